What follows belongs to an exercise in optimizing a design on an open flow for small area; a production flow would make more cautious choices. The RTL was checked by simulation tests, not by an equivalence proof against the original design. The runs stand in the order in which they began. Some may have run side by side, so a run need not build on the results above it, and the first need not be the original design. Some runs may be left out. An edit can pass the tests and still lose a function that they never use. Power figures rest on the tool's default switching activity, not on a simulated workload.

`flow/config.mk`:
```
export PLATFORM = sky130hd
export DESIGN_NAME = top
export DESIGN_NICKNAME = top
export VERILOG_FILES = /design/flow/design.v
export SDC_FILE = /design/flow/constraint.sdc
export NUM_CORES = 4
export LEC_CHECK = 0
export CAP_MARGIN = 20
export CORE_MARGIN = 2
export CORE_UTILIZATION = 40
export SLEW_MARGIN = 20
```
`flow/constraint.sdc`:
```
create_clock -name core_clock -period 10.0 [get_ports {clock_12MHz}]
set_input_delay 2.0000 -clock core_clock [delete_from_list [all_inputs] [get_ports {clock_12MHz}]]
set_output_delay 2.0000 -clock core_clock [all_outputs]
set_load 0.01 [all_outputs]
```
`flow/design.v`:
```
`timescale 1ns / 1ps
module bin2seg(
	input [3:0] bin_data,
	output wire [7:0] seg_data
);
assign seg_data = (bin_data==0)?8'b00000011:
						(bin_data==1)?8'b10011111:
						(bin_data==2)?8'b00100101:
						(bin_data==3)?8'b00001101:
						(bin_data==4)?8'b10011001:
						(bin_data==5)?8'b01001001:
						(bin_data==6)?8'b01000001:
						(bin_data==7)?8'b00011011:
						(bin_data==8)?8'b00000001:
						8'b00001001;
endmodule
`timescale 1ns / 1ps
module led_ctrl(
	input RESET,
	input CLK,
	input Mode_Switch,
	input [8:0] KEY,
	output [7:0] LED,
	input		[3:0]	LEFT_KEY
);
reg status_led;
reg [24:0] cnt;
reg [7:0] regLED;
reg [7:0] regLED2;
reg LEFT_K0;
reg LEFT_K1;
reg LEFT_K2;
reg LEFT_K3;
reg Rec_on;
reg [26:0] Rec_cnt;
reg		[26:0] Rec_wait;
reg		Rec_start;
always @ (posedge CLK or posedge RESET)
begin
	if(RESET)
		cnt <= 25'd0;
	else if(cnt<25'd11999)
		cnt <= cnt + 25'd1;
	else
	cnt <= 25'd0;
end
always @ (posedge CLK or posedge RESET)
begin
	if(RESET)
		status_led <= 0;
	else if(cnt==25'd11999)
		status_led <= ~(status_led);
end
always @ (posedge CLK or posedge RESET)
begin
	if(RESET)
	begin
		regLED <= 8'b11111111;
		regLED2 <= 8'b11111111;
		LEFT_K0 <= 0;
		LEFT_K1 <= 0;
		LEFT_K2 <= 0;
		LEFT_K3 <= 0;
		Rec_on <=0;
		Rec_cnt <=27'd0;
		Rec_wait <= 27'd0;
		Rec_start <=0;
	end
	else
	begin
		if(LEFT_KEY[0]==1) begin
			LEFT_K0<=1;
			LEFT_K1<=0;
			LEFT_K2<=0;
			LEFT_K3<=0;
			Rec_on<= 0;
			Rec_start <=0; end
		else if(LEFT_KEY[1]==1) begin
			LEFT_K0<=0;
			LEFT_K1<=1;
			LEFT_K2<=0;
			LEFT_K3<=0;
			Rec_on<= 0;
			Rec_start <=0; end	
		else if(LEFT_KEY[2]==1) begin
			LEFT_K0<=0;
			LEFT_K1<=0;
			LEFT_K2<=1;
			LEFT_K3<=0;end	
		else if(LEFT_KEY[3]==1) begin
			LEFT_K0<=0;
			LEFT_K1<=0;
			LEFT_K2<=0;
			LEFT_K3<=1;
			Rec_on<= 0;
			Rec_start <=0; end	
		if(LEFT_K0==1) begin
				regLED 	<= 8'b11101110; 
				regLED2 	<= 8'b11101110; end
		else if(LEFT_K1==1) begin
				regLED 	<= 8'b11011101;
				regLED2	<= 8'b11011101;end	
		else if(LEFT_K2==1) 
		begin
				if(LEFT_KEY[2]==1)
				begin
					if(Rec_on ==0)
					begin
							if(Rec_cnt >27'd71999)
							begin
									Rec_on <=1;
									Rec_cnt<= 27'd0;
							end
							else	begin	Rec_cnt<= Rec_cnt+ 27'd1;	end
					end
				Rec_wait <=27'd0;	
				end
				else begin Rec_cnt<= 27'd0; end
				if((Rec_on==1) && (LEFT_KEY[2]==0))
				begin 
					if(Rec_wait>27'd71999)
					begin
							Rec_start <=1;
							Rec_wait <=27'd0;
					end
					else begin Rec_wait <= Rec_wait + 27'd1; end
					if(Rec_start==1)
					begin
						if(status_led==1)begin
							regLED<=8'b10111011;
							regLED2<=8'b10111011; end
						else begin
							regLED<=8'b11111111;
							regLED2<=8'b11111111; end
					end
				end
				else
				begin
					regLED<=8'b10111011;	
					regLED2<=8'b10111011;
				end
		end
		else if(LEFT_K3==1) 
				begin
					regLED<=8'b01110111;
					if(status_led==1)begin
						regLED2<=8'b01110111; end
					else begin
						regLED2<=8'b11111111; end
				end
		else begin
				regLED 	<= 8'b11111111;
				regLED	<= 8'b11111111;end	
	end
end
assign LED = (!Mode_Switch) ? regLED : regLED2;       
endmodule
`timescale 1ns / 1ps
module segment(
	input					CLK,
	input					RESET,
	input		[8:0]		KEY,
	input					Mode_Switch,
	output	reg	[3:0]		FND_COM,
	output	reg	[7:0]		FND_DATA
);
reg	[31:0]	cnt_time0;
reg				sec;
reg	[15:0]	cnt64k;
reg	[1:0]		cnt4;
reg	[15:0]	regseg;
wire	[7:0]		seg0;
wire	[7:0]		seg1;
wire	[7:0]		seg2;
wire	[7:0]		seg3;
reg [3:0] off_cnt;
reg [3:0] on_cnt;
reg [24:0] cnt1;
reg [1:0] cnt1_bit;
always @ (posedge CLK or posedge RESET)
begin
	if(RESET)
		cnt1 <= 25'd0;
	else if(cnt1<25'd11999)                          
		cnt1 <= cnt1 + 25'd1;
	else
	cnt1 <= 25'd0;
end
always @ (posedge CLK or posedge RESET)
begin
	if(RESET)
		cnt1_bit <= 0;
	else if(cnt1==25'd11999)
	begin
			if(cnt1_bit == 2'd3)
				cnt1_bit <= 2'd0;
			else
				cnt1_bit<= cnt1_bit + 1'd1;
	end
end
always @ (posedge RESET or posedge CLK)
begin
	if(RESET)
		cnt_time0 <= 32'd0;
	else
		if (cnt_time0 < 32'd23999)	
			cnt_time0 <= cnt_time0 + 32'd1;
		else
			cnt_time0 <= 32'd0;
end
always @ (posedge RESET or posedge CLK)
begin
	if (RESET)
		sec <= 16'd0;
	else
		if (cnt_time0 == 32'd23999)
			sec <= 1'b1;
		else
			sec <= 1'b0;
end
always @ (posedge RESET or posedge CLK)
begin
	if (RESET)
		cnt64k <= 16'd0;
	else
		begin
			if (cnt64k < 16'hffff)
				cnt64k <= cnt64k + 16'd1;
			else
				cnt64k <= 16'd0;
		end
end
always @ (posedge RESET or posedge CLK)
begin
	if (RESET)
		cnt4 <= 2'b00;
	else
		begin
			if (cnt64k == 16'hffff)
				begin
					if (cnt4 < 2'b11)
						cnt4 <= cnt4 + 2'b01;
					else
						cnt4 <= 2'b00;
				end
		end
end
always @ (posedge RESET or posedge CLK)
begin
	if(RESET)
	begin
		regseg <= 16'd0;
		off_cnt <= 4'd0;
		on_cnt <= 4'd0;
	end
	else 
	begin
		if(sec)
			if(regseg == 16'h9999)
				regseg <= 16'h0000;
			else if (regseg[11:0] == 12'h999)
				regseg <= {regseg[15:12] + 4'd1, 12'h000};
			else if (regseg[7:0] == 8'h99)
				regseg[11:0] <= {regseg[11:8] + 4'd1, 8'h00};
			else if (regseg[3:0] == 4'h9)
				regseg[7:0] <= {regseg[7:4] + 4'd1, 4'h0};
			else
				regseg[3:0] <= regseg[3:0] + 4'd1;
	end
end
always @ (cnt4)
begin
	case (cnt4)
		2'b00		:	FND_COM	<=	4'b1000;
		2'b01		:	FND_COM	<=	4'b0100;
		2'b10		:	FND_COM	<=	4'b0010;
		default	:	FND_COM	<=	4'b0001;
	endcase
end
bin2seg u0 (.bin_data(regseg[15:12]), .seg_data(seg0));
bin2seg u1 (.bin_data(regseg[11:8]), .seg_data(seg1));
bin2seg u2 (.bin_data(regseg[7:4]), .seg_data(seg2));
bin2seg u3 (.bin_data(regseg[3:0]), .seg_data(seg3));
always @*
begin
	FND_DATA	<=	8'b11110011;
	if(cnt1_bit ==2'd0)
	begin
		case (FND_COM)
			4'b1000	:	FND_DATA	<=	8'b11101110; 
			4'b0100	:	FND_DATA	<=	8'b11110011; 
			4'b0010	:	FND_DATA	<=	8'b11110011;  
			default	:	FND_DATA	<=	8'b11110011; 
		endcase
	end
	if(cnt1_bit ==2'd1)
	begin
		case (FND_COM)
			4'b1000	:	FND_DATA	<=	8'b11110011; 
			4'b0100	:	FND_DATA	<=	8'b11101110; 
			4'b0010	:	FND_DATA	<=	8'b11110011;  
			default	:	FND_DATA	<=	8'b11110011; 
		endcase
	end
	if(cnt1_bit ==2'd2)
	begin
		case (FND_COM)
			4'b1000	:	FND_DATA	<=	8'b11110011; 
			4'b0100	:	FND_DATA	<=	8'b11110011; 
			4'b0010	:	FND_DATA	<=	8'b11101110;  
			default	:	FND_DATA	<=	8'b11110011; 
		endcase
	end
	if(cnt1_bit ==2'd3)
	begin
		case (FND_COM)
			4'b1000	:	FND_DATA	<=	8'b11110011; 
			4'b0100	:	FND_DATA	<=	8'b11110011; 
			4'b0010	:	FND_DATA	<=	8'b11110011;  
			default	:	FND_DATA	<=	8'b11101110; 
		endcase
	end
end 
endmodule
`timescale 1ns / 1ps
module dot(
	input RESET,
	input CLK,
	output [9:0] DOT_COL,
	output [13:0] DOT_RAW,
	input[8:0] KEY,
	input Mode_Switch,
	input		[3:0]	LEFT_KEY
);
reg [12:0]	cnt;
reg [7:0]	COL_counter;
reg [24:0] 	DOT_Data_counter;
reg [9:0]	dot_COL_reg;
reg [6:0]	dot_raw_reg;
reg [24:0]  Dot_raw_counter;
reg [7:0]   Dot_raw0;
reg [10:0]  Dot_COL0;
reg [7:0]   Dot_raw1;
reg [10:0]  Dot_COL1;
reg [7:0]   Dot_raw2;
reg [10:0]  Dot_COL2;
reg [7:0]   Dot_raw3;
reg [10:0]  Dot_COL3;
reg [7:0]   Dot_raw4; reg[7:0] Dot_raw4_1; reg[7:0] Dot_raw4_2; reg[7:0] Dot_raw4_3; reg[7:0] Dot_raw4_4;
reg [10:0]  Dot_COL4;
reg [7:0]   Dot_raw5;
reg [10:0]  Dot_COL5;
reg [7:0]   Dot_raw6;
reg [10:0]  Dot_COL6;
reg [7:0]   Dot_raw7;
reg [10:0]  Dot_COL7;
reg [7:0]   Dot_raw8;
reg [10:0]  Dot_COL8;
reg n0;	reg n1;	reg n2;	reg n3;	reg n4;	reg n5;	reg n6;	reg n7;	reg n8;
reg c0;	reg c1;	reg c2;	reg c3;	reg c4;	reg c5;	reg c6;	reg c7;	reg c8;
reg [4:0] n4_b;
reg SW[8:0];
reg LEFT_K0;
reg LEFT_K1;
reg LEFT_K2;
reg LEFT_K3;
reg [25:0] cnt_K1;
reg [24:0] cnt_K3;
reg cnt_K3_on;
reg Rec_on;
reg [26:0] Rec_cnt;
reg		[26:0] Rec_wait;
reg [2:0] Rec_start_sec;
always @ (posedge RESET or posedge CLK)
begin
	if (RESET)
		begin
			cnt <= 13'd0;
		end
	else
		begin
			if (cnt < 13'd5)
				cnt <= cnt + 13'd1;
			else
				cnt <= 13'd0;
		end
end
always @ (posedge RESET or posedge CLK)
begin
	if (RESET)
		COL_counter <=8'd0;
	else
		if (cnt > 13'd4)
			if(COL_counter > 8'd89)
				COL_counter <=8'd0;
			else
				COL_counter <= COL_counter + 1'b1;
end
always @ (posedge RESET or posedge CLK)
begin
	if(RESET)
		DOT_Data_counter <=25'd0;
	else
		if(DOT_Data_counter < 25'd23999)
			DOT_Data_counter <= DOT_Data_counter + 25'd1;
		else
			DOT_Data_counter <= 25'd0;
end
always @ (posedge RESET or posedge CLK)
begin
	if(RESET)
		Dot_raw_counter <=25'd0;
	else
		if(Dot_raw_counter < 25'd4799)
			Dot_raw_counter <= Dot_raw_counter + 25'd1;
		else
			Dot_raw_counter <= 25'd0;
end
always @ (posedge RESET or posedge CLK)
begin
	if(RESET)
	begin
		Dot_raw0<=8'b0;	Dot_raw1<=8'b0;		Dot_raw2<=8'b0;		Dot_raw3<=8'b0;		Dot_raw4<=8'b0;	Dot_raw4_1<=8'b0; Dot_raw4_2<=8'b0; Dot_raw4_3<=8'b0; Dot_raw4_4<=8'b0;
		Dot_raw5<=8'b0;	Dot_raw6<=8'b0;		Dot_raw7<=8'b0;		Dot_raw8<=8'b0;	
		Dot_COL0<=11'b0;	Dot_COL1<=11'b0;		Dot_COL2<=11'b0;		Dot_COL3<=11'b0;		Dot_COL4<=11'b0;
		Dot_COL5<=11'b0;	Dot_COL6<=11'b0;		Dot_COL7<=11'b0;		Dot_COL8<=11'b0;
		n0<=0;	n1<=0;	n2<=0;	n3<=0;	n4<=0;	n5<=0;	n6<=0;	n7<=0;	n8<=0;	
		c0<=0;	c1<=0;	c2<=0;	c3<=0;	c4<=0;	c5<=0;	c6<=0;	c7<=0;	c8<=0;
		n4_b<=5'd0;
		LEFT_K0 <= 0;
		LEFT_K1 <= 0;
		LEFT_K2 <= 0;
		LEFT_K3 <= 0;
		cnt_K3 <=25'd0;
		cnt_K3_on <=0;
		cnt_K1 <=26'd0;
		SW[0]<=0; SW[1]<=0; SW[2]<=0; SW[3]<=0; SW[4]<=0; SW[5]<=0; SW[6]<=0; SW[7]<=0; SW[8]<=0;
		Rec_on <=0;
		Rec_cnt <=27'd0;
		Rec_wait <= 27'd0;
		Rec_start_sec <=3'd0;
	end
	else begin
		if(LEFT_KEY[0]==1) begin
				LEFT_K0<=1;
				LEFT_K1<=0;
				LEFT_K2<=0;
				LEFT_K3<=0;
				Rec_on<= 0;
				Rec_start_sec <=3'd0;				
				end
			else if(LEFT_KEY[1]==1) begin
				LEFT_K0<=0;
				LEFT_K1<=1;
				LEFT_K2<=0;
				LEFT_K3<=0;
				Rec_on<= 0;
				Rec_start_sec <=3'd0;
				end	
			else if(LEFT_KEY[2]==1) begin
				LEFT_K0<=0;
				LEFT_K1<=0;
				LEFT_K2<=1;
				LEFT_K3<=0;
				SW[8]<=0;
				end	
			else if(LEFT_KEY[3]==1) begin
				LEFT_K0<=0;
				LEFT_K1<=0;
				LEFT_K2<=0;
				LEFT_K3<=1;
				Rec_on<= 0;
				Rec_start_sec <=3'd0;
				end
		if(LEFT_K0==1) 
		begin
			if(KEY[0] == 1)
			begin
				Dot_raw0<=8'b0;
				Dot_COL0<=11'b0;
				n0<=1;
				c0<=1;
				SW[0]<=1;
			end
			if(KEY[1] == 1)
			begin
				Dot_raw1<=8'b0;
				Dot_COL1<=11'b0;
				n1<=1;
				c1<=1;
				SW[1]<=1; 		
			end
			if(KEY[2] == 1)
			begin
				Dot_raw2<=8'b0;
				Dot_COL2<=11'b0;
				n2<=1;
				c2<=1;
				SW[2]<=1; 
			end
			if(KEY[3] == 1)
			begin
				Dot_raw3<=8'b0;
				Dot_COL3<=11'b0;
				n3<=1;
				c3<=1;
				SW[3]<=1; 
			end
			if(KEY[4] == 1)
			begin
				Dot_raw4<=8'b0;
				Dot_raw4_1 <=8'b0;
				Dot_raw4_2 <=8'b0;
				Dot_raw4_3 <=8'b0;
				Dot_raw4_4 <=8'b0;
				Dot_COL4<=11'b0;
				n4_b<= 5'd0;
				n4<=1;
				c4<=1;
				SW[4]<=1; 
			end
			if(KEY[5] == 1)
			begin
				Dot_raw5<=8'b0;
				Dot_COL5<=11'b0;
				n5<=1;
				c5<=1;
				SW[5]<=1; 
			end		
			if(KEY[6] == 1)
			begin
				Dot_raw6<=8'b0;
				Dot_COL6<=11'b0;
				n6<=1;
				c6<=1;
				SW[6]<=1; 
			end	
			if(KEY[7] == 1)
			begin
				Dot_raw7<=8'b0;
				Dot_COL7<=11'b0;
				n7<=1;
				c7<=1;
				SW[7]<=1; 		
			end
			if(KEY[8] == 1)
			begin
				Dot_raw8<=8'b0;
				Dot_COL8<=11'b0;
				n8<=1;
				c8<=1;
				SW[8]<=1; 
			end		
			if(Dot_raw_counter == 25'd4799)
			begin
				if(n0==1)
				begin
					if(Dot_raw0 == 8'b00000000)
						Dot_raw0 <= 8'b10000000;
					else 
						Dot_raw0 <= (Dot_raw0>>1);
					if(Dot_raw0 == 8'b00000001)
						n0<=0;                         
				end
				if(c0==1)
				begin
					if(Dot_COL0 == 11'b00000000000)
						Dot_COL0 <= 11'b00000000001;
					else
						Dot_COL0 <= (Dot_COL0<<1);
					if(Dot_COL0 == 11'b10000000000)
						c0<=0;
				end
				if(n1==1)
				begin
					if(Dot_raw1 == 8'b00000000)
						Dot_raw1 <= 8'b11111111;
					else
						Dot_raw1 <= 8'b11111111;
				end
				if(c1==1)
				begin
					if(Dot_COL1 == 11'b00000000000)
						Dot_COL1 <= 11'b00000000001;
					else
						Dot_COL1 <= (Dot_COL1<<1)+1'b1;
					if(Dot_COL1 == 11'b11111111111)begin
						c1<=0;
						Dot_COL1 <= 11'b00000000000;
						end
				end
				if(n2==1)
				begin
					if(Dot_raw2 == 8'b00000000)
						Dot_raw2 <= 8'b00000001;
					else 
						Dot_raw2 <= (Dot_raw2<<1);
					if(Dot_raw2 == 8'b10000000)
						n2<=0;                         
				end
				if(c2==1)
				begin
					if(Dot_COL2 == 11'b00000000000)
						Dot_COL2 <= 11'b00000000001;
					else
						Dot_COL2 <= (Dot_COL2<<1);
					if(Dot_COL2 == 11'b10000000000)
						c2<=0;
				end		
				if(n3==1)
				begin
					if(Dot_raw3 == 8'b00000000)
						Dot_raw3 <= 8'b10000000;
					else
						Dot_raw3 <= (Dot_raw3>>1);
					if(Dot_raw3 == 8'b00000001)
						n3<=0;
				end
				if(c3==1)
				begin
					if(Dot_COL3 == 11'b00000000000)
						Dot_COL3 <= 11'b11111111111;
					else
						Dot_COL3 <= 11'b11111111111;
				end
				if(n4==1)
				begin
					if (n4_b > 5'd0  &&	n4_b<5'd31)
					begin
							Dot_raw4 <=~(Dot_raw4); 
							Dot_raw4_1 <=~(Dot_raw4_1);
							Dot_raw4_2 <=~(Dot_raw4_2);
							Dot_raw4_3 <=~(Dot_raw4_3);
							Dot_raw4_4 <=~(Dot_raw4_4);
							n4_b <= n4_b + 5'd1;
					end
					else if(n4_b==5'd31)
					begin
							n4_b <=5'd0;
							n4<=0;
					end
					else if(Dot_raw4 == 8'b00000000)
							Dot_raw4 <= 8'b00001000;
					else if(Dot_raw4 == 8'b00001000)
					begin
							Dot_raw4 <= 8'b00011100;
							Dot_raw4_1 <=8'b00011100;
					end
					else if(Dot_raw4 == 8'b00011100)
					begin
							Dot_raw4 <= 8'b00111110;
							Dot_raw4_1 <=8'b00111110;	
							Dot_raw4_2 <=8'b00111110;					
					end
					else if(Dot_raw4 == 8'b00111110)
					begin
							Dot_raw4 <= 8'b01111111;
							Dot_raw4_1 <=8'b01111111;	
							Dot_raw4_2 <=8'b01111111;	
							Dot_raw4_3 <=8'b01111111;						
					end
					else if(Dot_raw4 == 8'b01111111)
					begin
							Dot_raw4 <= 8'b11111111;
							Dot_raw4_1 <=8'b11111111;	
							Dot_raw4_2 <=8'b11111111;	
							Dot_raw4_3 <=8'b11111111;
							Dot_raw4_4 <=8'b01111111;						
					end
					else if(Dot_raw4 ==8'b11111111)
					begin
							Dot_raw4 <=8'b00000000; 
							Dot_raw4_1 <=8'b00000000;
							Dot_raw4_2 <=8'b00000000;
							Dot_raw4_3 <=8'b00000000;
							Dot_raw4_4 <=8'b00000000;		
							n4_b <= n4_b + 5'd1;
					end				
				end
				if(n5==1)
				begin
					if(Dot_raw5 == 8'b00000000)
						Dot_raw5 <= 8'b00000001;
					else
						Dot_raw5 <= (Dot_raw5<<1);
					if(Dot_raw5 == 8'b10000000)
						n5<=0;
				end
				if(c5==1)
				begin
					if(Dot_COL5 == 11'b00000000000)
						Dot_COL5 <= 11'b11111111111;
					else
						Dot_COL5 <= 11'b11111111111;
				end
				if(n6==1)
				begin
					if(Dot_raw6 == 8'b00000000)
						Dot_raw6 <= 8'b10000000;
					else
						Dot_raw6 <= (Dot_raw6>>1);
					if(Dot_raw6 == 8'b00000001)
						n6<=0;
				end
				if(c6==1)
				begin
					if(Dot_COL6 == 11'b00000000000)
						Dot_COL6 <= 11'b10000000000;
					else
						Dot_COL6 <= (Dot_COL6>>1);
					if(Dot_COL6 == 11'b00000000001)	
						c6<=0;
				end
				if(n7==1)
				begin
					if(Dot_raw7 == 8'b00000000)
						Dot_raw7 <= 8'b11111111;
					else
						Dot_raw7 <= 8'b11111111;
				end
				if(c7==1)
				begin
					if(Dot_COL7 == 11'b00000000000)
						Dot_COL7 <= 11'b10000000000;
					else
						Dot_COL7 <= (Dot_COL7>>1)+11'b10000000000;
					if(Dot_COL7 == 11'b11111111111)
					begin
						c7<=0;
						Dot_COL7 <= 11'b00000000000;
					end
				end
				if(n8==1)
				begin
					if(Dot_raw8 == 8'b00000000)
						Dot_raw8 <= 8'b00000001;
					else
						Dot_raw8 <= (Dot_raw8<<1);
					if(Dot_raw8 == 8'b10000000)
						n8<=0;
				end
				if(c8==1)
				begin
					if(Dot_COL8 == 11'b00000000000)
						Dot_COL8 <= 11'b10000000000;
					else
						Dot_COL8 <= (Dot_COL8>>1);
					if(Dot_COL8 == 11'b00000000001)	
						c8<=0;
				end			
			end
		end 
		else if(LEFT_K1==1)
		begin
			if(KEY[0] == 1)	begin SW[0]<= 1; SW[1]<= 0; SW[2]<= 0; SW[3]<= 0; SW[4]<= 0; SW[5]<= 0; SW[6]<= 0; SW[7]<= 0; SW[8]<= 0; cnt_K1<= 26'd0; end
			if(KEY[1] == 1)	begin SW[0]<= 0; SW[1]<= 1; SW[2]<= 0; SW[3]<= 0; SW[4]<= 0; SW[5]<= 0; SW[6]<= 0; SW[7]<= 0; SW[8]<= 0; cnt_K1<= 26'd0; end
			if(KEY[2] == 1)	begin SW[0]<= 0; SW[1]<= 0; SW[2]<= 1; SW[3]<= 0; SW[4]<= 0; SW[5]<= 0; SW[6]<= 0; SW[7]<= 0; SW[8]<= 0; cnt_K1<= 26'd0; end
			if(KEY[3] == 1)	begin SW[0]<= 0; SW[1]<= 0; SW[2]<= 0; SW[3]<= 1; SW[4]<= 0; SW[5]<= 0; SW[6]<= 0; SW[7]<= 0; SW[8]<= 0; cnt_K1<= 26'd0; end
			if(KEY[4] == 1)	begin SW[0]<= 0; SW[1]<= 0; SW[2]<= 0; SW[3]<= 0; SW[4]<= 1; SW[5]<= 0; SW[6]<= 0; SW[7]<= 0; SW[8]<= 0; cnt_K1<= 26'd0; end
			if(KEY[5] == 1)	begin SW[0]<= 0; SW[1]<= 0; SW[2]<= 0; SW[3]<= 0; SW[4]<= 0; SW[5]<= 1; SW[6]<= 0; SW[7]<= 0; SW[8]<= 0; cnt_K1<= 26'd0; end
			if(KEY[6] == 1)	begin SW[0]<= 0; SW[1]<= 0; SW[2]<= 0; SW[3]<= 0; SW[4]<= 0; SW[5]<= 0; SW[6]<= 1; SW[7]<= 0; SW[8]<= 0; cnt_K1<= 26'd0; end
			if(KEY[7] == 1)	begin SW[0]<= 0; SW[1]<= 0; SW[2]<= 0; SW[3]<= 0; SW[4]<= 0; SW[5]<= 0; SW[6]<= 0; SW[7]<= 1; SW[8]<= 0; cnt_K1<= 26'd0; end
			if(KEY[8] == 1)	begin SW[0]<= 0; SW[1]<= 0; SW[2]<= 0; SW[3]<= 0; SW[4]<= 0; SW[5]<= 0; SW[6]<= 0; SW[7]<= 0; SW[8]<= 1; cnt_K1<= 26'd0; end
			if(SW[0]==1)
			begin
				if(cnt_K1 > 26'd35999)	begin	cnt_K1<= 26'd0;	SW[0]<=0;	end
				else	begin	cnt_K1 <=cnt_K1 + 26'd1;	SW[0]<=1;	end
			end
			else if(SW[1]==1)
			begin
				if(cnt_K1 > 26'd17999)	begin	cnt_K1<= 26'd0;	SW[1]<=0;	end
				else	begin	cnt_K1 <=cnt_K1 + 26'd1;	SW[1]<=1;	end
			end
			else if(SW[2]==1)
			begin
				if(cnt_K1 > 26'd35999)	begin	cnt_K1<= 26'd0;	SW[2]<=0;	end
				else	begin	cnt_K1 <=cnt_K1 + 26'd1;	SW[2]<=1;	end
			end
			else if(SW[3]==1)
			begin
				if(cnt_K1 > 26'd17999)	begin	cnt_K1<= 26'd0;	SW[3]<=0;	end
				else	begin	cnt_K1 <=cnt_K1 + 26'd1;	SW[3]<=1;	end
			end
			else if(SW[4]==1)
			begin
				if(cnt_K1 > 26'd17999)	begin	cnt_K1<= 26'd0;	SW[4]<=0;	end
				else	begin	cnt_K1 <=cnt_K1 + 26'd1;	SW[4]<=1;	end
			end
			else if(SW[5]==1)
			begin
				if(cnt_K1 > 26'd35999)	begin	cnt_K1<= 26'd0;	SW[5]<=0;	end
				else	begin	cnt_K1 <=cnt_K1 + 26'd1;	SW[5]<=1;	end
			end
			else if(SW[6]==1)
			begin
				if(cnt_K1 > 26'd35999)	begin	cnt_K1<= 26'd0;	SW[6]<=0;	end
				else	begin	cnt_K1 <=cnt_K1 + 26'd1;	SW[6]<=1;	end
			end
			else if(SW[7]==1)
			begin
				if(cnt_K1 > 26'd17999)	begin	cnt_K1<= 26'd0;	SW[7]<=0;	end
				else	begin	cnt_K1 <=cnt_K1 + 26'd1;	SW[7]<=1;	end
			end
			else if(SW[8]==1)
			begin
				if(cnt_K1 > 26'd35999)	begin	cnt_K1<= 26'd0;	SW[8]<=0;	end
				else	begin	cnt_K1 <=cnt_K1 + 26'd1;	SW[8]<=1;	end
			end
		end 
					else if(LEFT_K2==1)
					begin
								if(LEFT_KEY[2]==1)
								begin
									if(Rec_on ==0)
									begin
												if(Rec_cnt >27'd71999)
												begin
														Rec_on <=1;
														Rec_start_sec <= 3'd1;
														Rec_cnt<= 27'd0;
												end
												else	begin	Rec_cnt<= Rec_cnt+ 27'd1;	end
									end
									Rec_wait <=27'd0;	
								end
					else begin Rec_cnt<= 27'd0; end
					if((Rec_on==1) && (LEFT_KEY[2]==0))
					begin 
						if(Rec_start_sec <3'd4)
						begin
							if(Rec_wait>27'd23999)
							begin
									Rec_start_sec <= Rec_start_sec + 3'd1;
									Rec_wait <=27'd0;
							end
							else begin Rec_wait <= Rec_wait + 27'd1; end
						end
					end
					if( Rec_start_sec == 3'd4)
					begin
						if(KEY[8])
							SW[8]<=1;
					end
		end 
		else if((LEFT_K3==1) && (Mode_Switch))
		begin
			if(KEY[0] == 1)	begin SW[0]<= 1; SW[1]<= 0; SW[2]<= 0; SW[3]<= 0; SW[4]<= 0; SW[5]<= 0; SW[6]<= 0; SW[7]<= 0; SW[8]<= 0; end
			if(KEY[1] == 1)	begin SW[0]<= 0; SW[1]<= 1; SW[2]<= 0; SW[3]<= 0; SW[4]<= 0; SW[5]<= 0; SW[6]<= 0; SW[7]<= 0; SW[8]<= 0; end
			if(KEY[2] == 1)	begin SW[0]<= 0; SW[1]<= 0; SW[2]<= 1; SW[3]<= 0; SW[4]<= 0; SW[5]<= 0; SW[6]<= 0; SW[7]<= 0; SW[8]<= 0; end
			if(KEY[3] == 1)	begin SW[0]<= 0; SW[1]<= 0; SW[2]<= 0; SW[3]<= 1; SW[4]<= 0; SW[5]<= 0; SW[6]<= 0; SW[7]<= 0; SW[8]<= 0; end
			if(KEY[4] == 1)	begin SW[0]<= 0; SW[1]<= 0; SW[2]<= 0; SW[3]<= 0; SW[4]<= 1; SW[5]<= 0; SW[6]<= 0; SW[7]<= 0; SW[8]<= 0; end
			if(KEY[5] == 1)	begin SW[0]<= 0; SW[1]<= 0; SW[2]<= 0; SW[3]<= 0; SW[4]<= 0; SW[5]<= 1; SW[6]<= 0; SW[7]<= 0; SW[8]<= 0; end
			if(KEY[6] == 1)	begin SW[0]<= 0; SW[1]<= 0; SW[2]<= 0; SW[3]<= 0; SW[4]<= 0; SW[5]<= 0; SW[6]<= 1; SW[7]<= 0; SW[8]<= 0; end
			if(KEY[7] == 1)	begin SW[0]<= 0; SW[1]<= 0; SW[2]<= 0; SW[3]<= 0; SW[4]<= 0; SW[5]<= 0; SW[6]<= 0; SW[7]<= 1; SW[8]<= 0; end
			if(KEY[8] == 1)	begin SW[0]<= 0; SW[1]<= 0; SW[2]<= 0; SW[3]<= 0; SW[4]<= 0; SW[5]<= 0; SW[6]<= 0; SW[7]<= 0; SW[8]<= 1; end
			if(KEY[0]==1 || KEY[1]==1 || KEY[2]==1 || KEY[3]==1 || KEY[4]==1 || KEY[5]==1 || KEY[6]==1 || KEY[7]==1 || KEY[8]==1)
			begin
				cnt_K3_on <=1;
				cnt_K3 <=25'd0;
			end
			if(cnt_K3_on ==1)
			begin
				if(cnt_K3 > 25'd47999)
				begin
					cnt_K3 <= 25'd0;
					cnt_K3_on <=0;
				end
				else
				begin
					cnt_K3 <= cnt_K3+25'd1;
					cnt_K3_on <=1;	
				end
			end	
		end 
	end
end
always @ (posedge CLK or posedge RESET)
begin
	if(RESET)
	begin
		dot_COL_reg<=10'b0000000000;
		dot_raw_reg<=7'b0000000;
	end
	else
	begin
		if(LEFT_K0==1) 
		begin
			if(SW[0] == 1)
			begin
					case(COL_counter)
						8'd0	: begin dot_COL_reg <= 10'b0000000001; dot_raw_reg <= ~{Dot_raw0[7:1]}; end
						8'd1	: begin dot_COL_reg <= Dot_COL0[9:0]; dot_raw_reg <= ~{7'b1000000}; end
						8'd2	: begin dot_COL_reg <= 10'b0000000000; dot_raw_reg <= ~{7'b0000000}; end
						8'd3	: begin dot_COL_reg <= 10'b0000000000; dot_raw_reg <= ~{7'b0000000}; end
						8'd4	: begin dot_COL_reg <= 10'b0000000000; dot_raw_reg <= ~{7'b0000000}; end
						8'd5	: begin dot_COL_reg <= 10'b0000000000; dot_raw_reg <= ~{7'b0000000}; end
						8'd6	: begin dot_COL_reg <= 10'b0000000000; dot_raw_reg <= ~{7'b0000000}; end
						8'd7	: begin dot_COL_reg <= 10'b0000000000; dot_raw_reg <= ~{7'b0000000}; end
						8'd8	: begin dot_COL_reg <= 10'b0000000000; dot_raw_reg <= ~{7'b0000000}; end
						8'd9	: begin dot_COL_reg <= 10'b0000000000; dot_raw_reg <= ~{7'b0000000}; end
					endcase
			end
			if(SW[1] == 1)
			begin
					case(COL_counter)
						8'd10	: begin dot_COL_reg <= Dot_COL1[9:0]; dot_raw_reg <= ~{7'b1111111}; end
						8'd11	: begin dot_COL_reg <= Dot_COL1[9:0]; dot_raw_reg <= ~{7'b1111111}; end
						8'd12	: begin dot_COL_reg <= Dot_COL1[9:0]; dot_raw_reg <= ~{7'b1111111}; end
						8'd13	: begin dot_COL_reg <= Dot_COL1[9:0]; dot_raw_reg <= ~{7'b1111111}; end
						8'd14	: begin dot_COL_reg <= Dot_COL1[9:0]; dot_raw_reg <= ~{7'b1111111}; end
						8'd15	: begin dot_COL_reg <= Dot_COL1[9:0]; dot_raw_reg <= ~{7'b1111111}; end
						8'd16	: begin dot_COL_reg <= Dot_COL1[9:0]; dot_raw_reg <= ~{7'b1111111}; end
						8'd17	: begin dot_COL_reg <= Dot_COL1[9:0]; dot_raw_reg <= ~{7'b1111111}; end
						8'd18	: begin dot_COL_reg <= Dot_COL1[9:0]; dot_raw_reg <= ~{7'b1111111}; end
						8'd19	: begin dot_COL_reg <= Dot_COL1[9:0]; dot_raw_reg <= ~{7'b1111111}; end
					endcase
			end
			if(SW[2] == 1)
			begin
					case(COL_counter)
						8'd20	: begin dot_COL_reg <= 10'b0000000001; dot_raw_reg <= ~{Dot_raw2[6:0]}; end
						8'd21	: begin dot_COL_reg <= 10'b0000000001; dot_raw_reg <= ~{Dot_raw2[6:0]}; end
						8'd22	: begin dot_COL_reg <= 10'b0000000001; dot_raw_reg <= ~{Dot_raw2[6:0]}; end
						8'd23	: begin dot_COL_reg <= 10'b0000000001; dot_raw_reg <= ~{Dot_raw2[6:0]}; end
						8'd24	: begin dot_COL_reg <= 10'b0000000000; dot_raw_reg <= ~{7'b0000000}; end
						8'd25	: begin dot_COL_reg <= 10'b0000000000; dot_raw_reg <= ~{7'b0000000}; end
						8'd26	: begin dot_COL_reg <= Dot_COL2[9:0]; dot_raw_reg <= ~{7'b0000001}; end
						8'd27	: begin dot_COL_reg <= Dot_COL2[9:0]; dot_raw_reg <= ~{7'b0000001}; end
						8'd28	: begin dot_COL_reg <= Dot_COL2[9:0]; dot_raw_reg <= ~{7'b0000001}; end
						8'd29	: begin dot_COL_reg <= Dot_COL2[9:0]; dot_raw_reg <= ~{7'b0000001}; end
					endcase
			end
			if(SW[3] == 1)
			begin
					case(COL_counter)
						8'd30	: begin dot_COL_reg <= 10'b1111111111; dot_raw_reg <= ~{Dot_raw3[7:1]}; end
						8'd31	: begin dot_COL_reg <= 10'b1111111111; dot_raw_reg <= ~{Dot_raw3[7:1]}; end
						8'd32	: begin dot_COL_reg <= 10'b1111111111; dot_raw_reg <= ~{Dot_raw3[7:1]}; end
						8'd33	: begin dot_COL_reg <= 10'b1111111111; dot_raw_reg <= ~{Dot_raw3[7:1]}; end
						8'd34	: begin dot_COL_reg <= 10'b1111111111; dot_raw_reg <= ~{Dot_raw3[7:1]}; end
						8'd35	: begin dot_COL_reg <= 10'b1111111111; dot_raw_reg <= ~{Dot_raw3[7:1]}; end
						8'd36	: begin dot_COL_reg <= 10'b1111111111; dot_raw_reg <= ~{Dot_raw3[7:1]}; end
						8'd37	: begin dot_COL_reg <= 10'b1111111111; dot_raw_reg <= ~{Dot_raw3[7:1]}; end
						8'd38	: begin dot_COL_reg <= 10'b1111111111; dot_raw_reg <= ~{Dot_raw3[7:1]}; end
						8'd39	: begin dot_COL_reg <= 10'b1111111111; dot_raw_reg <= ~{Dot_raw3[7:1]}; end
					endcase
			end
			if(SW[4] == 1)
			begin
					case(COL_counter)
						8'd40	: begin dot_COL_reg <= 10'b1111111111; dot_raw_reg <= ~{Dot_raw4_4[6:0]}; end
						8'd41	: begin dot_COL_reg <= 10'b0111111110; dot_raw_reg <= ~{Dot_raw4_3[6:0]}; end
						8'd42	: begin dot_COL_reg <= 10'b0011111100; dot_raw_reg <= ~{Dot_raw4_2[6:0]}; end
						8'd43	: begin dot_COL_reg <= 10'b0001111000; dot_raw_reg <= ~{Dot_raw4_1[6:0]}; end
						8'd44	: begin dot_COL_reg <= 10'b0000110000; dot_raw_reg <= ~{Dot_raw4[6:0]}; end
						8'd45	: begin dot_COL_reg <= 10'b0000110000; dot_raw_reg <= ~{Dot_raw4[6:0]}; end
						8'd46	: begin dot_COL_reg <= 10'b0001111000; dot_raw_reg <= ~{Dot_raw4_1[6:0]}; end
						8'd47	: begin dot_COL_reg <= 10'b0011111100; dot_raw_reg <= ~{Dot_raw4_2[6:0]}; end
						8'd48	: begin dot_COL_reg <= 10'b0111111110; dot_raw_reg <= ~{Dot_raw4_3[6:0]}; end
						8'd49	: begin dot_COL_reg <= 10'b1111111111; dot_raw_reg <= ~{Dot_raw4_4[6:0]}; end
					endcase
			end
			if(SW[5] == 1)
			begin
					case(COL_counter)
						8'd50	: begin dot_COL_reg <= 10'b1111111111; dot_raw_reg <= ~{Dot_raw5[6:0]}; end
						8'd51	: begin dot_COL_reg <= 10'b1111111111; dot_raw_reg <= ~{Dot_raw5[6:0]}; end
						8'd52	: begin dot_COL_reg <= 10'b1111111111; dot_raw_reg <= ~{Dot_raw5[6:0]}; end
						8'd53	: begin dot_COL_reg <= 10'b1111111111; dot_raw_reg <= ~{Dot_raw5[6:0]}; end
						8'd54	: begin dot_COL_reg <= 10'b1111111111; dot_raw_reg <= ~{Dot_raw5[6:0]}; end
						8'd55	: begin dot_COL_reg <= 10'b1111111111; dot_raw_reg <= ~{Dot_raw5[6:0]}; end
						8'd56	: begin dot_COL_reg <= 10'b1111111111; dot_raw_reg <= ~{Dot_raw5[6:0]}; end
						8'd57	: begin dot_COL_reg <= 10'b1111111111; dot_raw_reg <= ~{Dot_raw5[6:0]}; end
						8'd58	: begin dot_COL_reg <= 10'b1111111111; dot_raw_reg <= ~{Dot_raw5[6:0]}; end
						8'd59	: begin dot_COL_reg <= 10'b1111111111; dot_raw_reg <= ~{Dot_raw5[6:0]}; end
					endcase
			end
			if(SW[6] == 1)
			begin
					case(COL_counter)
						8'd60	: begin dot_COL_reg <= 10'b1000000000; dot_raw_reg <= ~{Dot_raw6[7:1]}; end
						8'd61	: begin dot_COL_reg <= 10'b1000000000; dot_raw_reg <= ~{Dot_raw6[7:1]}; end
						8'd62	: begin dot_COL_reg <= 10'b1000000000; dot_raw_reg <= ~{Dot_raw6[7:1]}; end
						8'd63	: begin dot_COL_reg <= 10'b1000000000; dot_raw_reg <= ~{Dot_raw6[7:1]}; end
						8'd64	: begin dot_COL_reg <= 10'b0000000000; dot_raw_reg <= ~{7'b0000000}; end
						8'd65	: begin dot_COL_reg <= 10'b0000000000; dot_raw_reg <= ~{7'b0000000}; end
						8'd66	: begin dot_COL_reg <= Dot_COL6[10:1]; dot_raw_reg <= ~{7'b1000000}; end
						8'd67	: begin dot_COL_reg <= Dot_COL6[10:1]; dot_raw_reg <= ~{7'b1000000}; end
						8'd68	: begin dot_COL_reg <= Dot_COL6[10:1]; dot_raw_reg <= ~{7'b1000000}; end
						8'd69	: begin dot_COL_reg <= Dot_COL6[10:1]; dot_raw_reg <= ~{7'b1000000}; end
					endcase
			end
			if(SW[7] == 1)
			begin
					case(COL_counter)
						8'd70	: begin dot_COL_reg <= Dot_COL7[10:1]; dot_raw_reg <= ~{7'b1111111}; end
						8'd71	: begin dot_COL_reg <= Dot_COL7[10:1]; dot_raw_reg <= ~{7'b1111111}; end
						8'd72	: begin dot_COL_reg <= Dot_COL7[10:1]; dot_raw_reg <= ~{7'b1111111}; end
						8'd73	: begin dot_COL_reg <= Dot_COL7[10:1]; dot_raw_reg <= ~{7'b1111111}; end
						8'd74	: begin dot_COL_reg <= Dot_COL7[10:1]; dot_raw_reg <= ~{7'b1111111}; end
						8'd75	: begin dot_COL_reg <= Dot_COL7[10:1]; dot_raw_reg <= ~{7'b1111111}; end
						8'd76	: begin dot_COL_reg <= Dot_COL7[10:1]; dot_raw_reg <= ~{7'b1111111}; end
						8'd77	: begin dot_COL_reg <= Dot_COL7[10:1]; dot_raw_reg <= ~{7'b1111111}; end
						8'd78	: begin dot_COL_reg <= Dot_COL7[10:1]; dot_raw_reg <= ~{7'b1111111}; end
						8'd79	: begin dot_COL_reg <= Dot_COL7[10:1]; dot_raw_reg <= ~{7'b1111111}; end
					endcase
			end		
			if(SW[8] == 1)
			begin
					case(COL_counter)
						8'd80	: begin dot_COL_reg <= 10'b1000000000; dot_raw_reg <= ~{Dot_raw8[6:0]}; end
						8'd81	: begin dot_COL_reg <= 10'b1000000000; dot_raw_reg <= ~{Dot_raw8[6:0]}; end
						8'd82	: begin dot_COL_reg <= 10'b1000000000; dot_raw_reg <= ~{Dot_raw8[6:0]}; end
						8'd83	: begin dot_COL_reg <= 10'b1000000000; dot_raw_reg <= ~{Dot_raw8[6:0]}; end
						8'd84	: begin dot_COL_reg <= 10'b0000000000; dot_raw_reg <= ~{7'b0000000}; end
						8'd85	: begin dot_COL_reg <= 10'b0000000000; dot_raw_reg <= ~{7'b0000000}; end
						8'd86	: begin dot_COL_reg <= Dot_COL8[10:1]; dot_raw_reg <= ~{7'b0000001}; end
						8'd87	: begin dot_COL_reg <= Dot_COL8[10:1]; dot_raw_reg <= ~{7'b0000001}; end
						8'd88	: begin dot_COL_reg <= Dot_COL8[10:1]; dot_raw_reg <= ~{7'b0000001}; end
						8'd89	: begin dot_COL_reg <= Dot_COL8[10:1]; dot_raw_reg <= ~{7'b0000001}; end
					endcase
			end
			else
			begin
				case(COL_counter%10)
						8'd0	: begin dot_COL_reg <= 10'b0000000000; dot_raw_reg <= ~{7'b0000000}; end
						8'd1	: begin dot_COL_reg <= 10'b0000000000; dot_raw_reg <= ~{7'b0000000}; end
						8'd2	: begin dot_COL_reg <= 10'b0000000000; dot_raw_reg <= ~{7'b0000000}; end
						8'd3	: begin dot_COL_reg <= 10'b0000000000; dot_raw_reg <= ~{7'b0000000}; end
						8'd4	: begin dot_COL_reg <= 10'b0000000000; dot_raw_reg <= ~{7'b0000000}; end
						8'd5	: begin dot_COL_reg <= 10'b0000000000; dot_raw_reg <= ~{7'b0000000}; end
						8'd6	: begin dot_COL_reg <= 10'b0000000000; dot_raw_reg <= ~{7'b0000000}; end
						8'd7	: begin dot_COL_reg <= 10'b0000000000; dot_raw_reg <= ~{7'b0000000}; end
						8'd8	: begin dot_COL_reg <= 10'b0000000000; dot_raw_reg <= ~{7'b0000000}; end
						8'd9	: begin dot_COL_reg <= 10'b0000000000; dot_raw_reg <= ~{7'b0000000}; end
				endcase
			end
		end 
		else if(LEFT_K1==1)
		begin
			if(SW[0] == 1)
			begin
					case(COL_counter%10)
						8'd0	: begin dot_COL_reg <= 10'b0000000000; dot_raw_reg <= ~{7'b0000000}; end
						8'd1	: begin dot_COL_reg <= 10'b0000000000; dot_raw_reg <= ~{7'b0000000}; end
						8'd2	: begin dot_COL_reg <= 10'b1111111111; dot_raw_reg <= ~{7'b1110111}; end
						8'd3	: begin dot_COL_reg <= 10'b1111111111; dot_raw_reg <= ~{7'b1110111}; end
						8'd4	: begin dot_COL_reg <= 10'b1111111111; dot_raw_reg <= ~{7'b1110111}; end
						8'd5	: begin dot_COL_reg <= 10'b1111111111; dot_raw_reg <= ~{7'b1110111}; end
						8'd6	: begin dot_COL_reg <= 10'b1111111111; dot_raw_reg <= ~{7'b1110111}; end
						8'd7	: begin dot_COL_reg <= 10'b1111111111; dot_raw_reg <= ~{7'b1110111}; end
						8'd8	: begin dot_COL_reg <= 10'b0000000000; dot_raw_reg <= ~{7'b0000000}; end
						8'd9	: begin dot_COL_reg <= 10'b0000000000; dot_raw_reg <= ~{7'b0000000}; end
					endcase
			end
			else if(SW[1] == 1)
			begin
					case(COL_counter%10 +10 )
						8'd10	: begin dot_COL_reg <= 10'b0000000000; dot_raw_reg <= ~{7'b0000000}; end
						8'd11	: begin dot_COL_reg <= 10'b0000000000; dot_raw_reg <= ~{7'b0000000}; end
						8'd12	: begin dot_COL_reg <= 10'b1111111111; dot_raw_reg <= ~{7'b1110111}; end
						8'd13	: begin dot_COL_reg <= 10'b1111111111; dot_raw_reg <= ~{7'b1110111}; end
						8'd14	: begin dot_COL_reg <= 10'b1111111111; dot_raw_reg <= ~{7'b1110111}; end
						8'd15	: begin dot_COL_reg <= 10'b0000000111; dot_raw_reg <= ~{7'b0001000}; end
						8'd16	: begin dot_COL_reg <= 10'b0000000111; dot_raw_reg <= ~{7'b0001000}; end
						8'd17	: begin dot_COL_reg <= 10'b0000000111; dot_raw_reg <= ~{7'b0001000}; end
						8'd18	: begin dot_COL_reg <= 10'b0000000000; dot_raw_reg <= ~{7'b0000000}; end
						8'd19	: begin dot_COL_reg <= 10'b0000000000; dot_raw_reg <= ~{7'b0000000}; end
					endcase
			end
			else if(SW[2] == 1)
			begin
					case(COL_counter%10 + 20)
						8'd20	: begin dot_COL_reg <= 10'b0000000000; dot_raw_reg <= ~{7'b0000000}; end
						8'd21	: begin dot_COL_reg <= 10'b0000000000; dot_raw_reg <= ~{7'b0000000}; end
						8'd22	: begin dot_COL_reg <= 10'b1111111000; dot_raw_reg <= ~{7'b1110111}; end
						8'd23	: begin dot_COL_reg <= 10'b1111111000; dot_raw_reg <= ~{7'b1110111}; end
						8'd24	: begin dot_COL_reg <= 10'b1111111000; dot_raw_reg <= ~{7'b1110111}; end
						8'd25	: begin dot_COL_reg <= 10'b0000000111; dot_raw_reg <= ~{7'b0000111}; end
						8'd26	: begin dot_COL_reg <= 10'b0000000111; dot_raw_reg <= ~{7'b0000111}; end
						8'd27	: begin dot_COL_reg <= 10'b0000000111; dot_raw_reg <= ~{7'b0000111}; end
						8'd28	: begin dot_COL_reg <= 10'b0000000000; dot_raw_reg <= ~{7'b0000000}; end
						8'd29	: begin dot_COL_reg <= 10'b0000000000; dot_raw_reg <= ~{7'b0000000}; end
					endcase
			end
			else if(SW[3] == 1)
			begin
					case(COL_counter%10 + 30)
						8'd30	: begin dot_COL_reg <= 10'b0000000000; dot_raw_reg <= ~{7'b0000000}; end
						8'd31	: begin dot_COL_reg <= 10'b0000000000; dot_raw_reg <= ~{7'b0000000}; end
						8'd32	: begin dot_COL_reg <= 10'b1111111000; dot_raw_reg <= ~{7'b1110111}; end
						8'd33	: begin dot_COL_reg <= 10'b1111111000; dot_raw_reg <= ~{7'b1110111}; end
						8'd34	: begin dot_COL_reg <= 10'b1111111000; dot_raw_reg <= ~{7'b1110111}; end
						8'd35	: begin dot_COL_reg <= 10'b1111111000; dot_raw_reg <= ~{7'b1110111}; end
						8'd36	: begin dot_COL_reg <= 10'b1111111000; dot_raw_reg <= ~{7'b1110111}; end
						8'd37	: begin dot_COL_reg <= 10'b1111111000; dot_raw_reg <= ~{7'b1110111}; end
						8'd38	: begin dot_COL_reg <= 10'b0000000000; dot_raw_reg <= ~{7'b0000000}; end
						8'd39	: begin dot_COL_reg <= 10'b0000000000; dot_raw_reg <= ~{7'b0000000}; end
					endcase
			end
			else if(SW[4] == 1)
			begin
					case(COL_counter%10 +40)
						8'd40	: begin dot_COL_reg <= 10'b0000000000; dot_raw_reg <= ~{7'b0000000}; end
						8'd41	: begin dot_COL_reg <= 10'b0000000000; dot_raw_reg <= ~{7'b0000000}; end
						8'd42	: begin dot_COL_reg <= 10'b1111111111; dot_raw_reg <= ~{7'b1110111}; end
						8'd43	: begin dot_COL_reg <= 10'b1111111111; dot_raw_reg <= ~{7'b1110111}; end
						8'd44	: begin dot_COL_reg <= 10'b1111111111; dot_raw_reg <= ~{7'b1110111}; end
						8'd45	: begin dot_COL_reg <= 10'b0001111111; dot_raw_reg <= ~{7'b0001000}; end
						8'd46	: begin dot_COL_reg <= 10'b0001111111; dot_raw_reg <= ~{7'b0001000}; end
						8'd47	: begin dot_COL_reg <= 10'b0001111111; dot_raw_reg <= ~{7'b0001000}; end
						8'd48	: begin dot_COL_reg <= 10'b0000000000; dot_raw_reg <= ~{7'b0000000}; end
						8'd49	: begin dot_COL_reg <= 10'b0000000000; dot_raw_reg <= ~{7'b0000000}; end
					endcase
			end
			else if(SW[5] == 1)
			begin
					case(COL_counter%10 + 50)
						8'd50	: begin dot_COL_reg <= 10'b0000000000; dot_raw_reg <= ~{7'b0000000}; end
						8'd51	: begin dot_COL_reg <= 10'b0000000000; dot_raw_reg <= ~{7'b0000000}; end
						8'd52	: begin dot_COL_reg <= 10'b1110000000; dot_raw_reg <= ~{7'b1110111}; end
						8'd53	: begin dot_COL_reg <= 10'b1110000000; dot_raw_reg <= ~{7'b1110111}; end
						8'd54	: begin dot_COL_reg <= 10'b1110000000; dot_raw_reg <= ~{7'b1110111}; end
						8'd55	: begin dot_COL_reg <= 10'b0001111000; dot_raw_reg <= ~{7'b0000111}; end
						8'd56	: begin dot_COL_reg <= 10'b0001111000; dot_raw_reg <= ~{7'b0000111}; end
						8'd57	: begin dot_COL_reg <= 10'b0001111000; dot_raw_reg <= ~{7'b0000111}; end
						8'd58	: begin dot_COL_reg <= 10'b0000000000; dot_raw_reg <= ~{7'b0000000}; end
						8'd59	: begin dot_COL_reg <= 10'b0000000000; dot_raw_reg <= ~{7'b0000000}; end
					endcase
			end
			else if(SW[6] == 1)
			begin
					case(COL_counter%10 + 60)
						8'd60	: begin dot_COL_reg <= 10'b0000000000; dot_raw_reg <= ~{7'b0000000}; end
						8'd61	: begin dot_COL_reg <= 10'b0000000000; dot_raw_reg <= ~{7'b0000000}; end
						8'd62	: begin dot_COL_reg <= 10'b1110000000; dot_raw_reg <= ~{7'b1110111}; end
						8'd63	: begin dot_COL_reg <= 10'b1110000000; dot_raw_reg <= ~{7'b1110111}; end
						8'd64	: begin dot_COL_reg <= 10'b1110000000; dot_raw_reg <= ~{7'b1110111}; end
						8'd65	: begin dot_COL_reg <= 10'b1110000000; dot_raw_reg <= ~{7'b1110111}; end
						8'd66	: begin dot_COL_reg <= 10'b1110000000; dot_raw_reg <= ~{7'b1110111}; end
						8'd67	: begin dot_COL_reg <= 10'b1110000000; dot_raw_reg <= ~{7'b1110111}; end
						8'd68	: begin dot_COL_reg <= 10'b0000000000; dot_raw_reg <= ~{7'b0000000}; end
						8'd69	: begin dot_COL_reg <= 10'b0000000000; dot_raw_reg <= ~{7'b0000000}; end
					endcase
			end
			else if(SW[7] == 1)
			begin
					case(COL_counter%10 + 70)
						8'd70	: begin dot_COL_reg <= 10'b0000000000; dot_raw_reg <= ~{7'b0000000}; end
						8'd71	: begin dot_COL_reg <= 10'b0000000000; dot_raw_reg <= ~{7'b0000000}; end
						8'd72	: begin dot_COL_reg <= 10'b1111111111; dot_raw_reg <= ~{7'b1111111}; end
						8'd73	: begin dot_COL_reg <= 10'b1111111111; dot_raw_reg <= ~{7'b1111111}; end
						8'd74	: begin dot_COL_reg <= 10'b1111111111; dot_raw_reg <= ~{7'b1111111}; end
						8'd75	: begin dot_COL_reg <= 10'b1111111111; dot_raw_reg <= ~{7'b1111111}; end
						8'd76	: begin dot_COL_reg <= 10'b1111111111; dot_raw_reg <= ~{7'b1111111}; end
						8'd77	: begin dot_COL_reg <= 10'b1111111111; dot_raw_reg <= ~{7'b1111111}; end
						8'd78	: begin dot_COL_reg <= 10'b0000000000; dot_raw_reg <= ~{7'b0000000}; end
						8'd79	: begin dot_COL_reg <= 10'b0000000000; dot_raw_reg <= ~{7'b0000000}; end
					endcase
			end		
			else if(SW[8] == 1)
			begin
					case(COL_counter%10 + 80)
						8'd80	: begin dot_COL_reg <= 10'b0000000000; dot_raw_reg <= ~{7'b0000000}; end
						8'd81	: begin dot_COL_reg <= 10'b0000000000; dot_raw_reg <= ~{7'b0000000}; end
						8'd82	: begin dot_COL_reg <= 10'b1110000000; dot_raw_reg <= ~{7'b0000111}; end
						8'd83	: begin dot_COL_reg <= 10'b1110000000; dot_raw_reg <= ~{7'b0000111}; end
						8'd84	: begin dot_COL_reg <= 10'b1110000000; dot_raw_reg <= ~{7'b0000111}; end
						8'd85	: begin dot_COL_reg <= 10'b1110000000; dot_raw_reg <= ~{7'b0000111}; end
						8'd86	: begin dot_COL_reg <= 10'b1110000000; dot_raw_reg <= ~{7'b0000111}; end
						8'd87	: begin dot_COL_reg <= 10'b1110000000; dot_raw_reg <= ~{7'b0000111}; end
						8'd88	: begin dot_COL_reg <= 10'b0000000000; dot_raw_reg <= ~{7'b0000000}; end
						8'd89	: begin dot_COL_reg <= 10'b0000000000; dot_raw_reg <= ~{7'b0000000}; end
					endcase
			end
			else
			begin
				case(COL_counter%10)
						8'd0	: begin dot_COL_reg <= 10'b0000000000; dot_raw_reg <= ~{7'b0000000}; end
						8'd1	: begin dot_COL_reg <= 10'b0000000000; dot_raw_reg <= ~{7'b0000000}; end
						8'd2	: begin dot_COL_reg <= 10'b0000000000; dot_raw_reg <= ~{7'b0000000}; end
						8'd3	: begin dot_COL_reg <= 10'b0000000000; dot_raw_reg <= ~{7'b0000000}; end
						8'd4	: begin dot_COL_reg <= 10'b0000000000; dot_raw_reg <= ~{7'b0000000}; end
						8'd5	: begin dot_COL_reg <= 10'b0000000000; dot_raw_reg <= ~{7'b0000000}; end
						8'd6	: begin dot_COL_reg <= 10'b0000000000; dot_raw_reg <= ~{7'b0000000}; end
						8'd7	: begin dot_COL_reg <= 10'b0000000000; dot_raw_reg <= ~{7'b0000000}; end
						8'd8	: begin dot_COL_reg <= 10'b0000000000; dot_raw_reg <= ~{7'b0000000}; end
						8'd9	: begin dot_COL_reg <= 10'b0000000000; dot_raw_reg <= ~{7'b0000000}; end
				endcase
			end
		end 
		else if(LEFT_K2==1)
		begin			
				if(Rec_start_sec==3'd1)
				begin
					case(COL_counter%10)
					4'd0	: begin dot_COL_reg <= 10'b0000000001; dot_raw_reg <= ~{7'b1111111}; end
					4'd1	: begin dot_COL_reg <= 10'b0000000010; dot_raw_reg <= ~{7'b1111111}; end
					4'd2	: begin dot_COL_reg <= 10'b0000000100; dot_raw_reg <= ~{7'b0000011}; end
					4'd3	: begin dot_COL_reg <= 10'b0000001000; dot_raw_reg <= ~{7'b0000011}; end
					4'd4	: begin dot_COL_reg <= 10'b0000010000; dot_raw_reg <= ~{7'b1111111}; end
					4'd5	: begin dot_COL_reg <= 10'b0000100000; dot_raw_reg <= ~{7'b1111111}; end
					4'd6	: begin dot_COL_reg <= 10'b0001000000; dot_raw_reg <= ~{7'b0000011}; end
					4'd7	: begin dot_COL_reg <= 10'b0010000000; dot_raw_reg <= ~{7'b0000011}; end
					4'd8	: begin dot_COL_reg <= 10'b0100000000; dot_raw_reg <= ~{7'b1111111}; end
					4'd9	: begin dot_COL_reg <= 10'b1000000000; dot_raw_reg <= ~{7'b1111111}; end
					endcase
				end
				else if(Rec_start_sec==3'd2)
				begin
					case(COL_counter%10)
					4'd0	: begin dot_COL_reg <= 10'b0000000001; dot_raw_reg <= ~{7'b1111111}; end
					4'd1	: begin dot_COL_reg <= 10'b0000000010; dot_raw_reg <= ~{7'b1111111}; end
					4'd2	: begin dot_COL_reg <= 10'b0000000100; dot_raw_reg <= ~{7'b0000011}; end
					4'd3	: begin dot_COL_reg <= 10'b0000001000; dot_raw_reg <= ~{7'b0000011}; end
					4'd4	: begin dot_COL_reg <= 10'b0000010000; dot_raw_reg <= ~{7'b1111111}; end
					4'd5	: begin dot_COL_reg <= 10'b0000100000; dot_raw_reg <= ~{7'b1111111}; end
					4'd6	: begin dot_COL_reg <= 10'b0001000000; dot_raw_reg <= ~{7'b1100000}; end
					4'd7	: begin dot_COL_reg <= 10'b0010000000; dot_raw_reg <= ~{7'b1100000}; end
					4'd8	: begin dot_COL_reg <= 10'b0100000000; dot_raw_reg <= ~{7'b1111111}; end
					4'd9	: begin dot_COL_reg <= 10'b1000000000; dot_raw_reg <= ~{7'b1111111}; end
					endcase
				end
				else if(Rec_start_sec==3'd3)
				begin
					case(COL_counter%10)
					4'd0	: begin dot_COL_reg <= 10'b0000000001; dot_raw_reg <= ~{7'b0001100}; end
					4'd1	: begin dot_COL_reg <= 10'b0000000010; dot_raw_reg <= ~{7'b0011100}; end
					4'd2	: begin dot_COL_reg <= 10'b0000000100; dot_raw_reg <= ~{7'b0011100}; end
					4'd3	: begin dot_COL_reg <= 10'b0000001000; dot_raw_reg <= ~{7'b0001100}; end
					4'd4	: begin dot_COL_reg <= 10'b0000010000; dot_raw_reg <= ~{7'b0001100}; end
					4'd5	: begin dot_COL_reg <= 10'b0000100000; dot_raw_reg <= ~{7'b0001100}; end
					4'd6	: begin dot_COL_reg <= 10'b0001000000; dot_raw_reg <= ~{7'b0001100}; end
					4'd7	: begin dot_COL_reg <= 10'b0010000000; dot_raw_reg <= ~{7'b0001100}; end
					4'd8	: begin dot_COL_reg <= 10'b0100000000; dot_raw_reg <= ~{7'b0001100}; end
					4'd9	: begin dot_COL_reg <= 10'b1000000000; dot_raw_reg <= ~{7'b0011110}; end
					endcase
				end
				else if(Rec_start_sec==3'd4)
				begin
					if(SW[8]==0)
					begin
							case(COL_counter%10)
							4'd0	: begin dot_COL_reg <= 10'b0000000001; dot_raw_reg <= ~{7'b1111110}; end
							4'd1	: begin dot_COL_reg <= 10'b0000000010; dot_raw_reg <= ~{7'b1111111}; end
							4'd2	: begin dot_COL_reg <= 10'b0000000100; dot_raw_reg <= ~{7'b1100011}; end
							4'd3	: begin dot_COL_reg <= 10'b0000001000; dot_raw_reg <= ~{7'b1100110}; end
							4'd4	: begin dot_COL_reg <= 10'b0000010000; dot_raw_reg <= ~{7'b1101100}; end
							4'd5	: begin dot_COL_reg <= 10'b0000100000; dot_raw_reg <= ~{7'b1111000}; end
							4'd6	: begin dot_COL_reg <= 10'b0001000000; dot_raw_reg <= ~{7'b1110000}; end
							4'd7	: begin dot_COL_reg <= 10'b0010000000; dot_raw_reg <= ~{7'b1101100}; end
							4'd8	: begin dot_COL_reg <= 10'b0100000000; dot_raw_reg <= ~{7'b1100110}; end
							4'd9	: begin dot_COL_reg <= 10'b1000000000; dot_raw_reg <= ~{7'b1100011}; end
							endcase
					end
					else
					begin
							case(COL_counter%10)
							4'd0	: begin dot_COL_reg <= 10'b0000000001; dot_raw_reg <= ~{7'b1111110}; end
							4'd1	: begin dot_COL_reg <= 10'b0000000010; dot_raw_reg <= ~{7'b1111111}; end
							4'd2	: begin dot_COL_reg <= 10'b0000000100; dot_raw_reg <= ~{7'b1100011}; end
							4'd3	: begin dot_COL_reg <= 10'b0000001000; dot_raw_reg <= ~{7'b1100011}; end
							4'd4	: begin dot_COL_reg <= 10'b0000010000; dot_raw_reg <= ~{7'b1111110}; end
							4'd5	: begin dot_COL_reg <= 10'b0000100000; dot_raw_reg <= ~{7'b1111100}; end
							4'd6	: begin dot_COL_reg <= 10'b0001000000; dot_raw_reg <= ~{7'b1100000}; end
							4'd7	: begin dot_COL_reg <= 10'b0010000000; dot_raw_reg <= ~{7'b1100000}; end
							4'd8	: begin dot_COL_reg <= 10'b0100000000; dot_raw_reg <= ~{7'b1100000}; end
							4'd9	: begin dot_COL_reg <= 10'b1000000000; dot_raw_reg <= ~{7'b1100000}; end
							endcase
					end
				end
				else
				begin
						case(COL_counter%10)
							8'd0	: begin dot_COL_reg <= 10'b0000000000; dot_raw_reg <= ~{7'b0000000}; end             
							8'd1	: begin dot_COL_reg <= 10'b0000000000; dot_raw_reg <= ~{7'b0000000}; end
							8'd2	: begin dot_COL_reg <= 10'b0000000000; dot_raw_reg <= ~{7'b0000000}; end
							8'd3	: begin dot_COL_reg <= 10'b0000000000; dot_raw_reg <= ~{7'b0000000}; end
							8'd4	: begin dot_COL_reg <= 10'b0000000000; dot_raw_reg <= ~{7'b0000000}; end
							8'd5	: begin dot_COL_reg <= 10'b0000000000; dot_raw_reg <= ~{7'b0000000}; end
							8'd6	: begin dot_COL_reg <= 10'b0000000000; dot_raw_reg <= ~{7'b0000000}; end
							8'd7	: begin dot_COL_reg <= 10'b0000000000; dot_raw_reg <= ~{7'b0000000}; end
							8'd8	: begin dot_COL_reg <= 10'b0000000000; dot_raw_reg <= ~{7'b0000000}; end
							8'd9	: begin dot_COL_reg <= 10'b0000000000; dot_raw_reg <= ~{7'b0000000}; end
						endcase
				end
		end 
		else if(LEFT_K3==1)
		begin	
			if( (!(Mode_Switch)&&(KEY[0] == 1))		||		((Mode_Switch)&&(SW[0]==1)&&(cnt_K3_on)))
			begin
					case(COL_counter%10)
						8'd0	: begin dot_COL_reg <= 10'b0000000001; dot_raw_reg <= ~{7'b0000000}; end              
						8'd1	: begin dot_COL_reg <= 10'b0000000010; dot_raw_reg <= ~{7'b0000000}; end
						8'd2	: begin dot_COL_reg <= 10'b0000000100; dot_raw_reg <= ~{7'b0011100}; end
						8'd3	: begin dot_COL_reg <= 10'b0000001000; dot_raw_reg <= ~{7'b0100010}; end
						8'd4	: begin dot_COL_reg <= 10'b0000010000; dot_raw_reg <= ~{7'b0100010}; end
						8'd5	: begin dot_COL_reg <= 10'b0000100000; dot_raw_reg <= ~{7'b0100000}; end
						8'd6	: begin dot_COL_reg <= 10'b0001000000; dot_raw_reg <= ~{7'b0100010}; end
						8'd7	: begin dot_COL_reg <= 10'b0010000000; dot_raw_reg <= ~{7'b0011100}; end
						8'd8	: begin dot_COL_reg <= 10'b0100000000; dot_raw_reg <= ~{7'b0000000}; end
						8'd9	: begin dot_COL_reg <= 10'b1000000000; dot_raw_reg <= ~{7'b0000000}; end
					endcase
			end
			else if( (!(Mode_Switch)&&(KEY[1] == 1))		||		((Mode_Switch)&&(SW[1]==1)&&(cnt_K3_on)))
			begin
					case(COL_counter%10)
						8'd0	: begin dot_COL_reg <= 10'b0000000001; dot_raw_reg <= ~{7'b0000000}; end              
						8'd1	: begin dot_COL_reg <= 10'b0000000010; dot_raw_reg <= ~{7'b0000000}; end
						8'd2	: begin dot_COL_reg <= 10'b0000000100; dot_raw_reg <= ~{7'b0111100}; end
						8'd3	: begin dot_COL_reg <= 10'b0000001000; dot_raw_reg <= ~{7'b0100010}; end
						8'd4	: begin dot_COL_reg <= 10'b0000010000; dot_raw_reg <= ~{7'b0100010}; end
						8'd5	: begin dot_COL_reg <= 10'b0000100000; dot_raw_reg <= ~{7'b0100010}; end
						8'd6	: begin dot_COL_reg <= 10'b0001000000; dot_raw_reg <= ~{7'b0100010}; end
						8'd7	: begin dot_COL_reg <= 10'b0010000000; dot_raw_reg <= ~{7'b0111100}; end
						8'd8	: begin dot_COL_reg <= 10'b0100000000; dot_raw_reg <= ~{7'b0000000}; end
						8'd9	: begin dot_COL_reg <= 10'b1000000000; dot_raw_reg <= ~{7'b0000000}; end
					endcase
			end
			else if( (!(Mode_Switch)&&(KEY[2] == 1))		||		((Mode_Switch)&&(SW[2]==1)&&(cnt_K3_on)))
			begin
					case(COL_counter%10)
						8'd0	: begin dot_COL_reg <= 10'b0000000001; dot_raw_reg <= ~{7'b0000000}; end               
						8'd1	: begin dot_COL_reg <= 10'b0000000010; dot_raw_reg <= ~{7'b0000000}; end
						8'd2	: begin dot_COL_reg <= 10'b0000000100; dot_raw_reg <= ~{7'b0111110}; end
						8'd3	: begin dot_COL_reg <= 10'b0000001000; dot_raw_reg <= ~{7'b0100000}; end
						8'd4	: begin dot_COL_reg <= 10'b0000010000; dot_raw_reg <= ~{7'b0111110}; end
						8'd5	: begin dot_COL_reg <= 10'b0000100000; dot_raw_reg <= ~{7'b0100000}; end
						8'd6	: begin dot_COL_reg <= 10'b0001000000; dot_raw_reg <= ~{7'b0100000}; end
						8'd7	: begin dot_COL_reg <= 10'b0010000000; dot_raw_reg <= ~{7'b0111110}; end
						8'd8	: begin dot_COL_reg <= 10'b0100000000; dot_raw_reg <= ~{7'b0000000}; end
						8'd9	: begin dot_COL_reg <= 10'b1000000000; dot_raw_reg <= ~{7'b0000000}; end
					endcase
			end
			else if( (!(Mode_Switch)&&(KEY[3] == 1))		||		((Mode_Switch)&&(SW[3]==1)&&(cnt_K3_on)))
			begin
					case(COL_counter%10)
						8'd0	: begin dot_COL_reg <= 10'b0000000001; dot_raw_reg <= ~{7'b0000000}; end                
						8'd1	: begin dot_COL_reg <= 10'b0000000010; dot_raw_reg <= ~{7'b0000000}; end
						8'd2	: begin dot_COL_reg <= 10'b0000000100; dot_raw_reg <= ~{7'b0111100}; end
						8'd3	: begin dot_COL_reg <= 10'b0000001000; dot_raw_reg <= ~{7'b0100000}; end
						8'd4	: begin dot_COL_reg <= 10'b0000010000; dot_raw_reg <= ~{7'b0100000}; end
						8'd5	: begin dot_COL_reg <= 10'b0000100000; dot_raw_reg <= ~{7'b0111100}; end
						8'd6	: begin dot_COL_reg <= 10'b0001000000; dot_raw_reg <= ~{7'b0100000}; end
						8'd7	: begin dot_COL_reg <= 10'b0010000000; dot_raw_reg <= ~{7'b0100000}; end
						8'd8	: begin dot_COL_reg <= 10'b0100000000; dot_raw_reg <= ~{7'b0000000}; end
						8'd9	: begin dot_COL_reg <= 10'b1000000000; dot_raw_reg <= ~{7'b0000000}; end
					endcase
			end
			else if( (!(Mode_Switch)&&(KEY[4] == 1))		||		((Mode_Switch)&&(SW[4]==1)&&(cnt_K3_on)))
			begin
					case(COL_counter%10)
						8'd0	: begin dot_COL_reg <= 10'b0000000001; dot_raw_reg <= ~{7'b0000000}; end                 
						8'd1	: begin dot_COL_reg <= 10'b0000000010; dot_raw_reg <= ~{7'b0000000}; end
						8'd2	: begin dot_COL_reg <= 10'b0000000100; dot_raw_reg <= ~{7'b0011100}; end
						8'd3	: begin dot_COL_reg <= 10'b0000001000; dot_raw_reg <= ~{7'b0100010}; end
						8'd4	: begin dot_COL_reg <= 10'b0000010000; dot_raw_reg <= ~{7'b0100000}; end
						8'd5	: begin dot_COL_reg <= 10'b0000100000; dot_raw_reg <= ~{7'b0101110}; end
						8'd6	: begin dot_COL_reg <= 10'b0001000000; dot_raw_reg <= ~{7'b0100010}; end
						8'd7	: begin dot_COL_reg <= 10'b0010000000; dot_raw_reg <= ~{7'b0011100}; end
						8'd8	: begin dot_COL_reg <= 10'b0100000000; dot_raw_reg <= ~{7'b0000000}; end
						8'd9	: begin dot_COL_reg <= 10'b1000000000; dot_raw_reg <= ~{7'b0000000}; end
					endcase
			end
			else if( (!(Mode_Switch)&&(KEY[5] == 1))		||		((Mode_Switch)&&(SW[5]==1)&&(cnt_K3_on)))
			begin
					case(COL_counter%10)
						8'd0	: begin dot_COL_reg <= 10'b0000000001; dot_raw_reg <= ~{7'b0000000}; end             
						8'd1	: begin dot_COL_reg <= 10'b0000000010; dot_raw_reg <= ~{7'b0000000}; end
						8'd2	: begin dot_COL_reg <= 10'b0000000100; dot_raw_reg <= ~{7'b0011100}; end
						8'd3	: begin dot_COL_reg <= 10'b0000001000; dot_raw_reg <= ~{7'b0100010}; end
						8'd4	: begin dot_COL_reg <= 10'b0000010000; dot_raw_reg <= ~{7'b0100010}; end
						8'd5	: begin dot_COL_reg <= 10'b0000100000; dot_raw_reg <= ~{7'b0111110}; end
						8'd6	: begin dot_COL_reg <= 10'b0001000000; dot_raw_reg <= ~{7'b0100010}; end
						8'd7	: begin dot_COL_reg <= 10'b0010000000; dot_raw_reg <= ~{7'b0100010}; end
						8'd8	: begin dot_COL_reg <= 10'b0100000000; dot_raw_reg <= ~{7'b0000000}; end
						8'd9	: begin dot_COL_reg <= 10'b1000000000; dot_raw_reg <= ~{7'b0000000}; end
					endcase
			end
			else if( (!(Mode_Switch)&&(KEY[6] == 1))		||		((Mode_Switch)&&(SW[6]==1)&&(cnt_K3_on)))
			begin
					case(COL_counter%10)
						8'd0	: begin dot_COL_reg <= 10'b0000000001; dot_raw_reg <= ~{7'b0000000}; end             
						8'd1	: begin dot_COL_reg <= 10'b0000000010; dot_raw_reg <= ~{7'b0000000}; end
						8'd2	: begin dot_COL_reg <= 10'b0000000100; dot_raw_reg <= ~{7'b0111100}; end
						8'd3	: begin dot_COL_reg <= 10'b0000001000; dot_raw_reg <= ~{7'b0100010}; end
						8'd4	: begin dot_COL_reg <= 10'b0000010000; dot_raw_reg <= ~{7'b0111110}; end
						8'd5	: begin dot_COL_reg <= 10'b0000100000; dot_raw_reg <= ~{7'b0100010}; end
						8'd6	: begin dot_COL_reg <= 10'b0001000000; dot_raw_reg <= ~{7'b0100010}; end
						8'd7	: begin dot_COL_reg <= 10'b0010000000; dot_raw_reg <= ~{7'b0111100}; end
						8'd8	: begin dot_COL_reg <= 10'b0100000000; dot_raw_reg <= ~{7'b0000000}; end
						8'd9	: begin dot_COL_reg <= 10'b1000000000; dot_raw_reg <= ~{7'b0000000}; end
					endcase
			end
			else if( (!(Mode_Switch)&&(KEY[7] == 1))		||		((Mode_Switch)&&(SW[7]==1)&&(cnt_K3_on)))
			begin
					case(COL_counter%10)
						8'd0	: begin dot_COL_reg <= 10'b0000000001; dot_raw_reg <= ~{7'b0000000}; end              
						8'd1	: begin dot_COL_reg <= 10'b0000000010; dot_raw_reg <= ~{7'b0000000}; end
						8'd2	: begin dot_COL_reg <= 10'b0000000100; dot_raw_reg <= ~{7'b0011100}; end
						8'd3	: begin dot_COL_reg <= 10'b0000001000; dot_raw_reg <= ~{7'b0100010}; end
						8'd4	: begin dot_COL_reg <= 10'b0000010000; dot_raw_reg <= ~{7'b0100010}; end
						8'd5	: begin dot_COL_reg <= 10'b0000100000; dot_raw_reg <= ~{7'b0100000}; end
						8'd6	: begin dot_COL_reg <= 10'b0001000000; dot_raw_reg <= ~{7'b0100010}; end
						8'd7	: begin dot_COL_reg <= 10'b0010000000; dot_raw_reg <= ~{7'b0011100}; end
						8'd8	: begin dot_COL_reg <= 10'b0100000000; dot_raw_reg <= ~{7'b0000000}; end
						8'd9	: begin dot_COL_reg <= 10'b1000000000; dot_raw_reg <= ~{7'b0000000}; end
					endcase
			end
			else if( (!(Mode_Switch)&&(KEY[8] == 1))		||		((Mode_Switch)&&(SW[8]==1)&&(cnt_K3_on)))
			begin
					case(COL_counter%10)
						8'd0	: begin dot_COL_reg <= 10'b0000000001; dot_raw_reg <= ~{7'b0000000}; end              
						8'd1	: begin dot_COL_reg <= 10'b0000000010; dot_raw_reg <= ~{7'b0000000}; end
						8'd2	: begin dot_COL_reg <= 10'b0000000100; dot_raw_reg <= ~{7'b0111100}; end
						8'd3	: begin dot_COL_reg <= 10'b0000001000; dot_raw_reg <= ~{7'b0100010}; end
						8'd4	: begin dot_COL_reg <= 10'b0000010000; dot_raw_reg <= ~{7'b0100010}; end
						8'd5	: begin dot_COL_reg <= 10'b0000100000; dot_raw_reg <= ~{7'b0100010}; end
						8'd6	: begin dot_COL_reg <= 10'b0001000000; dot_raw_reg <= ~{7'b0100010}; end
						8'd7	: begin dot_COL_reg <= 10'b0010000000; dot_raw_reg <= ~{7'b0111100}; end
						8'd8	: begin dot_COL_reg <= 10'b0100000000; dot_raw_reg <= ~{7'b0000000}; end
						8'd9	: begin dot_COL_reg <= 10'b1000000000; dot_raw_reg <= ~{7'b0000000}; end
					endcase
			end
			else
			begin
					case(COL_counter%10)
						8'd0	: begin dot_COL_reg <= 10'b0000000000; dot_raw_reg <= ~{7'b0000000}; end              
						8'd1	: begin dot_COL_reg <= 10'b0000000000; dot_raw_reg <= ~{7'b0000000}; end
						8'd2	: begin dot_COL_reg <= 10'b0000000000; dot_raw_reg <= ~{7'b0000000}; end
						8'd3	: begin dot_COL_reg <= 10'b0000000000; dot_raw_reg <= ~{7'b0000000}; end
						8'd4	: begin dot_COL_reg <= 10'b0000000000; dot_raw_reg <= ~{7'b0000000}; end
						8'd5	: begin dot_COL_reg <= 10'b0000000000; dot_raw_reg <= ~{7'b0000000}; end
						8'd6	: begin dot_COL_reg <= 10'b0000000000; dot_raw_reg <= ~{7'b0000000}; end
						8'd7	: begin dot_COL_reg <= 10'b0000000000; dot_raw_reg <= ~{7'b0000000}; end
						8'd8	: begin dot_COL_reg <= 10'b0000000000; dot_raw_reg <= ~{7'b0000000}; end
						8'd9	: begin dot_COL_reg <= 10'b0000000000; dot_raw_reg <= ~{7'b0000000}; end
					endcase
			end
		end 
	end
end	
assign DOT_COL = dot_COL_reg;
assign DOT_RAW[13:7] = dot_raw_reg ;
assign DOT_RAW[6:0] = dot_raw_reg ;
endmodule
`timescale 1ns / 1ps
module textlcd(
	input		RESET,			 
	input		CLK,				 
	output wire	LCD_RS,		 
	output wire	LCD_RW,		 
	output reg	LCD_EN,		 
	output wire	[7:0]	LCD_DATA,
	input		[3:0]	LEFT_KEY,
	input Mode_Switch
);
reg	[31:0] 	cnt;		 
reg	[2:0]		status;	 
reg	[10:0]	delay_lcdclk;	 
reg	[5:0]		count_lcd;		 
reg	[127:0] 	line_1;
reg	[127:0] 	line_2;
reg 	[8:0] 	set_data;
reg LEFT_K0;
reg LEFT_K1;
reg LEFT_K2;
reg LEFT_K3;
reg Rec_on;
reg [26:0] Rec_cnt;
reg		[26:0] Rec_wait;
reg		Rec_start;
always @ (posedge CLK or posedge RESET)
begin
	if (RESET)
		cnt <= 25'd0;
	else
		begin
			if (cnt < 25'd23999)		
				cnt <= cnt + 25'd1;
			else
			   cnt <= 25'd0;
		end
end
always @ (posedge CLK or posedge RESET)
begin
	if (RESET)
		status <= 3'd0;
	else
		begin
			if (cnt == 25'd23999)
			begin
				if(status == 3'd7)		
					status <= 3'd0;
				else
					status <= status + 3'd1;
			end
		end
end
always @(posedge RESET or posedge CLK)
begin
	if(RESET)
		begin
			delay_lcdclk	<=	11'd0;
			count_lcd		<=	6'd0; 
			LCD_EN		<=	1'b0;
			LEFT_K0 <= 0;
			LEFT_K1 <= 0;
			LEFT_K2 <= 0;
			LEFT_K3 <= 0;
			line_1	<= {"Select LEFT_KEY "};
			line_2	<= {"1Fre2REC3BK24BK1"};
			Rec_on <=0;
			Rec_cnt <=27'd0;
			Rec_wait <= 27'd0;
			Rec_start <=0;
		end
	else
		begin
			if (delay_lcdclk < 11'd2000)
				delay_lcdclk <=  delay_lcdclk + 11'd1;
			else
				delay_lcdclk <= 11'd0;
			if (delay_lcdclk == 11'd0)
				begin
					if (count_lcd < 6'd40)
						count_lcd <= count_lcd + 6'd1;
					else
						count_lcd <= 6'd7;
				end
			if (delay_lcdclk == 11'd200)
				LCD_EN <= 1'b1;
			else if (delay_lcdclk == 11'd1800)
				LCD_EN <= 1'b0;
			if(LEFT_KEY[0]==1) begin
				LEFT_K0<=1;
				LEFT_K1<=0;
				LEFT_K2<=0;
				LEFT_K3<=0;
				Rec_on<= 0;
			   Rec_start <=0; end
			else if(LEFT_KEY[1]==1) begin
				LEFT_K0<=0;
				LEFT_K1<=1;
				LEFT_K2<=0;
				LEFT_K3<=0;
				Rec_on<= 0;
			   Rec_start <=0; end	
			else if(LEFT_KEY[2]==1) begin
				LEFT_K0<=0;
				LEFT_K1<=0;
				LEFT_K2<=1;
				LEFT_K3<=0;end	
			else if(LEFT_KEY[3]==1) begin
				LEFT_K0<=0;
				LEFT_K1<=0;
				LEFT_K2<=0;
				LEFT_K3<=1;
				Rec_on<= 0;
			   Rec_start <=0; end
			if(LEFT_K0==1)
				begin
					line_1 <= {"Mode Bank1      "};
					case(status)
						3'd0 : begin line_2 <= {"A Flightless Air"}; end
						3'd1 : begin line_2 <= {" Flightless Airp"}; end
						3'd2 : begin line_2 <= {"Flightless Airpl"}; end
						3'd3 : begin line_2 <= {"lightless Airpla"}; end
						3'd4 : begin line_2 <= {"ightless Airplan"}; end
						3'd5 : begin line_2 <= {"ghtless Airplane"}; end
						3'd6 : begin line_2 <= {"htless Airplane "}; end
						3'd7 : begin line_2 <= {"tless Airplane  "}; end
					endcase
				end
			else if(LEFT_K1==1)
				begin line_1 <= {"Mode Bank2      "}; line_2 <= {"Toy Forest      "}; end
			else if(LEFT_K2==1) 
			begin 
				if(LEFT_KEY[2]==1)
				begin
					if(Rec_on ==0)
					begin
							if(Rec_cnt >27'd71999)
							begin
									Rec_on <=1;
									Rec_cnt<= 27'd0;
							end
							else	begin	Rec_cnt<= Rec_cnt+ 27'd1;	end
					end
				Rec_wait <=27'd0;	
				end
				else begin Rec_cnt<= 27'd0; end
				if((Rec_on==1) && (LEFT_KEY[2]==0))
				begin 
					if(Rec_wait>27'd71999)
					begin
							Rec_start <=1;
							Rec_wait <=27'd0;
					end
					else begin Rec_wait <= Rec_wait + 27'd1; end
					if(Rec_start==1)
					begin
						begin line_1 <= {"Mode Record     "}; line_2 <= {"Recoding...     "}; end
					end
				end
				else
					begin line_1 <= {"Mode Record     "}; line_2 <= {"Stay push L_SW2 "}; end
			end	 
			else if(LEFT_K3==1)
			begin
				if(!Mode_Switch)
					begin line_1 <= {"Mode Free       "}; line_2 <= {"Scale scale     "}; end
				else
					begin line_1 <= {"Mode Free       "}; line_2 <= {"Scale Arpeggio  "}; end
			end		
	end
end
always @(posedge RESET or posedge CLK)
begin
	if (RESET)
		set_data <= 9'd0;
	else
		begin
			case (count_lcd)
				16'd0		:	set_data	<=	{1'b0, 8'h38};	 
				16'd1		:	set_data	<=	{1'b0, 8'h38};	 
				16'd2		:	set_data	<=	{1'b0, 8'h0e};  
				16'd3		:	set_data	<=	{1'b0, 8'h06};  
				16'd4		:	set_data	<=	{1'b0, 8'h02};	 
				16'd5		:	set_data	<=	{1'b0, 8'h01};	 
				16'd6		:	set_data	<=	{1'b0, 8'h80};	 
				16'd7		:	set_data	<=	{1'b1, line_1[127:120]};
				16'd8		:	set_data	<=	{1'b1, line_1[119:112]};
				16'd9		:	set_data	<=	{1'b1, line_1[111:104]};
				16'd10	:	set_data	<=	{1'b1, line_1[103:96]};
				16'd11	:	set_data	<=	{1'b1, line_1[95:88]};
				16'd12	:	set_data	<=	{1'b1, line_1[87:80]};
				16'd13	:	set_data	<=	{1'b1, line_1[79:72]};
				16'd14	:	set_data	<=	{1'b1, line_1[71:64]};
				16'd15	:	set_data	<=	{1'b1, line_1[63:56]};
				16'd16	:	set_data	<=	{1'b1, line_1[55:48]};
				16'd17	:	set_data	<=	{1'b1, line_1[47:40]};
				16'd18	:	set_data	<=	{1'b1, line_1[39:32]};
				16'd19	:	set_data	<=	{1'b1, line_1[31:24]};
				16'd20	:	set_data	<=	{1'b1, line_1[23:16]};
				16'd21	:	set_data	<=	{1'b1, line_1[15:8]};
				16'd22	:	set_data	<=	{1'b1, line_1[7:0]};
				16'd23	:	set_data	<=	{1'b0, 8'hc0};		 
				16'd24	:	set_data	<=	{1'b1, line_2[127:120]};	
				16'd25	:	set_data	<=	{1'b1, line_2[119:112]};
				16'd26	:	set_data	<=	{1'b1, line_2[111:104]};
				16'd27	:	set_data	<=	{1'b1, line_2[103:96]};
				16'd28	:	set_data	<=	{1'b1, line_2[95:88]};	
				16'd29	:	set_data	<=	{1'b1, line_2[87:80]};
				16'd30	:	set_data	<=	{1'b1, line_2[79:72]};
				16'd31	:	set_data	<=	{1'b1, line_2[71:64]};
				16'd32	:	set_data	<=	{1'b1, line_2[63:56]};	
				16'd33	:	set_data	<=	{1'b1, line_2[55:48]};
				16'd34	:	set_data	<=	{1'b1, line_2[47:40]};
				16'd35	:	set_data	<=	{1'b1, line_2[39:32]};
				16'd36	:	set_data	<=	{1'b1, line_2[31:24]};	
				16'd37	:	set_data	<=	{1'b1, line_2[23:16]};
				16'd38	:	set_data	<=	{1'b1, line_2[15:8]};
				16'd39	:	set_data	<=	{1'b1, line_2[7:0]};
				16'd40	:	set_data	<=	{1'b0, 8'h02};	 
				16'd41	:	set_data	<=	{1'b0, 8'h02};	 
				default	:	begin end
			endcase
		end
end
assign LCD_RS = set_data[8];
assign LCD_RW = 1'b0;
assign LCD_DATA = set_data[7:0];
endmodule
`timescale 1ns / 1ps
module motor(
	input		RESET,
	input 	Mode_Switch,
	input		CLK,
	input		[3:0]	LEFT_KEY,
	output	reg 	[3:0]	MOTOR_OUT,
	input[8:0] KEY
);
reg	[31:0]	cnt_motor;
reg	[7:0]		cnt_sw_dir;
reg	[7:0]		cnt_sw_on;
reg			sw_dir;
reg			sw_on;
wire	[31:0]	motor_speed;
reg			reg_MOTOR_DIR;
reg			reg_MOTOR_ON;
reg [8:0] SW;
reg	[31:0] Motor_time;
reg LEFT_K0;
reg LEFT_K1;
reg LEFT_K2;
reg LEFT_K3;
assign motor_speed = 32'd2000;  
always @ (posedge RESET or posedge CLK)
begin
	if(RESET)
		begin
			reg_MOTOR_DIR	<=	1'b0;
			reg_MOTOR_ON		<=	1'b0;
			sw_dir			<=	1'b0;
			sw_on			<=	1'b0;
			SW<=9'b0;
			Motor_time <= 32'd0;
			LEFT_K0 <= 0;
			LEFT_K1 <= 0;
			LEFT_K2 <= 0;
			LEFT_K3 <= 0;
		end
	else
		begin
			if(LEFT_KEY[0]==1) begin
				LEFT_K0<=1;
				LEFT_K1<=0;
				LEFT_K2<=0;
				LEFT_K3<=0;
				sw_on<=1'b0; end
			else if(LEFT_KEY[1]==1) begin
				LEFT_K0<=0;
				LEFT_K1<=1;
				LEFT_K2<=0;
				LEFT_K3<=0;
				sw_on<=1'b0; end	
			else if(LEFT_KEY[2]==1) begin
				LEFT_K0<=0;
				LEFT_K1<=0;
				LEFT_K2<=1;
				LEFT_K3<=0;
				sw_on<=1'b0; end	
			else if(LEFT_KEY[3]==1) begin
				LEFT_K0<=0;
				LEFT_K1<=0;
				LEFT_K2<=0;
				LEFT_K3<=1;
				sw_on<=1'b0; end
			if(KEY[0]==1)
				SW <= 9'b000000001;
			else if(KEY[1]==1)
				SW <= 9'b000000010;
			else if(KEY[2]==1)
				SW <= 9'b000000100;
			else if(KEY[3]==1)
				SW <= 9'b000001000;
			else if(KEY[4]==1)
				SW <= 9'b000010000;
			else if(KEY[5]==1)
				SW <= 9'b000100000;
			else if(KEY[6]==1)
				SW <= 9'b001000000;
			else if(KEY[7]==1)
				SW <= 9'b010000000;
			else if(KEY[8]==1)
				SW <= 9'b100000000;		
			if(LEFT_K0==1) 
			begin
				if(KEY[0]==1||KEY[1]==1||KEY[2]==1||KEY[3]==1||KEY[4]==1||KEY[5]==1||KEY[6]==1||KEY[7]==1||KEY[8]==1)
					sw_on<=1'b1;
				if(sw_on==1)
				begin
					Motor_time<= Motor_time+1'd1;			
					if(SW == 9'b000000001)               
					begin
						if(Motor_time > 32'd95999)     
						begin
							sw_on<=1'b0;
							Motor_time <=32'd0;
							SW <= 9'b000000000;
						end
					end
					else if(SW == 9'b000000010)          
					begin
						if(Motor_time > 32'd47999)     
						begin
							sw_on<=1'b0;
							Motor_time <=32'd0;
							SW <= 9'b000000000;
						end
					end
					else if(SW == 9'b000000100)          
					begin
						if(Motor_time > 32'd95999)     
						begin
							sw_on<=1'b0;
							Motor_time <=32'd0;
							SW <= 9'b000000000;
						end
					end
					else if(SW == 9'b000001000)          
					begin
						if(Motor_time > 32'd47999)     
						begin
							sw_on<=1'b0;
							Motor_time <=32'd0;
							SW <= 9'b000000000;
						end
					end
					else if(SW == 9'b000010000)          
					begin
						if(Motor_time > 32'd191999)    
						begin
							sw_on<=1'b0;
							Motor_time <=32'd0;
							SW <= 9'b000000000;
						end
					end
					else if(SW == 9'b000100000)          
					begin
						if(Motor_time > 32'd47999)     
						begin
							sw_on<=1'b0;
							Motor_time <=32'd0;
							SW <= 9'b000000000;
						end
					end
					else if(SW == 9'b001000000)         
					begin
						if(Motor_time > 32'd95999)     
						begin
							sw_on<=1'b0;
							Motor_time <=32'd0;
							SW <= 9'b000000000;
						end
					end
					else if(SW == 9'b010000000)         
					begin
						if(Motor_time > 32'd47999)     
						begin
							sw_on<=1'b0;
							Motor_time <=32'd0;
							SW <= 9'b000000000;
						end
					end
					else if(SW == 9'b100000000)           
					begin
						if(Motor_time > 32'd95999)     
						begin
							sw_on<=1'b0;
							Motor_time <=32'd0;
							SW <= 9'b000000000;
						end
					end											
				end
			end 
			else if(LEFT_K1==1)
         begin
				if(KEY[0]==1||KEY[1]==1||KEY[2]==1||KEY[3]==1||KEY[4]==1||KEY[5]==1||KEY[6]==1||KEY[7]==1||KEY[8]==1)
					sw_on<=1'b1;
				if(sw_on==1)
				begin
					Motor_time<= Motor_time+1'd1;			
					if(SW == 9'b000000001)               
					begin
						if(Motor_time > 32'd35999)     
						begin
							sw_on<=1'b0;
							Motor_time <=32'd0;
							SW <= 9'b000000000;
						end
					end
					else if(SW == 9'b000000010)          
					begin
						if(Motor_time > 32'd17999)     
						begin
							sw_on<=1'b0;
							Motor_time <=32'd0;
							SW <= 9'b000000000;
						end
					end
					else if(SW == 9'b000000100)          
					begin
						if(Motor_time > 32'd35999)     
						begin
							sw_on<=1'b0;
							Motor_time <=32'd0;
							SW <= 9'b000000000;
						end
					end
					else if(SW == 9'b000001000)          
					begin
						if(Motor_time > 32'd17999)     
						begin
							sw_on<=1'b0;
							Motor_time <=32'd0;
							SW <= 9'b000000000;
						end
					end
					else if(SW == 9'b000010000)          
					begin
						if(Motor_time > 32'd17999)     
						begin
							sw_on<=1'b0;
							Motor_time <=32'd0;
							SW <= 9'b000000000;
						end
					end
					else if(SW == 9'b000100000)          
					begin
						if(Motor_time > 32'd35999)     
						begin
							sw_on<=1'b0;
							Motor_time <=32'd0;
							SW <= 9'b000000000;
						end
					end
					else if(SW == 9'b001000000)         
					begin
						if(Motor_time > 32'd35999)     
						begin
							sw_on<=1'b0;
							Motor_time <=32'd0;
							SW <= 9'b000000000;
						end
					end
					else if(SW == 9'b010000000)         
					begin
						if(Motor_time > 32'd35999)     
						begin
							sw_on<=1'b0;
							Motor_time <=32'd0;
							SW <= 9'b000000000;
						end
					end
					else if(SW == 9'b100000000)           
					begin
						if(Motor_time > 32'd35999)     
						begin
							sw_on<=1'b0;
							Motor_time <=32'd0;
							SW <= 9'b000000000;
						end
					end											
				end
			end 
			else if((LEFT_K3==1)&&(Mode_Switch))
			begin
				if(KEY[0]==1||KEY[1]==1||KEY[2]==1||KEY[3]==1||KEY[4]==1||KEY[5]==1||KEY[6]==1||KEY[7]==1||KEY[8]==1)
					sw_on<=1'b1;
				if(sw_on==1)
				begin
					Motor_time<= Motor_time+1'd1;			
					if(SW == 9'b000000001)               
					begin
						if(Motor_time > 32'd47999)     
						begin
							sw_on<=1'b0;
							Motor_time <=32'd0;
							SW <= 9'b000000000;
						end
					end
					else if(SW == 9'b000000010)          
					begin
						if(Motor_time > 32'd47999)     
						begin
							sw_on<=1'b0;
							Motor_time <=32'd0;
							SW <= 9'b000000000;
						end
					end
					else if(SW == 9'b000000100)          
					begin
						if(Motor_time > 32'd47999)     
						begin
							sw_on<=1'b0;
							Motor_time <=32'd0;
							SW <= 9'b000000000;
						end
					end
					else if(SW == 9'b000001000)          
					begin
						if(Motor_time > 32'd47999)     
						begin
							sw_on<=1'b0;
							Motor_time <=32'd0;
							SW <= 9'b000000000;
						end
					end
					else if(SW == 9'b000010000)          
					begin
						if(Motor_time > 32'd47999)     
						begin
							sw_on<=1'b0;
							Motor_time <=32'd0;
							SW <= 9'b000000000;
						end
					end
					else if(SW == 9'b000100000)          
					begin
						if(Motor_time > 32'd47999)     
						begin
							sw_on<=1'b0;
							Motor_time <=32'd0;
							SW <= 9'b000000000;
						end
					end
					else if(SW == 9'b001000000)         
					begin
						if(Motor_time > 32'd47999)     
						begin
							sw_on<=1'b0;
							Motor_time <=32'd0;
							SW <= 9'b000000000;
						end
					end
					else if(SW == 9'b010000000)         
					begin
						if(Motor_time > 32'd47999)     
						begin
							sw_on<=1'b0;
							Motor_time <=32'd0;
							SW <= 9'b000000000;
						end
					end
					else if(SW == 9'b100000000)           
					begin
						if(Motor_time > 32'd47999)     
						begin
							sw_on<=1'b0;
							Motor_time <=32'd0;
							SW <= 9'b000000000;
						end
					end											
				end
			end
		end
end
always @ (posedge RESET or posedge CLK)
begin
	if(RESET)
		begin
			cnt_motor <= 32'd0;
			MOTOR_OUT <= 4'b1001;
		end
	else
		begin
			if(!sw_on)
				cnt_motor <= 32'd0;
			else if(cnt_motor < (motor_speed-1))
				cnt_motor <= cnt_motor + 32'd1;
			else
				cnt_motor <= 32'd0;
			case (cnt_motor)
				0				:
					if(sw_dir)
						MOTOR_OUT <= 4'b0101;
					else
						MOTOR_OUT <= 4'b1001;
				(motor_speed/4)	:
					if(sw_dir)
						MOTOR_OUT <= 4'b0110;
					else
						MOTOR_OUT <= 4'b1010;
				(motor_speed/4)*2	:
					if(sw_dir)
						MOTOR_OUT <= 4'b1010;
					else
						MOTOR_OUT <= 4'b0110;
				(motor_speed/4)*3	:
					if(sw_dir)
						MOTOR_OUT <= 4'b1001;
					else
						MOTOR_OUT <= 4'b0101;
			endcase
		end
end
endmodule
module piezo(
	input			RESET,
	input			CLK,
	input	[8:0]	KEY,
	output wire	BUZZER,
	input		[3:0]	LEFT_KEY,
	input Mode_Switch
);
parameter	[15:0]	reg_low_low_si	= 16'd3076;
parameter	[15:0]	reg_low_do	= 16'd2902;	    
parameter	[15:0]	reg_low_do_s	= 16'd2744;     
parameter	[15:0]	reg_low_re	= 16'd2585;		 
parameter	[15:0]	reg_low_mi	= 16'd2301;		 
parameter	[15:0]	reg_low_pa	= 16'd2171;		 
parameter	[15:0]	reg_low_pa_s	= 16'd2052;     
parameter	[15:0]	reg_low_sol	= 16'd1933;		 
parameter	[15:0]	reg_low_sol_s	= 16'd1833;     
parameter	[15:0]	reg_low_ra	= 16'd1733;		 
parameter	[15:0]	reg_low_si	= 16'd1544;		 
parameter	[15:0]	reg_do		= 16'd1457;		 
parameter	[15:0]	reg_do_s			= 16'd1377;     
parameter	[15:0]	reg_re		= 16'd1298;		 
parameter	[15:0]	reg_re_s			= 16'd1227;     
parameter	[15:0]	reg_mi		= 16'd1156;			 
parameter	[15:0]	reg_pa		= 16'd1092;			 
parameter	[15:0]	reg_pa_s			= 16'd1032;     
parameter	[15:0]	reg_sol		= 16'd972;			 
parameter	[15:0]	reg_sol_s		= 16'd916;     
parameter	[15:0]	reg_ra		= 16'd866;			 
parameter	[15:0]	reg_si		= 16'd771;			 
parameter	[15:0]	reg_high_do	= 16'd728;			 
parameter	[15:0]	reg_high_do_s	= 16'd688;			 
parameter	[15:0]	reg_high_re	= 16'd649;        
parameter	[15:0]	reg_high_mi	= 16'd578;        
parameter	[15:0]	reg_high_pa	= 16'd545;        
parameter	[15:0]	reg_high_pa_s	= 16'd515;        
parameter	[15:0]	reg_high_sol	= 16'd486;      
reg 						reg_break;
reg		[15:0]	buzzer_counter_max;
reg		[15:0]	buzzer_counter;
reg				regBUZZER;
reg 		[24:0]	cnt;
reg		[6:0]		status;
reg SW[8:0];
reg LEFT_K0;
reg LEFT_K1;
reg LEFT_K2;
reg LEFT_K3;
reg [26:0] Rec_cnt;
reg Rec_on;
reg Rec_play;
reg [15:0] Rec_mel;
reg [15:0] Rec0 ,	 Rec1, Rec2, 	 Rec3, 	 Rec4, 	 Rec5 , 	 Rec6,	 Rec7,	 Rec8, 	 Rec9,	
	  Rec10, Rec11,   Rec12,	 Rec13,	 Rec14, 	 Rec15,	Rec16, Rec17, Rec18, 	 Rec19, 
	  Rec20,  Rec21,   Rec22,	 Rec23,	 Rec24, 	 Rec25, 	 Rec26, 	 Rec27, 	 Rec28, Rec29, 
	  Rec30,  Rec31,  Rec32, 	 Rec33,   Rec34,	 Rec35,	 Rec36, 	 Rec37,  Rec38, 	Rec39,
	  Rec40,  Rec41,  Rec42, 	 Rec43, 	 Rec44, 	 Rec45, 	 Rec46, 	 Rec47, 	 Rec48, 	 Rec49,
	  Rec50,  Rec51,  Rec52,   Rec53,   Rec54,   Rec55,   Rec56,   Rec57,Rec58,   Rec59,
	  Rec60, Rec61 ,  Rec62,  Rec63;
reg 		[24:0]	cnt_Rec;
reg		[6:0]		status_Rec;
reg		[26:0] Rec_wait;
reg		Rec_start;
always @ (posedge CLK or posedge RESET)
begin
	if(RESET)
		cnt <= 25'd0;
	else if(cnt<25'd6000)
		cnt <= cnt + 25'd1;
	else
	cnt <= 25'd0;
end
always @ (posedge CLK or posedge RESET)
begin
	if(RESET)
		status <= 7'd0;
	else 
		if(cnt==25'd6000)                         
			if(status == 7'd64||KEY[0]==1||KEY[1]==1||KEY[2]==1||KEY[3]==1||KEY[4]==1||KEY[5]==1||KEY[6]==1||KEY[7]==1||KEY[8]==1 ||LEFT_KEY[2]==1)            
				status <= 7'd0;
			else
				status <= status + 7'd1;
end
always @ (posedge CLK or posedge RESET)
begin
	if(RESET)
		cnt_Rec <= 25'd0;
	else
	begin
		if((Rec_on==1) && (LEFT_KEY[2]==0) &&	(Rec_start==1))
		begin
			if(cnt_Rec<25'd6000)
				cnt_Rec <= cnt_Rec + 25'd1;
			else
				cnt_Rec <= 25'd0;
		end
		else
			cnt_Rec <= 25'd0;
	end
end
always @ (posedge CLK or posedge RESET)
begin
	if(RESET)
		status_Rec <= 7'd0;
	else
	begin
		if((Rec_on==1) && (LEFT_KEY[2]==0) &&	(Rec_start==1))
		begin
			if(cnt_Rec==25'd6000)                         
				if(status_Rec == 7'd64 )                 
					status_Rec <= 7'd0;
				else
					status_Rec <= status_Rec + 7'd1;
		end
		else
			begin status_Rec<=7'd0; end
	end
end
always @ (posedge CLK or posedge RESET)
begin
	if(RESET)
	begin
		buzzer_counter_max <= 16'd0;
		reg_break <=0;
		SW[0]<=0;
		SW[1]<=0;
		SW[2]<=0;
		SW[3]<=0;
		SW[4]<=0;
		SW[5]<=0;
		SW[6]<=0;
		SW[7]<=0;
		SW[8]<=0;
		LEFT_K0 <= 0;
		LEFT_K1 <= 0;
		LEFT_K2 <= 0;
		LEFT_K3 <= 0;
		Rec_cnt <= 27'd0;
		Rec_on <=0;
		Rec_play <=0;
		Rec_mel <=16'd0;
		Rec_wait <=27'd0;
		Rec_start <=0;
		Rec0<=16'd0; Rec1<=16'd0; Rec2<=16'd0; Rec3<=16'd0; Rec4<=16'd0; Rec5<=16'd0; Rec6<=16'd0; Rec7<=16'd0; Rec8<=16'd0; Rec9<=16'd0; Rec10<=16'd0; Rec11<=16'd0; Rec12<=16'd0; Rec13<=16'd0; Rec14<=16'd0; Rec15<=16'd0; Rec16<=16'd0; Rec17<=16'd0; Rec18<=16'd0; Rec19<=16'd0; Rec20<=16'd0; Rec21<=16'd0; Rec22<=16'd0; Rec23<=16'd0; Rec24<=16'd0; Rec25<=16'd0; Rec26<=16'd0; Rec27<=16'd0; Rec28<=16'd0; Rec29<=16'd0; Rec30<=16'd0; Rec31<=16'd0; Rec32<=16'd0; Rec33<=16'd0; Rec34<=16'd0; Rec35<=16'd0; Rec36<=16'd0; Rec37<=16'd0; Rec38<=16'd0; Rec39<=16'd0; Rec40<=16'd0; Rec41<=16'd0; Rec42<=16'd0; Rec43<=16'd0; Rec44<=16'd0; Rec45<=16'd0; Rec46<=16'd0; Rec47<=16'd0; Rec48<=16'd0; Rec49<=16'd0; Rec50<=16'd0; Rec51<=16'd0; Rec52<=16'd0; Rec53<=16'd0; Rec54<=16'd0; Rec55<=16'd0; Rec56<=16'd0; Rec57<=16'd0; Rec58<=16'd0; Rec59<=16'd0; Rec60<=16'd0; Rec61<=16'd0; Rec62<=16'd0; Rec63<=16'd0; 
	end
	else
	begin
		if(LEFT_KEY[0]==1) begin
			LEFT_K0<=1;
			LEFT_K1<=0;
			LEFT_K2<=0;
			LEFT_K3<=0;
			Rec_on <=0;
			Rec_play <=0;
			reg_break<=1;end
		else if(LEFT_KEY[1]==1) begin
			LEFT_K0<=0;
			LEFT_K1<=1;
			LEFT_K2<=0;
			LEFT_K3<=0;
			Rec_on <=0;
			Rec_play <=0;
			reg_break<=1;end	
		else if(LEFT_KEY[2]==1) begin
			LEFT_K0<=0;
			LEFT_K1<=0;
			LEFT_K2<=1;
			LEFT_K3<=0;
			reg_break<=1;			
			end	
		else if(LEFT_KEY[3]==1) begin
			LEFT_K0<=0;
			LEFT_K1<=0;
			LEFT_K2<=0;
			LEFT_K3<=1;
			Rec_on <=0;
			Rec_play <=0;
			reg_break<=1;end	
		if(LEFT_K0==1) 
		begin
			if(KEY[0]==1)begin
				SW[0]<=1;
				reg_break<=0;end
			if(SW[0]==1)
			begin
				case(status)                                             
					7'd0	:	buzzer_counter_max <= reg_mi; 
					7'd1	:	buzzer_counter_max <= reg_mi;
					7'd2	:	buzzer_counter_max <= reg_mi;
					7'd3	:	buzzer_counter_max <= reg_re;
					7'd4	:	buzzer_counter_max <= reg_do;
					7'd5	:	buzzer_counter_max <= reg_do;
					7'd6	:	buzzer_counter_max <= reg_re;
					7'd7	:	buzzer_counter_max <= reg_re;
					7'd8	:	buzzer_counter_max <= reg_mi;
					7'd9	:	reg_break<=1;
					7'd10	:	begin reg_break<=0; buzzer_counter_max <= reg_mi; end
					7'd11	:	reg_break<=1;
					7'd12	:	begin reg_break<=0; buzzer_counter_max <= reg_mi; end
					7'd13	:	buzzer_counter_max <= reg_mi;
					7'd14	:	buzzer_counter_max <= reg_mi;
					7'd15	:	buzzer_counter_max <= reg_mi;
				endcase
				if(status>7'd15||KEY[1]==1||KEY[2]==1||KEY[3]==1||KEY[4]==1||KEY[5]==1||KEY[6]==1||KEY[7]==1||KEY[8]==1)
					SW[0]<=0;	
			end
			if(KEY[1]==1)begin
				SW[1]<=1;
				reg_break<=0;end
			if(SW[1]==1)
			begin
				case(status)
					7'd0	:	buzzer_counter_max <= reg_high_re; 
					7'd1	:	buzzer_counter_max <= reg_high_re; 
					7'd2	:	buzzer_counter_max <= reg_high_re; 
					7'd3	:	buzzer_counter_max <= reg_high_re; 
					7'd4	:	buzzer_counter_max <= reg_high_re; 
					7'd5	:	buzzer_counter_max <= reg_high_re; 
					7'd6	:	buzzer_counter_max <= reg_high_mi; 
					7'd7	:	buzzer_counter_max <= reg_high_re; 
				endcase
				if(status>7'd7||KEY[0]==1||KEY[2]==1||KEY[3]==1||KEY[4]==1||KEY[5]==1||KEY[6]==1||KEY[7]==1||KEY[8]==1)
					SW[1]<=0;	
			end
			if(KEY[2]==1)begin
				SW[2]<=1;
				reg_break<=0;end
			if(SW[2]==1)
			begin
				case(status)                                              
					7'd0	:	buzzer_counter_max <= reg_re; 
					7'd1	:	reg_break<=1;
					7'd2	:	begin reg_break<=0; buzzer_counter_max <= reg_re; end
					7'd3	:	reg_break<=1;
					7'd4	:	begin reg_break<=0; buzzer_counter_max <= reg_re; end
					7'd5	:	buzzer_counter_max <= reg_re;
					7'd6	:	buzzer_counter_max <= reg_re;
					7'd7	:	buzzer_counter_max <= reg_re;
					7'd8	:	buzzer_counter_max <= reg_mi;
					7'd9	:	buzzer_counter_max <= reg_mi;
					7'd10	:	buzzer_counter_max <= reg_sol;
					7'd11	:	reg_break<=1;
					7'd12	:	begin reg_break<=0; buzzer_counter_max <= reg_sol; end
					7'd13	:	buzzer_counter_max <= reg_sol;
					7'd14	:	buzzer_counter_max <= reg_sol;
					7'd15	:	buzzer_counter_max <= reg_sol;
				endcase
				if(status>7'd15||KEY[0]==1||KEY[1]==1||KEY[3]==1||KEY[4]==1||KEY[5]==1||KEY[6]==1||KEY[7]==1||KEY[8]==1)
					SW[2]<=0;	
			end
			if(KEY[3]==1)begin
				SW[3]<=1;
				reg_break<=0;end
			if(SW[3]==1)
			begin
				case(status)
					7'd0	:	buzzer_counter_max <= reg_high_do; 
					7'd1	:	buzzer_counter_max <= reg_high_do; 
					7'd2	:	buzzer_counter_max <= reg_high_do; 
					7'd3	:	buzzer_counter_max <= reg_high_do; 
					7'd4	:	buzzer_counter_max <= reg_high_do;
					7'd5	:	buzzer_counter_max <= reg_sol;
					7'd6	:	buzzer_counter_max <= reg_high_do;
					7'd7	:	buzzer_counter_max <= reg_high_re;
				endcase
				if(status>7'd7||KEY[0]==1||KEY[1]==1||KEY[2]==1||KEY[4]==1||KEY[5]==1||KEY[6]==1||KEY[7]==1||KEY[8]==1)
					SW[3]<=0;	
			end
			if(KEY[4]==1)begin
				SW[4]<=1;
				reg_break<=0;end
			if(SW[4]==1)
			begin
				case(status)
					7'd0	:	buzzer_counter_max <= reg_do; 
					7'd1	:	buzzer_counter_max <= reg_do; 
					7'd2	:	buzzer_counter_max <= reg_do; 
					7'd3	:	buzzer_counter_max <= reg_do; 
					7'd4	:	buzzer_counter_max <= reg_do; 
					7'd5	:	buzzer_counter_max <= reg_high_do; 
					7'd6	:	buzzer_counter_max <= reg_si;
					7'd7	:	buzzer_counter_max <= reg_ra;
					7'd8	:	buzzer_counter_max <= reg_ra;
					7'd9	:	buzzer_counter_max <= reg_ra;
					7'd10	:	buzzer_counter_max <= reg_ra;
					7'd11	:	reg_break<=1; 
					7'd12	:	begin reg_break<=0; buzzer_counter_max <= reg_ra; end
					7'd13	:	buzzer_counter_max <= reg_ra;
					7'd14	:	buzzer_counter_max <= reg_sol;
					7'd15	:	buzzer_counter_max <= reg_mi;
					7'd16	:	buzzer_counter_max <= reg_mi;
					7'd17	:	buzzer_counter_max <= reg_mi;
					7'd18	:	buzzer_counter_max <= reg_mi;
					7'd19	:	buzzer_counter_max <= reg_mi;
					7'd20	:	reg_break<=1;
					7'd21	:	begin reg_break<=0; buzzer_counter_max <= reg_mi; end
					7'd22	:	buzzer_counter_max <= reg_mi;
					7'd23	:	buzzer_counter_max <= reg_re;
					7'd24	:	buzzer_counter_max <= reg_re;
					7'd25	:	buzzer_counter_max <= reg_re;
					7'd26	:	buzzer_counter_max <= reg_re;
					7'd27	:	buzzer_counter_max <= reg_re;
					7'd28	:	buzzer_counter_max <= reg_mi;
					7'd29	:	buzzer_counter_max <= reg_mi;
					7'd30	:	buzzer_counter_max <= reg_sol;
					7'd31	:	buzzer_counter_max <= reg_sol;
				endcase
				if(status>7'd31||KEY[0]==1||KEY[1]==1||KEY[2]==1||KEY[3]==1||KEY[5]==1||KEY[6]==1||KEY[7]==1||KEY[8]==1)
					SW[4]<=0;	
			end
			if(KEY[5]==1)begin
				SW[5]<=1;
				reg_break<=0;end
			if(SW[5]==1)
			begin
				case(status)
					7'd0	:	buzzer_counter_max <= reg_high_mi; 
					7'd1	:	buzzer_counter_max <= reg_high_mi;
					7'd2	:	buzzer_counter_max <= reg_high_mi;
					7'd3	:	buzzer_counter_max <= reg_high_mi;
					7'd4	:	buzzer_counter_max <= reg_high_mi;
					7'd5	:	reg_break<=1;
					7'd6	:	begin reg_break<=0; buzzer_counter_max <= reg_high_mi; end
					7'd7	:	buzzer_counter_max <= reg_high_mi;
				endcase
				if(status>7'd7||KEY[0]==1||KEY[1]==1||KEY[2]==1||KEY[3]==1||KEY[4]==1||KEY[6]==1||KEY[7]==1||KEY[8]==1)
					SW[5]<=0;	
			end
			if(KEY[6]==1)begin
				SW[6]<=1;
				reg_break<=0;end
			if(SW[6]==1)
			begin
				case(status)                                            
					7'd0	:	buzzer_counter_max <= reg_mi; 
					7'd1	:	buzzer_counter_max <= reg_mi;
					7'd2	:	buzzer_counter_max <= reg_mi;
					7'd3	:	buzzer_counter_max <= reg_re;
					7'd4	:	buzzer_counter_max <= reg_do;
					7'd5	:	buzzer_counter_max <= reg_do;
					7'd6	:	buzzer_counter_max <= reg_re;
					7'd7	:	buzzer_counter_max <= reg_re;
					7'd8	:	buzzer_counter_max <= reg_mi;
					7'd9	:	reg_break<=1;
					7'd10	:	begin reg_break<=0; buzzer_counter_max <= reg_mi; end
					7'd11	:	reg_break<=1;
					7'd12	:	begin reg_break<=0; buzzer_counter_max <= reg_mi; end
					7'd13	:	buzzer_counter_max <= reg_mi;
					7'd14	:	buzzer_counter_max <= reg_mi;
					7'd15	:	buzzer_counter_max <= reg_mi;
				endcase
				if(status>7'd15||KEY[0]==1||KEY[1]==1||KEY[2]==1||KEY[3]==1||KEY[4]==1||KEY[5]==1||KEY[7]==1||KEY[8]==1)
					SW[6]<=0;	
			end
			if(KEY[7]==1)begin
				SW[7]<=1;
				reg_break<=0;end
			if(SW[7]==1)
			begin
				case(status)
					7'd0	:	buzzer_counter_max <= reg_high_do;
					7'd1	:	buzzer_counter_max <= reg_high_do;
					7'd2	:	buzzer_counter_max <= reg_high_do;
					7'd3	:	buzzer_counter_max <= reg_high_do;
					7'd4	:	buzzer_counter_max <= reg_high_do;
					7'd5	:	buzzer_counter_max <= reg_high_do;
					7'd6	:	buzzer_counter_max <= reg_high_do;
					7'd7	:	buzzer_counter_max <= reg_high_do;
				endcase
				if(status>7'd7||KEY[0]==1||KEY[1]==1||KEY[2]==1||KEY[3]==1||KEY[4]==1||KEY[5]==1||KEY[6]==1||KEY[8]==1)
					SW[7]<=0;	
			end
			if(KEY[8]==1)begin
				SW[8]<=1;
				reg_break<=0;end
			if(SW[8]==1)
			begin
				case(status)                                                 
					7'd0	:	buzzer_counter_max <= reg_re; 
					7'd1	:	reg_break<=1;
					7'd2	:	begin reg_break<=0; buzzer_counter_max <= reg_re; end
					7'd3	:	reg_break<=1;
					7'd4	:	begin reg_break<=0; buzzer_counter_max <= reg_mi; end
					7'd5	:	buzzer_counter_max <= reg_mi;
					7'd6	:	buzzer_counter_max <= reg_re;
					7'd7	:	buzzer_counter_max <= reg_re;
					7'd8	:	buzzer_counter_max <= reg_do;
					7'd9	:	buzzer_counter_max <= reg_do;
					7'd10	:	buzzer_counter_max <= reg_do;
					7'd11	:	buzzer_counter_max <= reg_do;
					7'd12	:	buzzer_counter_max <= reg_do;
					7'd13	:	buzzer_counter_max <= reg_do;
					7'd14	:	buzzer_counter_max <= reg_do;
					7'd15	:	buzzer_counter_max <= reg_do;
				endcase
				if(status>7'd15||KEY[0]==1||KEY[1]==1||KEY[2]==1||KEY[3]==1||KEY[4]==1||KEY[5]==1||KEY[6]==1||KEY[7]==1)
					SW[8]<=0;	
			end
		end		 
		else if(LEFT_K1==1)
		begin
			if(KEY[0]==1)begin
				SW[0]<=1;
				reg_break<=0;end
			if(SW[0]==1)
			begin
				case(status)                                             
					7'd0	:	buzzer_counter_max <= reg_re; 
					7'd1	:	buzzer_counter_max <= reg_do_s; 
					7'd2	:	buzzer_counter_max <= reg_low_ra; 
					7'd3	:	buzzer_counter_max <= reg_low_pa_s; 
					7'd4	:	buzzer_counter_max <= reg_low_mi; 
					7'd5	:	buzzer_counter_max <= reg_low_re; 		
				endcase
				if(status>7'd5||KEY[1]==1||KEY[2]==1||KEY[3]==1||KEY[4]==1||KEY[5]==1||KEY[6]==1||KEY[7]==1||KEY[8]==1)
					SW[0]<=0;	
			end
			if(KEY[1]==1)begin
				SW[1]<=1;
				reg_break<=0;end
			if(SW[1]==1)
			begin
				case(status)                                             
					7'd0	:	buzzer_counter_max <= reg_low_low_si; 
					7'd1	:	buzzer_counter_max <= reg_low_do_s; 
					7'd2	:	buzzer_counter_max <= reg_low_re; 		
				endcase
				if(status>7'd2||KEY[0]==1||KEY[2]==1||KEY[3]==1||KEY[4]==1||KEY[5]==1||KEY[6]==1||KEY[7]==1||KEY[8]==1)
					SW[1]<=0;	
			end
			if(KEY[2]==1)begin
				SW[2]<=1;
				reg_break<=0;end
			if(SW[2]==1)
			begin
				case(status)                                             
					7'd0	:	buzzer_counter_max <= reg_low_pa_s; 
					7'd1	:	reg_break<=1;
					7'd2	:	begin reg_break<=0;	buzzer_counter_max <= reg_low_ra; end
					7'd3	:	buzzer_counter_max <= reg_low_mi; 
					7'd4	:	reg_break<=1;
					7'd5	:	begin reg_break<=0;	buzzer_counter_max <= reg_low_ra; end
				endcase
				if(status>7'd5||KEY[0]==1||KEY[1]==1||KEY[3]==1||KEY[4]==1||KEY[5]==1||KEY[6]==1||KEY[7]==1||KEY[8]==1)
					SW[2]<=0;	
			end	
			if(KEY[3]==1)begin
				SW[3]<=1;
				reg_break<=0;end
			if(SW[3]==1)
			begin
				case(status)                                             
					7'd0	:	buzzer_counter_max <= reg_low_pa_s; 
					7'd1	:	buzzer_counter_max <= reg_low_pa_s; 
					7'd2	:	buzzer_counter_max <= reg_low_pa_s;
				endcase
				if(status>7'd2||KEY[0]==1||KEY[1]==1||KEY[2]==1||KEY[4]==1||KEY[5]==1||KEY[6]==1||KEY[7]==1||KEY[8]==1)
					SW[3]<=0;	
			end
			if(KEY[4]==1)begin
				SW[4]<=1;
				reg_break<=0;end
			if(SW[4]==1)
			begin
				case(status)                                             
					7'd0	:	buzzer_counter_max <= reg_low_do_s; 
					7'd1	:	buzzer_counter_max <= reg_low_re; 
					7'd2	:	buzzer_counter_max <= reg_low_mi; 		
				endcase
				if(status>7'd2||KEY[0]==1||KEY[1]==1||KEY[2]==1||KEY[3]==1||KEY[5]==1||KEY[6]==1||KEY[7]==1||KEY[8]==1)
					SW[4]<=0;	
			end
			if(KEY[5]==1)begin
				SW[5]<=1;
				reg_break<=0;end
			if(SW[5]==1)
			begin
				case(status)                                             
					7'd0	:	buzzer_counter_max <= reg_low_si; 
					7'd1	:	buzzer_counter_max <= reg_do_s; 
					7'd2	:	buzzer_counter_max <= reg_re; 
					7'd3	:	buzzer_counter_max <= reg_do_s; 
					7'd4	:	buzzer_counter_max <= reg_low_si; 
					7'd5	:	buzzer_counter_max <= reg_low_ra;
				endcase
				if(status>7'd5||KEY[0]==1||KEY[1]==1||KEY[2]==1||KEY[3]==1||KEY[4]==1||KEY[6]==1||KEY[7]==1||KEY[8]==1)
					SW[5]<=0;	
			end
			if(KEY[6]==1)begin
				SW[6]<=1;
				reg_break<=0;end
			if(SW[6]==1)
			begin
				case(status)                                             
					7'd0	:	buzzer_counter_max <= reg_re; 
					7'd1	:	reg_break<=1;
					7'd2	:	begin reg_break<=0;	buzzer_counter_max <= reg_ra; end
					7'd3	:	buzzer_counter_max <= reg_do_s; 
					7'd4	:	reg_break<=1;
					7'd5	:	begin reg_break<=0;	buzzer_counter_max <= reg_ra; end
				endcase
				if(status>7'd5||KEY[0]==1||KEY[1]==1||KEY[2]==1||KEY[3]==1||KEY[4]==1||KEY[5]==1||KEY[7]==1||KEY[8]==1)
					SW[6]<=0;	
			end	
			if(KEY[7]==1)begin
				SW[7]<=1;
				reg_break<=0;end
			if(SW[7]==1)
			begin
				case(status)                                             
					7'd0	:	buzzer_counter_max <= reg_low_re; 
					7'd1	:	buzzer_counter_max <= reg_low_re; 
					7'd2	:	buzzer_counter_max <= reg_low_re; 		
					7'd3	:	buzzer_counter_max <= reg_low_re; 
					7'd4	:	buzzer_counter_max <= reg_low_re; 
					7'd5	:	buzzer_counter_max <= reg_low_re; 
				endcase
				if(status>7'd5||KEY[0]==1||KEY[1]==1||KEY[2]==1||KEY[3]==1||KEY[4]==1||KEY[5]==1||KEY[6]==1||KEY[8]==1)
					SW[7]<=0;	
			end
			if(KEY[8]==1)begin
				SW[8]<=1;
				reg_break<=0;end
			if(SW[8]==1)
			begin
				case(status)                                             
					7'd0	:	buzzer_counter_max <= reg_pa_s; 
					7'd1	:	reg_break<=1;
					7'd2	:	begin reg_break<=0;	buzzer_counter_max <= reg_ra; end
					7'd3	:	buzzer_counter_max <= reg_mi; 
					7'd4	:	reg_break<=1;
					7'd5	:	begin reg_break<=0;	buzzer_counter_max <= reg_ra; end
				endcase
				if(status>7'd5||KEY[0]==1||KEY[1]==1||KEY[2]==1||KEY[3]==1||KEY[4]==1||KEY[5]==1||KEY[6]==1||KEY[7]==1)
					SW[8]<=0;	
			end	
		end 
		else if(LEFT_K2==1)
		begin
			if(LEFT_KEY[2]==1)
			begin
				if(Rec_on ==0)
				begin
						if(Rec_cnt >27'd71999)
						begin
								Rec_on <=1;
								Rec_cnt<= 27'd0;
								Rec_play <=0;
						end
						else	begin	Rec_cnt<= Rec_cnt+ 27'd1;	end
				end
			Rec0<=16'd0;  Rec1<=16'd0;  Rec2<=16'd0;  Rec3<=16'd0;  Rec4<=16'd0;  Rec5<=16'd0;  Rec6<=16'd0;  Rec7<=16'd0;  Rec8<=16'd0;  Rec9<=16'd0;
			Rec10<=16'd0; Rec11<=16'd0; Rec12<=16'd0; Rec13<=16'd0; Rec14<=16'd0; Rec15<=16'd0; Rec16<=16'd0; Rec17<=16'd0; Rec18<=16'd0; Rec19<=16'd0;
			Rec20<=16'd0; Rec21<=16'd0; Rec22<=16'd0; Rec23<=16'd0; Rec24<=16'd0; Rec25<=16'd0; Rec26<=16'd0; Rec27<=16'd0; Rec28<=16'd0; Rec29<=16'd0;
			Rec30<=16'd0; Rec31<=16'd0; Rec32<=16'd0; Rec33<=16'd0; Rec34<=16'd0; Rec35<=16'd0; Rec36<=16'd0; Rec37<=16'd0; Rec38<=16'd0; Rec39<=16'd0;
			Rec40<=16'd0; Rec41<=16'd0; Rec42<=16'd0; Rec43<=16'd0; Rec44<=16'd0; Rec45<=16'd0; Rec46<=16'd0; Rec47<=16'd0; Rec48<=16'd0; Rec49<=16'd0;
			Rec50<=16'd0; Rec51<=16'd0; Rec52<=16'd0; Rec53<=16'd0; Rec54<=16'd0; Rec55<=16'd0; Rec56<=16'd0; Rec57<=16'd0; Rec58<=16'd0; Rec59<=16'd0;
			Rec60<=16'd0; Rec61<=16'd0; Rec62<=16'd0; Rec63<=16'd0;
			end
			else begin Rec_cnt<= 27'd0; end
			if((Rec_on==1) && (LEFT_KEY[2]==0))
			begin 
				if(Rec_wait>27'd71999)
				begin
						Rec_start <=1;
						Rec_wait <=27'd0;
				end
				else begin Rec_wait <= Rec_wait + 27'd1; end
				if(Rec_start==1)
				begin
						reg_break<=0;
						if(KEY[0]) begin Rec_mel <= reg_do; buzzer_counter_max <= reg_do; end
						else if(KEY[1]) begin Rec_mel <= reg_re; buzzer_counter_max <= reg_re; end
						else if(KEY[2]) begin Rec_mel <= reg_mi; buzzer_counter_max <= reg_mi; end
						else if(KEY[3]) begin Rec_mel <= reg_pa; buzzer_counter_max <= reg_pa; end
						else if(KEY[4]) begin Rec_mel <= reg_sol; buzzer_counter_max <= reg_sol; end
						else if(KEY[5]) begin Rec_mel <= reg_ra; buzzer_counter_max <= reg_ra; end
						else if(KEY[6]) begin Rec_mel <= reg_si; buzzer_counter_max <= reg_si; end
						else if(KEY[7]) begin Rec_mel <= reg_high_do; buzzer_counter_max <= reg_high_do; end
						else begin Rec_mel <= 16'd0 ; end
						case(status_Rec)
							7'd0	:	Rec0 <= Rec_mel;
							7'd1	:	Rec1 <= Rec_mel;
							7'd2	:	Rec2 <= Rec_mel;
							7'd3	:	Rec3 <= Rec_mel;
							7'd4	:	Rec4 <= Rec_mel;
							7'd5	:	Rec5 <= Rec_mel;
							7'd6	:	Rec6 <= Rec_mel;
							7'd7	:	Rec7 <= Rec_mel;
							7'd8	:	Rec8 <= Rec_mel;
							7'd9	:	Rec9 <= Rec_mel;
							7'd10	:	Rec10 <= Rec_mel;
							7'd11	:	Rec11 <= Rec_mel;
							7'd12	:	Rec12 <= Rec_mel;
							7'd13	:	Rec13 <= Rec_mel;
							7'd14	:	Rec14 <= Rec_mel;
							7'd15	:	Rec15 <= Rec_mel;
							7'd16	:	Rec16 <= Rec_mel;
							7'd17	:	Rec17 <= Rec_mel;
							7'd18	:	Rec18 <= Rec_mel;
							7'd19	:	Rec19 <= Rec_mel;
							7'd20	:	Rec20 <= Rec_mel;
							7'd21	:	Rec21 <= Rec_mel;
							7'd22	:	Rec22 <= Rec_mel;
							7'd23	:	Rec23 <= Rec_mel;
							7'd24	:	Rec24 <= Rec_mel;
							7'd25	:	Rec25 <= Rec_mel;
							7'd26	:	Rec26 <= Rec_mel;
							7'd27	:	Rec27 <= Rec_mel;
							7'd28	:	Rec28 <= Rec_mel;
							7'd29	:	Rec29 <= Rec_mel;
							7'd30	:	Rec30 <= Rec_mel;
							7'd31	:	Rec31 <= Rec_mel;
							7'd32	:	Rec32 <= Rec_mel;
							7'd33	:	Rec33 <= Rec_mel;
							7'd34	:	Rec34 <= Rec_mel;
							7'd35	:	Rec35 <= Rec_mel;
							7'd36	:	Rec36 <= Rec_mel;
							7'd37	:	Rec37 <= Rec_mel;
							7'd38	:	Rec38 <= Rec_mel;
							7'd39	:	Rec39 <= Rec_mel;
							7'd40	:	Rec40 <= Rec_mel;
							7'd41	:	Rec41 <= Rec_mel;
							7'd42	:	Rec42 <= Rec_mel;
							7'd43	:	Rec43 <= Rec_mel;
							7'd44	:	Rec44 <= Rec_mel;
							7'd45	:	Rec45 <= Rec_mel;
							7'd46	:	Rec46 <= Rec_mel;
							7'd47	:	Rec47 <= Rec_mel;
							7'd48	:	Rec48 <= Rec_mel;
							7'd49	:	Rec49 <= Rec_mel;
							7'd50	:	Rec50 <= Rec_mel;
							7'd51	:	Rec51 <= Rec_mel;
							7'd52	:	Rec52 <= Rec_mel;
							7'd53	:	Rec53 <= Rec_mel;
							7'd54	:	Rec54 <= Rec_mel;
							7'd55	:	Rec55 <= Rec_mel;
							7'd56	:	Rec56 <= Rec_mel;
							7'd57	:	Rec57 <= Rec_mel;
							7'd58	:	Rec58 <= Rec_mel;
							7'd59	:	Rec59 <= Rec_mel;
							7'd60	:	Rec60 <= Rec_mel;
							7'd61	:	Rec61 <= Rec_mel;
							7'd62	:	Rec62 <= Rec_mel;
							7'd63	:	Rec63 <= Rec_mel;	
						endcase
						if(KEY[8]==1 || status_Rec == 7'd64)
						begin
							Rec_play <=1;
							Rec_on <=0;
							Rec_start<= 0 ;
						end
				end
			end
			if(Rec_play ==1)
				begin
					case(status)                                             
						7'd0	:	begin if(Rec0==16'd0)begin reg_break<=1; end  else begin reg_break<= 0; buzzer_counter_max <= Rec0; end end
						7'd1	:	begin if(Rec1==16'd0)begin reg_break<=1; end  else begin reg_break<= 0; buzzer_counter_max <= Rec1; end end
						7'd2	:	begin if(Rec2==16'd0)begin reg_break<=1; end  else begin reg_break<= 0; buzzer_counter_max <= Rec2; end end
						7'd3	:	begin if(Rec3==16'd0)begin reg_break<=1; end  else begin reg_break<= 0; buzzer_counter_max <= Rec3; end end
						7'd4	:	begin if(Rec4==16'd0)begin reg_break<=1; end  else begin reg_break<= 0; buzzer_counter_max <= Rec4; end end
						7'd5	:	begin if(Rec5==16'd0)begin reg_break<=1; end  else begin reg_break<= 0; buzzer_counter_max <= Rec5; end end
						7'd6	:	begin if(Rec6==16'd0)begin reg_break<=1; end  else begin reg_break<= 0; buzzer_counter_max <= Rec6; end end 
						7'd7	:	begin if(Rec7==16'd0)begin reg_break<=1; end  else begin reg_break<= 0; buzzer_counter_max <= Rec7; end end
						7'd8	:	begin if(Rec8==16'd0)begin reg_break<=1; end  else begin reg_break<= 0; buzzer_counter_max <= Rec8; end end
						7'd9	:	begin if(Rec9==16'd0)begin reg_break<=1; end  else begin reg_break<= 0; buzzer_counter_max <= Rec9; end end
						7'd10	:	begin if(Rec10==16'd0)begin reg_break<=1; end  else begin reg_break<= 0; buzzer_counter_max <= Rec10; end end
						7'd11	:	begin if(Rec11==16'd0)begin reg_break<=1; end  else begin reg_break<= 0; buzzer_counter_max <= Rec11; end end
						7'd12	:	begin if(Rec12==16'd0)begin reg_break<=1; end  else begin reg_break<= 0; buzzer_counter_max <= Rec12; end end
						7'd13	:	begin if(Rec13==16'd0)begin reg_break<=1; end  else begin reg_break<= 0; buzzer_counter_max <= Rec13; end end
						7'd14	:	begin if(Rec14==16'd0)begin reg_break<=1; end  else begin reg_break<= 0; buzzer_counter_max <= Rec14; end end
						7'd15	:	begin if(Rec15==16'd0)begin reg_break<=1; end  else begin reg_break<= 0; buzzer_counter_max <= Rec15; end end
						7'd16	:	begin if(Rec16==16'd0)begin reg_break<=1; end  else begin reg_break<= 0; buzzer_counter_max <= Rec16; end end 
						7'd17	:	begin if(Rec17==16'd0)begin reg_break<=1; end  else begin reg_break<= 0; buzzer_counter_max <= Rec17; end end
						7'd18	:	begin if(Rec18==16'd0)begin reg_break<=1; end  else begin reg_break<= 0; buzzer_counter_max <= Rec18; end end
						7'd19	:	begin if(Rec19==16'd0)begin reg_break<=1; end  else begin reg_break<= 0; buzzer_counter_max <= Rec19; end end
						7'd20	:	begin if(Rec20==16'd0)begin reg_break<=1; end  else begin reg_break<= 0; buzzer_counter_max <= Rec20; end end
						7'd21	:	begin if(Rec21==16'd0)begin reg_break<=1; end  else begin reg_break<= 0; buzzer_counter_max <= Rec21; end end
						7'd22	:	begin if(Rec22==16'd0)begin reg_break<=1; end  else begin reg_break<= 0; buzzer_counter_max <= Rec22; end end
						7'd23	:	begin if(Rec23==16'd0)begin reg_break<=1; end  else begin reg_break<= 0; buzzer_counter_max <= Rec23; end end
						7'd24	:	begin if(Rec24==16'd0)begin reg_break<=1; end  else begin reg_break<= 0; buzzer_counter_max <= Rec24; end end
						7'd25	:	begin if(Rec25==16'd0)begin reg_break<=1; end  else begin reg_break<= 0; buzzer_counter_max <= Rec25; end end
						7'd26	:	begin if(Rec26==16'd0)begin reg_break<=1; end  else begin reg_break<= 0; buzzer_counter_max <= Rec26; end end 
						7'd27	:	begin if(Rec27==16'd0)begin reg_break<=1; end  else begin reg_break<= 0; buzzer_counter_max <= Rec27; end end
						7'd28	:	begin if(Rec28==16'd0)begin reg_break<=1; end  else begin reg_break<= 0; buzzer_counter_max <= Rec28; end end
						7'd29	:	begin if(Rec29==16'd0)begin reg_break<=1; end  else begin reg_break<= 0; buzzer_counter_max <= Rec29; end end
						7'd30	:	begin if(Rec30==16'd0)begin reg_break<=1; end  else begin reg_break<= 0; buzzer_counter_max <= Rec30; end end
						7'd31	:	begin if(Rec31==16'd0)begin reg_break<=1; end  else begin reg_break<= 0; buzzer_counter_max <= Rec31; end end
						7'd32	:	begin if(Rec32==16'd0)begin reg_break<=1; end  else begin reg_break<= 0; buzzer_counter_max <= Rec32; end end
						7'd33	:	begin if(Rec33==16'd0)begin reg_break<=1; end  else begin reg_break<= 0; buzzer_counter_max <= Rec33; end end
						7'd34	:	begin if(Rec34==16'd0)begin reg_break<=1; end  else begin reg_break<= 0; buzzer_counter_max <= Rec34; end end
						7'd35	:	begin if(Rec35==16'd0)begin reg_break<=1; end  else begin reg_break<= 0; buzzer_counter_max <= Rec35; end end
						7'd36	:	begin if(Rec36==16'd0)begin reg_break<=1; end  else begin reg_break<= 0; buzzer_counter_max <= Rec36; end end 
						7'd37	:	begin if(Rec37==16'd0)begin reg_break<=1; end  else begin reg_break<= 0; buzzer_counter_max <= Rec37; end end
						7'd38	:	begin if(Rec38==16'd0)begin reg_break<=1; end  else begin reg_break<= 0; buzzer_counter_max <= Rec38; end end
						7'd39	:	begin if(Rec39==16'd0)begin reg_break<=1; end  else begin reg_break<= 0; buzzer_counter_max <= Rec39; end end
						7'd40	:	begin if(Rec40==16'd0)begin reg_break<=1; end  else begin reg_break<= 0; buzzer_counter_max <= Rec40; end end
						7'd41	:	begin if(Rec41==16'd0)begin reg_break<=1; end  else begin reg_break<= 0; buzzer_counter_max <= Rec41; end end
						7'd42	:	begin if(Rec42==16'd0)begin reg_break<=1; end  else begin reg_break<= 0; buzzer_counter_max <= Rec42; end end
						7'd43	:	begin if(Rec43==16'd0)begin reg_break<=1; end  else begin reg_break<= 0; buzzer_counter_max <= Rec43; end end
						7'd44	:	begin if(Rec44==16'd0)begin reg_break<=1; end  else begin reg_break<= 0; buzzer_counter_max <= Rec44; end end
						7'd45	:	begin if(Rec45==16'd0)begin reg_break<=1; end  else begin reg_break<= 0; buzzer_counter_max <= Rec45; end end
						7'd46	:	begin if(Rec46==16'd0)begin reg_break<=1; end  else begin reg_break<= 0; buzzer_counter_max <= Rec46; end end 
						7'd47	:	begin if(Rec47==16'd0)begin reg_break<=1; end  else begin reg_break<= 0; buzzer_counter_max <= Rec47; end end
						7'd48	:	begin if(Rec48==16'd0)begin reg_break<=1; end  else begin reg_break<= 0; buzzer_counter_max <= Rec48; end end
						7'd49	:	begin if(Rec49==16'd0)begin reg_break<=1; end  else begin reg_break<= 0; buzzer_counter_max <= Rec49; end end
						7'd50	:	begin if(Rec50==16'd0)begin reg_break<=1; end  else begin reg_break<= 0; buzzer_counter_max <= Rec50; end end
						7'd51	:	begin if(Rec51==16'd0)begin reg_break<=1; end  else begin reg_break<= 0; buzzer_counter_max <= Rec51; end end
						7'd52	:	begin if(Rec52==16'd0)begin reg_break<=1; end  else begin reg_break<= 0; buzzer_counter_max <= Rec52; end end
						7'd53	:	begin if(Rec53==16'd0)begin reg_break<=1; end  else begin reg_break<= 0; buzzer_counter_max <= Rec53; end end
						7'd54	:	begin if(Rec54==16'd0)begin reg_break<=1; end  else begin reg_break<= 0; buzzer_counter_max <= Rec54; end end
						7'd55	:	begin if(Rec55==16'd0)begin reg_break<=1; end  else begin reg_break<= 0; buzzer_counter_max <= Rec55; end end
						7'd56	:	begin if(Rec56==16'd0)begin reg_break<=1; end  else begin reg_break<= 0; buzzer_counter_max <= Rec56; end end 
						7'd57	:	begin if(Rec57==16'd0)begin reg_break<=1; end  else begin reg_break<= 0; buzzer_counter_max <= Rec57; end end
						7'd58	:	begin if(Rec58==16'd0)begin reg_break<=1; end  else begin reg_break<= 0; buzzer_counter_max <= Rec58; end end
						7'd59	:	begin if(Rec59==16'd0)begin reg_break<=1; end  else begin reg_break<= 0; buzzer_counter_max <= Rec59; end end
						7'd60	:	begin if(Rec60==16'd0)begin reg_break<=1; end  else begin reg_break<= 0; buzzer_counter_max <= Rec60; end end
						7'd61	:	begin if(Rec61==16'd0)begin reg_break<=1; end  else begin reg_break<= 0; buzzer_counter_max <= Rec61; end end
						7'd62	:	begin if(Rec62==16'd0)begin reg_break<=1; end  else begin reg_break<= 0; buzzer_counter_max <= Rec62; end end
						7'd63	:	begin if(Rec63==16'd0)begin reg_break<=1; end  else begin reg_break<= 0; buzzer_counter_max <= Rec63; end end
					endcase
				end
		end 
		else if(LEFT_K3==1)
		begin
			if(!Mode_Switch)
			begin
				if(KEY[0])	buzzer_counter_max <= reg_do;
				else if(KEY[1])	buzzer_counter_max <= reg_re;
				else if(KEY[2])	buzzer_counter_max <= reg_mi;
				else if(KEY[3])	buzzer_counter_max <= reg_pa;
				else if(KEY[4])	buzzer_counter_max <= reg_sol;
				else if(KEY[5])	buzzer_counter_max <= reg_ra;
				else if(KEY[6])	buzzer_counter_max <= reg_si;
				else if(KEY[7])	buzzer_counter_max <= reg_high_do;
				else if(KEY[8])	buzzer_counter_max <= reg_high_re;
			end
			else
			begin
				if(KEY[0]==1)begin
					SW[0]<=1;
					reg_break<=0;end
				if(SW[0]==1)
				begin
					case(status)                                             
						7'd0	:	buzzer_counter_max <= reg_low_do; 
						7'd1	:	buzzer_counter_max <= reg_low_mi;
						7'd2	:	buzzer_counter_max <= reg_low_sol;
						7'd3	:	buzzer_counter_max <= reg_do;
						7'd4	:	buzzer_counter_max <= reg_mi;
						7'd5	:	buzzer_counter_max <= reg_low_do;
						7'd6	:	buzzer_counter_max <= reg_low_sol;
						7'd7	:	buzzer_counter_max <= reg_low_mi;
					endcase
					if(status>7'd7||KEY[1]==1||KEY[2]==1||KEY[3]==1||KEY[4]==1||KEY[5]==1||KEY[6]==1||KEY[7]==1||KEY[8]==1)
						SW[0]<=0;	
				end
				if(KEY[1]==1)begin
					SW[1]<=1;
					reg_break<=0;end
				if(SW[1]==1)
				begin
					case(status)                                             
						7'd0	:	buzzer_counter_max <= reg_low_re; 
						7'd1	:	buzzer_counter_max <= reg_low_pa_s;
						7'd2	:	buzzer_counter_max <= reg_low_ra;
						7'd3	:	buzzer_counter_max <= reg_re;
						7'd4	:	buzzer_counter_max <= reg_pa_s;
						7'd5	:	buzzer_counter_max <= reg_re;
						7'd6	:	buzzer_counter_max <= reg_low_ra;
						7'd7	:	buzzer_counter_max <= reg_low_pa_s;
					endcase
					if(status>7'd7||KEY[0]==1||KEY[2]==1||KEY[3]==1||KEY[4]==1||KEY[5]==1||KEY[6]==1||KEY[7]==1||KEY[8]==1)
						SW[1]<=0;	
				end
				if(KEY[2]==1)begin
					SW[2]<=1;
					reg_break<=0;end
				if(SW[2]==1)
				begin
					case(status)                                             
						7'd0	:	buzzer_counter_max <= reg_low_mi; 
						7'd1	:	buzzer_counter_max <= reg_low_sol_s;
						7'd2	:	buzzer_counter_max <= reg_low_si;
						7'd3	:	buzzer_counter_max <= reg_mi;
						7'd4	:	buzzer_counter_max <= reg_sol_s;
						7'd5	:	buzzer_counter_max <= reg_mi;
						7'd6	:	buzzer_counter_max <= reg_low_si;
						7'd7	:	buzzer_counter_max <= reg_low_sol_s;
					endcase
					if(status>7'd7||KEY[0]==1||KEY[1]==1||KEY[3]==1||KEY[4]==1||KEY[5]==1||KEY[6]==1||KEY[7]==1||KEY[8]==1)
						SW[2]<=0;	
				end
				if(KEY[3]==1)begin
					SW[3]<=1;
					reg_break<=0;end
				if(SW[3]==1)
				begin
					case(status)                                             
						7'd0	:	buzzer_counter_max <= reg_low_pa; 
						7'd1	:	buzzer_counter_max <= reg_low_ra;
						7'd2	:	buzzer_counter_max <= reg_do;
						7'd3	:	buzzer_counter_max <= reg_pa;
						7'd4	:	buzzer_counter_max <= reg_ra;
						7'd5	:	buzzer_counter_max <= reg_pa;
						7'd6	:	buzzer_counter_max <= reg_do;
						7'd7	:	buzzer_counter_max <= reg_low_ra;
					endcase
					if(status>7'd7||KEY[0]==1||KEY[1]==1||KEY[2]==1||KEY[4]==1||KEY[5]==1||KEY[6]==1||KEY[7]==1||KEY[8]==1)
						SW[3]<=0;	
				end
				if(KEY[4]==1)begin
					SW[4]<=1;
					reg_break<=0;end
				if(SW[4]==1)
				begin
					case(status)                                             
						7'd0	:	buzzer_counter_max <= reg_low_sol; 
						7'd1	:	buzzer_counter_max <= reg_low_si;
						7'd2	:	buzzer_counter_max <= reg_re;
						7'd3	:	buzzer_counter_max <= reg_sol;
						7'd4	:	buzzer_counter_max <= reg_si;
						7'd5	:	buzzer_counter_max <= reg_sol;
						7'd6	:	buzzer_counter_max <= reg_re;
						7'd7	:	buzzer_counter_max <= reg_low_si;
					endcase
					if(status>7'd7||KEY[0]==1||KEY[1]==1||KEY[2]==1||KEY[3]==1||KEY[5]==1||KEY[6]==1||KEY[7]==1||KEY[8]==1)
						SW[4]<=0;	
				end
				if(KEY[5]==1)begin
					SW[5]<=1;
					reg_break<=0;end
				if(SW[5]==1)
				begin
					case(status)                                             
						7'd0	:	buzzer_counter_max <= reg_low_ra; 
						7'd1	:	buzzer_counter_max <= reg_do_s;
						7'd2	:	buzzer_counter_max <= reg_mi;
						7'd3	:	buzzer_counter_max <= reg_ra;
						7'd4	:	buzzer_counter_max <= reg_high_do_s;
						7'd5	:	buzzer_counter_max <= reg_ra;
						7'd6	:	buzzer_counter_max <= reg_mi;
						7'd7	:	buzzer_counter_max <= reg_do_s;
					endcase
					if(status>7'd7||KEY[0]==1||KEY[1]==1||KEY[2]==1||KEY[3]==1||KEY[4]==1||KEY[6]==1||KEY[7]==1||KEY[8]==1)
						SW[5]<=0;	
				end
				if(KEY[6]==1)begin
					SW[6]<=1;
					reg_break<=0;end
				if(SW[6]==1)
				begin
					case(status)                                             
						7'd0	:	buzzer_counter_max <= reg_low_si; 
						7'd1	:	buzzer_counter_max <= reg_re_s;
						7'd2	:	buzzer_counter_max <= reg_pa_s;
						7'd3	:	buzzer_counter_max <= reg_si;
						7'd4	:	buzzer_counter_max <= reg_high_re;
						7'd5	:	buzzer_counter_max <= reg_si;
						7'd6	:	buzzer_counter_max <= reg_pa_s;
						7'd7	:	buzzer_counter_max <= reg_re_s;
					endcase
					if(status>7'd7||KEY[0]==1||KEY[1]==1||KEY[2]==1||KEY[3]==1||KEY[4]==1||KEY[5]==1||KEY[7]==1||KEY[8]==1)
						SW[6]<=0;	
				end
				if(KEY[7]==1)begin
					SW[7]<=1;
					reg_break<=0;end
				if(SW[7]==1)
				begin
					case(status)                                             
						7'd0	:	buzzer_counter_max <= reg_do; 
						7'd1	:	buzzer_counter_max <= reg_mi;
						7'd2	:	buzzer_counter_max <= reg_sol;
						7'd3	:	buzzer_counter_max <= reg_high_do;
						7'd4	:	buzzer_counter_max <= reg_high_mi;
						7'd5	:	buzzer_counter_max <= reg_high_do;
						7'd6	:	buzzer_counter_max <= reg_sol;
						7'd7	:	buzzer_counter_max <= reg_mi;
					endcase
					if(status>7'd7||KEY[0]==1||KEY[1]==1||KEY[2]==1||KEY[3]==1||KEY[4]==1||KEY[5]==1||KEY[6]==1||KEY[8]==1)
						SW[7]<=0;	
				end
				if(KEY[8]==1)begin
					SW[8]<=1;
					reg_break<=0;end
				if(SW[8]==1)
				begin
					case(status)                                             
						7'd0	:	buzzer_counter_max <= reg_re; 
						7'd1	:	buzzer_counter_max <= reg_pa_s;
						7'd2	:	buzzer_counter_max <= reg_ra;
						7'd3	:	buzzer_counter_max <= reg_high_re;
						7'd4	:	buzzer_counter_max <= reg_high_pa_s;
						7'd5	:	buzzer_counter_max <= reg_high_re;
						7'd6	:	buzzer_counter_max <= reg_ra;
						7'd7	:	buzzer_counter_max <= reg_pa_s;
					endcase
					if(status>7'd7||KEY[0]==1||KEY[1]==1||KEY[2]==1||KEY[3]==1||KEY[4]==1||KEY[5]==1||KEY[6]==1||KEY[7]==1)
						SW[8]<=0;	
				end
			end
		end 
	end	
end
always @ (posedge CLK or posedge RESET)
begin
	if(RESET)
		buzzer_counter <= 16'd0;
	else
		if(buzzer_counter > buzzer_counter_max)
			buzzer_counter <= 16'd0;
		else
			buzzer_counter <= buzzer_counter + 1;
end
always @ (posedge CLK or posedge RESET)
begin
	if(RESET)begin
		regBUZZER <= 1'b1;
	end
	else
		begin
			if(LEFT_K0==1 || LEFT_K1==1	||	(LEFT_K3==1 && Mode_Switch))
			begin
						if(SW[0]==0	&&	SW[1]==0	&&	SW[2]==0	&&	SW[3]==0	&&	SW[4]==0	&&	SW[5]==0	&&	SW[6]==0	&&	SW[7]==0	&&	SW[8]== 0 ||reg_break==1)
							regBUZZER <= 1'b1;
						else
						begin
							if(buzzer_counter == 16'd1)
								regBUZZER <= ~regBUZZER;
						end	
			end
			else if(LEFT_K3==1 && !Mode_Switch)
			begin
						if(KEY[8:0] == 0)
							regBUZZER <= 1'b1;
						else
						begin
							if(buzzer_counter == 16'd1)
								regBUZZER <= ~regBUZZER;
						end
			end
			else if(LEFT_K2==1)
			begin
						if((((Rec_on==1) && !(KEY[8:0]==0)) || Rec_play ==1) && reg_break==0)
						begin
							if(buzzer_counter == 16'd1)
								regBUZZER <= ~regBUZZER;
						end
						else
							regBUZZER <= 1'b1;
			end
		end
end
assign	BUZZER = regBUZZER;
endmodule
`timescale 1ns / 1ps
module top(
	input clock_12MHz,
	input RESET,
	input Mode_Switch,
	input [8:0] KEY,
	input [3:0] LEFT_KEY,
	output wire [7:0] LED,
	output wire [3:0] FND_COM,
	output wire [7:0] FND_DATA,
	output wire [9:0] DOT_COL,
	output wire [13:0] DOT_RAW,
	output wire			LCD_RS,
	output wire			LCD_RW,
	output wire			LCD_EN,
	output wire	[7:0]		LCD_DATA,
	output wire [3:0] MOTOR_OUT,
	output wire			BUZZER
); 
wire clock_24MHz = clock_12MHz;
led_ctrl led_ctrl(
	.RESET(RESET),
	.CLK(clock_24MHz),
	.Mode_Switch(Mode_Switch),
	.KEY(KEY),
	.LED(LED),
	.LEFT_KEY(LEFT_KEY)
);
segment segment(
	.RESET(RESET),
	.Mode_Switch(Mode_Switch),
	.KEY(KEY),
	.CLK(clock_24MHz),
	.FND_COM(FND_COM),
	.FND_DATA(FND_DATA)
);
dot dot(
	.RESET(RESET),
	.CLK(clock_24MHz),
	.DOT_COL(DOT_COL),
	.DOT_RAW(DOT_RAW),
	.KEY(KEY),
	.Mode_Switch(Mode_Switch),
	.LEFT_KEY(LEFT_KEY)
);
textlcd textlcd(
	.RESET(RESET),
	.CLK(clock_24MHz),
	.LCD_RS(LCD_RS),
	.LCD_RW(LCD_RW),
	.LCD_EN(LCD_EN),
	.LCD_DATA(LCD_DATA),
	.LEFT_KEY(LEFT_KEY),
	.Mode_Switch(Mode_Switch)
);
motor motor(
	.RESET(RESET),
	.Mode_Switch(Mode_Switch),
	.CLK(clock_24MHz),
	.LEFT_KEY(LEFT_KEY),
	.MOTOR_OUT(MOTOR_OUT),
	.KEY(KEY)
);
piezo piezo(
	.RESET(RESET),
	.CLK(clock_24MHz),
	.KEY(KEY),
	.BUZZER(BUZZER),
	.LEFT_KEY(LEFT_KEY),
	.Mode_Switch(Mode_Switch)
);
endmodule
```
`flow/run.sh`:
```
#!/bin/bash
# synth_recipe.tcl (not shown) runs the flow's synth.tcl, then flattens the netlist and writes it again
# the make line also repeats each setting of config.mk as NAME=value (left out here)
make -C /OpenROAD-flow-scripts/flow DESIGN_CONFIG=/design/flow/config.mk WORK_HOME=/design/flow/orfs CLKGATE_MAP_FILE= SYNTH_SCRIPT=/design/flow/synth_recipe.tcl finish
```
==> results of run 1 <==
[synthesized netlist by cell type (all sizes together), types with 161 or more instances]
cell	instances
a21oi	514
a221oi	171
a22o	802
a22oi	496
and2	504
and3	161
clkbuf	673
dfrtp	1936
nand2	996
nand3	330
nand4	215
nor2	958
nor3	182
nor4	378
o21ai	876
[metrics by stage]
| stage | total power, mW | std cells |
|---|---|---|
| floorplan | 14.32 | 11120 |
| global placement | 17.27 | 14140 |
| detailed placement | 17.17 | 14140 |
| CTS | 26.07 | 14560 |
| global route | 27.19 | 14590 |
| finish | 26.31 | 14670 |
[worst max-delay path: stages, from the launching register on]
cell	delay, ns
dfrtp_1	0.93
nor2_1	0.25
inv_1	0.11
ha_1	0.42
nor2b_1	0.42
a2111o_1	0.26
a211oi_1	0.10
a211oi_1	0.42
nand3_2	0.45
nand3_1	0.32
o31a_1	0.50
nand3_4	0.29
xnor2_2	0.37
inv_1	0.20
ha_1	0.30
nand2_1	0.07
o221ai_1	0.14
buf_4	0.22
or3_1	0.36
a21boi_0	0.33
o221a_2	0.27
o211a_2	0.22
and3_1	0.38
mux2_4	0.33
[final cells by class]
class | instances | area, sq um
inverter | 153 | 578.1
antenna | 89 | 222.7
fill | 24370 | 139700
clock inverter | 97 | 1379
tap | 3384 | 4234
clock buffer | 314 | 6479
sequential | 1999 | 50110
multi-input combinational | 8185 | 50300
timing repair buffer | 447 | 3721
[where the power goes]
group,leakage [nW],switching (mW),internal (mW),total [mW]
Combinational,21.2,5.93,2.57,8.50
Sequential,26.2,0.495,8.34,8.84
Clock,3.85,3.71,5.27,8.97
[worst max-delay path by stage]
stage	start	end	slack, ns	cells past startpoint
after global routing	dot.COL_counter[5]	dot.dot_raw_reg[4]	1.51	22
after detailed placement	dot.COL_counter[5]	dot.dot_raw_reg[4]	2.35	23
final	dot.COL_counter[5]	dot.dot_raw_reg[4]	2.14	23
after floorplan	RESET	dot.COL_counter[0]	-19.70	1
after global placement	dot.COL_counter[5]	dot.dot_raw_reg[0]	2.32	23
after CTS	dot.COL_counter[5]	dot.dot_raw_reg[4]	2.24	23
[layer usage]
layer  vias to the layer above  share of wire (%)  track usage [%]
met4                        38                 10            37.77
met5                         -              0.071           0.5114
met1                     52570                 37            54.13
met3                      2352                 11            15.34
li1                      41490                  -                -
met2                      8093                 42            65.12
[logic make-up (layout without fill, tap and decap cells)]
logic type / count (synthesis) / in the layout / synth area share, %
xor+xnor: 155 / 155 / 1.323
fa+ha+maj: 89 / 89 / 1.079
simple gates: 4072 / 4072 / 19.72
other cells: 2 / 200 / 0.007278
mux: 37 / 37 / 0.3807
buf+inv: 935 / 1011 / 3.583
flops: 1999 / 1999 / 48.55
compound gates: 3721 / 3721 / 25.36
==> PnR_summary.wiki, run 1 <==
{| class="wikitable"
! Metric !! Value
|-
| Register containing the most flip-flops in the final layout || textlcd.line_2
|-
| Most used cells in the layout excluding fill and tap cells || 1931 x dfrtp_1, 989 x nand2_1, 926 x nor2_1
|-
| Number of warnings printed during yosys synthesis || 8
|-
| Total global routing track utilization || 45.13%
|-
| Measured slew at the worst slew-check pin || 1.425 ns
|-
| Synthesized cell area || about 0.10 sq mm
|-
| Reported max-cap violation count || 0
|-
| Final worst clock skew || approximately 0.096 ns
|-
| Hold depth || 2
|-
| Avg Inst Size Synth || roughly 9.4 sq um
|-
| Arrival time reported for the critical path endpoint || about 8.6 ns
|-
| Number of global-route vias before repair || between 90000 and 100k
|-
| Sum of negative setup slack || 0 ns
|-
| Post-Place Setup Slack || between 2 and 2.5 ns
|-
| Placed cell areas || roughly 0.11 sq mm
|-
| WL/cell || 41.25 um
|-
| Die area || 0.2621 sq mm
|-
| Fin. max-slew vios || 0
|-
| # port buffers || 70
|-
| Upper clock frequency limit || roughly 130 MHz
|-
| I/O Pins || between 70 and 80
|-
| Clock-pin slew reported for the worst setup and hold paths after clock tree synthesis || around 0.060 ns
|-
| Post-Route WL || between 600000 and 700000 um
|-
| Largest net degree at the start of global routing || between 150 and 200
|-
| Fin. Hold Viols || 0
|-
| Width of the chip || 511.9 um
|-
| Worst-case headroom to the max-slew limit || between 4 and 5%
|-
| Wire length of the first global-routing pass || 822200 um
|-
| GPL Wtd Cong || approximately 1.1
|-
| Clk buf depth || 4
|-
| Number of resized instances in the post-cts repair step || 0
|-
| Setup repair after global routing missed its margin || false
|-
| First-pass iteration count of the detailed router || 10
|-
| Final-report setup violation count || 0
|-
| Run status || finished clean
|-
| Number of sinks on the clock net || between 1500 and 2000
|-
| Total number of placement rows || 186
|-
| Cell area power density || 224.8 mW/mm^2
|-
| Worst min-delay path startpoint || textlcd.line_1[67]
|-
| Crit share post-route || a little under 80%
|-
| Top FF cell, synth || dfrtp_1
|-
| Nets@finish || 11120
|-
| Number of antenna violations at the first check in global routing || 113
|-
| Share of synthesized registers carrying an async set or reset || between 90% and 100%
|-
| Number of register bits inferred by synthesis || 1999
|-
| Area fraction of the dominant cell type after synthesis || between 40% and 50%
|-
| Worst IR drop on VDD || about 0.40 mV
|-
| Starting density of the core || about two fifths
|-
| Length in cells of the worst reg-to-reg path || 23
|-
| Number of design rule violations left after detail routing || 0
|-
| Worst hold margin || 0.4572 ns
|-
| Count of H-tree levels built during CTS || 4
|-
| Share of post-route cells with drive strength above 1 || 9.263%
|-
| Max Fanout on Critical Path || 29
|-
| Most common cell after layout, fill and taps aside || dfrtp_1
|-
| Hold-fix buffer count after cts || 0
|-
| Die height || a little over 500 um
|-
| Leakage Power || a little over 50 nW
|-
| Worst R2R Start || dot.COL_counter[5]
|-
| Largest area contributor in the synthesized netlist || dfrtp_1
|-
| Register-to-register setup slack || around 2.1 ns
|-
| Core area || 0.2567 sq mm
|-
| Routed Antenna Nets || 0
|-
| Layout Utilization || a little under half
|-
| R2R Path End || dot.dot_raw_reg[4]
|-
| Area overhead of the layout relative to synthesis || 13.41%
|-
| HPWL Detailed || between 400000 and 500000 um
|-
| Number of CTS-inserted buffers || roughly 230
|-
| Number of flip-flops in the largest register || between 100 and 150
|-
| Nature of the critical path endpoint || flip-flop
|-
| Overflow left after global routing || 0
|-
| Launching element type of the critical path || flip-flop
|-
| Post-route worst setup slack || 2.137 ns
|-
| Via-to-Cell Ratio || roughly 7
|-
| Clock insertion delay at the later pin of the skew report || just under 1 ns
|-
| Worst hold path class || reg -> reg
|-
| CTS Root Buffer Type || clkbuf_16
|-
| Seq/Total Area, Yosys || around half
|-
| Clock tree from TritonCTS || done
|-
| Number of library cell types mapped by synthesis || 115
|-
| Non-Filler Cell Area, Final || between 0.1 and 0.15 sq mm
|-
| Number of violations reported at the end of detailed-routing iteration 0 || ~17000
|-
| Top cells by area in the synthesized netlist || dfrtp_1 47%, a22o_1 6.8%, o21ai_0 4.1%
|-
| Number of synthesized flops with an enable pin || 0
|-
| Category of the most critical setup path || reg -> reg
|-
| Routed via count || 104500
|-
| Final worst path period need || slightly below 8 ns
|-
| Data required time at the worst endpoint || about 11 ns
|-
| Post-CTS Setup Inserts || 0
|-
| Synthesized netlist cell count || 11010
|-
| Worst Hold Endpoint || textlcd.line_1[67]
|}
==> run 2, diff against run 1 <==
--- a/flow/design.v
+++ b/flow/design.v
@@ -21,137 +21,38 @@
 	input Mode_Switch,
-	input [8:0] KEY,
-	output [7:0] LED,
-	input		[3:0]	LEFT_KEY
+	input K0, K1, K2, K3,
+	input status_led,
+	input rec_shown,
+	input Rec_start,
+	output [7:0] LED
 );
-reg status_led;
-reg [24:0] cnt;
-reg [7:0] regLED;
-reg [7:0] regLED2;
-reg LEFT_K0;
-reg LEFT_K1;
-reg LEFT_K2;
-reg LEFT_K3;
-reg Rec_on;
-reg [26:0] Rec_cnt;
-reg		[26:0] Rec_wait;
-reg		Rec_start;
-always @ (posedge CLK or posedge RESET)
-begin
-	if(RESET)
-		cnt <= 25'd0;
-	else if(cnt<25'd11999)
-		cnt <= cnt + 25'd1;
-	else
-	cnt <= 25'd0;
-end
-always @ (posedge CLK or posedge RESET)
-begin
-	if(RESET)
-		status_led <= 0;
-	else if(cnt==25'd11999)
-		status_led <= ~(status_led);
-end
+reg [3:0] n1;	 
+reg [3:0] n2;	 
 always @ (posedge CLK or posedge RESET)
 begin
-	if(RESET)
-	begin
-		regLED <= 8'b11111111;
-		regLED2 <= 8'b11111111;
-		LEFT_K0 <= 0;
-		LEFT_K1 <= 0;
-		LEFT_K2 <= 0;
-		LEFT_K3 <= 0;
-		Rec_on <=0;
-		Rec_cnt <=27'd0;
-		Rec_wait <= 27'd0;
-		Rec_start <=0;
-	end
-	else
-	begin
-		if(LEFT_KEY[0]==1) begin
-			LEFT_K0<=1;
-			LEFT_K1<=0;
-			LEFT_K2<=0;
-			LEFT_K3<=0;
-			Rec_on<= 0;
-			Rec_start <=0; end
-		else if(LEFT_KEY[1]==1) begin
-			LEFT_K0<=0;
-			LEFT_K1<=1;
-			LEFT_K2<=0;
-			LEFT_K3<=0;
-			Rec_on<= 0;
-			Rec_start <=0; end	
-		else if(LEFT_KEY[2]==1) begin
-			LEFT_K0<=0;
-			LEFT_K1<=0;
-			LEFT_K2<=1;
-			LEFT_K3<=0;end	
-		else if(LEFT_KEY[3]==1) begin
-			LEFT_K0<=0;
-			LEFT_K1<=0;
-			LEFT_K2<=0;
-			LEFT_K3<=1;
-			Rec_on<= 0;
-			Rec_start <=0; end	
-		if(LEFT_K0==1) begin
-				regLED 	<= 8'b11101110; 
-				regLED2 	<= 8'b11101110; end
-		else if(LEFT_K1==1) begin
-				regLED 	<= 8'b11011101;
-				regLED2	<= 8'b11011101;end	
-		else if(LEFT_K2==1) 
-		begin
-				if(LEFT_KEY[2]==1)
-				begin
-					if(Rec_on ==0)
-					begin
-							if(Rec_cnt >27'd71999)
-							begin
-									Rec_on <=1;
-									Rec_cnt<= 27'd0;
-							end
-							else	begin	Rec_cnt<= Rec_cnt+ 27'd1;	end
-					end
-				Rec_wait <=27'd0;	
-				end
-				else begin Rec_cnt<= 27'd0; end
-				if((Rec_on==1) && (LEFT_KEY[2]==0))
-				begin 
-					if(Rec_wait>27'd71999)
-					begin
-							Rec_start <=1;
-							Rec_wait <=27'd0;
-					end
-					else begin Rec_wait <= Rec_wait + 27'd1; end
-					if(Rec_start==1)
-					begin
-						if(status_led==1)begin
-							regLED<=8'b10111011;
-							regLED2<=8'b10111011; end
-						else begin
-							regLED<=8'b11111111;
-							regLED2<=8'b11111111; end
-					end
-				end
-				else
-				begin
-					regLED<=8'b10111011;	
-					regLED2<=8'b10111011;
-				end
-		end
-		else if(LEFT_K3==1) 
-				begin
-					regLED<=8'b01110111;
-					if(status_led==1)begin
-						regLED2<=8'b01110111; end
-					else begin
-						regLED2<=8'b11111111; end
-				end
-		else begin
-				regLED 	<= 8'b11111111;
-				regLED	<= 8'b11111111;end	
+	if (RESET) begin
+		n1 <= 4'b0000;
+		n2 <= 4'b0000;
+	end else begin
+		if (K0) begin
+			n1 <= 4'b0001; n2 <= 4'b0001;
+		end else if (K1) begin
+			n1 <= 4'b0010; n2 <= 4'b0010;
+		end else if (K2) begin
+			if (rec_shown) begin
+				if (Rec_start) begin
+					if (status_led) begin n1 <= 4'b0100; n2 <= 4'b0100; end
+					else begin n1 <= 4'b0000; n2 <= 4'b0000; end
+				end
+			end else begin
+				n1 <= 4'b0100; n2 <= 4'b0100;
+			end
+		end else if (K3) begin
+			n1 <= 4'b1000;
+			n2 <= status_led ? 4'b1000 : 4'b0000;
+		end else
+			n1 <= 4'b0000;
 	end
 end
-assign LED = (!Mode_Switch) ? regLED : regLED2;       
+wire [3:0] n = Mode_Switch ? n2 : n1;
+assign LED = ~{n, n};
 endmodule
@@ -159,166 +60,22 @@
 module segment(
-	input					CLK,
-	input					RESET,
-	input		[8:0]		KEY,
-	input					Mode_Switch,
-	output	reg	[3:0]		FND_COM,
-	output	reg	[7:0]		FND_DATA
+	input				CLK,
+	input				RESET,
+	input		[1:0]	cnt1_bit,
+	output	reg	[3:0]	FND_COM,
+	output		[7:0]	FND_DATA
 );
-reg	[31:0]	cnt_time0;
-reg				sec;
-reg	[15:0]	cnt64k;
-reg	[1:0]		cnt4;
-reg	[15:0]	regseg;
-wire	[7:0]		seg0;
-wire	[7:0]		seg1;
-wire	[7:0]		seg2;
-wire	[7:0]		seg3;
-reg [3:0] off_cnt;
-reg [3:0] on_cnt;
-reg [24:0] cnt1;
-reg [1:0] cnt1_bit;
-always @ (posedge CLK or posedge RESET)
-begin
-	if(RESET)
-		cnt1 <= 25'd0;
-	else if(cnt1<25'd11999)                          
-		cnt1 <= cnt1 + 25'd1;
-	else
-	cnt1 <= 25'd0;
-end
-always @ (posedge CLK or posedge RESET)
-begin
-	if(RESET)
-		cnt1_bit <= 0;
-	else if(cnt1==25'd11999)
-	begin
-			if(cnt1_bit == 2'd3)
-				cnt1_bit <= 2'd0;
-			else
-				cnt1_bit<= cnt1_bit + 1'd1;
-	end
-end
-always @ (posedge RESET or posedge CLK)
-begin
-	if(RESET)
-		cnt_time0 <= 32'd0;
-	else
-		if (cnt_time0 < 32'd23999)	
-			cnt_time0 <= cnt_time0 + 32'd1;
-		else
-			cnt_time0 <= 32'd0;
-end
+reg [17:0] cnt;		 
 always @ (posedge RESET or posedge CLK)
-begin
 	if (RESET)
-		sec <= 16'd0;
+		cnt <= 18'd0;
 	else
-		if (cnt_time0 == 32'd23999)
-			sec <= 1'b1;
-		else
-			sec <= 1'b0;
-end
-always @ (posedge RESET or posedge CLK)
-begin
-	if (RESET)
-		cnt64k <= 16'd0;
-	else
-		begin
-			if (cnt64k < 16'hffff)
-				cnt64k <= cnt64k + 16'd1;
-			else
-				cnt64k <= 16'd0;
-		end
-end
-always @ (posedge RESET or posedge CLK)
-begin
-	if (RESET)
-		cnt4 <= 2'b00;
-	else
-		begin
-			if (cnt64k == 16'hffff)
-				begin
-					if (cnt4 < 2'b11)
-						cnt4 <= cnt4 + 2'b01;
-					else
-						cnt4 <= 2'b00;
-				end
-		end
-end
-always @ (posedge RESET or posedge CLK)
-begin
-	if(RESET)
-	begin
-		regseg <= 16'd0;
-		off_cnt <= 4'd0;
-		on_cnt <= 4'd0;
-	end
-	else 
-	begin
-		if(sec)
-			if(regseg == 16'h9999)
-				regseg <= 16'h0000;
-			else if (regseg[11:0] == 12'h999)
-				regseg <= {regseg[15:12] + 4'd1, 12'h000};
-			else if (regseg[7:0] == 8'h99)
-				regseg[11:0] <= {regseg[11:8] + 4'd1, 8'h00};
-			else if (regseg[3:0] == 4'h9)
-				regseg[7:0] <= {regseg[7:4] + 4'd1, 4'h0};
-			else
-				regseg[3:0] <= regseg[3:0] + 4'd1;
-	end
-end
-always @ (cnt4)
-begin
-	case (cnt4)
-		2'b00		:	FND_COM	<=	4'b1000;
-		2'b01		:	FND_COM	<=	4'b0100;
-		2'b10		:	FND_COM	<=	4'b0010;
-		default	:	FND_COM	<=	4'b0001;
-	endcase
-end
-bin2seg u0 (.bin_data(regseg[15:12]), .seg_data(seg0));
-bin2seg u1 (.bin_data(regseg[11:8]), .seg_data(seg1));
-bin2seg u2 (.bin_data(regseg[7:4]), .seg_data(seg2));
-bin2seg u3 (.bin_data(regseg[3:0]), .seg_data(seg3));
+		cnt <= cnt + 18'd1;
 always @*
-begin
-	FND_DATA	<=	8'b11110011;
-	if(cnt1_bit ==2'd0)
-	begin
-		case (FND_COM)
-			4'b1000	:	FND_DATA	<=	8'b11101110; 
-			4'b0100	:	FND_DATA	<=	8'b11110011; 
-			4'b0010	:	FND_DATA	<=	8'b11110011;  
-			default	:	FND_DATA	<=	8'b11110011; 
-		endcase
-	end
-	if(cnt1_bit ==2'd1)
-	begin
-		case (FND_COM)
-			4'b1000	:	FND_DATA	<=	8'b11110011; 
-			4'b0100	:	FND_DATA	<=	8'b11101110; 
-			4'b0010	:	FND_DATA	<=	8'b11110011;  
-			default	:	FND_DATA	<=	8'b11110011; 
-		endcase
-	end
-	if(cnt1_bit ==2'd2)
-	begin
-		case (FND_COM)
-			4'b1000	:	FND_DATA	<=	8'b11110011; 
-			4'b0100	:	FND_DATA	<=	8'b11110011; 
-			4'b0010	:	FND_DATA	<=	8'b11101110;  
-			default	:	FND_DATA	<=	8'b11110011; 
-		endcase
-	end
-	if(cnt1_bit ==2'd3)
-	begin
-		case (FND_COM)
-			4'b1000	:	FND_DATA	<=	8'b11110011; 
-			4'b0100	:	FND_DATA	<=	8'b11110011; 
-			4'b0010	:	FND_DATA	<=	8'b11110011;  
-			default	:	FND_DATA	<=	8'b11101110; 
-		endcase
-	end
-end 
+	case (cnt[17:16])
+		2'b00   : FND_COM = 4'b1000;
+		2'b01   : FND_COM = 4'b0100;
+		2'b10   : FND_COM = 4'b0010;
+		default : FND_COM = 4'b0001;
+	endcase
+assign FND_DATA = (cnt1_bit == cnt[17:16]) ? 8'b11101110 : 8'b11110011;
 endmodule
@@ -332,10 +89,16 @@
 	input Mode_Switch,
-	input		[3:0]	LEFT_KEY
+	input		[3:0]	LEFT_KEY,
+	input K0, K1, K2, K3,
+	input tick4800,
+	input Rec_on,
+	input Rec_cnt_done
 );
-reg [12:0]	cnt;
-reg [7:0]	COL_counter;
-reg [24:0] 	DOT_Data_counter;
+wire LEFT_K0 = K0;
+wire LEFT_K1 = K1;
+wire LEFT_K2 = K2;
+wire LEFT_K3 = K3;
+reg [2:0]	cnt;
+reg [6:0]	COL_counter;
 reg [9:0]	dot_COL_reg;
 reg [6:0]	dot_raw_reg;
-reg [24:0]  Dot_raw_counter;
 reg [7:0]   Dot_raw0;
@@ -362,12 +125,6 @@
 reg SW[8:0];
-reg LEFT_K0;
-reg LEFT_K1;
-reg LEFT_K2;
-reg LEFT_K3;
-reg [25:0] cnt_K1;
-reg [24:0] cnt_K3;
+reg [15:0] cnt_K1;
+reg [15:0] cnt_K3;
 reg cnt_K3_on;
-reg Rec_on;
-reg [26:0] Rec_cnt;
-reg		[26:0] Rec_wait;
+reg		[14:0] Rec_wait;
 reg [2:0] Rec_start_sec;
@@ -376,12 +133,7 @@
 	if (RESET)
-		begin
-			cnt <= 13'd0;
-		end
+		cnt <= 3'd0;
+	else if (cnt < 3'd5)
+		cnt <= cnt + 3'd1;
 	else
-		begin
-			if (cnt < 13'd5)
-				cnt <= cnt + 13'd1;
-			else
-				cnt <= 13'd0;
-		end
+		cnt <= 3'd0;
 end
@@ -390,29 +142,9 @@
 	if (RESET)
-		COL_counter <=8'd0;
-	else
-		if (cnt > 13'd4)
-			if(COL_counter > 8'd89)
-				COL_counter <=8'd0;
-			else
-				COL_counter <= COL_counter + 1'b1;
-end
-always @ (posedge RESET or posedge CLK)
-begin
-	if(RESET)
-		DOT_Data_counter <=25'd0;
-	else
-		if(DOT_Data_counter < 25'd23999)
-			DOT_Data_counter <= DOT_Data_counter + 25'd1;
+		COL_counter <= 7'd0;
+	else if (cnt == 3'd5) begin
+		if (COL_counter > 7'd89)
+			COL_counter <= 7'd0;
 		else
-			DOT_Data_counter <= 25'd0;
-end
-always @ (posedge RESET or posedge CLK)
-begin
-	if(RESET)
-		Dot_raw_counter <=25'd0;
-	else
-		if(Dot_raw_counter < 25'd4799)
-			Dot_raw_counter <= Dot_raw_counter + 25'd1;
-		else
-			Dot_raw_counter <= 25'd0;
+			COL_counter <= COL_counter + 7'd1;
+	end
 end
@@ -429,13 +161,7 @@
 		n4_b<=5'd0;
-		LEFT_K0 <= 0;
-		LEFT_K1 <= 0;
-		LEFT_K2 <= 0;
-		LEFT_K3 <= 0;
-		cnt_K3 <=25'd0;
+		cnt_K3 <=16'd0;
 		cnt_K3_on <=0;
-		cnt_K1 <=26'd0;
+		cnt_K1 <=16'd0;
 		SW[0]<=0; SW[1]<=0; SW[2]<=0; SW[3]<=0; SW[4]<=0; SW[5]<=0; SW[6]<=0; SW[7]<=0; SW[8]<=0;
-		Rec_on <=0;
-		Rec_cnt <=27'd0;
-		Rec_wait <= 27'd0;
+		Rec_wait <= 15'd0;
 		Rec_start_sec <=3'd0;
@@ -444,7 +170,2 @@
 		if(LEFT_KEY[0]==1) begin
-				LEFT_K0<=1;
-				LEFT_K1<=0;
-				LEFT_K2<=0;
-				LEFT_K3<=0;
-				Rec_on<= 0;
 				Rec_start_sec <=3'd0;				
@@ -452,7 +173,2 @@
 			else if(LEFT_KEY[1]==1) begin
-				LEFT_K0<=0;
-				LEFT_K1<=1;
-				LEFT_K2<=0;
-				LEFT_K3<=0;
-				Rec_on<= 0;
 				Rec_start_sec <=3'd0;
@@ -460,6 +176,2 @@
 			else if(LEFT_KEY[2]==1) begin
-				LEFT_K0<=0;
-				LEFT_K1<=0;
-				LEFT_K2<=1;
-				LEFT_K3<=0;
 				SW[8]<=0;
@@ -467,7 +179,2 @@
 			else if(LEFT_KEY[3]==1) begin
-				LEFT_K0<=0;
-				LEFT_K1<=0;
-				LEFT_K2<=0;
-				LEFT_K3<=1;
-				Rec_on<= 0;
 				Rec_start_sec <=3'd0;
@@ -553,3 +260,3 @@
 			end		
-			if(Dot_raw_counter == 25'd4799)
+			if(tick4800)
 			begin
@@ -754,15 +461,15 @@
 		begin
-			if(KEY[0] == 1)	begin SW[0]<= 1; SW[1]<= 0; SW[2]<= 0; SW[3]<= 0; SW[4]<= 0; SW[5]<= 0; SW[6]<= 0; SW[7]<= 0; SW[8]<= 0; cnt_K1<= 26'd0; end
-			if(KEY[1] == 1)	begin SW[0]<= 0; SW[1]<= 1; SW[2]<= 0; SW[3]<= 0; SW[4]<= 0; SW[5]<= 0; SW[6]<= 0; SW[7]<= 0; SW[8]<= 0; cnt_K1<= 26'd0; end
-			if(KEY[2] == 1)	begin SW[0]<= 0; SW[1]<= 0; SW[2]<= 1; SW[3]<= 0; SW[4]<= 0; SW[5]<= 0; SW[6]<= 0; SW[7]<= 0; SW[8]<= 0; cnt_K1<= 26'd0; end
-			if(KEY[3] == 1)	begin SW[0]<= 0; SW[1]<= 0; SW[2]<= 0; SW[3]<= 1; SW[4]<= 0; SW[5]<= 0; SW[6]<= 0; SW[7]<= 0; SW[8]<= 0; cnt_K1<= 26'd0; end
-			if(KEY[4] == 1)	begin SW[0]<= 0; SW[1]<= 0; SW[2]<= 0; SW[3]<= 0; SW[4]<= 1; SW[5]<= 0; SW[6]<= 0; SW[7]<= 0; SW[8]<= 0; cnt_K1<= 26'd0; end
-			if(KEY[5] == 1)	begin SW[0]<= 0; SW[1]<= 0; SW[2]<= 0; SW[3]<= 0; SW[4]<= 0; SW[5]<= 1; SW[6]<= 0; SW[7]<= 0; SW[8]<= 0; cnt_K1<= 26'd0; end
-			if(KEY[6] == 1)	begin SW[0]<= 0; SW[1]<= 0; SW[2]<= 0; SW[3]<= 0; SW[4]<= 0; SW[5]<= 0; SW[6]<= 1; SW[7]<= 0; SW[8]<= 0; cnt_K1<= 26'd0; end
-			if(KEY[7] == 1)	begin SW[0]<= 0; SW[1]<= 0; SW[2]<= 0; SW[3]<= 0; SW[4]<= 0; SW[5]<= 0; SW[6]<= 0; SW[7]<= 1; SW[8]<= 0; cnt_K1<= 26'd0; end
-			if(KEY[8] == 1)	begin SW[0]<= 0; SW[1]<= 0; SW[2]<= 0; SW[3]<= 0; SW[4]<= 0; SW[5]<= 0; SW[6]<= 0; SW[7]<= 0; SW[8]<= 1; cnt_K1<= 26'd0; end
+			if(KEY[0] == 1)	begin SW[0]<= 1; SW[1]<= 0; SW[2]<= 0; SW[3]<= 0; SW[4]<= 0; SW[5]<= 0; SW[6]<= 0; SW[7]<= 0; SW[8]<= 0; cnt_K1<= 16'd0; end
+			if(KEY[1] == 1)	begin SW[0]<= 0; SW[1]<= 1; SW[2]<= 0; SW[3]<= 0; SW[4]<= 0; SW[5]<= 0; SW[6]<= 0; SW[7]<= 0; SW[8]<= 0; cnt_K1<= 16'd0; end
+			if(KEY[2] == 1)	begin SW[0]<= 0; SW[1]<= 0; SW[2]<= 1; SW[3]<= 0; SW[4]<= 0; SW[5]<= 0; SW[6]<= 0; SW[7]<= 0; SW[8]<= 0; cnt_K1<= 16'd0; end
+			if(KEY[3] == 1)	begin SW[0]<= 0; SW[1]<= 0; SW[2]<= 0; SW[3]<= 1; SW[4]<= 0; SW[5]<= 0; SW[6]<= 0; SW[7]<= 0; SW[8]<= 0; cnt_K1<= 16'd0; end
+			if(KEY[4] == 1)	begin SW[0]<= 0; SW[1]<= 0; SW[2]<= 0; SW[3]<= 0; SW[4]<= 1; SW[5]<= 0; SW[6]<= 0; SW[7]<= 0; SW[8]<= 0; cnt_K1<= 16'd0; end
+			if(KEY[5] == 1)	begin SW[0]<= 0; SW[1]<= 0; SW[2]<= 0; SW[3]<= 0; SW[4]<= 0; SW[5]<= 1; SW[6]<= 0; SW[7]<= 0; SW[8]<= 0; cnt_K1<= 16'd0; end
+			if(KEY[6] == 1)	begin SW[0]<= 0; SW[1]<= 0; SW[2]<= 0; SW[3]<= 0; SW[4]<= 0; SW[5]<= 0; SW[6]<= 1; SW[7]<= 0; SW[8]<= 0; cnt_K1<= 16'd0; end
+			if(KEY[7] == 1)	begin SW[0]<= 0; SW[1]<= 0; SW[2]<= 0; SW[3]<= 0; SW[4]<= 0; SW[5]<= 0; SW[6]<= 0; SW[7]<= 1; SW[8]<= 0; cnt_K1<= 16'd0; end
+			if(KEY[8] == 1)	begin SW[0]<= 0; SW[1]<= 0; SW[2]<= 0; SW[3]<= 0; SW[4]<= 0; SW[5]<= 0; SW[6]<= 0; SW[7]<= 0; SW[8]<= 1; cnt_K1<= 16'd0; end
 			if(SW[0]==1)
 			begin
-				if(cnt_K1 > 26'd35999)	begin	cnt_K1<= 26'd0;	SW[0]<=0;	end
-				else	begin	cnt_K1 <=cnt_K1 + 26'd1;	SW[0]<=1;	end
+				if(cnt_K1 > 16'd35999)	begin	cnt_K1<= 16'd0;	SW[0]<=0;	end
+				else	begin	cnt_K1 <=cnt_K1 + 16'd1;	SW[0]<=1;	end
 			end
@@ -770,4 +477,4 @@
 			begin
-				if(cnt_K1 > 26'd17999)	begin	cnt_K1<= 26'd0;	SW[1]<=0;	end
-				else	begin	cnt_K1 <=cnt_K1 + 26'd1;	SW[1]<=1;	end
+				if(cnt_K1 > 16'd17999)	begin	cnt_K1<= 16'd0;	SW[1]<=0;	end
+				else	begin	cnt_K1 <=cnt_K1 + 16'd1;	SW[1]<=1;	end
 			end
@@ -775,4 +482,4 @@
 			begin
-				if(cnt_K1 > 26'd35999)	begin	cnt_K1<= 26'd0;	SW[2]<=0;	end
-				else	begin	cnt_K1 <=cnt_K1 + 26'd1;	SW[2]<=1;	end
+				if(cnt_K1 > 16'd35999)	begin	cnt_K1<= 16'd0;	SW[2]<=0;	end
+				else	begin	cnt_K1 <=cnt_K1 + 16'd1;	SW[2]<=1;	end
 			end
@@ -780,4 +487,4 @@
 			begin
-				if(cnt_K1 > 26'd17999)	begin	cnt_K1<= 26'd0;	SW[3]<=0;	end
-				else	begin	cnt_K1 <=cnt_K1 + 26'd1;	SW[3]<=1;	end
+				if(cnt_K1 > 16'd17999)	begin	cnt_K1<= 16'd0;	SW[3]<=0;	end
+				else	begin	cnt_K1 <=cnt_K1 + 16'd1;	SW[3]<=1;	end
 			end
@@ -785,4 +492,4 @@
 			begin
-				if(cnt_K1 > 26'd17999)	begin	cnt_K1<= 26'd0;	SW[4]<=0;	end
-				else	begin	cnt_K1 <=cnt_K1 + 26'd1;	SW[4]<=1;	end
+				if(cnt_K1 > 16'd17999)	begin	cnt_K1<= 16'd0;	SW[4]<=0;	end
+				else	begin	cnt_K1 <=cnt_K1 + 16'd1;	SW[4]<=1;	end
 			end
@@ -790,4 +497,4 @@
 			begin
-				if(cnt_K1 > 26'd35999)	begin	cnt_K1<= 26'd0;	SW[5]<=0;	end
-				else	begin	cnt_K1 <=cnt_K1 + 26'd1;	SW[5]<=1;	end
+				if(cnt_K1 > 16'd35999)	begin	cnt_K1<= 16'd0;	SW[5]<=0;	end
+				else	begin	cnt_K1 <=cnt_K1 + 16'd1;	SW[5]<=1;	end
 			end
@@ -795,4 +502,4 @@
 			begin
-				if(cnt_K1 > 26'd35999)	begin	cnt_K1<= 26'd0;	SW[6]<=0;	end
-				else	begin	cnt_K1 <=cnt_K1 + 26'd1;	SW[6]<=1;	end
+				if(cnt_K1 > 16'd35999)	begin	cnt_K1<= 16'd0;	SW[6]<=0;	end
+				else	begin	cnt_K1 <=cnt_K1 + 16'd1;	SW[6]<=1;	end
 			end
@@ -800,4 +507,4 @@
 			begin
-				if(cnt_K1 > 26'd17999)	begin	cnt_K1<= 26'd0;	SW[7]<=0;	end
-				else	begin	cnt_K1 <=cnt_K1 + 26'd1;	SW[7]<=1;	end
+				if(cnt_K1 > 16'd17999)	begin	cnt_K1<= 16'd0;	SW[7]<=0;	end
+				else	begin	cnt_K1 <=cnt_K1 + 16'd1;	SW[7]<=1;	end
 			end
@@ -805,4 +512,4 @@
 			begin
-				if(cnt_K1 > 26'd35999)	begin	cnt_K1<= 26'd0;	SW[8]<=0;	end
-				else	begin	cnt_K1 <=cnt_K1 + 26'd1;	SW[8]<=1;	end
+				if(cnt_K1 > 16'd35999)	begin	cnt_K1<= 16'd0;	SW[8]<=0;	end
+				else	begin	cnt_K1 <=cnt_K1 + 16'd1;	SW[8]<=1;	end
 			end
@@ -813,15 +520,6 @@
 								begin
-									if(Rec_on ==0)
-									begin
-												if(Rec_cnt >27'd71999)
-												begin
-														Rec_on <=1;
-														Rec_start_sec <= 3'd1;
-														Rec_cnt<= 27'd0;
-												end
-												else	begin	Rec_cnt<= Rec_cnt+ 27'd1;	end
-									end
-									Rec_wait <=27'd0;	
+									if(Rec_on ==0 && Rec_cnt_done)
+										Rec_start_sec <= 3'd1;
+									Rec_wait <=15'd0;
 								end
-					else begin Rec_cnt<= 27'd0; end
 					if((Rec_on==1) && (LEFT_KEY[2]==0))
@@ -830,8 +528,8 @@
 						begin
-							if(Rec_wait>27'd23999)
+							if(Rec_wait>15'd23999)
 							begin
 									Rec_start_sec <= Rec_start_sec + 3'd1;
-									Rec_wait <=27'd0;
+									Rec_wait <=15'd0;
 							end
-							else begin Rec_wait <= Rec_wait + 27'd1; end
+							else begin Rec_wait <= Rec_wait + 15'd1; end
 						end
@@ -858,3 +556,3 @@
 				cnt_K3_on <=1;
-				cnt_K3 <=25'd0;
+				cnt_K3 <=16'd0;
 			end
@@ -862,3 +560,3 @@
 			begin
-				if(cnt_K3 > 25'd47999)
+				if(cnt_K3 > 16'd47999)
 				begin
@@ -869,3 +567,3 @@
 				begin
-					cnt_K3 <= cnt_K3+25'd1;
+					cnt_K3 <= cnt_K3+16'd1;
 					cnt_K3_on <=1;	
@@ -1448,171 +1146,95 @@
 module textlcd(
-	input		RESET,			 
-	input		CLK,				 
-	output wire	LCD_RS,		 
-	output wire	LCD_RW,		 
-	output reg	LCD_EN,		 
-	output wire	[7:0]	LCD_DATA,
-	input		[3:0]	LEFT_KEY,
-	input Mode_Switch
+	input		RESET,
+	input		CLK,
+	input		Mode_Switch,
+	input		K0, K1, K2, K3,
+	input	[2:0]	status,
+	input		rec_shown,
+	input		Rec_start,
+	output wire	LCD_RS,
+	output wire	LCD_RW,
+	output reg	LCD_EN,
+	output wire	[7:0]	LCD_DATA
 );
-reg	[31:0] 	cnt;		 
-reg	[2:0]		status;	 
-reg	[10:0]	delay_lcdclk;	 
-reg	[5:0]		count_lcd;		 
-reg	[127:0] 	line_1;
-reg	[127:0] 	line_2;
-reg 	[8:0] 	set_data;
-reg LEFT_K0;
-reg LEFT_K1;
-reg LEFT_K2;
-reg LEFT_K3;
-reg Rec_on;
-reg [26:0] Rec_cnt;
-reg		[26:0] Rec_wait;
-reg		Rec_start;
-always @ (posedge CLK or posedge RESET)
-begin
-	if (RESET)
-		cnt <= 25'd0;
-	else
-		begin
-			if (cnt < 25'd23999)		
-				cnt <= cnt + 25'd1;
-			else
-			   cnt <= 25'd0;
-		end
-end
-always @ (posedge CLK or posedge RESET)
-begin
-	if (RESET)
-		status <= 3'd0;
-	else
-		begin
-			if (cnt == 25'd23999)
-			begin
-				if(status == 3'd7)		
-					status <= 3'd0;
-				else
-					status <= status + 3'd1;
-			end
-		end
-end
+localparam [127:0] L1_SEL = "Select LEFT_KEY ";
+localparam [127:0] L1_B1  = "Mode Bank1      ";
+localparam [127:0] L1_B2  = "Mode Bank2      ";
+localparam [127:0] L1_REC = "Mode Record     ";
+localparam [127:0] L1_FRE = "Mode Free       ";
+localparam [127:0] L2_SEL = "1Fre2REC3BK24BK1";
+localparam [183:0] L2_AIR = "A Flightless Airplane  ";
+localparam [127:0] L2_TOY = "Toy Forest      ";
+localparam [127:0] L2_RCD = "Recoding...     ";
+localparam [127:0] L2_STY = "Stay push L_SW2 ";
+localparam [127:0] L2_SCL = "Scale scale     ";
+localparam [127:0] L2_ARP = "Scale Arpeggio  ";
+reg	[10:0]	delay_lcdclk;
+reg	[5:0]	count_lcd;
+reg	[3:0]	lcode;
+reg	[8:0]	set_data;
 always @(posedge RESET or posedge CLK)
 begin
-	if(RESET)
-		begin
-			delay_lcdclk	<=	11'd0;
-			count_lcd		<=	6'd0; 
-			LCD_EN		<=	1'b0;
-			LEFT_K0 <= 0;
-			LEFT_K1 <= 0;
-			LEFT_K2 <= 0;
-			LEFT_K3 <= 0;
-			line_1	<= {"Select LEFT_KEY "};
-			line_2	<= {"1Fre2REC3BK24BK1"};
-			Rec_on <=0;
-			Rec_cnt <=27'd0;
-			Rec_wait <= 27'd0;
-			Rec_start <=0;
-		end
-	else
-		begin
-			if (delay_lcdclk < 11'd2000)
-				delay_lcdclk <=  delay_lcdclk + 11'd1;
+	if (RESET) begin
+		delay_lcdclk <= 11'd0;
+		count_lcd <= 6'd0;
+		LCD_EN <= 1'b0;
+		lcode <= 4'd0;
+	end else begin
+		if (delay_lcdclk < 11'd2000)
+			delay_lcdclk <= delay_lcdclk + 11'd1;
+		else
+			delay_lcdclk <= 11'd0;
+		if (delay_lcdclk == 11'd0) begin
+			if (count_lcd < 6'd40)
+				count_lcd <= count_lcd + 6'd1;
 			else
-				delay_lcdclk <= 11'd0;
-			if (delay_lcdclk == 11'd0)
-				begin
-					if (count_lcd < 6'd40)
-						count_lcd <= count_lcd + 6'd1;
-					else
-						count_lcd <= 6'd7;
-				end
-			if (delay_lcdclk == 11'd200)
-				LCD_EN <= 1'b1;
-			else if (delay_lcdclk == 11'd1800)
-				LCD_EN <= 1'b0;
-			if(LEFT_KEY[0]==1) begin
-				LEFT_K0<=1;
-				LEFT_K1<=0;
-				LEFT_K2<=0;
-				LEFT_K3<=0;
-				Rec_on<= 0;
-			   Rec_start <=0; end
-			else if(LEFT_KEY[1]==1) begin
-				LEFT_K0<=0;
-				LEFT_K1<=1;
-				LEFT_K2<=0;
-				LEFT_K3<=0;
-				Rec_on<= 0;
-			   Rec_start <=0; end	
-			else if(LEFT_KEY[2]==1) begin
-				LEFT_K0<=0;
-				LEFT_K1<=0;
-				LEFT_K2<=1;
-				LEFT_K3<=0;end	
-			else if(LEFT_KEY[3]==1) begin
-				LEFT_K0<=0;
-				LEFT_K1<=0;
-				LEFT_K2<=0;
-				LEFT_K3<=1;
-				Rec_on<= 0;
-			   Rec_start <=0; end
-			if(LEFT_K0==1)
-				begin
-					line_1 <= {"Mode Bank1      "};
-					case(status)
-						3'd0 : begin line_2 <= {"A Flightless Air"}; end
-						3'd1 : begin line_2 <= {" Flightless Airp"}; end
-						3'd2 : begin line_2 <= {"Flightless Airpl"}; end
-						3'd3 : begin line_2 <= {"lightless Airpla"}; end
-						3'd4 : begin line_2 <= {"ightless Airplan"}; end
-						3'd5 : begin line_2 <= {"ghtless Airplane"}; end
-						3'd6 : begin line_2 <= {"htless Airplane "}; end
-						3'd7 : begin line_2 <= {"tless Airplane  "}; end
-					endcase
-				end
-			else if(LEFT_K1==1)
-				begin line_1 <= {"Mode Bank2      "}; line_2 <= {"Toy Forest      "}; end
-			else if(LEFT_K2==1) 
-			begin 
-				if(LEFT_KEY[2]==1)
-				begin
-					if(Rec_on ==0)
-					begin
-							if(Rec_cnt >27'd71999)
-							begin
-									Rec_on <=1;
-									Rec_cnt<= 27'd0;
-							end
-							else	begin	Rec_cnt<= Rec_cnt+ 27'd1;	end
-					end
-				Rec_wait <=27'd0;	
-				end
-				else begin Rec_cnt<= 27'd0; end
-				if((Rec_on==1) && (LEFT_KEY[2]==0))
-				begin 
-					if(Rec_wait>27'd71999)
-					begin
-							Rec_start <=1;
-							Rec_wait <=27'd0;
-					end
-					else begin Rec_wait <= Rec_wait + 27'd1; end
-					if(Rec_start==1)
-					begin
-						begin line_1 <= {"Mode Record     "}; line_2 <= {"Recoding...     "}; end
-					end
-				end
-				else
-					begin line_1 <= {"Mode Record     "}; line_2 <= {"Stay push L_SW2 "}; end
-			end	 
-			else if(LEFT_K3==1)
-			begin
-				if(!Mode_Switch)
-					begin line_1 <= {"Mode Free       "}; line_2 <= {"Scale scale     "}; end
-				else
-					begin line_1 <= {"Mode Free       "}; line_2 <= {"Scale Arpeggio  "}; end
-			end		
+				count_lcd <= 6'd7;
+		end
+		if (delay_lcdclk == 11'd200)
+			LCD_EN <= 1'b1;
+		else if (delay_lcdclk == 11'd1800)
+			LCD_EN <= 1'b0;
+		if (K0)
+			lcode <= {1'b1, status};
+		else if (K1)
+			lcode <= 4'd1;
+		else if (K2) begin
+			if (rec_shown) begin
+				if (Rec_start) lcode <= 4'd2;
+			end else
+				lcode <= 4'd3;
+		end else if (K3)
+			lcode <= Mode_Switch ? 4'd5 : 4'd4;
 	end
 end
+function [7:0] ch1(input [3:0] c, input [3:0] p);
+	reg [127:0] s;
+	begin
+		case (c)
+			4'd0: s = L1_SEL;
+			4'd1: s = L1_B2;
+			4'd2, 4'd3: s = L1_REC;
+			4'd4, 4'd5: s = L1_FRE;
+			default: s = L1_B1;
+		endcase
+		ch1 = s[127 - 8*p -: 8];
+	end
+endfunction
+function [7:0] ch2(input [3:0] c, input [3:0] p);
+	reg [127:0] s;
+	begin
+		case (c)
+			4'd0: s = L2_SEL;
+			4'd1: s = L2_TOY;
+			4'd2: s = L2_RCD;
+			4'd3: s = L2_STY;
+			4'd4: s = L2_SCL;
+			4'd5: s = L2_ARP;
+			default: s = L2_AIR[183 - 8*c[2:0] -: 128];
+		endcase
+		ch2 = s[127 - 8*p -: 8];
+	end
+endfunction
+wire [5:0] p1 = count_lcd - 6'd7;
+wire [5:0] p2 = count_lcd - 6'd24;
 always @(posedge RESET or posedge CLK)
@@ -1621,50 +1243,20 @@
 		set_data <= 9'd0;
-	else
-		begin
-			case (count_lcd)
-				16'd0		:	set_data	<=	{1'b0, 8'h38};	 
-				16'd1		:	set_data	<=	{1'b0, 8'h38};	 
-				16'd2		:	set_data	<=	{1'b0, 8'h0e};  
-				16'd3		:	set_data	<=	{1'b0, 8'h06};  
-				16'd4		:	set_data	<=	{1'b0, 8'h02};	 
-				16'd5		:	set_data	<=	{1'b0, 8'h01};	 
-				16'd6		:	set_data	<=	{1'b0, 8'h80};	 
-				16'd7		:	set_data	<=	{1'b1, line_1[127:120]};
-				16'd8		:	set_data	<=	{1'b1, line_1[119:112]};
-				16'd9		:	set_data	<=	{1'b1, line_1[111:104]};
-				16'd10	:	set_data	<=	{1'b1, line_1[103:96]};
-				16'd11	:	set_data	<=	{1'b1, line_1[95:88]};
-				16'd12	:	set_data	<=	{1'b1, line_1[87:80]};
-				16'd13	:	set_data	<=	{1'b1, line_1[79:72]};
-				16'd14	:	set_data	<=	{1'b1, line_1[71:64]};
-				16'd15	:	set_data	<=	{1'b1, line_1[63:56]};
-				16'd16	:	set_data	<=	{1'b1, line_1[55:48]};
-				16'd17	:	set_data	<=	{1'b1, line_1[47:40]};
-				16'd18	:	set_data	<=	{1'b1, line_1[39:32]};
-				16'd19	:	set_data	<=	{1'b1, line_1[31:24]};
-				16'd20	:	set_data	<=	{1'b1, line_1[23:16]};
-				16'd21	:	set_data	<=	{1'b1, line_1[15:8]};
-				16'd22	:	set_data	<=	{1'b1, line_1[7:0]};
-				16'd23	:	set_data	<=	{1'b0, 8'hc0};		 
-				16'd24	:	set_data	<=	{1'b1, line_2[127:120]};	
-				16'd25	:	set_data	<=	{1'b1, line_2[119:112]};
-				16'd26	:	set_data	<=	{1'b1, line_2[111:104]};
-				16'd27	:	set_data	<=	{1'b1, line_2[103:96]};
-				16'd28	:	set_data	<=	{1'b1, line_2[95:88]};	
-				16'd29	:	set_data	<=	{1'b1, line_2[87:80]};
-				16'd30	:	set_data	<=	{1'b1, line_2[79:72]};
-				16'd31	:	set_data	<=	{1'b1, line_2[71:64]};
-				16'd32	:	set_data	<=	{1'b1, line_2[63:56]};	
-				16'd33	:	set_data	<=	{1'b1, line_2[55:48]};
-				16'd34	:	set_data	<=	{1'b1, line_2[47:40]};
-				16'd35	:	set_data	<=	{1'b1, line_2[39:32]};
-				16'd36	:	set_data	<=	{1'b1, line_2[31:24]};	
-				16'd37	:	set_data	<=	{1'b1, line_2[23:16]};
-				16'd38	:	set_data	<=	{1'b1, line_2[15:8]};
-				16'd39	:	set_data	<=	{1'b1, line_2[7:0]};
-				16'd40	:	set_data	<=	{1'b0, 8'h02};	 
-				16'd41	:	set_data	<=	{1'b0, 8'h02};	 
-				default	:	begin end
-			endcase
-		end
+	else begin
+		case (count_lcd)
+			6'd0, 6'd1 : set_data <= {1'b0, 8'h38};
+			6'd2       : set_data <= {1'b0, 8'h0e};
+			6'd3       : set_data <= {1'b0, 8'h06};
+			6'd4       : set_data <= {1'b0, 8'h02};
+			6'd5       : set_data <= {1'b0, 8'h01};
+			6'd6       : set_data <= {1'b0, 8'h80};
+			6'd23      : set_data <= {1'b0, 8'hc0};
+			6'd40, 6'd41 : set_data <= {1'b0, 8'h02};
+			default : begin
+				if (count_lcd >= 6'd7 && count_lcd <= 6'd22)
+					set_data <= {1'b1, ch1(lcode, p1[3:0])};
+				else if (count_lcd >= 6'd24 && count_lcd <= 6'd39)
+					set_data <= {1'b1, ch2(lcode, p2[3:0])};
+			end
+		endcase
+	end
 end
@@ -1677,350 +1269,60 @@
 	input		RESET,
-	input 	Mode_Switch,
+	input 		Mode_Switch,
 	input		CLK,
-	input		[3:0]	LEFT_KEY,
-	output	reg 	[3:0]	MOTOR_OUT,
-	input[8:0] KEY
+	input	[3:0]	LEFT_KEY,
+	input	[8:0]	KEY,
+	input		K0, K1, K3,
+	output	[3:0]	MOTOR_OUT
 );
-reg	[31:0]	cnt_motor;
-reg	[7:0]		cnt_sw_dir;
-reg	[7:0]		cnt_sw_on;
-reg			sw_dir;
+reg		[10:0]	cnt_motor;
 reg			sw_on;
-wire	[31:0]	motor_speed;
-reg			reg_MOTOR_DIR;
-reg			reg_MOTOR_ON;
-reg [8:0] SW;
-reg	[31:0] Motor_time;
-reg LEFT_K0;
-reg LEFT_K1;
-reg LEFT_K2;
-reg LEFT_K3;
-assign motor_speed = 32'd2000;  
+reg		[3:0]	sw;
+reg		[17:0]	Motor_time;
+reg			ma, mb;
+wire any_key = |KEY;
+reg [17:0] lim;
+always @* begin
+	lim = 18'd0;
+	if (K0)
+		case (sw)
+			4'd2, 4'd4, 4'd6, 4'd8: lim = 18'd47999;
+			4'd5:                   lim = 18'd191999;
+			default:                lim = 18'd95999;
+		endcase
+	else if (K1)
+		case (sw)
+			4'd2, 4'd4, 4'd5:       lim = 18'd17999;
+			default:                lim = 18'd35999;
+		endcase
+	else
+		lim = 18'd47999;
+end
+wire run = K0 | K1 | (K3 & Mode_Switch);
 always @ (posedge RESET or posedge CLK)
 begin
-	if(RESET)
-		begin
-			reg_MOTOR_DIR	<=	1'b0;
-			reg_MOTOR_ON		<=	1'b0;
-			sw_dir			<=	1'b0;
-			sw_on			<=	1'b0;
-			SW<=9'b0;
-			Motor_time <= 32'd0;
-			LEFT_K0 <= 0;
-			LEFT_K1 <= 0;
-			LEFT_K2 <= 0;
-			LEFT_K3 <= 0;
-		end
-	else
-		begin
-			if(LEFT_KEY[0]==1) begin
-				LEFT_K0<=1;
-				LEFT_K1<=0;
-				LEFT_K2<=0;
-				LEFT_K3<=0;
-				sw_on<=1'b0; end
-			else if(LEFT_KEY[1]==1) begin
-				LEFT_K0<=0;
-				LEFT_K1<=1;
-				LEFT_K2<=0;
-				LEFT_K3<=0;
-				sw_on<=1'b0; end	
-			else if(LEFT_KEY[2]==1) begin
-				LEFT_K0<=0;
-				LEFT_K1<=0;
-				LEFT_K2<=1;
-				LEFT_K3<=0;
-				sw_on<=1'b0; end	
-			else if(LEFT_KEY[3]==1) begin
-				LEFT_K0<=0;
-				LEFT_K1<=0;
-				LEFT_K2<=0;
-				LEFT_K3<=1;
-				sw_on<=1'b0; end
-			if(KEY[0]==1)
-				SW <= 9'b000000001;
-			else if(KEY[1]==1)
-				SW <= 9'b000000010;
-			else if(KEY[2]==1)
-				SW <= 9'b000000100;
-			else if(KEY[3]==1)
-				SW <= 9'b000001000;
-			else if(KEY[4]==1)
-				SW <= 9'b000010000;
-			else if(KEY[5]==1)
-				SW <= 9'b000100000;
-			else if(KEY[6]==1)
-				SW <= 9'b001000000;
-			else if(KEY[7]==1)
-				SW <= 9'b010000000;
-			else if(KEY[8]==1)
-				SW <= 9'b100000000;		
-			if(LEFT_K0==1) 
-			begin
-				if(KEY[0]==1||KEY[1]==1||KEY[2]==1||KEY[3]==1||KEY[4]==1||KEY[5]==1||KEY[6]==1||KEY[7]==1||KEY[8]==1)
-					sw_on<=1'b1;
-				if(sw_on==1)
-				begin
-					Motor_time<= Motor_time+1'd1;			
-					if(SW == 9'b000000001)               
-					begin
-						if(Motor_time > 32'd95999)     
-						begin
-							sw_on<=1'b0;
-							Motor_time <=32'd0;
-							SW <= 9'b000000000;
-						end
-					end
-					else if(SW == 9'b000000010)          
-					begin
-						if(Motor_time > 32'd47999)     
-						begin
-							sw_on<=1'b0;
-							Motor_time <=32'd0;
-							SW <= 9'b000000000;
-						end
-					end
-					else if(SW == 9'b000000100)          
-					begin
-						if(Motor_time > 32'd95999)     
-						begin
-							sw_on<=1'b0;
-							Motor_time <=32'd0;
-							SW <= 9'b000000000;
-						end
-					end
-					else if(SW == 9'b000001000)          
-					begin
-						if(Motor_time > 32'd47999)     
-						begin
-							sw_on<=1'b0;
-							Motor_time <=32'd0;
-							SW <= 9'b000000000;
-						end
-					end
-					else if(SW == 9'b000010000)          
-					begin
-						if(Motor_time > 32'd191999)    
-						begin
-							sw_on<=1'b0;
-							Motor_time <=32'd0;
-							SW <= 9'b000000000;
-						end
-					end
-					else if(SW == 9'b000100000)          
-					begin
-						if(Motor_time > 32'd47999)     
-						begin
-							sw_on<=1'b0;
-							Motor_time <=32'd0;
-							SW <= 9'b000000000;
-						end
-					end
-					else if(SW == 9'b001000000)         
-					begin
-						if(Motor_time > 32'd95999)     
-						begin
-							sw_on<=1'b0;
-							Motor_time <=32'd0;
-							SW <= 9'b000000000;
-						end
-					end
-					else if(SW == 9'b010000000)         
-					begin
-						if(Motor_time > 32'd47999)     
-						begin
-							sw_on<=1'b0;
-							Motor_time <=32'd0;
-							SW <= 9'b000000000;
-						end
-					end
-					else if(SW == 9'b100000000)           
-					begin
-						if(Motor_time > 32'd95999)     
-						begin
-							sw_on<=1'b0;
-							Motor_time <=32'd0;
-							SW <= 9'b000000000;
-						end
-					end											
-				end
-			end 
-			else if(LEFT_K1==1)
-         begin
-				if(KEY[0]==1||KEY[1]==1||KEY[2]==1||KEY[3]==1||KEY[4]==1||KEY[5]==1||KEY[6]==1||KEY[7]==1||KEY[8]==1)
-					sw_on<=1'b1;
-				if(sw_on==1)
-				begin
-					Motor_time<= Motor_time+1'd1;			
-					if(SW == 9'b000000001)               
-					begin
-						if(Motor_time > 32'd35999)     
-						begin
-							sw_on<=1'b0;
-							Motor_time <=32'd0;
-							SW <= 9'b000000000;
-						end
-					end
-					else if(SW == 9'b000000010)          
-					begin
-						if(Motor_time > 32'd17999)     
-						begin
-							sw_on<=1'b0;
-							Motor_time <=32'd0;
-							SW <= 9'b000000000;
-						end
-					end
-					else if(SW == 9'b000000100)          
-					begin
-						if(Motor_time > 32'd35999)     
-						begin
-							sw_on<=1'b0;
-							Motor_time <=32'd0;
-							SW <= 9'b000000000;
-						end
-					end
-					else if(SW == 9'b000001000)          
-					begin
-						if(Motor_time > 32'd17999)     
-						begin
-							sw_on<=1'b0;
-							Motor_time <=32'd0;
-							SW <= 9'b000000000;
-						end
-					end
-					else if(SW == 9'b000010000)          
-					begin
-						if(Motor_time > 32'd17999)     
-						begin
-							sw_on<=1'b0;
-							Motor_time <=32'd0;
-							SW <= 9'b000000000;
-						end
-					end
-					else if(SW == 9'b000100000)          
-					begin
-						if(Motor_time > 32'd35999)     
-						begin
-							sw_on<=1'b0;
-							Motor_time <=32'd0;
-							SW <= 9'b000000000;
-						end
-					end
-					else if(SW == 9'b001000000)         
-					begin
-						if(Motor_time > 32'd35999)     
-						begin
-							sw_on<=1'b0;
-							Motor_time <=32'd0;
-							SW <= 9'b000000000;
-						end
-					end
-					else if(SW == 9'b010000000)         
-					begin
-						if(Motor_time > 32'd35999)     
-						begin
-							sw_on<=1'b0;
-							Motor_time <=32'd0;
-							SW <= 9'b000000000;
-						end
-					end
-					else if(SW == 9'b100000000)           
-					begin
-						if(Motor_time > 32'd35999)     
-						begin
-							sw_on<=1'b0;
-							Motor_time <=32'd0;
-							SW <= 9'b000000000;
-						end
-					end											
-				end
-			end 
-			else if((LEFT_K3==1)&&(Mode_Switch))
-			begin
-				if(KEY[0]==1||KEY[1]==1||KEY[2]==1||KEY[3]==1||KEY[4]==1||KEY[5]==1||KEY[6]==1||KEY[7]==1||KEY[8]==1)
-					sw_on<=1'b1;
-				if(sw_on==1)
-				begin
-					Motor_time<= Motor_time+1'd1;			
-					if(SW == 9'b000000001)               
-					begin
-						if(Motor_time > 32'd47999)     
-						begin
-							sw_on<=1'b0;
-							Motor_time <=32'd0;
-							SW <= 9'b000000000;
-						end
-					end
-					else if(SW == 9'b000000010)          
-					begin
-						if(Motor_time > 32'd47999)     
-						begin
-							sw_on<=1'b0;
-							Motor_time <=32'd0;
-							SW <= 9'b000000000;
-						end
-					end
-					else if(SW == 9'b000000100)          
-					begin
-						if(Motor_time > 32'd47999)     
-						begin
-							sw_on<=1'b0;
-							Motor_time <=32'd0;
-							SW <= 9'b000000000;
-						end
-					end
-					else if(SW == 9'b000001000)          
-					begin
-						if(Motor_time > 32'd47999)     
-						begin
-							sw_on<=1'b0;
-							Motor_time <=32'd0;
-							SW <= 9'b000000000;
-						end
-					end
-					else if(SW == 9'b000010000)          
-					begin
-						if(Motor_time > 32'd47999)     
-						begin
-							sw_on<=1'b0;
-							Motor_time <=32'd0;
-							SW <= 9'b000000000;
-						end
-					end
-					else if(SW == 9'b000100000)          
-					begin
-						if(Motor_time > 32'd47999)     
-						begin
-							sw_on<=1'b0;
-							Motor_time <=32'd0;
-							SW <= 9'b000000000;
-						end
-					end
-					else if(SW == 9'b001000000)         
-					begin
-						if(Motor_time > 32'd47999)     
-						begin
-							sw_on<=1'b0;
-							Motor_time <=32'd0;
-							SW <= 9'b000000000;
-						end
-					end
-					else if(SW == 9'b010000000)         
-					begin
-						if(Motor_time > 32'd47999)     
-						begin
-							sw_on<=1'b0;
-							Motor_time <=32'd0;
-							SW <= 9'b000000000;
-						end
-					end
-					else if(SW == 9'b100000000)           
-					begin
-						if(Motor_time > 32'd47999)     
-						begin
-							sw_on<=1'b0;
-							Motor_time <=32'd0;
-							SW <= 9'b000000000;
-						end
-					end											
+	if (RESET) begin
+		sw_on <= 1'b0;
+		sw <= 4'd0;
+		Motor_time <= 18'd0;
+	end else begin
+		if (|LEFT_KEY)
+			sw_on <= 1'b0;
+		if (KEY[0])      sw <= 4'd1;
+		else if (KEY[1]) sw <= 4'd2;
+		else if (KEY[2]) sw <= 4'd3;
+		else if (KEY[3]) sw <= 4'd4;
+		else if (KEY[4]) sw <= 4'd5;
+		else if (KEY[5]) sw <= 4'd6;
+		else if (KEY[6]) sw <= 4'd7;
+		else if (KEY[7]) sw <= 4'd8;
+		else if (KEY[8]) sw <= 4'd9;
+		if (run) begin
+			if (any_key)
+				sw_on <= 1'b1;
+			if (sw_on) begin
+				Motor_time <= Motor_time + 18'd1;
+				if (sw != 4'd0 && Motor_time > lim) begin
+					sw_on <= 1'b0;
+					Motor_time <= 18'd0;
+					sw <= 4'd0;
 				end
@@ -2028,2 +1330,3 @@
 		end
+	end
 end
@@ -2031,39 +1334,23 @@
 begin
-	if(RESET)
-		begin
-			cnt_motor <= 32'd0;
-			MOTOR_OUT <= 4'b1001;
-		end
-	else
-		begin
-			if(!sw_on)
-				cnt_motor <= 32'd0;
-			else if(cnt_motor < (motor_speed-1))
-				cnt_motor <= cnt_motor + 32'd1;
-			else
-				cnt_motor <= 32'd0;
-			case (cnt_motor)
-				0				:
-					if(sw_dir)
-						MOTOR_OUT <= 4'b0101;
-					else
-						MOTOR_OUT <= 4'b1001;
-				(motor_speed/4)	:
-					if(sw_dir)
-						MOTOR_OUT <= 4'b0110;
-					else
-						MOTOR_OUT <= 4'b1010;
-				(motor_speed/4)*2	:
-					if(sw_dir)
-						MOTOR_OUT <= 4'b1010;
-					else
-						MOTOR_OUT <= 4'b0110;
-				(motor_speed/4)*3	:
-					if(sw_dir)
-						MOTOR_OUT <= 4'b1001;
-					else
-						MOTOR_OUT <= 4'b0101;
-			endcase
-		end
+	if (RESET) begin
+		cnt_motor <= 11'd0;
+		ma <= 1'b1;
+		mb <= 1'b0;
+	end else begin
+		if (!sw_on)
+			cnt_motor <= 11'd0;
+		else if (cnt_motor < 11'd1999)
+			cnt_motor <= cnt_motor + 11'd1;
+		else
+			cnt_motor <= 11'd0;
+		case (cnt_motor)
+			11'd0:    begin ma <= 1'b1; mb <= 1'b0; end
+			11'd500:  begin ma <= 1'b1; mb <= 1'b1; end
+			11'd1000: begin ma <= 1'b0; mb <= 1'b1; end
+			11'd1500: begin ma <= 1'b0; mb <= 1'b0; end
+			default: ;
+		endcase
+	end
 end
+assign MOTOR_OUT = {ma, ~ma, mb, ~mb};
 endmodule
@@ -2075,59 +1362,96 @@
 	input		[3:0]	LEFT_KEY,
-	input Mode_Switch
+	input Mode_Switch,
+	input K0, K1, K2, K3
 );
-parameter	[15:0]	reg_low_low_si	= 16'd3076;
-parameter	[15:0]	reg_low_do	= 16'd2902;	    
-parameter	[15:0]	reg_low_do_s	= 16'd2744;     
-parameter	[15:0]	reg_low_re	= 16'd2585;		 
-parameter	[15:0]	reg_low_mi	= 16'd2301;		 
-parameter	[15:0]	reg_low_pa	= 16'd2171;		 
-parameter	[15:0]	reg_low_pa_s	= 16'd2052;     
-parameter	[15:0]	reg_low_sol	= 16'd1933;		 
-parameter	[15:0]	reg_low_sol_s	= 16'd1833;     
-parameter	[15:0]	reg_low_ra	= 16'd1733;		 
-parameter	[15:0]	reg_low_si	= 16'd1544;		 
-parameter	[15:0]	reg_do		= 16'd1457;		 
-parameter	[15:0]	reg_do_s			= 16'd1377;     
-parameter	[15:0]	reg_re		= 16'd1298;		 
-parameter	[15:0]	reg_re_s			= 16'd1227;     
-parameter	[15:0]	reg_mi		= 16'd1156;			 
-parameter	[15:0]	reg_pa		= 16'd1092;			 
-parameter	[15:0]	reg_pa_s			= 16'd1032;     
-parameter	[15:0]	reg_sol		= 16'd972;			 
-parameter	[15:0]	reg_sol_s		= 16'd916;     
-parameter	[15:0]	reg_ra		= 16'd866;			 
-parameter	[15:0]	reg_si		= 16'd771;			 
-parameter	[15:0]	reg_high_do	= 16'd728;			 
-parameter	[15:0]	reg_high_do_s	= 16'd688;			 
-parameter	[15:0]	reg_high_re	= 16'd649;        
-parameter	[15:0]	reg_high_mi	= 16'd578;        
-parameter	[15:0]	reg_high_pa	= 16'd545;        
-parameter	[15:0]	reg_high_pa_s	= 16'd515;        
-parameter	[15:0]	reg_high_sol	= 16'd486;      
-reg 						reg_break;
-reg		[15:0]	buzzer_counter_max;
-reg		[15:0]	buzzer_counter;
-reg				regBUZZER;
-reg 		[24:0]	cnt;
-reg		[6:0]		status;
+localparam [4:0] reg_do = 5'd1;	 
+localparam [4:0] reg_re = 5'd2;	 
+localparam [4:0] reg_mi = 5'd3;	 
+localparam [4:0] reg_pa = 5'd4;	 
+localparam [4:0] reg_sol = 5'd5;	 
+localparam [4:0] reg_ra = 5'd6;	 
+localparam [4:0] reg_si = 5'd7;	 
+localparam [4:0] reg_high_do = 5'd8;	 
+localparam [4:0] reg_low_low_si = 5'd9;	 
+localparam [4:0] reg_low_do = 5'd10;	 
+localparam [4:0] reg_low_do_s = 5'd11;	 
+localparam [4:0] reg_low_re = 5'd12;	 
+localparam [4:0] reg_low_mi = 5'd13;	 
+localparam [4:0] reg_low_pa = 5'd14;	 
+localparam [4:0] reg_low_pa_s = 5'd15;	 
+localparam [4:0] reg_low_sol = 5'd16;	 
+localparam [4:0] reg_low_sol_s = 5'd17;	 
+localparam [4:0] reg_low_ra = 5'd18;	 
+localparam [4:0] reg_low_si = 5'd19;	 
+localparam [4:0] reg_do_s = 5'd20;	 
+localparam [4:0] reg_re_s = 5'd21;	 
+localparam [4:0] reg_pa_s = 5'd22;	 
+localparam [4:0] reg_sol_s = 5'd23;	 
+localparam [4:0] reg_high_do_s = 5'd24;	 
+localparam [4:0] reg_high_re = 5'd25;	 
+localparam [4:0] reg_high_mi = 5'd26;	 
+localparam [4:0] reg_high_pa_s = 5'd27;	 
+localparam [4:0] reg_high_pa = 5'd28;	 
+localparam [4:0] reg_high_sol = 5'd29;	 
+function [11:0] note_period(input [4:0] c);
+	case (c)
+		5'd1: note_period = 12'd1457;
+		5'd2: note_period = 12'd1298;
+		5'd3: note_period = 12'd1156;
+		5'd4: note_period = 12'd1092;
+		5'd5: note_period = 12'd972;
+		5'd6: note_period = 12'd866;
+		5'd7: note_period = 12'd771;
+		5'd8: note_period = 12'd728;
+		5'd9: note_period = 12'd3076;
+		5'd10: note_period = 12'd2902;
+		5'd11: note_period = 12'd2744;
+		5'd12: note_period = 12'd2585;
+		5'd13: note_period = 12'd2301;
+		5'd14: note_period = 12'd2171;
+		5'd15: note_period = 12'd2052;
+		5'd16: note_period = 12'd1933;
+		5'd17: note_period = 12'd1833;
+		5'd18: note_period = 12'd1733;
+		5'd19: note_period = 12'd1544;
+		5'd20: note_period = 12'd1377;
+		5'd21: note_period = 12'd1227;
+		5'd22: note_period = 12'd1032;
+		5'd23: note_period = 12'd916;
+		5'd24: note_period = 12'd688;
+		5'd25: note_period = 12'd649;
+		5'd26: note_period = 12'd578;
+		5'd27: note_period = 12'd515;
+		5'd28: note_period = 12'd545;
+		5'd29: note_period = 12'd486;
+		default: note_period = 12'd0;
+	endcase
+endfunction
+wire LEFT_K0 = K0;
+wire LEFT_K1 = K1;
+wire LEFT_K2 = K2;
+wire LEFT_K3 = K3;
+reg 			reg_break;
+reg	[4:0]	buzzer_counter_max;
+reg	[11:0]	buzzer_counter;
+reg			regBUZZER;
+reg	[12:0]	cnt;
+reg	[6:0]	status;
 reg SW[8:0];
-reg LEFT_K0;
-reg LEFT_K1;
-reg LEFT_K2;
-reg LEFT_K3;
-reg [26:0] Rec_cnt;
+reg [16:0] Rec_cnt;
 reg Rec_on;
 reg Rec_play;
-reg [15:0] Rec_mel;
-reg [15:0] Rec0 ,	 Rec1, Rec2, 	 Rec3, 	 Rec4, 	 Rec5 , 	 Rec6,	 Rec7,	 Rec8, 	 Rec9,	
-	  Rec10, Rec11,   Rec12,	 Rec13,	 Rec14, 	 Rec15,	Rec16, Rec17, Rec18, 	 Rec19, 
-	  Rec20,  Rec21,   Rec22,	 Rec23,	 Rec24, 	 Rec25, 	 Rec26, 	 Rec27, 	 Rec28, Rec29, 
-	  Rec30,  Rec31,  Rec32, 	 Rec33,   Rec34,	 Rec35,	 Rec36, 	 Rec37,  Rec38, 	Rec39,
-	  Rec40,  Rec41,  Rec42, 	 Rec43, 	 Rec44, 	 Rec45, 	 Rec46, 	 Rec47, 	 Rec48, 	 Rec49,
-	  Rec50,  Rec51,  Rec52,   Rec53,   Rec54,   Rec55,   Rec56,   Rec57,Rec58,   Rec59,
-	  Rec60, Rec61 ,  Rec62,  Rec63;
-reg 		[24:0]	cnt_Rec;
-reg		[6:0]		status_Rec;
-reg		[26:0] Rec_wait;
+reg [3:0] Rec_mel;
+reg [255:0] Rec;	 
+reg	[12:0]	cnt_Rec;
+reg	[6:0]	status_Rec;
+reg	[16:0] Rec_wait;
 reg		Rec_start;
+wire [3:0] rec_out = Rec[status[5:0]*4 +: 4];
+wire rec_clear = LEFT_K2 & LEFT_KEY[2];
+wire rec_we = LEFT_K2 & Rec_on & ~LEFT_KEY[2] & Rec_start & ~status_Rec[6];
+always @ (posedge CLK)
+	if (rec_clear)
+		Rec <= 256'd0;
+	else if (rec_we)
+		Rec[status_Rec[5:0]*4 +: 4] <= Rec_mel;
 always @ (posedge CLK or posedge RESET)
@@ -2135,7 +1459,7 @@
 	if(RESET)
-		cnt <= 25'd0;
-	else if(cnt<25'd6000)
-		cnt <= cnt + 25'd1;
+		cnt <= 13'd0;
+	else if(cnt<13'd6000)
+		cnt <= cnt + 13'd1;
 	else
-	cnt <= 25'd0;
+	cnt <= 13'd0;
 end
@@ -2146,3 +1470,3 @@
 	else 
-		if(cnt==25'd6000)                         
+		if(cnt==13'd6000)                         
 			if(status == 7'd64||KEY[0]==1||KEY[1]==1||KEY[2]==1||KEY[3]==1||KEY[4]==1||KEY[5]==1||KEY[6]==1||KEY[7]==1||KEY[8]==1 ||LEFT_KEY[2]==1)            
@@ -2155,3 +1479,3 @@
 	if(RESET)
-		cnt_Rec <= 25'd0;
+		cnt_Rec <= 13'd0;
 	else
@@ -2160,9 +1484,9 @@
 		begin
-			if(cnt_Rec<25'd6000)
-				cnt_Rec <= cnt_Rec + 25'd1;
+			if(cnt_Rec<13'd6000)
+				cnt_Rec <= cnt_Rec + 13'd1;
 			else
-				cnt_Rec <= 25'd0;
+				cnt_Rec <= 13'd0;
 		end
 		else
-			cnt_Rec <= 25'd0;
+			cnt_Rec <= 13'd0;
 	end
@@ -2177,3 +1501,3 @@
 		begin
-			if(cnt_Rec==25'd6000)                         
+			if(cnt_Rec==13'd6000)                         
 				if(status_Rec == 7'd64 )                 
@@ -2191,3 +1515,3 @@
 	begin
-		buzzer_counter_max <= 16'd0;
+		buzzer_counter_max <= 5'd0;
 		reg_break <=0;
@@ -2202,13 +1526,8 @@
 		SW[8]<=0;
-		LEFT_K0 <= 0;
-		LEFT_K1 <= 0;
-		LEFT_K2 <= 0;
-		LEFT_K3 <= 0;
-		Rec_cnt <= 27'd0;
+		Rec_cnt <= 17'd0;
 		Rec_on <=0;
 		Rec_play <=0;
-		Rec_mel <=16'd0;
-		Rec_wait <=27'd0;
+		Rec_mel <=4'd0;
+		Rec_wait <=17'd0;
 		Rec_start <=0;
-		Rec0<=16'd0; Rec1<=16'd0; Rec2<=16'd0; Rec3<=16'd0; Rec4<=16'd0; Rec5<=16'd0; Rec6<=16'd0; Rec7<=16'd0; Rec8<=16'd0; Rec9<=16'd0; Rec10<=16'd0; Rec11<=16'd0; Rec12<=16'd0; Rec13<=16'd0; Rec14<=16'd0; Rec15<=16'd0; Rec16<=16'd0; Rec17<=16'd0; Rec18<=16'd0; Rec19<=16'd0; Rec20<=16'd0; Rec21<=16'd0; Rec22<=16'd0; Rec23<=16'd0; Rec24<=16'd0; Rec25<=16'd0; Rec26<=16'd0; Rec27<=16'd0; Rec28<=16'd0; Rec29<=16'd0; Rec30<=16'd0; Rec31<=16'd0; Rec32<=16'd0; Rec33<=16'd0; Rec34<=16'd0; Rec35<=16'd0; Rec36<=16'd0; Rec37<=16'd0; Rec38<=16'd0; Rec39<=16'd0; Rec40<=16'd0; Rec41<=16'd0; Rec42<=16'd0; Rec43<=16'd0; Rec44<=16'd0; Rec45<=16'd0; Rec46<=16'd0; Rec47<=16'd0; Rec48<=16'd0; Rec49<=16'd0; Rec50<=16'd0; Rec51<=16'd0; Rec52<=16'd0; Rec53<=16'd0; Rec54<=16'd0; Rec55<=16'd0; Rec56<=16'd0; Rec57<=16'd0; Rec58<=16'd0; Rec59<=16'd0; Rec60<=16'd0; Rec61<=16'd0; Rec62<=16'd0; Rec63<=16'd0; 
 	end
@@ -2217,6 +1536,2 @@
 		if(LEFT_KEY[0]==1) begin
-			LEFT_K0<=1;
-			LEFT_K1<=0;
-			LEFT_K2<=0;
-			LEFT_K3<=0;
 			Rec_on <=0;
@@ -2225,6 +1540,2 @@
 		else if(LEFT_KEY[1]==1) begin
-			LEFT_K0<=0;
-			LEFT_K1<=1;
-			LEFT_K2<=0;
-			LEFT_K3<=0;
 			Rec_on <=0;
@@ -2233,6 +1544,2 @@
 		else if(LEFT_KEY[2]==1) begin
-			LEFT_K0<=0;
-			LEFT_K1<=0;
-			LEFT_K2<=1;
-			LEFT_K3<=0;
 			reg_break<=1;			
@@ -2240,6 +1547,2 @@
 		else if(LEFT_KEY[3]==1) begin
-			LEFT_K0<=0;
-			LEFT_K1<=0;
-			LEFT_K2<=0;
-			LEFT_K3<=1;
 			Rec_on <=0;
@@ -2612,27 +1915,20 @@
 				begin
-						if(Rec_cnt >27'd71999)
+						if(Rec_cnt >17'd71999)
 						begin
 								Rec_on <=1;
-								Rec_cnt<= 27'd0;
+								Rec_cnt<= 17'd0;
 								Rec_play <=0;
 						end
-						else	begin	Rec_cnt<= Rec_cnt+ 27'd1;	end
+						else	begin	Rec_cnt<= Rec_cnt+ 17'd1;	end
 				end
-			Rec0<=16'd0;  Rec1<=16'd0;  Rec2<=16'd0;  Rec3<=16'd0;  Rec4<=16'd0;  Rec5<=16'd0;  Rec6<=16'd0;  Rec7<=16'd0;  Rec8<=16'd0;  Rec9<=16'd0;
-			Rec10<=16'd0; Rec11<=16'd0; Rec12<=16'd0; Rec13<=16'd0; Rec14<=16'd0; Rec15<=16'd0; Rec16<=16'd0; Rec17<=16'd0; Rec18<=16'd0; Rec19<=16'd0;
-			Rec20<=16'd0; Rec21<=16'd0; Rec22<=16'd0; Rec23<=16'd0; Rec24<=16'd0; Rec25<=16'd0; Rec26<=16'd0; Rec27<=16'd0; Rec28<=16'd0; Rec29<=16'd0;
-			Rec30<=16'd0; Rec31<=16'd0; Rec32<=16'd0; Rec33<=16'd0; Rec34<=16'd0; Rec35<=16'd0; Rec36<=16'd0; Rec37<=16'd0; Rec38<=16'd0; Rec39<=16'd0;
-			Rec40<=16'd0; Rec41<=16'd0; Rec42<=16'd0; Rec43<=16'd0; Rec44<=16'd0; Rec45<=16'd0; Rec46<=16'd0; Rec47<=16'd0; Rec48<=16'd0; Rec49<=16'd0;
-			Rec50<=16'd0; Rec51<=16'd0; Rec52<=16'd0; Rec53<=16'd0; Rec54<=16'd0; Rec55<=16'd0; Rec56<=16'd0; Rec57<=16'd0; Rec58<=16'd0; Rec59<=16'd0;
-			Rec60<=16'd0; Rec61<=16'd0; Rec62<=16'd0; Rec63<=16'd0;
 			end
-			else begin Rec_cnt<= 27'd0; end
+			else begin Rec_cnt<= 17'd0; end
 			if((Rec_on==1) && (LEFT_KEY[2]==0))
 			begin 
-				if(Rec_wait>27'd71999)
+				if(Rec_wait>17'd71999)
 				begin
 						Rec_start <=1;
-						Rec_wait <=27'd0;
+						Rec_wait <=17'd0;
 				end
-				else begin Rec_wait <= Rec_wait + 27'd1; end
+				else begin Rec_wait <= Rec_wait + 17'd1; end
 				if(Rec_start==1)
@@ -2640,77 +1936,11 @@
 						reg_break<=0;
-						if(KEY[0]) begin Rec_mel <= reg_do; buzzer_counter_max <= reg_do; end
-						else if(KEY[1]) begin Rec_mel <= reg_re; buzzer_counter_max <= reg_re; end
-						else if(KEY[2]) begin Rec_mel <= reg_mi; buzzer_counter_max <= reg_mi; end
-						else if(KEY[3]) begin Rec_mel <= reg_pa; buzzer_counter_max <= reg_pa; end
-						else if(KEY[4]) begin Rec_mel <= reg_sol; buzzer_counter_max <= reg_sol; end
-						else if(KEY[5]) begin Rec_mel <= reg_ra; buzzer_counter_max <= reg_ra; end
-						else if(KEY[6]) begin Rec_mel <= reg_si; buzzer_counter_max <= reg_si; end
-						else if(KEY[7]) begin Rec_mel <= reg_high_do; buzzer_counter_max <= reg_high_do; end
-						else begin Rec_mel <= 16'd0 ; end
-						case(status_Rec)
-							7'd0	:	Rec0 <= Rec_mel;
-							7'd1	:	Rec1 <= Rec_mel;
-							7'd2	:	Rec2 <= Rec_mel;
-							7'd3	:	Rec3 <= Rec_mel;
-							7'd4	:	Rec4 <= Rec_mel;
-							7'd5	:	Rec5 <= Rec_mel;
-							7'd6	:	Rec6 <= Rec_mel;
-							7'd7	:	Rec7 <= Rec_mel;
-							7'd8	:	Rec8 <= Rec_mel;
-							7'd9	:	Rec9 <= Rec_mel;
-							7'd10	:	Rec10 <= Rec_mel;
-							7'd11	:	Rec11 <= Rec_mel;
-							7'd12	:	Rec12 <= Rec_mel;
-							7'd13	:	Rec13 <= Rec_mel;
-							7'd14	:	Rec14 <= Rec_mel;
-							7'd15	:	Rec15 <= Rec_mel;
-							7'd16	:	Rec16 <= Rec_mel;
-							7'd17	:	Rec17 <= Rec_mel;
-							7'd18	:	Rec18 <= Rec_mel;
-							7'd19	:	Rec19 <= Rec_mel;
-							7'd20	:	Rec20 <= Rec_mel;
-							7'd21	:	Rec21 <= Rec_mel;
-							7'd22	:	Rec22 <= Rec_mel;
-							7'd23	:	Rec23 <= Rec_mel;
-							7'd24	:	Rec24 <= Rec_mel;
-							7'd25	:	Rec25 <= Rec_mel;
-							7'd26	:	Rec26 <= Rec_mel;
-							7'd27	:	Rec27 <= Rec_mel;
-							7'd28	:	Rec28 <= Rec_mel;
-							7'd29	:	Rec29 <= Rec_mel;
-							7'd30	:	Rec30 <= Rec_mel;
-							7'd31	:	Rec31 <= Rec_mel;
-							7'd32	:	Rec32 <= Rec_mel;
-							7'd33	:	Rec33 <= Rec_mel;
-							7'd34	:	Rec34 <= Rec_mel;
-							7'd35	:	Rec35 <= Rec_mel;
-							7'd36	:	Rec36 <= Rec_mel;
-							7'd37	:	Rec37 <= Rec_mel;
-							7'd38	:	Rec38 <= Rec_mel;
-							7'd39	:	Rec39 <= Rec_mel;
-							7'd40	:	Rec40 <= Rec_mel;
-							7'd41	:	Rec41 <= Rec_mel;
-							7'd42	:	Rec42 <= Rec_mel;
-							7'd43	:	Rec43 <= Rec_mel;
-							7'd44	:	Rec44 <= Rec_mel;
-							7'd45	:	Rec45 <= Rec_mel;
-							7'd46	:	Rec46 <= Rec_mel;
-							7'd47	:	Rec47 <= Rec_mel;
-							7'd48	:	Rec48 <= Rec_mel;
-							7'd49	:	Rec49 <= Rec_mel;
-							7'd50	:	Rec50 <= Rec_mel;
-							7'd51	:	Rec51 <= Rec_mel;
-							7'd52	:	Rec52 <= Rec_mel;
-							7'd53	:	Rec53 <= Rec_mel;
-							7'd54	:	Rec54 <= Rec_mel;
-							7'd55	:	Rec55 <= Rec_mel;
-							7'd56	:	Rec56 <= Rec_mel;
-							7'd57	:	Rec57 <= Rec_mel;
-							7'd58	:	Rec58 <= Rec_mel;
-							7'd59	:	Rec59 <= Rec_mel;
-							7'd60	:	Rec60 <= Rec_mel;
-							7'd61	:	Rec61 <= Rec_mel;
-							7'd62	:	Rec62 <= Rec_mel;
-							7'd63	:	Rec63 <= Rec_mel;	
-						endcase
+						if(KEY[0]) begin Rec_mel <= reg_do[3:0]; buzzer_counter_max <= reg_do; end
+						else if(KEY[1]) begin Rec_mel <= reg_re[3:0]; buzzer_counter_max <= reg_re; end
+						else if(KEY[2]) begin Rec_mel <= reg_mi[3:0]; buzzer_counter_max <= reg_mi; end
+						else if(KEY[3]) begin Rec_mel <= reg_pa[3:0]; buzzer_counter_max <= reg_pa; end
+						else if(KEY[4]) begin Rec_mel <= reg_sol[3:0]; buzzer_counter_max <= reg_sol; end
+						else if(KEY[5]) begin Rec_mel <= reg_ra[3:0]; buzzer_counter_max <= reg_ra; end
+						else if(KEY[6]) begin Rec_mel <= reg_si[3:0]; buzzer_counter_max <= reg_si; end
+						else if(KEY[7]) begin Rec_mel <= reg_high_do[3:0]; buzzer_counter_max <= reg_high_do; end
+						else begin Rec_mel <= 4'd0 ; end
 						if(KEY[8]==1 || status_Rec == 7'd64)
@@ -2725,68 +1955,6 @@
 				begin
-					case(status)                                             
-						7'd0	:	begin if(Rec0==16'd0)begin reg_break<=1; end  else begin reg_break<= 0; buzzer_counter_max <= Rec0; end end
-						7'd1	:	begin if(Rec1==16'd0)begin reg_break<=1; end  else begin reg_break<= 0; buzzer_counter_max <= Rec1; end end
-						7'd2	:	begin if(Rec2==16'd0)begin reg_break<=1; end  else begin reg_break<= 0; buzzer_counter_max <= Rec2; end end
-						7'd3	:	begin if(Rec3==16'd0)begin reg_break<=1; end  else begin reg_break<= 0; buzzer_counter_max <= Rec3; end end
-						7'd4	:	begin if(Rec4==16'd0)begin reg_break<=1; end  else begin reg_break<= 0; buzzer_counter_max <= Rec4; end end
-						7'd5	:	begin if(Rec5==16'd0)begin reg_break<=1; end  else begin reg_break<= 0; buzzer_counter_max <= Rec5; end end
-						7'd6	:	begin if(Rec6==16'd0)begin reg_break<=1; end  else begin reg_break<= 0; buzzer_counter_max <= Rec6; end end 
-						7'd7	:	begin if(Rec7==16'd0)begin reg_break<=1; end  else begin reg_break<= 0; buzzer_counter_max <= Rec7; end end
-						7'd8	:	begin if(Rec8==16'd0)begin reg_break<=1; end  else begin reg_break<= 0; buzzer_counter_max <= Rec8; end end
-						7'd9	:	begin if(Rec9==16'd0)begin reg_break<=1; end  else begin reg_break<= 0; buzzer_counter_max <= Rec9; end end
-						7'd10	:	begin if(Rec10==16'd0)begin reg_break<=1; end  else begin reg_break<= 0; buzzer_counter_max <= Rec10; end end
-						7'd11	:	begin if(Rec11==16'd0)begin reg_break<=1; end  else begin reg_break<= 0; buzzer_counter_max <= Rec11; end end
-						7'd12	:	begin if(Rec12==16'd0)begin reg_break<=1; end  else begin reg_break<= 0; buzzer_counter_max <= Rec12; end end
-						7'd13	:	begin if(Rec13==16'd0)begin reg_break<=1; end  else begin reg_break<= 0; buzzer_counter_max <= Rec13; end end
-						7'd14	:	begin if(Rec14==16'd0)begin reg_break<=1; end  else begin reg_break<= 0; buzzer_counter_max <= Rec14; end end
-						7'd15	:	begin if(Rec15==16'd0)begin reg_break<=1; end  else begin reg_break<= 0; buzzer_counter_max <= Rec15; end end
-						7'd16	:	begin if(Rec16==16'd0)begin reg_break<=1; end  else begin reg_break<= 0; buzzer_counter_max <= Rec16; end end 
-						7'd17	:	begin if(Rec17==16'd0)begin reg_break<=1; end  else begin reg_break<= 0; buzzer_counter_max <= Rec17; end end
-						7'd18	:	begin if(Rec18==16'd0)begin reg_break<=1; end  else begin reg_break<= 0; buzzer_counter_max <= Rec18; end end
-						7'd19	:	begin if(Rec19==16'd0)begin reg_break<=1; end  else begin reg_break<= 0; buzzer_counter_max <= Rec19; end end
-						7'd20	:	begin if(Rec20==16'd0)begin reg_break<=1; end  else begin reg_break<= 0; buzzer_counter_max <= Rec20; end end
-						7'd21	:	begin if(Rec21==16'd0)begin reg_break<=1; end  else begin reg_break<= 0; buzzer_counter_max <= Rec21; end end
-						7'd22	:	begin if(Rec22==16'd0)begin reg_break<=1; end  else begin reg_break<= 0; buzzer_counter_max <= Rec22; end end
-						7'd23	:	begin if(Rec23==16'd0)begin reg_break<=1; end  else begin reg_break<= 0; buzzer_counter_max <= Rec23; end end
-						7'd24	:	begin if(Rec24==16'd0)begin reg_break<=1; end  else begin reg_break<= 0; buzzer_counter_max <= Rec24; end end
-						7'd25	:	begin if(Rec25==16'd0)begin reg_break<=1; end  else begin reg_break<= 0; buzzer_counter_max <= Rec25; end end
-						7'd26	:	begin if(Rec26==16'd0)begin reg_break<=1; end  else begin reg_break<= 0; buzzer_counter_max <= Rec26; end end 
-						7'd27	:	begin if(Rec27==16'd0)begin reg_break<=1; end  else begin reg_break<= 0; buzzer_counter_max <= Rec27; end end
-						7'd28	:	begin if(Rec28==16'd0)begin reg_break<=1; end  else begin reg_break<= 0; buzzer_counter_max <= Rec28; end end
-						7'd29	:	begin if(Rec29==16'd0)begin reg_break<=1; end  else begin reg_break<= 0; buzzer_counter_max <= Rec29; end end
-						7'd30	:	begin if(Rec30==16'd0)begin reg_break<=1; end  else begin reg_break<= 0; buzzer_counter_max <= Rec30; end end
-						7'd31	:	begin if(Rec31==16'd0)begin reg_break<=1; end  else begin reg_break<= 0; buzzer_counter_max <= Rec31; end end
-						7'd32	:	begin if(Rec32==16'd0)begin reg_break<=1; end  else begin reg_break<= 0; buzzer_counter_max <= Rec32; end end
-						7'd33	:	begin if(Rec33==16'd0)begin reg_break<=1; end  else begin reg_break<= 0; buzzer_counter_max <= Rec33; end end
-						7'd34	:	begin if(Rec34==16'd0)begin reg_break<=1; end  else begin reg_break<= 0; buzzer_counter_max <= Rec34; end end
-						7'd35	:	begin if(Rec35==16'd0)begin reg_break<=1; end  else begin reg_break<= 0; buzzer_counter_max <= Rec35; end end
-						7'd36	:	begin if(Rec36==16'd0)begin reg_break<=1; end  else begin reg_break<= 0; buzzer_counter_max <= Rec36; end end 
-						7'd37	:	begin if(Rec37==16'd0)begin reg_break<=1; end  else begin reg_break<= 0; buzzer_counter_max <= Rec37; end end
-						7'd38	:	begin if(Rec38==16'd0)begin reg_break<=1; end  else begin reg_break<= 0; buzzer_counter_max <= Rec38; end end
-						7'd39	:	begin if(Rec39==16'd0)begin reg_break<=1; end  else begin reg_break<= 0; buzzer_counter_max <= Rec39; end end
-						7'd40	:	begin if(Rec40==16'd0)begin reg_break<=1; end  else begin reg_break<= 0; buzzer_counter_max <= Rec40; end end
-						7'd41	:	begin if(Rec41==16'd0)begin reg_break<=1; end  else begin reg_break<= 0; buzzer_counter_max <= Rec41; end end
-						7'd42	:	begin if(Rec42==16'd0)begin reg_break<=1; end  else begin reg_break<= 0; buzzer_counter_max <= Rec42; end end
-						7'd43	:	begin if(Rec43==16'd0)begin reg_break<=1; end  else begin reg_break<= 0; buzzer_counter_max <= Rec43; end end
-						7'd44	:	begin if(Rec44==16'd0)begin reg_break<=1; end  else begin reg_break<= 0; buzzer_counter_max <= Rec44; end end
-						7'd45	:	begin if(Rec45==16'd0)begin reg_break<=1; end  else begin reg_break<= 0; buzzer_counter_max <= Rec45; end end
-						7'd46	:	begin if(Rec46==16'd0)begin reg_break<=1; end  else begin reg_break<= 0; buzzer_counter_max <= Rec46; end end 
-						7'd47	:	begin if(Rec47==16'd0)begin reg_break<=1; end  else begin reg_break<= 0; buzzer_counter_max <= Rec47; end end
-						7'd48	:	begin if(Rec48==16'd0)begin reg_break<=1; end  else begin reg_break<= 0; buzzer_counter_max <= Rec48; end end
-						7'd49	:	begin if(Rec49==16'd0)begin reg_break<=1; end  else begin reg_break<= 0; buzzer_counter_max <= Rec49; end end
-						7'd50	:	begin if(Rec50==16'd0)begin reg_break<=1; end  else begin reg_break<= 0; buzzer_counter_max <= Rec50; end end
-						7'd51	:	begin if(Rec51==16'd0)begin reg_break<=1; end  else begin reg_break<= 0; buzzer_counter_max <= Rec51; end end
-						7'd52	:	begin if(Rec52==16'd0)begin reg_break<=1; end  else begin reg_break<= 0; buzzer_counter_max <= Rec52; end end
-						7'd53	:	begin if(Rec53==16'd0)begin reg_break<=1; end  else begin reg_break<= 0; buzzer_counter_max <= Rec53; end end
-						7'd54	:	begin if(Rec54==16'd0)begin reg_break<=1; end  else begin reg_break<= 0; buzzer_counter_max <= Rec54; end end
-						7'd55	:	begin if(Rec55==16'd0)begin reg_break<=1; end  else begin reg_break<= 0; buzzer_counter_max <= Rec55; end end
-						7'd56	:	begin if(Rec56==16'd0)begin reg_break<=1; end  else begin reg_break<= 0; buzzer_counter_max <= Rec56; end end 
-						7'd57	:	begin if(Rec57==16'd0)begin reg_break<=1; end  else begin reg_break<= 0; buzzer_counter_max <= Rec57; end end
-						7'd58	:	begin if(Rec58==16'd0)begin reg_break<=1; end  else begin reg_break<= 0; buzzer_counter_max <= Rec58; end end
-						7'd59	:	begin if(Rec59==16'd0)begin reg_break<=1; end  else begin reg_break<= 0; buzzer_counter_max <= Rec59; end end
-						7'd60	:	begin if(Rec60==16'd0)begin reg_break<=1; end  else begin reg_break<= 0; buzzer_counter_max <= Rec60; end end
-						7'd61	:	begin if(Rec61==16'd0)begin reg_break<=1; end  else begin reg_break<= 0; buzzer_counter_max <= Rec61; end end
-						7'd62	:	begin if(Rec62==16'd0)begin reg_break<=1; end  else begin reg_break<= 0; buzzer_counter_max <= Rec62; end end
-						7'd63	:	begin if(Rec63==16'd0)begin reg_break<=1; end  else begin reg_break<= 0; buzzer_counter_max <= Rec63; end end
-					endcase
+					if (status < 7'd64) begin
+						if (rec_out == 4'd0) reg_break <= 1;
+						else begin reg_break <= 0; buzzer_counter_max <= {1'b0, rec_out}; end
+					end
 				end
@@ -2978,6 +2146,6 @@
 	if(RESET)
-		buzzer_counter <= 16'd0;
+		buzzer_counter <= 12'd0;
 	else
-		if(buzzer_counter > buzzer_counter_max)
-			buzzer_counter <= 16'd0;
+		if(buzzer_counter > note_period(buzzer_counter_max))
+			buzzer_counter <= 12'd0;
 		else
@@ -2998,3 +2166,3 @@
 						begin
-							if(buzzer_counter == 16'd1)
+							if(buzzer_counter == 12'd1)
 								regBUZZER <= ~regBUZZER;
@@ -3008,3 +2176,3 @@
 						begin
-							if(buzzer_counter == 16'd1)
+							if(buzzer_counter == 12'd1)
 								regBUZZER <= ~regBUZZER;
@@ -3016,3 +2184,3 @@
 						begin
-							if(buzzer_counter == 16'd1)
+							if(buzzer_counter == 12'd1)
 								regBUZZER <= ~regBUZZER;
@@ -3044,54 +2212,97 @@
 	output wire			BUZZER
-); 
-wire clock_24MHz = clock_12MHz;
+);
+wire CLK = clock_12MHz;
+reg K0, K1, K2, K3;
+always @(posedge CLK or posedge RESET)
+	if (RESET) begin
+		K0 <= 1'b0; K1 <= 1'b0; K2 <= 1'b0; K3 <= 1'b0;
+	end else if (LEFT_KEY[0]) begin
+		K0 <= 1'b1; K1 <= 1'b0; K2 <= 1'b0; K3 <= 1'b0;
+	end else if (LEFT_KEY[1]) begin
+		K0 <= 1'b0; K1 <= 1'b1; K2 <= 1'b0; K3 <= 1'b0;
+	end else if (LEFT_KEY[2]) begin
+		K0 <= 1'b0; K1 <= 1'b0; K2 <= 1'b1; K3 <= 1'b0;
+	end else if (LEFT_KEY[3]) begin
+		K0 <= 1'b0; K1 <= 1'b0; K2 <= 1'b0; K3 <= 1'b1;
+	end
+reg [11:0] tb_a;
+reg [2:0]  tb_i;
+reg [3:0]  tb_k;
+wire tb_a_end = (tb_a == 12'd2399);
+wire tick12k  = tb_a_end & (tb_i == 3'd4);         
+wire tick4800 = tb_a_end & (tb_i[0] ^ tb_k[0]);    
+always @(posedge CLK or posedge RESET)
+	if (RESET) begin
+		tb_a <= 12'd0; tb_i <= 3'd0; tb_k <= 4'd0;
+	end else begin
+		tb_a <= tb_a_end ? 12'd0 : tb_a + 12'd1;
+		if (tb_a_end) tb_i <= (tb_i == 3'd4) ? 3'd0 : tb_i + 3'd1;
+		if (tick12k) tb_k <= tb_k + 4'd1;
+	end
+reg        Rec_on;
+reg [16:0] Rec_cnt;
+reg [16:0] Rec_wait;
+reg        Rec_start;
+wire clr_rec = LEFT_KEY[0] | LEFT_KEY[1] | (LEFT_KEY[3] & ~LEFT_KEY[2]);
+always @(posedge CLK or posedge RESET)
+	if (RESET) begin
+		Rec_on <= 1'b0; Rec_cnt <= 17'd0; Rec_wait <= 17'd0; Rec_start <= 1'b0;
+	end else begin
+		if (clr_rec) begin
+			Rec_on <= 1'b0;
+			Rec_start <= 1'b0;
+		end
+		if (K2) begin
+			if (LEFT_KEY[2]) begin
+				if (!Rec_on) begin
+					if (Rec_cnt > 17'd71999) begin
+						Rec_on <= 1'b1;
+						Rec_cnt <= 17'd0;
+					end else
+						Rec_cnt <= Rec_cnt + 17'd1;
+				end
+				Rec_wait <= 17'd0;
+			end else
+				Rec_cnt <= 17'd0;
+			if (Rec_on && !LEFT_KEY[2]) begin
+				if (Rec_wait > 17'd71999) begin
+					Rec_start <= 1'b1;
+					Rec_wait <= 17'd0;
+				end else
+					Rec_wait <= Rec_wait + 17'd1;
+			end
+		end
+	end
+wire rec_shown = Rec_on & ~LEFT_KEY[2];    
 led_ctrl led_ctrl(
-	.RESET(RESET),
-	.CLK(clock_24MHz),
-	.Mode_Switch(Mode_Switch),
-	.KEY(KEY),
-	.LED(LED),
-	.LEFT_KEY(LEFT_KEY)
+	.RESET(RESET), .CLK(CLK), .Mode_Switch(Mode_Switch),
+	.K0(K0), .K1(K1), .K2(K2), .K3(K3),
+	.status_led(tb_k[0]), .rec_shown(rec_shown), .Rec_start(Rec_start),
+	.LED(LED)
 );
 segment segment(
-	.RESET(RESET),
-	.Mode_Switch(Mode_Switch),
-	.KEY(KEY),
-	.CLK(clock_24MHz),
-	.FND_COM(FND_COM),
-	.FND_DATA(FND_DATA)
+	.RESET(RESET), .CLK(CLK), .cnt1_bit(tb_k[1:0]),
+	.FND_COM(FND_COM), .FND_DATA(FND_DATA)
 );
 dot dot(
-	.RESET(RESET),
-	.CLK(clock_24MHz),
-	.DOT_COL(DOT_COL),
-	.DOT_RAW(DOT_RAW),
-	.KEY(KEY),
-	.Mode_Switch(Mode_Switch),
-	.LEFT_KEY(LEFT_KEY)
+	.RESET(RESET), .CLK(CLK), .KEY(KEY), .Mode_Switch(Mode_Switch), .LEFT_KEY(LEFT_KEY),
+	.K0(K0), .K1(K1), .K2(K2), .K3(K3),
+	.tick4800(tick4800), .Rec_on(Rec_on), .Rec_cnt_done(Rec_cnt > 17'd71999),
+	.DOT_COL(DOT_COL), .DOT_RAW(DOT_RAW)
 );
 textlcd textlcd(
-	.RESET(RESET),
-	.CLK(clock_24MHz),
-	.LCD_RS(LCD_RS),
-	.LCD_RW(LCD_RW),
-	.LCD_EN(LCD_EN),
-	.LCD_DATA(LCD_DATA),
-	.LEFT_KEY(LEFT_KEY),
-	.Mode_Switch(Mode_Switch)
+	.RESET(RESET), .CLK(CLK), .Mode_Switch(Mode_Switch),
+	.K0(K0), .K1(K1), .K2(K2), .K3(K3),
+	.status(tb_k[3:1]), .rec_shown(rec_shown), .Rec_start(Rec_start),
+	.LCD_RS(LCD_RS), .LCD_RW(LCD_RW), .LCD_EN(LCD_EN), .LCD_DATA(LCD_DATA)
 );
 motor motor(
-	.RESET(RESET),
-	.Mode_Switch(Mode_Switch),
-	.CLK(clock_24MHz),
-	.LEFT_KEY(LEFT_KEY),
-	.MOTOR_OUT(MOTOR_OUT),
-	.KEY(KEY)
+	.RESET(RESET), .CLK(CLK), .Mode_Switch(Mode_Switch), .KEY(KEY), .LEFT_KEY(LEFT_KEY),
+	.K0(K0), .K1(K1), .K3(K3),
+	.MOTOR_OUT(MOTOR_OUT)
 );
 piezo piezo(
-	.RESET(RESET),
-	.CLK(clock_24MHz),
-	.KEY(KEY),
-	.BUZZER(BUZZER),
-	.LEFT_KEY(LEFT_KEY),
-	.Mode_Switch(Mode_Switch)
+	.RESET(RESET), .CLK(CLK), .KEY(KEY), .LEFT_KEY(LEFT_KEY), .Mode_Switch(Mode_Switch),
+	.K0(K0), .K1(K1), .K2(K2), .K3(K3),
+	.BUZZER(BUZZER)
 );
==> PnR_summary.wiki, run 2 <==
{| class="wikitable"
! Metric !! Value
|-
| Final-report setup violation count || 0 (unchanged)
|-
| Number of library cell types mapped by synthesis || 120 (+4.3%)
|-
| WL/cell || 23.11 um (-44%)
|-
| GPL Wtd Cong || 1.030 (-8.5%)
|-
| Worst hold margin || 0.4539 ns (-0.003296 ns)
|-
| CTS Root Buffer Type || clkbuf_16
|-
| Core area || 0.1257 sq mm (-51%)
|-
| Width of the chip || 359.9 um (-30%)
|-
| Crit share post-route || 72.15% (-6.5 points)
|-
| Clk buf depth || 3 (-1)
|-
| Number of global-route vias before repair || 45680 (-52%)
|-
| Capturing instance or port of the critical path || dot.dot_raw_reg[3]
|-
| Cell area power density || 155.4 mW/mm^2 (-31%)
|-
| Count of H-tree levels built during CTS || 3 (-1)
|-
| Share of synthesized registers carrying an async set or reset || 66.80% (-33 points)
|-
| First-pass iteration count of the detailed router || 8 (-2)
|-
| Final worst path period need || 7.215 ns (-0.6478 ns)
|-
| Final worst clock skew || 0.03512 ns (-0.06112 ns)
|-
| Length in cells of the worst reg-to-reg path || 18 (-22%)
|-
| Number of warnings printed during yosys synthesis || 9 (+1)
|-
| Hold-fix buffer count after cts || 0 (unchanged)
|-
| Worst IR drop on VDD || 0.1308 mV (-67%)
|-
| Post-CTS Setup Inserts || 0 (unchanged)
|-
| Most common cell after layout, fill and taps aside || nor2_1
|-
| Fin. max-slew vios || 0 (unchanged)
|-
| Worst R2R Start || dot.COL_counter[4]
|-
| Top FF cell, synth || dfrtp_1
|-
| Register-to-register setup slack || 2.78 ns (+0.65 ns)
|-
| Post-Route WL || 179500 um (-70%)
|-
| Worst min-delay path startpoint || piezo.Rec[181]
|-
| Seq/Total Area, Yosys || 35.56% (-13 points)
|-
| Count of placed standard cells including taps || 7597 (-46%)
|-
| Starting density of the core || 40.29% (+0.094 points)
|-
| Share of post-route cells with drive strength above 1 || 7.357% (-1.9 points)
|-
| Post-Place Setup Slack || 2.956 ns (+0.6081 ns)
|-
| Clock insertion delay at the later pin of the skew report || 0.72 ns (-0.25 ns)
|-
| Number of flip-flops in the largest register || 256 (+150%)
|-
| Data required time at the worst endpoint || 10.59 ns (-0.18 ns)
|-
| Most used cells in the layout excluding fill and tap cells || 827 x nor2_1, 655 x nand2_1, 570 x o21ai_0
|-
| Die area || 0.1295 sq mm (-51%)
|-
| Area overhead of the layout relative to synthesis || 9.861%
|-
| Number of design rule violations left after detail routing || 0 (unchanged)
|-
| Wire length of the first global-routing pass || 277600 um (-66%)
|-
| Number of synthesized flops with an enable pin || 0 (unchanged)
|-
| Upper clock frequency limit || 138.6 MHz (+9.0%)
|-
| Fin. Hold Viols || 0 (unchanged)
|-
| Leading cell type by number of instances after synthesis || nor2_1
|-
| Sum of negative setup slack || 0 ns (unchanged)
|-
| # port buffers || 70 (unchanged)
|-
| Setup repair after global routing missed its margin || false
|-
| Leading registers by flop count || piezo.Rec x256, motor.Motor_time x18, segment.cnt x18
|-
| Synthesized netlist cell count || 6235 (-43%)
|-
| Synthesized cell area || 0.05066 sq mm (-51%)
|-
| Number of sinks on the clock net || 771 (-61%)
|-
| HPWL Detailed || 123200 um (-72%)
|-
| Top cells by area in the synthesized netlist || dfrtp_1 25%, dfxtp_1 10%, nor2_1 6.1%
|-
| Clock tree from TritonCTS || done
|-
| Number of antenna violations at the first check in global routing || 6 (-95%)
|-
| Number of register bits inferred by synthesis || 771 (-61%)
|-
| Routed Antenna Nets || 0 (unchanged)
|-
| Overflow left after global routing || 0 (unchanged)
|-
| Total global routing track utilization || 26.72% (-18 points)
|-
| Reported max-cap violation count || 0 (unchanged)
|-
| Final cell count without fillers || 7768 (-47%)
|-
| Clock-pin slew reported for the worst setup and hold paths after clock tree synthesis || 0.06 ns (about the same)
|-
| Via-to-Cell Ratio || 6.352 (-11%)
|-
| Run status || finished clean
|-
| Worst hold path class || reg -> reg
|-
| Largest net degree at the start of global routing || 132 (-24%)
|-
| Worst-case headroom to the max-slew limit || 16.60% (+12 points)
|-
| Number of resized instances in the post-cts repair step || 0 (unchanged)
|-
| Category of the most critical setup path || reg -> reg
|-
| Nets@finish || 6151 (-45%)
|-
| Die height || 359.9 um (-30%)
|-
| I/O Pins || 76 (unchanged)
|-
| Worst setup path startpoint || dot.COL_counter[4]
|-
| Arrival time reported for the critical path endpoint || 7.81 ns (-0.82 ns)
|-
| Launching element type of the critical path || flip-flop
|-
| Largest area contributor in the synthesized netlist || dfrtp_1
|-
| Avg Inst Size Synth || 8.126 sq um (-13%)
|-
| R2R Path End || dot.dot_raw_reg[3]
|-
| Nature of the critical path endpoint || flip-flop
|-
| Register containing the most flip-flops in the final layout || piezo.Rec
|-
| Area fraction of the dominant cell type after synthesis || 25.34% (-22 points)
|-
| Leakage Power || 22.47 nW (-56%)
|-
| Total number of placement rows || 130 (-30%)
|-
| Routed via count || 49340 (-53%)
|-
| Number of violations reported at the end of detailed-routing iteration 0 || 6046 (-64%)
|-
| Measured slew at the worst slew-check pin || 1.235 ns (-0.1903 ns)
|-
| Fill cell count || 12510 (-49%)
|-
| Max Fanout on Critical Path || 25 (-14%)
|-
| Cell types with the highest counts after synthesis || 828 x nor2_1, 655 x nand2_1, 577 x o21ai_0, 513 x dfrtp_1, 451 x a21oi_1
|-
| Post-route worst setup slack || 2.785 ns (+0.6478 ns)
|-
| Number of CTS-inserted buffers || 90 (-61%)
|}
==> run 2: per-layer routing <==
| layer | share of wire, % | up-vias | global-route usage, % |
|---|---|---|---|
| li1 | - | 22540 | - |
| met3 | 8.9 | 453 | 5.124 |
| met5 | 0.035 | - | 0 |
| met2 | 43 | 2375 | 39.36 |
| met1 | 44 | 23970 | 38.31 |
| met4 | 4.0 | 10 | 10.69 |
==> run 2: kinds of logic (layout without fill, tap and decap cells) <==
| logic type | count (synthesis) | after routing | synth area share (%) |
|---|---|---|---|
| simple gates | 2312 | 2312 | 21.03 |
| compound gates | 1984 | 1984 | 25.50 |
| flops | 771 | 771 | 35.56 |
| buf+inv | 596 | 475 | 4.685 |
| mux | 332 | 332 | 8.372 |
| xor+xnor | 140 | 140 | 2.435 |
| fa+ha+maj | 98 | 98 | 2.405 |
| other cells | 2 | 6 | 0.01482 |
==> run 2: per-stage QoR <==
stage | area [sq um] | total power, mW | utilization, %
CTS | 55620 | 8.650 | 44.24
floorplan | 50680 | 4.526 | -
global route | 55660 | 9.007 | 44.27
detailed placement | 52460 | 5.116 | 41.72
global placement | 52450 | 5.118 | 41.71
finish | 55660 | 8.650 | 44.27
==> run 2: how the worst min path moves through the flow <==
stage | end | slack (ns) | depth (start not counted)
global placement | piezo.Rec[172] | 0.44 | 2
finish | piezo.Rec[181] | 0.45 | 2
CTS | piezo.Rec[63] | 0.46 | 2
floorplan | dot.n0 | 0.43 | 1
detailed placement | piezo.Rec[63] | 0.45 | 2
global route | piezo.Rec[183] | 0.47 | 2
==> run 2: power by group <==
group          total (mW)  leakage [nW]  switching (mW)  internal, mW
Combinational        1.68          12.0            1.10         0.583
Sequential           3.46          8.92           0.267          3.19
Clock                3.51          1.55            1.44          2.08
==> run 2: cell type report <==
type                       count  area [sq um]  share of cell area [%]
clock inverter                38         533.0                  0.9576
tap                         1650          2064                   3.709
clock buffer                 131          2629                   4.723
timing repair buffer         170          1478                   2.655
sequential                   771         18030                   32.39
inverter                     136         514.2                  0.9239
multi-input combinational   4871         30410                   54.63
antenna                        1         2.502                0.004496
==> run 2: critical path, stage by stage (launching register included) <==
cell	delay, ns
dfrtp_1	0.68
nor2_4	0.37
inv_2	0.08
ha_1	0.42
and3b_4	0.27
mux2_4	0.28
nor3_4	0.51
nand3_1	0.25
and4_1	0.50
o31ai_2	0.50
nand2_2	0.23
inv_2	0.22
ha_1	0.36
xnor2_1	0.30
or3_1	0.47
a21o_1	0.18
a311o_1	0.38
nor4_4	0.65
mux2_2	0.40
==> run 3, diff against run 2 <==
==> flow/design.v (replaced) <==
`timescale 1ns / 1ps
module bin2seg(
	input [3:0] bin_data,
	output wire [7:0] seg_data
);
assign seg_data = (bin_data==0)?8'b00000011:
						(bin_data==1)?8'b10011111:
						(bin_data==2)?8'b00100101:
						(bin_data==3)?8'b00001101:
						(bin_data==4)?8'b10011001:
						(bin_data==5)?8'b01001001:
						(bin_data==6)?8'b01000001:
						(bin_data==7)?8'b00011011:
						(bin_data==8)?8'b00000001:
						8'b00001001;
endmodule
`timescale 1ns / 1ps
module led_ctrl(
	input RESET,
	input CLK,
	input Mode_Switch,
	input K0, K1, K2, K3,
	input status_led,
	input rec_shown,
	input Rec_start,
	output [7:0] LED
);
reg [3:0] n1;	 
reg [3:0] n2;	 
always @ (posedge CLK or posedge RESET)
begin
	if (RESET) begin
		n1 <= 4'b0000;
		n2 <= 4'b0000;
	end else begin
		if (K0) begin
			n1 <= 4'b0001; n2 <= 4'b0001;
		end else if (K1) begin
			n1 <= 4'b0010; n2 <= 4'b0010;
		end else if (K2) begin
			if (rec_shown) begin
				if (Rec_start) begin
					if (status_led) begin n1 <= 4'b0100; n2 <= 4'b0100; end
					else begin n1 <= 4'b0000; n2 <= 4'b0000; end
				end
			end else begin
				n1 <= 4'b0100; n2 <= 4'b0100;
			end
		end else if (K3) begin
			n1 <= 4'b1000;
			n2 <= status_led ? 4'b1000 : 4'b0000;
		end else
			n1 <= 4'b0000;
	end
end
wire [3:0] n = Mode_Switch ? n2 : n1;
assign LED = ~{n, n};
endmodule
`timescale 1ns / 1ps
module segment(
	input				CLK,
	input				RESET,
	input		[1:0]	cnt1_bit,
	output	reg	[3:0]	FND_COM,
	output		[7:0]	FND_DATA
);
reg [17:0] cnt;		 
always @ (posedge RESET or posedge CLK)
	if (RESET)
		cnt <= 18'd0;
	else
		cnt <= cnt + 18'd1;
always @*
	case (cnt[17:16])
		2'b00   : FND_COM = 4'b1000;
		2'b01   : FND_COM = 4'b0100;
		2'b10   : FND_COM = 4'b0010;
		default : FND_COM = 4'b0001;
	endcase
assign FND_DATA = (cnt1_bit == cnt[17:16]) ? 8'b11101110 : 8'b11110011;
endmodule
`timescale 1ns / 1ps
module dot(
	input RESET,
	input CLK,
	output [9:0] DOT_COL,
	output [13:0] DOT_RAW,
	input [8:0] KEY,
	input Mode_Switch,
	input [3:0] LEFT_KEY,
	input K0, K1, K2, K3,
	input tick4800,
	input Rec_on,
	input Rec_cnt_done
);
reg [2:0] cnt;
reg [3:0] ct;	 
reg [3:0] co;	 
always @ (posedge RESET or posedge CLK)
	if (RESET)
		cnt <= 3'd0;
	else if (cnt < 3'd5)
		cnt <= cnt + 3'd1;
	else
		cnt <= 3'd0;
always @ (posedge RESET or posedge CLK)
	if (RESET) begin
		ct <= 4'd0; co <= 4'd0;
	end else if (cnt == 3'd5) begin
		if (ct == 4'd9 && co == 4'd0) begin		 
			ct <= 4'd0; co <= 4'd0;
		end else if (co == 4'd9) begin
			ct <= ct + 4'd1; co <= 4'd0;
		end else
			co <= co + 4'd1;
	end
localparam [3:0] RI = 4'b1001, CI = 4'b1010;
localparam [5:0] R4I = 6'b011011;
reg [3:0] r0, r2, r3, r5, r6, r8;
reg [3:0] c0, c1, c2, c6, c7, c8;
reg [5:0] r4;
wire tk = K0 & tick4800;
function [3:0] nx4(input [3:0] s); nx4 = {s[2:0], ~(s[3] ^ s[2])}; endfunction
function [5:0] nx6(input [5:0] s); nx6 = {s[4:0], ~(s[5] ^ s[4])}; endfunction
always @ (posedge RESET or posedge CLK)
	if (RESET) begin
		r0 <= RI; r2 <= RI; r3 <= RI; r5 <= RI; r6 <= RI; r8 <= RI;
		c0 <= CI; c1 <= CI; c2 <= CI; c6 <= CI; c7 <= CI; c8 <= CI;
		r4 <= R4I;
	end else begin
		if (tk && r0 != RI) r0 <= nx4(r0); else if (K0 && KEY[0]) r0 <= 4'd0;
		if (tk && r2 != RI) r2 <= nx4(r2); else if (K0 && KEY[2]) r2 <= 4'd0;
		if (tk && r3 != RI) r3 <= nx4(r3); else if (K0 && KEY[3]) r3 <= 4'd0;
		if (tk && r5 != RI) r5 <= nx4(r5); else if (K0 && KEY[5]) r5 <= 4'd0;
		if (tk && r6 != RI) r6 <= nx4(r6); else if (K0 && KEY[6]) r6 <= 4'd0;
		if (tk && r8 != RI) r8 <= nx4(r8); else if (K0 && KEY[8]) r8 <= 4'd0;
		if (tk && c0 != CI) c0 <= nx4(c0); else if (K0 && KEY[0]) c0 <= 4'd0;
		if (tk && c1 != CI) c1 <= nx4(c1); else if (K0 && KEY[1]) c1 <= 4'd0;
		if (tk && c2 != CI) c2 <= nx4(c2); else if (K0 && KEY[2]) c2 <= 4'd0;
		if (tk && c6 != CI) c6 <= nx4(c6); else if (K0 && KEY[6]) c6 <= 4'd0;
		if (tk && c7 != CI) c7 <= nx4(c7); else if (K0 && KEY[7]) c7 <= 4'd0;
		if (tk && c8 != CI) c8 <= nx4(c8); else if (K0 && KEY[8]) c8 <= 4'd0;
		if (tk && r4 != R4I) r4 <= nx6(r4); else if (K0 && KEY[4]) r4 <= 6'd0;
	end
function [6:0] rowR(input [3:0] r);
	begin
		rowR[0] = (r == 4'b0110);
		rowR[1] = (r == 4'b1011);
		rowR[2] = (r == 4'b1101);
		rowR[3] = (r == 4'b1110);
		rowR[4] = (r == 4'b0111);
		rowR[5] = (r == 4'b0011);
		rowR[6] = (r == 4'b0001);
	end
endfunction
function [6:0] rowL(input [3:0] r);
	begin
		rowL[0] = (r == 4'b0001);
		rowL[1] = (r == 4'b0011);
		rowL[2] = (r == 4'b0111);
		rowL[3] = (r == 4'b1110);
		rowL[4] = (r == 4'b1101);
		rowL[5] = (r == 4'b1011);
		rowL[6] = (r == 4'b0110);
	end
endfunction
function [9:0] colL(input [3:0] r);
	begin
		colL[0] = (r == 4'b0001);
		colL[1] = (r == 4'b0011);
		colL[2] = (r == 4'b0111);
		colL[3] = (r == 4'b1110);
		colL[4] = (r == 4'b1101);
		colL[5] = (r == 4'b1011);
		colL[6] = (r == 4'b0110);
		colL[7] = (r == 4'b1100);
		colL[8] = (r == 4'b1001);
		colL[9] = (r == 4'b0010);
	end
endfunction
function [9:0] colR(input [3:0] r);
	begin
		colR[0] = (r == 4'b0010);
		colR[1] = (r == 4'b1001);
		colR[2] = (r == 4'b1100);
		colR[3] = (r == 4'b0110);
		colR[4] = (r == 4'b1011);
		colR[5] = (r == 4'b1101);
		colR[6] = (r == 4'b1110);
		colR[7] = (r == 4'b0111);
		colR[8] = (r == 4'b0011);
		colR[9] = (r == 4'b0001);
	end
endfunction
function [9:0] colFL(input [3:0] r);
	begin
		colFL[0] = (r == 4'b0001) || (r == 4'b0011) || (r == 4'b0111) || (r == 4'b1110) || (r == 4'b1101) || (r == 4'b1011) || (r == 4'b0110) || (r == 4'b1100) || (r == 4'b1001) || (r == 4'b0010) || (r == 4'b0101);
		colFL[1] = (r == 4'b0011) || (r == 4'b0111) || (r == 4'b1110) || (r == 4'b1101) || (r == 4'b1011) || (r == 4'b0110) || (r == 4'b1100) || (r == 4'b1001) || (r == 4'b0010) || (r == 4'b0101);
		colFL[2] = (r == 4'b0111) || (r == 4'b1110) || (r == 4'b1101) || (r == 4'b1011) || (r == 4'b0110) || (r == 4'b1100) || (r == 4'b1001) || (r == 4'b0010) || (r == 4'b0101);
		colFL[3] = (r == 4'b1110) || (r == 4'b1101) || (r == 4'b1011) || (r == 4'b0110) || (r == 4'b1100) || (r == 4'b1001) || (r == 4'b0010) || (r == 4'b0101);
		colFL[4] = (r == 4'b1101) || (r == 4'b1011) || (r == 4'b0110) || (r == 4'b1100) || (r == 4'b1001) || (r == 4'b0010) || (r == 4'b0101);
		colFL[5] = (r == 4'b1011) || (r == 4'b0110) || (r == 4'b1100) || (r == 4'b1001) || (r == 4'b0010) || (r == 4'b0101);
		colFL[6] = (r == 4'b0110) || (r == 4'b1100) || (r == 4'b1001) || (r == 4'b0010) || (r == 4'b0101);
		colFL[7] = (r == 4'b1100) || (r == 4'b1001) || (r == 4'b0010) || (r == 4'b0101);
		colFL[8] = (r == 4'b1001) || (r == 4'b0010) || (r == 4'b0101);
		colFL[9] = (r == 4'b0010) || (r == 4'b0101);
	end
endfunction
function [9:0] colFR(input [3:0] r);
	begin
		colFR[0] = (r == 4'b0010) || (r == 4'b0101);
		colFR[1] = (r == 4'b1001) || (r == 4'b0010) || (r == 4'b0101);
		colFR[2] = (r == 4'b1100) || (r == 4'b1001) || (r == 4'b0010) || (r == 4'b0101);
		colFR[3] = (r == 4'b0110) || (r == 4'b1100) || (r == 4'b1001) || (r == 4'b0010) || (r == 4'b0101);
		colFR[4] = (r == 4'b1011) || (r == 4'b0110) || (r == 4'b1100) || (r == 4'b1001) || (r == 4'b0010) || (r == 4'b0101);
		colFR[5] = (r == 4'b1101) || (r == 4'b1011) || (r == 4'b0110) || (r == 4'b1100) || (r == 4'b1001) || (r == 4'b0010) || (r == 4'b0101);
		colFR[6] = (r == 4'b1110) || (r == 4'b1101) || (r == 4'b1011) || (r == 4'b0110) || (r == 4'b1100) || (r == 4'b1001) || (r == 4'b0010) || (r == 4'b0101);
		colFR[7] = (r == 4'b0111) || (r == 4'b1110) || (r == 4'b1101) || (r == 4'b1011) || (r == 4'b0110) || (r == 4'b1100) || (r == 4'b1001) || (r == 4'b0010) || (r == 4'b0101);
		colFR[8] = (r == 4'b0011) || (r == 4'b0111) || (r == 4'b1110) || (r == 4'b1101) || (r == 4'b1011) || (r == 4'b0110) || (r == 4'b1100) || (r == 4'b1001) || (r == 4'b0010) || (r == 4'b0101);
		colFR[9] = (r == 4'b0001) || (r == 4'b0011) || (r == 4'b0111) || (r == 4'b1110) || (r == 4'b1101) || (r == 4'b1011) || (r == 4'b0110) || (r == 4'b1100) || (r == 4'b1001) || (r == 4'b0010) || (r == 4'b0101);
	end
endfunction
wire r4on = (r4 == 6'b111101) || (r4 == 6'b110111) || (r4 == 6'b011110) || (r4 == 6'b111001) || (r4 == 6'b100111) || (r4 == 6'b011101) || (r4 == 6'b110101) || (r4 == 6'b010110) || (r4 == 6'b011000) || (r4 == 6'b100001) || (r4 == 6'b000101) || (r4 == 6'b010111) || (r4 == 6'b011100) || (r4 == 6'b110001) || (r4 == 6'b000110);
wire r4s1 = (r4 == 6'b000001), r4s2 = (r4 == 6'b000011), r4s3 = (r4 == 6'b000111), r4s4 = (r4 == 6'b001111), r4s5 = (r4 == 6'b011111);
wire [6:0] d4   = (r4on | r4s4 | r4s5) ? 7'h7f : r4s1 ? 7'h08 : r4s2 ? 7'h1c : r4s3 ? 7'h3e : 7'h00;
wire [6:0] d4_1 = (r4on | r4s4 | r4s5) ? 7'h7f : r4s2 ? 7'h1c : r4s3 ? 7'h3e : 7'h00;
wire [6:0] d4_2 = (r4on | r4s4 | r4s5) ? 7'h7f : r4s3 ? 7'h3e : 7'h00;
wire [6:0] d4_3 = (r4on | r4s4 | r4s5) ? 7'h7f : 7'h00;
wire [6:0] d4_4 = (r4on | r4s5) ? 7'h7f : 7'h00;
reg SW[8:0];
reg [15:0] cnt_K1;
reg [15:0] cnt_K3;
reg cnt_K3_on;
reg [14:0] Rec_wait;
reg [2:0] Rec_start_sec;
integer i;
always @ (posedge CLK or posedge RESET)
begin
	if (RESET) begin
		for (i = 0; i < 9; i = i + 1) SW[i] <= 1'b0;
		cnt_K1 <= 16'd0;
		cnt_K3_on <= 1'b0;
		Rec_start_sec <= 3'd0;
	end else begin
		if (LEFT_KEY[0] | LEFT_KEY[1])
			Rec_start_sec <= 3'd0;
		else if (LEFT_KEY[2])
			SW[8] <= 1'b0;
		else if (LEFT_KEY[3])
			Rec_start_sec <= 3'd0;
		if (K0) begin
			for (i = 0; i < 9; i = i + 1)
				if (KEY[i]) SW[i] <= 1'b1;
		end else if (K1) begin
			for (i = 0; i < 9; i = i + 1)
				if (KEY[i]) begin
					SW[0] <= 1'b0; SW[1] <= 1'b0; SW[2] <= 1'b0; SW[3] <= 1'b0; SW[4] <= 1'b0;
					SW[5] <= 1'b0; SW[6] <= 1'b0; SW[7] <= 1'b0; SW[8] <= 1'b0;
					SW[i] <= 1'b1;
					cnt_K1 <= 16'd0;
				end
			if (SW[0]) begin
				if (cnt_K1 > 16'd35999) begin cnt_K1 <= 16'd0; SW[0] <= 1'b0; end
				else begin cnt_K1 <= cnt_K1 + 16'd1; SW[0] <= 1'b1; end
			end else if (SW[1]) begin
				if (cnt_K1 > 16'd17999) begin cnt_K1 <= 16'd0; SW[1] <= 1'b0; end
				else begin cnt_K1 <= cnt_K1 + 16'd1; SW[1] <= 1'b1; end
			end else if (SW[2]) begin
				if (cnt_K1 > 16'd35999) begin cnt_K1 <= 16'd0; SW[2] <= 1'b0; end
				else begin cnt_K1 <= cnt_K1 + 16'd1; SW[2] <= 1'b1; end
			end else if (SW[3]) begin
				if (cnt_K1 > 16'd17999) begin cnt_K1 <= 16'd0; SW[3] <= 1'b0; end
				else begin cnt_K1 <= cnt_K1 + 16'd1; SW[3] <= 1'b1; end
			end else if (SW[4]) begin
				if (cnt_K1 > 16'd17999) begin cnt_K1 <= 16'd0; SW[4] <= 1'b0; end
				else begin cnt_K1 <= cnt_K1 + 16'd1; SW[4] <= 1'b1; end
			end else if (SW[5]) begin
				if (cnt_K1 > 16'd35999) begin cnt_K1 <= 16'd0; SW[5] <= 1'b0; end
				else begin cnt_K1 <= cnt_K1 + 16'd1; SW[5] <= 1'b1; end
			end else if (SW[6]) begin
				if (cnt_K1 > 16'd35999) begin cnt_K1 <= 16'd0; SW[6] <= 1'b0; end
				else begin cnt_K1 <= cnt_K1 + 16'd1; SW[6] <= 1'b1; end
			end else if (SW[7]) begin
				if (cnt_K1 > 16'd17999) begin cnt_K1 <= 16'd0; SW[7] <= 1'b0; end
				else begin cnt_K1 <= cnt_K1 + 16'd1; SW[7] <= 1'b1; end
			end else if (SW[8]) begin
				if (cnt_K1 > 16'd35999) begin cnt_K1 <= 16'd0; SW[8] <= 1'b0; end
				else begin cnt_K1 <= cnt_K1 + 16'd1; SW[8] <= 1'b1; end
			end
		end else if (K2) begin
			if (LEFT_KEY[2]) begin
				if (!Rec_on && Rec_cnt_done)
					Rec_start_sec <= 3'd1;
			end
			if (Rec_on && !LEFT_KEY[2]) begin
				if (Rec_start_sec < 3'd4 && Rec_wait > 15'd23999)
					Rec_start_sec <= Rec_start_sec + 3'd1;
			end
			if (Rec_start_sec == 3'd4 && KEY[8])
				SW[8] <= 1'b1;
		end else if (K3 && Mode_Switch) begin
			for (i = 0; i < 9; i = i + 1)
				if (KEY[i]) begin
					SW[0] <= 1'b0; SW[1] <= 1'b0; SW[2] <= 1'b0; SW[3] <= 1'b0; SW[4] <= 1'b0;
					SW[5] <= 1'b0; SW[6] <= 1'b0; SW[7] <= 1'b0; SW[8] <= 1'b0;
					SW[i] <= 1'b1;
				end
			if (|KEY)
				cnt_K3_on <= 1'b1;
			if (cnt_K3_on)
				cnt_K3_on <= ~(cnt_K3 > 16'd47999);
		end
	end
end
always @ (posedge CLK) begin
	if (K2) begin
		if (LEFT_KEY[2])
			Rec_wait <= 15'd0;
		else if (Rec_on && Rec_start_sec < 3'd4)
			Rec_wait <= (Rec_wait > 15'd23999) ? 15'd0 : Rec_wait + 15'd1;
	end
	if (K3 && Mode_Switch) begin
		if (cnt_K3_on)
			cnt_K3 <= (cnt_K3 > 16'd47999) ? 16'd0 : cnt_K3 + 16'd1;
		else if (|KEY)
			cnt_K3 <= 16'd0;
	end
end
reg upd;
reg [9:0] ncol;
reg [6:0] nrow;		 
wire [9:0] onehot_col = 10'd1 << co;
reg [3:0] k1sel;	 
reg [3:0] k3sel;	 
reg k3b;
always @* begin
	k1sel = 4'd9;
	for (i = 8; i >= 0; i = i - 1)
		if (SW[i]) k1sel = i;
	k3sel = 4'd9;
	for (i = 8; i >= 0; i = i - 1) begin
		k3b = Mode_Switch ? (SW[i] & cnt_K3_on) : KEY[i];
		if (k3b) k3sel = i;
	end
end
always @* begin
	upd = 1'b1;
	ncol = 10'd0;
	nrow = 7'd0;
	if (K0) begin
		if (SW[8]) begin
			upd = 1'b0;
			case (ct)
				4'd0: if (SW[0]) begin
					upd = 1'b1;
					if (co == 4'd0) begin ncol = 10'b0000000001; nrow = rowR(r0); end
					else if (co == 4'd1) begin ncol = colL(c0); nrow = 7'b1000000; end
				end
				4'd1: if (SW[1]) begin
					upd = 1'b1; ncol = colFL(c1); nrow = 7'b1111111;
				end
				4'd2: if (SW[2]) begin
					upd = 1'b1;
					if (co <= 4'd3) begin ncol = 10'b0000000001; nrow = rowL(r2); end
					else if (co >= 4'd6) begin ncol = colL(c2); nrow = 7'b0000001; end
				end
				4'd3: if (SW[3]) begin
					upd = 1'b1; ncol = 10'b1111111111; nrow = rowR(r3);
				end
				4'd4: if (SW[4]) begin
					upd = 1'b1;
					case (co)
						4'd0, 4'd9: begin ncol = 10'b1111111111; nrow = d4_4; end
						4'd1, 4'd8: begin ncol = 10'b0111111110; nrow = d4_3; end
						4'd2, 4'd7: begin ncol = 10'b0011111100; nrow = d4_2; end
						4'd3, 4'd6: begin ncol = 10'b0001111000; nrow = d4_1; end
						default:    begin ncol = 10'b0000110000; nrow = d4; end
					endcase
				end
				4'd5: if (SW[5]) begin
					upd = 1'b1; ncol = 10'b1111111111; nrow = rowL(r5);
				end
				4'd6: if (SW[6]) begin
					upd = 1'b1;
					if (co <= 4'd3) begin ncol = 10'b1000000000; nrow = rowR(r6); end
					else if (co >= 4'd6) begin ncol = colR(c6); nrow = 7'b1000000; end
				end
				4'd7: if (SW[7]) begin
					upd = 1'b1; ncol = colFR(c7); nrow = 7'b1111111;
				end
				4'd8: begin
					upd = 1'b1;
					if (co <= 4'd3) begin ncol = 10'b1000000000; nrow = rowL(r8); end
					else if (co >= 4'd6) begin ncol = colR(c8); nrow = 7'b0000001; end
				end
				default: ;	 
			endcase
		end
	end else if (K1) begin
		if (co >= 4'd2 && co <= 4'd7) begin
			case (k1sel)
				4'd0: begin ncol = 10'b1111111111; nrow = 7'b1110111; end
				4'd1: if (co <= 4'd4) begin ncol = 10'b1111111111; nrow = 7'b1110111; end
				      else begin ncol = 10'b0000000111; nrow = 7'b0001000; end
				4'd2: if (co <= 4'd4) begin ncol = 10'b1111111000; nrow = 7'b1110111; end
				      else begin ncol = 10'b0000000111; nrow = 7'b0000111; end
				4'd3: begin ncol = 10'b1111111000; nrow = 7'b1110111; end
				4'd4: if (co <= 4'd4) begin ncol = 10'b1111111111; nrow = 7'b1110111; end
				      else begin ncol = 10'b0001111111; nrow = 7'b0001000; end
				4'd5: if (co <= 4'd4) begin ncol = 10'b1110000000; nrow = 7'b1110111; end
				      else begin ncol = 10'b0001111000; nrow = 7'b0000111; end
				4'd6: begin ncol = 10'b1110000000; nrow = 7'b1110111; end
				4'd7: begin ncol = 10'b1111111111; nrow = 7'b1111111; end
				4'd8: begin ncol = 10'b1110000000; nrow = 7'b0000111; end
				default: ;
			endcase
		end
	end else if (K2) begin
		if (Rec_start_sec >= 3'd1 && Rec_start_sec <= 3'd4) begin
			ncol = onehot_col;
			case (Rec_start_sec)
				3'd1: case (co)
					4'd2, 4'd3, 4'd6, 4'd7: nrow = 7'b0000011;
					default: nrow = 7'b1111111;
				endcase
				3'd2: case (co)
					4'd2, 4'd3: nrow = 7'b0000011;
					4'd6, 4'd7: nrow = 7'b1100000;
					default: nrow = 7'b1111111;
				endcase
				3'd3: case (co)
					4'd1, 4'd2: nrow = 7'b0011100;
					4'd9:       nrow = 7'b0011110;
					default:    nrow = 7'b0001100;
				endcase
				default: if (!SW[8]) case (co)
					4'd0: nrow = 7'b1111110;
					4'd1: nrow = 7'b1111111;
					4'd2: nrow = 7'b1100011;
					4'd3: nrow = 7'b1100110;
					4'd4: nrow = 7'b1101100;
					4'd5: nrow = 7'b1111000;
					4'd6: nrow = 7'b1110000;
					4'd7: nrow = 7'b1101100;
					4'd8: nrow = 7'b1100110;
					default: nrow = 7'b1100011;
				endcase else case (co)
					4'd0: nrow = 7'b1111110;
					4'd1: nrow = 7'b1111111;
					4'd2, 4'd3: nrow = 7'b1100011;
					4'd4: nrow = 7'b1111110;
					4'd5: nrow = 7'b1111100;
					default: nrow = 7'b1100000;
				endcase
			endcase
		end
	end else if (K3) begin
		if (k3sel != 4'd9) begin
			ncol = onehot_col;
			case (k3sel)
				4'd0, 4'd7: case (co)	 
					4'd2, 4'd7: nrow = 7'b0011100;
					4'd3, 4'd4, 4'd6: nrow = 7'b0100010;
					4'd5: nrow = 7'b0100000;
					default: nrow = 7'b0000000;
				endcase
				4'd1, 4'd8: case (co)	 
					4'd2, 4'd7: nrow = 7'b0111100;
					4'd3, 4'd4, 4'd5, 4'd6: nrow = 7'b0100010;
					default: nrow = 7'b0000000;
				endcase
				4'd2: case (co)		 
					4'd2, 4'd4, 4'd7: nrow = 7'b0111110;
					4'd3, 4'd5, 4'd6: nrow = 7'b0100000;
					default: nrow = 7'b0000000;
				endcase
				4'd3: case (co)		 
					4'd2, 4'd5: nrow = 7'b0111100;
					4'd3, 4'd4, 4'd6, 4'd7: nrow = 7'b0100000;
					default: nrow = 7'b0000000;
				endcase
				4'd4: case (co)		 
					4'd2, 4'd7: nrow = 7'b0011100;
					4'd3, 4'd6: nrow = 7'b0100010;
					4'd4: nrow = 7'b0100000;
					4'd5: nrow = 7'b0101110;
					default: nrow = 7'b0000000;
				endcase
				4'd5: case (co)		 
					4'd2: nrow = 7'b0011100;
					4'd3, 4'd4, 4'd6, 4'd7: nrow = 7'b0100010;
					4'd5: nrow = 7'b0111110;
					default: nrow = 7'b0000000;
				endcase
				default: case (co)	 
					4'd2, 4'd7: nrow = 7'b0111100;
					4'd3, 4'd5, 4'd6: nrow = 7'b0100010;
					4'd4: nrow = 7'b0111110;
					default: nrow = 7'b0000000;
				endcase
			endcase
		end
	end else
		upd = 1'b0;
end
reg [9:0] dot_COL_reg;
reg [6:0] dot_raw_reg;
always @ (posedge CLK or posedge RESET)
	if (RESET) begin
		dot_COL_reg <= 10'b0;
		dot_raw_reg <= 7'b0;
	end else if (upd) begin
		dot_COL_reg <= ncol;
		dot_raw_reg <= ~nrow;
	end
assign DOT_COL = dot_COL_reg;
assign DOT_RAW[13:7] = dot_raw_reg;
assign DOT_RAW[6:0] = dot_raw_reg;
endmodule
`timescale 1ns / 1ps
module textlcd(
	input		RESET,
	input		CLK,
	input		Mode_Switch,
	input		K0, K1, K2, K3,
	input	[2:0]	status,
	input		rec_shown,
	input		Rec_start,
	output wire	LCD_RS,
	output wire	LCD_RW,
	output reg	LCD_EN,
	output wire	[7:0]	LCD_DATA
);
reg	[10:0]	delay_lcdclk;
reg	[5:0]	count_lcd;
reg	[3:0]	lcode;
reg	[8:0]	set_data;
always @(posedge RESET or posedge CLK)
begin
	if (RESET) begin
		delay_lcdclk <= 11'd0;
		count_lcd <= 6'd0;
		LCD_EN <= 1'b0;
		lcode <= 4'd0;
	end else begin
		if (delay_lcdclk < 11'd2000)
			delay_lcdclk <= delay_lcdclk + 11'd1;
		else
			delay_lcdclk <= 11'd0;
		if (delay_lcdclk == 11'd0) begin
			if (count_lcd < 6'd40)
				count_lcd <= count_lcd + 6'd1;
			else
				count_lcd <= 6'd7;
		end
		if (delay_lcdclk == 11'd200)
			LCD_EN <= 1'b1;
		else if (delay_lcdclk == 11'd1800)
			LCD_EN <= 1'b0;
		if (K0)
			lcode <= {1'b1, status};
		else if (K1)
			lcode <= 4'd1;
		else if (K2) begin
			if (rec_shown) begin
				if (Rec_start) lcode <= 4'd2;
			end else
				lcode <= 4'd3;
		end else if (K3)
			lcode <= Mode_Switch ? 4'd5 : 4'd4;
	end
end
wire [2:0] l1sel = lcode[3] ? 3'd1 : (lcode == 4'd0) ? 3'd0 : (lcode == 4'd1) ? 3'd2 : lcode[2] ? 3'd4 : 3'd3;
wire [3:0] p1 = count_lcd[3:0] - 4'd7;    
wire [3:0] p2 = count_lcd[3:0] - 4'd8;    
wire [4:0] pa = {1'b0, p2} + {2'b0, lcode[2:0]};
reg [6:0] c1, c2, ca;
always @* begin
	case ({l1sel, p1})
		{3'd0, 4'd0}: c1 = 7'h53;
		{3'd0, 4'd1}: c1 = 7'h65;
		{3'd0, 4'd2}: c1 = 7'h6c;
		{3'd0, 4'd3}: c1 = 7'h65;
		{3'd0, 4'd4}: c1 = 7'h63;
		{3'd0, 4'd5}: c1 = 7'h74;
		{3'd0, 4'd6}: c1 = 7'h20;
		{3'd0, 4'd7}: c1 = 7'h4c;
		{3'd0, 4'd8}: c1 = 7'h45;
		{3'd0, 4'd9}: c1 = 7'h46;
		{3'd0, 4'd10}: c1 = 7'h54;
		{3'd0, 4'd11}: c1 = 7'h5f;
		{3'd0, 4'd12}: c1 = 7'h4b;
		{3'd0, 4'd13}: c1 = 7'h45;
		{3'd0, 4'd14}: c1 = 7'h59;
		{3'd0, 4'd15}: c1 = 7'h20;
		{3'd1, 4'd0}: c1 = 7'h4d;
		{3'd1, 4'd1}: c1 = 7'h6f;
		{3'd1, 4'd2}: c1 = 7'h64;
		{3'd1, 4'd3}: c1 = 7'h65;
		{3'd1, 4'd4}: c1 = 7'h20;
		{3'd1, 4'd5}: c1 = 7'h42;
		{3'd1, 4'd6}: c1 = 7'h61;
		{3'd1, 4'd7}: c1 = 7'h6e;
		{3'd1, 4'd8}: c1 = 7'h6b;
		{3'd1, 4'd9}: c1 = 7'h31;
		{3'd1, 4'd10}: c1 = 7'h20;
		{3'd1, 4'd11}: c1 = 7'h20;
		{3'd1, 4'd12}: c1 = 7'h20;
		{3'd1, 4'd13}: c1 = 7'h20;
		{3'd1, 4'd14}: c1 = 7'h20;
		{3'd1, 4'd15}: c1 = 7'h20;
		{3'd2, 4'd0}: c1 = 7'h4d;
		{3'd2, 4'd1}: c1 = 7'h6f;
		{3'd2, 4'd2}: c1 = 7'h64;
		{3'd2, 4'd3}: c1 = 7'h65;
		{3'd2, 4'd4}: c1 = 7'h20;
		{3'd2, 4'd5}: c1 = 7'h42;
		{3'd2, 4'd6}: c1 = 7'h61;
		{3'd2, 4'd7}: c1 = 7'h6e;
		{3'd2, 4'd8}: c1 = 7'h6b;
		{3'd2, 4'd9}: c1 = 7'h32;
		{3'd2, 4'd10}: c1 = 7'h20;
		{3'd2, 4'd11}: c1 = 7'h20;
		{3'd2, 4'd12}: c1 = 7'h20;
		{3'd2, 4'd13}: c1 = 7'h20;
		{3'd2, 4'd14}: c1 = 7'h20;
		{3'd2, 4'd15}: c1 = 7'h20;
		{3'd3, 4'd0}: c1 = 7'h4d;
		{3'd3, 4'd1}: c1 = 7'h6f;
		{3'd3, 4'd2}: c1 = 7'h64;
		{3'd3, 4'd3}: c1 = 7'h65;
		{3'd3, 4'd4}: c1 = 7'h20;
		{3'd3, 4'd5}: c1 = 7'h52;
		{3'd3, 4'd6}: c1 = 7'h65;
		{3'd3, 4'd7}: c1 = 7'h63;
		{3'd3, 4'd8}: c1 = 7'h6f;
		{3'd3, 4'd9}: c1 = 7'h72;
		{3'd3, 4'd10}: c1 = 7'h64;
		{3'd3, 4'd11}: c1 = 7'h20;
		{3'd3, 4'd12}: c1 = 7'h20;
		{3'd3, 4'd13}: c1 = 7'h20;
		{3'd3, 4'd14}: c1 = 7'h20;
		{3'd3, 4'd15}: c1 = 7'h20;
		{3'd4, 4'd0}: c1 = 7'h4d;
		{3'd4, 4'd1}: c1 = 7'h6f;
		{3'd4, 4'd2}: c1 = 7'h64;
		{3'd4, 4'd3}: c1 = 7'h65;
		{3'd4, 4'd4}: c1 = 7'h20;
		{3'd4, 4'd5}: c1 = 7'h46;
		{3'd4, 4'd6}: c1 = 7'h72;
		{3'd4, 4'd7}: c1 = 7'h65;
		{3'd4, 4'd8}: c1 = 7'h65;
		{3'd4, 4'd9}: c1 = 7'h20;
		{3'd4, 4'd10}: c1 = 7'h20;
		{3'd4, 4'd11}: c1 = 7'h20;
		{3'd4, 4'd12}: c1 = 7'h20;
		{3'd4, 4'd13}: c1 = 7'h20;
		{3'd4, 4'd14}: c1 = 7'h20;
		{3'd4, 4'd15}: c1 = 7'h20;
		default: c1 = 7'h20;
	endcase
	case ({lcode[2:0], p2})
		{3'd0, 4'd0}: c2 = 7'h31;
		{3'd0, 4'd1}: c2 = 7'h46;
		{3'd0, 4'd2}: c2 = 7'h72;
		{3'd0, 4'd3}: c2 = 7'h65;
		{3'd0, 4'd4}: c2 = 7'h32;
		{3'd0, 4'd5}: c2 = 7'h52;
		{3'd0, 4'd6}: c2 = 7'h45;
		{3'd0, 4'd7}: c2 = 7'h43;
		{3'd0, 4'd8}: c2 = 7'h33;
		{3'd0, 4'd9}: c2 = 7'h42;
		{3'd0, 4'd10}: c2 = 7'h4b;
		{3'd0, 4'd11}: c2 = 7'h32;
		{3'd0, 4'd12}: c2 = 7'h34;
		{3'd0, 4'd13}: c2 = 7'h42;
		{3'd0, 4'd14}: c2 = 7'h4b;
		{3'd0, 4'd15}: c2 = 7'h31;
		{3'd1, 4'd0}: c2 = 7'h54;
		{3'd1, 4'd1}: c2 = 7'h6f;
		{3'd1, 4'd2}: c2 = 7'h79;
		{3'd1, 4'd3}: c2 = 7'h20;
		{3'd1, 4'd4}: c2 = 7'h46;
		{3'd1, 4'd5}: c2 = 7'h6f;
		{3'd1, 4'd6}: c2 = 7'h72;
		{3'd1, 4'd7}: c2 = 7'h65;
		{3'd1, 4'd8}: c2 = 7'h73;
		{3'd1, 4'd9}: c2 = 7'h74;
		{3'd1, 4'd10}: c2 = 7'h20;
		{3'd1, 4'd11}: c2 = 7'h20;
		{3'd1, 4'd12}: c2 = 7'h20;
		{3'd1, 4'd13}: c2 = 7'h20;
		{3'd1, 4'd14}: c2 = 7'h20;
		{3'd1, 4'd15}: c2 = 7'h20;
		{3'd2, 4'd0}: c2 = 7'h52;
		{3'd2, 4'd1}: c2 = 7'h65;
		{3'd2, 4'd2}: c2 = 7'h63;
		{3'd2, 4'd3}: c2 = 7'h6f;
		{3'd2, 4'd4}: c2 = 7'h64;
		{3'd2, 4'd5}: c2 = 7'h69;
		{3'd2, 4'd6}: c2 = 7'h6e;
		{3'd2, 4'd7}: c2 = 7'h67;
		{3'd2, 4'd8}: c2 = 7'h2e;
		{3'd2, 4'd9}: c2 = 7'h2e;
		{3'd2, 4'd10}: c2 = 7'h2e;
		{3'd2, 4'd11}: c2 = 7'h20;
		{3'd2, 4'd12}: c2 = 7'h20;
		{3'd2, 4'd13}: c2 = 7'h20;
		{3'd2, 4'd14}: c2 = 7'h20;
		{3'd2, 4'd15}: c2 = 7'h20;
		{3'd3, 4'd0}: c2 = 7'h53;
		{3'd3, 4'd1}: c2 = 7'h74;
		{3'd3, 4'd2}: c2 = 7'h61;
		{3'd3, 4'd3}: c2 = 7'h79;
		{3'd3, 4'd4}: c2 = 7'h20;
		{3'd3, 4'd5}: c2 = 7'h70;
		{3'd3, 4'd6}: c2 = 7'h75;
		{3'd3, 4'd7}: c2 = 7'h73;
		{3'd3, 4'd8}: c2 = 7'h68;
		{3'd3, 4'd9}: c2 = 7'h20;
		{3'd3, 4'd10}: c2 = 7'h4c;
		{3'd3, 4'd11}: c2 = 7'h5f;
		{3'd3, 4'd12}: c2 = 7'h53;
		{3'd3, 4'd13}: c2 = 7'h57;
		{3'd3, 4'd14}: c2 = 7'h32;
		{3'd3, 4'd15}: c2 = 7'h20;
		{3'd4, 4'd0}: c2 = 7'h53;
		{3'd4, 4'd1}: c2 = 7'h63;
		{3'd4, 4'd2}: c2 = 7'h61;
		{3'd4, 4'd3}: c2 = 7'h6c;
		{3'd4, 4'd4}: c2 = 7'h65;
		{3'd4, 4'd5}: c2 = 7'h20;
		{3'd4, 4'd6}: c2 = 7'h73;
		{3'd4, 4'd7}: c2 = 7'h63;
		{3'd4, 4'd8}: c2 = 7'h61;
		{3'd4, 4'd9}: c2 = 7'h6c;
		{3'd4, 4'd10}: c2 = 7'h65;
		{3'd4, 4'd11}: c2 = 7'h20;
		{3'd4, 4'd12}: c2 = 7'h20;
		{3'd4, 4'd13}: c2 = 7'h20;
		{3'd4, 4'd14}: c2 = 7'h20;
		{3'd4, 4'd15}: c2 = 7'h20;
		{3'd5, 4'd0}: c2 = 7'h53;
		{3'd5, 4'd1}: c2 = 7'h63;
		{3'd5, 4'd2}: c2 = 7'h61;
		{3'd5, 4'd3}: c2 = 7'h6c;
		{3'd5, 4'd4}: c2 = 7'h65;
		{3'd5, 4'd5}: c2 = 7'h20;
		{3'd5, 4'd6}: c2 = 7'h41;
		{3'd5, 4'd7}: c2 = 7'h72;
		{3'd5, 4'd8}: c2 = 7'h70;
		{3'd5, 4'd9}: c2 = 7'h65;
		{3'd5, 4'd10}: c2 = 7'h67;
		{3'd5, 4'd11}: c2 = 7'h67;
		{3'd5, 4'd12}: c2 = 7'h69;
		{3'd5, 4'd13}: c2 = 7'h6f;
		{3'd5, 4'd14}: c2 = 7'h20;
		{3'd5, 4'd15}: c2 = 7'h20;
		default: c2 = 7'h20;
	endcase
	case (pa)
		5'd0: ca = 7'h41;
		5'd1: ca = 7'h20;
		5'd2: ca = 7'h46;
		5'd3: ca = 7'h6c;
		5'd4: ca = 7'h69;
		5'd5: ca = 7'h67;
		5'd6: ca = 7'h68;
		5'd7: ca = 7'h74;
		5'd8: ca = 7'h6c;
		5'd9: ca = 7'h65;
		5'd10: ca = 7'h73;
		5'd11: ca = 7'h73;
		5'd12: ca = 7'h20;
		5'd13: ca = 7'h41;
		5'd14: ca = 7'h69;
		5'd15: ca = 7'h72;
		5'd16: ca = 7'h70;
		5'd17: ca = 7'h6c;
		5'd18: ca = 7'h61;
		5'd19: ca = 7'h6e;
		5'd20: ca = 7'h65;
		5'd21: ca = 7'h20;
		5'd22: ca = 7'h20;
		default: ca = 7'h20;
	endcase
end
reg [8:0] sd_next;
always @* begin
	case (count_lcd)
		6'd0: sd_next = 9'h038;
		6'd1: sd_next = 9'h038;
		6'd2: sd_next = 9'h00e;
		6'd3: sd_next = 9'h006;
		6'd4: sd_next = 9'h002;
		6'd5: sd_next = 9'h001;
		6'd6: sd_next = 9'h080;
		6'd23: sd_next = 9'h0c0;
		default:
			if (count_lcd <= 6'd22) sd_next = {2'b10, c1};
			else if (count_lcd <= 6'd39) sd_next = {2'b10, lcode[3] ? ca : c2};
			else sd_next = 9'h002;
	endcase
end
always @(posedge RESET or posedge CLK)
begin
	if (RESET)
		set_data <= 9'd0;
	else
		set_data <= sd_next;
end
assign LCD_RS = set_data[8];
assign LCD_RW = 1'b0;
assign LCD_DATA = set_data[7:0];
endmodule
`timescale 1ns / 1ps
module motor(
	input		RESET,
	input 		Mode_Switch,
	input		CLK,
	input	[3:0]	LEFT_KEY,
	input	[8:0]	KEY,
	input		K0, K1, K3,
	output	[3:0]	MOTOR_OUT
);
reg		[10:0]	cnt_motor;
reg			sw_on;
reg		[3:0]	sw;
reg		[17:0]	Motor_time;
reg			ma, mb;
wire any_key = |KEY;
reg [17:0] lim;
always @* begin
	lim = 18'd0;
	if (K0)
		case (sw)
			4'd2, 4'd4, 4'd6, 4'd8: lim = 18'd47999;
			4'd5:                   lim = 18'd191999;
			default:                lim = 18'd95999;
		endcase
	else if (K1)
		case (sw)
			4'd2, 4'd4, 4'd5:       lim = 18'd17999;
			default:                lim = 18'd35999;
		endcase
	else
		lim = 18'd47999;
end
wire run = K0 | K1 | (K3 & Mode_Switch);
always @ (posedge RESET or posedge CLK)
begin
	if (RESET) begin
		sw_on <= 1'b0;
		sw <= 4'd0;
		Motor_time <= 18'd0;
	end else begin
		if (|LEFT_KEY)
			sw_on <= 1'b0;
		if (KEY[0])      sw <= 4'd1;
		else if (KEY[1]) sw <= 4'd2;
		else if (KEY[2]) sw <= 4'd3;
		else if (KEY[3]) sw <= 4'd4;
		else if (KEY[4]) sw <= 4'd5;
		else if (KEY[5]) sw <= 4'd6;
		else if (KEY[6]) sw <= 4'd7;
		else if (KEY[7]) sw <= 4'd8;
		else if (KEY[8]) sw <= 4'd9;
		if (run) begin
			if (any_key)
				sw_on <= 1'b1;
			if (sw_on) begin
				Motor_time <= Motor_time + 18'd1;
				if (sw != 4'd0 && Motor_time > lim) begin
					sw_on <= 1'b0;
					Motor_time <= 18'd0;
					sw <= 4'd0;
				end
			end
		end
	end
end
always @ (posedge RESET or posedge CLK)
begin
	if (RESET) begin
		cnt_motor <= 11'd0;
		ma <= 1'b1;
		mb <= 1'b0;
	end else begin
		if (!sw_on)
			cnt_motor <= 11'd0;
		else if (cnt_motor < 11'd1999)
			cnt_motor <= cnt_motor + 11'd1;
		else
			cnt_motor <= 11'd0;
		case (cnt_motor)
			11'd0:    begin ma <= 1'b1; mb <= 1'b0; end
			11'd500:  begin ma <= 1'b1; mb <= 1'b1; end
			11'd1000: begin ma <= 1'b0; mb <= 1'b1; end
			11'd1500: begin ma <= 1'b0; mb <= 1'b0; end
			default: ;
		endcase
	end
end
assign MOTOR_OUT = {ma, ~ma, mb, ~mb};
endmodule
module piezo(
	input			RESET,
	input			CLK,
	input	[8:0]	KEY,
	output wire	BUZZER,
	input		[3:0]	LEFT_KEY,
	input Mode_Switch,
	input K0, K1, K2, K3
);
localparam [4:0] reg_do = 5'd1;	 
localparam [4:0] reg_re = 5'd2;	 
localparam [4:0] reg_mi = 5'd3;	 
localparam [4:0] reg_pa = 5'd4;	 
localparam [4:0] reg_sol = 5'd5;	 
localparam [4:0] reg_ra = 5'd6;	 
localparam [4:0] reg_si = 5'd7;	 
localparam [4:0] reg_high_do = 5'd8;	 
localparam [4:0] reg_low_low_si = 5'd9;	 
localparam [4:0] reg_low_do = 5'd10;	 
localparam [4:0] reg_low_do_s = 5'd11;	 
localparam [4:0] reg_low_re = 5'd12;	 
localparam [4:0] reg_low_mi = 5'd13;	 
localparam [4:0] reg_low_pa = 5'd14;	 
localparam [4:0] reg_low_pa_s = 5'd15;	 
localparam [4:0] reg_low_sol = 5'd16;	 
localparam [4:0] reg_low_sol_s = 5'd17;	 
localparam [4:0] reg_low_ra = 5'd18;	 
localparam [4:0] reg_low_si = 5'd19;	 
localparam [4:0] reg_do_s = 5'd20;	 
localparam [4:0] reg_re_s = 5'd21;	 
localparam [4:0] reg_pa_s = 5'd22;	 
localparam [4:0] reg_sol_s = 5'd23;	 
localparam [4:0] reg_high_do_s = 5'd24;	 
localparam [4:0] reg_high_re = 5'd25;	 
localparam [4:0] reg_high_mi = 5'd26;	 
localparam [4:0] reg_high_pa_s = 5'd27;	 
localparam [4:0] reg_high_pa = 5'd28;	 
localparam [4:0] reg_high_sol = 5'd29;	 
function [11:0] note_period(input [4:0] c);
	case (c)
		5'd1: note_period = 12'd1457;
		5'd2: note_period = 12'd1298;
		5'd3: note_period = 12'd1156;
		5'd4: note_period = 12'd1092;
		5'd5: note_period = 12'd972;
		5'd6: note_period = 12'd866;
		5'd7: note_period = 12'd771;
		5'd8: note_period = 12'd728;
		5'd9: note_period = 12'd3076;
		5'd10: note_period = 12'd2902;
		5'd11: note_period = 12'd2744;
		5'd12: note_period = 12'd2585;
		5'd13: note_period = 12'd2301;
		5'd14: note_period = 12'd2171;
		5'd15: note_period = 12'd2052;
		5'd16: note_period = 12'd1933;
		5'd17: note_period = 12'd1833;
		5'd18: note_period = 12'd1733;
		5'd19: note_period = 12'd1544;
		5'd20: note_period = 12'd1377;
		5'd21: note_period = 12'd1227;
		5'd22: note_period = 12'd1032;
		5'd23: note_period = 12'd916;
		5'd24: note_period = 12'd688;
		5'd25: note_period = 12'd649;
		5'd26: note_period = 12'd578;
		5'd27: note_period = 12'd515;
		5'd28: note_period = 12'd545;
		5'd29: note_period = 12'd486;
		default: note_period = 12'd0;
	endcase
endfunction
wire LEFT_K0 = K0;
wire LEFT_K1 = K1;
wire LEFT_K2 = K2;
wire LEFT_K3 = K3;
reg 			reg_break;
reg	[4:0]	buzzer_counter_max;
reg	[11:0]	buzzer_counter;
reg			regBUZZER;
reg	[12:0]	cnt;
reg	[6:0]	status;
reg SW[8:0];
reg Rec_on;
reg Rec_play;
reg [3:0] Rec_mel;
reg [255:0] Rec;	 
reg	[19:0]	Rec_y;
wire	[12:0]	cnt_Rec = Rec_y[12:0];
wire	[6:0]	status_Rec = Rec_y[19:13];
wire	[16:0]	Rec_cnt = Rec_y[16:0];
reg	[12:0]	cnt_Rec_n;
reg	[6:0]	status_Rec_n;
reg	[16:0]	Rec_cnt_n;
reg	[16:0] Rec_wait;
reg		Rec_start;
wire [63:0] rm1;	 
wire [15:0] rm2;	 
genvar g;
generate
	for (g = 0; g < 16; g = g + 1) begin : rd1
		assign rm1[g*4 +: 4] = status[1] ? (status[0] ? Rec[(g*4+3)*4 +: 4] : Rec[(g*4+2)*4 +: 4])
		                                 : (status[0] ? Rec[(g*4+1)*4 +: 4] : Rec[(g*4)*4 +: 4]);
	end
	for (g = 0; g < 4; g = g + 1) begin : rd2
		assign rm2[g*4 +: 4] = status[3] ? (status[2] ? rm1[(g*4+3)*4 +: 4] : rm1[(g*4+2)*4 +: 4])
		                                 : (status[2] ? rm1[(g*4+1)*4 +: 4] : rm1[(g*4)*4 +: 4]);
	end
endgenerate
wire [3:0] rec_out = status[5] ? (status[4] ? rm2[15:12] : rm2[11:8]) : (status[4] ? rm2[7:4] : rm2[3:0]);
wire rec_clear = LEFT_K2 & LEFT_KEY[2];
wire rec_we = LEFT_K2 & Rec_on & ~LEFT_KEY[2] & Rec_start & ~status_Rec[6];
wire [3:0] rec_d = rec_clear ? 4'd0 : Rec_mel;
generate
	for (g = 0; g < 64; g = g + 1) begin : wr
		always @ (posedge CLK)
			if (rec_clear | (rec_we & (status_Rec[5:0] == g)))
				Rec[g*4 +: 4] <= rec_d;
	end
endgenerate
always @ (posedge CLK or posedge RESET)
begin
	if(RESET)
		cnt <= 13'd0;
	else if(cnt<13'd6000)
		cnt <= cnt + 13'd1;
	else
	cnt <= 13'd0;
end
always @ (posedge CLK or posedge RESET)
begin
	if(RESET)
		status <= 7'd0;
	else 
		if(cnt==13'd6000)                         
			if(status == 7'd64||KEY[0]==1||KEY[1]==1||KEY[2]==1||KEY[3]==1||KEY[4]==1||KEY[5]==1||KEY[6]==1||KEY[7]==1||KEY[8]==1 ||LEFT_KEY[2]==1)            
				status <= 7'd0;
			else
				status <= status + 7'd1;
end
wire rec_act = Rec_on & ~LEFT_KEY[2] & Rec_start;
always @*
begin
	cnt_Rec_n = 13'd0;
	status_Rec_n = 7'd0;
	if (rec_act) begin
		cnt_Rec_n = (cnt_Rec < 13'd6000) ? cnt_Rec + 13'd1 : 13'd0;
		status_Rec_n = status_Rec;
		if (cnt_Rec == 13'd6000)
			status_Rec_n = (status_Rec == 7'd64) ? 7'd0 : status_Rec + 7'd1;
	end
end
always @*
begin
	Rec_cnt_n = Rec_on ? 17'd0 : Rec_cnt;
	if (LEFT_K2) begin
		if (LEFT_KEY[2]) begin
			if (!Rec_on)
				Rec_cnt_n = (Rec_cnt > 17'd71999) ? 17'd0 : Rec_cnt + 17'd1;
		end else
			Rec_cnt_n = 17'd0;
	end
end
wire rec_rise = LEFT_K2 & LEFT_KEY[2] & ~Rec_on & (Rec_cnt > 17'd71999);
wire rec_fall = LEFT_KEY[0] | LEFT_KEY[1] | (LEFT_KEY[3] & ~LEFT_KEY[2]) |
	(LEFT_K2 & ~LEFT_KEY[2] & Rec_start & (KEY[8] | (status_Rec == 7'd64)));
wire rec_on_n = Rec_on ? ~rec_fall : rec_rise;
always @ (posedge CLK or posedge RESET)
	if (RESET) begin
		Rec_on <= 1'b0;
		Rec_y <= 20'd0;
	end else begin
		Rec_on <= rec_on_n;
		Rec_y <= rec_on_n ? {status_Rec_n, cnt_Rec_n} : {3'd0, Rec_cnt_n};
	end
always @ (posedge CLK or posedge RESET)
begin
	if(RESET)
	begin
		buzzer_counter_max <= 5'd0;
		reg_break <=0;
		SW[0]<=0;
		SW[1]<=0;
		SW[2]<=0;
		SW[3]<=0;
		SW[4]<=0;
		SW[5]<=0;
		SW[6]<=0;
		SW[7]<=0;
		SW[8]<=0;
		Rec_play <=0;
		Rec_mel <=4'd0;
		Rec_wait <=17'd0;
		Rec_start <=0;
	end
	else
	begin
		if(LEFT_KEY[0]==1) begin
			Rec_play <=0;
			reg_break<=1;end
		else if(LEFT_KEY[1]==1) begin
			Rec_play <=0;
			reg_break<=1;end	
		else if(LEFT_KEY[2]==1) begin
			reg_break<=1;			
			end	
		else if(LEFT_KEY[3]==1) begin
			Rec_play <=0;
			reg_break<=1;end	
		if(LEFT_K0==1) 
		begin
			if(KEY[0]==1)begin
				SW[0]<=1;
				reg_break<=0;end
			if(SW[0]==1)
			begin
				case(status)                                             
					7'd0	:	buzzer_counter_max <= reg_mi; 
					7'd1	:	buzzer_counter_max <= reg_mi;
					7'd2	:	buzzer_counter_max <= reg_mi;
					7'd3	:	buzzer_counter_max <= reg_re;
					7'd4	:	buzzer_counter_max <= reg_do;
					7'd5	:	buzzer_counter_max <= reg_do;
					7'd6	:	buzzer_counter_max <= reg_re;
					7'd7	:	buzzer_counter_max <= reg_re;
					7'd8	:	buzzer_counter_max <= reg_mi;
					7'd9	:	reg_break<=1;
					7'd10	:	begin reg_break<=0; buzzer_counter_max <= reg_mi; end
					7'd11	:	reg_break<=1;
					7'd12	:	begin reg_break<=0; buzzer_counter_max <= reg_mi; end
					7'd13	:	buzzer_counter_max <= reg_mi;
					7'd14	:	buzzer_counter_max <= reg_mi;
					7'd15	:	buzzer_counter_max <= reg_mi;
				endcase
				if(status>7'd15||KEY[1]==1||KEY[2]==1||KEY[3]==1||KEY[4]==1||KEY[5]==1||KEY[6]==1||KEY[7]==1||KEY[8]==1)
					SW[0]<=0;	
			end
			if(KEY[1]==1)begin
				SW[1]<=1;
				reg_break<=0;end
			if(SW[1]==1)
			begin
				case(status)
					7'd0	:	buzzer_counter_max <= reg_high_re; 
					7'd1	:	buzzer_counter_max <= reg_high_re; 
					7'd2	:	buzzer_counter_max <= reg_high_re; 
					7'd3	:	buzzer_counter_max <= reg_high_re; 
					7'd4	:	buzzer_counter_max <= reg_high_re; 
					7'd5	:	buzzer_counter_max <= reg_high_re; 
					7'd6	:	buzzer_counter_max <= reg_high_mi; 
					7'd7	:	buzzer_counter_max <= reg_high_re; 
				endcase
				if(status>7'd7||KEY[0]==1||KEY[2]==1||KEY[3]==1||KEY[4]==1||KEY[5]==1||KEY[6]==1||KEY[7]==1||KEY[8]==1)
					SW[1]<=0;	
			end
			if(KEY[2]==1)begin
				SW[2]<=1;
				reg_break<=0;end
			if(SW[2]==1)
			begin
				case(status)                                              
					7'd0	:	buzzer_counter_max <= reg_re; 
					7'd1	:	reg_break<=1;
					7'd2	:	begin reg_break<=0; buzzer_counter_max <= reg_re; end
					7'd3	:	reg_break<=1;
					7'd4	:	begin reg_break<=0; buzzer_counter_max <= reg_re; end
					7'd5	:	buzzer_counter_max <= reg_re;
					7'd6	:	buzzer_counter_max <= reg_re;
					7'd7	:	buzzer_counter_max <= reg_re;
					7'd8	:	buzzer_counter_max <= reg_mi;
					7'd9	:	buzzer_counter_max <= reg_mi;
					7'd10	:	buzzer_counter_max <= reg_sol;
					7'd11	:	reg_break<=1;
					7'd12	:	begin reg_break<=0; buzzer_counter_max <= reg_sol; end
					7'd13	:	buzzer_counter_max <= reg_sol;
					7'd14	:	buzzer_counter_max <= reg_sol;
					7'd15	:	buzzer_counter_max <= reg_sol;
				endcase
				if(status>7'd15||KEY[0]==1||KEY[1]==1||KEY[3]==1||KEY[4]==1||KEY[5]==1||KEY[6]==1||KEY[7]==1||KEY[8]==1)
					SW[2]<=0;	
			end
			if(KEY[3]==1)begin
				SW[3]<=1;
				reg_break<=0;end
			if(SW[3]==1)
			begin
				case(status)
					7'd0	:	buzzer_counter_max <= reg_high_do; 
					7'd1	:	buzzer_counter_max <= reg_high_do; 
					7'd2	:	buzzer_counter_max <= reg_high_do; 
					7'd3	:	buzzer_counter_max <= reg_high_do; 
					7'd4	:	buzzer_counter_max <= reg_high_do;
					7'd5	:	buzzer_counter_max <= reg_sol;
					7'd6	:	buzzer_counter_max <= reg_high_do;
					7'd7	:	buzzer_counter_max <= reg_high_re;
				endcase
				if(status>7'd7||KEY[0]==1||KEY[1]==1||KEY[2]==1||KEY[4]==1||KEY[5]==1||KEY[6]==1||KEY[7]==1||KEY[8]==1)
					SW[3]<=0;	
			end
			if(KEY[4]==1)begin
				SW[4]<=1;
				reg_break<=0;end
			if(SW[4]==1)
			begin
				case(status)
					7'd0	:	buzzer_counter_max <= reg_do; 
					7'd1	:	buzzer_counter_max <= reg_do; 
					7'd2	:	buzzer_counter_max <= reg_do; 
					7'd3	:	buzzer_counter_max <= reg_do; 
					7'd4	:	buzzer_counter_max <= reg_do; 
					7'd5	:	buzzer_counter_max <= reg_high_do; 
					7'd6	:	buzzer_counter_max <= reg_si;
					7'd7	:	buzzer_counter_max <= reg_ra;
					7'd8	:	buzzer_counter_max <= reg_ra;
					7'd9	:	buzzer_counter_max <= reg_ra;
					7'd10	:	buzzer_counter_max <= reg_ra;
					7'd11	:	reg_break<=1; 
					7'd12	:	begin reg_break<=0; buzzer_counter_max <= reg_ra; end
					7'd13	:	buzzer_counter_max <= reg_ra;
					7'd14	:	buzzer_counter_max <= reg_sol;
					7'd15	:	buzzer_counter_max <= reg_mi;
					7'd16	:	buzzer_counter_max <= reg_mi;
					7'd17	:	buzzer_counter_max <= reg_mi;
					7'd18	:	buzzer_counter_max <= reg_mi;
					7'd19	:	buzzer_counter_max <= reg_mi;
					7'd20	:	reg_break<=1;
					7'd21	:	begin reg_break<=0; buzzer_counter_max <= reg_mi; end
					7'd22	:	buzzer_counter_max <= reg_mi;
					7'd23	:	buzzer_counter_max <= reg_re;
					7'd24	:	buzzer_counter_max <= reg_re;
					7'd25	:	buzzer_counter_max <= reg_re;
					7'd26	:	buzzer_counter_max <= reg_re;
					7'd27	:	buzzer_counter_max <= reg_re;
					7'd28	:	buzzer_counter_max <= reg_mi;
					7'd29	:	buzzer_counter_max <= reg_mi;
					7'd30	:	buzzer_counter_max <= reg_sol;
					7'd31	:	buzzer_counter_max <= reg_sol;
				endcase
				if(status>7'd31||KEY[0]==1||KEY[1]==1||KEY[2]==1||KEY[3]==1||KEY[5]==1||KEY[6]==1||KEY[7]==1||KEY[8]==1)
					SW[4]<=0;	
			end
			if(KEY[5]==1)begin
				SW[5]<=1;
				reg_break<=0;end
			if(SW[5]==1)
			begin
				case(status)
					7'd0	:	buzzer_counter_max <= reg_high_mi; 
					7'd1	:	buzzer_counter_max <= reg_high_mi;
					7'd2	:	buzzer_counter_max <= reg_high_mi;
					7'd3	:	buzzer_counter_max <= reg_high_mi;
					7'd4	:	buzzer_counter_max <= reg_high_mi;
					7'd5	:	reg_break<=1;
					7'd6	:	begin reg_break<=0; buzzer_counter_max <= reg_high_mi; end
					7'd7	:	buzzer_counter_max <= reg_high_mi;
				endcase
				if(status>7'd7||KEY[0]==1||KEY[1]==1||KEY[2]==1||KEY[3]==1||KEY[4]==1||KEY[6]==1||KEY[7]==1||KEY[8]==1)
					SW[5]<=0;	
			end
			if(KEY[6]==1)begin
				SW[6]<=1;
				reg_break<=0;end
			if(SW[6]==1)
			begin
				case(status)                                            
					7'd0	:	buzzer_counter_max <= reg_mi; 
					7'd1	:	buzzer_counter_max <= reg_mi;
					7'd2	:	buzzer_counter_max <= reg_mi;
					7'd3	:	buzzer_counter_max <= reg_re;
					7'd4	:	buzzer_counter_max <= reg_do;
					7'd5	:	buzzer_counter_max <= reg_do;
					7'd6	:	buzzer_counter_max <= reg_re;
					7'd7	:	buzzer_counter_max <= reg_re;
					7'd8	:	buzzer_counter_max <= reg_mi;
					7'd9	:	reg_break<=1;
					7'd10	:	begin reg_break<=0; buzzer_counter_max <= reg_mi; end
					7'd11	:	reg_break<=1;
					7'd12	:	begin reg_break<=0; buzzer_counter_max <= reg_mi; end
					7'd13	:	buzzer_counter_max <= reg_mi;
					7'd14	:	buzzer_counter_max <= reg_mi;
					7'd15	:	buzzer_counter_max <= reg_mi;
				endcase
				if(status>7'd15||KEY[0]==1||KEY[1]==1||KEY[2]==1||KEY[3]==1||KEY[4]==1||KEY[5]==1||KEY[7]==1||KEY[8]==1)
					SW[6]<=0;	
			end
			if(KEY[7]==1)begin
				SW[7]<=1;
				reg_break<=0;end
			if(SW[7]==1)
			begin
				case(status)
					7'd0	:	buzzer_counter_max <= reg_high_do;
					7'd1	:	buzzer_counter_max <= reg_high_do;
					7'd2	:	buzzer_counter_max <= reg_high_do;
					7'd3	:	buzzer_counter_max <= reg_high_do;
					7'd4	:	buzzer_counter_max <= reg_high_do;
					7'd5	:	buzzer_counter_max <= reg_high_do;
					7'd6	:	buzzer_counter_max <= reg_high_do;
					7'd7	:	buzzer_counter_max <= reg_high_do;
				endcase
				if(status>7'd7||KEY[0]==1||KEY[1]==1||KEY[2]==1||KEY[3]==1||KEY[4]==1||KEY[5]==1||KEY[6]==1||KEY[8]==1)
					SW[7]<=0;	
			end
			if(KEY[8]==1)begin
				SW[8]<=1;
				reg_break<=0;end
			if(SW[8]==1)
			begin
				case(status)                                                 
					7'd0	:	buzzer_counter_max <= reg_re; 
					7'd1	:	reg_break<=1;
					7'd2	:	begin reg_break<=0; buzzer_counter_max <= reg_re; end
					7'd3	:	reg_break<=1;
					7'd4	:	begin reg_break<=0; buzzer_counter_max <= reg_mi; end
					7'd5	:	buzzer_counter_max <= reg_mi;
					7'd6	:	buzzer_counter_max <= reg_re;
					7'd7	:	buzzer_counter_max <= reg_re;
					7'd8	:	buzzer_counter_max <= reg_do;
					7'd9	:	buzzer_counter_max <= reg_do;
					7'd10	:	buzzer_counter_max <= reg_do;
					7'd11	:	buzzer_counter_max <= reg_do;
					7'd12	:	buzzer_counter_max <= reg_do;
					7'd13	:	buzzer_counter_max <= reg_do;
					7'd14	:	buzzer_counter_max <= reg_do;
					7'd15	:	buzzer_counter_max <= reg_do;
				endcase
				if(status>7'd15||KEY[0]==1||KEY[1]==1||KEY[2]==1||KEY[3]==1||KEY[4]==1||KEY[5]==1||KEY[6]==1||KEY[7]==1)
					SW[8]<=0;	
			end
		end		 
		else if(LEFT_K1==1)
		begin
			if(KEY[0]==1)begin
				SW[0]<=1;
				reg_break<=0;end
			if(SW[0]==1)
			begin
				case(status)                                             
					7'd0	:	buzzer_counter_max <= reg_re; 
					7'd1	:	buzzer_counter_max <= reg_do_s; 
					7'd2	:	buzzer_counter_max <= reg_low_ra; 
					7'd3	:	buzzer_counter_max <= reg_low_pa_s; 
					7'd4	:	buzzer_counter_max <= reg_low_mi; 
					7'd5	:	buzzer_counter_max <= reg_low_re; 		
				endcase
				if(status>7'd5||KEY[1]==1||KEY[2]==1||KEY[3]==1||KEY[4]==1||KEY[5]==1||KEY[6]==1||KEY[7]==1||KEY[8]==1)
					SW[0]<=0;	
			end
			if(KEY[1]==1)begin
				SW[1]<=1;
				reg_break<=0;end
			if(SW[1]==1)
			begin
				case(status)                                             
					7'd0	:	buzzer_counter_max <= reg_low_low_si; 
					7'd1	:	buzzer_counter_max <= reg_low_do_s; 
					7'd2	:	buzzer_counter_max <= reg_low_re; 		
				endcase
				if(status>7'd2||KEY[0]==1||KEY[2]==1||KEY[3]==1||KEY[4]==1||KEY[5]==1||KEY[6]==1||KEY[7]==1||KEY[8]==1)
					SW[1]<=0;	
			end
			if(KEY[2]==1)begin
				SW[2]<=1;
				reg_break<=0;end
			if(SW[2]==1)
			begin
				case(status)                                             
					7'd0	:	buzzer_counter_max <= reg_low_pa_s; 
					7'd1	:	reg_break<=1;
					7'd2	:	begin reg_break<=0;	buzzer_counter_max <= reg_low_ra; end
					7'd3	:	buzzer_counter_max <= reg_low_mi; 
					7'd4	:	reg_break<=1;
					7'd5	:	begin reg_break<=0;	buzzer_counter_max <= reg_low_ra; end
				endcase
				if(status>7'd5||KEY[0]==1||KEY[1]==1||KEY[3]==1||KEY[4]==1||KEY[5]==1||KEY[6]==1||KEY[7]==1||KEY[8]==1)
					SW[2]<=0;	
			end	
			if(KEY[3]==1)begin
				SW[3]<=1;
				reg_break<=0;end
			if(SW[3]==1)
			begin
				case(status)                                             
					7'd0	:	buzzer_counter_max <= reg_low_pa_s; 
					7'd1	:	buzzer_counter_max <= reg_low_pa_s; 
					7'd2	:	buzzer_counter_max <= reg_low_pa_s;
				endcase
				if(status>7'd2||KEY[0]==1||KEY[1]==1||KEY[2]==1||KEY[4]==1||KEY[5]==1||KEY[6]==1||KEY[7]==1||KEY[8]==1)
					SW[3]<=0;	
			end
			if(KEY[4]==1)begin
				SW[4]<=1;
				reg_break<=0;end
			if(SW[4]==1)
			begin
				case(status)                                             
					7'd0	:	buzzer_counter_max <= reg_low_do_s; 
					7'd1	:	buzzer_counter_max <= reg_low_re; 
					7'd2	:	buzzer_counter_max <= reg_low_mi; 		
				endcase
				if(status>7'd2||KEY[0]==1||KEY[1]==1||KEY[2]==1||KEY[3]==1||KEY[5]==1||KEY[6]==1||KEY[7]==1||KEY[8]==1)
					SW[4]<=0;	
			end
			if(KEY[5]==1)begin
				SW[5]<=1;
				reg_break<=0;end
			if(SW[5]==1)
			begin
				case(status)                                             
					7'd0	:	buzzer_counter_max <= reg_low_si; 
					7'd1	:	buzzer_counter_max <= reg_do_s; 
					7'd2	:	buzzer_counter_max <= reg_re; 
					7'd3	:	buzzer_counter_max <= reg_do_s; 
					7'd4	:	buzzer_counter_max <= reg_low_si; 
					7'd5	:	buzzer_counter_max <= reg_low_ra;
				endcase
				if(status>7'd5||KEY[0]==1||KEY[1]==1||KEY[2]==1||KEY[3]==1||KEY[4]==1||KEY[6]==1||KEY[7]==1||KEY[8]==1)
					SW[5]<=0;	
			end
			if(KEY[6]==1)begin
				SW[6]<=1;
				reg_break<=0;end
			if(SW[6]==1)
			begin
				case(status)                                             
					7'd0	:	buzzer_counter_max <= reg_re; 
					7'd1	:	reg_break<=1;
					7'd2	:	begin reg_break<=0;	buzzer_counter_max <= reg_ra; end
					7'd3	:	buzzer_counter_max <= reg_do_s; 
					7'd4	:	reg_break<=1;
					7'd5	:	begin reg_break<=0;	buzzer_counter_max <= reg_ra; end
				endcase
				if(status>7'd5||KEY[0]==1||KEY[1]==1||KEY[2]==1||KEY[3]==1||KEY[4]==1||KEY[5]==1||KEY[7]==1||KEY[8]==1)
					SW[6]<=0;	
			end	
			if(KEY[7]==1)begin
				SW[7]<=1;
				reg_break<=0;end
			if(SW[7]==1)
			begin
				case(status)                                             
					7'd0	:	buzzer_counter_max <= reg_low_re; 
					7'd1	:	buzzer_counter_max <= reg_low_re; 
					7'd2	:	buzzer_counter_max <= reg_low_re; 		
					7'd3	:	buzzer_counter_max <= reg_low_re; 
					7'd4	:	buzzer_counter_max <= reg_low_re; 
					7'd5	:	buzzer_counter_max <= reg_low_re; 
				endcase
				if(status>7'd5||KEY[0]==1||KEY[1]==1||KEY[2]==1||KEY[3]==1||KEY[4]==1||KEY[5]==1||KEY[6]==1||KEY[8]==1)
					SW[7]<=0;	
			end
			if(KEY[8]==1)begin
				SW[8]<=1;
				reg_break<=0;end
			if(SW[8]==1)
			begin
				case(status)                                             
					7'd0	:	buzzer_counter_max <= reg_pa_s; 
					7'd1	:	reg_break<=1;
					7'd2	:	begin reg_break<=0;	buzzer_counter_max <= reg_ra; end
					7'd3	:	buzzer_counter_max <= reg_mi; 
					7'd4	:	reg_break<=1;
					7'd5	:	begin reg_break<=0;	buzzer_counter_max <= reg_ra; end
				endcase
				if(status>7'd5||KEY[0]==1||KEY[1]==1||KEY[2]==1||KEY[3]==1||KEY[4]==1||KEY[5]==1||KEY[6]==1||KEY[7]==1)
					SW[8]<=0;	
			end	
		end 
		else if(LEFT_K2==1)
		begin
			if(LEFT_KEY[2]==1)
			begin
				if(Rec_on ==0)
				begin
						if(Rec_cnt >17'd71999)
								Rec_play <=0;
				end
			end
			if((Rec_on==1) && (LEFT_KEY[2]==0))
			begin 
				if(Rec_wait>17'd71999)
				begin
						Rec_start <=1;
						Rec_wait <=17'd0;
				end
				else begin Rec_wait <= Rec_wait + 17'd1; end
				if(Rec_start==1)
				begin
						reg_break<=0;
						if(KEY[0]) begin Rec_mel <= reg_do[3:0]; buzzer_counter_max <= reg_do; end
						else if(KEY[1]) begin Rec_mel <= reg_re[3:0]; buzzer_counter_max <= reg_re; end
						else if(KEY[2]) begin Rec_mel <= reg_mi[3:0]; buzzer_counter_max <= reg_mi; end
						else if(KEY[3]) begin Rec_mel <= reg_pa[3:0]; buzzer_counter_max <= reg_pa; end
						else if(KEY[4]) begin Rec_mel <= reg_sol[3:0]; buzzer_counter_max <= reg_sol; end
						else if(KEY[5]) begin Rec_mel <= reg_ra[3:0]; buzzer_counter_max <= reg_ra; end
						else if(KEY[6]) begin Rec_mel <= reg_si[3:0]; buzzer_counter_max <= reg_si; end
						else if(KEY[7]) begin Rec_mel <= reg_high_do[3:0]; buzzer_counter_max <= reg_high_do; end
						else begin Rec_mel <= 4'd0 ; end
						if(KEY[8]==1 || status_Rec == 7'd64)
						begin
							Rec_play <=1;
							Rec_start<= 0 ;
						end
				end
			end
			if(Rec_play ==1)
				begin
					if (status < 7'd64) begin
						if (rec_out == 4'd0) reg_break <= 1;
						else begin reg_break <= 0; buzzer_counter_max <= {1'b0, rec_out}; end
					end
				end
		end 
		else if(LEFT_K3==1)
		begin
			if(!Mode_Switch)
			begin
				if(KEY[0])	buzzer_counter_max <= reg_do;
				else if(KEY[1])	buzzer_counter_max <= reg_re;
				else if(KEY[2])	buzzer_counter_max <= reg_mi;
				else if(KEY[3])	buzzer_counter_max <= reg_pa;
				else if(KEY[4])	buzzer_counter_max <= reg_sol;
				else if(KEY[5])	buzzer_counter_max <= reg_ra;
				else if(KEY[6])	buzzer_counter_max <= reg_si;
				else if(KEY[7])	buzzer_counter_max <= reg_high_do;
				else if(KEY[8])	buzzer_counter_max <= reg_high_re;
			end
			else
			begin
				if(KEY[0]==1)begin
					SW[0]<=1;
					reg_break<=0;end
				if(SW[0]==1)
				begin
					case(status)                                             
						7'd0	:	buzzer_counter_max <= reg_low_do; 
						7'd1	:	buzzer_counter_max <= reg_low_mi;
						7'd2	:	buzzer_counter_max <= reg_low_sol;
						7'd3	:	buzzer_counter_max <= reg_do;
						7'd4	:	buzzer_counter_max <= reg_mi;
						7'd5	:	buzzer_counter_max <= reg_low_do;
						7'd6	:	buzzer_counter_max <= reg_low_sol;
						7'd7	:	buzzer_counter_max <= reg_low_mi;
					endcase
					if(status>7'd7||KEY[1]==1||KEY[2]==1||KEY[3]==1||KEY[4]==1||KEY[5]==1||KEY[6]==1||KEY[7]==1||KEY[8]==1)
						SW[0]<=0;	
				end
				if(KEY[1]==1)begin
					SW[1]<=1;
					reg_break<=0;end
				if(SW[1]==1)
				begin
					case(status)                                             
						7'd0	:	buzzer_counter_max <= reg_low_re; 
						7'd1	:	buzzer_counter_max <= reg_low_pa_s;
						7'd2	:	buzzer_counter_max <= reg_low_ra;
						7'd3	:	buzzer_counter_max <= reg_re;
						7'd4	:	buzzer_counter_max <= reg_pa_s;
						7'd5	:	buzzer_counter_max <= reg_re;
						7'd6	:	buzzer_counter_max <= reg_low_ra;
						7'd7	:	buzzer_counter_max <= reg_low_pa_s;
					endcase
					if(status>7'd7||KEY[0]==1||KEY[2]==1||KEY[3]==1||KEY[4]==1||KEY[5]==1||KEY[6]==1||KEY[7]==1||KEY[8]==1)
						SW[1]<=0;	
				end
				if(KEY[2]==1)begin
					SW[2]<=1;
					reg_break<=0;end
				if(SW[2]==1)
				begin
					case(status)                                             
						7'd0	:	buzzer_counter_max <= reg_low_mi; 
						7'd1	:	buzzer_counter_max <= reg_low_sol_s;
						7'd2	:	buzzer_counter_max <= reg_low_si;
						7'd3	:	buzzer_counter_max <= reg_mi;
						7'd4	:	buzzer_counter_max <= reg_sol_s;
						7'd5	:	buzzer_counter_max <= reg_mi;
						7'd6	:	buzzer_counter_max <= reg_low_si;
						7'd7	:	buzzer_counter_max <= reg_low_sol_s;
					endcase
					if(status>7'd7||KEY[0]==1||KEY[1]==1||KEY[3]==1||KEY[4]==1||KEY[5]==1||KEY[6]==1||KEY[7]==1||KEY[8]==1)
						SW[2]<=0;	
				end
				if(KEY[3]==1)begin
					SW[3]<=1;
					reg_break<=0;end
				if(SW[3]==1)
				begin
					case(status)                                             
						7'd0	:	buzzer_counter_max <= reg_low_pa; 
						7'd1	:	buzzer_counter_max <= reg_low_ra;
						7'd2	:	buzzer_counter_max <= reg_do;
						7'd3	:	buzzer_counter_max <= reg_pa;
						7'd4	:	buzzer_counter_max <= reg_ra;
						7'd5	:	buzzer_counter_max <= reg_pa;
						7'd6	:	buzzer_counter_max <= reg_do;
						7'd7	:	buzzer_counter_max <= reg_low_ra;
					endcase
					if(status>7'd7||KEY[0]==1||KEY[1]==1||KEY[2]==1||KEY[4]==1||KEY[5]==1||KEY[6]==1||KEY[7]==1||KEY[8]==1)
						SW[3]<=0;	
				end
				if(KEY[4]==1)begin
					SW[4]<=1;
					reg_break<=0;end
				if(SW[4]==1)
				begin
					case(status)                                             
						7'd0	:	buzzer_counter_max <= reg_low_sol; 
						7'd1	:	buzzer_counter_max <= reg_low_si;
						7'd2	:	buzzer_counter_max <= reg_re;
						7'd3	:	buzzer_counter_max <= reg_sol;
						7'd4	:	buzzer_counter_max <= reg_si;
						7'd5	:	buzzer_counter_max <= reg_sol;
						7'd6	:	buzzer_counter_max <= reg_re;
						7'd7	:	buzzer_counter_max <= reg_low_si;
					endcase
					if(status>7'd7||KEY[0]==1||KEY[1]==1||KEY[2]==1||KEY[3]==1||KEY[5]==1||KEY[6]==1||KEY[7]==1||KEY[8]==1)
						SW[4]<=0;	
				end
				if(KEY[5]==1)begin
					SW[5]<=1;
					reg_break<=0;end
				if(SW[5]==1)
				begin
					case(status)                                             
						7'd0	:	buzzer_counter_max <= reg_low_ra; 
						7'd1	:	buzzer_counter_max <= reg_do_s;
						7'd2	:	buzzer_counter_max <= reg_mi;
						7'd3	:	buzzer_counter_max <= reg_ra;
						7'd4	:	buzzer_counter_max <= reg_high_do_s;
						7'd5	:	buzzer_counter_max <= reg_ra;
						7'd6	:	buzzer_counter_max <= reg_mi;
						7'd7	:	buzzer_counter_max <= reg_do_s;
					endcase
					if(status>7'd7||KEY[0]==1||KEY[1]==1||KEY[2]==1||KEY[3]==1||KEY[4]==1||KEY[6]==1||KEY[7]==1||KEY[8]==1)
						SW[5]<=0;	
				end
				if(KEY[6]==1)begin
					SW[6]<=1;
					reg_break<=0;end
				if(SW[6]==1)
				begin
					case(status)                                             
						7'd0	:	buzzer_counter_max <= reg_low_si; 
						7'd1	:	buzzer_counter_max <= reg_re_s;
						7'd2	:	buzzer_counter_max <= reg_pa_s;
						7'd3	:	buzzer_counter_max <= reg_si;
						7'd4	:	buzzer_counter_max <= reg_high_re;
						7'd5	:	buzzer_counter_max <= reg_si;
						7'd6	:	buzzer_counter_max <= reg_pa_s;
						7'd7	:	buzzer_counter_max <= reg_re_s;
					endcase
					if(status>7'd7||KEY[0]==1||KEY[1]==1||KEY[2]==1||KEY[3]==1||KEY[4]==1||KEY[5]==1||KEY[7]==1||KEY[8]==1)
						SW[6]<=0;	
				end
				if(KEY[7]==1)begin
					SW[7]<=1;
					reg_break<=0;end
				if(SW[7]==1)
				begin
					case(status)                                             
						7'd0	:	buzzer_counter_max <= reg_do; 
						7'd1	:	buzzer_counter_max <= reg_mi;
						7'd2	:	buzzer_counter_max <= reg_sol;
						7'd3	:	buzzer_counter_max <= reg_high_do;
						7'd4	:	buzzer_counter_max <= reg_high_mi;
						7'd5	:	buzzer_counter_max <= reg_high_do;
						7'd6	:	buzzer_counter_max <= reg_sol;
						7'd7	:	buzzer_counter_max <= reg_mi;
					endcase
					if(status>7'd7||KEY[0]==1||KEY[1]==1||KEY[2]==1||KEY[3]==1||KEY[4]==1||KEY[5]==1||KEY[6]==1||KEY[8]==1)
						SW[7]<=0;	
				end
				if(KEY[8]==1)begin
					SW[8]<=1;
					reg_break<=0;end
				if(SW[8]==1)
				begin
					case(status)                                             
						7'd0	:	buzzer_counter_max <= reg_re; 
						7'd1	:	buzzer_counter_max <= reg_pa_s;
						7'd2	:	buzzer_counter_max <= reg_ra;
						7'd3	:	buzzer_counter_max <= reg_high_re;
						7'd4	:	buzzer_counter_max <= reg_high_pa_s;
						7'd5	:	buzzer_counter_max <= reg_high_re;
						7'd6	:	buzzer_counter_max <= reg_ra;
						7'd7	:	buzzer_counter_max <= reg_pa_s;
					endcase
					if(status>7'd7||KEY[0]==1||KEY[1]==1||KEY[2]==1||KEY[3]==1||KEY[4]==1||KEY[5]==1||KEY[6]==1||KEY[7]==1)
						SW[8]<=0;	
				end
			end
		end 
	end	
end
always @ (posedge CLK or posedge RESET)
begin
	if(RESET)
		buzzer_counter <= 12'd0;
	else
		if(buzzer_counter > note_period(buzzer_counter_max))
			buzzer_counter <= 12'd0;
		else
			buzzer_counter <= buzzer_counter + 1;
end
always @ (posedge CLK or posedge RESET)
begin
	if(RESET)begin
		regBUZZER <= 1'b1;
	end
	else
		begin
			if(LEFT_K0==1 || LEFT_K1==1	||	(LEFT_K3==1 && Mode_Switch))
			begin
						if(SW[0]==0	&&	SW[1]==0	&&	SW[2]==0	&&	SW[3]==0	&&	SW[4]==0	&&	SW[5]==0	&&	SW[6]==0	&&	SW[7]==0	&&	SW[8]== 0 ||reg_break==1)
							regBUZZER <= 1'b1;
						else
						begin
							if(buzzer_counter == 12'd1)
								regBUZZER <= ~regBUZZER;
						end	
			end
			else if(LEFT_K3==1 && !Mode_Switch)
			begin
						if(KEY[8:0] == 0)
							regBUZZER <= 1'b1;
						else
						begin
							if(buzzer_counter == 12'd1)
								regBUZZER <= ~regBUZZER;
						end
			end
			else if(LEFT_K2==1)
			begin
						if((((Rec_on==1) && !(KEY[8:0]==0)) || Rec_play ==1) && reg_break==0)
						begin
							if(buzzer_counter == 12'd1)
								regBUZZER <= ~regBUZZER;
						end
						else
							regBUZZER <= 1'b1;
			end
		end
end
assign	BUZZER = regBUZZER;
endmodule
`timescale 1ns / 1ps
module top(
	input clock_12MHz,
	input RESET,
	input Mode_Switch,
	input [8:0] KEY,
	input [3:0] LEFT_KEY,
	output wire [7:0] LED,
	output wire [3:0] FND_COM,
	output wire [7:0] FND_DATA,
	output wire [9:0] DOT_COL,
	output wire [13:0] DOT_RAW,
	output wire			LCD_RS,
	output wire			LCD_RW,
	output wire			LCD_EN,
	output wire	[7:0]		LCD_DATA,
	output wire [3:0] MOTOR_OUT,
	output wire			BUZZER
);
wire CLK = clock_12MHz;
reg K0, K1, K2, K3;
always @(posedge CLK or posedge RESET)
	if (RESET) begin
		K0 <= 1'b0; K1 <= 1'b0; K2 <= 1'b0; K3 <= 1'b0;
	end else if (LEFT_KEY[0]) begin
		K0 <= 1'b1; K1 <= 1'b0; K2 <= 1'b0; K3 <= 1'b0;
	end else if (LEFT_KEY[1]) begin
		K0 <= 1'b0; K1 <= 1'b1; K2 <= 1'b0; K3 <= 1'b0;
	end else if (LEFT_KEY[2]) begin
		K0 <= 1'b0; K1 <= 1'b0; K2 <= 1'b1; K3 <= 1'b0;
	end else if (LEFT_KEY[3]) begin
		K0 <= 1'b0; K1 <= 1'b0; K2 <= 1'b0; K3 <= 1'b1;
	end
reg [11:0] tb_a;
reg [2:0]  tb_i;
reg [3:0]  tb_k;
wire tb_a_end = (tb_a == 12'd2399);
wire tick12k  = tb_a_end & (tb_i == 3'd4);         
wire tick4800 = tb_a_end & (tb_i[0] ^ tb_k[0]);    
always @(posedge CLK or posedge RESET)
	if (RESET) begin
		tb_a <= 12'd0; tb_i <= 3'd0; tb_k <= 4'd0;
	end else begin
		tb_a <= tb_a_end ? 12'd0 : tb_a + 12'd1;
		if (tb_a_end) tb_i <= (tb_i == 3'd4) ? 3'd0 : tb_i + 3'd1;
		if (tick12k) tb_k <= tb_k + 4'd1;
	end
reg        Rec_on;
reg [16:0] Rec_x;
reg        Rec_start;
wire clr_rec = LEFT_KEY[0] | LEFT_KEY[1] | (LEFT_KEY[3] & ~LEFT_KEY[2]);
wire rec_x_done = (Rec_x > 17'd71999);
wire [16:0] rec_x_inc = Rec_x + 17'd1;
reg        on_n;
reg [16:0] cnt_n, wait_n;
always @* begin
	on_n = Rec_on;
	cnt_n = Rec_on ? 17'd0 : Rec_x;
	wait_n = Rec_x;
	if (clr_rec)
		on_n = 1'b0;
	if (K2) begin
		if (LEFT_KEY[2]) begin
			if (!Rec_on) begin
				if (rec_x_done) begin
					on_n = 1'b1;
					cnt_n = 17'd0;
				end else
					cnt_n = rec_x_inc;
			end
			wait_n = 17'd0;
		end else
			cnt_n = 17'd0;
		if (Rec_on && !LEFT_KEY[2])
			wait_n = rec_x_done ? 17'd0 : rec_x_inc;
	end
end
always @(posedge CLK or posedge RESET)
	if (RESET) begin
		Rec_on <= 1'b0; Rec_x <= 17'd0; Rec_start <= 1'b0;
	end else begin
		Rec_on <= on_n;
		Rec_x <= on_n ? wait_n : cnt_n;
		if (clr_rec)
			Rec_start <= 1'b0;
		if (K2 && Rec_on && !LEFT_KEY[2] && rec_x_done)
			Rec_start <= 1'b1;
	end
wire rec_shown = Rec_on & ~LEFT_KEY[2];    
led_ctrl led_ctrl(
	.RESET(RESET), .CLK(CLK), .Mode_Switch(Mode_Switch),
	.K0(K0), .K1(K1), .K2(K2), .K3(K3),
	.status_led(tb_k[0]), .rec_shown(rec_shown), .Rec_start(Rec_start),
	.LED(LED)
);
segment segment(
	.RESET(RESET), .CLK(CLK), .cnt1_bit(tb_k[1:0]),
	.FND_COM(FND_COM), .FND_DATA(FND_DATA)
);
dot dot(
	.RESET(RESET), .CLK(CLK), .KEY(KEY), .Mode_Switch(Mode_Switch), .LEFT_KEY(LEFT_KEY),
	.K0(K0), .K1(K1), .K2(K2), .K3(K3),
	.tick4800(tick4800), .Rec_on(Rec_on), .Rec_cnt_done(rec_x_done),
	.DOT_COL(DOT_COL), .DOT_RAW(DOT_RAW)
);
textlcd textlcd(
	.RESET(RESET), .CLK(CLK), .Mode_Switch(Mode_Switch),
	.K0(K0), .K1(K1), .K2(K2), .K3(K3),
	.status(tb_k[3:1]), .rec_shown(rec_shown), .Rec_start(Rec_start),
	.LCD_RS(LCD_RS), .LCD_RW(LCD_RW), .LCD_EN(LCD_EN), .LCD_DATA(LCD_DATA)
);
motor motor(
	.RESET(RESET), .CLK(CLK), .Mode_Switch(Mode_Switch), .KEY(KEY), .LEFT_KEY(LEFT_KEY),
	.K0(K0), .K1(K1), .K3(K3),
	.MOTOR_OUT(MOTOR_OUT)
);
piezo piezo(
	.RESET(RESET), .CLK(CLK), .KEY(KEY), .LEFT_KEY(LEFT_KEY), .Mode_Switch(Mode_Switch),
	.K0(K0), .K1(K1), .K2(K2), .K3(K3),
	.BUZZER(BUZZER)
);
endmodule
==> PnR_summary.wiki, run 3 <==
{| class="wikitable"
! Metric !! Value
|-
| Top FF cell, synth || dfrtp_1
|-
| Leakage Power || 17.18 nW (-24%)
|-
| Worst-case headroom to the max-slew limit || 21.32% (+4.7 points)
|-
| Worst min-delay path startpoint || segment.cnt[4]
|-
| Width of the chip || 316.1 um (-12%)
|-
| Leading cell type by number of instances after synthesis || nand2_1
|-
| I/O Pins || 76 (unchanged)
|-
| Worst IR drop on VDD || 0.1129 mV (-14%)
|-
| Clk buf depth || 3 (unchanged)
|-
| Cell types with the highest counts after synthesis || 448 x nand2_1, 399 x nor2_1, 394 x o21ai_0, 307 x dfrtp_1, 287 x edfxtp_1
|-
| Leading registers by flop count || piezo.Rec x256, piezo.Rec_y x20
|-
| Arrival time reported for the critical path endpoint || 3.83 ns (-3.98 ns)
|-
| Synth Area in Simple Gates || 18.78% (-2.2 points)
|-
| Synth Area in Compound Gates || 19.75% (-5.7 points)
|-
| # port buffers || 70 (unchanged)
|-
| Die area || 0.09989 sq mm (-23%)
|-
| Number of violations reported at the end of detailed-routing iteration 0 || 3580 (-41%)
|-
| Crit share post-route || 58.27% (-14 points)
|-
| Cell area power density || 160.9 mW/mm^2 (+3.5%)
|-
| Number of synthesized flops with an enable pin || 287 (+287)
|-
| Fin. Hold Viols || 0 (unchanged)
|-
| Sum of negative setup slack || 0 ns (unchanged)
|-
| Via-to-Cell Ratio || 6.087 (-4.2%)
|-
| Most common cell after layout, fill and taps aside || nand2_1
|-
| Share of post-route cells with drive strength above 1 || 7.917% (+0.56 points)
|-
| Core area || 0.09657 sq mm (-23%)
|-
| Xor and xnor area share after synthesis || 2.990% (+0.56 points)
|-
| HPWL Detailed || 81990 um (-33%)
|-
| Fin. max-slew vios || 0 (unchanged)
|-
| Number of flip-flops in the largest register || 256 (unchanged)
|-
| Largest family of logic cells by synthesized area || compound AO/OA/AOI/OAI gates
|-
| Number of sinks on the clock net || 624 (-19%)
|-
| Worst R2R Start || piezo.status[1]
|-
| Non-Filler Cell Area, Final || 0.04316 sq mm (-22%)
|-
| Number of CTS-inserted buffers || 74 (-18%)
|-
| Most used cells in the layout excluding fill and tap cells || 447 x nand2_1, 399 x nor2_1, 394 x o21ai_0
|-
| Clock tree from TritonCTS || done
|-
| Die height || 316.1 um (-12%)
|-
| Number of global-route vias before repair || 31550 (-31%)
|-
| Max Fanout on Critical Path || 38 (+52%)
|-
| CTS Root Buffer Type || clkbuf_16
|-
| WL/cell || 21.62 um (-6.5%)
|-
| Clock-pin slew reported for the worst setup and hold paths after clock tree synthesis || 0.06 ns (about the same)
|-
| Number of warnings printed during yosys synthesis || 9 (unchanged)
|-
| Wire length of the first global-routing pass || 184800 um (-33%)
|-
| Clock insertion delay at the later pin of the skew report || 0.69 ns (-0.03 ns)
|-
| Upper clock frequency limit || 171.6 MHz (+24%)
|-
| Final worst clock skew || 0.06310 ns (+0.02798 ns)
|-
| Register containing the most flip-flops in the final layout || piezo.Rec
|-
| Total global routing track utilization || 23.33% (-3.4 points)
|-
| Final worst path period need || 5.827 ns (-1.389 ns)
|-
| Nature of the critical path endpoint || primary output
|-
| Starting density of the core || 40.34% (+0.043 points)
|-
| Number of register bits inferred by synthesis || 624 (-19%)
|-
| Seq/Total Area, Yosys || 43.87% (+8.3 points)
|-
| Largest area contributor in the synthesized netlist || edfxtp_1
|-
| Largest net degree at the start of global routing || 78 (-41%)
|-
| Area overhead of the layout relative to synthesis || 10.80%
|-
| Data required time at the worst endpoint || 8.00 ns (-2.59 ns)
|-
| Final-report setup violation count || 0 (unchanged)
|-
| First-pass iteration count of the detailed router || 8 (unchanged)
|-
| Post-CTS Setup Inserts || 0 (unchanged)
|-
| Area fraction of the dominant cell type after synthesis || 22.13% (-3.2 points)
|-
| Post-Route WL || 118800 um (-34%)
|-
| Hold-fix buffer count after cts || 0 (unchanged)
|-
| Count of H-tree levels built during CTS || 3 (unchanged)
|-
| Number of antenna violations at the first check in global routing || 3 (-3)
|-
| Share of synthesized registers carrying an async set or reset || 54.01% (-13 points)
|-
| Total design power || 6.944 mW (-20%)
|-
| Run status || finished clean
|-
| Worst hold path class || reg -> reg
|-
| Adder-cell share of the synthesized area || 5.062% (+2.7 points)
|-
| GPL Wtd Cong || 0.9802 (-4.8%)
|-
| Number of library cell types mapped by synthesis || 101 (-16%)
|-
| Total number of placement rows || 114 (-12%)
|-
| Fill cell count || 9258 (-26%)
|-
| Setup repair after global routing missed its margin || false
|-
| Routed via count || 33450 (-32%)
|-
| Fraction of synthesized area in multiplexers || 5.204% (-3.2 points)
|-
| Placed cell areas || 0.04068 sq mm (-22%)
|-
| Worst setup path startpoint || Mode_Switch
|-
| Reported max-cap violation count || 0 (unchanged)
|-
| Avg Inst Size Synth || 9.263 sq um (+14%)
|-
| Overflow left after global routing || 0 (unchanged)
|-
| Launching element type of the critical path || input pin
|-
| Top cells by area in the synthesized netlist || edfxtp_1 22%, dfrtp_1 20%, o21ai_0 5.1%
|-
| Number of resized instances in the post-cts repair step || 0 (unchanged)
|-
| Nets@finish || 4330 (-30%)
|-
| Measured slew at the worst slew-check pin || 1.169 ns (-0.06539 ns)
|-
| Synthesized netlist cell count || 4205 (-33%)
|-
| Synthesized cell area || 0.03895 sq mm (-23%)
|-
| Routed Antenna Nets || 0 (unchanged)
|-
| Category of the most critical setup path || in -> out
|-
| Number of design rule violations left after detail routing || 0 (unchanged)
|}
==> run 3: cell count changes in the layout (fill, tap and decap cells not counted), sizes merged, moves of 42 or more <==
cell	change
clkbuf	-42
dfrtp	-206
nand2	-208
a21oi	-210
ha	+61
o21ai	-205
a22o	-94
edfxtp	+287
mux2i	-186
dfxtp	-256
a31oi	-48
nor2	-430
==> run 3: final timing paths <==
path                                                    end  slack [ns]  cells after the start
min in group asynchronous               textlcd.set_data[0]        1.89                      3
worst min-delay path                         segment.cnt[4]        0.46                      1
worst max register to register  piezo.buzzer_counter_max[4]        5.43                      9
worst max-delay path                                 LED[3]        4.17                      4
worst min register to register               segment.cnt[4]        0.46                      1
max in group asynchronous                                K0        6.57                      4
==> run 3: layout make-up <==
class / instances / area [sq um] / share of cell area (%)
multi-input combinational: 3174 / 20240 / 46.89
sequential: 624 / 17100 / 39.62
clock buffer: 90 / 1953 / 4.526
tap: 1276 / 1597 / 3.699
timing repair buffer: 135 / 1192 / 2.763
inverter: 148 / 559.3 / 1.296
clock inverter: 48 / 518.0 / 1.200
antenna: 1 / 2.502 / 0.005798
==> run 3: cells by family (layout without fill, tap and decap cells) <==
family / Yosys count / after routing
and+or+nand+nor: 1545 / 1545
AOI/OAI and AO/OA: 1205 / 1205
DFF: 624 / 624
buffers and inverters: 410 / 421
adders and majority gates: 157 / 157
xor gates and xnor gates: 133 / 133
muxes: 129 / 129
other: 2 / 6
==> run 3: critical path: stages <==
cell,delay [ns]
clkdlybuf4s50_1,0.46
buf_4,0.43
mux2i_1,0.31
clkdlybuf4s50_1,0.58
==> run 3: stage by stage <==
| stage | util, % | hold WS [ns] | worst slack (ns) | cells |
|---|---|---|---|---|
| after floorplan | - | 0.4375 | 3.520 | 4208 |
| after global placement | 42.10 | 0.4544 | 4.240 | 5355 |
| after detailed placement | 42.12 | 0.4556 | 4.195 | 5357 |
| after CTS | 44.68 | 0.4678 | 4.177 | 5495 |
| after global routing | 44.69 | 0.4747 | 4.104 | 5495 |
| final | 44.69 | 0.4632 | 4.173 | 5496 |
==> run 3: where the power goes <==
group / leakage (nW) / switching, mW / internal [mW]
clock network: 1.19 / 1.20 / 1.53
logic: 8.45 / 0.788 / 0.468
registers: 7.55 / 0.179 / 2.78
total: 17.2 / 2.17 / 4.77
==> run 3: per-layer routing <==
metal	track usage [%]	wire (um)	vias up
met5	0	31	-
met4	8.078	3950	6
met3	4.284	9272	265
met2	36.22	53190	1419
met1	32.76	52360	16260
li1	-	-	15500
==> run 4, diff against run 3 <==
--- a/flow/config.mk
+++ b/flow/config.mk
@@ -10,2 +10,4 @@
 export CORE_UTILIZATION = 40
+export CTS_CLUSTER_DIAMETER = 150
+export CTS_CLUSTER_SIZE = 20
 export SLEW_MARGIN = 20
==> PnR_summary.wiki, run 4 <==
{| class="wikitable"
! Metric !! Value
|-
| Run status || finished clean
|-
| Number of inserted diodes || 0 (-1)
|-
| Data required time at the worst endpoint || 8.00 ns (about the same)
|-
| Overflow left after global routing || 0 (unchanged)
|-
| Die area || 0.09989 sq mm (unchanged)
|-
| R2R Path End || piezo.buzzer_counter_max[4]
|-
| Post-CTS Setup Inserts || 0 (unchanged)
|-
| Cell types with the highest counts after synthesis || 448 x nand2_1, 399 x nor2_1, 394 x o21ai_0, 307 x dfrtp_1, 287 x edfxtp_1
|-
| Top FF cell, synth || dfrtp_1
|-
| Final worst path period need || 5.835 ns (+0.007930 ns)
|-
| Area fraction of the dominant cell type after synthesis || 22.13% (unchanged)
|-
| Fill cell count || 9361 (+1.1%)
|-
| I/O Pins || 76 (unchanged)
|-
| Seq/Total Area, Yosys || 43.87% (unchanged)
|-
| WL/cell || 21.73 um (+0.50%)
|-
| Number of register bits inferred by synthesis || 624 (unchanged)
|-
| Clock tree from TritonCTS || done
|-
| Core area || 0.09657 sq mm (unchanged)
|-
| Count of H-tree levels built during CTS || 2 (-1)
|-
| Fin. max-slew vios || 0 (unchanged)
|-
| Synthesized netlist cell count || 4205 (unchanged)
|-
| Number of warnings printed during yosys synthesis || 9 (unchanged)
|-
| HPWL Detailed || 81990 um (unchanged)
|-
| Total number of placement rows || 114 (unchanged)
|-
| Setup repair after global routing missed its margin || false
|-
| Number of violations reported at the end of detailed-routing iteration 0 || 3656 (+2.1%)
|-
| Via-to-Cell Ratio || 6.112 (+0.41%)
|-
| Number of global-route vias before repair || 31080 (-1.5%)
|-
| Register-to-register setup slack || 5.46 ns (+0.03 ns)
|-
| Worst-case headroom to the max-slew limit || 14.91% (-6.4 points)
|-
| Series of cell instances along the critical path || clkdlybuf4s50_1 > buf_4 > mux2i_1 > clkdlybuf4s50_1
|-
| Leading cell type by number of instances after synthesis || nand2_1
|-
| Met1 usage || 32.69% (-0.069 points)
|-
| Leading registers by flop count || piezo.Rec x256, piezo.Rec_y x20
|-
| Worst IR drop on VDD || 0.1120 mV (-0.80%)
|-
| Area overhead of the layout relative to synthesis || 7.401%
|-
| CP delay by family, top || buffers and inverters
|-
| Number of design rule violations left after detail routing || 0 (unchanged)
|-
| Clk buf depth || 3 (unchanged)
|-
| Number of flip-flops in the largest register || 256 (unchanged)
|-
| Largest family of logic cells by synthesized area || compound AO/OA/AOI/OAI gates
|-
| Worst Hold Endpoint || segment.cnt[4]
|-
| Most Crowded Layer GR || met2
|-
| Worst min-delay path startpoint || segment.cnt[4]
|-
| Synth Area in Compound Gates || 19.75% (unchanged)
|-
| Measured slew at the worst slew-check pin || 1.265 ns (+0.09537 ns)
|-
| GPL Wtd Cong || 0.9802 (unchanged)
|-
| Most frequent cell on the critical path || clkdlybuf4s50_1
|-
| Clock-pin slew reported for the worst setup and hold paths after clock tree synthesis || 0.08 ns (+0.02 ns)
|-
| Number of library cell types mapped by synthesis || 101 (unchanged)
|-
| Share of post-route cells with drive strength above 1 || 6.411% (-1.5 points)
|-
| Number of sinks on the clock net || 624 (unchanged)
|-
| Starting density of the core || 40.34% (unchanged)
|-
| Post-Route WL || 117900 um (-0.80%)
|-
| Synthesized cell area || 0.03895 sq mm (unchanged)
|-
| Routed via count || 33160 (-0.88%)
|-
| Category of the most critical setup path || in -> out
|-
| Total global routing track utilization || 23.02% (-0.31 points)
|-
| Number of antenna violations at the first check in global routing || 3 (unchanged)
|-
| Worst hold path class || reg -> reg
|-
| Number of CTS-inserted buffers || 37 (-50%)
|-
| Cell area power density || 140.4 mW/mm^2 (-13%)
|-
| Upper clock frequency limit || 171.4 MHz (-0.14%)
|-
| CTS Root Buffer Type || clkbuf_16
|-
| Number of resized instances in the post-cts repair step || 0 (unchanged)
|-
| Worst hold margin || 0.4676 ns (+0.004385 ns)
|-
| Routed Antenna Nets || 0 (unchanged)
|-
| Most common cell after layout, fill and taps aside || nand2_1
|-
| Worst R2R Start || piezo.status[1]
|-
| Nets@finish || 4293 (-0.85%)
|-
| Die height || 316.1 um (unchanged)
|-
| Number of synthesized flops with an enable pin || 287 (unchanged)
|-
| Avg Inst Size Synth || 9.263 sq um (unchanged)
|-
| Fin. Hold Viols || 0 (unchanged)
|-
| Crit share post-route || 58.35% (+0.079 points)
|-
| Most used cells in the layout excluding fill and tap cells || 447 x nand2_1, 399 x nor2_1, 394 x o21ai_0
|-
| Buffering stage count on the worst path with inverters included || 3 (unchanged)
|-
| First-pass iteration count of the detailed router || 5 (-3)
|-
| Clock insertion delay at the later pin of the skew report || 0.64 ns (-0.05 ns)
|-
| # port buffers || 70 (unchanged)
|-
| Reported max-cap violation count || 0 (unchanged)
|-
| Top cells by area in the synthesized netlist || edfxtp_1 22%, dfrtp_1 20%, o21ai_0 5.1%
|-
| Adder-cell share of the synthesized area || 5.062% (unchanged)
|-
| Width of the chip || 316.1 um (unchanged)
|-
| Nature of the critical path endpoint || primary output
|-
| Critical Path Slowest Stage Cell || clkdlybuf4s50_1
|-
| Xor and xnor area share after synthesis || 2.990% (unchanged)
|-
| Share of synthesized registers carrying an async set or reset || 54.01% (unchanged)
|-
| GR met3 Demand/Resource || 3.761% (-0.52 points)
|-
| Fraction of synthesized area in multiplexers || 5.204% (unchanged)
|-
| Leakage Power || 16.53 nW (-3.8%)
|-
| Final worst clock skew || 0.03122 ns (-0.03188 ns)
|-
| Wire length of the first global-routing pass || 183000 um (-0.94%)
|-
| Length in cells of the worst reg-to-reg path || 9 (unchanged)
|-
| Maximum cell stage delay along the critical path || 0.58 ns (about the same)
|-
| Hold-fix buffer count after cts || 0 (unchanged)
|-
| Met2 track utilization from global routing || 36.17% (-0.055 points)
|-
| Arrival time reported for the critical path endpoint || 3.83 ns (about the same)
|-
| Max Fanout on Critical Path || 38 (unchanged)
|-
| Sum of negative setup slack || 0 ns (unchanged)
|-
| Largest area contributor in the synthesized netlist || edfxtp_1
|-
| Synth Area in Simple Gates || 18.78% (unchanged)
|-
| Largest net degree at the start of global routing || 78 (unchanged)
|-
| Register containing the most flip-flops in the final layout || piezo.Rec
|-
| Final-report setup violation count || 0 (unchanged)
|-
| Hold depth || 1 (unchanged)
|-
| Launching element type of the critical path || input pin
|}
## run 4: cell families after synthesis
logic type / count (synthesis)
other: 2
adder cells (fa/ha/maj): 157
flip-flops: 624
AND/OR/NAND/NOR: 1545
buffers and inverters: 410
AO/OA/AOI/OAI: 1205
multiplexers: 129
XOR/XNOR: 133
## run 4: worst max path at each step
| stage | from | cells after the start | endpoint | slack [ns] |
|---|---|---|---|---|
| 2_1_floorplan | RESET | 1 | K0 | 3.52 |
| 3_3_place_gp | Mode_Switch | 4 | LED[7] | 4.24 |
| 3_5_place_dp | Mode_Switch | 4 | LED[1] | 4.19 |
| 4_1_cts | Mode_Switch | 4 | LED[7] | 4.17 |
| 5_1_grt | Mode_Switch | 4 | LED[2] | 4.10 |
| 6_report | Mode_Switch | 4 | LED[3] | 4.17 |
## run 4: final cells by class
type / instances / area [sq um] / share of cell area, %
clock inverters: 5 / 106.4 / 0.2542
well taps: 1276 / 1597 / 3.816
clock buffers: 63 / 1045 / 2.497
multi-input cells: 3174 / 20240 / 48.37
flip-flops and latches: 624 / 17100 / 40.88
repair buffers: 135 / 1192 / 2.850
inverters: 148 / 559.3 / 1.337
## run 4: worst register-to-register path, delay by kind of cell (launching register included)
kind | cells | cell delay [ns]
AO/OA/AOI/OAI | 5 | 1.29
buffers and inverters | 1 | 0.64
flip-flops | 1 | 0.89
multiplexers | 1 | 0.65
AND/OR/NAND/NOR | 2 | 1.04
## run 4: through the flow
step	power, mW	instance area [sq um]	std cells	util (%)	setup WS (ns)
after global placement	4.217	40660	5355	42.10	4.240
after detailed placement	4.224	40680	5357	42.12	4.195
final	5.872	41840	5425	43.32	4.165
after floorplan	3.826	38970	4208	-	3.520
after global routing	6.158	41840	5425	43.32	4.103
after CTS	5.900	41830	5425	43.32	4.171
## run 4: layer usage
| metal | share of wire, % | vias up |
|---|---|---|
| li1 | - | 15370 |
| met1 | 44 | 16170 |
| met2 | 45 | 1399 |
| met3 | 7.7 | 213 |
| met4 | 2.7 | 6 |
| met5 | 0.026 | - |
## run 4: power by group
part	internal, mW	leakage, nW	switching (mW)
Clock	0.737	0.536	0.934
Sequential	2.77	7.55	0.178
Combinational	0.468	8.45	0.784
==> run 5, diff against run 4 <==
--- a/flow/design.v
+++ b/flow/design.v
@@ -328,2 +328,28 @@
 end
+reg [3:0] k0r, k0c;
+always @* begin
+	case (ct)
+		4'd0: begin k0r = r0; k0c = c0; end
+		4'd2: begin k0r = r2; k0c = c2; end
+		4'd3: begin k0r = r3; k0c = c2; end
+		4'd5: begin k0r = r5; k0c = c2; end
+		4'd6: begin k0r = r6; k0c = c6; end
+		4'd7: begin k0r = r6; k0c = c7; end
+		4'd8: begin k0r = r8; k0c = c8; end
+		default: begin k0r = r0; k0c = c1; end
+	endcase
+end
+wire [6:0] k0rR = rowR(k0r);
+wire [9:0] k0cL = colL(k0c);
+wire [9:0] k0cF = colFL(k0c);
+function [6:0] rev7(input [6:0] v);
+	integer j;
+	for (j = 0; j < 7; j = j + 1) rev7[j] = v[6-j];
+endfunction
+function [9:0] rev10(input [9:0] v);
+	integer j;
+	for (j = 0; j < 10; j = j + 1) rev10[j] = v[9-j];
+endfunction
+wire [6:0] k0row = (ct == 4'd0 || ct == 4'd3 || ct == 4'd6) ? k0rR : rev7(k0rR);
+wire [9:0] k0col = (ct == 4'd1) ? k0cF : (ct == 4'd7) ? rev10(k0cF) : (ct[3] | ct[2]) ? rev10(k0cL) : k0cL;
 reg upd;
@@ -352,22 +378,8 @@
 			upd = 1'b0;
-			case (ct)
-				4'd0: if (SW[0]) begin
-					upd = 1'b1;
-					if (co == 4'd0) begin ncol = 10'b0000000001; nrow = rowR(r0); end
-					else if (co == 4'd1) begin ncol = colL(c0); nrow = 7'b1000000; end
-				end
-				4'd1: if (SW[1]) begin
-					upd = 1'b1; ncol = colFL(c1); nrow = 7'b1111111;
-				end
-				4'd2: if (SW[2]) begin
-					upd = 1'b1;
-					if (co <= 4'd3) begin ncol = 10'b0000000001; nrow = rowL(r2); end
-					else if (co >= 4'd6) begin ncol = colL(c2); nrow = 7'b0000001; end
-				end
-				4'd3: if (SW[3]) begin
-					upd = 1'b1; ncol = 10'b1111111111; nrow = rowR(r3);
-				end
-				4'd4: if (SW[4]) begin
-					upd = 1'b1;
-					case (co)
+			if (ct <= 4'd8 && SW[ct]) begin
+				upd = 1'b1;
+				case (ct)
+					4'd1, 4'd7: begin ncol = k0col; nrow = 7'b1111111; end
+					4'd3, 4'd5: begin ncol = 10'b1111111111; nrow = k0row; end
+					4'd4: case (co)
 						4'd0, 4'd9: begin ncol = 10'b1111111111; nrow = d4_4; end
@@ -378,21 +390,13 @@
 					endcase
-				end
-				4'd5: if (SW[5]) begin
-					upd = 1'b1; ncol = 10'b1111111111; nrow = rowL(r5);
-				end
-				4'd6: if (SW[6]) begin
-					upd = 1'b1;
-					if (co <= 4'd3) begin ncol = 10'b1000000000; nrow = rowR(r6); end
-					else if (co >= 4'd6) begin ncol = colR(c6); nrow = 7'b1000000; end
-				end
-				4'd7: if (SW[7]) begin
-					upd = 1'b1; ncol = colFR(c7); nrow = 7'b1111111;
-				end
-				4'd8: begin
-					upd = 1'b1;
-					if (co <= 4'd3) begin ncol = 10'b1000000000; nrow = rowL(r8); end
-					else if (co >= 4'd6) begin ncol = colR(c8); nrow = 7'b0000001; end
-				end
-				default: ;	 
-			endcase
+					default: begin	 
+						if (ct == 4'd0 ? co == 4'd0 : co <= 4'd3) begin
+							ncol = (ct[3] | ct[2]) ? 10'b1000000000 : 10'b0000000001;
+							nrow = k0row;
+						end else if (ct == 4'd0 ? co == 4'd1 : co >= 4'd6) begin
+							ncol = k0col;
+							nrow = (ct == 4'd2 || ct == 4'd8) ? 7'b0000001 : 7'b1000000;
+						end
+					end
+				endcase
+			end
 		end
@@ -1080,2 +1084,333 @@
 	end
+wire [1:0] tmode = LEFT_K0 ? 2'd0 : LEFT_K1 ? 2'd1 : 2'd2;
+reg [8:0] sw_nx;
+reg [8:0] t_note, t_b1, t_b0;    
+reg [3:0] t_sel;                  
+reg t_brk_v, t_brk;
+integer ti;
+always @* begin
+	case (tmode)
+		2'd0: begin t_note[0] = (status <= 7'd15) && !(status == 7'd9 || status == 7'd11); t_b1[0] = status == 7'd9 || status == 7'd11; t_b0[0] = status == 7'd10 || status == 7'd12;
+			sw_nx[0] = (SW[0] && (status > 7'd15 || (|(KEY & ~9'd1)))) ? 1'b0 : (KEY[0] | SW[0]); end
+		2'd1: begin t_note[0] = (status <= 7'd5); t_b1[0] = 1'b0; t_b0[0] = 1'b0;
+			sw_nx[0] = (SW[0] && (status > 7'd5 || (|(KEY & ~9'd1)))) ? 1'b0 : (KEY[0] | SW[0]); end
+		2'd2: begin t_note[0] = (status <= 7'd7); t_b1[0] = 1'b0; t_b0[0] = 1'b0;
+			sw_nx[0] = (SW[0] && (status > 7'd7 || (|(KEY & ~9'd1)))) ? 1'b0 : (KEY[0] | SW[0]); end
+		default: begin t_note[0] = 1'b0; t_b1[0] = 1'b0; t_b0[0] = 1'b0; sw_nx[0] = SW[0]; end
+	endcase
+	case (tmode)
+		2'd0: begin t_note[1] = (status <= 7'd7); t_b1[1] = 1'b0; t_b0[1] = 1'b0;
+			sw_nx[1] = (SW[1] && (status > 7'd7 || (|(KEY & ~9'd2)))) ? 1'b0 : (KEY[1] | SW[1]); end
+		2'd1: begin t_note[1] = (status <= 7'd2); t_b1[1] = 1'b0; t_b0[1] = 1'b0;
+			sw_nx[1] = (SW[1] && (status > 7'd2 || (|(KEY & ~9'd2)))) ? 1'b0 : (KEY[1] | SW[1]); end
+		2'd2: begin t_note[1] = (status <= 7'd7); t_b1[1] = 1'b0; t_b0[1] = 1'b0;
+			sw_nx[1] = (SW[1] && (status > 7'd7 || (|(KEY & ~9'd2)))) ? 1'b0 : (KEY[1] | SW[1]); end
+		default: begin t_note[1] = 1'b0; t_b1[1] = 1'b0; t_b0[1] = 1'b0; sw_nx[1] = SW[1]; end
+	endcase
+	case (tmode)
+		2'd0: begin t_note[2] = (status <= 7'd15) && !(status == 7'd1 || status == 7'd3 || status == 7'd11); t_b1[2] = status == 7'd1 || status == 7'd3 || status == 7'd11; t_b0[2] = status == 7'd2 || status == 7'd4 || status == 7'd12;
+			sw_nx[2] = (SW[2] && (status > 7'd15 || (|(KEY & ~9'd4)))) ? 1'b0 : (KEY[2] | SW[2]); end
+		2'd1: begin t_note[2] = (status <= 7'd5) && !(status == 7'd1 || status == 7'd4); t_b1[2] = status == 7'd1 || status == 7'd4; t_b0[2] = status == 7'd2 || status == 7'd5;
+			sw_nx[2] = (SW[2] && (status > 7'd5 || (|(KEY & ~9'd4)))) ? 1'b0 : (KEY[2] | SW[2]); end
+		2'd2: begin t_note[2] = (status <= 7'd7); t_b1[2] = 1'b0; t_b0[2] = 1'b0;
+			sw_nx[2] = (SW[2] && (status > 7'd7 || (|(KEY & ~9'd4)))) ? 1'b0 : (KEY[2] | SW[2]); end
+		default: begin t_note[2] = 1'b0; t_b1[2] = 1'b0; t_b0[2] = 1'b0; sw_nx[2] = SW[2]; end
+	endcase
+	case (tmode)
+		2'd0: begin t_note[3] = (status <= 7'd7); t_b1[3] = 1'b0; t_b0[3] = 1'b0;
+			sw_nx[3] = (SW[3] && (status > 7'd7 || (|(KEY & ~9'd8)))) ? 1'b0 : (KEY[3] | SW[3]); end
+		2'd1: begin t_note[3] = (status <= 7'd2); t_b1[3] = 1'b0; t_b0[3] = 1'b0;
+			sw_nx[3] = (SW[3] && (status > 7'd2 || (|(KEY & ~9'd8)))) ? 1'b0 : (KEY[3] | SW[3]); end
+		2'd2: begin t_note[3] = (status <= 7'd7); t_b1[3] = 1'b0; t_b0[3] = 1'b0;
+			sw_nx[3] = (SW[3] && (status > 7'd7 || (|(KEY & ~9'd8)))) ? 1'b0 : (KEY[3] | SW[3]); end
+		default: begin t_note[3] = 1'b0; t_b1[3] = 1'b0; t_b0[3] = 1'b0; sw_nx[3] = SW[3]; end
+	endcase
+	case (tmode)
+		2'd0: begin t_note[4] = (status <= 7'd31) && !(status == 7'd11 || status == 7'd20); t_b1[4] = status == 7'd11 || status == 7'd20; t_b0[4] = status == 7'd12 || status == 7'd21;
+			sw_nx[4] = (SW[4] && (status > 7'd31 || (|(KEY & ~9'd16)))) ? 1'b0 : (KEY[4] | SW[4]); end
+		2'd1: begin t_note[4] = (status <= 7'd2); t_b1[4] = 1'b0; t_b0[4] = 1'b0;
+			sw_nx[4] = (SW[4] && (status > 7'd2 || (|(KEY & ~9'd16)))) ? 1'b0 : (KEY[4] | SW[4]); end
+		2'd2: begin t_note[4] = (status <= 7'd7); t_b1[4] = 1'b0; t_b0[4] = 1'b0;
+			sw_nx[4] = (SW[4] && (status > 7'd7 || (|(KEY & ~9'd16)))) ? 1'b0 : (KEY[4] | SW[4]); end
+		default: begin t_note[4] = 1'b0; t_b1[4] = 1'b0; t_b0[4] = 1'b0; sw_nx[4] = SW[4]; end
+	endcase
+	case (tmode)
+		2'd0: begin t_note[5] = (status <= 7'd7) && !(status == 7'd5); t_b1[5] = status == 7'd5; t_b0[5] = status == 7'd6;
+			sw_nx[5] = (SW[5] && (status > 7'd7 || (|(KEY & ~9'd32)))) ? 1'b0 : (KEY[5] | SW[5]); end
+		2'd1: begin t_note[5] = (status <= 7'd5); t_b1[5] = 1'b0; t_b0[5] = 1'b0;
+			sw_nx[5] = (SW[5] && (status > 7'd5 || (|(KEY & ~9'd32)))) ? 1'b0 : (KEY[5] | SW[5]); end
+		2'd2: begin t_note[5] = (status <= 7'd7); t_b1[5] = 1'b0; t_b0[5] = 1'b0;
+			sw_nx[5] = (SW[5] && (status > 7'd7 || (|(KEY & ~9'd32)))) ? 1'b0 : (KEY[5] | SW[5]); end
+		default: begin t_note[5] = 1'b0; t_b1[5] = 1'b0; t_b0[5] = 1'b0; sw_nx[5] = SW[5]; end
+	endcase
+	case (tmode)
+		2'd0: begin t_note[6] = (status <= 7'd15) && !(status == 7'd9 || status == 7'd11); t_b1[6] = status == 7'd9 || status == 7'd11; t_b0[6] = status == 7'd10 || status == 7'd12;
+			sw_nx[6] = (SW[6] && (status > 7'd15 || (|(KEY & ~9'd64)))) ? 1'b0 : (KEY[6] | SW[6]); end
+		2'd1: begin t_note[6] = (status <= 7'd5) && !(status == 7'd1 || status == 7'd4); t_b1[6] = status == 7'd1 || status == 7'd4; t_b0[6] = status == 7'd2 || status == 7'd5;
+			sw_nx[6] = (SW[6] && (status > 7'd5 || (|(KEY & ~9'd64)))) ? 1'b0 : (KEY[6] | SW[6]); end
+		2'd2: begin t_note[6] = (status <= 7'd7); t_b1[6] = 1'b0; t_b0[6] = 1'b0;
+			sw_nx[6] = (SW[6] && (status > 7'd7 || (|(KEY & ~9'd64)))) ? 1'b0 : (KEY[6] | SW[6]); end
+		default: begin t_note[6] = 1'b0; t_b1[6] = 1'b0; t_b0[6] = 1'b0; sw_nx[6] = SW[6]; end
+	endcase
+	case (tmode)
+		2'd0: begin t_note[7] = (status <= 7'd7); t_b1[7] = 1'b0; t_b0[7] = 1'b0;
+			sw_nx[7] = (SW[7] && (status > 7'd7 || (|(KEY & ~9'd128)))) ? 1'b0 : (KEY[7] | SW[7]); end
+		2'd1: begin t_note[7] = (status <= 7'd5); t_b1[7] = 1'b0; t_b0[7] = 1'b0;
+			sw_nx[7] = (SW[7] && (status > 7'd5 || (|(KEY & ~9'd128)))) ? 1'b0 : (KEY[7] | SW[7]); end
+		2'd2: begin t_note[7] = (status <= 7'd7); t_b1[7] = 1'b0; t_b0[7] = 1'b0;
+			sw_nx[7] = (SW[7] && (status > 7'd7 || (|(KEY & ~9'd128)))) ? 1'b0 : (KEY[7] | SW[7]); end
+		default: begin t_note[7] = 1'b0; t_b1[7] = 1'b0; t_b0[7] = 1'b0; sw_nx[7] = SW[7]; end
+	endcase
+	case (tmode)
+		2'd0: begin t_note[8] = (status <= 7'd15) && !(status == 7'd1 || status == 7'd3); t_b1[8] = status == 7'd1 || status == 7'd3; t_b0[8] = status == 7'd2 || status == 7'd4;
+			sw_nx[8] = (SW[8] && (status > 7'd15 || (|(KEY & ~9'd256)))) ? 1'b0 : (KEY[8] | SW[8]); end
+		2'd1: begin t_note[8] = (status <= 7'd5) && !(status == 7'd1 || status == 7'd4); t_b1[8] = status == 7'd1 || status == 7'd4; t_b0[8] = status == 7'd2 || status == 7'd5;
+			sw_nx[8] = (SW[8] && (status > 7'd5 || (|(KEY & ~9'd256)))) ? 1'b0 : (KEY[8] | SW[8]); end
+		2'd2: begin t_note[8] = (status <= 7'd7); t_b1[8] = 1'b0; t_b0[8] = 1'b0;
+			sw_nx[8] = (SW[8] && (status > 7'd7 || (|(KEY & ~9'd256)))) ? 1'b0 : (KEY[8] | SW[8]); end
+		default: begin t_note[8] = 1'b0; t_b1[8] = 1'b0; t_b0[8] = 1'b0; sw_nx[8] = SW[8]; end
+	endcase
+	t_sel = 4'd15;
+	t_brk_v = 1'b0;
+	t_brk = 1'b0;
+	for (ti = 0; ti < 9; ti = ti + 1) begin
+		if (SW[ti] && t_note[ti]) t_sel = ti;
+		if (KEY[ti]) begin t_brk_v = 1'b1; t_brk = 1'b0; end
+		if (SW[ti] && t_b1[ti]) begin t_brk_v = 1'b1; t_brk = 1'b1; end
+		if (SW[ti] && t_b0[ti]) begin t_brk_v = 1'b1; t_brk = 1'b0; end
+	end
+end
+reg [4:0] t_code;
+always @* begin
+	case ({tmode, t_sel, status[4:0]})
+		{2'd0, 4'd0, 5'd0}: t_code = reg_mi;
+		{2'd0, 4'd0, 5'd1}: t_code = reg_mi;
+		{2'd0, 4'd0, 5'd2}: t_code = reg_mi;
+		{2'd0, 4'd0, 5'd3}: t_code = reg_re;
+		{2'd0, 4'd0, 5'd4}: t_code = reg_do;
+		{2'd0, 4'd0, 5'd5}: t_code = reg_do;
+		{2'd0, 4'd0, 5'd6}: t_code = reg_re;
+		{2'd0, 4'd0, 5'd7}: t_code = reg_re;
+		{2'd0, 4'd0, 5'd8}: t_code = reg_mi;
+		{2'd0, 4'd0, 5'd10}: t_code = reg_mi;
+		{2'd0, 4'd0, 5'd12}: t_code = reg_mi;
+		{2'd0, 4'd0, 5'd13}: t_code = reg_mi;
+		{2'd0, 4'd0, 5'd14}: t_code = reg_mi;
+		{2'd0, 4'd0, 5'd15}: t_code = reg_mi;
+		{2'd0, 4'd1, 5'd0}: t_code = reg_high_re;
+		{2'd0, 4'd1, 5'd1}: t_code = reg_high_re;
+		{2'd0, 4'd1, 5'd2}: t_code = reg_high_re;
+		{2'd0, 4'd1, 5'd3}: t_code = reg_high_re;
+		{2'd0, 4'd1, 5'd4}: t_code = reg_high_re;
+		{2'd0, 4'd1, 5'd5}: t_code = reg_high_re;
+		{2'd0, 4'd1, 5'd6}: t_code = reg_high_mi;
+		{2'd0, 4'd1, 5'd7}: t_code = reg_high_re;
+		{2'd0, 4'd2, 5'd0}: t_code = reg_re;
+		{2'd0, 4'd2, 5'd2}: t_code = reg_re;
+		{2'd0, 4'd2, 5'd4}: t_code = reg_re;
+		{2'd0, 4'd2, 5'd5}: t_code = reg_re;
+		{2'd0, 4'd2, 5'd6}: t_code = reg_re;
+		{2'd0, 4'd2, 5'd7}: t_code = reg_re;
+		{2'd0, 4'd2, 5'd8}: t_code = reg_mi;
+		{2'd0, 4'd2, 5'd9}: t_code = reg_mi;
+		{2'd0, 4'd2, 5'd10}: t_code = reg_sol;
+		{2'd0, 4'd2, 5'd12}: t_code = reg_sol;
+		{2'd0, 4'd2, 5'd13}: t_code = reg_sol;
+		{2'd0, 4'd2, 5'd14}: t_code = reg_sol;
+		{2'd0, 4'd2, 5'd15}: t_code = reg_sol;
+		{2'd0, 4'd3, 5'd0}: t_code = reg_high_do;
+		{2'd0, 4'd3, 5'd1}: t_code = reg_high_do;
+		{2'd0, 4'd3, 5'd2}: t_code = reg_high_do;
+		{2'd0, 4'd3, 5'd3}: t_code = reg_high_do;
+		{2'd0, 4'd3, 5'd4}: t_code = reg_high_do;
+		{2'd0, 4'd3, 5'd5}: t_code = reg_sol;
+		{2'd0, 4'd3, 5'd6}: t_code = reg_high_do;
+		{2'd0, 4'd3, 5'd7}: t_code = reg_high_re;
+		{2'd0, 4'd4, 5'd0}: t_code = reg_do;
+		{2'd0, 4'd4, 5'd1}: t_code = reg_do;
+		{2'd0, 4'd4, 5'd2}: t_code = reg_do;
+		{2'd0, 4'd4, 5'd3}: t_code = reg_do;
+		{2'd0, 4'd4, 5'd4}: t_code = reg_do;
+		{2'd0, 4'd4, 5'd5}: t_code = reg_high_do;
+		{2'd0, 4'd4, 5'd6}: t_code = reg_si;
+		{2'd0, 4'd4, 5'd7}: t_code = reg_ra;
+		{2'd0, 4'd4, 5'd8}: t_code = reg_ra;
+		{2'd0, 4'd4, 5'd9}: t_code = reg_ra;
+		{2'd0, 4'd4, 5'd10}: t_code = reg_ra;
+		{2'd0, 4'd4, 5'd12}: t_code = reg_ra;
+		{2'd0, 4'd4, 5'd13}: t_code = reg_ra;
+		{2'd0, 4'd4, 5'd14}: t_code = reg_sol;
+		{2'd0, 4'd4, 5'd15}: t_code = reg_mi;
+		{2'd0, 4'd4, 5'd16}: t_code = reg_mi;
+		{2'd0, 4'd4, 5'd17}: t_code = reg_mi;
+		{2'd0, 4'd4, 5'd18}: t_code = reg_mi;
+		{2'd0, 4'd4, 5'd19}: t_code = reg_mi;
+		{2'd0, 4'd4, 5'd21}: t_code = reg_mi;
+		{2'd0, 4'd4, 5'd22}: t_code = reg_mi;
+		{2'd0, 4'd4, 5'd23}: t_code = reg_re;
+		{2'd0, 4'd4, 5'd24}: t_code = reg_re;
+		{2'd0, 4'd4, 5'd25}: t_code = reg_re;
+		{2'd0, 4'd4, 5'd26}: t_code = reg_re;
+		{2'd0, 4'd4, 5'd27}: t_code = reg_re;
+		{2'd0, 4'd4, 5'd28}: t_code = reg_mi;
+		{2'd0, 4'd4, 5'd29}: t_code = reg_mi;
+		{2'd0, 4'd4, 5'd30}: t_code = reg_sol;
+		{2'd0, 4'd4, 5'd31}: t_code = reg_sol;
+		{2'd0, 4'd5, 5'd0}: t_code = reg_high_mi;
+		{2'd0, 4'd5, 5'd1}: t_code = reg_high_mi;
+		{2'd0, 4'd5, 5'd2}: t_code = reg_high_mi;
+		{2'd0, 4'd5, 5'd3}: t_code = reg_high_mi;
+		{2'd0, 4'd5, 5'd4}: t_code = reg_high_mi;
+		{2'd0, 4'd5, 5'd6}: t_code = reg_high_mi;
+		{2'd0, 4'd5, 5'd7}: t_code = reg_high_mi;
+		{2'd0, 4'd6, 5'd0}: t_code = reg_mi;
+		{2'd0, 4'd6, 5'd1}: t_code = reg_mi;
+		{2'd0, 4'd6, 5'd2}: t_code = reg_mi;
+		{2'd0, 4'd6, 5'd3}: t_code = reg_re;
+		{2'd0, 4'd6, 5'd4}: t_code = reg_do;
+		{2'd0, 4'd6, 5'd5}: t_code = reg_do;
+		{2'd0, 4'd6, 5'd6}: t_code = reg_re;
+		{2'd0, 4'd6, 5'd7}: t_code = reg_re;
+		{2'd0, 4'd6, 5'd8}: t_code = reg_mi;
+		{2'd0, 4'd6, 5'd10}: t_code = reg_mi;
+		{2'd0, 4'd6, 5'd12}: t_code = reg_mi;
+		{2'd0, 4'd6, 5'd13}: t_code = reg_mi;
+		{2'd0, 4'd6, 5'd14}: t_code = reg_mi;
+		{2'd0, 4'd6, 5'd15}: t_code = reg_mi;
+		{2'd0, 4'd7, 5'd0}: t_code = reg_high_do;
+		{2'd0, 4'd7, 5'd1}: t_code = reg_high_do;
+		{2'd0, 4'd7, 5'd2}: t_code = reg_high_do;
+		{2'd0, 4'd7, 5'd3}: t_code = reg_high_do;
+		{2'd0, 4'd7, 5'd4}: t_code = reg_high_do;
+		{2'd0, 4'd7, 5'd5}: t_code = reg_high_do;
+		{2'd0, 4'd7, 5'd6}: t_code = reg_high_do;
+		{2'd0, 4'd7, 5'd7}: t_code = reg_high_do;
+		{2'd0, 4'd8, 5'd0}: t_code = reg_re;
+		{2'd0, 4'd8, 5'd2}: t_code = reg_re;
+		{2'd0, 4'd8, 5'd4}: t_code = reg_mi;
+		{2'd0, 4'd8, 5'd5}: t_code = reg_mi;
+		{2'd0, 4'd8, 5'd6}: t_code = reg_re;
+		{2'd0, 4'd8, 5'd7}: t_code = reg_re;
+		{2'd0, 4'd8, 5'd8}: t_code = reg_do;
+		{2'd0, 4'd8, 5'd9}: t_code = reg_do;
+		{2'd0, 4'd8, 5'd10}: t_code = reg_do;
+		{2'd0, 4'd8, 5'd11}: t_code = reg_do;
+		{2'd0, 4'd8, 5'd12}: t_code = reg_do;
+		{2'd0, 4'd8, 5'd13}: t_code = reg_do;
+		{2'd0, 4'd8, 5'd14}: t_code = reg_do;
+		{2'd0, 4'd8, 5'd15}: t_code = reg_do;
+		{2'd1, 4'd0, 5'd0}: t_code = reg_re;
+		{2'd1, 4'd0, 5'd1}: t_code = reg_do_s;
+		{2'd1, 4'd0, 5'd2}: t_code = reg_low_ra;
+		{2'd1, 4'd0, 5'd3}: t_code = reg_low_pa_s;
+		{2'd1, 4'd0, 5'd4}: t_code = reg_low_mi;
+		{2'd1, 4'd0, 5'd5}: t_code = reg_low_re;
+		{2'd1, 4'd1, 5'd0}: t_code = reg_low_low_si;
+		{2'd1, 4'd1, 5'd1}: t_code = reg_low_do_s;
+		{2'd1, 4'd1, 5'd2}: t_code = reg_low_re;
+		{2'd1, 4'd2, 5'd0}: t_code = reg_low_pa_s;
+		{2'd1, 4'd2, 5'd2}: t_code = reg_low_ra;
+		{2'd1, 4'd2, 5'd3}: t_code = reg_low_mi;
+		{2'd1, 4'd2, 5'd5}: t_code = reg_low_ra;
+		{2'd1, 4'd3, 5'd0}: t_code = reg_low_pa_s;
+		{2'd1, 4'd3, 5'd1}: t_code = reg_low_pa_s;
+		{2'd1, 4'd3, 5'd2}: t_code = reg_low_pa_s;
+		{2'd1, 4'd4, 5'd0}: t_code = reg_low_do_s;
+		{2'd1, 4'd4, 5'd1}: t_code = reg_low_re;
+		{2'd1, 4'd4, 5'd2}: t_code = reg_low_mi;
+		{2'd1, 4'd5, 5'd0}: t_code = reg_low_si;
+		{2'd1, 4'd5, 5'd1}: t_code = reg_do_s;
+		{2'd1, 4'd5, 5'd2}: t_code = reg_re;
+		{2'd1, 4'd5, 5'd3}: t_code = reg_do_s;
+		{2'd1, 4'd5, 5'd4}: t_code = reg_low_si;
+		{2'd1, 4'd5, 5'd5}: t_code = reg_low_ra;
+		{2'd1, 4'd6, 5'd0}: t_code = reg_re;
+		{2'd1, 4'd6, 5'd2}: t_code = reg_ra;
+		{2'd1, 4'd6, 5'd3}: t_code = reg_do_s;
+		{2'd1, 4'd6, 5'd5}: t_code = reg_ra;
+		{2'd1, 4'd7, 5'd0}: t_code = reg_low_re;
+		{2'd1, 4'd7, 5'd1}: t_code = reg_low_re;
+		{2'd1, 4'd7, 5'd2}: t_code = reg_low_re;
+		{2'd1, 4'd7, 5'd3}: t_code = reg_low_re;
+		{2'd1, 4'd7, 5'd4}: t_code = reg_low_re;
+		{2'd1, 4'd7, 5'd5}: t_code = reg_low_re;
+		{2'd1, 4'd8, 5'd0}: t_code = reg_pa_s;
+		{2'd1, 4'd8, 5'd2}: t_code = reg_ra;
+		{2'd1, 4'd8, 5'd3}: t_code = reg_mi;
+		{2'd1, 4'd8, 5'd5}: t_code = reg_ra;
+		{2'd2, 4'd0, 5'd0}: t_code = reg_low_do;
+		{2'd2, 4'd0, 5'd1}: t_code = reg_low_mi;
+		{2'd2, 4'd0, 5'd2}: t_code = reg_low_sol;
+		{2'd2, 4'd0, 5'd3}: t_code = reg_do;
+		{2'd2, 4'd0, 5'd4}: t_code = reg_mi;
+		{2'd2, 4'd0, 5'd5}: t_code = reg_low_do;
+		{2'd2, 4'd0, 5'd6}: t_code = reg_low_sol;
+		{2'd2, 4'd0, 5'd7}: t_code = reg_low_mi;
+		{2'd2, 4'd1, 5'd0}: t_code = reg_low_re;
+		{2'd2, 4'd1, 5'd1}: t_code = reg_low_pa_s;
+		{2'd2, 4'd1, 5'd2}: t_code = reg_low_ra;
+		{2'd2, 4'd1, 5'd3}: t_code = reg_re;
+		{2'd2, 4'd1, 5'd4}: t_code = reg_pa_s;
+		{2'd2, 4'd1, 5'd5}: t_code = reg_re;
+		{2'd2, 4'd1, 5'd6}: t_code = reg_low_ra;
+		{2'd2, 4'd1, 5'd7}: t_code = reg_low_pa_s;
+		{2'd2, 4'd2, 5'd0}: t_code = reg_low_mi;
+		{2'd2, 4'd2, 5'd1}: t_code = reg_low_sol_s;
+		{2'd2, 4'd2, 5'd2}: t_code = reg_low_si;
+		{2'd2, 4'd2, 5'd3}: t_code = reg_mi;
+		{2'd2, 4'd2, 5'd4}: t_code = reg_sol_s;
+		{2'd2, 4'd2, 5'd5}: t_code = reg_mi;
+		{2'd2, 4'd2, 5'd6}: t_code = reg_low_si;
+		{2'd2, 4'd2, 5'd7}: t_code = reg_low_sol_s;
+		{2'd2, 4'd3, 5'd0}: t_code = reg_low_pa;
+		{2'd2, 4'd3, 5'd1}: t_code = reg_low_ra;
+		{2'd2, 4'd3, 5'd2}: t_code = reg_do;
+		{2'd2, 4'd3, 5'd3}: t_code = reg_pa;
+		{2'd2, 4'd3, 5'd4}: t_code = reg_ra;
+		{2'd2, 4'd3, 5'd5}: t_code = reg_pa;
+		{2'd2, 4'd3, 5'd6}: t_code = reg_do;
+		{2'd2, 4'd3, 5'd7}: t_code = reg_low_ra;
+		{2'd2, 4'd4, 5'd0}: t_code = reg_low_sol;
+		{2'd2, 4'd4, 5'd1}: t_code = reg_low_si;
+		{2'd2, 4'd4, 5'd2}: t_code = reg_re;
+		{2'd2, 4'd4, 5'd3}: t_code = reg_sol;
+		{2'd2, 4'd4, 5'd4}: t_code = reg_si;
+		{2'd2, 4'd4, 5'd5}: t_code = reg_sol;
+		{2'd2, 4'd4, 5'd6}: t_code = reg_re;
+		{2'd2, 4'd4, 5'd7}: t_code = reg_low_si;
+		{2'd2, 4'd5, 5'd0}: t_code = reg_low_ra;
+		{2'd2, 4'd5, 5'd1}: t_code = reg_do_s;
+		{2'd2, 4'd5, 5'd2}: t_code = reg_mi;
+		{2'd2, 4'd5, 5'd3}: t_code = reg_ra;
+		{2'd2, 4'd5, 5'd4}: t_code = reg_high_do_s;
+		{2'd2, 4'd5, 5'd5}: t_code = reg_ra;
+		{2'd2, 4'd5, 5'd6}: t_code = reg_mi;
+		{2'd2, 4'd5, 5'd7}: t_code = reg_do_s;
+		{2'd2, 4'd6, 5'd0}: t_code = reg_low_si;
+		{2'd2, 4'd6, 5'd1}: t_code = reg_re_s;
+		{2'd2, 4'd6, 5'd2}: t_code = reg_pa_s;
+		{2'd2, 4'd6, 5'd3}: t_code = reg_si;
+		{2'd2, 4'd6, 5'd4}: t_code = reg_high_re;
+		{2'd2, 4'd6, 5'd5}: t_code = reg_si;
+		{2'd2, 4'd6, 5'd6}: t_code = reg_pa_s;
+		{2'd2, 4'd6, 5'd7}: t_code = reg_re_s;
+		{2'd2, 4'd7, 5'd0}: t_code = reg_do;
+		{2'd2, 4'd7, 5'd1}: t_code = reg_mi;
+		{2'd2, 4'd7, 5'd2}: t_code = reg_sol;
+		{2'd2, 4'd7, 5'd3}: t_code = reg_high_do;
+		{2'd2, 4'd7, 5'd4}: t_code = reg_high_mi;
+		{2'd2, 4'd7, 5'd5}: t_code = reg_high_do;
+		{2'd2, 4'd7, 5'd6}: t_code = reg_sol;
+		{2'd2, 4'd7, 5'd7}: t_code = reg_mi;
+		{2'd2, 4'd8, 5'd0}: t_code = reg_re;
+		{2'd2, 4'd8, 5'd1}: t_code = reg_pa_s;
+		{2'd2, 4'd8, 5'd2}: t_code = reg_ra;
+		{2'd2, 4'd8, 5'd3}: t_code = reg_high_re;
+		{2'd2, 4'd8, 5'd4}: t_code = reg_high_pa_s;
+		{2'd2, 4'd8, 5'd5}: t_code = reg_high_re;
+		{2'd2, 4'd8, 5'd6}: t_code = reg_ra;
+		{2'd2, 4'd8, 5'd7}: t_code = reg_pa_s;
+		default: t_code = 5'd0;
+	endcase
+end
 always @ (posedge CLK or posedge RESET)
@@ -1114,361 +1449,8 @@
 			reg_break<=1;end	
-		if(LEFT_K0==1) 
-		begin
-			if(KEY[0]==1)begin
-				SW[0]<=1;
-				reg_break<=0;end
-			if(SW[0]==1)
-			begin
-				case(status)                                             
-					7'd0	:	buzzer_counter_max <= reg_mi; 
-					7'd1	:	buzzer_counter_max <= reg_mi;
-					7'd2	:	buzzer_counter_max <= reg_mi;
-					7'd3	:	buzzer_counter_max <= reg_re;
-					7'd4	:	buzzer_counter_max <= reg_do;
-					7'd5	:	buzzer_counter_max <= reg_do;
-					7'd6	:	buzzer_counter_max <= reg_re;
-					7'd7	:	buzzer_counter_max <= reg_re;
-					7'd8	:	buzzer_counter_max <= reg_mi;
-					7'd9	:	reg_break<=1;
-					7'd10	:	begin reg_break<=0; buzzer_counter_max <= reg_mi; end
-					7'd11	:	reg_break<=1;
-					7'd12	:	begin reg_break<=0; buzzer_counter_max <= reg_mi; end
-					7'd13	:	buzzer_counter_max <= reg_mi;
-					7'd14	:	buzzer_counter_max <= reg_mi;
-					7'd15	:	buzzer_counter_max <= reg_mi;
-				endcase
-				if(status>7'd15||KEY[1]==1||KEY[2]==1||KEY[3]==1||KEY[4]==1||KEY[5]==1||KEY[6]==1||KEY[7]==1||KEY[8]==1)
-					SW[0]<=0;	
-			end
-			if(KEY[1]==1)begin
-				SW[1]<=1;
-				reg_break<=0;end
-			if(SW[1]==1)
-			begin
-				case(status)
-					7'd0	:	buzzer_counter_max <= reg_high_re; 
-					7'd1	:	buzzer_counter_max <= reg_high_re; 
-					7'd2	:	buzzer_counter_max <= reg_high_re; 
-					7'd3	:	buzzer_counter_max <= reg_high_re; 
-					7'd4	:	buzzer_counter_max <= reg_high_re; 
-					7'd5	:	buzzer_counter_max <= reg_high_re; 
-					7'd6	:	buzzer_counter_max <= reg_high_mi; 
-					7'd7	:	buzzer_counter_max <= reg_high_re; 
-				endcase
-				if(status>7'd7||KEY[0]==1||KEY[2]==1||KEY[3]==1||KEY[4]==1||KEY[5]==1||KEY[6]==1||KEY[7]==1||KEY[8]==1)
-					SW[1]<=0;	
-			end
-			if(KEY[2]==1)begin
-				SW[2]<=1;
-				reg_break<=0;end
-			if(SW[2]==1)
-			begin
-				case(status)                                              
-					7'd0	:	buzzer_counter_max <= reg_re; 
-					7'd1	:	reg_break<=1;
-					7'd2	:	begin reg_break<=0; buzzer_counter_max <= reg_re; end
-					7'd3	:	reg_break<=1;
-					7'd4	:	begin reg_break<=0; buzzer_counter_max <= reg_re; end
-					7'd5	:	buzzer_counter_max <= reg_re;
-					7'd6	:	buzzer_counter_max <= reg_re;
-					7'd7	:	buzzer_counter_max <= reg_re;
-					7'd8	:	buzzer_counter_max <= reg_mi;
-					7'd9	:	buzzer_counter_max <= reg_mi;
-					7'd10	:	buzzer_counter_max <= reg_sol;
-					7'd11	:	reg_break<=1;
-					7'd12	:	begin reg_break<=0; buzzer_counter_max <= reg_sol; end
-					7'd13	:	buzzer_counter_max <= reg_sol;
-					7'd14	:	buzzer_counter_max <= reg_sol;
-					7'd15	:	buzzer_counter_max <= reg_sol;
-				endcase
-				if(status>7'd15||KEY[0]==1||KEY[1]==1||KEY[3]==1||KEY[4]==1||KEY[5]==1||KEY[6]==1||KEY[7]==1||KEY[8]==1)
-					SW[2]<=0;	
-			end
-			if(KEY[3]==1)begin
-				SW[3]<=1;
-				reg_break<=0;end
-			if(SW[3]==1)
-			begin
-				case(status)
-					7'd0	:	buzzer_counter_max <= reg_high_do; 
-					7'd1	:	buzzer_counter_max <= reg_high_do; 
-					7'd2	:	buzzer_counter_max <= reg_high_do; 
-					7'd3	:	buzzer_counter_max <= reg_high_do; 
-					7'd4	:	buzzer_counter_max <= reg_high_do;
-					7'd5	:	buzzer_counter_max <= reg_sol;
-					7'd6	:	buzzer_counter_max <= reg_high_do;
-					7'd7	:	buzzer_counter_max <= reg_high_re;
-				endcase
-				if(status>7'd7||KEY[0]==1||KEY[1]==1||KEY[2]==1||KEY[4]==1||KEY[5]==1||KEY[6]==1||KEY[7]==1||KEY[8]==1)
-					SW[3]<=0;	
-			end
-			if(KEY[4]==1)begin
-				SW[4]<=1;
-				reg_break<=0;end
-			if(SW[4]==1)
-			begin
-				case(status)
-					7'd0	:	buzzer_counter_max <= reg_do; 
-					7'd1	:	buzzer_counter_max <= reg_do; 
-					7'd2	:	buzzer_counter_max <= reg_do; 
-					7'd3	:	buzzer_counter_max <= reg_do; 
-					7'd4	:	buzzer_counter_max <= reg_do; 
-					7'd5	:	buzzer_counter_max <= reg_high_do; 
-					7'd6	:	buzzer_counter_max <= reg_si;
-					7'd7	:	buzzer_counter_max <= reg_ra;
-					7'd8	:	buzzer_counter_max <= reg_ra;
-					7'd9	:	buzzer_counter_max <= reg_ra;
-					7'd10	:	buzzer_counter_max <= reg_ra;
-					7'd11	:	reg_break<=1; 
-					7'd12	:	begin reg_break<=0; buzzer_counter_max <= reg_ra; end
-					7'd13	:	buzzer_counter_max <= reg_ra;
-					7'd14	:	buzzer_counter_max <= reg_sol;
-					7'd15	:	buzzer_counter_max <= reg_mi;
-					7'd16	:	buzzer_counter_max <= reg_mi;
-					7'd17	:	buzzer_counter_max <= reg_mi;
-					7'd18	:	buzzer_counter_max <= reg_mi;
-					7'd19	:	buzzer_counter_max <= reg_mi;
-					7'd20	:	reg_break<=1;
-					7'd21	:	begin reg_break<=0; buzzer_counter_max <= reg_mi; end
-					7'd22	:	buzzer_counter_max <= reg_mi;
-					7'd23	:	buzzer_counter_max <= reg_re;
-					7'd24	:	buzzer_counter_max <= reg_re;
-					7'd25	:	buzzer_counter_max <= reg_re;
-					7'd26	:	buzzer_counter_max <= reg_re;
-					7'd27	:	buzzer_counter_max <= reg_re;
-					7'd28	:	buzzer_counter_max <= reg_mi;
-					7'd29	:	buzzer_counter_max <= reg_mi;
-					7'd30	:	buzzer_counter_max <= reg_sol;
-					7'd31	:	buzzer_counter_max <= reg_sol;
-				endcase
-				if(status>7'd31||KEY[0]==1||KEY[1]==1||KEY[2]==1||KEY[3]==1||KEY[5]==1||KEY[6]==1||KEY[7]==1||KEY[8]==1)
-					SW[4]<=0;	
-			end
-			if(KEY[5]==1)begin
-				SW[5]<=1;
-				reg_break<=0;end
-			if(SW[5]==1)
-			begin
-				case(status)
-					7'd0	:	buzzer_counter_max <= reg_high_mi; 
-					7'd1	:	buzzer_counter_max <= reg_high_mi;
-					7'd2	:	buzzer_counter_max <= reg_high_mi;
-					7'd3	:	buzzer_counter_max <= reg_high_mi;
-					7'd4	:	buzzer_counter_max <= reg_high_mi;
-					7'd5	:	reg_break<=1;
-					7'd6	:	begin reg_break<=0; buzzer_counter_max <= reg_high_mi; end
-					7'd7	:	buzzer_counter_max <= reg_high_mi;
-				endcase
-				if(status>7'd7||KEY[0]==1||KEY[1]==1||KEY[2]==1||KEY[3]==1||KEY[4]==1||KEY[6]==1||KEY[7]==1||KEY[8]==1)
-					SW[5]<=0;	
-			end
-			if(KEY[6]==1)begin
-				SW[6]<=1;
-				reg_break<=0;end
-			if(SW[6]==1)
-			begin
-				case(status)                                            
-					7'd0	:	buzzer_counter_max <= reg_mi; 
-					7'd1	:	buzzer_counter_max <= reg_mi;
-					7'd2	:	buzzer_counter_max <= reg_mi;
-					7'd3	:	buzzer_counter_max <= reg_re;
-					7'd4	:	buzzer_counter_max <= reg_do;
-					7'd5	:	buzzer_counter_max <= reg_do;
-					7'd6	:	buzzer_counter_max <= reg_re;
-					7'd7	:	buzzer_counter_max <= reg_re;
-					7'd8	:	buzzer_counter_max <= reg_mi;
-					7'd9	:	reg_break<=1;
-					7'd10	:	begin reg_break<=0; buzzer_counter_max <= reg_mi; end
-					7'd11	:	reg_break<=1;
-					7'd12	:	begin reg_break<=0; buzzer_counter_max <= reg_mi; end
-					7'd13	:	buzzer_counter_max <= reg_mi;
-					7'd14	:	buzzer_counter_max <= reg_mi;
-					7'd15	:	buzzer_counter_max <= reg_mi;
-				endcase
-				if(status>7'd15||KEY[0]==1||KEY[1]==1||KEY[2]==1||KEY[3]==1||KEY[4]==1||KEY[5]==1||KEY[7]==1||KEY[8]==1)
-					SW[6]<=0;	
-			end
-			if(KEY[7]==1)begin
-				SW[7]<=1;
-				reg_break<=0;end
-			if(SW[7]==1)
-			begin
-				case(status)
-					7'd0	:	buzzer_counter_max <= reg_high_do;
-					7'd1	:	buzzer_counter_max <= reg_high_do;
-					7'd2	:	buzzer_counter_max <= reg_high_do;
-					7'd3	:	buzzer_counter_max <= reg_high_do;
-					7'd4	:	buzzer_counter_max <= reg_high_do;
-					7'd5	:	buzzer_counter_max <= reg_high_do;
-					7'd6	:	buzzer_counter_max <= reg_high_do;
-					7'd7	:	buzzer_counter_max <= reg_high_do;
-				endcase
-				if(status>7'd7||KEY[0]==1||KEY[1]==1||KEY[2]==1||KEY[3]==1||KEY[4]==1||KEY[5]==1||KEY[6]==1||KEY[8]==1)
-					SW[7]<=0;	
-			end
-			if(KEY[8]==1)begin
-				SW[8]<=1;
-				reg_break<=0;end
-			if(SW[8]==1)
-			begin
-				case(status)                                                 
-					7'd0	:	buzzer_counter_max <= reg_re; 
-					7'd1	:	reg_break<=1;
-					7'd2	:	begin reg_break<=0; buzzer_counter_max <= reg_re; end
-					7'd3	:	reg_break<=1;
-					7'd4	:	begin reg_break<=0; buzzer_counter_max <= reg_mi; end
-					7'd5	:	buzzer_counter_max <= reg_mi;
-					7'd6	:	buzzer_counter_max <= reg_re;
-					7'd7	:	buzzer_counter_max <= reg_re;
-					7'd8	:	buzzer_counter_max <= reg_do;
-					7'd9	:	buzzer_counter_max <= reg_do;
-					7'd10	:	buzzer_counter_max <= reg_do;
-					7'd11	:	buzzer_counter_max <= reg_do;
-					7'd12	:	buzzer_counter_max <= reg_do;
-					7'd13	:	buzzer_counter_max <= reg_do;
-					7'd14	:	buzzer_counter_max <= reg_do;
-					7'd15	:	buzzer_counter_max <= reg_do;
-				endcase
-				if(status>7'd15||KEY[0]==1||KEY[1]==1||KEY[2]==1||KEY[3]==1||KEY[4]==1||KEY[5]==1||KEY[6]==1||KEY[7]==1)
-					SW[8]<=0;	
-			end
-		end		 
-		else if(LEFT_K1==1)
-		begin
-			if(KEY[0]==1)begin
-				SW[0]<=1;
-				reg_break<=0;end
-			if(SW[0]==1)
-			begin
-				case(status)                                             
-					7'd0	:	buzzer_counter_max <= reg_re; 
-					7'd1	:	buzzer_counter_max <= reg_do_s; 
-					7'd2	:	buzzer_counter_max <= reg_low_ra; 
-					7'd3	:	buzzer_counter_max <= reg_low_pa_s; 
-					7'd4	:	buzzer_counter_max <= reg_low_mi; 
-					7'd5	:	buzzer_counter_max <= reg_low_re; 		
-				endcase
-				if(status>7'd5||KEY[1]==1||KEY[2]==1||KEY[3]==1||KEY[4]==1||KEY[5]==1||KEY[6]==1||KEY[7]==1||KEY[8]==1)
-					SW[0]<=0;	
-			end
-			if(KEY[1]==1)begin
-				SW[1]<=1;
-				reg_break<=0;end
-			if(SW[1]==1)
-			begin
-				case(status)                                             
-					7'd0	:	buzzer_counter_max <= reg_low_low_si; 
-					7'd1	:	buzzer_counter_max <= reg_low_do_s; 
-					7'd2	:	buzzer_counter_max <= reg_low_re; 		
-				endcase
-				if(status>7'd2||KEY[0]==1||KEY[2]==1||KEY[3]==1||KEY[4]==1||KEY[5]==1||KEY[6]==1||KEY[7]==1||KEY[8]==1)
-					SW[1]<=0;	
-			end
-			if(KEY[2]==1)begin
-				SW[2]<=1;
-				reg_break<=0;end
-			if(SW[2]==1)
-			begin
-				case(status)                                             
-					7'd0	:	buzzer_counter_max <= reg_low_pa_s; 
-					7'd1	:	reg_break<=1;
-					7'd2	:	begin reg_break<=0;	buzzer_counter_max <= reg_low_ra; end
-					7'd3	:	buzzer_counter_max <= reg_low_mi; 
-					7'd4	:	reg_break<=1;
-					7'd5	:	begin reg_break<=0;	buzzer_counter_max <= reg_low_ra; end
-				endcase
-				if(status>7'd5||KEY[0]==1||KEY[1]==1||KEY[3]==1||KEY[4]==1||KEY[5]==1||KEY[6]==1||KEY[7]==1||KEY[8]==1)
-					SW[2]<=0;	
-			end	
-			if(KEY[3]==1)begin
-				SW[3]<=1;
-				reg_break<=0;end
-			if(SW[3]==1)
-			begin
-				case(status)                                             
-					7'd0	:	buzzer_counter_max <= reg_low_pa_s; 
-					7'd1	:	buzzer_counter_max <= reg_low_pa_s; 
-					7'd2	:	buzzer_counter_max <= reg_low_pa_s;
-				endcase
-				if(status>7'd2||KEY[0]==1||KEY[1]==1||KEY[2]==1||KEY[4]==1||KEY[5]==1||KEY[6]==1||KEY[7]==1||KEY[8]==1)
-					SW[3]<=0;	
-			end
-			if(KEY[4]==1)begin
-				SW[4]<=1;
-				reg_break<=0;end
-			if(SW[4]==1)
-			begin
-				case(status)                                             
-					7'd0	:	buzzer_counter_max <= reg_low_do_s; 
-					7'd1	:	buzzer_counter_max <= reg_low_re; 
-					7'd2	:	buzzer_counter_max <= reg_low_mi; 		
-				endcase
-				if(status>7'd2||KEY[0]==1||KEY[1]==1||KEY[2]==1||KEY[3]==1||KEY[5]==1||KEY[6]==1||KEY[7]==1||KEY[8]==1)
-					SW[4]<=0;	
-			end
-			if(KEY[5]==1)begin
-				SW[5]<=1;
-				reg_break<=0;end
-			if(SW[5]==1)
-			begin
-				case(status)                                             
-					7'd0	:	buzzer_counter_max <= reg_low_si; 
-					7'd1	:	buzzer_counter_max <= reg_do_s; 
-					7'd2	:	buzzer_counter_max <= reg_re; 
-					7'd3	:	buzzer_counter_max <= reg_do_s; 
-					7'd4	:	buzzer_counter_max <= reg_low_si; 
-					7'd5	:	buzzer_counter_max <= reg_low_ra;
-				endcase
-				if(status>7'd5||KEY[0]==1||KEY[1]==1||KEY[2]==1||KEY[3]==1||KEY[4]==1||KEY[6]==1||KEY[7]==1||KEY[8]==1)
-					SW[5]<=0;	
-			end
-			if(KEY[6]==1)begin
-				SW[6]<=1;
-				reg_break<=0;end
-			if(SW[6]==1)
-			begin
-				case(status)                                             
-					7'd0	:	buzzer_counter_max <= reg_re; 
-					7'd1	:	reg_break<=1;
-					7'd2	:	begin reg_break<=0;	buzzer_counter_max <= reg_ra; end
-					7'd3	:	buzzer_counter_max <= reg_do_s; 
-					7'd4	:	reg_break<=1;
-					7'd5	:	begin reg_break<=0;	buzzer_counter_max <= reg_ra; end
-				endcase
-				if(status>7'd5||KEY[0]==1||KEY[1]==1||KEY[2]==1||KEY[3]==1||KEY[4]==1||KEY[5]==1||KEY[7]==1||KEY[8]==1)
-					SW[6]<=0;	
-			end	
-			if(KEY[7]==1)begin
-				SW[7]<=1;
-				reg_break<=0;end
-			if(SW[7]==1)
-			begin
-				case(status)                                             
-					7'd0	:	buzzer_counter_max <= reg_low_re; 
-					7'd1	:	buzzer_counter_max <= reg_low_re; 
-					7'd2	:	buzzer_counter_max <= reg_low_re; 		
-					7'd3	:	buzzer_counter_max <= reg_low_re; 
-					7'd4	:	buzzer_counter_max <= reg_low_re; 
-					7'd5	:	buzzer_counter_max <= reg_low_re; 
-				endcase
-				if(status>7'd5||KEY[0]==1||KEY[1]==1||KEY[2]==1||KEY[3]==1||KEY[4]==1||KEY[5]==1||KEY[6]==1||KEY[8]==1)
-					SW[7]<=0;	
-			end
-			if(KEY[8]==1)begin
-				SW[8]<=1;
-				reg_break<=0;end
-			if(SW[8]==1)
-			begin
-				case(status)                                             
-					7'd0	:	buzzer_counter_max <= reg_pa_s; 
-					7'd1	:	reg_break<=1;
-					7'd2	:	begin reg_break<=0;	buzzer_counter_max <= reg_ra; end
-					7'd3	:	buzzer_counter_max <= reg_mi; 
-					7'd4	:	reg_break<=1;
-					7'd5	:	begin reg_break<=0;	buzzer_counter_max <= reg_ra; end
-				endcase
-				if(status>7'd5||KEY[0]==1||KEY[1]==1||KEY[2]==1||KEY[3]==1||KEY[4]==1||KEY[5]==1||KEY[6]==1||KEY[7]==1)
-					SW[8]<=0;	
-			end	
-		end 
+		if (LEFT_K0 | LEFT_K1) begin
+				SW[0] <= sw_nx[0]; SW[1] <= sw_nx[1]; SW[2] <= sw_nx[2]; SW[3] <= sw_nx[3]; SW[4] <= sw_nx[4];
+				SW[5] <= sw_nx[5]; SW[6] <= sw_nx[6]; SW[7] <= sw_nx[7]; SW[8] <= sw_nx[8];
+				if (t_sel != 4'd15) buzzer_counter_max <= t_code;
+				if (t_brk_v) reg_break <= t_brk;
+		end
 		else if(LEFT_K2==1)
@@ -1532,166 +1514,7 @@
 			end
-			else
-			begin
-				if(KEY[0]==1)begin
-					SW[0]<=1;
-					reg_break<=0;end
-				if(SW[0]==1)
-				begin
-					case(status)                                             
-						7'd0	:	buzzer_counter_max <= reg_low_do; 
-						7'd1	:	buzzer_counter_max <= reg_low_mi;
-						7'd2	:	buzzer_counter_max <= reg_low_sol;
-						7'd3	:	buzzer_counter_max <= reg_do;
-						7'd4	:	buzzer_counter_max <= reg_mi;
-						7'd5	:	buzzer_counter_max <= reg_low_do;
-						7'd6	:	buzzer_counter_max <= reg_low_sol;
-						7'd7	:	buzzer_counter_max <= reg_low_mi;
-					endcase
-					if(status>7'd7||KEY[1]==1||KEY[2]==1||KEY[3]==1||KEY[4]==1||KEY[5]==1||KEY[6]==1||KEY[7]==1||KEY[8]==1)
-						SW[0]<=0;	
-				end
-				if(KEY[1]==1)begin
-					SW[1]<=1;
-					reg_break<=0;end
-				if(SW[1]==1)
-				begin
-					case(status)                                             
-						7'd0	:	buzzer_counter_max <= reg_low_re; 
-						7'd1	:	buzzer_counter_max <= reg_low_pa_s;
-						7'd2	:	buzzer_counter_max <= reg_low_ra;
-						7'd3	:	buzzer_counter_max <= reg_re;
-						7'd4	:	buzzer_counter_max <= reg_pa_s;
-						7'd5	:	buzzer_counter_max <= reg_re;
-						7'd6	:	buzzer_counter_max <= reg_low_ra;
-						7'd7	:	buzzer_counter_max <= reg_low_pa_s;
-					endcase
-					if(status>7'd7||KEY[0]==1||KEY[2]==1||KEY[3]==1||KEY[4]==1||KEY[5]==1||KEY[6]==1||KEY[7]==1||KEY[8]==1)
-						SW[1]<=0;	
-				end
-				if(KEY[2]==1)begin
-					SW[2]<=1;
-					reg_break<=0;end
-				if(SW[2]==1)
-				begin
-					case(status)                                             
-						7'd0	:	buzzer_counter_max <= reg_low_mi; 
-						7'd1	:	buzzer_counter_max <= reg_low_sol_s;
-						7'd2	:	buzzer_counter_max <= reg_low_si;
-						7'd3	:	buzzer_counter_max <= reg_mi;
-						7'd4	:	buzzer_counter_max <= reg_sol_s;
-						7'd5	:	buzzer_counter_max <= reg_mi;
-						7'd6	:	buzzer_counter_max <= reg_low_si;
-						7'd7	:	buzzer_counter_max <= reg_low_sol_s;
-					endcase
-					if(status>7'd7||KEY[0]==1||KEY[1]==1||KEY[3]==1||KEY[4]==1||KEY[5]==1||KEY[6]==1||KEY[7]==1||KEY[8]==1)
-						SW[2]<=0;	
-				end
-				if(KEY[3]==1)begin
-					SW[3]<=1;
-					reg_break<=0;end
-				if(SW[3]==1)
-				begin
-					case(status)                                             
-						7'd0	:	buzzer_counter_max <= reg_low_pa; 
-						7'd1	:	buzzer_counter_max <= reg_low_ra;
-						7'd2	:	buzzer_counter_max <= reg_do;
-						7'd3	:	buzzer_counter_max <= reg_pa;
-						7'd4	:	buzzer_counter_max <= reg_ra;
-						7'd5	:	buzzer_counter_max <= reg_pa;
-						7'd6	:	buzzer_counter_max <= reg_do;
-						7'd7	:	buzzer_counter_max <= reg_low_ra;
-					endcase
-					if(status>7'd7||KEY[0]==1||KEY[1]==1||KEY[2]==1||KEY[4]==1||KEY[5]==1||KEY[6]==1||KEY[7]==1||KEY[8]==1)
-						SW[3]<=0;	
-				end
-				if(KEY[4]==1)begin
-					SW[4]<=1;
-					reg_break<=0;end
-				if(SW[4]==1)
-				begin
-					case(status)                                             
-						7'd0	:	buzzer_counter_max <= reg_low_sol; 
-						7'd1	:	buzzer_counter_max <= reg_low_si;
-						7'd2	:	buzzer_counter_max <= reg_re;
-						7'd3	:	buzzer_counter_max <= reg_sol;
-						7'd4	:	buzzer_counter_max <= reg_si;
-						7'd5	:	buzzer_counter_max <= reg_sol;
-						7'd6	:	buzzer_counter_max <= reg_re;
-						7'd7	:	buzzer_counter_max <= reg_low_si;
-					endcase
-					if(status>7'd7||KEY[0]==1||KEY[1]==1||KEY[2]==1||KEY[3]==1||KEY[5]==1||KEY[6]==1||KEY[7]==1||KEY[8]==1)
-						SW[4]<=0;	
-				end
-				if(KEY[5]==1)begin
-					SW[5]<=1;
-					reg_break<=0;end
-				if(SW[5]==1)
-				begin
-					case(status)                                             
-						7'd0	:	buzzer_counter_max <= reg_low_ra; 
-						7'd1	:	buzzer_counter_max <= reg_do_s;
-						7'd2	:	buzzer_counter_max <= reg_mi;
-						7'd3	:	buzzer_counter_max <= reg_ra;
-						7'd4	:	buzzer_counter_max <= reg_high_do_s;
-						7'd5	:	buzzer_counter_max <= reg_ra;
-						7'd6	:	buzzer_counter_max <= reg_mi;
-						7'd7	:	buzzer_counter_max <= reg_do_s;
-					endcase
-					if(status>7'd7||KEY[0]==1||KEY[1]==1||KEY[2]==1||KEY[3]==1||KEY[4]==1||KEY[6]==1||KEY[7]==1||KEY[8]==1)
-						SW[5]<=0;	
-				end
-				if(KEY[6]==1)begin
-					SW[6]<=1;
-					reg_break<=0;end
-				if(SW[6]==1)
-				begin
-					case(status)                                             
-						7'd0	:	buzzer_counter_max <= reg_low_si; 
-						7'd1	:	buzzer_counter_max <= reg_re_s;
-						7'd2	:	buzzer_counter_max <= reg_pa_s;
-						7'd3	:	buzzer_counter_max <= reg_si;
-						7'd4	:	buzzer_counter_max <= reg_high_re;
-						7'd5	:	buzzer_counter_max <= reg_si;
-						7'd6	:	buzzer_counter_max <= reg_pa_s;
-						7'd7	:	buzzer_counter_max <= reg_re_s;
-					endcase
-					if(status>7'd7||KEY[0]==1||KEY[1]==1||KEY[2]==1||KEY[3]==1||KEY[4]==1||KEY[5]==1||KEY[7]==1||KEY[8]==1)
-						SW[6]<=0;	
-				end
-				if(KEY[7]==1)begin
-					SW[7]<=1;
-					reg_break<=0;end
-				if(SW[7]==1)
-				begin
-					case(status)                                             
-						7'd0	:	buzzer_counter_max <= reg_do; 
-						7'd1	:	buzzer_counter_max <= reg_mi;
-						7'd2	:	buzzer_counter_max <= reg_sol;
-						7'd3	:	buzzer_counter_max <= reg_high_do;
-						7'd4	:	buzzer_counter_max <= reg_high_mi;
-						7'd5	:	buzzer_counter_max <= reg_high_do;
-						7'd6	:	buzzer_counter_max <= reg_sol;
-						7'd7	:	buzzer_counter_max <= reg_mi;
-					endcase
-					if(status>7'd7||KEY[0]==1||KEY[1]==1||KEY[2]==1||KEY[3]==1||KEY[4]==1||KEY[5]==1||KEY[6]==1||KEY[8]==1)
-						SW[7]<=0;	
-				end
-				if(KEY[8]==1)begin
-					SW[8]<=1;
-					reg_break<=0;end
-				if(SW[8]==1)
-				begin
-					case(status)                                             
-						7'd0	:	buzzer_counter_max <= reg_re; 
-						7'd1	:	buzzer_counter_max <= reg_pa_s;
-						7'd2	:	buzzer_counter_max <= reg_ra;
-						7'd3	:	buzzer_counter_max <= reg_high_re;
-						7'd4	:	buzzer_counter_max <= reg_high_pa_s;
-						7'd5	:	buzzer_counter_max <= reg_high_re;
-						7'd6	:	buzzer_counter_max <= reg_ra;
-						7'd7	:	buzzer_counter_max <= reg_pa_s;
-					endcase
-					if(status>7'd7||KEY[0]==1||KEY[1]==1||KEY[2]==1||KEY[3]==1||KEY[4]==1||KEY[5]==1||KEY[6]==1||KEY[7]==1)
-						SW[8]<=0;	
-				end
+			else begin
+				SW[0] <= sw_nx[0]; SW[1] <= sw_nx[1]; SW[2] <= sw_nx[2]; SW[3] <= sw_nx[3]; SW[4] <= sw_nx[4];
+				SW[5] <= sw_nx[5]; SW[6] <= sw_nx[6]; SW[7] <= sw_nx[7]; SW[8] <= sw_nx[8];
+				if (t_sel != 4'd15) buzzer_counter_max <= t_code;
+				if (t_brk_v) reg_break <= t_brk;
 			end
==> PnR_summary.wiki, run 5 <==
{| class="wikitable"
! Metric !! Value
|-
| Worst hold path class || reg -> reg
|-
| Cell area power density || 141.5 mW/mm^2 (+0.80%)
|-
| Die area || 0.09706 sq mm (-2.8%)
|-
| Switching share of power || 30.99% (-1.3 points)
|-
| Clk buf depth || 3 (unchanged)
|-
| Number of sinks on the clock net || 624 (unchanged)
|-
| Avg Inst Size Synth || 9.314 sq um (+0.54%)
|-
| Number of global-route vias before repair || 29380 (-5.5%)
|-
| Nature of the critical path endpoint || flip-flop
|-
| Total global routing track utilization || 21.62% (-1.4 points)
|-
| Category of the most critical setup path || reg -> reg
|-
| Cell types with the highest counts after synthesis || 489 x nand2_1, 413 x nor2_1, 369 x o21ai_0, 307 x dfrtp_1, 287 x edfxtp_1
|-
| Area fraction of the dominant cell type after synthesis || 22.78% (+0.65 points)
|-
| HPWL Detailed || 74500 um (-9.1%)
|-
| Number of violations reported at the end of detailed-routing iteration 0 || 3791 (+3.7%)
|-
| Synthesized netlist cell count || 4062 (-3.4%)
|-
| Data required time at the worst endpoint || 10.50 ns (+2.50 ns)
|-
| Register containing the most flip-flops in the final layout || piezo.Rec
|-
| Met2 track utilization from global routing || 33.83% (-2.3 points)
|-
| Met1 usage || 30.74% (-2.0 points)
|-
| Number of CTS-inserted buffers || 37 (unchanged)
|-
| Internal || 3.965 mW (-0.26%)
|-
| Seq pwr share || 51.9% (+1.7 points)
|-
| GR met3 Demand/Resource || 2.642% (-1.1 points)
|-
| First-pass iteration count of the detailed router || 6 (+1)
|-
| Most Crowded Layer GR || met2
|-
| Sum of negative setup slack || 0 ns (unchanged)
|-
| Maximum cell stage delay along the critical path || 0.78 ns (+0.20 ns)
|-
| Launching element type of the critical path || flip-flop
|-
| Layout Utilization || 43.45% (+0.12 points)
|-
| Top FF cell, synth || dfrtp_1
|-
| Post-route worst setup slack || 4.333 ns (+0.1677 ns)
|-
| Run status || finished clean
|-
| Area overhead of the layout relative to synthesis || 7.339% (about the same)
|-
| Upper clock frequency limit || 176.5 MHz (+3.0%)
|-
| Critical Path Slowest Stage Cell || ha_1
|-
| Number of resized instances in the post-cts repair step || 0 (unchanged)
|-
| Number of synthesized flops with an enable pin || 287 (unchanged)
|-
| GPL Wtd Cong || 1.016 (+3.6%)
|-
| Post-CTS Setup Inserts || 0 (unchanged)
|-
| Largest area contributor in the synthesized netlist || edfxtp_1
|-
| Worst-case headroom to the max-slew limit || 22.44% (+7.5 points)
|-
| Final worst clock skew || 0.03749 ns (+0.006271 ns)
|-
| Clock-pin slew reported for the worst setup and hold paths after clock tree synthesis || 0.10 ns (+0.02 ns)
|-
| Fin. Hold Viols || 0 (unchanged)
|-
| Most common cell after layout, fill and taps aside || nand2_1
|-
| Top cells by area in the synthesized netlist || edfxtp_1 23%, dfrtp_1 20%, o21ai_0 4.9%
|-
| Number of flip-flops in the largest register || 256 (unchanged)
|-
| Crit share post-route || 56.67% (-1.7 points)
|-
| Share of synthesized registers carrying an async set or reset || 54.01% (unchanged)
|-
| Count of H-tree levels built during CTS || 2 (unchanged)
|-
| Reported max-cap violation count || 0 (unchanged)
|-
| I/O Pins || 76 (unchanged)
|-
| # port buffers || 70 (unchanged)
|-
| Switching power || 1.780 mW (-6.1%)
|-
| Final worst path period need || 5.667 ns (-0.1677 ns)
|-
| CTS Root Buffer Type || clkbuf_16
|-
| Leading cell type by number of instances after synthesis || nand2_1
|-
| Arrival time reported for the critical path endpoint || 6.16 ns (+2.33 ns)
|-
| Max Fanout on Critical Path || 40 (+5.3%)
|-
| Combinational share of power || 19.7% (-1.6 points)
|-
| Synthesized cell area || 0.03783 sq mm (-2.9%)
|-
| Leakage Power || 14.69 nW (-11%)
|-
| WL/cell || 20.64 um (-5.0%)
|-
| Clk network pwr share || 28.4% (about the same)
|-
| Number of register bits inferred by synthesis || 624 (unchanged)
|-
| Number of warnings printed during yosys synthesis || 9 (unchanged)
|-
| Seq/Total Area, Yosys || 45.17% (+1.3 points)
|-
| Wire length of the first global-routing pass || 170200 um (-7.0%)
|-
| Fill cell count || 9012 (-3.7%)
|-
| Routed Antenna Nets || 0 (unchanged)
|-
| Clock tree from TritonCTS || done
|-
| Via-to-Cell Ratio || 5.965 (-2.4%)
|-
| Nets@finish || 4107 (-4.3%)
|-
| Hold-fix buffer count after cts || 0 (unchanged)
|-
| Starting density of the core || 40.48% (+0.14 points)
|-
| Most used cells in the layout excluding fill and tap cells || 488 x nand2_1, 413 x nor2_1, 367 x o21ai_0
|-
| Post-Place Setup Slack || 4.332 ns (+0.1371 ns)
|-
| Worst hold margin || 0.4722 ns (+0.004616 ns)
|-
| Overflow left after global routing || 0 (unchanged)
|-
| Number of library cell types mapped by synthesis || 121 (+20%)
|-
| Clock insertion delay at the later pin of the skew report || 0.62 ns (-0.02 ns)
|-
| Worst IR drop on VDD || 0.1425 mV (+27%)
|-
| Measured slew at the worst slew-check pin || 1.153 ns (-0.1120 ns)
|-
| Die height || 311.5 um (-1.4%)
|-
| Largest net degree at the start of global routing || 148 (+90%)
|-
| Series of cell instances along the critical path || buf_4 > ha_1 > and4bb_1 > a2111oi_1 > a22o_1 > nor2_1 > nand2_1 > or3_1 > nor3_1 > a311o_1 > nand4bb_1 > nor4_1 > a31oi_1
|-
| Fin. max-slew vios || 0 (unchanged)
|-
| Total number of placement rows || 112 (-1.8%)
|-
| Number of design rule violations left after detail routing || 0 (unchanged)
|-
| Width of the chip || 311.5 um (-1.4%)
|-
| Number of antenna violations at the first check in global routing || 5 (+2)
|-
| Core area || 0.09347 sq mm (-3.2%)
|-
| Routed via count || 31350 (-5.5%)
|-
| Total design power || 5.745 mW (-2.2%)
|-
| Post-Route WL || 108500 um (-7.9%)
|-
| Setup repair after global routing missed its margin || false
|-
| Share of post-route cells with drive strength above 1 || 6.600% (+0.19 points)
|-
| Leading registers by flop count || piezo.Rec x256, piezo.Rec_y x20
|-
| Final-report setup violation count || 0 (unchanged)
|}
## run 5: cell count changes after synthesis, moves of 13 or more
cell	delta
ha_1	-37
nor2_1	+14
a21oi_1	+33
o21ai_0	-25
o31ai_1	-13
nand3_1	-22
o22ai_1	+21
and3_1	-29
mux4_2	+14
a21o_1	-19
clkbuf_1	-13
nand2_1	+41
nor3_1	-24
mux2i_1	-31
## run 5: path summary, 6_finish.rpt
check	slack, ns	cells past startpoint	end	start
setup / recovery	4.33	13	piezo.buzzer_counter_max[4]	piezo.status[0]
hold / removal	0.47	1	segment.cnt[10]	segment.cnt[10]
setup reg to reg	4.33	13	piezo.buzzer_counter_max[4]	piezo.status[0]
hold reg to reg	0.47	1	segment.cnt[10]	segment.cnt[10]
max in group asynchronous	6.70	4	piezo.Rec_y[11]	RESET
min in group asynchronous	1.96	3	dot.c2[2]	RESET
## run 5: routing by layer
| layer | share of wire [%] | wire length (um) |
|---|---|---|
| met1 | 45 | 48290 |
| met3 | 6.3 | 6887 |
| met5 | 0 | 0 |
| met4 | 3.5 | 3796 |
| met2 | 46 | 49520 |
## run 5: worst max-delay path: cells and delay by family, from the launching register on
family,cells,cell delay (ns)
AO/OA/AOI/OAI,4,1.42
AND/OR/NAND/NOR,7,1.90
flip-flops,1,0.76
buffers and inverters,1,0.64
adder cells (fa/ha/maj),1,0.78
## run 5: cell type report
cell class | instances | area, sq um | area share, %
Multi-Input combinational cell | 3050 | 19190 | 47.25
Sequential cell | 624 | 17100 | 42.11
Tap cell | 1254 | 1569 | 3.864
Timing Repair Buffer | 118 | 1086 | 2.674
Clock buffer | 64 | 1027 | 2.530
Inverter | 140 | 529.3 | 1.303
Clock inverter | 4 | 106.4 | 0.2619
Antenna cell | 2 | 5.005 | 0.01232
## run 5: power by group through the flow
stage	Clock (mW)	Sequential, mW	Combinational [mW]
floorplan	0	2.94	0.875
global placement	0	3.03	1.11
detailed placement	0	3.03	1.11
CTS	1.69	2.98	1.12
global route	1.78	3.00	1.26
finish	1.63	2.98	1.13
## run 5: cell families (layout without fill, tap and decap cells)
kind of cell / Yosys count / in the layout / synth area share, %
muxes: 104 / 104 / 5.014
AOI/OAI and AO/OA: 1178 / 1178 / 19.67
adders and majority gates: 120 / 120 / 3.988
and+or+nand+nor: 1500 / 1500 / 18.58
xor gates and xnor gates: 143 / 143 / 3.311
DFF: 624 / 624 / 45.17
buffers and inverters: 391 / 326 / 4.246
other: 2 / 7 / 0.01985
## run 5: metrics by stage
| step | cells | cell area (sq um) |
|---|---|---|
| 2_1_floorplan | 4065 | 37850 |
| 3_3_place_gp | 5186 | 39470 |
| 3_5_place_dp | 5186 | 39470 |
| 4_1_cts | 5254 | 40600 |
| 5_1_grt | 5256 | 40610 |
| 6_report | 5256 | 40610 |

==> what the ideal ports hide <==
The results above use ideal ports. As a check the final layouts listed here were re-extracted and re-timed, cells and wires unchanged.
Step 1 assumes that a clkbuf_16 drives the clock port and a buf_2 every other input.
Step 2 adds t to the input delays and takes it off the output delays; t is the mean of the earliest and latest rising clock arrival at the registers after step 1. Input paths then give back, and output paths get back, about the clock's delay inside the block.
Slacks: no drivers / after step 1 / after step 2; pairs: no drivers / after step 1.
run | shift t [ns] | setup WS [ns] | worst register clock-pin slew, ns | worst slew at a driven data input, ns
run 1 | 1.036 | 2.137 / 2.137 / 2.137 | 0.07 / 0.07 | 0.09
run 2 | 0.790 | 2.785 / 2.785 / 2.785 | 0.06 / 0.06 | 0.09
run 3 | 0.726 | 4.173 / 4.147 / 4.147 | 0.07 / 0.07 | 0.16
run 4 | 0.689 | 4.165 / 4.140 / 4.140 | 0.10 / 0.10 | 0.16
run 5 | 0.667 | 4.333 / 4.306 / 4.306 | 0.10 / 0.10 | 0.11
After both steps setup and hold are still met in every run listed. The setup slack of run 5, which loses most, moves by -0.027 ns with the drivers and by -0.027 ns with both steps.
